Context: an optimization exercise on an open-source flow, tuned for small area and a short achievable clock period. The choices shown serve that exercise and are no tape-out recipe.
At most, simulation tests tie the RTL to the original design; equivalence was not proved.
Runs are listed by start time; runs that overlapped did not see each other's results, and the first one shown may already differ from the original design.
The series may have gaps, and a smaller design here may also do less where the tests do not look.
For runs 1 to 8, 11, 12, 22, 29, 30, 32, 36, 37, 42 and 43, only the layout was checked, not whether the RTL still works.

`flow/run.sh`:
```
#!/bin/bash
# synth_recipe.tcl (not shown) runs the flow's synth.tcl, then flattens the netlist and writes it again
# the make line also repeats each setting of config.mk as NAME=value (left out here)
make -C /OpenROAD-flow-scripts/flow DESIGN_CONFIG=/design/flow/config.mk WORK_HOME=/design/flow/orfs CLKGATE_MAP_FILE= SYNTH_SCRIPT=/design/flow/synth_recipe.tcl finish
```
`flow/config.mk`:
```
export PLATFORM = sky130hd
export DESIGN_NAME = cordic_sqrt_pipelined
export DESIGN_NICKNAME = cordic_sqrt_pipelined
export VERILOG_FILES = /design/flow/design.v
export SDC_FILE = /design/flow/constraint.sdc
export NUM_CORES = 4
export LEC_CHECK = 0
export CAP_MARGIN = 20
export CORE_MARGIN = 2
export CORE_UTILIZATION = 40
export SLEW_MARGIN = 20
```
`flow/constraint.sdc`:
```
create_clock -name core_clock -period 7.3 [get_ports {clk}]
set_input_delay 1.4600 -clock core_clock [delete_from_list [all_inputs] [get_ports {clk}]]
set_output_delay 1.4600 -clock core_clock [all_outputs]
set_load 0.01 [all_outputs]
```
`flow/design.v`:
```
`timescale 1ns/1ps
module cordic_stage_vectoring #(
    parameter DATA_WIDTH = 18,
    parameter ANGLE_WIDTH = 16,
    parameter STAGE_NUM = 0
)(
    input  wire clk,
    input  wire rst_n,
    input  wire signed [DATA_WIDTH-1:0] x_i,
    input  wire signed [DATA_WIDTH-1:0] y_i,
    input  wire signed [ANGLE_WIDTH-1:0] z_i,
    input  wire signed [ANGLE_WIDTH-1:0] arctan_val,
    output reg  signed [DATA_WIDTH-1:0] x_o,
    output reg  signed [DATA_WIDTH-1:0] y_o,
    output reg  signed [ANGLE_WIDTH-1:0] z_o
);
    reg signed [DATA_WIDTH-1:0] x_next, y_next;
    reg signed [ANGLE_WIDTH-1:0] z_next;
    wire d_direction;
    assign d_direction = (y_i[DATA_WIDTH-1] == 1);  
    always @(*) begin
        if (d_direction == 1) begin  
            x_next = x_i - (y_i >>> STAGE_NUM);
            y_next = y_i + (x_i >>> STAGE_NUM);
            z_next = z_i - arctan_val;
        end else begin  
            x_next = x_i + (y_i >>> STAGE_NUM);
            y_next = y_i - (x_i >>> STAGE_NUM);
            z_next = z_i + arctan_val;
        end
    end
    always @(posedge clk or negedge rst_n) begin
        if (!rst_n) begin
            x_o <= 0;
            y_o <= 0;
            z_o <= 0;
        end else begin
            x_o <= x_next;
            y_o <= y_next;
            z_o <= z_next;
        end
    end
endmodule
module cordic_sqrt_pipelined(
    input  wire clk,
    input  wire rst_n,
    input  wire start,
    input  wire signed [17:0] x_in,
    input  wire signed [17:0] y_in,
    output reg  signed [17:0] sqrt_out,
    output reg  done
);
    parameter DATA_WIDTH  = 18;
    parameter ANGLE_WIDTH = 16;
    parameter NUM_STAGES  = 12;
    wire signed [DATA_WIDTH-1:0] x_pipe [0:NUM_STAGES];
    wire signed [DATA_WIDTH-1:0] y_pipe [0:NUM_STAGES];
    wire signed [ANGLE_WIDTH-1:0] z_pipe [0:NUM_STAGES];
    function signed [ANGLE_WIDTH-1:0] get_arctan_val (input integer stage_num);
        case(stage_num)
            0:  get_arctan_val = 16'h2D00;
            1:  get_arctan_val = 16'h1A92;
            2:  get_arctan_val = 16'h0E09;
            3:  get_arctan_val = 16'h0722;
            4:  get_arctan_val = 16'h0395;
            5:  get_arctan_val = 16'h01CA;
            6:  get_arctan_val = 16'h00E5;
            7:  get_arctan_val = 16'h0073;
            8:  get_arctan_val = 16'h0039;
            9:  get_arctan_val = 16'h001D;
            10: get_arctan_val = 16'h000E;
            11: get_arctan_val = 16'h0007;
            default: get_arctan_val = 16'h0000;
        endcase
    endfunction
    assign x_pipe[0] = (x_in[DATA_WIDTH-1]) ? -x_in : x_in;
    assign y_pipe[0] = (y_in[DATA_WIDTH-1]) ? -y_in : y_in;
    assign z_pipe[0] = 0;
    genvar i;
    generate
        for (i = 0; i < NUM_STAGES; i = i + 1) begin : stage_gen
            cordic_stage_vectoring #(.STAGE_NUM(i)) stage (
                .clk(clk),
                .rst_n(rst_n),
                .x_i(x_pipe[i]),
                .y_i(y_pipe[i]),
                .z_i(z_pipe[i]),
                .x_o(x_pipe[i+1]),
                .y_o(y_pipe[i+1]),
                .z_o(z_pipe[i+1]),
                .arctan_val(get_arctan_val(i))
            );
        end
    endgenerate
    wire signed [DATA_WIDTH-1:0] raw_output = x_pipe[NUM_STAGES];
    wire signed [DATA_WIDTH-1:0] scaled_result_temp;
    wire signed [DATA_WIDTH-1:0] intermediate_result;
    wire signed [DATA_WIDTH-1:0] final_scaled_result;
    assign scaled_result_temp = (raw_output >>> 1) + (raw_output >>> 3) - (raw_output >>> 6) - (raw_output >>> 9);
    assign intermediate_result = scaled_result_temp - (scaled_result_temp >>> 12);
    assign final_scaled_result = intermediate_result - (intermediate_result >>> 9);  
    reg [NUM_STAGES:0] start_delay_pipe;
    always @(posedge clk or negedge rst_n) begin
        if (!rst_n) begin
            sqrt_out <= 0;
            done <= 0;
            start_delay_pipe <= 0;
        end else begin
            sqrt_out <= final_scaled_result;
            start_delay_pipe <= {start_delay_pipe[NUM_STAGES-1:0], start};
            done <= start_delay_pipe[NUM_STAGES-1];  
        end
    end
endmodule
```
==> results.toml, run 1 <==
[synth]
synth-edff-count = 0
synth.top_cells.by_area = "dfrtp_1 (29%), ha_1 (16%), xnor2_1 (9.5%)"
yosysSeqAreaShare = 0.294
avgSynthCellArea_um2 = 8.83
syn-num-nets = 4738
synth-async-reset-ratio = 1.00
ys_ff_latch = 432
syn_area_mm2 = 0.0368
yosys.area.top_type = "dfrtp_1"
synthDominantCellAreaShare = 0.294
ys_types = 92
synth_ff_type = "dfrtp_1"
synthCells = 4166
ys_warn_count = 13

[drt]
drtIter0Drc = 1428
vias = 28600
vias_per_cell = 5.21
drt_wl_total_mm = 83.2
wl_per_cell_um = 15.1
drt.antenna.violating_nets = 0
drcViolationCount = 0
dr.pass1.iters = 5

[worst_hold_path]
min_path_cells = 0
hold_path_class = "reg2reg"

[finish]
diodes = 0
nets = 4839
utilization = 0.449
regArea_mm2 = 0.0108
syn2layout_area_growth_pct = 11.6
drive_gt1_frac = 0.0548
fill_cells = 8937
multi_input_area_mm2 = 0.0245

[grt]
grt_use_total = 0.178
gr-max-usage-layer = "met2"
grt_max_degree = 164
grt_pass1_wl_mm = 140
grt_util_met3 = 0.0190
grt_pass1_vias = 28400
grtUsageMet1 = 0.218
grt-ovfl-total = 0
met2_usage = 0.331
antenna_found_initial = 0

[clock_network]
cts-root-buf = "clkbuf_16"
clockBufferDepth = 3
clkTransAtPathRegs_ns = 0.06
numCtsBuffers = 51
clock_latency_ns = 0.62
ctsHoldBuffers = 0
clkSinkCount = 432
cts_tree = "yes"
h-tree-depth = 2

[sta]
slew_viol_final = 0
post-route-min-period_ns = 7.03
clock.fmax_ghz = 0.142
fin_crit_sh = 0.962
tns_ns = 0
finClkSkew_ns = 0.0299
setup_violations = 0
slew_headroom = 0.256
final-hold-violation-count = 0
tightest_slew_ns = 1.10
holdWs_ns = 0.338

[worst_setup_path]
endpoint_kind = "flip-flop"
crit_path_top_delay_cell = "fa_1"
path_class = "reg2reg"
required_ns = 7.83
startpoint_type = "flip-flop"
cp_common_cell = "a21o_1"
crit_arrival_ns = 7.56
max_stage_delay_ns = 0.49
crit_fanout = 7
r2r.worst_path.cells = 31

[place]
globalplace.congestion = 0.872
port_buffers = 57
place_hpwl_mm = 66.8

[status]
status = "complete, no violations"

[floorplan]
fp.dieW_um = 307
rows = 111
start_util = 0.403
core-area_mm2 = 0.0914
fp.dieArea_mm2 = 0.0944
fp.dieH_um = 307
io_pins = 58

[flow_run]
max_cap_violations = 0
layout by cell type (no fill, tap or decap), types with 149 or more instances in the layout:
master,netlist,layout
a21oi_1,395,389
dfrtp_1,432,431
ha_1,483,476
inv_1,385,385
nand2_1,218,218
nor2_1,381,381
nor3_1,153,149
o21ai_0,222,220
xnor2_1,398,397
xor2_1,177,177
area by class of cell:
| class | count | area share |
|---|---|---|
| Sequential cell | 432 | 0.263 |
| Inverter | 387 | 0.0354 |
| Multi-Input combinational cell | 3276 | 0.596 |
| Timing Repair Buffer | 119 | 0.0262 |
| Clock inverter | 21 | 0.00622 |
| Clock buffer | 72 | 0.0367 |
| Tap cell | 1186 | 0.0361 |
worst max-delay path: cells and delay by family (launching register included):
kind            cells  cell delay (ns)
compound gates     16             3.29
fa+ha+maj           6             2.22
simple gates        5             0.65
flops               1             0.38
buf+inv             3             0.29
xor+xnor            1             0.11
flip-flops by register name (all words and copies together), names as in the netlist:
register and count:
done 1, sqrt_out 18, stage_gen.stage.x_o 215, stage_gen.stage.y_o 186
start_delay_pipe 12
per-stage QoR:
stage	instances	worst slack, ns	area [um2]
global route	5493	-0.0824	41100
CTS	5485	0.00478	40800
floorplan	4166	0.294	36800
detailed placement	5391	0.0353	39000
global placement	5391	0.0618	39000
finish	5493	0.274	41100
path summary, 6_finish.rpt:
check / start / endpoint / slack (ns)
worst min register to register: start_delay_pipe[2] / start_delay_pipe[3] / 0.34
max in group asynchronous: rst_n / stage_gen[2].stage.x_o[11] / 5.18
worst min-delay path: start_delay_pipe[2] / start_delay_pipe[3] / 0.34
worst max register to register: stage_gen[11].stage.x_o[9] / sqrt_out[16] / 0.27
min in group asynchronous: rst_n / done / 0.80
worst max-delay path: stage_gen[11].stage.x_o[9] / sqrt_out[16] / 0.27
Yosys cell counts, types with 4 or more instances:
cell,n
nor2b_1,74
or4_1,9
o41ai_1,25
a21oi_1,395
a311o_1,8
nand2b_1,43
nor2_1,381
or3_1,16
a31oi_1,35
a41oi_1,11
nor4_1,52
o21a_1,26
nand2_1,218
o41a_1,4
a2bb2oi_1,9
a211o_1,5
nand3_1,42
or2_1,4
a221oi_1,12
and2_1,14
xnor2_1,398
dfrtp_1,432
mux2i_1,33
nor3_1,153
a21o_1,77
ha_1,483
o21ai_0,222
o21bai_1,100
o211ai_1,5
xor2_1,177
and3_1,17
o31ai_1,6
nor4b_1,10
inv_1,385
o31a_1,14
or2_2,6
a21boi_0,31
a211oi_1,15
fa_1,50
nor3b_1,10
buf_1,13
o21ai_1,4
mux2_2,16
a211oi_2,5
clkbuf_1,53
kinds of logic after synthesis:
logic type               synth area share
flip-flops                          0.294
AND/OR/NAND/NOR                     0.137
AO/OA/AOI/OAI                       0.178
XOR/XNOR                            0.138
multiplexers                       0.0142
adder cells (fa/ha/maj)             0.192
buffers and inverters              0.0471
metal layers:
metal	share of wire	wire, um
met2	0.51	42100
met1	0.44	36800
met3	0.027	2270
met5	0	0
met4	0.023	1940
what timing repair did:
action,CTS,global route
buffers inserted,1,7
cloned,0,0
pin swaps,0,12
gates resized for setup,0,47
endpoints found under the setup margin,1,11
Power of run 1 is left out: the tool's default activity adds up to more than one toggle a clock period on the data nets, which glitch-free logic cannot reach.
==> run 2: changes to the inputs <==
==> flow/design.v (replaced) <==
`timescale 1ns/1ps
module cordic_sqrt_pipelined(
    input  wire clk,
    input  wire rst_n,
    input  wire start,
    input  wire signed [17:0] x_in,
    input  wire signed [17:0] y_in,
    output reg  signed [17:0] sqrt_out,
    output reg  done
);
    localparam N = 12;
    localparam LAT = N + 4;    
    reg signed [17:0] xr [0:N];
    reg signed [17:0] yr [0:N-1];
    always @(posedge clk) begin
        xr[0] <= x_in[17] ? -x_in : x_in;
        yr[0] <= y_in[17] ? -y_in : y_in;
    end
    genvar i;
    generate
        for (i = 0; i < N; i = i + 1) begin : st
            wire signed [17:0] x = xr[i];
            wire signed [17:0] y = yr[i];
            wire neg = y[17];
            wire signed [17:0] ys = y >>> i;
            wire signed [17:0] xs = x >>> i;
            wire [17:0] xn = x + (ys ^ {18{neg}}) + neg;
            wire [17:0] yn = y + (xs ^ {18{~neg}}) + !neg;
            always @(posedge clk) xr[i+1] <= xn;
            if (i < N - 1) begin : yreg
                always @(posedge clk) yr[i+1] <= yn;
            end
        end
    endgenerate
    wire signed [17:0] raw = xr[N];
    wire signed [17:0] s_w = (raw >>> 1) + (raw >>> 3) - (raw >>> 6) - (raw >>> 9);
    reg  signed [17:0] s_r;
    wire signed [17:0] m_w = s_r - (s_r >>> 12);
    reg  signed [17:0] m_r;
    wire signed [17:0] f_w = m_r - (m_r >>> 9);
    always @(posedge clk) begin
        s_r <= s_w;
        m_r <= m_w;
        sqrt_out <= f_w;
    end
    reg [LAT-2:0] vld;
    always @(posedge clk or negedge rst_n) begin
        if (!rst_n) begin
            vld <= 0;
            done <= 1'b0;
        end else begin
            vld <= {vld[LAT-3:0], start};
            done <= vld[LAT-2];
        end
    end
endmodule
==> run 2 against run 1 <==
  * Cell count decreased by 16%
  * Wire length decreased by 18%
  * Cell area decreased by 13%
  * Synthesized cell count decreased by 17%
==> results.toml, run 2 <==
[status]
status = "complete, no violations"

[finish]
syn2layout_area_growth_pct = 11.7
diodes = 0
utilization = 0.451
largest-register = "xr"
drive_gt1_frac = 0.0412
final_common_cell = "dfxtp_1"
layout_common_cells = "dfxtp_1 (489), xnor2_1 (391), ha_1 (360)"
final_area_mm2 = 0.0355
nets = 3987
top_regs = "xr: 233 flops, yr: 204 flops"
largest_reg_flops = 233
fill_cells = 7757

[synth]
synthCells = 3472
synth.top_cells.by_area = "dfxtp_1 (31%), ha_1 (14%), xnor2_1 (11%)"
synthDominantCellAreaShare = 0.309
ys_types = 72
synth_ff_type = "dfxtp_1"
synth-edff-count = 0
avgSynthCellArea_um2 = 9.16
syn-num-nets = 3920
synth-async-reset-ratio = 0.0316
yosys.area.top_type = "dfxtp_1"
yosysSeqAreaShare = 0.321
syn_area_mm2 = 0.0318
ys_warn_count = 3
ys_ff_latch = 507
yosysMostFrequentCell = "dfxtp_1"
synth_common_cells = "dfxtp_1 (491), xnor2_1 (391), ha_1 (360), xor2_1 (258), nor2_1 (233)"

[grt]
grt_pass1_vias = 23400
antenna_found_initial = 0
grt_max_degree = 35
grt_util_met3 = 0.0250
met2_usage = 0.315
grt_use_total = 0.168
grt_pass1_wl_mm = 114
grtUsageMet1 = 0.195
gr-max-usage-layer = "met2"
grt-ovfl-total = 0

[sta]
post-route-min-period_ns = 3.70
slew_viol_final = 0
final-hold-violation-count = 0
tightest_slew_ns = 1.00
tns_ns = 0
finClkSkew_ns = 0.0149
setup_violations = 0
fin_crit_sh = 0.508
rsz0062_at_grt = "false"
slew_headroom = 0.331
clock.fmax_ghz = 0.270

[drt]
drt_wl_total_mm = 68.3
drcViolationCount = 0
dr.pass1.iters = 7
vias = 23400
drtIter0Drc = 1066
wl_per_cell_um = 14.7
drt.antenna.violating_nets = 0
vias_per_cell = 5.05

[worst_setup_path]
rr_endpoint = "s_r[15]"
cp_common_cell = "inv_1"
rrSetupSlack_ns = 3.60
crit_buf_inv = 3
startpoint_type = "flip-flop"
r2r-start = "xr[12][9]"
max_stage_delay_ns = 0.60
r2r.worst_path.cells = 13
crit_family = "compound AO/OA/AOI/OAI gates"
path_class = "reg2reg"
crit_fanout = 3
required_ns = 7.85
cp.depth = 13
crit_path_top_delay_cell = "a2111oi_0"
crit_arrival_ns = 4.25
path_cells = "inv_1, fa_1, inv_1, fa_1, inv_1, ha_1, a211o_1, a2111oi_0, o32ai_1, o2111ai_1, nand2_1, a31oi_1, xnor2_1"
endpoint_kind = "flip-flop"

[clock_network]
cts-root-buf = "clkbuf_16"
h-tree-depth = 2
clkSinkCount = 507
clkTransAtPathRegs_ns = 0.06
numCtsBuffers = 59
ctsHoldBuffers = 0
clockBufferDepth = 3
cts_resized = 0
clock_latency_ns = 0.62
cts_tree = "yes"
cts_setup_buffers = 0

[floorplan]
core-area_mm2 = 0.0789
fp.dieArea_mm2 = 0.0818
io_pins = 58
fp.dieW_um = 286
fp.dieH_um = 286
rows = 103
start_util = 0.403

[place]
globalplace.congestion = 0.836
place_hpwl_mm = 54.7
port_buffers = 57
place_area_mm2 = 0.0335

[worst_hold_path]
worstHoldStart = "vld[10]"
min_path_cells = 0
hold_path_class = "reg2reg"
worstHoldEndpoint = "vld[11]"

[flow_run]
max_cap_violations = 0
[run 2: changes by cell type after synthesis, sizes merged, moves of 60 or more]
| cell | previous run | this run |
|---|---|---|
| ha | 483 | 360 |
| o21a | 26 | 86 |
| o21bai | 100 | 33 |
| dfxtp | 0 | 491 |
| xor2 | 180 | 258 |
| dfrtp | 432 | 16 |
| a21oi | 395 | 229 |
| nor2 | 381 | 233 |
| inv | 385 | 216 |
| nor3 | 153 | 46 |
[run 2: cells by family after synthesis]
family,synth area share
AO/OA/AOI/OAI,0.180
AND/OR/NAND/NOR,0.111
XOR/XNOR,0.179
flip-flops,0.321
adder cells (fa/ha/maj),0.172
buffers and inverters,0.0328
multiplexers,0.00421
[run 2: through the flow]
step | worst slack [ns] | hold WS, ns | instances
after detailed placement | 3.59 | 0.336 | 4528
after global placement | 3.56 | 0.334 | 4528
after floorplan | 3.92 | 0.331 | 3472
after CTS | 3.59 | 0.347 | 4639
after global routing | 3.27 | 0.356 | 4639
final | 3.60 | 0.345 | 4639
[run 2: worst max path at each step]
stage	slack, ns	end	from
detailed placement	3.59	yr[0][16]	y_in[5]
floorplan	3.92	s_r[16]	xr[12][9]
finish	3.60	s_r[15]	xr[12][9]
global placement	3.56	s_r[15]	xr[12][9]
global route	3.27	s_r[15]	xr[12][9]
CTS	3.59	s_r[15]	xr[12][9]
[run 2: final cells by class]
cell class / count / area (um2) / share of cell area
multi-input cells: 2692 / 20500 / 0.578
clock buffers: 84 / 1740 / 0.0490
repair buffers: 63 / 616 / 0.0173
well taps: 1050 / 1310 / 0.0370
inverters: 216 / 811 / 0.0228
flip-flops and latches: 507 / 10200 / 0.288
clock inverters: 27 / 288 / 0.00810
[run 2: worst reg2reg max path: cells and delay by family (launching register included)]
kind / cells / cell delay, ns
fa+ha+maj: 3 / 1.19
compound gates: 5 / 1.62
simple gates: 1 / 0.12
flops: 1 / 0.35
buf+inv: 3 / 0.23
xor+xnor: 1 / 0.13
[run 2: layer usage]
metal / up-vias / part of all wire
met4: 0 / 0.028
met5: - / 0
met2: 317 / 0.51
met1: 10800 / 0.44
met3: 110 / 0.029
li1: 12200 / -
Power of run 2 is left out for the same reason.
==> run 3: changes to the inputs <==
--- a/flow/config.mk
+++ b/flow/config.mk
@@ -5,7 +5,9 @@
 export SDC_FILE = /design/flow/constraint.sdc
 export NUM_CORES = 4
 export LEC_CHECK = 0
+export ABC_CLOCK_PERIOD_IN_PS = 2500
 export CAP_MARGIN = 20
 export CORE_MARGIN = 2
 export CORE_UTILIZATION = 40
+export SETUP_SLACK_MARGIN = 4.4
 export SLEW_MARGIN = 20
==> run 3 against run 2 <==
  * Cell area rose by 3.4%
  * Via count rose by 1.1%
  * Clock skew is 0.012 ns higher
  * Wire length grew 2.9%
  * Sequential share of layout area decreased by 0.87 points
  * Critical path type unchanged
  * Non-clock buffer count increased by 70
  * Synthesized cell count unchanged
  * Count of clock-buffer cells in the layout down 5
  * Highest routed layer unchanged
  * Synthesized area did not move
  * Register-to-register slack improved by 0.52 ns
  * Critical path depth unchanged
  * Flip-flop and latch count did not move
==> results.toml, run 3 <==
[grt]
grt-ovfl-total = 0
grt_max_degree = 32
grt_use_total = 0.169
grt_pass1_vias = 23400
antenna_found_initial = 0
grt_pass1_wl_mm = 115

[synth]
avgSynthCellArea_um2 = 9.16
ys_types = 72
ys_ff_latch = 507
synth_common_cells = "dfxtp_1 (491), xnor2_1 (391), ha_1 (360), xor2_1 (258), nor2_1 (233)"
synth-async-reset-ratio = 0.0316
synthCells = 3472
syn-num-nets = 3920
synth_ff_type = "dfxtp_1"
syn_area_mm2 = 0.0318
synthDominantCellAreaShare = 0.309
yosysMostFrequentCell = "dfxtp_1"
yosys.area.top_type = "dfxtp_1"
yosysSeqAreaShare = 0.321
synth-edff-count = 0
synth.top_cells.by_area = "dfxtp_1 (31%), ha_1 (14%), xnor2_1 (11%)"
ys_warn_count = 3

[floorplan]
core-area_mm2 = 0.0789
start_util = 0.403
fp.dieW_um = 286
fp.dieH_um = 286
io_pins = 58
fp.dieArea_mm2 = 0.0818
rows = 103

[sta]
clock.fmax_ghz = 0.314
finClkSkew_ns = 0.0273
post-route-min-period_ns = 3.19
setup_violations = 0
slew_viol_final = 0
fin_crit_sh = 0.436
holdWs_ns = 0.347
rsz0062_at_grt = "true"
slew_headroom = 0.529
final-hold-violation-count = 0
tns_ns = 0
tightest_slew_ns = 0.704

[worst_setup_path]
rr_endpoint = "s_r[13]"
rrSetupSlack_ns = 4.11
r2r.worst_path.cells = 13
crit_arrival_ns = 3.68
endpoint_kind = "flip-flop"
max_stage_delay_ns = 0.49
startpoint_type = "flip-flop"
path_class = "reg2reg"
crit_buf_inv = 4
crit_family = "adder cells"
crit_fanout = 3
required_ns = 7.79
crit_path_top_delay_cell = "fa_1"
path_cells = "inv_4, fa_1, inv_1, fa_1, inv_2, ha_4, a211o_1, a2111oi_4, o32ai_2, o2111ai_1, nand2_1, buf_4, xor2_1"
cp_common_cell = "fa_1"
r2r-start = "xr[12][6]"

[place]
dpl.cell_count = 4528
globalplace.congestion = 0.849
place_hpwl_mm = 55.0
port_buffers = 57

[finish]
nets = 4054
syn2layout_area_growth_pct = 15.5
drive_gt1_frac = 0.0849
utilization = 0.466
regArea_mm2 = 0.0103
multi_input_area_mm2 = 0.0211
largest-register = "xr"
largest_reg_flops = 233
top_regs = "xr: 233 flops, yr: 204 flops"
fill_cells = 7640
layout_common_cells = "dfxtp_1 (476), xnor2_1 (382), ha_1 (356)"
fin_cells = 4701
final_common_cell = "dfxtp_1"
diodes = 0

[clock_network]
cts_tree = "yes"
clkSinkCount = 507
clkTransAtPathRegs_ns = 0.06
h-tree-depth = 2
cts-root-buf = "clkbuf_16"
clockBufferDepth = 3
clock_latency_ns = 0.63
numCtsBuffers = 56

[flow_run]
max_cap_violations = 0

[worst_hold_path]
hold_path_class = "reg2reg"
min_path_cells = 0
worstHoldEndpoint = "vld[1]"
worstHoldStart = "vld[0]"

[drt]
wl_per_cell_um = 15.0
drcViolationCount = 0
vias = 23700
drt.antenna.violating_nets = 0
drtIter0Drc = 1037
drt_wl_total_mm = 70.3
vias_per_cell = 5.04
dr.pass1.iters = 5

[status]
status = "complete, no violations"
==> run 3: cell counts after synthesis <==
No cell type changed its count.
==> run 3: how the worst max path moves through the flow <==
| stage | cells past startpoint | start | endpoint |
|---|---|---|---|
| 2_1_floorplan | 15 | xr[12][9] | s_r[16] |
| 3_3_place_gp | 7 | x_in[3] | xr[0][15] |
| 3_5_place_dp | 11 | yr[0][17] | yr[1][16] |
| 4_1_cts | 15 | xr[12][6] | s_r[16] |
| 5_1_grt | 15 | xr[12][6] | s_r[16] |
| 6_report | 13 | xr[12][6] | s_r[13] |
==> run 3: per-stage QoR <==
stage,instance area (um2),worst slack [ns]
final,36700,4.11
after global placement,33600,3.64
after floorplan,31900,4.22
after detailed placement,33600,3.68
after CTS,35800,4.09
after global routing,36700,3.94
==> run 3: final cells by class <==
class                      count  area share
clock buffer                  79      0.0424
clock inverter                24     0.00984
inverter                     216      0.0222
multi-input combinational   2692       0.574
sequential                   507       0.279
tap                         1050      0.0358
timing repair buffer         133      0.0363
==> run 3: metal layers <==
| layer | track usage | vias up | wire length [um] |
|---|---|---|---|
| met4 | 0.0526 | 0 | 2070 |
| li1 | - | 12300 | - |
| met1 | 0.193 | 11000 | 30100 |
| met5 | 0 | - | 0 |
| met2 | 0.323 | 276 | 36300 |
| met3 | 0.0214 | 122 | 1820 |
==> run 3: logic make-up after synthesis <==
kind of cell / after synthesis / synth area share
flip-flops: 507 / 0.321
AND/OR/NAND/NOR: 739 / 0.111
adder cells (fa/ha/maj): 409 / 0.172
XOR/XNOR: 649 / 0.179
multiplexers: 13 / 0.00421
AO/OA/AOI/OAI: 882 / 0.180
buffers and inverters: 273 / 0.0328
==> run 3: timing repair <==
item	4_1_cts	5_1_grt
pin swaps	16	37
setup buffers	11	55
setup endpoints to repair	138	105
hold buffers	0	0
cloned	1	3
hold endpoints to repair	0	0
resized for setup	69	104
Power of run 3 is left out for the same reason.
==> run 4: changes to the inputs <==
--- a/flow/config.mk
+++ b/flow/config.mk
@@ -9,5 +9,4 @@
 export CAP_MARGIN = 20
 export CORE_MARGIN = 2
 export CORE_UTILIZATION = 40
-export SETUP_SLACK_MARGIN = 4.4
 export SLEW_MARGIN = 20
==> run 4 against run 3 <==
  * Count of clock-buffer cells in the layout up 5
  * Non-clock buffer count decreased by 70
  * Via count shrank 1.1%
  * Global-route usage shrank 0.13 points
  * Setup slack got worse by 0.52 ns
  * Register-to-register slack got worse by 0.52 ns
  * Wire length is 2.9% lower
  * Highest routed layer unchanged
  * Critical path type unchanged
  * Synthesized cell count stayed put
  * Core utilization decreased by 1.5 points
==> results.toml, run 4 <==
[drt]
drt.antenna.violating_nets = 0
drt_wl_total_mm = 68.3
vias = 23400
vias_per_cell = 5.05
wl_per_cell_um = 14.7
drcViolationCount = 0
dr.pass1.iters = 7
drtIter0Drc = 1066

[synth]
synth_ff_type = "dfxtp_1"
synth-async-reset-ratio = 0.0316
avgSynthCellArea_um2 = 9.16
synth-edff-count = 0
ys_ff_latch = 507
yosysSeqAreaShare = 0.321
ys_types = 72
yosys.area.top_type = "dfxtp_1"
syn-num-nets = 3920
ys_warn_count = 3
synth_common_cells = "dfxtp_1 (491), xnor2_1 (391), ha_1 (360), xor2_1 (258), nor2_1 (233)"
yosysMostFrequentCell = "dfxtp_1"
syn_area_mm2 = 0.0318
synthDominantCellAreaShare = 0.309
synthCells = 3472
synth.top_cells.by_area = "dfxtp_1 (31%), ha_1 (14%), xnor2_1 (11%)"

[finish]
syn2layout_area_growth_pct = 11.7
nets = 3987
drive_gt1_frac = 0.0412
layout_common_cells = "dfxtp_1 (489), xnor2_1 (391), ha_1 (360)"
largest_reg_flops = 233
diodes = 0
top_regs = "xr: 233 flops, yr: 204 flops"
largest-register = "xr"
final_common_cell = "dfxtp_1"

[worst_setup_path]
crit_path_top_delay_cell = "a2111oi_0"
path_cells = "inv_1, fa_1, inv_1, fa_1, inv_1, ha_1, a211o_1, a2111oi_0, o32ai_1, o2111ai_1, nand2_1, a31oi_1, xnor2_1"
cp_common_cell = "inv_1"
crit_arrival_ns = 4.25
crit_buf_inv = 3
required_ns = 7.85
max_stage_delay_ns = 0.60
startpoint_type = "flip-flop"
path_class = "reg2reg"
crit_family = "compound AO/OA/AOI/OAI gates"
crit_fanout = 3
endpoint_kind = "flip-flop"

[place]
globalplace.congestion = 0.836
place_hpwl_mm = 54.7
port_buffers = 57
dpl_worst_slack_ns = 3.59

[floorplan]
fp.dieH_um = 286
fp.dieArea_mm2 = 0.0818
start_util = 0.403
io_pins = 58
rows = 103
fp.dieW_um = 286
core-area_mm2 = 0.0789

[sta]
fin_crit_sh = 0.508
final-hold-violation-count = 0
post-route-min-period_ns = 3.70
slew_viol_final = 0
finClkSkew_ns = 0.0149
rsz0062_at_grt = "false"
tns_ns = 0
slew_headroom = 0.331
clock.fmax_ghz = 0.270
setup_ws_ns = 3.60
setup_violations = 0
tightest_slew_ns = 1.00

[status]
status = "complete, no violations"

[grt]
grt_pass1_vias = 23400
grt-ovfl-total = 0
grt_pass1_wl_mm = 114
grt_max_degree = 35
grt_use_total = 0.168
antenna_found_initial = 0

[clock_network]
numCtsBuffers = 59
ctsHoldBuffers = 0
clock_latency_ns = 0.62
clockBufferDepth = 3
cts-root-buf = "clkbuf_16"
cts_resized = 0
clkTransAtPathRegs_ns = 0.06
clkSinkCount = 507
h-tree-depth = 2
cts_tree = "yes"
cts_setup_buffers = 0

[worst_hold_path]
hold_path_class = "reg2reg"

[flow_run]
max_cap_violations = 0
## run 4: metrics by stage
| stage | area [um2] | utilization | hold slack (ns) | instances |
|---|---|---|---|---|
| final | 35500 | 0.451 | 0.345 | 4639 |
| after global routing | 35500 | 0.451 | 0.356 | 4639 |
| after CTS | 35500 | 0.451 | 0.347 | 4639 |
| after detailed placement | 33500 | 0.425 | 0.336 | 4528 |
| after global placement | 33500 | 0.425 | 0.334 | 4528 |
| after floorplan | 31800 | - | 0.331 | 3472 |
## run 4: cells by family (layout without fill, tap and decap cells)
group / Yosys count / after routing / share of synthesized area
muxes: 13 / 13 / 0.00421
AOI/OAI and AO/OA: 882 / 882 / 0.180
buffers and inverters: 273 / 390 / 0.0328
adders and majority gates: 409 / 409 / 0.172
and+or+nand+nor: 739 / 739 / 0.111
DFF: 507 / 507 / 0.321
xor gates and xnor gates: 649 / 649 / 0.179
## run 4: final cells by class
cell class	instances	area, um2
Timing Repair Buffer	63	616
Clock buffer	84	1740
Tap cell	1050	1310
Sequential cell	507	10200
Clock inverter	27	288
Inverter	216	811
Multi-Input combinational cell	2692	20500
Fill cell	7757	43300
## run 4: worst paths after layout
| check | from | end | slack [ns] | cells after the start |
|---|---|---|---|---|
| min | vld[10] | vld[11] | 0.34 | 0 |
| min reg2reg | vld[10] | vld[11] | 0.34 | 0 |
| max | xr[12][9] | s_r[15] | 3.60 | 13 |
| max reg2reg | xr[12][9] | s_r[15] | 3.60 | 13 |
| max in group asynchronous | rst_n | vld[6] | 5.59 | 1 |
| min in group asynchronous | rst_n | vld[3] | 1.26 | 1 |
## run 4: metal layers
| layer | up-vias | wire, um | share of wire | global-route usage |
|---|---|---|---|---|
| met3 | 110 | 1980 | 0.029 | 0.0250 |
| met1 | 10800 | 29800 | 0.44 | 0.195 |
| li1 | 12200 | - | - | - |
| met2 | 317 | 34600 | 0.51 | 0.315 |
| met4 | 0 | 1940 | 0.028 | 0.0495 |
| met5 | - | 0 | 0 | 0 |
## run 4: worst reg2reg max path: cells and delay by family, from the launching register on
family / cells / cell delay, ns
AOI/OAI and AO/OA: 5 / 1.62
xor gates and xnor gates: 1 / 0.13
adders and majority gates: 3 / 1.19
buffers and inverters: 3 / 0.23
DFF: 1 / 0.35
and+or+nand+nor: 1 / 0.12
Power of run 4 is left out for the same reason.
==> run 5: changes to the inputs <==
--- a/flow/design.v
+++ b/flow/design.v
@@ -1,4 +1,30 @@
 `timescale 1ns/1ps
+module bk_add #(parameter W = 18) (
+    input  wire [W-1:0] a,
+    input  wire [W-1:0] b,
+    input  wire         ci,
+    output wire [W-1:0] s
+);
+    reg [W-1:0] p, G, P;
+    integer l, j;
+    always @* begin
+        p = a ^ b;
+        G = a & b;
+        P = p;
+        G[0] = G[0] | (p[0] & ci);
+        for (l = 1; (1 << l) <= 2 * W; l = l + 1)
+            for (j = (1 << l) - 1; j < W; j = j + (1 << l)) begin
+                G[j] = G[j] | (P[j] & G[j - (1 << (l - 1))]);
+                P[j] = P[j] & P[j - (1 << (l - 1))];
+            end
+        for (l = 6; l > 0; l = l - 1)
+            for (j = (1 << l) + (1 << (l - 1)) - 1; j < W; j = j + (1 << l)) begin
+                G[j] = G[j] | (P[j] & G[j - (1 << (l - 1))]);
+                P[j] = P[j] & P[j - (1 << (l - 1))];
+            end
+    end
+    assign s = p ^ {G[W-2:0], ci};
+endmodule
 module cordic_sqrt_pipelined(
     input  wire clk,
     input  wire rst_n,
@@ -24,20 +50,33 @@
             wire neg = y[17];
             wire signed [17:0] ys = y >>> i;
             wire signed [17:0] xs = x >>> i;
-            wire [17:0] xn = x + (ys ^ {18{neg}}) + neg;
-            wire [17:0] yn = y + (xs ^ {18{~neg}}) + !neg;
+            wire [17:0] xn, yn;
+            bk_add #(18) ax (.a(x), .b(ys ^ {18{neg}}), .ci(neg), .s(xn));
             always @(posedge clk) xr[i+1] <= xn;
-            if (i < N - 1) begin : yreg
+            if (i < N - 1) begin : yu
+                bk_add #(18) ay (.a(y), .b(xs ^ {18{~neg}}), .ci(~neg), .s(yn));
                 always @(posedge clk) yr[i+1] <= yn;
             end
         end
     endgenerate
     wire signed [17:0] raw = xr[N];
-    wire signed [17:0] s_w = (raw >>> 1) + (raw >>> 3) - (raw >>> 6) - (raw >>> 9);
-    reg  signed [17:0] s_r;
-    wire signed [17:0] m_w = s_r - (s_r >>> 12);
-    reg  signed [17:0] m_r;
-    wire signed [17:0] f_w = m_r - (m_r >>> 9);
+    wire [17:0] o1 = raw >>> 1;
+    wire [17:0] o2 = raw >>> 3;
+    wire [17:0] o3 = ~(raw >>> 6);
+    wire [17:0] o4 = ~(raw >>> 9);
+    wire [17:0] c1s = o1 ^ o2 ^ o3;
+    wire [17:0] c1c = (o1 & o2) | (o1 & o3) | (o2 & o3);
+    wire [17:0] r2b = {c1c[16:0], 1'b0};
+    wire [17:0] c2s = c1s ^ r2b ^ o4;
+    wire [17:0] c2c = (c1s & r2b) | (c1s & o4) | (r2b & o4);
+    wire [17:0] s_w;
+    bk_add #(18) as_ (.a(c2s), .b({c2c[16:0], 1'b1}), .ci(1'b1), .s(s_w));
+    reg  [17:0] s_r;
+    wire [17:0] m_w;
+    bk_add #(18) am (.a(s_r), .b(~{{12{s_r[17]}}, s_r[17:12]}), .ci(1'b1), .s(m_w));
+    reg  [17:0] m_r;
+    wire [17:0] f_w;
+    bk_add #(18) af (.a(m_r), .b(~{{9{m_r[17]}}, m_r[17:9]}), .ci(1'b1), .s(f_w));
     always @(posedge clk) begin
         s_r <= s_w;
         m_r <= m_w;
--- a/flow/config.mk
+++ b/flow/config.mk
@@ -5,8 +5,8 @@
 export SDC_FILE = /design/flow/constraint.sdc
 export NUM_CORES = 4
 export LEC_CHECK = 0
-export ABC_CLOCK_PERIOD_IN_PS = 2500
 export CAP_MARGIN = 20
 export CORE_MARGIN = 2
 export CORE_UTILIZATION = 40
+export SETUP_SLACK_MARGIN = 4.4
 export SLEW_MARGIN = 20
==> run 5 against run 4 <==
  * Highest routed layer unchanged
  * Hold slack worse by 0.0071 ns
  * Non-clock buffer count is 38 higher
  * Synthesized area down 5.0%
  * Synthesized cell count is 14% lower
  * Clock skew increased by 0.028 ns
  * Via count shrank 20%
  * Flip-flop and latch count did not move
  * Wire length down 17%
==> results.toml, run 5 <==
[drt]
vias = 18800
drtIter0Drc = 558
drt_wl_total_mm = 56.8
drcViolationCount = 0
wl_per_cell_um = 13.8
dr.pass1.iters = 4
drt.antenna.violating_nets = 0
vias_per_cell = 4.55

[worst_setup_path]
crit_fanout = 2
required_ns = 7.81
endpoint_kind = "flip-flop"
path_class = "reg2reg"
crit_arrival_ns = 4.17
startpoint_type = "flip-flop"

[finish]
fill_cells = 6967
top_regs = "xr: 233 flops, yr: 204 flops"
final_common_cell = "inv_1"
largest_reg_flops = 233
layout_common_cells = "inv_1 (573), dfxtp_1 (474), ha_1 (354)"
diodes = 0
nets = 3718
drive_gt1_frac = 0.0964
syn2layout_area_growth_pct = 16.3
largest-register = "xr"

[grt]
grt_pass1_wl_mm = 95.5
grt_pass1_vias = 19700
antenna_found_initial = 0
grt_max_degree = 34
grt-ovfl-total = 0
grt_use_total = 0.150

[synth]
synth_top_family_by_area = "adder cells"
synthAdderAreaFrac = 0.290
yosys.area.top_type = "dfxtp_1"
syn_area_mm2 = 0.0302
synth-xor-area-share = 0.150
ys_warn_count = 4
syn-num-nets = 3597
yosysMostFrequentCell = "inv_1"
avgSynthCellArea_um2 = 10.1
synth.top_cells.by_area = "dfxtp_1 (33%), ha_1 (15%), fa_1 (14%)"
synth-simple-area-share = 0.0603
synthCells = 2986
ys_types = 54
ys_ff_latch = 507
synthDominantCellAreaShare = 0.325
synth-edff-count = 0
synth_compound_area_frac = 0.0786
synth-async-reset-ratio = 0.0316
synth_mux_area_frac = 0.00501
yosysSeqAreaShare = 0.338
synth_common_cells = "inv_1 (582), dfxtp_1 (491), ha_1 (357), xnor2_1 (318), fa_1 (215)"
synth_ff_type = "dfxtp_1"

[clock_network]
numCtsBuffers = 57
cts-root-buf = "clkbuf_16"
h-tree-depth = 2
clockBufferDepth = 3
cts_tree = "yes"
clkTransAtPathRegs_ns = 0.06
clock_latency_ns = 0.63
clkSinkCount = 507

[floorplan]
core-area_mm2 = 0.0747
rows = 100
io_pins = 58
fp.dieW_um = 279
fp.dieH_um = 279
start_util = 0.405
fp.dieArea_mm2 = 0.0778

[sta]
tightest_slew_ns = 0.741
slew_headroom = 0.504
setup_violations = 0
tns_ns = 0
final-hold-violation-count = 0
fin_crit_sh = 0.501
clock.fmax_ghz = 0.273
rsz0062_at_grt = "true"
finClkSkew_ns = 0.0433
post-route-min-period_ns = 3.66
slew_viol_final = 0

[worst_hold_path]
hold_path_class = "reg2reg"

[place]
place_hpwl_mm = 44.6
port_buffers = 57
globalplace.congestion = 0.799

[flow_run]
max_cap_violations = 0

[status]
status = "complete, no violations"
[run 5: cell type report]
cell class                      instances  area (um2)  share of cell area
Sequential cell                       507       10300               0.292
Tap cell                              969        1210              0.0345
Clock inverter                         31         490              0.0139
Multi-Input combinational cell       1858       18400               0.523
Clock buffer                           75        1580              0.0450
Inverter                              582        2190              0.0622
Timing Repair Buffer                  101        1060              0.0301
[run 5: kinds of logic after synthesis]
kind of cell,count (synthesis)
buffers and inverters,621
adder cells (fa/ha/maj),572
XOR/XNOR,519
flip-flops,507
AO/OA/AOI/OAI,379
AND/OR/NAND/NOR,373
multiplexers,15
[run 5: path summary, 6_finish.rpt]
path                       depth (start not counted)  slack (ns)      end       from
setup / recovery                                  13        3.64  s_r[17]  xr[12][5]
hold / removal                                     0        0.34  vld[13]    vld[12]
setup reg to reg                                  13        3.64  s_r[17]  xr[12][5]
hold reg to reg                                    0        0.34  vld[13]    vld[12]
max in group asynchronous                          1        5.60   vld[0]      rst_n
min in group asynchronous                          1        1.25  vld[14]      rst_n
[run 5: timing repair]
item                       4_1_cts  5_1_grt
pin swaps                       19       41
setup endpoints to repair      216      112
resized for setup               99      120
setup buffers                   17       17
hold buffers                     0        0
gates cloned                     1        2
[run 5: per-layer routing]
layer	up-vias	part of all wire	global-route usage	routed length (um)
li1	9683	-	-	-
met1	8819	0.44	0.178	24700
met2	173	0.51	0.276	28900
met3	95	0.029	0.0238	1620
met4	0	0.026	0.0437	1490
met5	-	0	0	0
[run 5: critical path, stage by stage (launching register included)]
cell and delay (ns):
dfxtp_2 0.32, inv_2 0.04, fa_1 0.48, fa_1 0.52, inv_1 0.05, ha_1 0.26, nor2b_4 0.12, o31a_1 0.29
o31a_1 0.27, a311oi_1 0.28, o21bai_1 0.15, a31o_2 0.26, fa_2 0.36, xor2_1 0.14
[run 5: per-stage QoR]
step                      utilization  setup WS (ns)  hold WS (ns)  instances  instance area, um2
after floorplan                     -           3.78         0.331       2986               30400
after global placement          0.429           3.57         0.333       3980               32000
after detailed placement        0.429           3.54         0.337       3980               32000
after CTS                       0.462           3.68         0.338       4104               34500
after global routing            0.471           3.51         0.335       4123               35200
final                           0.471           3.64         0.337       4123               35200
Power of run 5 is left out for the same reason.
==> run 6: changes to the inputs <==
--- a/flow/config.mk
+++ b/flow/config.mk
@@ -8,5 +8,5 @@
 export CAP_MARGIN = 20
 export CORE_MARGIN = 2
 export CORE_UTILIZATION = 40
-export SETUP_SLACK_MARGIN = 4.4
+export SETUP_SLACK_MARGIN = 4.8
 export SLEW_MARGIN = 20
==> run 6 against run 5 <==
  * Non-clock buffer count up 249
  * Global-route usage increased by 1.3 points
  * Fmax is 2.7% higher
  * Still clean
  * Clock skew fell by 0.021 ns
  * Sequential share of layout area fell by 3.9 points
  * Largest cell class unchanged
==> results.toml, run 6 <==
[synth]
synth_ff_type = "dfxtp_1"
avgSynthCellArea_um2 = 10.1
ys_warn_count = 4
syn_area_mm2 = 0.0302
synth-async-reset-ratio = 0.0316
synth-xor-area-share = 0.150
synth_top_family_by_area = "adder cells"
synthDominantCellAreaShare = 0.325
ys_types = 54
yosysMostFrequentCell = "inv_1"
synth-simple-area-share = 0.0603
synthCells = 2986
syn-num-nets = 3597
yosysSeqAreaShare = 0.338
synth_mux_area_frac = 0.00501
synth_compound_area_frac = 0.0786
synth.top_cells.by_area = "dfxtp_1 (33%), ha_1 (15%), fa_1 (14%)"
synth-edff-count = 0
synthAdderAreaFrac = 0.290
ys_ff_latch = 507
yosys.area.top_type = "dfxtp_1"
synth_common_cells = "inv_1 (582), dfxtp_1 (491), ha_1 (357), xnor2_1 (318), fa_1 (215)"

[worst_hold_path]
worstHoldEndpoint = "vld[9]"
min_path_cells = 0
worstHoldStart = "vld[8]"
hold_path_class = "reg2reg"

[finish]
fin_cells = 4375
top_regs = "xr: 233 flops, yr: 204 flops"
nets = 3969
syn2layout_area_growth_pct = 34.8
diodes = 0
fill_cells = 6285
drive_gt1_frac = 0.312
multi_input_area_mm2 = 0.0215
largest_reg_flops = 233
largest-register = "xr"
layout_common_cells = "inv_1 (553), dfxtp_1 (455), ha_1 (302)"
final_common_cell = "inv_1"
utilization = 0.546
regArea_mm2 = 0.0103

[place]
port_buffers = 57
dpl.cell_count = 3982
dpl_worst_slack_ns = 3.49
globalplace.congestion = 0.810
place_hpwl_mm = 44.3

[clock_network]
ctsHoldBuffers = 0
cts_tree = "yes"
clockBufferDepth = 3
clock_latency_ns = 0.61
clkTransAtPathRegs_ns = 0.06
numCtsBuffers = 58
cts-root-buf = "clkbuf_16"
clkSinkCount = 507
h-tree-depth = 2

[grt]
grt_max_degree = 19
grt_use_total = 0.163
antenna_found_initial = 1
grt-ovfl-total = 0
grt_pass1_wl_mm = 104
grt_pass1_vias = 21300

[drt]
met3_length_mm = 1.75
vias = 20300
wl_per_cell_um = 14.7
vias_per_cell = 4.64
drtIter0Drc = 565
drt.antenna.violating_nets = 0
dr.pass1.iters = 4
drcViolationCount = 0
wl_met1_mm = 26.0
drt_wl_total_mm = 64.3
top_layer = "met4"
wl_met2_mm = 34.7

[sta]
clock.fmax_ghz = 0.281
setup_ws_ns = 3.74
slew_headroom = 0.333
post-route-min-period_ns = 3.56
fin_crit_sh = 0.488
setup_violations = 0
tns_ns = 0
finClkSkew_ns = 0.0223
rsz0062_at_grt = "true"
slew_viol_final = 0
tightest_slew_ns = 0.999
final-hold-violation-count = 0

[worst_setup_path]
path_class = "reg2reg"
r2r-start = "xr[12][10]"
crit_fanout = 4
r2r.worst_path.cells = 12
required_ns = 7.80
crit_arrival_ns = 4.06
rrSetupSlack_ns = 3.74
endpoint_kind = "flip-flop"
startpoint_type = "flip-flop"
rr_endpoint = "s_r[17]"

[floorplan]
rows = 100
io_pins = 58
start_util = 0.405
fp.dieH_um = 279
fp.dieW_um = 279
core-area_mm2 = 0.0747
fp.dieArea_mm2 = 0.0778

[status]
status = "complete, no violations"

[flow_run]
max_cap_violations = 0
[run 6: cell counts after synthesis]
Identical to the previous run, type by type.
[run 6: routing by layer]
metal,up-vias,GRT usage
met5,-,0
li1,10200,-
met1,9772,0.186
met3,118,0.0235
met4,0,0.0502
met2,190,0.310
[run 6: how the worst max path moves through the flow]
| stage | startpoint | end | depth (start not counted) |
|---|---|---|---|
| after global routing | xr[12][8] | s_r[17] | 12 |
| final | xr[12][10] | s_r[17] | 12 |
| after detailed placement | y_in[8] | yr[0][15] | 6 |
| after CTS | xr[12][8] | s_r[17] | 12 |
| after global placement | y_in[8] | yr[0][15] | 6 |
| after floorplan | xr[12][5] | s_r[17] | 13 |
[run 6: repair_timing]
action                                 CTS  global route
setup endpoints to repair              319           266
gates resized for setup                600           373
pin swaps                              266           272
endpoints found under the hold margin    0             0
setup buffers                          170           100
cloned                                  14             1
[run 6: area by class of cell]
cell class | count | area share
multi-input combinational | 1859 | 0.528
sequential | 507 | 0.253
timing repair buffer | 350 | 0.0863
inverter | 582 | 0.0538
clock buffer | 68 | 0.0385
tap | 969 | 0.0297
clock inverter | 40 | 0.0112
[run 6: cells by family after synthesis]
group / after synthesis
and+or+nand+nor: 373
AOI/OAI and AO/OA: 379
DFF: 507
buffers and inverters: 621
adders and majority gates: 572
xor gates and xnor gates: 519
muxes: 15
[run 6: stage by stage]
step	instance area (um2)	hold WS, ns
2_1_floorplan	31100	0.331
3_3_place_gp	32500	0.332
3_5_place_dp	32500	0.335
4_1_cts	38200	0.350
5_1_grt	40800	0.356
6_report	40800	0.349
[run 6: critical path, stage by stage, from the launching register on]
cell and delay, ns:
dfxtp_1 0.37, inv_2 0.10, fa_1 0.47, fa_1 0.49
inv_1 0.06, ha_4 0.24, a211o_1 0.29, o31a_1 0.32
a311oi_2 0.22, o21bai_1 0.13, a31o_2 0.27, fa_2 0.35
xor2_1 0.14
Power of run 6 is left out for the same reason.
==> run 7: changes to the inputs <==
--- a/flow/config.mk
+++ b/flow/config.mk
@@ -5,8 +5,9 @@
 export SDC_FILE = /design/flow/constraint.sdc
 export NUM_CORES = 4
 export LEC_CHECK = 0
+export ABC_AREA = 1
 export CAP_MARGIN = 20
 export CORE_MARGIN = 2
 export CORE_UTILIZATION = 40
-export SETUP_SLACK_MARGIN = 4.8
+export SETUP_SLACK_MARGIN = 4.6
 export SLEW_MARGIN = 20
==> run 7 against run 6 <==
  * Critical endpoint unchanged
  * Cell area down 12%
  * Register-to-register slack better by 0.51 ns
  * Largest cell class unchanged
  * Hold slack worse by 0.0029 ns
  * Cell count down 1.2%
  * Die area up 0.72%
  * Count of clock-buffer cells in the layout up 11
  * Fmax up 17%
==> results.toml, run 7 <==
[flow_run]
max_cap_violations = 0

[drt]
dr.pass1.iters = 5
drcViolationCount = 0
drt.antenna.violating_nets = 0
vias_per_cell = 4.44
wl_per_cell_um = 12.9
drtIter0Drc = 633
vias = 19200
drt_wl_total_mm = 55.7

[worst_setup_path]
crit_arrival_ns = 3.57
rrSetupSlack_ns = 4.25
path_class = "reg2reg"
path_cells = "inv_2, fa_1, fa_1, inv_2, ha_4, a21oi_4, o21ai_2, nand4_1, nand3_2, a21oi_4, o21ai_2, fa_2, xor2_1"
crit_fanout = 3
r2r.worst_path.cells = 13
rr_endpoint = "s_r[17]"
max_stage_delay_ns = 0.51
startpoint_type = "flip-flop"
r2r-start = "xr[12][4]"
crit_path_top_delay_cell = "fa_1"
endpoint_kind = "flip-flop"
required_ns = 7.82

[synth]
synth-async-reset-ratio = 0.0316
yosysSeqAreaShare = 0.336
ys_ff_latch = 507
yosysMostFrequentCell = "inv_1"
synthDominantCellAreaShare = 0.323
avgSynthCellArea_um2 = 9.73
yosys.area.top_type = "dfxtp_1"
synthCells = 3130
ys_types = 49
syn-num-nets = 3741
synth_ff_type = "dfxtp_1"
synth_common_cells = "inv_1 (672), dfxtp_1 (491), ha_1 (357), xnor2_1 (294), nand2_1 (292)"
ys_warn_count = 4
syn_area_mm2 = 0.0305
synth.top_cells.by_area = "dfxtp_1 (32%), ha_1 (15%), fa_1 (14%)"
synth-edff-count = 0

[finish]
top_regs = "xr: 233 flops, yr: 204 flops"
final_common_cell = "inv_1"
regArea_mm2 = 0.0103
multi_input_area_mm2 = 0.0183
syn2layout_area_growth_pct = 17.9
fill_cells = 7040
diodes = 0
largest-register = "xr"
final_area_mm2 = 0.0359
largest_reg_flops = 233
drive_gt1_frac = 0.131
layout_common_cells = "inv_1 (654), dfxtp_1 (456), ha_1 (350)"
utilization = 0.475
nets = 3913

[floorplan]
fp.dieW_um = 280
rows = 101
fp.dieH_um = 280
fp.dieArea_mm2 = 0.0784
start_util = 0.402
io_pins = 58
core-area_mm2 = 0.0757

[grt]
antenna_found_initial = 0
grt-ovfl-total = 0
grt_use_total = 0.146
grt_pass1_wl_mm = 94.7
grt_pass1_vias = 19800
grt_max_degree = 34

[worst_hold_path]
worstHoldStart = "vld[3]"
worstHoldEndpoint = "vld[4]"
min_path_cells = 0
hold_path_class = "reg2reg"

[sta]
slew_viol_final = 0
post-route-min-period_ns = 3.05
final-hold-violation-count = 0
rsz0062_at_grt = "true"
finClkSkew_ns = 0.0434
setup_violations = 0
clock.fmax_ghz = 0.328
tightest_slew_ns = 0.681
tns_ns = 0
fin_crit_sh = 0.418
slew_headroom = 0.545

[clock_network]
cts_tree = "yes"
cts-root-buf = "clkbuf_16"
clockBufferDepth = 3
numCtsBuffers = 58
clkTransAtPathRegs_ns = 0.06
h-tree-depth = 2
clock_latency_ns = 0.63
clkSinkCount = 507

[place]
port_buffers = 57
place_hpwl_mm = 43.5
globalplace.congestion = 0.811
place_area_mm2 = 0.0322

[status]
status = "complete, no violations"
## run 7: cell families (layout without fill, tap and decap cells)
family / count (synthesis) / after routing / synth area share
flip-flops: 507 / 507 / 0.336
AND/OR/NAND/NOR: 479 / 479 / 0.0665
AO/OA/AOI/OAI: 313 / 313 / 0.0655
adder cells (fa/ha/maj): 572 / 572 / 0.288
buffers and inverters: 728 / 944 / 0.0912
multiplexers: 14 / 14 / 0.00460
XOR/XNOR: 517 / 517 / 0.149
## run 7: worst max-delay path, delay by kind of cell, from the launching register on
kind | cells | cell delay (ns)
AOI/OAI and AO/OA | 4 | 0.54
xor gates and xnor gates | 1 | 0.14
adders and majority gates | 4 | 1.61
buffers and inverters | 2 | 0.09
DFF | 1 | 0.32
and+or+nand+nor | 2 | 0.24
## run 7: worst max path at each step
stage | from | end | slack (ns) | depth (start not counted)
finish | xr[12][4] | s_r[17] | 4.25 | 13
global route | xr[12][4] | s_r[15] | 4.09 | 13
CTS | xr[12][4] | s_r[15] | 4.25 | 13
detailed placement | xr[12][17] | s_r[15] | 3.80 | 12
global placement | xr[12][17] | s_r[17] | 3.85 | 12
floorplan | xr[12][5] | s_r[16] | 4.39 | 12
## run 7: through the flow
| stage | hold WS [ns] | setup WS (ns) | instances |
|---|---|---|---|
| after global placement | 0.333 | 3.85 | 4135 |
| after floorplan | 0.331 | 4.39 | 3130 |
| after global routing | 0.352 | 4.09 | 4324 |
| after CTS | 0.348 | 4.25 | 4256 |
| final | 0.346 | 4.25 | 4324 |
| after detailed placement | 0.335 | 3.80 | 4135 |
## run 7: repair_timing
| item | CTS | global route |
|---|---|---|
| setup endpoints to repair | 203 | 115 |
| buffers inserted | 14 | 63 |
| gates resized for setup | 88 | 179 |
| endpoints found under the hold margin | 0 | 0 |
| pin swaps | 10 | 53 |
| gates cloned | 3 | 5 |
| hold buffers | 0 | 0 |
## run 7: area by class of cell
| class | instances | area share |
|---|---|---|
| multi-input combinational | 1895 | 0.510 |
| clock inverter | 25 | 0.00676 |
| clock buffer | 79 | 0.0460 |
| sequential | 507 | 0.287 |
| tap | 978 | 0.0341 |
| timing repair buffer | 148 | 0.0437 |
| inverter | 692 | 0.0725 |
## run 7: metal layers
metal,GRT usage,part of all wire,up-vias
met5,0,0,-
met1,0.178,0.45,8996
met2,0.267,0.50,139
met4,0.0433,0.030,0
li1,-,-,9958
met3,0.0212,0.024,100
Power of run 7 is left out for the same reason.
==> run 8: changes to the inputs <==
==> flow/design.v (replaced) <==
`timescale 1ns/1ps
module cordic_sqrt_pipelined(
    input  wire clk,
    input  wire rst_n,
    input  wire start,
    input  wire signed [17:0] x_in,
    input  wire signed [17:0] y_in,
    output reg  signed [17:0] sqrt_out,
    output reg  done
);
    localparam N = 12;
    localparam LAT = N + 4;    
    reg signed [17:0] xr [0:N];
    reg signed [17:0] yr [0:N-1];
    always @(posedge clk) begin
        xr[0] <= x_in[17] ? -x_in : x_in;
        yr[0] <= y_in[17] ? -y_in : y_in;
    end
    genvar i;
    generate
        for (i = 0; i < N; i = i + 1) begin : st
            wire signed [17:0] x = xr[i];
            wire signed [17:0] y = yr[i];
            wire neg = y[17];
            wire signed [17:0] ys = y >>> i;
            wire signed [17:0] xs = x >>> i;
            wire [17:0] xn = x + (ys ^ {18{neg}}) + neg;
            wire [17:0] yn = y + (xs ^ {18{~neg}}) + !neg;
            always @(posedge clk) xr[i+1] <= xn;
            if (i < N - 1) begin : yreg
                always @(posedge clk) yr[i+1] <= yn;
            end
        end
    endgenerate
    wire signed [17:0] raw = xr[N];
    wire signed [17:0] s_w = (raw >>> 1) + (raw >>> 3) - (raw >>> 6) - (raw >>> 9);
    reg  signed [17:0] s_r;
    wire signed [17:0] m_w = s_r - (s_r >>> 12);
    reg  signed [17:0] m_r;
    wire signed [17:0] f_w = m_r - (m_r >>> 9);
    always @(posedge clk) begin
        s_r <= s_w;
        m_r <= m_w;
        sqrt_out <= f_w;
    end
    reg [LAT-2:0] vld;
    always @(posedge clk or negedge rst_n) begin
        if (!rst_n) begin
            vld <= 0;
            done <= 1'b0;
        end else begin
            vld <= {vld[LAT-3:0], start};
            done <= vld[LAT-2];
        end
    end
endmodule
==> run 8 against run 7 <==
  * Hold slack worse by 0.0044 ns
  * Critical path depth is 1 higher
  * Cell count is 46% higher
  * Global-route usage is 4.7 points higher
  * Flip-flop and latch count stayed put
  * Sequential share of layout area is 3.4 points lower
  * Critical path type unchanged
  * Critical endpoint is now s_r[10]
==> results.toml, run 8 <==
[sta]
final-hold-violation-count = 0
post-route-min-period_ns = 2.69
tightest_slew_ns = 0.676
finClkSkew_ns = 0.0195
setup_violations = 0
tns_ns = 0
rsz0062_at_grt = "true"
slew_viol_final = 0
fin_crit_sh = 0.369
slew_headroom = 0.548
clock.fmax_ghz = 0.372

[synth]
avgSynthCellArea_um2 = 7.27
synthCells = 4968
ys_types = 46
ys_ff_latch = 507
synth.top_cells.by_area = "dfxtp_1 (27%), nand2_1 (14%), ha_1 (12%)"
syn-num-nets = 5416
synth-edff-count = 0
yosys.area.top_type = "dfxtp_1"
synth-async-reset-ratio = 0.0316
synth_ff_type = "dfxtp_1"
syn_area_mm2 = 0.0361
synth_common_cells = "nand2_1 (1,324), inv_1 (669), dfxtp_1 (491), xor2_1 (369), ha_1 (360)"
yosysMostFrequentCell = "nand2_1"
synthDominantCellAreaShare = 0.272
ys_warn_count = 3
yosysSeqAreaShare = 0.283

[floorplan]
fp.dieArea_mm2 = 0.0927
io_pins = 58
fp.dieW_um = 305
start_util = 0.403
rows = 110
core-area_mm2 = 0.0897
fp.dieH_um = 305

[grt]
grt_pass1_vias = 29500
grt-ovfl-total = 0
antenna_found_initial = 1
grt_use_total = 0.193
grt_pass1_wl_mm = 148
grt_max_degree = 35

[finish]
final_common_cell = "nand2_1"
nets = 5515
top_regs = "xr: 233 flops, yr: 204 flops"
diodes = 0
syn2layout_area_growth_pct = 12.1
largest_reg_flops = 233
fill_cells = 9171
largest-register = "xr"
layout_common_cells = "nand2_1 (1,319), inv_1 (663), dfxtp_1 (477)"
drive_gt1_frac = 0.0543

[worst_hold_path]
min_path_cells = 0
hold_path_class = "reg2reg"

[worst_setup_path]
r2r.worst_path.cells = 14
crit_fanout = 3
endpoint_kind = "flip-flop"
rrSetupSlack_ns = 4.61
required_ns = 7.83
path_cells = "inv_4, fa_1, inv_2, fa_1, inv_2, ha_4, fa_2, nand3_2, nand2_4, a21oi_4, nor2_1, nand2_1, nand2_1, xor2_1"
startpoint_type = "flip-flop"
path_class = "reg2reg"
crit_path_top_delay_cell = "fa_1"
crit_arrival_ns = 3.22
max_stage_delay_ns = 0.52

[clock_network]
clkSinkCount = 507
numCtsBuffers = 60
h-tree-depth = 2
clkTransAtPathRegs_ns = 0.06
clockBufferDepth = 3
clock_latency_ns = 0.64
cts_tree = "yes"
cts-root-buf = "clkbuf_16"

[place]
globalplace.congestion = 0.885
port_buffers = 57
place_hpwl_mm = 75.0

[flow_run]
max_cap_violations = 0

[drt]
drcViolationCount = 0
drt_wl_total_mm = 90.3
drtIter0Drc = 1521
vias = 30300
dr.pass1.iters = 5
drt.antenna.violating_nets = 0
vias_per_cell = 4.81
wl_per_cell_um = 14.4

[status]
status = "complete, no violations"
[run 8: cell count changes in the layout (fill, tap and decap cells not counted), sizes merged, moves of 43 or more]
cell    before   now
a21oi       94   314
a31oi       49     6
buf         82    17
fa         215    49
nand2      294  1337
nand3       33   306
nor2       112   327
nor3         7    76
o21ai       52   143
o21bai       0    55
xnor2      294   196
xor2       223   369
[run 8: per-layer routing]
layer  up-vias  GRT usage  part of all wire
li1      16100          -                 -
met1     13500      0.247              0.47
met2       459      0.344              0.47
met3       144     0.0197             0.032
met4         0     0.0542             0.026
met5         -          0                 0
[run 8: area by class of cell]
cell class	instances	area (um2)	area share
Multi-Input combinational cell	3749	23300	0.576
Sequential cell	507	10300	0.253
Clock inverter	37	572	0.0141
Clock buffer	75	1670	0.0412
Inverter	676	2540	0.0628
Timing Repair Buffer	73	669	0.0165
Tap cell	1176	1470	0.0363
[run 8: cell families after synthesis]
kind of cell,after synthesis,synth area share
simple gates,2138,0.244
buf+inv,712,0.0762
compound gates,637,0.108
xor+xnor,565,0.137
flops,507,0.283
fa+ha+maj,409,0.152
[run 8: critical path, delay by kind of cell, from the launching register on]
kind	cells	cell delay, ns
compound gates	1	0.13
xor+xnor	1	0.13
fa+ha+maj	4	1.51
buf+inv	3	0.14
flops	1	0.34
simple gates	5	0.35
[run 8: path summary, 6_finish.rpt]
kind | start | endpoint
max reg2reg | xr[12][6] | s_r[10]
min | vld[14] | done
max in group asynchronous | rst_n | vld[5]
min reg2reg | vld[14] | done
max | xr[12][6] | s_r[10]
min in group asynchronous | rst_n | done
[run 8: repair_timing]
item                                    in CTS  in global routing
pin swaps                                    3                  8
gates resized for setup                     55                 41
endpoints found under the setup margin      54                 50
hold buffers                                 0                  0
buffers inserted                             3                  7
[run 8: through the flow]
stage / std cells / hold slack (ns) / instance area (um2) / util / setup WS [ns]
floorplan: 4968 / 0.331 / 36100 / - / 4.60
finish: 6293 / 0.342 / 40500 / 0.451 / 4.61
global placement: 6171 / 0.332 / 38000 / 0.424 / 4.02
CTS: 6286 / 0.348 / 40300 / 0.450 / 4.53
global route: 6293 / 0.361 / 40500 / 0.451 / 4.48
detailed placement: 6171 / 0.335 / 38000 / 0.424 / 4.11
Power of run 8 is left out for the same reason.
==> run 9: changes to the inputs <==
--- a/flow/design.v
+++ b/flow/design.v
@@ -1,4 +1,30 @@
 `timescale 1ns/1ps
+module bk_add #(parameter W = 18) (
+    input  wire [W-1:0] a,
+    input  wire [W-1:0] b,
+    input  wire         ci,
+    output wire [W-1:0] s
+);
+    reg [W-1:0] p, G, P;
+    integer l, j;
+    always @* begin
+        p = a ^ b;
+        G = a & b;
+        P = p;
+        G[0] = G[0] | (p[0] & ci);
+        for (l = 1; (1 << l) <= 2 * W; l = l + 1)
+            for (j = (1 << l) - 1; j < W; j = j + (1 << l)) begin
+                G[j] = G[j] | (P[j] & G[j - (1 << (l - 1))]);
+                P[j] = P[j] & P[j - (1 << (l - 1))];
+            end
+        for (l = 6; l > 0; l = l - 1)
+            for (j = (1 << l) + (1 << (l - 1)) - 1; j < W; j = j + (1 << l)) begin
+                G[j] = G[j] | (P[j] & G[j - (1 << (l - 1))]);
+                P[j] = P[j] & P[j - (1 << (l - 1))];
+            end
+    end
+    assign s = p ^ {G[W-2:0], ci};
+endmodule
 module cordic_sqrt_pipelined(
     input  wire clk,
     input  wire rst_n,
@@ -9,7 +35,7 @@
     output reg  done
 );
     localparam N = 12;
-    localparam LAT = N + 4;    
+    localparam LAT = N + 5;    
     reg signed [17:0] xr [0:N];
     reg signed [17:0] yr [0:N-1];
     always @(posedge clk) begin
@@ -24,20 +50,38 @@
             wire neg = y[17];
             wire signed [17:0] ys = y >>> i;
             wire signed [17:0] xs = x >>> i;
-            wire [17:0] xn = x + (ys ^ {18{neg}}) + neg;
-            wire [17:0] yn = y + (xs ^ {18{~neg}}) + !neg;
+            wire [17:0] xn, yn;
+            bk_add #(18) ax (.a(x), .b(ys ^ {18{neg}}), .ci(neg), .s(xn));
             always @(posedge clk) xr[i+1] <= xn;
-            if (i < N - 1) begin : yreg
+            if (i < N - 1) begin : yu
+                bk_add #(18) ay (.a(y), .b(xs ^ {18{~neg}}), .ci(~neg), .s(yn));
                 always @(posedge clk) yr[i+1] <= yn;
             end
         end
     endgenerate
     wire signed [17:0] raw = xr[N];
-    wire signed [17:0] s_w = (raw >>> 1) + (raw >>> 3) - (raw >>> 6) - (raw >>> 9);
-    reg  signed [17:0] s_r;
-    wire signed [17:0] m_w = s_r - (s_r >>> 12);
-    reg  signed [17:0] m_r;
-    wire signed [17:0] f_w = m_r - (m_r >>> 9);
+    wire [17:0] o1 = raw >>> 1;
+    wire [17:0] o2 = raw >>> 3;
+    wire [17:0] o3 = ~(raw >>> 6);
+    wire [17:0] o4 = ~(raw >>> 9);
+    wire [17:0] c1s = o1 ^ o2 ^ o3;
+    wire [17:0] c1c = (o1 & o2) | (o1 & o3) | (o2 & o3);
+    wire [17:0] r2b = {c1c[16:0], 1'b0};
+    wire [17:0] c2s = c1s ^ r2b ^ o4;
+    wire [17:0] c2c = (c1s & r2b) | (c1s & o4) | (r2b & o4);
+    reg  [17:0] ps_r, pc_r;
+    always @(posedge clk) begin
+        ps_r <= c2s;
+        pc_r <= {c2c[16:0], 1'b1};
+    end
+    wire [17:0] s_w;
+    bk_add #(18) as_ (.a(ps_r), .b(pc_r), .ci(1'b1), .s(s_w));
+    reg  [17:0] s_r;
+    wire [17:0] m_w;
+    bk_add #(18) am (.a(s_r), .b(~{{12{s_r[17]}}, s_r[17:12]}), .ci(1'b1), .s(m_w));
+    reg  [17:0] m_r;
+    wire [17:0] f_w;
+    bk_add #(18) af (.a(m_r), .b(~{{9{m_r[17]}}, m_r[17:9]}), .ci(1'b1), .s(f_w));
     always @(posedge clk) begin
         s_r <= s_w;
         m_r <= m_w;
==> run 9 against run 8 <==
  * Still clean
  * First-iteration DRC count is 69% lower
  * Synthesized cell count down 41%
  * Count of clock-buffer cells in the layout up 10
  * Sequential share of layout area rose by 5.5 points
  * Cell count down 35%
  * Register-to-register slack better by 0.04 ns
  * Global-route usage decreased by 5.0 points
  * Critical path depth is 1 lower
  * Synthesized area decreased by 16%
  * Core utilization increased by 2.7 points
  * Wire length fell by 38%
  * Setup slack better by 0.041 ns
==> results.toml, run 9 <==
[clock_network]
clkSinkCount = 543
clkTransAtPathRegs_ns = 0.06
clock_latency_ns = 0.63
ctsHoldBuffers = 0
cts-root-buf = "clkbuf_16"
cts_tree = "yes"
clockBufferDepth = 3
h-tree-depth = 2
numCtsBuffers = 60

[sta]
finClkSkew_ns = 0.0586
tns_ns = 0
rsz0062_at_grt = "true"
tightest_slew_ns = 0.728
final-hold-violation-count = 0
post-route-min-period_ns = 2.65
fin_crit_sh = 0.363
slew_headroom = 0.513
setup_violations = 0
slew_viol_final = 0
clock.fmax_ghz = 0.377
setup_ws_ns = 4.65

[synth]
synthDominantCellAreaShare = 0.348
ys_ff_latch = 543
avgSynthCellArea_um2 = 10.4
synth_common_cells = "dfxtp_1 (526), inv_1 (452), ha_1 (357), xor2_1 (304), nand2_1 (275)"
synthCells = 2912
synth-async-reset-ratio = 0.0313
syn_area_mm2 = 0.0302
ys_types = 46
ys_warn_count = 4
synth-edff-count = 0
yosysMostFrequentCell = "dfxtp_1"
yosys.area.top_type = "dfxtp_1"
synth.top_cells.by_area = "dfxtp_1 (35%), ha_1 (15%), fa_1 (14%)"
syn-num-nets = 3523
yosysSeqAreaShare = 0.362
synth_ff_type = "dfxtp_1"

[drt]
drt_wl_total_mm = 55.9
dr.pass1.iters = 5
vias_per_cell = 4.55
drcViolationCount = 0
wl_per_cell_um = 13.6
vias = 18700
drt.antenna.violating_nets = 0
drtIter0Drc = 470

[floorplan]
fp.dieW_um = 279
core-area_mm2 = 0.0747
io_pins = 58
fp.dieArea_mm2 = 0.0778
fp.dieH_um = 279
start_util = 0.405
rows = 100

[worst_setup_path]
rrSetupSlack_ns = 4.65
crit_fanout = 8
path_class = "reg2reg"
crit_arrival_ns = 3.10
required_ns = 7.75
endpoint_kind = "flip-flop"
r2r.worst_path.cells = 13
r2r-start = "yr[2][17]"
startpoint_type = "flip-flop"
rr_endpoint = "yr[3][17]"

[place]
globalplace.congestion = 0.809
dpl_worst_slack_ns = 3.89
port_buffers = 57
place_hpwl_mm = 42.8

[grt]
grt_pass1_vias = 19300
grt-ovfl-total = 0
antenna_found_initial = 0
grt_use_total = 0.143
grt_max_degree = 28
grt_pass1_wl_mm = 92.3

[finish]
largest-register = "xr"
syn2layout_area_growth_pct = 18.3
drive_gt1_frac = 0.134
final_common_cell = "dfxtp_1"
top_regs = "xr: 232 flops, yr: 205 flops"
nets = 3695
diodes = 0
largest_reg_flops = 232
layout_common_cells = "dfxtp_1 (504), inv_1 (431), ha_1 (352)"

[flow_run]
max_cap_violations = 0

[worst_hold_path]
hold_path_class = "reg2reg"
worstHoldEndpoint = "vld[7]"
min_path_cells = 0
worstHoldStart = "vld[6]"

[status]
status = "complete, no violations"
[run 9: cells by family (layout without fill, tap and decap cells)]
| group | after synthesis | after routing | share of synthesized area |
|---|---|---|---|
| buffers and inverters | 492 | 711 | 0.0623 |
| adder cells (fa/ha/maj) | 572 | 572 | 0.290 |
| XOR/XNOR | 516 | 516 | 0.149 |
| AND/OR/NAND/NOR | 483 | 483 | 0.0698 |
| flip-flops | 543 | 543 | 0.362 |
| AO/OA/AOI/OAI | 289 | 289 | 0.0602 |
| multiplexers | 17 | 17 | 0.00567 |
[run 9: cell type report]
class                   instances  area (um2)
fillers                      6849       38900
multi-input cells            1877       18200
flip-flops and latches        543       11000
clock buffers                  85        1730
inverters                     455        1710
repair buffers                147        1600
well taps                     969        1210
clock inverters                24         329
[run 9: worst max path at each step]
| stage | start | endpoint | slack (ns) |
|---|---|---|---|
| global placement | yr[9][17] | yr[10][15] | 3.92 |
| floorplan | yr[9][17] | yr[10][15] | 4.63 |
| finish | yr[2][17] | yr[3][17] | 4.65 |
| global route | yr[2][17] | yr[3][17] | 4.51 |
| CTS | xr[3][3] | yr[4][15] | 4.60 |
| detailed placement | yr[9][17] | yr[10][15] | 3.89 |
[run 9: metal layers]
layer / part of all wire / GRT usage / vias up
li1: - / - / 9586
met1: 0.42 / 0.165 / 8774
met2: 0.52 / 0.269 / 179
met3: 0.027 / 0.0210 / 120
met4: 0.033 / 0.0477 / 0
met5: 0 / 0 / -
[run 9: worst max-delay path, stage by stage, from the launching register on]
cell      delay, ns
dfxtp_4        0.38
buf_12         0.15
buf_6          0.11
xnor2_2        0.13
ha_1           0.34
nand2_2        0.08
nor2_2         0.11
nand2_1        0.08
nand2_2        0.11
inv_2          0.07
o21ai_4        0.18
a211oi_2       0.11
fa_1           0.44
xor2_1         0.16
[run 9: timing repair]
item | in CTS | in global routing
endpoints found under the setup margin | 191 | 127
resized for setup | 86 | 181
buffers inserted | 14 | 58
cloned | 2 | 9
pin swaps | 5 | 62
[run 9: per-stage QoR]
| stage | util | instance area (um2) | std cells | hold slack [ns] |
|---|---|---|---|---|
| after detailed placement | 0.427 | 31900 | 3908 | 0.321 |
| final | 0.479 | 35800 | 4100 | 0.315 |
| after global routing | 0.479 | 35800 | 4100 | 0.323 |
| after floorplan | - | 30200 | 2912 | 0.310 |
| after global placement | 0.427 | 31900 | 3908 | 0.314 |
| after CTS | 0.460 | 34400 | 4033 | 0.304 |
Power of run 9 is left out for the same reason.
==> run 10: changes to the inputs <==
==> flow/flow/run.sh (new file) <==
#!/bin/bash
# Standard layout, run whole; its output goes to standard.log.
bash standard.sh > standard.log 2>&1
==> flow/standard.sh (new file) <==
#!/bin/bash
# synth_recipe.tcl (not shown) runs the flow's synth.tcl, then flattens the netlist and writes it again
# the make line also repeats each setting of config.mk as NAME=value (left out here)
make -C /OpenROAD-flow-scripts/flow DESIGN_CONFIG=/design/flow/config.mk WORK_HOME=/design/flow/orfs CLKGATE_MAP_FILE= SYNTH_SCRIPT=/design/flow/synth_recipe.tcl "${@:-finish}"
removed: flow/run.sh
==> run 10 against run 9 <==
  * Critical path depth unchanged
  * Highest routed layer unchanged
  * Sequential share of layout area unchanged
  * Synthesized area did not move
  * Non-clock buffer count is the same
  * Still clean
  * Register-to-register slack barely moved
  * Die area unchanged
==> results.toml, run 10 <==
[status]
status = "complete, no violations"

[floorplan]
rows = 100
fp.dieH_um = 279
fp.dieArea_mm2 = 0.0778
fp.dieW_um = 279
io_pins = 58
start_util = 0.405
core-area_mm2 = 0.0747

[synth]
syn-num-nets = 3523
ys_warn_count = 4
synthDominantCellAreaShare = 0.348
yosys.area.top_type = "dfxtp_1"
yosysMostFrequentCell = "dfxtp_1"
synth_common_cells = "dfxtp_1 (526), inv_1 (452), ha_1 (357), xor2_1 (304), nand2_1 (275)"
syn_area_mm2 = 0.0302
synth-async-reset-ratio = 0.0313
ys_ff_latch = 543
synthCells = 2912
avgSynthCellArea_um2 = 10.4
synth-edff-count = 0
ys_types = 46
yosysSeqAreaShare = 0.362
synth_ff_type = "dfxtp_1"
synth.top_cells.by_area = "dfxtp_1 (35%), ha_1 (15%), fa_1 (14%)"

[place]
globalplace.congestion = 0.809
place_hpwl_mm = 42.8
port_buffers = 57
dpl_worst_slack_ns = 3.89

[sta]
final-hold-violation-count = 0
setup_ws_ns = 4.65
rsz0062_at_grt = "true"
setup_violations = 0
tns_ns = 0
tightest_slew_ns = 0.728
slew_viol_final = 0
post-route-min-period_ns = 2.65
clock.fmax_ghz = 0.377
fin_crit_sh = 0.363
slew_headroom = 0.513
finClkSkew_ns = 0.0586

[finish]
top_regs = "xr: 232 flops, yr: 205 flops"
syn2layout_area_growth_pct = 18.3
layout_common_cells = "dfxtp_1 (504), inv_1 (431), ha_1 (352)"
multi_input_area_mm2 = 0.0182
fill_cells = 6849
largest-register = "xr"
drive_gt1_frac = 0.134
largest_reg_flops = 232
diodes = 0
regArea_mm2 = 0.0110
nets = 3695
final_common_cell = "dfxtp_1"

[drt]
wl_per_cell_um = 13.6
drt.antenna.violating_nets = 0
drtIter0Drc = 470
vias = 18700
drcViolationCount = 0
vias_per_cell = 4.55
dr.pass1.iters = 5
drt_wl_total_mm = 55.9

[clock_network]
clkSinkCount = 543
clockBufferDepth = 3
cts_tree = "yes"
clkTransAtPathRegs_ns = 0.06
cts-root-buf = "clkbuf_16"
numCtsBuffers = 60
h-tree-depth = 2
clock_latency_ns = 0.63
ctsHoldBuffers = 0

[worst_setup_path]
crit_arrival_ns = 3.10
endpoint_kind = "flip-flop"
r2r.worst_path.cells = 13
startpoint_type = "flip-flop"
crit_fanout = 8
required_ns = 7.75
path_class = "reg2reg"

[grt]
grt_max_degree = 28
grt_pass1_wl_mm = 92.3
grt_pass1_vias = 19300
antenna_found_initial = 0
grt-ovfl-total = 0
grt_use_total = 0.143

[flow_run]
max_cap_violations = 0

[worst_hold_path]
min_path_cells = 0
hold_path_class = "reg2reg"
run 10: cell counts after synthesis:
Identical to the previous run, type by type.
run 10: cell type report:
cell class / instances / area share
multi-input cells: 1877 / 0.508
flip-flops and latches: 543 / 0.308
clock buffers: 85 / 0.0483
inverters: 455 / 0.0479
repair buffers: 147 / 0.0448
well taps: 969 / 0.0339
clock inverters: 24 / 0.00920
run 10: final timing paths:
kind / from / endpoint / slack, ns
hold / removal: vld[6] / vld[7] / 0.31
min in group asynchronous: rst_n / done / 1.27
hold reg to reg: vld[6] / vld[7] / 0.31
setup reg to reg: yr[2][17] / yr[3][17] / 4.65
setup / recovery: yr[2][17] / yr[3][17] / 4.65
max in group asynchronous: rst_n / vld[0] / 5.52
run 10: what timing repair did:
item / CTS / global route
endpoints found under the setup margin: 191 / 127
gates cloned: 2 / 9
gates resized for setup: 86 / 181
buffers inserted: 14 / 58
pin swaps: 5 / 62
run 10: through the flow:
| stage | util | hold slack, ns | instance area [um2] | std cells |
|---|---|---|---|---|
| CTS | 0.460 | 0.304 | 34400 | 4033 |
| detailed placement | 0.427 | 0.321 | 31900 | 3908 |
| global route | 0.479 | 0.323 | 35800 | 4100 |
| global placement | 0.427 | 0.314 | 31900 | 3908 |
| floorplan | - | 0.310 | 30200 | 2912 |
| finish | 0.479 | 0.315 | 35800 | 4100 |
run 10: worst max-delay path: stages, from the launching register on:
cell and delay (ns):
dfxtp_4 0.38, buf_12 0.15, buf_6 0.11, xnor2_2 0.13, ha_1 0.34, nand2_2 0.08, nor2_2 0.11, nand2_1 0.08
nand2_2 0.11, inv_2 0.07, o21ai_4 0.18, a211oi_2 0.11, fa_1 0.44, xor2_1 0.16
run 10: metal layers:
layer  vias to the layer above  global-route usage  wire [um]
li1                       9586                   -          -
met1                      8774               0.165      23300
met2                       179               0.269      29300
met3                       120              0.0210       1480
met4                         0              0.0477       1840
met5                         -                   0          0
run 10: cell families after synthesis:
kind of cell / count (synthesis) / synth area share
and+or+nand+nor: 483 / 0.0698
buffers and inverters: 492 / 0.0623
adders and majority gates: 572 / 0.290
DFF: 543 / 0.362
AOI/OAI and AO/OA: 289 / 0.0602
muxes: 17 / 0.00567
xor gates and xnor gates: 516 / 0.149
Power of run 10 is left out for the same reason.
==> run 11: changes to the inputs <==
--- a/flow/design.v
+++ b/flow/design.v
@@ -35,7 +35,7 @@
     output reg  done
 );
     localparam N = 12;
-    localparam LAT = N + 5;    
+    localparam LAT = N + 4;    
     reg signed [17:0] xr [0:N];
     reg signed [17:0] yr [0:N-1];
     always @(posedge clk) begin
@@ -77,14 +77,18 @@
     wire [17:0] s_w;
     bk_add #(18) as_ (.a(ps_r), .b(pc_r), .ci(1'b1), .s(s_w));
     reg  [17:0] s_r;
-    wire [17:0] m_w;
-    bk_add #(18) am (.a(s_r), .b(~{{12{s_r[17]}}, s_r[17:12]}), .ci(1'b1), .s(m_w));
-    reg  [17:0] m_r;
+    wire [5:0] t6 = s_r[17:12];
+    wire [6:0] nt7 = -{t6[5], t6};                       
+    wire [17:0] nt = {{11{nt7[6]}}, nt7};
+    wire [17:0] nh = ~{{9{s_r[17]}}, s_r[17:9]};         
+    wire dm = ~s_r[17] & (s_r[8:5] == 4'b0000) & (s_r[4:0] < s_r[16:12]);
+    wire dp =  s_r[17] & (s_r[8:5] == 4'b1111) & (s_r[4:0] >= s_r[16:12]);
+    wire [17:0] f1s = s_r ^ nt ^ nh;
+    wire [17:0] f1c = (s_r & nt) | (s_r & nh) | (nt & nh);
     wire [17:0] f_w;
-    bk_add #(18) af (.a(m_r), .b(~{{9{m_r[17]}}, m_r[17:9]}), .ci(1'b1), .s(f_w));
+    bk_add #(18) af (.a(f1s), .b({f1c[16:0], ~dp}), .ci(dm), .s(f_w));
     always @(posedge clk) begin
         s_r <= s_w;
-        m_r <= m_w;
         sqrt_out <= f_w;
     end
     reg [LAT-2:0] vld;
==> flow/run.sh (new file) <==
#!/bin/bash
# synth_recipe.tcl (not shown) runs the flow's synth.tcl, then flattens the netlist and writes it again
# the make line also repeats each setting of config.mk as NAME=value (left out here)
make -C /OpenROAD-flow-scripts/flow DESIGN_CONFIG=/design/flow/config.mk WORK_HOME=/design/flow/orfs CLKGATE_MAP_FILE= SYNTH_SCRIPT=/design/flow/synth_recipe.tcl finish
removed: flow/flow/run.sh
removed: flow/standard.sh
==> run 11 against run 10 <==
  * Still clean
  * Clock skew down 0.031 ns
  * Non-clock buffer count up 15
  * Wire length rose by 2.1%
  * Core utilization rose by 0.21 points
  * Critical path depth up 3
  * Via count rose by 2.8%
  * Fmax down 15%
  * Hold slack improved by 0.014 ns
  * Setup slack worse by 0.48 ns
  * Count of clock-buffer cells in the layout is 6 lower
  * Global-route usage increased by 0.23 points
  * Die area up 1.0%
  * Critical endpoint is now sqrt_out[13]
==> results.toml, run 11 <==
[status]
status = "complete, no violations"

[sta]
slew_headroom = 0.545
tns_ns = 0
setup_ws_ns = 4.17
setup_violations = 0
slew_viol_final = 0
rsz0062_at_grt = "true"
post-route-min-period_ns = 3.13
finClkSkew_ns = 0.0277
tightest_slew_ns = 0.681
final-hold-violation-count = 0
clock.fmax_ghz = 0.319
fin_crit_sh = 0.429

[finish]
fill_cells = 7045
top_regs = "xr: 233 flops, yr: 204 flops"
drive_gt1_frac = 0.132
final_common_cell = "inv_1"
utilization = 0.481
diodes = 0
largest-register = "xr"
nets = 3891
layout_common_cells = "inv_1 (639), dfxtp_1 (486), ha_1 (340)"
largest_reg_flops = 233
syn2layout_area_growth_pct = 19.3

[synth]
syn_area_mm2 = 0.0305
synth_common_cells = "inv_1 (655), dfxtp_1 (508), ha_1 (349), nand2_1 (282), xnor2_1 (272)"
synthDominantCellAreaShare = 0.333
synth.top_cells.by_area = "dfxtp_1 (33%), ha_1 (14%), fa_1 (14%)"
avgSynthCellArea_um2 = 9.85
synthCells = 3102
synth_ff_type = "dfxtp_1"
synth-async-reset-ratio = 0.0305
yosys.area.top_type = "dfxtp_1"
ys_warn_count = 4
synth-edff-count = 0
syn-num-nets = 3705
yosysSeqAreaShare = 0.346
ys_ff_latch = 524
yosysMostFrequentCell = "inv_1"
ys_types = 51

[grt]
grt_pass1_vias = 19600
grt_pass1_wl_mm = 94.1
grt_use_total = 0.146
antenna_found_initial = 0
grt_max_degree = 34
grt-ovfl-total = 0

[clock_network]
cts-root-buf = "clkbuf_16"
clockBufferDepth = 3
ctsHoldBuffers = 0
clock_latency_ns = 0.63
numCtsBuffers = 59
clkTransAtPathRegs_ns = 0.06
h-tree-depth = 2
clkSinkCount = 524
cts_tree = "yes"

[drt]
drt_wl_total_mm = 57.1
drcViolationCount = 0
vias = 19200
drtIter0Drc = 624
vias_per_cell = 4.45
wl_per_cell_um = 13.2
drt.antenna.violating_nets = 0
dr.pass1.iters = 5

[floorplan]
fp.dieH_um = 280
fp.dieW_um = 280
core-area_mm2 = 0.0758
fp.dieArea_mm2 = 0.0786
start_util = 0.403
io_pins = 58
rows = 101

[place]
port_buffers = 57
dpl_worst_slack_ns = 3.88
place_hpwl_mm = 43.9
globalplace.congestion = 0.795

[worst_setup_path]
cp-startpoint = "s_r[12]"
path_cells = "inv_2, ha_2, nand3_2, nor2_4, nand2_4, nand2_2, inv_1, fa_2, ha_1, a21oi_1, nor2_1, a211oi_2, nand2_4, buf_4, fa_2, xor2_1"
required_ns = 7.82
crit_arrival_ns = 3.65
crit_path_top_delay_cell = "fa_2"
r2r-start = "s_r[12]"
startpoint_type = "flip-flop"
crit_fanout = 8
path_class = "reg2reg"
max_stage_delay_ns = 0.39
endpoint_kind = "flip-flop"

[worst_hold_path]
hold_path_class = "reg2reg"
worstHoldStart = "ps_r[0]"

[flow_run]
max_cap_violations = 0
## run 11: cells by family after synthesis
logic type / Yosys count / synth area share
multiplexers: 15 / 0.00496
flip-flops: 524 / 0.346
adder cells (fa/ha/maj): 564 / 0.284
AND/OR/NAND/NOR: 484 / 0.0676
XOR/XNOR: 522 / 0.150
buffers and inverters: 693 / 0.0864
AO/OA/AOI/OAI: 300 / 0.0614
## run 11: final timing paths
kind,end,slack (ns),depth (start not counted)
setup / recovery,sqrt_out[13],4.17,16
max in group asynchronous,done,5.59,1
hold / removal,s_r[0],0.33,0
setup reg to reg,sqrt_out[13],4.17,16
hold reg to reg,s_r[0],0.33,0
min in group asynchronous,vld[0],1.26,1
## run 11: per-stage QoR
stage	instances	hold slack, ns	instance area [um2]
final	4315	0.329	36400
after global routing	4315	0.329	36400
after floorplan	3102	0.310	30700
after CTS	4234	0.328	34900
after global placement	4107	0.314	32300
after detailed placement	4107	0.320	32300
## run 11: per-layer routing
| metal | GRT usage | wire length, um | vias up |
|---|---|---|---|
| li1 | - | - | 9935 |
| met1 | 0.182 | 26100 | 9031 |
| met2 | 0.261 | 28300 | 141 |
| met3 | 0.0191 | 1410 | 77 |
| met4 | 0.0403 | 1310 | 0 |
| met5 | 0 | 0 | - |
## run 11: worst max-delay path, delay by kind of cell, from the launching register on
family                   cells  cell delay [ns]
adder cells (fa/ha/maj)      4             1.15
AND/OR/NAND/NOR              6             0.61
AO/OA/AOI/OAI                2             0.41
buffers and inverters        3             0.37
flip-flops                   1             0.32
XOR/XNOR                     1             0.16
## run 11: what timing repair did
action / 4_1_cts / 5_1_grt
cloned: 1 / 10
pin swaps: 17 / 52
setup endpoints to repair: 186 / 109
hold endpoints to repair: 0 / 0
buffers inserted: 16 / 71
resized for setup: 109 / 167
## run 11: cell type report
cell class                 instances  area, um2  area share
timing repair buffer             162       1710      0.0469
inverter                         656       2470      0.0678
sequential                       524      10600       0.292
tap                              978       1220      0.0336
multi-input combinational       1885      18300       0.502
clock inverter                    31        389      0.0107
clock buffer                      79       1710      0.0470
Power of run 11 is left out for the same reason.
==> run 12: changes to the inputs <==
==> flow/flow/run.sh (new file) <==
#!/bin/bash
# Standard layout, except that the port buffers are buf_2 cells rather than
# the delay cells buffer_ports picks by default. Output goes to standard.log.
export BUFFER_PORTS_ARGS="-buffer_cell sky130_fd_sc_hd__buf_2"
bash standard.sh "BUFFER_PORTS_ARGS=$BUFFER_PORTS_ARGS" finish > standard.log 2>&1
==> flow/standard.sh (new file) <==
#!/bin/bash
# synth_recipe.tcl (not shown) runs the flow's synth.tcl, then flattens the netlist and writes it again
# the make line also repeats each setting of config.mk as NAME=value (left out here)
make -C /OpenROAD-flow-scripts/flow DESIGN_CONFIG=/design/flow/config.mk WORK_HOME=/design/flow/orfs CLKGATE_MAP_FILE= SYNTH_SCRIPT=/design/flow/synth_recipe.tcl "${@:-finish}"
removed: flow/run.sh
==> run 12 against run 11 <==
  * Still clean
  * Non-clock buffer count up 5
  * Die area stayed put
  * Wire length grew 0.39%
  * Hold slack better by 0.018 ns
  * Synthesized area did not move
  * Fmax down 2.1%
  * Via count rose by 0.32%
==> results.toml, run 12 <==
[floorplan]
fp.dieH_um = 280
fp.dieW_um = 280
core-area_mm2 = 0.0758
rows = 101
fp.dieArea_mm2 = 0.0786
start_util = 0.403
io_pins = 58

[sta]
clock.fmax_ghz = 0.313
slew_headroom = 0.627
fin_crit_sh = 0.438
tns_ns = 0
rsz0062_at_grt = "true"
setup_violations = 0
final-hold-violation-count = 0
post-route-min-period_ns = 3.20
slew_viol_final = 0
tightest_slew_ns = 0.559
finClkSkew_ns = 0.0284

[synth]
yosysSeqAreaShare = 0.346
ys_ff_latch = 524
syn_area_mm2 = 0.0305
synth.top_cells.by_area = "dfxtp_1 (33%), ha_1 (14%), fa_1 (14%)"
synth_common_cells = "inv_1 (655), dfxtp_1 (508), ha_1 (349), nand2_1 (282), xnor2_1 (272)"
syn-num-nets = 3705
yosysMostFrequentCell = "inv_1"
synth-async-reset-ratio = 0.0305
ys_warn_count = 4
ys_types = 51
synth_ff_type = "dfxtp_1"
yosys.area.top_type = "dfxtp_1"
synth-edff-count = 0
synthDominantCellAreaShare = 0.333
synthCells = 3102
avgSynthCellArea_um2 = 9.85

[finish]
final_common_cell = "inv_1"
diodes = 0
nets = 3895
largest_reg_flops = 233
drive_gt1_frac = 0.150
syn2layout_area_growth_pct = 18.6
top_regs = "xr: 233 flops, yr: 204 flops"
fill_cells = 7039
layout_common_cells = "inv_1 (636), dfxtp_1 (487), ha_1 (341)"
largest-register = "xr"

[worst_setup_path]
crit_fanout = 4
max_stage_delay_ns = 0.54
path_cells = "inv_4, ha_4, nand4_1, o221ai_2, o211ai_1, fa_2, fa_2, nand3_2, nand2_2, nand3_2, nand2_2, nand3_2, nand2_4, nand2_4, nand2_4, nand2_1, nand2_2, fa_2"
endpoint_kind = "flip-flop"
crit_arrival_ns = 3.78
crit_family = "adder cells"
crit_path_top_delay_cell = "fa_2"
crit_buf_inv = 1
required_ns = 7.88
path_class = "reg2reg"
startpoint_type = "flip-flop"

[grt]
grt_pass1_wl_mm = 94.5
antenna_found_initial = 0
grt_use_total = 0.146
grt_pass1_vias = 19700
grt_max_degree = 34
grt-ovfl-total = 0

[place]
globalplace.congestion = 0.800
port_buffers = 57
place_hpwl_mm = 43.7

[worst_hold_path]
hold_path_class = "reg2reg"

[clock_network]
h-tree-depth = 2
clkSinkCount = 524
numCtsBuffers = 58
clock_latency_ns = 0.63
cts-root-buf = "clkbuf_16"
clkTransAtPathRegs_ns = 0.06
ctsHoldBuffers = 0
cts_tree = "yes"
clockBufferDepth = 3

[drt]
drcViolationCount = 0
drtIter0Drc = 643
wl_per_cell_um = 13.3
drt_wl_total_mm = 57.3
drt.antenna.violating_nets = 0
vias_per_cell = 4.46
vias = 19200
dr.pass1.iters = 5

[status]
status = "complete, no violations"

[flow_run]
max_cap_violations = 0
-- run 12: path summary, 6_finish.rpt --
check                             start           end  slack [ns]  cells past startpoint
worst max register to register  s_r[13]  sqrt_out[16]        4.10                     18
worst max-delay path            s_r[13]  sqrt_out[16]        4.10                     18
max in group asynchronous         rst_n       vld[11]        6.28                      1
min in group asynchronous         rst_n        vld[0]        0.74                      1
worst min register to register   vld[2]        vld[3]        0.35                      0
worst min-delay path             vld[2]        vld[3]        0.35                      0
-- run 12: cell type report --
cell class	instances	area, um2	area share
well taps	978	1220	0.0338
clock buffers	81	1720	0.0475
clock inverters	28	380	0.0105
inverters	656	2470	0.0683
repair buffers	167	1470	0.0406
multi-input cells	1885	18300	0.506
flip-flops and latches	524	10600	0.293
-- run 12: kinds of logic after synthesis --
logic type,after synthesis,share of synthesized area
buffers and inverters,693,0.0864
adder cells (fa/ha/maj),564,0.284
flip-flops,524,0.346
XOR/XNOR,522,0.150
AND/OR/NAND/NOR,484,0.0676
AO/OA/AOI/OAI,300,0.0614
multiplexers,15,0.00496
-- run 12: per-stage QoR --
step / cell area [um2] / std cells / util / hold slack [ns] / worst slack [ns]
after floorplan: 30700 / 3102 / - / 0.310 / 4.23
after global placement: 32100 / 4107 / 0.423 / 0.333 / 3.86
after detailed placement: 32100 / 4107 / 0.423 / 0.335 / 3.85
after CTS: 34600 / 4234 / 0.457 / 0.349 / 4.14
after global routing: 36200 / 4319 / 0.478 / 0.355 / 3.91
final: 36200 / 4319 / 0.478 / 0.347 / 4.10
-- run 12: worst reg2reg max path, cell delays in order (launching register included) --
cell	delay (ns)
dfxtp_2	0.35
inv_4	0.06
ha_4	0.26
nand4_1	0.13
o221ai_2	0.21
o211ai_1	0.16
fa_2	0.42
fa_2	0.36
nand3_2	0.07
nand2_2	0.06
nand3_2	0.06
nand2_2	0.06
nand3_2	0.08
nand2_4	0.07
nand2_4	0.06
nand2_4	0.06
nand2_1	0.08
nand2_2	0.06
fa_2	0.54
-- run 12: per-layer routing --
layer	GRT usage	vias to the layer above	part of all wire
li1	-	9921	-
met1	0.182	9081	0.46
met2	0.264	153	0.49
met3	0.0205	91	0.026
met4	0.0380	0	0.024
met5	0	-	0
-- run 12: repair_timing --
item | CTS | global route
cloned | 2 | 7
setup buffers | 16 | 78
gates resized for setup | 72 | 176
pin swaps | 20 | 65
setup endpoints to repair | 181 | 116
Power of run 12 is left out for the same reason.
==> run 13: changes to the inputs <==
--- a/flow/design.v
+++ b/flow/design.v
@@ -35,7 +35,7 @@
     output reg  done
 );
     localparam N = 12;
-    localparam LAT = N + 4;    
+    localparam LAT = N + 5;    
     reg signed [17:0] xr [0:N];
     reg signed [17:0] yr [0:N-1];
     always @(posedge clk) begin
@@ -77,18 +77,14 @@
     wire [17:0] s_w;
     bk_add #(18) as_ (.a(ps_r), .b(pc_r), .ci(1'b1), .s(s_w));
     reg  [17:0] s_r;
-    wire [5:0] t6 = s_r[17:12];
-    wire [6:0] nt7 = -{t6[5], t6};                       
-    wire [17:0] nt = {{11{nt7[6]}}, nt7};
-    wire [17:0] nh = ~{{9{s_r[17]}}, s_r[17:9]};         
-    wire dm = ~s_r[17] & (s_r[8:5] == 4'b0000) & (s_r[4:0] < s_r[16:12]);
-    wire dp =  s_r[17] & (s_r[8:5] == 4'b1111) & (s_r[4:0] >= s_r[16:12]);
-    wire [17:0] f1s = s_r ^ nt ^ nh;
-    wire [17:0] f1c = (s_r & nt) | (s_r & nh) | (nt & nh);
+    wire [17:0] m_w;
+    bk_add #(18) am (.a(s_r), .b(~{{12{s_r[17]}}, s_r[17:12]}), .ci(1'b1), .s(m_w));
+    reg  [17:0] m_r;
     wire [17:0] f_w;
-    bk_add #(18) af (.a(f1s), .b({f1c[16:0], ~dp}), .ci(dm), .s(f_w));
+    bk_add #(18) af (.a(m_r), .b(~{{9{m_r[17]}}, m_r[17:9]}), .ci(1'b1), .s(f_w));
     always @(posedge clk) begin
         s_r <= s_w;
+        m_r <= m_w;
         sqrt_out <= f_w;
     end
     reg [LAT-2:0] vld;
==> run 13 against run 12 <==
  * Synthesized cell count decreased by 6.1%
  * Synthesized area decreased by 1.0%
  * Core utilization decreased by 0.77 points
  * Hold slack got worse by 0.020 ns
  * Flip-flop and latch count increased by 19
  * Non-clock buffer count decreased by 36
==> results.toml, run 13 <==
[floorplan]
fp.dieArea_mm2 = 0.0778
start_util = 0.405
io_pins = 58
fp.dieH_um = 279
rows = 100
core-area_mm2 = 0.0747
fp.dieW_um = 279

[finish]
top_regs = "xr: 232 flops, yr: 205 flops"
final_common_cell = "dfxtp_1"
layout_common_cells = "dfxtp_1 (505), inv_1 (435), ha_1 (357)"
nets = 3680
final_area_mm2 = 0.0351
diodes = 0
largest_reg_flops = 232
fin_cells = 4084
drive_gt1_frac = 0.138
largest-register = "xr"
syn2layout_area_growth_pct = 16.2
utilization = 0.470

[synth]
ys_ff_latch = 543
avgSynthCellArea_um2 = 10.4
synth-edff-count = 0
synth-async-reset-ratio = 0.0313
synthCells = 2912
syn-num-nets = 3523
ys_warn_count = 4
yosysMostFrequentCell = "dfxtp_1"
synth.top_cells.by_area = "dfxtp_1 (35%), ha_1 (15%), fa_1 (14%)"
yosys.area.top_type = "dfxtp_1"
synthDominantCellAreaShare = 0.348
syn_area_mm2 = 0.0302
synth_common_cells = "dfxtp_1 (526), inv_1 (452), ha_1 (357), xor2_1 (304), nand2_1 (275)"
ys_types = 46
yosysSeqAreaShare = 0.362
synth_ff_type = "dfxtp_1"

[status]
status = "complete, no violations"

[drt]
vias = 18400
drt_wl_total_mm = 55.0
wl_per_cell_um = 13.5
drtIter0Drc = 550
vias_per_cell = 4.51
drt.antenna.violating_nets = 0
drcViolationCount = 0
dr.pass1.iters = 5

[place]
place_hpwl_mm = 42.3
globalplace.congestion = 0.816
dpl.cell_count = 3909
port_buffers = 57
place_area_mm2 = 0.0316

[sta]
post-route-min-period_ns = 2.68
setup_violations = 0
slew_headroom = 0.614
clock.fmax_ghz = 0.373
slew_viol_final = 0
rsz0062_at_grt = "true"
final-hold-violation-count = 0
tns_ns = 0
tightest_slew_ns = 0.579
finClkSkew_ns = 0.0184
fin_crit_sh = 0.368

[flow_run]
max_cap_violations = 0

[grt]
grt_pass1_wl_mm = 90.6
grt_pass1_vias = 19000
grt-ovfl-total = 0
antenna_found_initial = 0
grt_max_degree = 28
grt_use_total = 0.142

[worst_setup_path]
endpoint_kind = "flip-flop"
startpoint_type = "flip-flop"
crit_fanout = 6
required_ns = 7.79
r2r.worst_path.cells = 14
crit_arrival_ns = 3.17
path_class = "reg2reg"

[clock_network]
numCtsBuffers = 61
cts_tree = "yes"
clkSinkCount = 543
cts-root-buf = "clkbuf_16"
clockBufferDepth = 3
clkTransAtPathRegs_ns = 0.06
clock_latency_ns = 0.61
h-tree-depth = 2

[worst_hold_path]
hold_path_class = "reg2reg"
min_path_cells = 0
-- run 13: routing by layer --
| metal | vias to the layer above | track usage | wire length (um) |
|---|---|---|---|
| li1 | 9550 | - | - |
| met1 | 8627 | 0.161 | 22900 |
| met2 | 160 | 0.269 | 29000 |
| met3 | 96 | 0.0200 | 1260 |
| met4 | 0 | 0.0484 | 1730 |
| met5 | - | 0 | 0 |
-- run 13: cells by family after synthesis --
kind of cell / count (synthesis) / share of synthesized area
adder cells (fa/ha/maj): 572 / 0.290
flip-flops: 543 / 0.362
XOR/XNOR: 516 / 0.149
buffers and inverters: 492 / 0.0623
AND/OR/NAND/NOR: 483 / 0.0698
AO/OA/AOI/OAI: 289 / 0.0602
multiplexers: 17 / 0.00567
-- run 13: through the flow --
stage	setup WS (ns)	hold WS, ns
after floorplan	4.63	0.310
after global placement	3.90	0.314
after detailed placement	3.88	0.317
after CTS	4.51	0.330
after global routing	4.45	0.332
final	4.62	0.327
-- run 13: area by class of cell --
cell class,count,area [um2]
Clock buffer,83,1760
Clock inverter,26,254
Fill cell,6914,39600
Inverter,455,1720
Multi-Input combinational cell,1877,18000
Sequential cell,543,11000
Tap cell,969,1210
Timing Repair Buffer,131,1150
-- run 13: final timing paths --
kind | slack, ns | start | to
max | 4.62 | yr[6][17] | yr[7][13]
min | 0.33 | ps_r[0] | s_r[0]
max reg2reg | 4.62 | yr[6][17] | yr[7][13]
min reg2reg | 0.33 | ps_r[0] | s_r[0]
max in group asynchronous | 6.28 | rst_n | vld[4]
min in group asynchronous | 0.75 | rst_n | done
-- run 13: critical path: stages (launching register included) --
cell and delay [ns]:
dfxtp_4 0.37, buf_12 0.15, buf_4 0.14, xnor2_2 0.20, ha_1 0.26, nand2_1 0.09
inv_1 0.04, a21boi_1 0.19, nand2_2 0.11, nand2_1 0.08, o211ai_1 0.08, buf_4 0.17
buf_4 0.13, fa_1 0.39, xor2_1 0.15
-- run 13: what timing repair did --
item,4_1_cts,5_1_grt
pin swaps,6,27
gates cloned,3,6
buffers inserted,11,46
setup endpoints to repair,164,100
resized for setup,66,137
hold buffers,0,0
Power of run 13 is left out for the same reason.
==> run 14: changes to the inputs <==
--- a/flow/config.mk
+++ b/flow/config.mk
@@ -9,5 +9,5 @@
 export CAP_MARGIN = 20
 export CORE_MARGIN = 2
 export CORE_UTILIZATION = 40
-export SETUP_SLACK_MARGIN = 4.6
+export SETUP_SLACK_MARGIN = 4.75
 export SLEW_MARGIN = 20
==> run 14 against run 13 <==
  * Critical path depth unchanged
  * Non-clock buffer count grew 114
  * Register-to-register slack improved by 0.06 ns
  * Hold slack about the same
  * Via count grew 4.6%
  * Cell count up 2.8%
  * Core utilization is 3.8 points higher
  * Global-route usage rose by 0.57 points
  * Critical endpoint is now yr[1][16]
  * Largest cell class unchanged
==> results.toml, run 14 <==
[synth]
synthDominantCellAreaShare = 0.348
synth-async-reset-ratio = 0.0313
yosysSeqAreaShare = 0.362
syn-num-nets = 3523
ys_types = 46
synth_top_family_by_area = "adder cells"
ys_warn_count = 4
synthCells = 2912
synth_common_cells = "dfxtp_1 (526), inv_1 (452), ha_1 (357), xor2_1 (304), nand2_1 (275)"
yosys.area.top_type = "dfxtp_1"
synth-simple-area-share = 0.0698
synth-xor-area-share = 0.149
synth_mux_area_frac = 0.00567
ys_ff_latch = 543
synth.top_cells.by_area = "dfxtp_1 (35%), ha_1 (15%), fa_1 (14%)"
synthAdderAreaFrac = 0.290
avgSynthCellArea_um2 = 10.4
syn_area_mm2 = 0.0302
synth_ff_type = "dfxtp_1"
synth-edff-count = 0
synth_compound_area_frac = 0.0602
yosysMostFrequentCell = "dfxtp_1"

[sta]
tns_ns = 0
slew_viol_final = 0
tightest_slew_ns = 0.580
clock.fmax_ghz = 0.381
rsz0062_at_grt = "true"
setup_violations = 0
slew_headroom = 0.613
finClkSkew_ns = 0.0254
final-hold-violation-count = 0
fin_crit_sh = 0.360
post-route-min-period_ns = 2.63

[finish]
top_regs = "xr: 232 flops, yr: 205 flops"
drive_gt1_frac = 0.253
regArea_mm2 = 0.0110
multi_input_area_mm2 = 0.0196
final_common_cell = "dfxtp_1"
syn2layout_area_growth_pct = 25.5
nets = 3792
final_area_mm2 = 0.0379
largest_reg_flops = 232
layout_common_cells = "dfxtp_1 (499), inv_1 (404), ha_1 (329)"
diodes = 0
largest-register = "xr"
fill_cells = 6555

[floorplan]
io_pins = 58
fp.dieArea_mm2 = 0.0778
rows = 100
start_util = 0.405
fp.dieW_um = 279
fp.dieH_um = 279
core-area_mm2 = 0.0747

[drt]
drt_wl_total_mm = 59.3
dr.pass1.iters = 5
vias_per_cell = 4.59
drt.antenna.violating_nets = 0
wl_per_cell_um = 14.1
vias = 19300
drtIter0Drc = 581
drcViolationCount = 0

[worst_hold_path]
min_path_cells = 0
hold_path_class = "reg2reg"

[worst_setup_path]
crit_fanout = 7
rrSetupSlack_ns = 4.67
required_ns = 7.84
startpoint_type = "flip-flop"
r2r.worst_path.cells = 14
endpoint_kind = "flip-flop"
path_class = "reg2reg"
crit_arrival_ns = 3.16

[clock_network]
cts-root-buf = "clkbuf_16"
clkSinkCount = 543
h-tree-depth = 2
numCtsBuffers = 59
ctsHoldBuffers = 0
clockBufferDepth = 3
cts_tree = "yes"
clkTransAtPathRegs_ns = 0.06
clock_latency_ns = 0.63

[place]
place_hpwl_mm = 42.7
port_buffers = 57
globalplace.congestion = 0.836
place_area_mm2 = 0.0317

[grt]
grt_max_degree = 28
grtUsageMet1 = 0.171
grt_pass1_wl_mm = 94.3
grt_util_met3 = 0.0223
grt_pass1_vias = 19600
gr-max-usage-layer = "met2"
met2_usage = 0.276
antenna_found_initial = 0
grt-ovfl-total = 0
grt_use_total = 0.147

[flow_run]
max_cap_violations = 0

[status]
status = "complete, no violations"
==> run 14: cell counts after synthesis <==
Identical to the previous run, type by type.
==> run 14: logic make-up (layout without fill, tap and decap cells) <==
logic type	count (synthesis)	count (layout)
mux	17	17
fa+ha+maj	572	572
compound gates	289	289
xor+xnor	516	516
buf+inv	492	810
flops	543	543
simple gates	483	483
==> run 14: timing repair <==
item,CTS,global route
endpoints found under the setup margin,237,166
hold endpoints to repair,0,0
resized for setup,156,416
setup buffers,53,116
pin swaps,45,160
cloned,7,6
==> run 14: per-stage QoR <==
| stage | hold WS (ns) | util | worst slack, ns | std cells |
|---|---|---|---|---|
| 2_1_floorplan | 0.310 | - | 4.75 | 2912 |
| 3_3_place_gp | 0.317 | 0.424 | 4.02 | 3907 |
| 3_5_place_dp | 0.317 | 0.424 | 4.02 | 3907 |
| 4_1_cts | 0.332 | 0.468 | 4.65 | 4077 |
| 5_1_grt | 0.331 | 0.508 | 4.55 | 4199 |
| 6_report | 0.327 | 0.508 | 4.67 | 4199 |
==> run 14: worst paths after layout <==
| path | from | end |
|---|---|---|
| hold reg to reg | ps_r[0] | s_r[0] |
| max in group asynchronous | rst_n | vld[3] |
| setup reg to reg | yr[0][17] | yr[1][16] |
| min in group asynchronous | rst_n | done |
| hold / removal | ps_r[0] | s_r[0] |
| setup / recovery | yr[0][17] | yr[1][16] |
==> run 14: cell type report <==
type	count	share of cell area
clock inverters	33	0.00990
inverters	455	0.0465
flip-flops and latches	543	0.291
well taps	969	0.0320
repair buffers	245	0.0598
multi-input cells	1877	0.517
clock buffers	77	0.0439
==> run 14: metal layers <==
layer / wire [um] / part of all wire
met5: 0 / 0
met4: 1670 / 0.028
met3: 1420 / 0.024
met2: 31600 / 0.53
met1: 24700 / 0.42
==> run 14: critical path, stage by stage (launching register included) <==
cell      delay, ns
dfxtp_4        0.40
buf_6          0.14
buf_12         0.12
buf_12         0.14
xnor2_4        0.14
ha_4           0.29
nand3_2        0.08
nand2_2        0.08
nand2_2        0.05
nand2_2        0.10
inv_4          0.05
o21ai_4        0.25
a211oi_2       0.12
fa_2           0.54
inv_1          0.03
Power of run 14 is left out for the same reason.
==> run 15: changes to the inputs <==
--- a/flow/config.mk
+++ b/flow/config.mk
@@ -9,5 +9,5 @@
 export CAP_MARGIN = 20
 export CORE_MARGIN = 2
 export CORE_UTILIZATION = 40
-export SETUP_SLACK_MARGIN = 4.75
+export SETUP_SLACK_MARGIN = 4.3
 export SLEW_MARGIN = 20
==> run 15 against run 14 <==
  * Core utilization decreased by 5.5 points
  * Cell area is 11% lower
  * Non-clock buffer count is 172 lower
  * Setup slack worse by 0.17 ns
  * Cell count down 4.1%
  * Hold slack about the same
  * Sequential share of layout area increased by 3.4 points
  * Register-to-register slack got worse by 0.17 ns
  * Synthesized cell count unchanged
  * Largest cell class unchanged
==> results.toml, run 15 <==
[worst_setup_path]
required_ns = 7.81
crit_arrival_ns = 3.31
path_cells = "buf_6, xor2_1, fa_1, inv_1, nand3_1, nand2_1, nand2_1, nand2_1, inv_1, o21ai_2, a31oi_1, fa_1, xnor2_1"
max_stage_delay_ns = 0.43
crit_path_top_delay_cell = "fa_1"
crit_buf_inv = 3
cp_common_cell = "nand2_1"
endpoint_kind = "flip-flop"
crit_fanout = 25
path_class = "reg2reg"
crit_family = "adder cells"
startpoint_type = "flip-flop"

[drt]
met3_length_mm = 1.28
wl_per_cell_um = 12.9
vias_per_cell = 4.49
top_layer = "met4"
wl_met2_mm = 26.8
drcViolationCount = 0
dr.pass1.iters = 5
drt_wl_total_mm = 51.9
drtIter0Drc = 510
vias = 18100
drt.antenna.violating_nets = 0
wl_met1_mm = 22.2

[synth]
yosysSeqAreaShare = 0.362
yosys.area.top_type = "dfxtp_1"
ys_ff_latch = 543
syn-num-nets = 3523
synthDominantCellAreaShare = 0.348
ys_types = 46
synth.top_cells.by_area = "dfxtp_1 (35%), ha_1 (15%), fa_1 (14%)"
syn_area_mm2 = 0.0302
synth-async-reset-ratio = 0.0313
synthCells = 2912
avgSynthCellArea_um2 = 10.4
synth_ff_type = "dfxtp_1"
yosysMostFrequentCell = "dfxtp_1"
synth-edff-count = 0
synth_common_cells = "dfxtp_1 (526), inv_1 (452), ha_1 (357), xor2_1 (304), nand2_1 (275)"
ys_warn_count = 4

[clock_network]
clkSinkCount = 543
cts-root-buf = "clkbuf_16"
clockBufferDepth = 3
h-tree-depth = 2
clock_latency_ns = 0.61
ctsHoldBuffers = 0
cts_tree = "yes"
clkTransAtPathRegs_ns = 0.06
numCtsBuffers = 61

[grt]
antenna_found_initial = 0
grt_max_degree = 35
grt-ovfl-total = 0
grt_pass1_wl_mm = 89.6
grt_pass1_vias = 18800
grt_use_total = 0.140

[finish]
layout_common_cells = "dfxtp_1 (519), inv_1 (448), ha_1 (357)"
fill_cells = 7035
final_common_cell = "dfxtp_1"
final_area_mm2 = 0.0339
nets = 3622
diodes = 0
largest_reg_flops = 232
top_regs = "xr: 232 flops, yr: 205 flops"
drive_gt1_frac = 0.0818
regArea_mm2 = 0.0110
syn2layout_area_growth_pct = 12.0
multi_input_area_mm2 = 0.0175
largest-register = "xr"

[sta]
setup_ws_ns = 4.50
slew_headroom = 0.616
rsz0062_at_grt = "false"
holdWs_ns = 0.327
finClkSkew_ns = 0.0205
tns_ns = 0
slew_viol_final = 0
fin_crit_sh = 0.383
final-hold-violation-count = 0
tightest_slew_ns = 0.575
post-route-min-period_ns = 2.80
clock.fmax_ghz = 0.357
setup_violations = 0

[place]
port_buffers = 57
place_hpwl_mm = 42.3
globalplace.congestion = 0.816
dpl_worst_slack_ns = 3.88
place_area_mm2 = 0.0316

[floorplan]
fp.dieArea_mm2 = 0.0778
io_pins = 58
fp.dieH_um = 279
fp.dieW_um = 279
core-area_mm2 = 0.0747
start_util = 0.405
rows = 100

[status]
status = "complete, no violations"

[worst_hold_path]
hold_path_class = "reg2reg"

[flow_run]
max_cap_violations = 0
[run 15: logic make-up (layout without fill, tap and decap cells)]
logic type	Yosys count	in the layout	share of synthesized area
xor+xnor	516	516	0.149
simple gates	483	483	0.0698
fa+ha+maj	572	572	0.290
compound gates	289	289	0.0602
mux	17	17	0.00567
flops	543	543	0.362
buf+inv	492	637	0.0623
[run 15: timing repair]
item	CTS	global route
resized for setup	14	27
pin swaps	1	2
buffers inserted	1	6
gates cloned	0	1
setup endpoints to repair	64	63
[run 15: cell type report]
type                            instances  share of cell area
Sequential cell                       543               0.324
Multi-Input combinational cell       1877               0.516
Clock buffer                           83              0.0520
Timing Repair Buffer                   73              0.0140
Clock inverter                         26             0.00750
Inverter                              455              0.0506
Tap cell                              969              0.0358
[run 15: stage by stage]
stage,instances,util
6_report,4026,0.453
3_5_place_dp,3909,0.423
5_1_grt,4026,0.453
2_1_floorplan,2912,-
3_3_place_gp,3909,0.423
4_1_cts,4019,0.451
[run 15: layer usage]
metal  vias to the layer above  GRT usage
li1                       9430          -
met1                      8395      0.159
met4                         0     0.0474
met3                        93     0.0202
met2                       153      0.264
met5                         -          0
[run 15: path summary, 6_finish.rpt]
kind | start | end | slack, ns | cells after the start
worst max-delay path | yr[5][17] | yr[6][15] | 4.50 | 13
worst min-delay path | ps_r[0] | s_r[0] | 0.33 | 0
worst max register to register | yr[5][17] | yr[6][15] | 4.50 | 13
worst min register to register | ps_r[0] | s_r[0] | 0.33 | 0
max in group asynchronous | rst_n | vld[4] | 6.28 | 1
min in group asynchronous | rst_n | done | 0.75 | 1
Power of run 15 is left out for the same reason.
==> run 16: changes to the inputs <==
--- a/flow/config.mk
+++ b/flow/config.mk
@@ -9,5 +9,6 @@
 export CAP_MARGIN = 20
 export CORE_MARGIN = 2
 export CORE_UTILIZATION = 40
-export SETUP_SLACK_MARGIN = 4.3
+export CTS_BUF_LIST = sky130_fd_sc_hd__clkbuf_8
+export SETUP_SLACK_MARGIN = 4.6
 export SLEW_MARGIN = 20
==> run 16 against run 15 <==
  * Synthesized cell count unchanged
  * Global-route usage increased by 0.51 points
  * Wire length increased by 7.7%
  * Clock skew increased by 0.032 ns
  * Critical endpoint is now xr[1][13]
  * Hold slack got worse by 0.021 ns
  * First-iteration DRC count increased by 2.4%
  * Synthesized area unchanged
==> results.toml, run 16 <==
[synth]
ys_types = 46
synth.top_cells.by_area = "dfxtp_1 (35%), ha_1 (15%), fa_1 (14%)"
synth_ff_type = "dfxtp_1"
ys_warn_count = 4
synthDominantCellAreaShare = 0.348
synth-edff-count = 0
yosysSeqAreaShare = 0.362
syn-num-nets = 3523
avgSynthCellArea_um2 = 10.4
yosys.area.top_type = "dfxtp_1"
synthCells = 2912
synth-async-reset-ratio = 0.0313
synth_common_cells = "dfxtp_1 (526), inv_1 (452), ha_1 (357), xor2_1 (304), nand2_1 (275)"
syn_area_mm2 = 0.0302
ys_ff_latch = 543
yosysMostFrequentCell = "dfxtp_1"

[floorplan]
fp.dieArea_mm2 = 0.0778
rows = 100
fp.dieH_um = 279
core-area_mm2 = 0.0747
fp.dieW_um = 279
io_pins = 58
start_util = 0.405

[sta]
setup_violations = 0
fin_crit_sh = 0.366
tns_ns = 0
slew_viol_final = 0
rsz0062_at_grt = "true"
post-route-min-period_ns = 2.67
clock.fmax_ghz = 0.375
final-hold-violation-count = 0
tightest_slew_ns = 0.582
slew_headroom = 0.612
finClkSkew_ns = 0.0527

[place]
place_hpwl_mm = 42.3
globalplace.congestion = 0.816
port_buffers = 57

[clock_network]
h-tree-depth = 3
cts_tree = "yes"
cts-root-buf = "clkbuf_8"
clkSinkCount = 543
numCtsBuffers = 95
clock_latency_ns = 0.72
clockBufferDepth = 3
clkTransAtPathRegs_ns = 0.07

[grt]
grt-ovfl-total = 0
grt_pass1_vias = 19400
grt_pass1_wl_mm = 92.0
grt_max_degree = 28
grt_use_total = 0.145
antenna_found_initial = 1

[worst_setup_path]
required_ns = 7.90
cp.depth = 13
max_stage_delay_ns = 0.38
path_cells = "buf_12, buf_4, xor2_2, ha_4, a21oi_2, a21boi_2, nand2_2, nand2_2, o211ai_1, buf_4, buf_4, fa_2, xor2_1"
endpoint_kind = "flip-flop"
crit_buf_inv = 4
path_class = "reg2reg"
crit_arrival_ns = 3.27
crit_fanout = 5
r2r.worst_path.cells = 13
crit_path_top_delay_cell = "dfxtp_4"
startpoint_type = "flip-flop"
cp_common_cell = "buf_4"
crit_family = "adder cells"

[status]
status = "complete, no violations"

[drt]
drt_wl_total_mm = 55.9
vias = 18900
dr.pass1.iters = 6
drcViolationCount = 0
drt.antenna.violating_nets = 0
wl_per_cell_um = 13.4
vias_per_cell = 4.51
drtIter0Drc = 522

[finish]
top_regs = "xr: 232 flops, yr: 205 flops"
final_common_cell = "dfxtp_1"
syn2layout_area_growth_pct = 18.0
largest-register = "xr"
nets = 3754
layout_common_cells = "dfxtp_1 (500), inv_1 (458), ha_1 (351)"
utilization = 0.478
drive_gt1_frac = 0.177
fill_cells = 6899
largest_reg_flops = 232

[worst_hold_path]
min_path_cells = 0
hold_path_class = "reg2reg"

[flow_run]
max_cap_violations = 0
-- run 16: cell counts after synthesis --
No cell type changed its count.
-- run 16: metrics by stage --
stage / worst slack [ns] / area [um2] / hold WS [ns] / instances
5_1_grt: 4.51 / 35700 / 0.315 / 4185
3_3_place_gp: 3.90 / 31600 / 0.314 / 3909
2_1_floorplan: 4.63 / 30200 / 0.310 / 2912
6_report: 4.63 / 35700 / 0.306 / 4185
3_5_place_dp: 3.88 / 31600 / 0.317 / 3909
4_1_cts: 4.57 / 34100 / 0.301 / 4093
-- run 16: area by class of cell --
class                   count  area (um2)  area share
multi-input cells        1877       18300       0.513
flip-flops and latches    543       11000       0.309
inverters                 455        1720      0.0481
clock buffers             115        1580      0.0443
repair buffers            171        1440      0.0404
well taps                 969        1210      0.0340
clock inverters            54         398      0.0111
diodes                      1        2.50   0.0000701
-- run 16: path summary, 6_finish.rpt --
check / start / to / slack, ns
worst max-delay path: yr[0][17] / xr[1][13] / 4.63
worst min-delay path: vld[7] / vld[8] / 0.31
worst max register to register: yr[0][17] / xr[1][13] / 4.63
worst min register to register: vld[7] / vld[8] / 0.31
max in group asynchronous: rst_n / vld[3] / 6.34
min in group asynchronous: rst_n / done / 0.65
-- run 16: logic make-up after synthesis --
kind of cell | count (synthesis) | synth area share
flip-flops | 543 | 0.362
buffers and inverters | 492 | 0.0623
XOR/XNOR | 516 | 0.149
adder cells (fa/ha/maj) | 572 | 0.290
multiplexers | 17 | 0.00567
AND/OR/NAND/NOR | 483 | 0.0698
AO/OA/AOI/OAI | 289 | 0.0602
-- run 16: layer usage --
layer	wire length (um)	up-vias	track usage
met5	0	-	0
met3	1570	129	0.0276
li1	-	9715	-
met1	23100	8837	0.160
met2	29200	204	0.269
met4	1980	0	0.0618
-- run 16: timing repair --
| action | CTS | global route |
|---|---|---|
| buffers inserted | 11 | 87 |
| gates cloned | 4 | 4 |
| endpoints found under the hold margin | 0 | 0 |
| setup endpoints to repair | 162 | 104 |
| hold buffers | 0 | 0 |
| pin swaps | 13 | 58 |
| gates resized for setup | 76 | 206 |
Power of run 16 is left out for the same reason.
==> run 17: changes to the inputs <==
--- a/flow/config.mk
+++ b/flow/config.mk
@@ -9,6 +9,7 @@
 export CAP_MARGIN = 20
 export CORE_MARGIN = 2
 export CORE_UTILIZATION = 40
-export CTS_BUF_LIST = sky130_fd_sc_hd__clkbuf_8
+export CTS_CLUSTER_DIAMETER = 100
+export CTS_CLUSTER_SIZE = 24
 export SETUP_SLACK_MARGIN = 4.6
 export SLEW_MARGIN = 20
==> run 17 against run 16 <==
  * Sequential share of layout area up 1.3 points
  * Hold slack better by 0.032 ns
  * Cell area down 4.2%
  * Wire length down 3.9%
  * Critical endpoint is now yr[5][13]
  * Register-to-register slack about the same
  * Fmax about the same
  * Count of clock-buffer cells in the layout down 82
  * Clock skew down 0.030 ns
  * Flip-flop and latch count unchanged
==> results.toml, run 17 <==
[status]
status = "complete, no violations"

[sta]
final-hold-violation-count = 0
slew_viol_final = 0
rsz0062_at_grt = "true"
tightest_slew_ns = 0.575
fin_crit_sh = 0.366
setup_violations = 0
clock.fmax_ghz = 0.375
slew_headroom = 0.616
tns_ns = 0
setup_ws_ns = 4.63
post-route-min-period_ns = 2.67
finClkSkew_ns = 0.0229

[place]
dpl_worst_slack_ns = 3.88
place_hpwl_mm = 42.3
port_buffers = 57
place_area_mm2 = 0.0316
globalplace.congestion = 0.816

[worst_hold_path]
hold_path_class = "reg2reg"
worstHoldStart = "ps_r[0]"
min_path_cells = 0
worstHoldEndpoint = "s_r[0]"

[clock_network]
numCtsBuffers = 30
clockBufferDepth = 3
clkSinkCount = 543
clkTransAtPathRegs_ns = 0.09
clock_latency_ns = 0.61
cts-root-buf = "clkbuf_16"
h-tree-depth = 1
cts_tree = "yes"

[worst_setup_path]
rr_endpoint = "yr[5][13]"
rrSetupSlack_ns = 4.63
path_cells = "buf_12, xnor2_2, ha_1, a21o_1, a21boi_1, nand2_1, nand2_1, o211ai_1, buf_4, buf_6, fa_2, xor2_1"
endpoint_kind = "flip-flop"
required_ns = 7.79
startpoint_type = "flip-flop"
crit_path_top_delay_cell = "dfxtp_4"
crit_arrival_ns = 3.16
crit_fanout = 7
cp-startpoint = "yr[4][17]"
max_stage_delay_ns = 0.39
r2r-start = "yr[4][17]"
r2r.worst_path.cells = 12
cp_common_cell = "nand2_1"
path_class = "reg2reg"

[grt]
antenna_found_initial = 0
grt_use_total = 0.138
grt_pass1_wl_mm = 89.1
grt_max_degree = 28
grt_pass1_vias = 18600
grt-ovfl-total = 0

[finish]
final_common_cell = "dfxtp_1"
top_regs = "xr: 232 flops, yr: 205 flops"
drive_gt1_frac = 0.130
layout_common_cells = "dfxtp_1 (505), inv_1 (434), ha_1 (356)"
nets = 3666
fill_cells = 7007
largest-register = "xr"
syn2layout_area_growth_pct = 13.1
diodes = 0
final_area_mm2 = 0.0342
largest_reg_flops = 232
utilization = 0.458

[drt]
dr.pass1.iters = 4
vias = 18200
drcViolationCount = 0
drt.antenna.violating_nets = 0
drt_wl_total_mm = 53.7
drtIter0Drc = 563
wl_per_cell_um = 13.3
vias_per_cell = 4.52

[synth]
synth_mux_area_frac = 0.00567
yosys.area.top_type = "dfxtp_1"
synth-xor-area-share = 0.149
syn_area_mm2 = 0.0302
avgSynthCellArea_um2 = 10.4
synth.top_cells.by_area = "dfxtp_1 (35%), ha_1 (15%), fa_1 (14%)"
ys_warn_count = 4
synth_top_family_by_area = "adder cells"
syn-num-nets = 3523
synthAdderAreaFrac = 0.290
synth_common_cells = "dfxtp_1 (526), inv_1 (452), ha_1 (357), xor2_1 (304), nand2_1 (275)"
synth_compound_area_frac = 0.0602
synthCells = 2912
synth_ff_type = "dfxtp_1"
yosysMostFrequentCell = "dfxtp_1"
ys_ff_latch = 543
synth-edff-count = 0
synth-async-reset-ratio = 0.0313
synthDominantCellAreaShare = 0.348
synth-simple-area-share = 0.0698
yosysSeqAreaShare = 0.362
ys_types = 46

[floorplan]
fp.dieW_um = 279
fp.dieH_um = 279
fp.dieArea_mm2 = 0.0778
start_util = 0.405
core-area_mm2 = 0.0747
io_pins = 58
rows = 100

[flow_run]
max_cap_violations = 0
## run 17: cell types whose count changed in the layout (fill, tap and decap cells not counted), sizes merged
| cell | previous run | this run |
|---|---|---|
| clkbuf | 119 | 40 |
| inv | 487 | 460 |
| buf | 165 | 139 |
| clkinv | 14 | 4 |
| clkinvlp | 5 | 2 |
| bufinv | 3 | 1 |
| diode | 1 | 0 |
## run 17: worst max-delay path by stage
stage                      end  slack (ns)
finish               yr[5][13]        4.63
global route         yr[5][13]        4.49
CTS                  yr[2][16]        4.51
detailed placement  yr[10][17]        3.88
global placement    yr[10][14]        3.90
floorplan           yr[10][15]        4.63
## run 17: final cells by class
type / count / area (um2) / share of cell area
clock buffers: 33 / 793 / 0.0232
clock inverters: 12 / 149 / 0.00436
inverters: 455 / 1710 / 0.0501
multi-input cells: 1877 / 18000 / 0.528
flip-flops and latches: 543 / 11000 / 0.322
well taps: 969 / 1210 / 0.0355
repair buffers: 148 / 1260 / 0.0368
## run 17: layer usage
| metal | track usage | part of all wire |
|---|---|---|
| met2 | 0.268 | 0.53 |
| met1 | 0.159 | 0.42 |
| met3 | 0.0138 | 0.016 |
| met4 | 0.0416 | 0.033 |
| met5 | 0 | 0 |
## run 17: kinds of logic after synthesis
group                    Yosys count
adder cells (fa/ha/maj)          572
multiplexers                      17
XOR/XNOR                         516
AO/OA/AOI/OAI                    289
buffers and inverters            492
AND/OR/NAND/NOR                  483
flip-flops                       543
## run 17: critical path, delay by kind of cell, from the launching register on
family	cells	cell delay, ns
AOI/OAI and AO/OA	3	0.57
xor gates and xnor gates	2	0.29
adders and majority gates	2	0.68
buffers and inverters	3	0.45
DFF	1	0.39
and+or+nand+nor	2	0.17
## run 17: repair_timing
action                     CTS  global route
gates resized for setup     68           149
hold buffers                 0             0
cloned                       3             6
buffers inserted            19            55
setup endpoints to repair  169           101
pin swaps                    8            58
## run 17: stage by stage
step	std cells	hold WS (ns)
after floorplan	2912	0.310
after global placement	3909	0.314
after detailed placement	3909	0.317
after CTS	3976	0.345
after global routing	4037	0.344
final	4037	0.337
Power of run 17 is left out for the same reason.
==> run 18: changes to the inputs <==
--- a/flow/config.mk
+++ b/flow/config.mk
@@ -8,8 +8,6 @@
 export ABC_AREA = 1
 export CAP_MARGIN = 20
 export CORE_MARGIN = 2
-export CORE_UTILIZATION = 40
-export CTS_CLUSTER_DIAMETER = 100
-export CTS_CLUSTER_SIZE = 24
+export CORE_UTILIZATION = 55
 export SETUP_SLACK_MARGIN = 4.6
 export SLEW_MARGIN = 20
==> run 18 against run 17 <==
  * Core utilization is 19 points higher
  * Critical endpoint is now yr[7][13]
  * Largest cell class unchanged
  * Via count up 5.3%
  * Count of clock-buffer cells in the layout up 46
  * Wire length rose by 12%
  * Non-clock buffer count decreased by 10
  * Flip-flop and latch count did not move
  * Synthesized area did not move
  * Critical path type unchanged
  * Global-route usage grew 7.8 points
  * Die area down 27%
  * Highest routed layer unchanged
==> results.toml, run 18 <==
[synth]
avgSynthCellArea_um2 = 10.4
synth.top_cells.by_area = "dfxtp_1 (35%), ha_1 (15%), fa_1 (14%)"
synth_compound_area_frac = 0.0602
syn-num-nets = 3523
synth-simple-area-share = 0.0698
syn_area_mm2 = 0.0302
ys_types = 46
synth-xor-area-share = 0.149
yosysSeqAreaShare = 0.362
synth_mux_area_frac = 0.00567
synth-edff-count = 0
synth_top_family_by_area = "adder cells"
synth_common_cells = "dfxtp_1 (526), inv_1 (452), ha_1 (357), xor2_1 (304), nand2_1 (275)"
synth_ff_type = "dfxtp_1"
synth-async-reset-ratio = 0.0313
ys_ff_latch = 543
yosysMostFrequentCell = "dfxtp_1"
synthDominantCellAreaShare = 0.348
synthCells = 2912
yosys.area.top_type = "dfxtp_1"
synthAdderAreaFrac = 0.290
ys_warn_count = 4

[finish]
syn2layout_area_growth_pct = 15.1
final_area_mm2 = 0.0348
nets = 3683
top_regs = "xr: 232 flops, yr: 205 flops"
diodes = 0
regArea_mm2 = 0.0110
drive_gt1_frac = 0.142
largest-register = "xr"
fin_cells = 3812
fill_cells = 4428
final_common_cell = "dfxtp_1"
multi_input_area_mm2 = 0.0180
largest_reg_flops = 232
layout_common_cells = "dfxtp_1 (506), inv_1 (431), ha_1 (353)"

[worst_setup_path]
crit_arrival_ns = 3.13
max_stage_delay_ns = 0.39
startpoint_type = "flip-flop"
endpoint_kind = "flip-flop"
crit_fanout = 12
crit_path_top_delay_cell = "fa_1"
crit_family = "adder cells"
path_class = "reg2reg"
required_ns = 7.80
crit_buf_inv = 3
path_cells = "buf_12, buf_4, xnor2_1, ha_1, a21o_1, a21boi_0, nand2_1, nand2_1, o211ai_1, buf_4, fa_1, xor2_1"

[sta]
tns_ns = 0
clock.fmax_ghz = 0.380
final-hold-violation-count = 0
slew_viol_final = 0
finClkSkew_ns = 0.0254
slew_headroom = 0.618
tightest_slew_ns = 0.572
setup_ws_ns = 4.67
post-route-min-period_ns = 2.63
setup_violations = 0
fin_crit_sh = 0.360
rsz0062_at_grt = "true"

[status]
status = "complete, no violations"

[place]
port_buffers = 57
dpl_worst_slack_ns = 3.82
place_area_mm2 = 0.0313
globalplace.congestion = 0.800
place_hpwl_mm = 46.6
dpl.cell_count = 3633

[drt]
dr.pass1.iters = 5
vias = 19200
drt_wl_total_mm = 60.2
wl_per_cell_um = 15.8
drcViolationCount = 0
drtIter0Drc = 528
drt.antenna.violating_nets = 0
vias_per_cell = 5.04

[clock_network]
h-tree-depth = 2
numCtsBuffers = 57
clockBufferDepth = 3
clkSinkCount = 543
clock_latency_ns = 0.63
clkTransAtPathRegs_ns = 0.06
cts_tree = "yes"
cts-root-buf = "clkbuf_16"

[grt]
grt_use_total = 0.217
grt-ovfl-total = 0
grt_pass1_vias = 20300
antenna_found_initial = 0
grt_pass1_wl_mm = 98.7
grt_max_degree = 28

[floorplan]
fp.dieH_um = 238
fp.dieArea_mm2 = 0.0569
core-area_mm2 = 0.0541
fp.dieW_um = 238
io_pins = 58
rows = 85
start_util = 0.558

[worst_hold_path]
hold_path_class = "reg2reg"

[flow_run]
max_cap_violations = 0
==> run 18: cell counts after synthesis <==
No cell type changed its count.
==> run 18: metal layers <==
metal,up-vias,part of all wire,track usage
met5,-,0,0
met4,0,0.032,0.0803
met3,130,0.024,0.0290
met2,205,0.53,0.411
met1,9334,0.41,0.246
li1,9535,-,-
==> run 18: cell families (layout without fill, tap and decap cells) <==
family	Yosys count	in the layout
XOR/XNOR	516	516
AO/OA/AOI/OAI	289	289
AND/OR/NAND/NOR	483	483
multiplexers	17	17
flip-flops	543	543
adder cells (fa/ha/maj)	572	572
buffers and inverters	492	696
==> run 18: cell type report <==
cell class	instances	share of cell area
multi-input cells	1877	0.519
inverters	455	0.0493
repair buffers	138	0.0328
well taps	696	0.0250
flip-flops and latches	543	0.316
clock inverters	24	0.0107
clock buffers	79	0.0474
==> run 18: worst register-to-register path, cell delays in order, from the launching register on <==
cell and delay [ns]:
dfxtp_4 0.36, buf_12 0.15, buf_4 0.14, xnor2_1 0.12
ha_1 0.33, a21o_1 0.18, a21boi_0 0.16, nand2_1 0.11
nand2_1 0.07, o211ai_1 0.15, buf_4 0.19, fa_1 0.39
xor2_1 0.15
==> run 18: repair_timing <==
action                     in CTS  in global routing
gates resized for setup        54                158
cloned                          2                  3
pin swaps                       7                 29
setup endpoints to repair     179                115
setup buffers                  17                 54
hold buffers                    0                  0
==> run 18: final timing paths <==
kind	from	end	slack, ns	cells after the start
setup / recovery	yr[6][17]	yr[7][13]	4.67	12
hold / removal	ps_r[0]	s_r[0]	0.34	0
setup reg to reg	yr[6][17]	yr[7][13]	4.67	12
hold reg to reg	ps_r[0]	s_r[0]	0.34	0
max in group asynchronous	rst_n	vld[8]	6.30	1
min in group asynchronous	rst_n	vld[15]	0.75	1
==> run 18: through the flow <==
step | util | hold WS (ns)
floorplan | - | 0.310
global placement | 0.577 | 0.320
detailed placement | 0.577 | 0.324
CTS | 0.622 | 0.344
global route | 0.643 | 0.355
finish | 0.643 | 0.338
Power of run 18 is left out for the same reason.
==> run 19: changes to the inputs <==
--- a/flow/config.mk
+++ b/flow/config.mk
@@ -9,5 +9,8 @@
 export CAP_MARGIN = 20
 export CORE_MARGIN = 2
 export CORE_UTILIZATION = 55
+export CTS_CLUSTER_DIAMETER = 100
+export CTS_CLUSTER_SIZE = 32
 export SETUP_SLACK_MARGIN = 4.6
 export SLEW_MARGIN = 20
+export TNS_END_PERCENT = 10
==> run 19 against run 18 <==
  * Flip-flop and latch count did not move
  * Synthesized cell count unchanged
  * Register-to-register slack got worse by 0.02 ns
  * Non-clock buffer count decreased by 16
  * Sequential share of layout area is 1.6 points higher
  * Still clean on timing, DRC and antenna
==> results.toml, run 19 <==
[sta]
rsz0062_at_grt = "true"
setup_violations = 0
slew_viol_final = 0
final-hold-violation-count = 0
finClkSkew_ns = 0.0232
slew_headroom = 0.620
post-route-min-period_ns = 2.65
tns_ns = 0
clock.fmax_ghz = 0.377
fin_crit_sh = 0.363
tightest_slew_ns = 0.569
holdWs_ns = 0.343

[drt]
vias_per_cell = 5.05
top_layer = "met4"
vias = 18800
wl_met1_mm = 24.5
wl_per_cell_um = 15.7
dr.pass1.iters = 5
met3_length_um = 958
drt_wl_total_mm = 58.3
drtIter0Drc = 514
drt.antenna.violating_nets = 0
wl_met2_mm = 31.1
drcViolationCount = 0

[worst_setup_path]
cp_common_cell = "nand2_1"
path_cells = "clkbuf_16, nand2_1, o21ai_0, fa_2, inv_2, nand3_1, nand2_2, nand2_1, nand2_2, nand2_1, o211ai_1, a31oi_2, fa_2, inv_1"
path_class = "reg2reg"
required_ns = 7.77
crit_family = "adder cells"
crit_fanout = 13
endpoint_kind = "flip-flop"
crit_arrival_ns = 3.12
crit_path_top_delay_cell = "fa_2"
startpoint_type = "flip-flop"
max_stage_delay_ns = 0.57
crit_buf_inv = 3

[synth]
syn-num-nets = 3523
synth_ff_type = "dfxtp_1"
ys_types = 46
yosysSeqAreaShare = 0.362
synth_common_cells = "dfxtp_1 (526), inv_1 (452), ha_1 (357), xor2_1 (304), nand2_1 (275)"
synth_top_family_by_area = "adder cells"
synth-edff-count = 0
synth-xor-area-share = 0.149
ys_warn_count = 4
syn_area_mm2 = 0.0302
ys_ff_latch = 543
yosys.area.top_type = "dfxtp_1"
synthCells = 2912
synth.top_cells.by_area = "dfxtp_1 (35%), ha_1 (15%), fa_1 (14%)"
avgSynthCellArea_um2 = 10.4
synth-simple-area-share = 0.0698
synth-async-reset-ratio = 0.0313
synth_compound_area_frac = 0.0602
synth_mux_area_frac = 0.00567
yosysMostFrequentCell = "dfxtp_1"
synthDominantCellAreaShare = 0.348
synthAdderAreaFrac = 0.290

[place]
globalplace.congestion = 0.800
place_hpwl_mm = 46.6
port_buffers = 57

[grt]
grt-ovfl-total = 0
antenna_found_initial = 0
grt_pass1_wl_mm = 96.4
grt_pass1_vias = 19900
grt_use_total = 0.209
grt_max_degree = 34

[finish]
final_common_cell = "dfxtp_1"
multi_input_area_mm2 = 0.0179
top_regs = "xr: 232 flops, yr: 205 flops"
syn2layout_area_growth_pct = 9.66
fill_cells = 4585
layout_common_cells = "dfxtp_1 (507), inv_1 (437), ha_1 (357)"
regArea_mm2 = 0.0110
nets = 3633
diodes = 0
largest-register = "xr"
drive_gt1_frac = 0.107
largest_reg_flops = 232

[floorplan]
rows = 85
start_util = 0.558
io_pins = 58
core-area_mm2 = 0.0541
fp.dieArea_mm2 = 0.0569
fp.dieH_um = 238
fp.dieW_um = 238

[worst_hold_path]
hold_path_class = "reg2reg"

[clock_network]
clockBufferDepth = 3
cts_tree = "yes"
clkSinkCount = 543
numCtsBuffers = 23
clock_latency_ns = 0.59
cts-root-buf = "clkbuf_16"
clkTransAtPathRegs_ns = 0.11
h-tree-depth = 1
ctsHoldBuffers = 0

[status]
status = "complete, no violations"

[flow_run]
max_cap_violations = 0
==> run 19: path summary, 6_finish.rpt <==
kind	startpoint	end	slack (ns)	cells after the start
setup / recovery	yr[4][17]	yr[5][14]	4.65	14
hold / removal	ps_r[0]	s_r[0]	0.34	0
setup reg to reg	yr[4][17]	yr[5][14]	4.65	14
hold reg to reg	ps_r[0]	s_r[0]	0.34	0
max in group asynchronous	rst_n	vld[10]	6.29	1
min in group asynchronous	rst_n	vld[6]	0.77	1
==> run 19: repair_timing <==
action,4_1_cts,5_1_grt
hold endpoints to repair,0,0
buffers inserted,16,39
cloned,1,4
pin swaps,5,26
resized for setup,39,134
setup endpoints to repair,180,132
==> run 19: layout make-up <==
type	instances	area share
repair buffers	122	0.0293
multi-input cells	1877	0.539
inverters	455	0.0517
clock buffers	25	0.0179
well taps	696	0.0263
clock inverters	7	0.00396
flip-flops and latches	543	0.332
==> run 19: logic make-up after synthesis <==
| logic type | count (synthesis) |
|---|---|
| and+or+nand+nor | 483 |
| xor gates and xnor gates | 516 |
| AOI/OAI and AO/OA | 289 |
| DFF | 543 |
| buffers and inverters | 492 |
| adders and majority gates | 572 |
| muxes | 17 |
==> run 19: through the flow <==
stage	util	cell area [um2]	instances	setup slack (ns)
3_3_place_gp	0.577	31300	3633	3.99
2_1_floorplan	-	30200	2912	4.63
3_5_place_dp	0.577	31300	3633	3.82
6_report	0.612	33200	3725	4.65
5_1_grt	0.612	33200	3725	4.50
4_1_cts	0.596	32300	3682	4.53
==> run 19: routing by layer <==
metal	global-route usage	vias up
li1	-	9404
met3	0.0194	96
met2	0.406	166
met5	0	-
met4	0.0614	0
met1	0.243	9151
Power of run 19 is left out for the same reason.
==> run 20: changes to the inputs <==
--- a/flow/config.mk
+++ b/flow/config.mk
@@ -10,7 +10,7 @@
 export CORE_MARGIN = 2
 export CORE_UTILIZATION = 55
 export CTS_CLUSTER_DIAMETER = 100
-export CTS_CLUSTER_SIZE = 32
+export CTS_CLUSTER_SIZE = 24
 export SETUP_SLACK_MARGIN = 4.6
 export SLEW_MARGIN = 20
 export TNS_END_PERCENT = 10
==> run 20 against run 19 <==
  * Still clean
  * Synthesized area unchanged
  * First-iteration DRC count down 5.8%
  * Cell count shrank 0.19%
  * Via count shrank 0.44%
  * Clock skew fell by 0.0078 ns
  * Global-route usage grew 0.14 points
  * Cell area is 0.66% lower
  * Wire length decreased by 0.45%
  * Critical path type unchanged
  * Critical endpoint is now yr[5][15]
==> results.toml, run 20 <==
[sta]
tightest_slew_ns = 0.585
slew_headroom = 0.610
post-route-min-period_ns = 2.70
fin_crit_sh = 0.370
clock.fmax_ghz = 0.370
finClkSkew_ns = 0.0154
tns_ns = 0
holdWs_ns = 0.330
slew_viol_final = 0
rsz0062_at_grt = "true"
final-hold-violation-count = 0
setup_violations = 0

[place]
place_area_mm2 = 0.0313
globalplace.congestion = 0.800
place_hpwl_mm = 46.6
port_buffers = 57

[synth]
synth_ff_type = "dfxtp_1"
yosysMostFrequentCell = "dfxtp_1"
ys_warn_count = 4
synthCells = 2912
synthDominantCellAreaShare = 0.348
ys_types = 46
ys_ff_latch = 543
synth-async-reset-ratio = 0.0313
yosysSeqAreaShare = 0.362
yosys.area.top_type = "dfxtp_1"
synth-edff-count = 0
syn_area_mm2 = 0.0302
avgSynthCellArea_um2 = 10.4
synth_common_cells = "dfxtp_1 (526), inv_1 (452), ha_1 (357), xor2_1 (304), nand2_1 (275)"
syn-num-nets = 3523
synth.top_cells.by_area = "dfxtp_1 (35%), ha_1 (15%), fa_1 (14%)"

[drt]
vias = 18700
dr.pass1.iters = 5
drtIter0Drc = 484
drt_wl_total_mm = 58.1
drt.antenna.violating_nets = 0
vias_per_cell = 5.04
drcViolationCount = 0
wl_per_cell_um = 15.6

[finish]
top_regs = "xr: 232 flops, yr: 205 flops"
syn2layout_area_growth_pct = 8.94
largest_reg_flops = 232
drive_gt1_frac = 0.0917
nets = 3627
layout_common_cells = "dfxtp_1 (510), inv_1 (440), ha_1 (356)"
diodes = 0
final_common_cell = "dfxtp_1"
final_area_mm2 = 0.0329
largest-register = "xr"

[worst_setup_path]
startpoint_type = "flip-flop"
path_class = "reg2reg"
crit_fanout = 27
rr_endpoint = "yr[5][15]"
rrSetupSlack_ns = 4.60
crit_arrival_ns = 3.17
r2r.worst_path.cells = 14
r2r-start = "yr[4][17]"
required_ns = 7.77
cp-startpoint = "yr[4][17]"
endpoint_kind = "flip-flop"
cp-endpoint = "yr[5][15]"

[grt]
grt_use_total = 0.211
grt-ovfl-total = 0
grt_pass1_vias = 20000
grt_max_degree = 32
grt_pass1_wl_mm = 96.9
antenna_found_initial = 0

[flow_run]
max_cap_violations = 0

[clock_network]
clock_latency_ns = 0.59
clkSinkCount = 543
cts_tree = "yes"
clkTransAtPathRegs_ns = 0.09
clockBufferDepth = 3
numCtsBuffers = 27
cts-root-buf = "clkbuf_16"
h-tree-depth = 1

[status]
status = "complete, no violations"

[floorplan]
core-area_mm2 = 0.0541
rows = 85
io_pins = 58
fp.dieArea_mm2 = 0.0569
fp.dieH_um = 238
fp.dieW_um = 238
start_util = 0.558

[worst_hold_path]
hold_path_class = "reg2reg"
worstHoldStart = "ps_r[0]"
[run 20: area by class of cell]
type / instances / area [um2]
Inverter: 455 / 1710
Clock inverter: 6 / 93.8
Tap cell: 696 / 871
Clock buffer: 29 / 683
Multi-Input combinational cell: 1877 / 17700
Sequential cell: 543 / 11000
Fill cell: 4606 / 21200
Timing Repair Buffer: 112 / 881
[run 20: cells by family (layout without fill, tap and decap cells)]
family	count (synthesis)	in the layout	synth area share
flip-flops	543	543	0.362
adder cells (fa/ha/maj)	572	572	0.290
XOR/XNOR	516	516	0.149
AO/OA/AOI/OAI	289	289	0.0602
AND/OR/NAND/NOR	483	483	0.0698
multiplexers	17	17	0.00567
buffers and inverters	492	602	0.0623
[run 20: per-layer routing]
metal,GRT usage,wire length (um),share of wire,up-vias
met5,0,0,0,-
met4,0.0652,1780,0.031,0
met3,0.0200,1160,0.020,104
met2,0.407,30800,0.53,178
met1,0.244,24300,0.42,9061
li1,-,-,-,9392
[run 20: timing repair]
item / CTS / global route
cloned: 1 / 3
resized for setup: 40 / 77
setup buffers: 17 / 29
pin swaps: 4 / 17
hold buffers: 0 / 0
setup endpoints to repair: 184 / 127
[run 20: critical path: stages, from the launching register on]
cell and delay [ns]:
dfxtp_1 0.33, buf_8 0.19, nand2_1 0.09, o21ai_0 0.10, fa_1 0.39, inv_1 0.10, nand3_1 0.08, nand2_1 0.14
nand2_1 0.07, nand2_1 0.12, nand2_1 0.06, o211ai_1 0.17, a31oi_1 0.18, fa_1 0.42, xnor2_1 0.15
[run 20: metrics by stage]
step | util | setup WS, ns | std cells
floorplan | - | 4.63 | 2912
global placement | 0.577 | 3.99 | 3633
detailed placement | 0.577 | 3.82 | 3633
CTS | 0.597 | 4.53 | 3686
global route | 0.608 | 4.40 | 3718
finish | 0.608 | 4.60 | 3718
[run 20: worst min path at each step]
stage,cells past startpoint,endpoint,slack (ns)
detailed placement,0,s_r[0],0.32
finish,0,s_r[0],0.33
CTS,0,s_r[0],0.34
global route,0,s_r[0],0.35
global placement,0,s_r[0],0.32
floorplan,0,s_r[0],0.31
Power of run 20 is left out for the same reason.
==> run 21: changes to the inputs <==
==> flow/run.sh (new file) <==
#!/bin/bash
# synth_recipe.tcl (not shown) runs the flow's synth.tcl, then flattens the netlist and writes it again
# the make line also repeats each setting of config.mk as NAME=value (left out here)
make -C /OpenROAD-flow-scripts/flow DESIGN_CONFIG=/design/flow/config.mk WORK_HOME=/design/flow/orfs CLKGATE_MAP_FILE= SYNTH_SCRIPT=/design/flow/synth_recipe.tcl finish
removed: flow/flow/run.sh
removed: flow/standard.sh
==> run 21 against run 20 <==
  * Critical path type is now reg2out
  * Register-to-register slack barely moved
  * Critical endpoint is now sqrt_out[1]
  * Synthesized cell count did not move
  * Wire length barely moved
==> results.toml, run 21 <==
[worst_setup_path]
crit_path_top_delay_cell = "clkdlybuf4s50_1"
required_ns = 5.84
startpoint_type = "flip-flop"
rr_endpoint = "yr[1][16]"
path_class = "reg2out"
crit_family = "buffers and inverters"
crit_buf_inv = 1
rrSetupSlack_ns = 4.60
r2r-start = "yr[0][17]"
endpoint_kind = "output pin"
cp-endpoint = "sqrt_out[1]"
crit_arrival_ns = 1.44
cp.depth = 1
cp-startpoint = "sqrt_out[1]"
max_stage_delay_ns = 0.53
r2r.worst_path.cells = 10
crit_fanout = 1
path_cells = "clkdlybuf4s50_1"

[sta]
finClkSkew_ns = 0.0169
slew_viol_final = 0
tightest_slew_ns = 0.693
post-route-min-period_ns = 2.90
clock.fmax_ghz = 0.344
setup_violations = 0
final-hold-violation-count = 0
tns_ns = 0
holdWs_ns = 0.336
rsz0062_at_grt = "true"
slew_headroom = 0.536
fin_crit_sh = 0.398

[finish]
diodes = 0
fin_cells = 3713
syn2layout_area_growth_pct = 9.75
final_area_mm2 = 0.0332
top_regs = "xr: 232 flops, yr: 205 flops"
drive_gt1_frac = 0.0709
largest-register = "xr"
fill_cells = 4470
final_common_cell = "dfxtp_1"
nets = 3621
largest_reg_flops = 232
layout_common_cells = "dfxtp_1 (513), inv_1 (438), ha_1 (356)"

[flow_run]
max_cap_violations = 0

[floorplan]
io_pins = 58
fp.dieArea_mm2 = 0.0569
fp.dieH_um = 238
start_util = 0.558
rows = 85
fp.dieW_um = 238
core-area_mm2 = 0.0541

[clock_network]
h-tree-depth = 1
clkSinkCount = 543
cts-root-buf = "clkbuf_16"
clockBufferDepth = 3
clock_latency_ns = 0.59
clkTransAtPathRegs_ns = 0.09
cts_tree = "yes"
numCtsBuffers = 27

[place]
dpl.cell_count = 3634
place_area_mm2 = 0.0315
port_buffers = 57
globalplace.congestion = 0.799
place_hpwl_mm = 46.6

[grt]
grt-ovfl-total = 0
antenna_found_initial = 0
grt_max_degree = 32
grt_pass1_wl_mm = 96.4
grt_use_total = 0.210
grt_pass1_vias = 19700

[synth]
synth-async-reset-ratio = 0.0313
yosysSeqAreaShare = 0.362
ys_warn_count = 4
yosysMostFrequentCell = "dfxtp_1"
syn-num-nets = 3523
synth-edff-count = 0
synthDominantCellAreaShare = 0.348
synthCells = 2912
ys_types = 46
syn_area_mm2 = 0.0302
avgSynthCellArea_um2 = 10.4
synth_common_cells = "dfxtp_1 (526), inv_1 (452), ha_1 (357), xor2_1 (304), nand2_1 (275)"
synth.top_cells.by_area = "dfxtp_1 (35%), ha_1 (15%), fa_1 (14%)"
synth_ff_type = "dfxtp_1"
yosys.area.top_type = "dfxtp_1"
ys_ff_latch = 543

[drt]
drt_wl_total_mm = 58.0
wl_per_cell_um = 15.6
vias = 18500
drcViolationCount = 0
drtIter0Drc = 619
dr.pass1.iters = 5
vias_per_cell = 4.97
drt.antenna.violating_nets = 0

[worst_hold_path]
hold_path_class = "reg2reg"

[status]
status = "complete, no violations"
run 21: worst min-delay path by stage:
stage                     startpoint      to  slack [ns]  cells past startpoint
after detailed placement     ps_r[0]  s_r[0]        0.31                      0
after floorplan              ps_r[0]  s_r[0]        0.31                      0
final                        ps_r[0]  s_r[0]        0.34                      0
after CTS                    ps_r[0]  s_r[0]        0.34                      0
after global routing         ps_r[0]  s_r[0]        0.36                      0
after global placement       ps_r[0]  s_r[0]        0.32                      0
run 21: final cells by class:
| class | count | area, um2 | share of cell area |
|---|---|---|---|
| inverters | 455 | 1710 | 0.0516 |
| well taps | 696 | 871 | 0.0262 |
| clock inverters | 4 | 36.3 | 0.00109 |
| repair buffers | 106 | 1150 | 0.0345 |
| clock buffers | 32 | 714 | 0.0215 |
| multi-input cells | 1877 | 17700 | 0.534 |
| flip-flops and latches | 543 | 11000 | 0.331 |
run 21: logic make-up after synthesis:
logic type / synth area share
AO/OA/AOI/OAI: 0.0602
AND/OR/NAND/NOR: 0.0698
multiplexers: 0.00567
XOR/XNOR: 0.149
buffers and inverters: 0.0623
adder cells (fa/ha/maj): 0.290
flip-flops: 0.362
run 21: stage by stage:
step	util	setup slack (ns)
3_5_place_dp	0.583	3.85
2_1_floorplan	-	4.63
6_report	0.613	4.40
3_3_place_gp	0.583	3.95
5_1_grt	0.613	4.34
4_1_cts	0.601	4.35
run 21: routing by layer:
metal  up-vias  global-route usage  share of wire
met1      8873               0.252           0.42
met5         -                   0              0
met3        75              0.0169          0.016
met2       134               0.402           0.53
li1       9381                   -              -
met4         0              0.0563          0.026
run 21: what timing repair did:
item / in CTS / in global routing
setup buffers: 16 / 21
resized for setup: 31 / 88
hold buffers: 0 / 0
gates cloned: 0 / 6
endpoints found under the setup margin: 182 / 172
pin swaps: 1 / 19
Power of run 21 is left out for the same reason.
==> run 22: changes to the inputs <==
--- a/flow/design.v
+++ b/flow/design.v
@@ -6,22 +6,19 @@
     output wire [W-1:0] s
 );
     reg [W-1:0] p, G, P;
-    integer l, j;
+    integer l, j, k;
     always @* begin
         p = a ^ b;
         G = a & b;
         P = p;
         G[0] = G[0] | (p[0] & ci);
-        for (l = 1; (1 << l) <= 2 * W; l = l + 1)
-            for (j = (1 << l) - 1; j < W; j = j + (1 << l)) begin
-                G[j] = G[j] | (P[j] & G[j - (1 << (l - 1))]);
-                P[j] = P[j] & P[j - (1 << (l - 1))];
-            end
-        for (l = 6; l > 0; l = l - 1)
-            for (j = (1 << l) + (1 << (l - 1)) - 1; j < W; j = j + (1 << l)) begin
-                G[j] = G[j] | (P[j] & G[j - (1 << (l - 1))]);
-                P[j] = P[j] & P[j - (1 << (l - 1))];
-            end
+        for (l = 0; (1 << l) < W; l = l + 1)
+            for (j = 0; j < W; j = j + 1)
+                if ((j >> l) & 1) begin
+                    k = ((j >> l) << l) - 1;
+                    G[j] = G[j] | (P[j] & G[k]);
+                    P[j] = P[j] & P[k];
+                end
     end
     assign s = p ^ {G[W-2:0], ci};
 endmodule
==> flow/flow/run.sh (new file) <==
#!/bin/bash
# Standard layout, except that the port buffers are buf_2 cells rather than
# the delay cells buffer_ports picks by default. Output goes to standard.log.
export BUFFER_PORTS_ARGS="-buffer_cell sky130_fd_sc_hd__buf_2"
bash standard.sh "BUFFER_PORTS_ARGS=$BUFFER_PORTS_ARGS" finish > standard.log 2>&1
==> flow/standard.sh (new file) <==
#!/bin/bash
# synth_recipe.tcl (not shown) runs the flow's synth.tcl, then flattens the netlist and writes it again
# the make line also repeats each setting of config.mk as NAME=value (left out here)
make -C /OpenROAD-flow-scripts/flow DESIGN_CONFIG=/design/flow/config.mk WORK_HOME=/design/flow/orfs CLKGATE_MAP_FILE= SYNTH_SCRIPT=/design/flow/synth_recipe.tcl "${@:-finish}"
removed: flow/run.sh
==> run 22 against run 21 <==
  * Count of clock-buffer cells in the layout decreased by 4
  * First-iteration DRC count rose by 39%
  * Critical path depth grew 9
  * Cell area grew 5.1%
  * Via count up 26%
  * Die area is 7.2% higher
  * Sequential share of layout area fell by 1.6 points
  * Cell count is 26% higher
  * Clock skew increased by 0.0078 ns
  * Setup slack improved by 0.22 ns
  * Still clean on timing, DRC and antenna
  * Critical endpoint is now yr[11][17]
  * Non-clock buffer count fell by 3
==> results.toml, run 22 <==
[status]
status = "complete, no violations"

[drt]
drt_wl_total_mm = 66.7
wl_per_cell_um = 14.2
vias = 23400
drcViolationCount = 0
drtIter0Drc = 861
vias_per_cell = 4.97
drt.antenna.violating_nets = 0
dr.pass1.iters = 5

[worst_setup_path]
rrSetupSlack_ns = 4.62
crit_path_top_delay_cell = "dfxtp_1"
crit_arrival_ns = 3.16
cp_common_cell = "xor2_1"
r2r.worst_path.cells = 10
path_cells = "xor2_1, inv_2, ha_1, nand2_1, o21ai_1, inv_1, o21ai_0, a21oi_1, fa_1, xor2_1"
crit_family = "adder cells"
crit_buf_inv = 2
r2r-start = "xr[10][17]"
required_ns = 7.78
path_class = "reg2reg"
crit_fanout = 9
endpoint_kind = "flip-flop"
rr_endpoint = "yr[11][17]"
startpoint_type = "flip-flop"
max_stage_delay_ns = 0.46

[clock_network]
clkSinkCount = 543
clockBufferDepth = 3
clkTransAtPathRegs_ns = 0.09
numCtsBuffers = 27
h-tree-depth = 1
clock_latency_ns = 0.60
cts-root-buf = "clkbuf_16"
cts_tree = "yes"

[finish]
layout_common_cells = "inv_1 (692), nand2_1 (682), dfxtp_1 (516)"
drive_gt1_frac = 0.0660
fill_cells = 5212
largest_reg_flops = 233
final_common_cell = "inv_1"
regArea_mm2 = 0.0110
multi_input_area_mm2 = 0.0187
top_regs = "xr: 233 flops, yr: 204 flops"
largest-register = "xr"
utilization = 0.594
syn2layout_area_growth_pct = 7.47
fin_cells = 4695
diodes = 0
nets = 4429

[grt]
grt_pass1_vias = 23300
grt_max_degree = 35
grt-ovfl-total = 0
antenna_found_initial = 1
grt_use_total = 0.219
grt_pass1_wl_mm = 109

[synth]
yosysMostFrequentCell = "inv_1"
synthDominantCellAreaShare = 0.324
synth-async-reset-ratio = 0.0313
avgSynthCellArea_um2 = 8.48
syn_area_mm2 = 0.0325
syn-num-nets = 4336
yosysSeqAreaShare = 0.338
synthCells = 3827
synth_common_cells = "inv_1 (694), nand2_1 (689), dfxtp_1 (526), ha_1 (335), xor2_1 (276)"
synth-edff-count = 0
ys_warn_count = 4
ys_ff_latch = 543
synth_ff_type = "dfxtp_1"
ys_types = 52
synth.top_cells.by_area = "dfxtp_1 (32%), ha_1 (13%), fa_1 (8.3%)"
yosys.area.top_type = "dfxtp_1"

[floorplan]
fp.dieH_um = 247
start_util = 0.553
core-area_mm2 = 0.0587
fp.dieArea_mm2 = 0.0610
fp.dieW_um = 247
rows = 89
io_pins = 58

[sta]
final-hold-violation-count = 0
tightest_slew_ns = 0.544
fin_crit_sh = 0.368
setup_violations = 0
clock.fmax_ghz = 0.373
slew_headroom = 0.638
finClkSkew_ns = 0.0247
slew_viol_final = 0
post-route-min-period_ns = 2.68
rsz0062_at_grt = "true"
holdWs_ns = 0.334
tns_ns = 0

[worst_hold_path]
worstHoldStart = "ps_r[0]"
hold_path_class = "reg2reg"
min_path_cells = 0
worstHoldEndpoint = "s_r[0]"

[place]
port_buffers = 57
place_hpwl_mm = 54.0
dpl.cell_count = 4623
globalplace.congestion = 0.856

[flow_run]
max_cap_violations = 0
run 22: changes by cell type after synthesis, moves of 28 or more:
| cell | delta |
|---|---|
| xor2_1 | -28 |
| inv_1 | +242 |
| fa_1 | -80 |
| nor2_1 | +72 |
| nand2_1 | +414 |
| xnor2_1 | -31 |
| a21oi_1 | +45 |
| o21bai_1 | +55 |
| nand3_1 | +204 |
run 22: routing by layer:
layer	up-vias	wire length, um	GRT usage
met4	0	1970	0.0656
li1	12100	-	-
met2	247	34500	0.416
met5	-	0	0
met1	10900	28600	0.260
met3	116	1640	0.0195
run 22: metrics by stage:
step	area, um2	worst slack, ns
after CTS	34400	4.48
after detailed placement	33500	4.01
after global routing	34900	4.45
after global placement	33500	4.08
final	34900	4.62
after floorplan	32500	4.68
run 22: how the worst max path moves through the flow:
stage,from,to,slack [ns],cells after the start
after floorplan,yr[3][17],yr[4][17],4.68,14
after global placement,yr[9][17],yr[10][16],4.08,10
after detailed placement,yr[9][17],yr[10][17],4.01,10
after CTS,yr[3][17],yr[4][17],4.48,13
after global routing,yr[0][17],yr[1][17],4.45,14
final,xr[10][17],yr[11][17],4.62,10
run 22: cells by family after synthesis:
| group | after synthesis | synth area share |
|---|---|---|
| AND/OR/NAND/NOR | 1181 | 0.153 |
| AO/OA/AOI/OAI | 396 | 0.0779 |
| adder cells (fa/ha/maj) | 470 | 0.212 |
| flip-flops | 543 | 0.338 |
| buffers and inverters | 762 | 0.0899 |
| multiplexers | 18 | 0.00559 |
| XOR/XNOR | 457 | 0.123 |
run 22: cell type report:
| class | instances | share of cell area |
|---|---|---|
| Clock buffer | 28 | 0.0195 |
| Clock inverter | 3 | 0.00104 |
| Inverter | 723 | 0.0778 |
| Multi-Input combinational cell | 2522 | 0.537 |
| Sequential cell | 543 | 0.315 |
| Tap cell | 773 | 0.0277 |
| Timing Repair Buffer | 103 | 0.0224 |
run 22: timing repair:
action | CTS | global route
pin swaps | 0 | 5
resized for setup | 18 | 47
setup buffers | 13 | 25
hold buffers | 0 | 0
gates cloned | 0 | 3
endpoints found under the hold margin | 0 | 0
endpoints found under the setup margin | 99 | 51
Power of run 22 is left out for the same reason.
==> run 23: changes to the inputs <==
--- a/flow/design.v
+++ b/flow/design.v
@@ -6,19 +6,22 @@
     output wire [W-1:0] s
 );
     reg [W-1:0] p, G, P;
-    integer l, j, k;
+    integer l, j;
     always @* begin
         p = a ^ b;
         G = a & b;
         P = p;
         G[0] = G[0] | (p[0] & ci);
-        for (l = 0; (1 << l) < W; l = l + 1)
-            for (j = 0; j < W; j = j + 1)
-                if ((j >> l) & 1) begin
-                    k = ((j >> l) << l) - 1;
-                    G[j] = G[j] | (P[j] & G[k]);
-                    P[j] = P[j] & P[k];
-                end
+        for (l = 1; (1 << l) <= 2 * W; l = l + 1)
+            for (j = (1 << l) - 1; j < W; j = j + (1 << l)) begin
+                G[j] = G[j] | (P[j] & G[j - (1 << (l - 1))]);
+                P[j] = P[j] & P[j - (1 << (l - 1))];
+            end
+        for (l = 6; l > 0; l = l - 1)
+            for (j = (1 << l) + (1 << (l - 1)) - 1; j < W; j = j + (1 << l)) begin
+                G[j] = G[j] | (P[j] & G[j - (1 << (l - 1))]);
+                P[j] = P[j] & P[j - (1 << (l - 1))];
+            end
     end
     assign s = p ^ {G[W-2:0], ci};
 endmodule
--- a/flow/config.mk
+++ b/flow/config.mk
@@ -10,7 +10,7 @@
 export CORE_MARGIN = 2
 export CORE_UTILIZATION = 55
 export CTS_CLUSTER_DIAMETER = 100
-export CTS_CLUSTER_SIZE = 24
+export CTS_CLUSTER_SIZE = 28
 export SETUP_SLACK_MARGIN = 4.6
 export SLEW_MARGIN = 20
 export TNS_END_PERCENT = 10
==> run 23 against run 22 <==
  * Sequential share of layout area increased by 2.1 points
  * Synthesized area is 6.9% lower
  * Setup slack got worse by 0.053 ns
  * Flip-flop and latch count did not move
  * Clock skew is 0.0023 ns higher
  * Cell count down 21%
  * Global-route usage fell by 1.0 points
  * Hold slack gained 0.0062 ns
  * Largest cell class unchanged
  * First-iteration DRC count shrank 44%
  * Still clean
  * Cell area is 6.3% lower
==> results.toml, run 23 <==
[status]
status = "complete, no violations"

[synth]
synth_ff_type = "dfxtp_1"
synthAdderAreaFrac = 0.290
yosys.area.top_type = "dfxtp_1"
yosysMostFrequentCell = "dfxtp_1"
ys_warn_count = 4
synthDominantCellAreaShare = 0.348
avgSynthCellArea_um2 = 10.4
ys_ff_latch = 543
synth_mux_area_frac = 0.00567
yosysSeqAreaShare = 0.362
syn_area_mm2 = 0.0302
synth_common_cells = "dfxtp_1 (526), inv_1 (452), ha_1 (357), xor2_1 (304), nand2_1 (275)"
synth-async-reset-ratio = 0.0313
synth-xor-area-share = 0.149
synth-edff-count = 0
synth-simple-area-share = 0.0698
synth_top_family_by_area = "adder cells"
synthCells = 2912
ys_types = 46
synth_compound_area_frac = 0.0602
syn-num-nets = 3523
synth.top_cells.by_area = "dfxtp_1 (35%), ha_1 (15%), fa_1 (14%)"

[drt]
drt_wl_total_mm = 57.3
dr.pass1.iters = 5
drt.antenna.violating_nets = 0
vias_per_cell = 5.02
vias = 18600
drtIter0Drc = 480
drcViolationCount = 0
wl_per_cell_um = 15.4

[sta]
rsz0062_at_grt = "true"
clock.fmax_ghz = 0.365
slew_viol_final = 0
setup_ws_ns = 4.56
tns_ns = 0
slew_headroom = 0.617
setup_violations = 0
tightest_slew_ns = 0.573
final-hold-violation-count = 0
post-route-min-period_ns = 2.74
finClkSkew_ns = 0.0270
fin_crit_sh = 0.375

[finish]
largest-register = "xr"
largest_reg_flops = 232
syn2layout_area_growth_pct = 8.10
top_regs = "xr: 232 flops, yr: 205 flops"
nets = 3615
diodes = 0
layout_common_cells = "dfxtp_1 (512), inv_1 (443), ha_1 (357)"
drive_gt1_frac = 0.0817
fill_cells = 4628
final_common_cell = "dfxtp_1"

[clock_network]
numCtsBuffers = 25
h-tree-depth = 1
clock_latency_ns = 0.60
clkTransAtPathRegs_ns = 0.11
clkSinkCount = 543
ctsHoldBuffers = 0
cts-root-buf = "clkbuf_16"
clockBufferDepth = 3
cts_tree = "yes"

[worst_setup_path]
cp-startpoint = "yr[8][17]"
crit_fanout = 9
endpoint_kind = "flip-flop"
crit_arrival_ns = 3.24
startpoint_type = "flip-flop"
r2r-start = "yr[8][17]"
path_class = "reg2reg"
required_ns = 7.80

[grt]
grt_pass1_vias = 19900
grt_max_degree = 32
grt-ovfl-total = 0
grt_pass1_wl_mm = 96.3
antenna_found_initial = 0
grt_use_total = 0.209

[floorplan]
fp.dieH_um = 238
fp.dieW_um = 238
rows = 85
io_pins = 58
core-area_mm2 = 0.0541
start_util = 0.558
fp.dieArea_mm2 = 0.0569

[place]
port_buffers = 57
globalplace.congestion = 0.800
dpl_worst_slack_ns = 3.82
place_hpwl_mm = 46.6

[flow_run]
max_cap_violations = 0

[worst_hold_path]
worstHoldStart = "ps_r[0]"
hold_path_class = "reg2reg"
[run 23: cell count changes after synthesis, sizes merged, moves of 57 or more]
cell and delta:
o21bai -57, inv -262, nor2 -77, nand3 -202, fa +80, nand2 -427
[run 23: timing repair]
action	CTS	global route
buffers inserted	15	22
hold endpoints to repair	0	0
endpoints found under the setup margin	183	128
resized for setup	37	48
gates cloned	1	2
pin swaps	3	8
[run 23: worst max-delay path, cell delays in order (launching register included)]
cell and delay (ns):
dfxtp_4 0.38, buf_4 0.19, nand2_1 0.07, o21ai_0 0.10
fa_1 0.41, inv_2 0.08, nand3_1 0.08, nand2_2 0.11
nand2_1 0.07, nand2_2 0.11, nand2_1 0.07, o211ai_1 0.21
a31oi_2 0.18, fa_2 0.55, inv_1 0.03
[run 23: cell families (layout without fill, tap and decap cells)]
logic type | after synthesis | count (layout)
DFF | 543 | 543
buffers and inverters | 492 | 592
xor gates and xnor gates | 516 | 516
and+or+nand+nor | 483 | 483
AOI/OAI and AO/OA | 289 | 289
adders and majority gates | 572 | 572
muxes | 17 | 17
[run 23: worst paths after layout]
| path | depth (start not counted) | slack, ns | end |
|---|---|---|---|
| max | 14 | 4.56 | yr[9][14] |
| max in group asynchronous | 1 | 6.29 | vld[8] |
| min reg2reg | 0 | 0.34 | s_r[0] |
| max reg2reg | 14 | 4.56 | yr[9][14] |
| min in group asynchronous | 1 | 0.75 | vld[15] |
| min | 0 | 0.34 | s_r[0] |
[run 23: per-layer routing]
metal,vias up,global-route usage,routed length [um]
met5,-,0,0
met4,0,0.0612,1840
met3,104,0.0199,1090
met2,155,0.405,30200
met1,8974,0.243,24100
li1,9366,-,-
[run 23: stage by stage]
step                hold slack (ns)  utilization  std cells  instance area (um2)
floorplan                     0.310            -       2912                30200
finish                        0.340        0.604       3708                32700
global placement              0.320        0.577       3633                31300
CTS                           0.343        0.596       3684                32300
detailed placement            0.324        0.577       3633                31300
global route                  0.357        0.604       3708                32700
[run 23: area by class of cell]
type / instances / area (um2) / share of cell area
multi-input combinational: 1877 / 17600 / 0.539
sequential: 543 / 11000 / 0.336
inverter: 455 / 1710 / 0.0524
tap: 696 / 871 / 0.0266
timing repair buffer: 102 / 759 / 0.0232
clock buffer: 28 / 637 / 0.0195
clock inverter: 7 / 88.8 / 0.00272
Power of run 23 is left out for the same reason.
==> run 24: changes to the inputs <==
--- a/flow/config.mk
+++ b/flow/config.mk
@@ -8,9 +8,9 @@
 export ABC_AREA = 1
 export CAP_MARGIN = 20
 export CORE_MARGIN = 2
-export CORE_UTILIZATION = 55
+export CORE_UTILIZATION = 60
 export CTS_CLUSTER_DIAMETER = 100
-export CTS_CLUSTER_SIZE = 28
-export SETUP_SLACK_MARGIN = 4.6
+export CTS_CLUSTER_SIZE = 24
+export SETUP_SLACK_MARGIN = 4.5
 export SLEW_MARGIN = 20
-export TNS_END_PERCENT = 10
+export TNS_END_PERCENT = 0
==> run 24 against run 23 <==
  * Still clean
  * Wire length fell by 2.2%
  * Synthesized area did not move
  * Fmax rose by 0.58%
  * Global-route usage rose by 1.0 points
  * Synthesized cell count did not move
  * Sequential share of layout area rose by 0.23 points
==> results.toml, run 24 <==
[status]
status = "complete, no violations"

[sta]
finClkSkew_ns = 0.0172
setup_violations = 0
fin_crit_sh = 0.373
slew_viol_final = 0
clock.fmax_ghz = 0.368
tns_ns = 0
tightest_slew_ns = 0.537
post-route-min-period_ns = 2.72
slew_headroom = 0.641
holdWs_ns = 0.340
setup_ws_ns = 4.58
final-hold-violation-count = 0
rsz0062_at_grt = "true"

[synth]
synthDominantCellAreaShare = 0.348
synth_common_cells = "dfxtp_1 (526), inv_1 (452), ha_1 (357), xor2_1 (304), nand2_1 (275)"
yosys.area.top_type = "dfxtp_1"
synth_ff_type = "dfxtp_1"
ys_warn_count = 4
synth-edff-count = 0
yosysMostFrequentCell = "dfxtp_1"
syn-num-nets = 3523
synthCells = 2912
ys_ff_latch = 543
avgSynthCellArea_um2 = 10.4
syn_area_mm2 = 0.0302
synth.top_cells.by_area = "dfxtp_1 (35%), ha_1 (15%), fa_1 (14%)"
yosysSeqAreaShare = 0.362
ys_types = 46
synth-async-reset-ratio = 0.0313

[clock_network]
clockBufferDepth = 3
numCtsBuffers = 27
clkTransAtPathRegs_ns = 0.09
cts_tree = "yes"
cts-root-buf = "clkbuf_16"
clock_latency_ns = 0.59
clkSinkCount = 543
h-tree-depth = 1

[floorplan]
core-area_mm2 = 0.0500
fp.dieArea_mm2 = 0.0522
start_util = 0.605
fp.dieW_um = 228
io_pins = 58
fp.dieH_um = 228
rows = 82

[drt]
dr.pass1.iters = 4
drt_wl_total_mm = 56.0
drtIter0Drc = 612
wl_per_cell_um = 15.3
vias_per_cell = 5.02
drt.antenna.violating_nets = 0
vias = 18400
drcViolationCount = 0

[worst_setup_path]
crit_fanout = 27
cp_common_cell = "nand2_1"
max_stage_delay_ns = 0.45
crit_arrival_ns = 3.18
path_class = "reg2reg"
crit_buf_inv = 2
crit_family = "adder cells"
crit_path_top_delay_cell = "fa_1"
startpoint_type = "flip-flop"
endpoint_kind = "flip-flop"
path_cells = "buf_12, nand2_1, o21ai_0, fa_1, inv_1, nand3_1, nand2_2, nand2_1, nand2_1, nand2_1, o211ai_1, a31oi_1, fa_1, xnor2_2"
required_ns = 7.76

[finish]
top_regs = "xr: 232 flops, yr: 205 flops"
diodes = 0
final_common_cell = "dfxtp_1"
largest-register = "xr"
nets = 3605
utilization = 0.649
layout_common_cells = "dfxtp_1 (517), inv_1 (446), ha_1 (357)"
drive_gt1_frac = 0.0707
fill_cells = 4121
largest_reg_flops = 232
syn2layout_area_growth_pct = 7.27

[flow_run]
max_cap_violations = 0

[place]
globalplace.congestion = 0.840
place_hpwl_mm = 45.6
port_buffers = 57
dpl_worst_slack_ns = 3.93

[grt]
antenna_found_initial = 0
grt_pass1_vias = 19400
grt_pass1_wl_mm = 93.9
grt-ovfl-total = 0
grt_use_total = 0.219
grt_max_degree = 34

[worst_hold_path]
hold_path_class = "reg2reg"
run 24: logic make-up (layout without fill, tap and decap cells):
logic type | after synthesis | in the layout | synth area share
flip-flops | 543 | 543 | 0.362
AND/OR/NAND/NOR | 483 | 483 | 0.0698
buffers and inverters | 492 | 580 | 0.0623
XOR/XNOR | 516 | 516 | 0.149
AO/OA/AOI/OAI | 289 | 289 | 0.0602
multiplexers | 17 | 17 | 0.00567
adder cells (fa/ha/maj) | 572 | 572 | 0.290
run 24: worst register-to-register path: stages (launching register included):
cell and delay (ns):
dfxtp_1 0.34, buf_12 0.18, nand2_1 0.09, o21ai_0 0.12, fa_1 0.40, inv_1 0.10
nand3_1 0.09, nand2_2 0.11, nand2_1 0.06, nand2_1 0.09, nand2_1 0.06, o211ai_1 0.19
a31oi_1 0.17, fa_1 0.45, xnor2_2 0.16
run 24: repair_timing:
item	CTS	global route
hold buffers	0	0
cloned	0	1
pin swaps	0	4
gates resized for setup	12	48
setup buffers	1	26
endpoints found under the setup margin	132	131
run 24: final cells by class:
type | count | area (um2) | share of cell area
timing repair buffer | 90 | 644 | 0.0199
inverter | 455 | 1710 | 0.0528
sequential | 543 | 11000 | 0.339
clock buffer | 31 | 711 | 0.0219
tap | 672 | 841 | 0.0259
clock inverter | 4 | 37.5 | 0.00116
multi-input combinational | 1877 | 17500 | 0.540
run 24: per-stage QoR:
stage | std cells | instance area, um2
floorplan | 2912 | 30200
finish | 3672 | 32400
detailed placement | 3609 | 31200
CTS | 3645 | 32000
global route | 3672 | 32400
global placement | 3609 | 31200
run 24: layer usage:
metal | vias up | global-route usage | share of wire
met1 | 8876 | 0.261 | 0.43
met3 | 80 | 0.0200 | 0.013
met4 | 0 | 0.0527 | 0.027
met5 | - | 0 | 0
li1 | 9364 | - | -
met2 | 106 | 0.424 | 0.53
run 24: final timing paths:
path	start	end	slack, ns	cells past startpoint
max	yr[4][17]	yr[5][15]	4.58	14
min	ps_r[0]	s_r[0]	0.34	0
max reg2reg	yr[4][17]	yr[5][15]	4.58	14
min reg2reg	ps_r[0]	s_r[0]	0.34	0
max in group asynchronous	rst_n	vld[8]	6.27	1
min in group asynchronous	rst_n	vld[12]	0.78	1
Power of run 24 is left out for the same reason.
==> run 25: changes to the inputs <==
==> flow/flow/run.sh (replaced) <==
#!/bin/bash
# Standard layout with two changes:
#  - full and half adders are left to abc as plain gates (sky130 fa and ha cells are added to
#    DONT_USE_CELLS; the platform's own list is repeated, since this replaces it);
#  - port buffers are buf_2 cells rather than the delay cells buffer_ports
#    picks by default.
# Output goes to standard.log.
DU=" sky130_fd_sc_hd__probe_p_8 sky130_fd_sc_hd__probec_p_8 sky130_fd_sc_hd__lpflow_bleeder_1 sky130_fd_sc_hd__lpflow_clkbufkapwr_1 sky130_fd_sc_hd__lpflow_clkbufkapwr_16 sky130_fd_sc_hd__lpflow_clkbufkapwr_2 sky130_fd_sc_hd__lpflow_clkbufkapwr_4 sky130_fd_sc_hd__lpflow_clkbufkapwr_8 sky130_fd_sc_hd__lpflow_clkinvkapwr_1 sky130_fd_sc_hd__lpflow_clkinvkapwr_16 sky130_fd_sc_hd__lpflow_clkinvkapwr_2 sky130_fd_sc_hd__lpflow_clkinvkapwr_4 sky130_fd_sc_hd__lpflow_clkinvkapwr_8 sky130_fd_sc_hd__lpflow_decapkapwr_12 sky130_fd_sc_hd__lpflow_decapkapwr_3 sky130_fd_sc_hd__lpflow_decapkapwr_4 sky130_fd_sc_hd__lpflow_decapkapwr_6 sky130_fd_sc_hd__lpflow_decapkapwr_8 sky130_fd_sc_hd__lpflow_inputiso0n_1 sky130_fd_sc_hd__lpflow_inputiso0p_1 sky130_fd_sc_hd__lpflow_inputiso1n_1 sky130_fd_sc_hd__lpflow_inputiso1p_1 sky130_fd_sc_hd__lpflow_inputisolatch_1 sky130_fd_sc_hd__lpflow_isobufsrc_1 sky130_fd_sc_hd__lpflow_isobufsrc_16 sky130_fd_sc_hd__lpflow_isobufsrc_2 sky130_fd_sc_hd__lpflow_isobufsrc_4 sky130_fd_sc_hd__lpflow_isobufsrc_8 sky130_fd_sc_hd__lpflow_isobufsrckapwr_16 sky130_fd_sc_hd__lpflow_lsbuf_lh_hl_isowell_tap_1 sky130_fd_sc_hd__lpflow_lsbuf_lh_hl_isowell_tap_2 sky130_fd_sc_hd__lpflow_lsbuf_lh_hl_isowell_tap_4 sky130_fd_sc_hd__lpflow_lsbuf_lh_isowell_4 sky130_fd_sc_hd__lpflow_lsbuf_lh_isowell_tap_1 sky130_fd_sc_hd__lpflow_lsbuf_lh_isowell_tap_2 sky130_fd_sc_hd__lpflow_lsbuf_lh_isowell_tap_4 #  sky130_fd_sc_hd__fa_1 sky130_fd_sc_hd__fa_2 sky130_fd_sc_hd__fa_4 sky130_fd_sc_hd__ha_1 sky130_fd_sc_hd__ha_2 sky130_fd_sc_hd__ha_4"
export BUFFER_PORTS_ARGS="-buffer_cell sky130_fd_sc_hd__buf_2"
bash standard.sh "DONT_USE_CELLS=$DU" "BUFFER_PORTS_ARGS=$BUFFER_PORTS_ARGS" finish > standard.log 2>&1
==> run 25 against run 24 <==
  * Fmax about the same
  * First-iteration DRC count grew 92%
  * Register-to-register slack hardly changed
  * Synthesized cell count grew 71%
  * Flip-flop and latch count did not move
  * Wire length grew 18%
  * Cell count up 56%
  * Via count increased by 49%
  * Setup slack worse by 0.00056 ns
  * Critical path type unchanged
  * Highest routed layer unchanged
==> results.toml, run 25 <==
[worst_setup_path]
r2r-start = "yr[10][17]"
crit_path_top_delay_cell = "dfxtp_1"
r2r.worst_path.cells = 17
path_class = "reg2reg"
cp-endpoint = "yr[11][15]"
rr_endpoint = "yr[11][15]"
startpoint_type = "flip-flop"
cp-startpoint = "yr[10][17]"
crit_fanout = 19
max_stage_delay_ns = 0.85
rrSetupSlack_ns = 4.58
cp_common_cell = "nand2_1"
endpoint_kind = "flip-flop"
required_ns = 7.81
path_cells = "inv_2, nand2_2, nand2_2, inv_2, nand2_1, nand2_1, nor2_1, a21oi_1, nand2_1, nand2_1, nand2_1, nand2_1, nand2_1, nand2_1, nand2_1, nand2_1, nand2_1"
crit_arrival_ns = 3.23

[finish]
utilization = 0.634
largest-register = "xr"
syn2layout_area_growth_pct = 3.97
final_area_mm2 = 0.0342
layout_common_cells = "nand2_1 (1,852), inv_1 (685), dfxtp_1 (524)"
top_regs = "xr: 232 flops, yr: 205 flops"
final_common_cell = "nand2_1"
largest_reg_flops = 232
nets = 5051
drive_gt1_frac = 0.0640
diodes = 0

[place]
globalplace.congestion = 0.852
place_hpwl_mm = 53.5
place_area_mm2 = 0.0335
port_buffers = 57

[grt]
grt-ovfl-total = 0
grt_use_total = 0.237
antenna_found_initial = 0
grt_pass1_wl_mm = 113
grt_max_degree = 42
grt_pass1_vias = 25100

[floorplan]
fp.dieArea_mm2 = 0.0568
rows = 85
core-area_mm2 = 0.0540
start_util = 0.610
fp.dieH_um = 238
fp.dieW_um = 238
io_pins = 58

[clock_network]
numCtsBuffers = 27
cts_resized = 0
clockBufferDepth = 3
cts_setup_buffers = 0
ctsHoldBuffers = 0
h-tree-depth = 1
cts_tree = "yes"
clkTransAtPathRegs_ns = 0.09
cts-root-buf = "clkbuf_16"
clkSinkCount = 543
clock_latency_ns = 0.61

[drt]
wl_per_cell_um = 11.6
drt_wl_total_mm = 66.1
vias_per_cell = 4.79
vias = 27400
drt.antenna.violating_nets = 0
dr.pass1.iters = 7
drcViolationCount = 0
drtIter0Drc = 1173

[sta]
tns_ns = 0
clock.fmax_ghz = 0.368
tightest_slew_ns = 0.817
holdWs_ns = 0.342
fin_crit_sh = 0.373
rsz0062_at_grt = "true"
finClkSkew_ns = 0.0236
setup_violations = 0
post-route-min-period_ns = 2.72
slew_headroom = 0.451
final-hold-violation-count = 0
slew_viol_final = 0

[synth]
synth-async-reset-ratio = 0.0313
synth.top_cells.by_area = "dfxtp_1 (32%), nand2_1 (21%), xor2_1 (11%)"
yosysSeqAreaShare = 0.333
synth_ff_type = "dfxtp_1"
yosys.area.top_type = "dfxtp_1"
syn-num-nets = 5032
synthCells = 4993
synthDominantCellAreaShare = 0.320
syn_area_mm2 = 0.0329
synth_common_cells = "nand2_1 (1,852), inv_1 (685), dfxtp_1 (526), xor2_1 (400), nor2_1 (360)"
ys_warn_count = 4
avgSynthCellArea_um2 = 6.60
yosysMostFrequentCell = "nand2_1"
synth-edff-count = 0
ys_ff_latch = 543
ys_types = 57

[status]
status = "complete, no violations"

[flow_run]
max_cap_violations = 0

[worst_hold_path]
hold_path_class = "reg2reg"
## run 25: changes by cell type after synthesis, moves of 29 or more
cell	delta
a21o_1	-30
buf_6	+36
fa_1	-215
ha_1	-357
inv_1	+233
nand2_1	+1577
nand2_2	+86
nand3_1	+178
nand3b_1	+29
nor2_1	+285
o21ai_0	+81
or2_1	+30
or2_2	+50
xor2_1	+96
## run 25: metal layers
| metal | vias to the layer above | wire length (um) | track usage |
|---|---|---|---|
| li1 | 15100 | - | - |
| met4 | 0 | 1710 | 0.0585 |
| met1 | 12000 | 29600 | 0.281 |
| met2 | 225 | 33500 | 0.458 |
| met5 | - | 0 | 0 |
| met3 | 82 | 1310 | 0.0185 |
## run 25: critical path, delay by kind of cell, from the launching register on
kind,cells,cell delay (ns)
and+or+nand+nor,14,1.14
buffers and inverters,2,0.47
AOI/OAI and AO/OA,1,0.15
DFF,1,0.85
## run 25: cell families (layout without fill, tap and decap cells)
| logic type | count (synthesis) | count (layout) | synth area share |
|---|---|---|---|
| AO/OA/AOI/OAI | 295 | 295 | 0.0526 |
| adder cells (fa/ha/maj) | 4 | 4 | 0.00122 |
| buffers and inverters | 789 | 814 | 0.102 |
| multiplexers | 1 | 1 | 0.000342 |
| XOR/XNOR | 596 | 596 | 0.161 |
| AND/OR/NAND/NOR | 2765 | 2765 | 0.350 |
| flip-flops | 543 | 543 | 0.333 |
## run 25: final cells by class
cell class / count / area [um2]
inverter: 713 / 2680
timing repair buffer: 66 / 353
tap: 696 / 871
clock buffer: 30 / 687
sequential: 543 / 11000
fill: 5202 / 19800
clock inverter: 5 / 71.3
multi-input combinational: 3661 / 18600
## run 25: worst min-delay path by stage
stage / from / to / slack [ns] / cells after the start
6_report: ps_r[0] / s_r[0] / 0.34 / 0
4_1_cts: vld[9] / vld[10] / 0.34 / 0
3_5_place_dp: ps_r[0] / s_r[0] / 0.32 / 0
2_1_floorplan: ps_r[0] / s_r[0] / 0.31 / 0
5_1_grt: ps_r[0] / s_r[0] / 0.36 / 0
3_3_place_gp: ps_r[0] / s_r[0] / 0.33 / 0
## run 25: per-stage QoR
stage / setup WS (ns) / std cells
detailed placement: 4.28 / 5679
floorplan: 4.66 / 4993
global placement: 4.28 / 5679
finish: 4.58 / 5714
CTS: 4.51 / 5714
global route: 4.20 / 5714
Power of run 25 is left out for the same reason.
==> run 26: changes to the inputs <==
==> flow/flow/run.sh (replaced) <==
#!/bin/bash
# Standard layout with two changes:
#  - full adders are left to abc as plain gates (sky130 fa cells are added to
#    DONT_USE_CELLS; the platform's own list is repeated, since this replaces it);
#  - port buffers are buf_2 cells rather than the delay cells buffer_ports
#    picks by default.
# Output goes to standard.log.
DU=" sky130_fd_sc_hd__probe_p_8 sky130_fd_sc_hd__probec_p_8 sky130_fd_sc_hd__lpflow_bleeder_1 sky130_fd_sc_hd__lpflow_clkbufkapwr_1 sky130_fd_sc_hd__lpflow_clkbufkapwr_16 sky130_fd_sc_hd__lpflow_clkbufkapwr_2 sky130_fd_sc_hd__lpflow_clkbufkapwr_4 sky130_fd_sc_hd__lpflow_clkbufkapwr_8 sky130_fd_sc_hd__lpflow_clkinvkapwr_1 sky130_fd_sc_hd__lpflow_clkinvkapwr_16 sky130_fd_sc_hd__lpflow_clkinvkapwr_2 sky130_fd_sc_hd__lpflow_clkinvkapwr_4 sky130_fd_sc_hd__lpflow_clkinvkapwr_8 sky130_fd_sc_hd__lpflow_decapkapwr_12 sky130_fd_sc_hd__lpflow_decapkapwr_3 sky130_fd_sc_hd__lpflow_decapkapwr_4 sky130_fd_sc_hd__lpflow_decapkapwr_6 sky130_fd_sc_hd__lpflow_decapkapwr_8 sky130_fd_sc_hd__lpflow_inputiso0n_1 sky130_fd_sc_hd__lpflow_inputiso0p_1 sky130_fd_sc_hd__lpflow_inputiso1n_1 sky130_fd_sc_hd__lpflow_inputiso1p_1 sky130_fd_sc_hd__lpflow_inputisolatch_1 sky130_fd_sc_hd__lpflow_isobufsrc_1 sky130_fd_sc_hd__lpflow_isobufsrc_16 sky130_fd_sc_hd__lpflow_isobufsrc_2 sky130_fd_sc_hd__lpflow_isobufsrc_4 sky130_fd_sc_hd__lpflow_isobufsrc_8 sky130_fd_sc_hd__lpflow_isobufsrckapwr_16 sky130_fd_sc_hd__lpflow_lsbuf_lh_hl_isowell_tap_1 sky130_fd_sc_hd__lpflow_lsbuf_lh_hl_isowell_tap_2 sky130_fd_sc_hd__lpflow_lsbuf_lh_hl_isowell_tap_4 sky130_fd_sc_hd__lpflow_lsbuf_lh_isowell_4 sky130_fd_sc_hd__lpflow_lsbuf_lh_isowell_tap_1 sky130_fd_sc_hd__lpflow_lsbuf_lh_isowell_tap_2 sky130_fd_sc_hd__lpflow_lsbuf_lh_isowell_tap_4 #  sky130_fd_sc_hd__fa_1 sky130_fd_sc_hd__fa_2 sky130_fd_sc_hd__fa_4"
export BUFFER_PORTS_ARGS="-buffer_cell sky130_fd_sc_hd__buf_2"
bash standard.sh "DONT_USE_CELLS=$DU" "BUFFER_PORTS_ARGS=$BUFFER_PORTS_ARGS" finish > standard.log 2>&1
==> run 26 against run 25 <==
  * Still clean
  * Hold slack worse by 0.0025 ns
  * Synthesized area down 11%
  * Flip-flop and latch count did not move
  * Critical path type unchanged
  * Critical endpoint is now xr[3][15]
==> results.toml, run 26 <==
[sta]
rsz0062_at_grt = "true"
tightest_slew_ns = 0.605
finClkSkew_ns = 0.0225
final-hold-violation-count = 0
post-route-min-period_ns = 2.71
setup_violations = 0
clock.fmax_ghz = 0.369
tns_ns = 0
setup_ws_ns = 4.59
slew_headroom = 0.593
slew_viol_final = 0
fin_crit_sh = 0.371

[clock_network]
clockBufferDepth = 3
cts_tree = "yes"
numCtsBuffers = 27
cts-root-buf = "clkbuf_16"
h-tree-depth = 1
clkSinkCount = 543
clkTransAtPathRegs_ns = 0.09
clock_latency_ns = 0.58

[drt]
vias = 19200
drt.antenna.violating_nets = 0
drt_wl_total_mm = 55.6
drcViolationCount = 0
dr.pass1.iters = 4
wl_per_cell_um = 15.1
drtIter0Drc = 559
vias_per_cell = 5.22

[place]
port_buffers = 57
dpl.cell_count = 3606
place_hpwl_mm = 45.3
globalplace.congestion = 0.830
dpl_worst_slack_ns = 4.05

[synth]
synth-async-reset-ratio = 0.0313
synthCells = 2971
ys_warn_count = 4
yosys.area.top_type = "dfxtp_1"
synthDominantCellAreaShare = 0.359
yosysMostFrequentCell = "ha_1"
ys_types = 43
synth-edff-count = 0
ys_ff_latch = 543
syn-num-nets = 3618
syn_area_mm2 = 0.0293
yosysSeqAreaShare = 0.374
avgSynthCellArea_um2 = 9.87
synth.top_cells.by_area = "dfxtp_1 (36%), ha_1 (26%), xnor2_1 (8.7%)"
synth_ff_type = "dfxtp_1"
synth_common_cells = "ha_1 (608), dfxtp_1 (526), nand2_1 (326), xnor2_1 (291), nor2_1 (280)"

[floorplan]
core-area_mm2 = 0.0479
fp.dieW_um = 225
fp.dieH_um = 225
fp.dieArea_mm2 = 0.0506
io_pins = 58
start_util = 0.611
rows = 80

[grt]
grt-ovfl-total = 0
grt_pass1_wl_mm = 92.1
grt_max_degree = 34
grt_use_total = 0.224
grt_pass1_vias = 19700
antenna_found_initial = 0

[finish]
drive_gt1_frac = 0.0723
layout_common_cells = "ha_1 (608), dfxtp_1 (515), nand2_1 (321)"
largest_reg_flops = 232
nets = 3702
fin_cells = 3672
diodes = 0
syn2layout_area_growth_pct = 7.50
largest-register = "xr"
utilization = 0.657
final_common_cell = "ha_1"
top_regs = "xr: 232 flops, yr: 205 flops"

[worst_setup_path]
endpoint_kind = "flip-flop"
cp_common_cell = "nand2_1"
required_ns = 7.82
startpoint_type = "flip-flop"
path_cells = "buf_12, xor2_1, ha_1, ha_1, or2_2, nand3_1, nand2_1, nand3_1, nand3_2, nand2_1, nand2_1, nand3_1, nand2_1, ha_1, nor2_1, xnor2_1"
rrSetupSlack_ns = 4.59
crit_fanout = 16
crit_arrival_ns = 3.22
max_stage_delay_ns = 0.39
crit_path_top_delay_cell = "dfxtp_2"
crit_family = "simple AND/OR/NAND/NOR gates"
crit_buf_inv = 1
path_class = "reg2reg"

[status]
status = "complete, no violations"

[flow_run]
max_cap_violations = 0

[worst_hold_path]
hold_path_class = "reg2reg"
run 26: cell types whose count changed in the layout (fill, tap and decap cells not counted), sizes merged, moves of 103 or more:
cell,change
nand3,-172
xor2,-165
nand2,-1618
ha,+608
inv,-507
xnor2,+103
run 26: timing repair:
action	in CTS	in global routing
hold buffers	0	0
buffers inserted	0	30
gates resized for setup	9	45
setup endpoints to repair	123	132
cloned	0	5
run 26: final cells by class:
class / count / area (um2)
timing repair buffer: 97 / 773
multi-input combinational: 2180 / 17500
tap: 615 / 769
sequential: 543 / 11000
clock inverter: 2 / 36.3
fill: 3913 / 16400
clock buffer: 29 / 683
inverter: 206 / 773
run 26: worst paths after layout:
kind,from,to,depth (start not counted)
max reg2reg,yr[2][17],xr[3][15],16
max in group asynchronous,rst_n,done,1
max,yr[2][17],xr[3][15],16
min,ps_r[0],s_r[0],0
min in group asynchronous,rst_n,vld[14],1
min reg2reg,ps_r[0],s_r[0],0
run 26: kinds of logic after synthesis:
| kind of cell | count (synthesis) | synth area share |
|---|---|---|
| flops | 543 | 0.374 |
| compound gates | 252 | 0.0559 |
| simple gates | 767 | 0.111 |
| buf+inv | 248 | 0.0332 |
| fa+ha+maj | 608 | 0.260 |
| xor+xnor | 534 | 0.160 |
| mux | 19 | 0.00696 |
run 26: stage by stage:
stage                     cell area (um2)  hold WS, ns
final                               31500        0.340
after floorplan                     29300        0.310
after global routing                31500        0.353
after detailed placement            30200        0.323
after CTS                           31000        0.345
after global placement              30200        0.314
run 26: worst register-to-register path, cell delays in order (launching register included):
cell and delay (ns):
dfxtp_2 0.39, buf_12 0.18, xor2_1 0.16, ha_1 0.24, ha_1 0.17, or2_2 0.28, nand3_1 0.07, nand2_1 0.10
nand3_1 0.10, nand3_2 0.14, nand2_1 0.10, nand2_1 0.11, nand3_1 0.10, nand2_1 0.05, ha_1 0.19, nor2_1 0.12
xnor2_1 0.12
run 26: per-layer routing:
metal,GRT usage,share of wire
met5,0,0
met4,0.0767,0.037
met3,0.0220,0.019
met2,0.437,0.53
met1,0.250,0.42
Power of run 26 is left out for the same reason.
==> run 27: changes to the inputs <==
--- a/flow/config.mk
+++ b/flow/config.mk
@@ -11,6 +11,6 @@
 export CORE_UTILIZATION = 60
 export CTS_CLUSTER_DIAMETER = 100
 export CTS_CLUSTER_SIZE = 24
-export SETUP_SLACK_MARGIN = 4.5
+export SETUP_SLACK_MARGIN = 4.78
 export SLEW_MARGIN = 20
 export TNS_END_PERCENT = 0
==> run 27 against run 26 <==
  * Count of clock-buffer cells in the layout is 1 higher
  * Synthesized cell count stayed put
  * Global-route usage is 0.29 points higher
  * Setup slack better by 0.13 ns
  * Die area stayed put
  * Still clean
  * Wire length is 4.3% higher
  * Highest routed layer unchanged
  * Critical path depth stayed put
  * Core utilization is 2.8 points higher
  * First-iteration DRC count is 6.8% lower
  * Clock skew is 0.0072 ns lower
  * Flip-flop and latch count stayed put
==> results.toml, run 27 <==
[clock_network]
numCtsBuffers = 26
clock_latency_ns = 0.59
clkTransAtPathRegs_ns = 0.09
h-tree-depth = 1
cts_tree = "yes"
clockBufferDepth = 3
cts-root-buf = "clkbuf_16"
clkSinkCount = 543
ctsHoldBuffers = 0

[worst_setup_path]
required_ns = 7.80
startpoint_type = "flip-flop"
path_class = "reg2reg"
endpoint_kind = "flip-flop"
crit_fanout = 6
r2r.worst_path.cells = 16
crit_arrival_ns = 3.07

[grt]
grt_pass1_wl_mm = 93.2
grt_max_degree = 26
grt_use_total = 0.226
antenna_found_initial = 0
grt_pass1_vias = 19800
grt-ovfl-total = 0

[finish]
utilization = 0.685
top_regs = "xr: 232 flops, yr: 205 flops"
largest_reg_flops = 232
diodes = 0
layout_common_cells = "ha_1 (585), dfxtp_1 (514), nand2_1 (281)"
fill_cells = 3777
final_common_cell = "ha_1"
nets = 3769
regArea_mm2 = 0.0110
multi_input_area_mm2 = 0.0183
largest-register = "xr"
drive_gt1_frac = 0.141
syn2layout_area_growth_pct = 12.0

[drt]
dr.pass1.iters = 5
drcViolationCount = 0
drt_wl_total_mm = 58.0
wl_per_cell_um = 15.5
drt.antenna.violating_nets = 0
vias = 19600
vias_per_cell = 5.23
drtIter0Drc = 521

[synth]
ys_warn_count = 4
avgSynthCellArea_um2 = 9.87
syn-num-nets = 3618
synthCells = 2971
yosysSeqAreaShare = 0.374
synthDominantCellAreaShare = 0.359
synth.top_cells.by_area = "dfxtp_1 (36%), ha_1 (26%), xnor2_1 (8.7%)"
synth-async-reset-ratio = 0.0313
syn_area_mm2 = 0.0293
yosysMostFrequentCell = "ha_1"
yosys.area.top_type = "dfxtp_1"
synth_ff_type = "dfxtp_1"
synth_common_cells = "ha_1 (608), dfxtp_1 (526), nand2_1 (326), xnor2_1 (291), nor2_1 (280)"
synth-edff-count = 0
ys_ff_latch = 543
ys_types = 43

[worst_hold_path]
min_path_cells = 0
hold_path_class = "reg2reg"

[sta]
tns_ns = 0
rsz0062_at_grt = "true"
setup_violations = 0
post-route-min-period_ns = 2.57
final-hold-violation-count = 0
finClkSkew_ns = 0.0153
clock.fmax_ghz = 0.389
tightest_slew_ns = 0.566
slew_viol_final = 0
slew_headroom = 0.622
fin_crit_sh = 0.352

[floorplan]
start_util = 0.611
rows = 80
io_pins = 58
core-area_mm2 = 0.0479
fp.dieH_um = 225
fp.dieW_um = 225
fp.dieArea_mm2 = 0.0506

[status]
status = "complete, no violations"

[place]
place_hpwl_mm = 44.9
port_buffers = 57
globalplace.congestion = 0.849

[flow_run]
max_cap_violations = 0
run 27: cell counts after synthesis:
Identical to the previous run, type by type.
run 27: area by class of cell:
type	instances	area share
multi-input combinational	2180	0.556
sequential	543	0.335
timing repair buffer	165	0.0409
inverter	206	0.0236
tap	615	0.0234
clock buffer	30	0.0209
clock inverter	2	0.000381
run 27: cells by family (layout without fill, tap and decap cells):
kind of cell    after synthesis  in the layout  share of synthesized area
buf+inv                     248            403                     0.0332
compound gates              252            252                     0.0559
simple gates                767            767                      0.111
xor+xnor                    534            534                      0.160
fa+ha+maj                   608            608                      0.260
mux                          19             19                    0.00696
flops                       543            543                      0.374
run 27: critical path, cell delays in order (launching register included):
cell and delay (ns):
dfxtp_2 0.35, buf_12 0.15, buf_4 0.14, buf_4 0.13, xnor2_1 0.16, ha_1 0.30
a21oi_1 0.18, nand2_2 0.10, nand3_2 0.07, nand3_2 0.10, nand2_2 0.10, nand2_2 0.06
nand4_1 0.10, nand2_1 0.08, ha_2 0.19, nor2_4 0.10, xor2_2 0.18
run 27: layer usage:
metal  routed length, um  share of wire  track usage
met1               24200           0.42        0.254
met2               30700           0.53        0.441
met4                2010          0.035       0.0771
met3                1030          0.018       0.0231
met5                   0              0            0
run 27: path summary, 6_finish.rpt:
kind                              to  startpoint  slack, ns
setup / recovery           yr[7][17]   yr[6][17]       4.73
hold / removal                s_r[0]     ps_r[0]       0.34
setup reg to reg           yr[7][17]   yr[6][17]       4.73
hold reg to reg               s_r[0]     ps_r[0]       0.34
max in group asynchronous       done       rst_n       6.28
min in group asynchronous     vld[0]       rst_n       0.77
run 27: timing repair:
| action | CTS | global route |
|---|---|---|
| gates cloned | 5 | 0 |
| pin swaps | 8 | 71 |
| setup endpoints to repair | 245 | 173 |
| resized for setup | 55 | 188 |
| setup buffers | 31 | 67 |
run 27: stage by stage:
| stage | worst slack [ns] | instances | hold slack, ns | instance area, um2 |
|---|---|---|---|---|
| global route | 4.57 | 3741 | 0.351 | 32800 |
| finish | 4.73 | 3741 | 0.335 | 32800 |
| floorplan | 4.69 | 2971 | 0.310 | 29300 |
| detailed placement | 4.10 | 3606 | 0.318 | 30200 |
| CTS | 4.67 | 3674 | 0.338 | 31500 |
| global placement | 4.16 | 3606 | 0.315 | 30200 |
Power of run 27 is left out for the same reason.
==> run 28: changes to the inputs <==
--- a/flow/config.mk
+++ b/flow/config.mk
@@ -11,6 +11,6 @@
 export CORE_UTILIZATION = 60
 export CTS_CLUSTER_DIAMETER = 100
 export CTS_CLUSTER_SIZE = 24
-export SETUP_SLACK_MARGIN = 4.78
+export SETUP_SLACK_MARGIN = 4.65
 export SLEW_MARGIN = 20
 export TNS_END_PERCENT = 0
==> run 28 against run 27 <==
  * Still clean on timing, DRC and antenna
  * Count of clock-buffer cells in the layout is 1 higher
  * Critical path depth stayed put
  * Non-clock buffer count is 12 lower
==> results.toml, run 28 <==
[finish]
drive_gt1_frac = 0.108
largest-register = "xr"
layout_common_cells = "ha_1 (602), dfxtp_1 (515), nand2_1 (306)"
syn2layout_area_growth_pct = 10.0
top_regs = "xr: 232 flops, yr: 205 flops"
fill_cells = 3906
nets = 3757
final_common_cell = "ha_1"
diodes = 0
largest_reg_flops = 232

[grt]
grt_pass1_wl_mm = 91.8
antenna_found_initial = 1
grt_max_degree = 34
grt_use_total = 0.222
grt_pass1_vias = 19800
grt-ovfl-total = 0

[drt]
drcViolationCount = 0
dr.pass1.iters = 6
met3_length_um = 967
vias = 19500
drt_wl_total_mm = 57.0
vias_per_cell = 5.22
wl_per_cell_um = 15.3
wl_met2_mm = 30.6
drt.antenna.violating_nets = 0
drtIter0Drc = 660
top_layer = "met5"
wl_met1_mm = 23.6

[synth]
yosysMostFrequentCell = "ha_1"
syn_area_mm2 = 0.0293
synth-edff-count = 0
synth-async-reset-ratio = 0.0313
yosys.area.top_type = "dfxtp_1"
synthDominantCellAreaShare = 0.359
yosysSeqAreaShare = 0.374
synth.top_cells.by_area = "dfxtp_1 (36%), ha_1 (26%), xnor2_1 (8.7%)"
avgSynthCellArea_um2 = 9.87
synth_ff_type = "dfxtp_1"
synth_common_cells = "ha_1 (608), dfxtp_1 (526), nand2_1 (326), xnor2_1 (291), nor2_1 (280)"
ys_warn_count = 4
ys_types = 43
synthCells = 2971
syn-num-nets = 3618
ys_ff_latch = 543

[sta]
post-route-min-period_ns = 2.60
rsz0062_at_grt = "true"
tightest_slew_ns = 0.560
slew_headroom = 0.626
fin_crit_sh = 0.357
setup_violations = 0
clock.fmax_ghz = 0.384
final-hold-violation-count = 0
slew_viol_final = 0
tns_ns = 0
finClkSkew_ns = 0.0284

[worst_setup_path]
max_stage_delay_ns = 0.36
r2r-start = "yr[2][17]"
crit_arrival_ns = 3.11
path_cells = "buf_12, xor2_2, ha_1, ha_1, or2_2, nand3_1, nand2_2, nand3_2, nand3_4, nand2_2, nand2_2, nand3_2, nand2_1, ha_1, nor2_2, xnor2_1"
cp.depth = 16
rrSetupSlack_ns = 4.70
crit_path_top_delay_cell = "dfxtp_4"
cp-startpoint = "yr[2][17]"
crit_fanout = 14
startpoint_type = "flip-flop"
path_class = "reg2reg"
crit_buf_inv = 1
required_ns = 7.81
r2r.worst_path.cells = 16
endpoint_kind = "flip-flop"
cp-endpoint = "xr[3][15]"
rr_endpoint = "xr[3][15]"
crit_family = "simple AND/OR/NAND/NOR gates"

[floorplan]
core-area_mm2 = 0.0479
fp.dieW_um = 225
fp.dieH_um = 225
start_util = 0.611
io_pins = 58
rows = 80
fp.dieArea_mm2 = 0.0506

[clock_network]
cts_tree = "yes"
numCtsBuffers = 26
clock_latency_ns = 0.60
clkTransAtPathRegs_ns = 0.09
clockBufferDepth = 3
cts-root-buf = "clkbuf_16"
h-tree-depth = 1
clkSinkCount = 543

[worst_hold_path]
hold_path_class = "reg2reg"

[place]
place_hpwl_mm = 45.3
port_buffers = 57
globalplace.congestion = 0.833

[status]
status = "complete, no violations"

[flow_run]
max_cap_violations = 0
==> run 28: final cells by class <==
| class | count | area [um2] | share of cell area |
|---|---|---|---|
| multi-input combinational | 2180 | 17800 | 0.552 |
| sequential | 543 | 11000 | 0.341 |
| timing repair buffer | 153 | 1200 | 0.0374 |
| inverter | 206 | 773 | 0.0240 |
| tap | 615 | 769 | 0.0239 |
| clock buffer | 31 | 679 | 0.0211 |
| clock inverter | 2 | 23.8 | 0.000737 |
==> run 28: logic make-up (layout without fill, tap and decap cells) <==
logic type,after synthesis,count (layout),share of synthesized area
buffers and inverters,248,392,0.0332
AOI/OAI and AO/OA,252,252,0.0559
and+or+nand+nor,767,767,0.111
xor gates and xnor gates,534,534,0.160
muxes,19,19,0.00696
DFF,543,543,0.374
adders and majority gates,608,608,0.260
==> run 28: worst min path at each step <==
stage	cells past startpoint	end	from	slack, ns
2_1_floorplan	0	s_r[0]	ps_r[0]	0.31
3_3_place_gp	0	s_r[0]	ps_r[0]	0.32
3_5_place_dp	0	s_r[0]	ps_r[0]	0.32
4_1_cts	0	s_r[0]	ps_r[0]	0.35
5_1_grt	0	vld[10]	vld[9]	0.34
6_report	0	s_r[0]	ps_r[0]	0.34
==> run 28: through the flow <==
step / std cells / cell area (um2) / hold slack (ns) / worst slack, ns / util
2_1_floorplan: 2971 / 29300 / 0.310 / 4.66 / -
3_3_place_gp: 3606 / 30200 / 0.317 / 4.18 / 0.630
3_5_place_dp: 3606 / 30200 / 0.324 / 4.09 / 0.630
4_1_cts: 3639 / 30900 / 0.345 / 4.41 / 0.645
5_1_grt: 3730 / 32200 / 0.344 / 4.54 / 0.673
6_report: 3730 / 32200 / 0.344 / 4.70 / 0.673
==> run 28: per-layer routing <==
layer,track usage,up-vias
met4,0.0679,2
met3,0.0232,108
met2,0.442,163
met1,0.244,9083
met5,0,-
li1,-,10100
==> run 28: what timing repair did <==
item,in CTS,in global routing
gates resized for setup,11,121
endpoints found under the setup margin,191,188
setup buffers,0,86
gates cloned,0,5
hold buffers,0,0
endpoints found under the hold margin,0,0
pin swaps,0,23
Power of run 28 is left out for the same reason.
==> run 29: changes to the inputs <==
--- a/flow/design.v
+++ b/flow/design.v
@@ -35,7 +35,7 @@
     output reg  done
 );
     localparam N = 12;
-    localparam LAT = N + 5;    
+    localparam LAT = N + 4;    
     reg signed [17:0] xr [0:N];
     reg signed [17:0] yr [0:N-1];
     always @(posedge clk) begin
@@ -77,14 +77,18 @@
     wire [17:0] s_w;
     bk_add #(18) as_ (.a(ps_r), .b(pc_r), .ci(1'b1), .s(s_w));
     reg  [17:0] s_r;
-    wire [17:0] m_w;
-    bk_add #(18) am (.a(s_r), .b(~{{12{s_r[17]}}, s_r[17:12]}), .ci(1'b1), .s(m_w));
-    reg  [17:0] m_r;
+    wire [5:0] t6 = s_r[17:12];
+    wire [6:0] nt7 = -{t6[5], t6};                       
+    wire [17:0] nt = {{11{nt7[6]}}, nt7};
+    wire [17:0] nh = ~{{9{s_r[17]}}, s_r[17:9]};         
+    wire dm = ~s_r[17] & (s_r[8:5] == 4'b0000) & (s_r[4:0] < s_r[16:12]);
+    wire dp =  s_r[17] & (s_r[8:5] == 4'b1111) & (s_r[4:0] >= s_r[16:12]);
+    wire [17:0] f1s = s_r ^ nt ^ nh;
+    wire [17:0] f1c = (s_r & nt) | (s_r & nh) | (nt & nh);
     wire [17:0] f_w;
-    bk_add #(18) af (.a(m_r), .b(~{{9{m_r[17]}}, m_r[17:9]}), .ci(1'b1), .s(f_w));
+    bk_add #(18) af (.a(f1s), .b({f1c[16:0], ~dp}), .ci(dm), .s(f_w));
     always @(posedge clk) begin
         s_r <= s_w;
-        m_r <= m_w;
         sqrt_out <= f_w;
     end
     reg [LAT-2:0] vld;
==> run 29 against run 28 <==
  * Still clean
  * Clock skew fell by 0.0066 ns
  * Register-to-register slack got worse by 0.65 ns
  * Hold slack improved by 0.010 ns
  * First-iteration DRC count fell by 8.9%
  * Via count fell by 3.2%
  * Count of clock-buffer cells in the layout fell by 2
  * Fmax fell by 20%
  * Synthesized area fell by 1.1%
  * Die area fell by 1.1%
  * Global-route usage rose by 0.12 points
  * Sequential share of layout area rose by 0.16 points
  * Largest cell class unchanged
==> results.toml, run 29 <==
[finish]
nets = 3666
drive_gt1_frac = 0.0709
final_common_cell = "ha_1"
syn2layout_area_growth_pct = 6.61
diodes = 0
fin_cells = 3647
layout_common_cells = "ha_1 (592), dfxtp_1 (499), nand2_1 (317)"
top_regs = "xr: 233 flops, yr: 204 flops"
largest-register = "xr"
largest_reg_flops = 233
fill_cells = 3955

[synth]
synthCells = 2965
syn-num-nets = 3603
synth-async-reset-ratio = 0.0305
synthDominantCellAreaShare = 0.351
synth_common_cells = "ha_1 (599), dfxtp_1 (508), nand2_1 (323), xnor2_1 (289), nor2_1 (264)"
ys_types = 46
synth.top_cells.by_area = "dfxtp_1 (35%), ha_1 (26%), xnor2_1 (8.7%)"
syn_area_mm2 = 0.0290
yosys.area.top_type = "dfxtp_1"
yosysMostFrequentCell = "ha_1"
avgSynthCellArea_um2 = 9.78
yosysSeqAreaShare = 0.364
ys_warn_count = 4
ys_ff_latch = 524
synth-edff-count = 0
synth_ff_type = "dfxtp_1"

[drt]
wl_per_cell_um = 14.9
dr.pass1.iters = 5
drt_wl_total_mm = 54.5
vias_per_cell = 5.17
drt.antenna.violating_nets = 0
drtIter0Drc = 601
drcViolationCount = 0
vias = 18900

[worst_setup_path]
r2r-start = "s_r[16]"
path_class = "reg2reg"
crit_arrival_ns = 3.77
cp-startpoint = "s_r[16]"
endpoint_kind = "flip-flop"
required_ns = 7.81
crit_fanout = 3
startpoint_type = "flip-flop"

[grt]
grt_use_total = 0.223
grt_max_degree = 34
antenna_found_initial = 0
grt_pass1_vias = 19200
grt_pass1_wl_mm = 91.3
grt-ovfl-total = 0

[floorplan]
fp.dieW_um = 224
io_pins = 58
fp.dieH_um = 224
core-area_mm2 = 0.0477
fp.dieArea_mm2 = 0.0501
start_util = 0.607
rows = 80

[sta]
finClkSkew_ns = 0.0218
clock.fmax_ghz = 0.307
setup_violations = 0
rsz0062_at_grt = "true"
final-hold-violation-count = 0
slew_headroom = 0.338
slew_viol_final = 0
tns_ns = 0
tightest_slew_ns = 0.992
fin_crit_sh = 0.446
post-route-min-period_ns = 3.25

[clock_network]
h-tree-depth = 1
clkSinkCount = 524
clock_latency_ns = 0.58
cts-root-buf = "clkbuf_16"
cts_tree = "yes"
numCtsBuffers = 26
clkTransAtPathRegs_ns = 0.10
clockBufferDepth = 3

[place]
port_buffers = 57
globalplace.congestion = 0.844
place_hpwl_mm = 45.0
dpl.cell_count = 3600

[worst_hold_path]
hold_path_class = "reg2reg"
worstHoldStart = "vld[13]"

[status]
status = "complete, no violations"

[flow_run]
max_cap_violations = 0
## run 29: cell count changes after synthesis, sizes merged, moves of 3 or more
cell / delta
dfxtp: -18
xor2: +14
o21ai: +13
nor2: -11
a21oi: +9
ha: -9
inv: +6
nand3: -5
a21o: -4
nand4: +4
a211oi: -3
## run 29: cell families after synthesis
kind of cell / share of synthesized area
mux: 0.00703
simple gates: 0.111
fa+ha+maj: 0.258
buf+inv: 0.0343
compound gates: 0.0595
flops: 0.364
xor+xnor: 0.165
## run 29: critical path, stage by stage (launching register included)
cell and delay [ns]:
dfxtp_4 0.38, inv_4 0.04, ha_4 0.27, nand2_4 0.05, nor3_2 0.14, nor2_1 0.05, o211ai_1 0.11, o2111ai_1 0.14
ha_1 0.30, ha_2 0.16, or2_4 0.23, ha_4 0.16, inv_2 0.04, nand2_2 0.05, a21oi_2 0.13, o21bai_2 0.08
nand4_1 0.10, nand2_2 0.08, nand2_2 0.07, nand2_2 0.06, nand2_1 0.07, nand2_1 0.05, ha_2 0.18, nor2_2 0.09
xor2_1 0.15
## run 29: worst paths after layout
| path | to | slack, ns | cells after the start |
|---|---|---|---|
| setup / recovery | sqrt_out[15] | 4.05 | 24 |
| hold / removal | vld[14] | 0.35 | 0 |
| setup reg to reg | sqrt_out[15] | 4.05 | 24 |
| hold reg to reg | vld[14] | 0.35 | 0 |
| max in group asynchronous | vld[7] | 6.30 | 1 |
| min in group asynchronous | vld[14] | 0.75 | 1 |
## run 29: repair_timing
item                                    CTS  global route
resized for setup                        16             8
hold buffers                              0             0
setup buffers                            14             1
endpoints found under the setup margin  174           246
pin swaps                                19             3
endpoints found under the hold margin     0             0
## run 29: cell type report
cell class	instances	area [um2]	area share
clock buffers	29	683	0.0221
clock inverters	3	65.1	0.00210
inverters	212	803	0.0260
multi-input cells	2186	17600	0.568
flip-flops and latches	524	10600	0.343
well taps	615	769	0.0249
repair buffers	78	447	0.0144
## run 29: stage by stage
stage                     setup WS (ns)  utilization  cell area (um2)  hold slack (ns)
after global routing               3.87        0.648            30900            0.359
after CTS                          4.06        0.647            30900            0.361
final                              4.05        0.648            30900            0.354
after floorplan                    4.12            -            29100            0.310
after global placement             3.83        0.628            30000            0.336
after detailed placement           3.79        0.628            30000            0.336
## run 29: layer usage
layer	wire [um]	up-vias	global-route usage
met2	29100	151	0.440
met4	1690	0	0.0675
li1	-	9955	-
met1	22700	8656	0.250
met5	0	-	0
met3	989	90	0.0219
Power of run 29 is left out for the same reason.
==> run 30: changes to the inputs <==
--- a/flow/design.v
+++ b/flow/design.v
@@ -24,6 +24,35 @@
             end
     end
     assign s = p ^ {G[W-2:0], ci};
+endmodule
+module bk_add_lc #(parameter W = 18) (
+    input  wire [W-1:0] a,
+    input  wire [W-1:1] b,
+    input  wire         b0,
+    input  wire         ci,
+    output wire [W-1:0] s
+);
+    localparam V = W - 1;
+    reg [V-1:0] p, G, P;
+    integer l, j;
+    always @* begin
+        p = a[W-1:1] ^ b;
+        G = a[W-1:1] & b;
+        P = p;
+        for (l = 1; (1 << l) <= 2 * V; l = l + 1)
+            for (j = (1 << l) - 1; j < V; j = j + (1 << l)) begin
+                G[j] = G[j] | (P[j] & G[j - (1 << (l - 1))]);
+                P[j] = P[j] & P[j - (1 << (l - 1))];
+            end
+        for (l = 6; l > 0; l = l - 1)
+            for (j = (1 << l) + (1 << (l - 1)) - 1; j < V; j = j + (1 << l)) begin
+                G[j] = G[j] | (P[j] & G[j - (1 << (l - 1))]);
+                P[j] = P[j] & P[j - (1 << (l - 1))];
+            end
+    end
+    wire c1 = (a[0] & b0) | (a[0] & ci) | (b0 & ci);
+    wire [V-1:0] c = G | (P & {V{c1}});    
+    assign s = {p ^ {c[V-2:0], c1}, a[0] ^ b0 ^ ci};
 endmodule
 module cordic_sqrt_pipelined(
     input  wire clk,
@@ -86,7 +115,7 @@
     wire [17:0] f1s = s_r ^ nt ^ nh;
     wire [17:0] f1c = (s_r & nt) | (s_r & nh) | (nt & nh);
     wire [17:0] f_w;
-    bk_add #(18) af (.a(f1s), .b({f1c[16:0], ~dp}), .ci(dm), .s(f_w));
+    bk_add_lc #(18) af (.a(f1s), .b(f1c[16:0]), .b0(~dp), .ci(dm), .s(f_w));
     always @(posedge clk) begin
         s_r <= s_w;
         sqrt_out <= f_w;
==> run 30 against run 29 <==
  * Setup slack better by 0.47 ns
  * Global-route usage rose by 0.63 points
  * Critical path depth is 10 lower
  * Largest cell class unchanged
==> results.toml, run 30 <==
[sta]
slew_viol_final = 0
tightest_slew_ns = 0.741
rsz0062_at_grt = "true"
tns_ns = 0
finClkSkew_ns = 0.0301
clock.fmax_ghz = 0.359
setup_violations = 0
slew_headroom = 0.502
final-hold-violation-count = 0
post-route-min-period_ns = 2.79
fin_crit_sh = 0.382

[synth]
synth-edff-count = 0
yosysMostFrequentCell = "ha_1"
syn_area_mm2 = 0.0292
yosys.area.top_type = "dfxtp_1"
synth.top_cells.by_area = "dfxtp_1 (35%), ha_1 (25%), xnor2_1 (8.3%)"
synthCells = 3061
synth_common_cells = "ha_1 (590), dfxtp_1 (508), nand2_1 (381), xnor2_1 (277), xor2_1 (273)"
synth_ff_type = "dfxtp_1"
syn-num-nets = 3690
synthDominantCellAreaShare = 0.348
avgSynthCellArea_um2 = 9.54
yosysSeqAreaShare = 0.362
synth-async-reset-ratio = 0.0305
ys_ff_latch = 524
ys_warn_count = 5
ys_types = 47

[grt]
grt_use_total = 0.230
antenna_found_initial = 0
grt_max_degree = 32
grt-ovfl-total = 0
grt_pass1_vias = 20100
grt_pass1_wl_mm = 94.0

[place]
place_hpwl_mm = 46.3
globalplace.congestion = 0.911
port_buffers = 57

[worst_setup_path]
rrSetupSlack_ns = 4.51
crit_arrival_ns = 3.32
path_cells = "inv_1, nand4_1, xor2_1, inv_1, ha_1, xnor2_1, ha_1, nand2_4, nor3_4, nand2_1, inv_2, nand2_4, nand3_1, xor2_1"
crit_path_top_delay_cell = "dfxtp_4"
startpoint_type = "flip-flop"
max_stage_delay_ns = 0.39
endpoint_kind = "flip-flop"
crit_fanout = 5
path_class = "reg2reg"
r2r.worst_path.cells = 14
required_ns = 7.83

[drt]
vias = 19800
drt.antenna.violating_nets = 0
vias_per_cell = 5.22
drtIter0Drc = 647
dr.pass1.iters = 7
drcViolationCount = 0
drt_wl_total_mm = 58.2
wl_per_cell_um = 15.4

[clock_network]
cts_tree = "yes"
clkTransAtPathRegs_ns = 0.10
cts-root-buf = "clkbuf_16"
clock_latency_ns = 0.60
clkSinkCount = 524
numCtsBuffers = 26
clockBufferDepth = 3
h-tree-depth = 1

[finish]
nets = 3799
top_regs = "xr: 233 flops, yr: 204 flops"
layout_common_cells = "ha_1 (583), dfxtp_1 (493), nand2_1 (365)"
diodes = 0
largest_reg_flops = 233
utilization = 0.666
fill_cells = 3835
drive_gt1_frac = 0.0888
largest-register = "xr"
final_common_cell = "ha_1"
syn2layout_area_growth_pct = 9.15

[worst_hold_path]
min_path_cells = 0
hold_path_class = "reg2reg"

[floorplan]
core-area_mm2 = 0.0478
start_util = 0.610
fp.dieArea_mm2 = 0.0505
rows = 80
fp.dieW_um = 225
fp.dieH_um = 225
io_pins = 58

[flow_run]
max_cap_violations = 0

[status]
status = "complete, no violations"
-- run 30: cell count changes after synthesis, sizes merged, moves of 9 or more --
cell and delta:
nand2 +58, inv +45, a21oi +25, a21o -24, nand3 -16, o21bai +16
xor2 +16, nor3 +13, xnor2 -12, or2 -11, a211oi -9, ha -9
-- run 30: cell type report --
cell class	count	area (um2)	share of cell area
clock buffers	30	687	0.0216
flip-flops and latches	524	10600	0.333
inverters	258	986	0.0309
repair buffers	125	976	0.0306
multi-input cells	2235	17800	0.557
clock inverters	4	85.1	0.00267
well taps	615	769	0.0241
-- run 30: final timing paths --
kind	startpoint	end
worst min register to register	ps_r[0]	s_r[0]
min in group asynchronous	rst_n	vld[3]
worst max register to register	s_r[16]	sqrt_out[9]
worst min-delay path	ps_r[0]	s_r[0]
worst max-delay path	s_r[16]	sqrt_out[9]
max in group asynchronous	rst_n	vld[0]
-- run 30: logic make-up (layout without fill, tap and decap cells) --
logic type / Yosys count / count (layout) / synth area share
AND/OR/NAND/NOR: 797 / 797 / 0.114
flip-flops: 524 / 524 / 0.362
XOR/XNOR: 550 / 550 / 0.165
multiplexers: 19 / 19 / 0.00698
AO/OA/AOI/OAI: 279 / 279 / 0.0589
adder cells (fa/ha/maj): 590 / 590 / 0.253
buffers and inverters: 302 / 417 / 0.0408
-- run 30: per-layer routing --
layer,share of wire,track usage
met1,0.41,0.258
met2,0.53,0.448
met3,0.031,0.0251
met4,0.027,0.0718
met5,0,0
-- run 30: repair_timing --
action                     CTS  global route
pin swaps                   15            26
setup endpoints to repair  172           177
cloned                       1             4
resized for setup           31            72
setup buffers               18            38
hold buffers                 0             0
-- run 30: stage by stage --
step	hold slack, ns	cell area, um2	worst slack (ns)	instances
after floorplan	0.310	29200	4.65	3061
after global placement	0.335	30100	4.21	3696
after detailed placement	0.326	30100	4.13	3696
after CTS	0.349	31200	4.51	3749
after global routing	0.359	31900	4.34	3791
final	0.348	31900	4.51	3791
-- run 30: critical path, delay by kind of cell, from the launching register on --
family | cells | cell delay [ns]
xor+xnor | 3 | 0.54
fa+ha+maj | 2 | 0.65
buf+inv | 3 | 0.35
flops | 1 | 0.39
simple gates | 6 | 0.80
Power of run 30 is left out for the same reason.
==> run 31: changes to the inputs <==
--- a/flow/design.v
+++ b/flow/design.v
@@ -25,35 +25,6 @@
     end
     assign s = p ^ {G[W-2:0], ci};
 endmodule
-module bk_add_lc #(parameter W = 18) (
-    input  wire [W-1:0] a,
-    input  wire [W-1:1] b,
-    input  wire         b0,
-    input  wire         ci,
-    output wire [W-1:0] s
-);
-    localparam V = W - 1;
-    reg [V-1:0] p, G, P;
-    integer l, j;
-    always @* begin
-        p = a[W-1:1] ^ b;
-        G = a[W-1:1] & b;
-        P = p;
-        for (l = 1; (1 << l) <= 2 * V; l = l + 1)
-            for (j = (1 << l) - 1; j < V; j = j + (1 << l)) begin
-                G[j] = G[j] | (P[j] & G[j - (1 << (l - 1))]);
-                P[j] = P[j] & P[j - (1 << (l - 1))];
-            end
-        for (l = 6; l > 0; l = l - 1)
-            for (j = (1 << l) + (1 << (l - 1)) - 1; j < V; j = j + (1 << l)) begin
-                G[j] = G[j] | (P[j] & G[j - (1 << (l - 1))]);
-                P[j] = P[j] & P[j - (1 << (l - 1))];
-            end
-    end
-    wire c1 = (a[0] & b0) | (a[0] & ci) | (b0 & ci);
-    wire [V-1:0] c = G | (P & {V{c1}});    
-    assign s = {p ^ {c[V-2:0], c1}, a[0] ^ b0 ^ ci};
-endmodule
 module cordic_sqrt_pipelined(
     input  wire clk,
     input  wire rst_n,
@@ -64,7 +35,7 @@
     output reg  done
 );
     localparam N = 12;
-    localparam LAT = N + 4;    
+    localparam LAT = N + 5;    
     reg signed [17:0] xr [0:N];
     reg signed [17:0] yr [0:N-1];
     always @(posedge clk) begin
@@ -106,18 +77,14 @@
     wire [17:0] s_w;
     bk_add #(18) as_ (.a(ps_r), .b(pc_r), .ci(1'b1), .s(s_w));
     reg  [17:0] s_r;
-    wire [5:0] t6 = s_r[17:12];
-    wire [6:0] nt7 = -{t6[5], t6};                       
-    wire [17:0] nt = {{11{nt7[6]}}, nt7};
-    wire [17:0] nh = ~{{9{s_r[17]}}, s_r[17:9]};         
-    wire dm = ~s_r[17] & (s_r[8:5] == 4'b0000) & (s_r[4:0] < s_r[16:12]);
-    wire dp =  s_r[17] & (s_r[8:5] == 4'b1111) & (s_r[4:0] >= s_r[16:12]);
-    wire [17:0] f1s = s_r ^ nt ^ nh;
-    wire [17:0] f1c = (s_r & nt) | (s_r & nh) | (nt & nh);
+    wire [17:0] m_w;
+    bk_add #(18) am (.a(s_r), .b(~{{12{s_r[17]}}, s_r[17:12]}), .ci(1'b1), .s(m_w));
+    reg  [17:0] m_r;
     wire [17:0] f_w;
-    bk_add_lc #(18) af (.a(f1s), .b(f1c[16:0]), .b0(~dp), .ci(dm), .s(f_w));
+    bk_add #(18) af (.a(m_r), .b(~{{9{m_r[17]}}, m_r[17:9]}), .ci(1'b1), .s(f_w));
     always @(posedge clk) begin
         s_r <= s_w;
+        m_r <= m_w;
         sqrt_out <= f_w;
     end
     reg [LAT-2:0] vld;
--- a/flow/config.mk
+++ b/flow/config.mk
@@ -5,7 +5,7 @@
 export SDC_FILE = /design/flow/constraint.sdc
 export NUM_CORES = 4
 export LEC_CHECK = 0
-export ABC_AREA = 1
+export ABC_AREA = 0
 export CAP_MARGIN = 20
 export CORE_MARGIN = 2
 export CORE_UTILIZATION = 60
==> run 31 against run 30 <==
  * Register-to-register slack worse by 0.02 ns
  * Still clean
  * First-iteration DRC count grew 23%
  * Synthesized cell count fell by 9.8%
  * Wire length down 3.3%
  * Critical path type is now in2reg
  * Sequential share of layout area up 1.7 points
  * Highest routed layer unchanged
  * Hold slack got worse by 0.018 ns
  * Largest cell class unchanged
  * Cell count is 8.8% lower
  * Critical endpoint is now yr[0][14]
==> results.toml, run 31 <==
[finish]
regArea_mm2 = 0.0110
final_common_cell = "ha_1"
syn2layout_area_growth_pct = 8.17
final_area_mm2 = 0.0314
drive_gt1_frac = 0.0830
layout_common_cells = "ha_1 (603), dfxtp_1 (515), xnor2_1 (336)"
diodes = 0
top_regs = "xr: 232 flops, yr: 205 flops"
fill_cells = 3867
nets = 3487
utilization = 0.658
multi_input_area_mm2 = 0.0180
largest-register = "xr"
largest_reg_flops = 232

[clock_network]
numCtsBuffers = 26
clock_latency_ns = 0.59
clkTransAtPathRegs_ns = 0.09
cts-root-buf = "clkbuf_16"
h-tree-depth = 1
ctsHoldBuffers = 0
cts_tree = "yes"
clkSinkCount = 543
clockBufferDepth = 3

[drt]
drtIter0Drc = 797
dr.pass1.iters = 5
drt_wl_total_mm = 56.3
vias = 18900
vias_per_cell = 5.46
drcViolationCount = 0
drt.antenna.violating_nets = 0
wl_per_cell_um = 16.3

[sta]
setup_violations = 0
tns_ns = 0
slew_headroom = 0.613
final-hold-violation-count = 0
post-route-min-period_ns = 2.86
finClkSkew_ns = 0.0213
slew_viol_final = 0
clock.fmax_ghz = 0.349
fin_crit_sh = 0.392
rsz0062_at_grt = "true"
tightest_slew_ns = 0.580

[place]
place_area_mm2 = 0.0300
globalplace.congestion = 0.834
place_hpwl_mm = 44.3
port_buffers = 57

[synth]
ys_ff_latch = 543
synthCells = 2760
synth.top_cells.by_area = "dfxtp_1 (36%), ha_1 (26%), xnor2_1 (10%)"
synth_ff_type = "dfxtp_1"
avgSynthCellArea_um2 = 10.5
synth-async-reset-ratio = 0.0313
ys_types = 53
yosysMostFrequentCell = "ha_1"
synth-edff-count = 0
syn-num-nets = 3407
ys_warn_count = 4
yosysSeqAreaShare = 0.377
yosys.area.top_type = "dfxtp_1"
syn_area_mm2 = 0.0291
synth_common_cells = "ha_1 (608), dfxtp_1 (526), xnor2_1 (342), nor2_1 (227), xor2_1 (196)"
synthDominantCellAreaShare = 0.362

[floorplan]
fp.dieH_um = 224
core-area_mm2 = 0.0477
start_util = 0.609
fp.dieArea_mm2 = 0.0502
fp.dieW_um = 224
rows = 80
io_pins = 58

[grt]
grt-ovfl-total = 0
grt_max_degree = 34
antenna_found_initial = 1
grt_pass1_vias = 19000
grt_pass1_wl_mm = 92.6
grt_use_total = 0.225

[worst_hold_path]
hold_path_class = "reg2reg"

[worst_setup_path]
crit_fanout = 4
path_class = "in2reg"
endpoint_kind = "flip-flop"
startpoint_type = "primary input"
crit_arrival_ns = 3.37
required_ns = 7.81

[status]
status = "complete, no violations"

[flow_run]
max_cap_violations = 0
[run 31: worst max-delay path, stage by stage]
cell and delay [ns]:
buf_2 0.12, or4_4 0.55, or4_4 0.52, or4_4 0.45, o21ai_2 0.15, xnor2_1 0.13
[run 31: worst paths after layout]
kind	to	startpoint	depth (start not counted)	slack [ns]
worst max-delay path	yr[0][14]	y_in[6]	6	4.44
worst min-delay path	s_r[0]	ps_r[0]	0	0.33
worst max register to register	xr[6][15]	yr[5][17]	12	4.49
worst min register to register	s_r[0]	ps_r[0]	0	0.33
max in group asynchronous	vld[9]	rst_n	1	6.29
min in group asynchronous	vld[15]	rst_n	1	0.75
[run 31: layout make-up]
| cell class | instances | share of cell area |
|---|---|---|
| inverters | 50 | 0.00597 |
| well taps | 615 | 0.0245 |
| clock buffers | 28 | 0.0209 |
| clock inverters | 3 | 0.00171 |
| flip-flops and latches | 543 | 0.350 |
| multi-input cells | 2123 | 0.572 |
| repair buffers | 96 | 0.0251 |
[run 31: through the flow]
stage                     hold slack (ns)  setup slack [ns]  cells
after floorplan                     0.310              4.07   2760
after global placement              0.314              3.89   3394
after detailed placement            0.323              3.82   3394
after CTS                           0.334              4.47   3441
after global routing                0.339              4.35   3458
final                               0.331              4.44   3458
[run 31: repair_timing]
action / in CTS / in global routing
gates resized for setup: 47 / 40
endpoints found under the setup margin: 224 / 173
setup buffers: 13 / 15
hold endpoints to repair: 0 / 0
pin swaps: 11 / 20
gates cloned: 3 / 2
[run 31: logic make-up (layout without fill, tap and decap cells)]
family / count (synthesis) / count (layout) / share of synthesized area
adders and majority gates: 608 / 608 / 0.262
and+or+nand+nor: 504 / 504 / 0.0782
AOI/OAI and AO/OA: 460 / 460 / 0.104
muxes: 13 / 13 / 0.00495
xor gates and xnor gates: 538 / 538 / 0.162
buffers and inverters: 94 / 177 / 0.0121
DFF: 543 / 543 / 0.377
[run 31: routing by layer]
metal / wire (um) / vias up / track usage
li1: - / 9768 / -
met1: 28300 / 8901 / 0.315
met2: 25800 / 158 / 0.381
met3: 1400 / 53 / 0.0235
met4: 835 / 0 / 0.0361
met5: 0 / - / 0
Power of run 31 is left out for the same reason.
==> run 32: changes to the inputs <==
--- a/flow/design.v
+++ b/flow/design.v
@@ -35,7 +35,7 @@
     output reg  done
 );
     localparam N = 12;
-    localparam LAT = N + 5;    
+    localparam LAT = N + 4;    
     reg signed [17:0] xr [0:N];
     reg signed [17:0] yr [0:N-1];
     always @(posedge clk) begin
@@ -69,24 +69,38 @@
     wire [17:0] r2b = {c1c[16:0], 1'b0};
     wire [17:0] c2s = c1s ^ r2b ^ o4;
     wire [17:0] c2c = (c1s & r2b) | (c1s & o4) | (r2b & o4);
-    reg  [17:0] ps_r, pc_r;
+    wire [9:0] lo_w = {1'b0, c2s[8:0]} + {1'b0, c2c[7:0], 1'b1} + 10'd1;
+    reg  [8:0] slo_r, psh_r, pch_r;
+    reg        c9_r;
     always @(posedge clk) begin
-        ps_r <= c2s;
-        pc_r <= {c2c[16:0], 1'b1};
+        slo_r <= lo_w[8:0];
+        c9_r  <= lo_w[9];
+        psh_r <= c2s[17:9];
+        pch_r <= c2c[16:8];
     end
-    wire [17:0] s_w;
-    bk_add #(18) as_ (.a(ps_r), .b(pc_r), .ci(1'b1), .s(s_w));
+    wire [8:0] shi_w;
+    bk_add #(9) as_ (.a(psh_r), .b(pch_r), .ci(c9_r), .s(shi_w));
+    wire [17:0] s_w = {shi_w, slo_r};
+    wire [5:0] t6 = s_w[17:12];
+    wire [6:0] nt_w = -{t6[5], t6};                       
+    wire dm_w = ~s_w[17] & (s_w[8:5] == 4'b0000) & (s_w[4:0] < s_w[16:12]);
+    wire dp_w =  s_w[17] & (s_w[8:5] == 4'b1111) & (s_w[4:0] >= s_w[16:12]);
     reg  [17:0] s_r;
-    wire [17:0] m_w;
-    bk_add #(18) am (.a(s_r), .b(~{{12{s_r[17]}}, s_r[17:12]}), .ci(1'b1), .s(m_w));
-    reg  [17:0] m_r;
+    reg  [6:0]  nt_r;
+    reg         dm_r, dp_r;
+    always @(posedge clk) begin
+        s_r  <= s_w;
+        nt_r <= nt_w;
+        dm_r <= dm_w;
+        dp_r <= dp_w;
+    end
+    wire [17:0] nt = {{11{nt_r[6]}}, nt_r};
+    wire [17:0] nh = ~{{9{s_r[17]}}, s_r[17:9]};           
+    wire [17:0] f1s = s_r ^ nt ^ nh;
+    wire [17:0] f1c = (s_r & nt) | (s_r & nh) | (nt & nh);
     wire [17:0] f_w;
-    bk_add #(18) af (.a(m_r), .b(~{{9{m_r[17]}}, m_r[17:9]}), .ci(1'b1), .s(f_w));
-    always @(posedge clk) begin
-        s_r <= s_w;
-        m_r <= m_w;
-        sqrt_out <= f_w;
-    end
+    bk_add #(18) af (.a(f1s), .b({f1c[16:0], ~dp_r}), .ci(dm_r), .s(f_w));
+    always @(posedge clk) sqrt_out <= f_w;
     reg [LAT-2:0] vld;
     always @(posedge clk or negedge rst_n) begin
         if (!rst_n) begin
--- a/flow/config.mk
+++ b/flow/config.mk
@@ -5,7 +5,7 @@
 export SDC_FILE = /design/flow/constraint.sdc
 export NUM_CORES = 4
 export LEC_CHECK = 0
-export ABC_AREA = 0
+export ABC_AREA = 1
 export CAP_MARGIN = 20
 export CORE_MARGIN = 2
 export CORE_UTILIZATION = 60
==> run 32 against run 31 <==
  * Register-to-register slack worse by 0.20 ns
  * Count of clock-buffer cells in the layout fell by 1
  * Critical path depth grew 17
  * Synthesized cell count grew 8.7%
  * Cell area fell by 0.94%
  * Hold slack improved by 0.013 ns
  * Flip-flop and latch count is 18 lower
  * Core utilization decreased by 0.89 points
  * Critical path type is now reg2reg
  * Clock skew is 0.0071 ns lower
  * Setup slack worse by 0.15 ns
  * Synthesized area grew 0.84%
==> results.toml, run 32 <==
[flow_run]
max_cap_violations = 0

[worst_hold_path]
hold_path_class = "reg2reg"

[synth]
synth-edff-count = 0
syn-num-nets = 3647
synth-simple-area-share = 0.116
yosysMostFrequentCell = "ha_1"
synth-xor-area-share = 0.165
ys_types = 47
yosysSeqAreaShare = 0.361
synthAdderAreaFrac = 0.259
ys_ff_latch = 525
syn_area_mm2 = 0.0293
yosys.area.top_type = "dfxtp_1"
ys_warn_count = 5
synth.top_cells.by_area = "dfxtp_1 (35%), ha_1 (26%), xnor2_1 (8.7%)"
synth_common_cells = "ha_1 (607), dfxtp_1 (509), nand2_1 (342), xnor2_1 (292), nor2_1 (272)"
synth_mux_area_frac = 0.00696
synthDominantCellAreaShare = 0.348
synth_compound_area_frac = 0.0585
synth_top_family_by_area = "adder cells"
avgSynthCellArea_um2 = 9.77
synth-async-reset-ratio = 0.0305
synthCells = 3001
synth_ff_type = "dfxtp_1"

[sta]
rsz0062_at_grt = "true"
fin_crit_sh = 0.413
finClkSkew_ns = 0.0142
clock.fmax_ghz = 0.332
slew_headroom = 0.449
post-route-min-period_ns = 3.01
final-hold-violation-count = 0
tns_ns = 0
slew_viol_final = 0
setup_violations = 0
tightest_slew_ns = 0.820

[worst_setup_path]
endpoint_kind = "flip-flop"
crit_arrival_ns = 3.50
path_cells = "ha_4, ha_2, or2_4, ha_4, inv_2, nand2_2, a21oi_2, o21bai_2, nand3_1, nand2_1, ha_2, nor2_4, xor2_2, inv_2, buf_4, buf_4, buf_4, buf_4, buf_4, nand2_2, inv_1, nand2_1, nand2_1"
path_class = "reg2reg"
crit_path_top_delay_cell = "dfxtp_2"
crit_buf_inv = 8
startpoint_type = "flip-flop"
cp_common_cell = "buf_4"
required_ns = 7.78
crit_family = "buffers and inverters"
crit_fanout = 3
max_stage_delay_ns = 0.34

[finish]
layout_common_cells = "ha_1 (598), dfxtp_1 (498), nand2_1 (337)"
final_common_cell = "ha_1"
drive_gt1_frac = 0.0711
syn2layout_area_growth_pct = 6.26
top_regs = "xr: 233 flops, yr: 204 flops, sqrt_out: 18 flops"
largest-register = "xr"
largest_reg_flops = 233
diodes = 0
nets = 3709

[floorplan]
core-area_mm2 = 0.0479
rows = 80
start_util = 0.611
fp.dieW_um = 225
fp.dieArea_mm2 = 0.0506
fp.dieH_um = 225
io_pins = 58

[place]
port_buffers = 57
globalplace.congestion = 0.860
place_hpwl_mm = 45.1

[drt]
wl_per_cell_um = 15.0
drtIter0Drc = 531
vias = 19000
dr.pass1.iters = 5
drt.antenna.violating_nets = 0
vias_per_cell = 5.17
drcViolationCount = 0
drt_wl_total_mm = 55.1

[clock_network]
clkTransAtPathRegs_ns = 0.10
clockBufferDepth = 3
h-tree-depth = 1
ctsHoldBuffers = 0
cts_tree = "yes"
clkSinkCount = 525
numCtsBuffers = 25
clock_latency_ns = 0.59
cts-root-buf = "clkbuf_16"

[status]
status = "complete, no violations"

[grt]
antenna_found_initial = 0
grt_pass1_vias = 19500
grt-ovfl-total = 0
grt_max_degree = 34
grt_use_total = 0.223
grt_pass1_wl_mm = 92.5
## run 32: area by class of cell
cell class / count / area, um2
Sequential cell: 525 / 10600
Clock buffer: 27 / 633
Inverter: 204 / 767
Multi-Input combinational cell: 2229 / 17900
Fill cell: 3936 / 16800
Timing Repair Buffer: 78 / 458
Tap cell: 615 / 769
Clock inverter: 1 / 5.00
## run 32: metrics by stage
step	cell area, um2	worst slack, ns	utilization	std cells	hold slack [ns]
global route	31100	4.12	0.650	3679	0.365
CTS	31100	4.25	0.649	3679	0.346
global placement	30300	3.94	0.631	3637	0.334
floorplan	29400	4.27	-	3001	0.331
detailed placement	30300	3.86	0.631	3637	0.336
finish	31100	4.29	0.650	3679	0.344
## run 32: logic make-up (layout without fill, tap and decap cells)
| group | count (synthesis) | in the layout |
|---|---|---|
| multiplexers | 19 | 19 |
| flip-flops | 525 | 525 |
| buffers and inverters | 247 | 310 |
| AO/OA/AOI/OAI | 263 | 263 |
| XOR/XNOR | 551 | 551 |
| AND/OR/NAND/NOR | 789 | 789 |
| adder cells (fa/ha/maj) | 607 | 607 |
## run 32: path summary, 6_finish.rpt
kind | startpoint | to | slack (ns) | depth (start not counted)
max | psh_r[0] | nt_r[5] | 4.29 | 23
min | vld[14] | done | 0.34 | 0
max reg2reg | psh_r[0] | nt_r[5] | 4.29 | 23
min reg2reg | vld[14] | done | 0.34 | 0
max in group asynchronous | rst_n | vld[12] | 6.28 | 1
min in group asynchronous | rst_n | done | 0.76 | 1
## run 32: timing repair
action                     CTS  global route
gates cloned                 0             0
setup endpoints to repair  183           225
setup buffers               14             0
pin swaps                   20             8
resized for setup           31             9
hold endpoints to repair     0             0
## run 32: layer usage
metal / vias up / routed length (um) / GRT usage
met2: 139 / 28800 / 0.433
li1: 10100 / - / -
met3: 84 / 1220 / 0.0227
met1: 8717 / 23600 / 0.257
met5: - / 0 / 0
met4: 0 / 1440 / 0.0620
## run 32: worst register-to-register path, stage by stage, from the launching register on
cell and delay [ns]:
dfxtp_2 0.34, ha_4 0.22, ha_2 0.15, or2_4 0.23, ha_4 0.15, inv_2 0.04, nand2_2 0.06, a21oi_2 0.13
o21bai_2 0.09, nand3_1 0.07, nand2_1 0.06, ha_2 0.19, nor2_4 0.10, xor2_2 0.17, inv_2 0.07, buf_4 0.13
buf_4 0.12, buf_4 0.12, buf_4 0.12, buf_4 0.12, nand2_2 0.07, inv_1 0.04, nand2_1 0.06, nand2_1 0.05
Power of run 32 is left out for the same reason.
==> run 33: changes to the inputs <==
--- a/flow/design.v
+++ b/flow/design.v
@@ -35,7 +35,7 @@
     output reg  done
 );
     localparam N = 12;
-    localparam LAT = N + 4;    
+    localparam LAT = N + 5;    
     reg signed [17:0] xr [0:N];
     reg signed [17:0] yr [0:N-1];
     always @(posedge clk) begin
@@ -69,38 +69,24 @@
     wire [17:0] r2b = {c1c[16:0], 1'b0};
     wire [17:0] c2s = c1s ^ r2b ^ o4;
     wire [17:0] c2c = (c1s & r2b) | (c1s & o4) | (r2b & o4);
-    wire [9:0] lo_w = {1'b0, c2s[8:0]} + {1'b0, c2c[7:0], 1'b1} + 10'd1;
-    reg  [8:0] slo_r, psh_r, pch_r;
-    reg        c9_r;
+    reg  [17:0] ps_r, pc_r;
     always @(posedge clk) begin
-        slo_r <= lo_w[8:0];
-        c9_r  <= lo_w[9];
-        psh_r <= c2s[17:9];
-        pch_r <= c2c[16:8];
+        ps_r <= c2s;
+        pc_r <= {c2c[16:0], 1'b1};
     end
-    wire [8:0] shi_w;
-    bk_add #(9) as_ (.a(psh_r), .b(pch_r), .ci(c9_r), .s(shi_w));
-    wire [17:0] s_w = {shi_w, slo_r};
-    wire [5:0] t6 = s_w[17:12];
-    wire [6:0] nt_w = -{t6[5], t6};                       
-    wire dm_w = ~s_w[17] & (s_w[8:5] == 4'b0000) & (s_w[4:0] < s_w[16:12]);
-    wire dp_w =  s_w[17] & (s_w[8:5] == 4'b1111) & (s_w[4:0] >= s_w[16:12]);
+    wire [17:0] s_w;
+    bk_add #(18) as_ (.a(ps_r), .b(pc_r), .ci(1'b1), .s(s_w));
     reg  [17:0] s_r;
-    reg  [6:0]  nt_r;
-    reg         dm_r, dp_r;
+    wire [17:0] m_w;
+    bk_add #(18) am (.a(s_r), .b(~{{12{s_r[17]}}, s_r[17:12]}), .ci(1'b1), .s(m_w));
+    reg  [17:0] m_r;
+    wire [17:0] f_w;
+    bk_add #(18) af (.a(m_r), .b(~{{9{m_r[17]}}, m_r[17:9]}), .ci(1'b1), .s(f_w));
     always @(posedge clk) begin
-        s_r  <= s_w;
-        nt_r <= nt_w;
-        dm_r <= dm_w;
-        dp_r <= dp_w;
+        s_r <= s_w;
+        m_r <= m_w;
+        sqrt_out <= f_w;
     end
-    wire [17:0] nt = {{11{nt_r[6]}}, nt_r};
-    wire [17:0] nh = ~{{9{s_r[17]}}, s_r[17:9]};           
-    wire [17:0] f1s = s_r ^ nt ^ nh;
-    wire [17:0] f1c = (s_r & nt) | (s_r & nh) | (nt & nh);
-    wire [17:0] f_w;
-    bk_add #(18) af (.a(f1s), .b({f1c[16:0], ~dp_r}), .ci(dm_r), .s(f_w));
-    always @(posedge clk) sqrt_out <= f_w;
     reg [LAT-2:0] vld;
     always @(posedge clk or negedge rst_n) begin
         if (!rst_n) begin
--- a/flow/config.mk
+++ b/flow/config.mk
@@ -8,7 +8,7 @@
 export ABC_AREA = 1
 export CAP_MARGIN = 20
 export CORE_MARGIN = 2
-export CORE_UTILIZATION = 60
+export CORE_UTILIZATION = 70
 export CTS_CLUSTER_DIAMETER = 100
 export CTS_CLUSTER_SIZE = 24
 export SETUP_SLACK_MARGIN = 4.65
==> run 33 against run 32 <==
  * Global-route usage is 3.4 points higher
  * First-iteration DRC count rose by 19%
  * Critical path depth down 7
  * Critical endpoint is now yr[4][15]
==> results.toml, run 33 <==
[status]
status = "complete, no violations"

[clock_network]
h-tree-depth = 1
clkTransAtPathRegs_ns = 0.09
cts-root-buf = "clkbuf_16"
cts_tree = "yes"
clockBufferDepth = 3
numCtsBuffers = 26
clkSinkCount = 543
clock_latency_ns = 0.58

[sta]
fin_crit_sh = 0.364
post-route-min-period_ns = 2.66
final-hold-violation-count = 0
rsz0062_at_grt = "true"
slew_headroom = 0.624
tightest_slew_ns = 0.560
finClkSkew_ns = 0.0140
clock.fmax_ghz = 0.376
tns_ns = 0
setup_violations = 0
slew_viol_final = 0

[finish]
largest_reg_flops = 232
fin_cells = 3622
syn2layout_area_growth_pct = 8.42
largest-register = "xr"
final_common_cell = "ha_1"
nets = 3735
top_regs = "xr: 232 flops, yr: 205 flops"
drive_gt1_frac = 0.0903
diodes = 0
layout_common_cells = "ha_1 (607), dfxtp_1 (515), nand2_1 (313)"
fill_cells = 2836

[grt]
antenna_found_initial = 0
grt_max_degree = 34
grt_pass1_vias = 19900
grt_use_total = 0.258
met2_usage = 0.511
grtUsageMet1 = 0.289
grt_util_met3 = 0.0212
grt_pass1_wl_mm = 92.5
gr-max-usage-layer = "met2"
grt-ovfl-total = 0

[worst_setup_path]
endpoint_kind = "flip-flop"
startpoint_type = "flip-flop"
max_stage_delay_ns = 0.37
required_ns = 7.81
crit_path_top_delay_cell = "dfxtp_4"
path_cells = "buf_12, xnor2_2, ha_1, ha_1, or2_2, nand3_1, nand2_2, nand3_1, nand3_2, nand2_2, nand2_2, nand3_1, nand2_1, ha_1, nor2_1, xnor2_1"
crit_fanout = 13
path_class = "reg2reg"
crit_arrival_ns = 3.17

[place]
dpl.cell_count = 3523
place_hpwl_mm = 45.1
globalplace.congestion = 0.859
port_buffers = 57

[drt]
drcViolationCount = 0
drt.antenna.violating_nets = 0
wl_per_cell_um = 15.9
drtIter0Drc = 632
dr.pass1.iters = 5
vias = 19600
drt_wl_total_mm = 57.5
vias_per_cell = 5.40

[floorplan]
fp.dieH_um = 209
fp.dieArea_mm2 = 0.0435
start_util = 0.713
io_pins = 58
core-area_mm2 = 0.0411
rows = 74
fp.dieW_um = 209

[synth]
ys_types = 43
syn_area_mm2 = 0.0293
synth_common_cells = "ha_1 (608), dfxtp_1 (526), nand2_1 (326), xnor2_1 (291), nor2_1 (280)"
yosysSeqAreaShare = 0.374
synth-edff-count = 0
synthCells = 2971
yosys.area.top_type = "dfxtp_1"
synth_ff_type = "dfxtp_1"
syn-num-nets = 3618
yosysMostFrequentCell = "ha_1"
ys_ff_latch = 543
synthDominantCellAreaShare = 0.359
ys_warn_count = 4
synth-async-reset-ratio = 0.0313
synth.top_cells.by_area = "dfxtp_1 (36%), ha_1 (26%), xnor2_1 (8.7%)"
avgSynthCellArea_um2 = 9.87

[worst_hold_path]
hold_path_class = "reg2reg"

[flow_run]
max_cap_violations = 0
[run 33: cell types whose count changed after synthesis, sizes merged, moves of 4 or more]
cell	delta
dfxtp	+17
inv	+4
nand3	-8
a21oi	-15
nand2	-20
xor2	-16
nor3	+5
nor4	-5
nor2	+7
[run 33: layout make-up]
class	count	area, um2	share of cell area
sequential	543	11000	0.346
clock buffer	29	683	0.0215
multi-input combinational	2180	17600	0.554
timing repair buffer	131	1040	0.0329
inverter	206	773	0.0243
clock inverter	1	11.3	0.000354
tap	532	666	0.0209
[run 33: metal layers]
| metal | share of wire | wire length [um] |
|---|---|---|
| met1 | 0.42 | 24100 |
| met2 | 0.53 | 30500 |
| met3 | 0.019 | 1080 |
| met4 | 0.033 | 1870 |
| met5 | 0 | 0 |
[run 33: logic make-up (layout without fill, tap and decap cells)]
group	count (synthesis)	in the layout	synth area share
multiplexers	19	19	0.00696
XOR/XNOR	534	534	0.160
adder cells (fa/ha/maj)	608	608	0.260
AND/OR/NAND/NOR	767	767	0.111
AO/OA/AOI/OAI	252	252	0.0559
flip-flops	543	543	0.374
buffers and inverters	248	367	0.0332
[run 33: what timing repair did]
item,4_1_cts,5_1_grt
pin swaps,0,7
setup endpoints to repair,189,152
gates resized for setup,20,65
hold buffers,0,0
setup buffers,1,63
cloned,2,3
[run 33: path summary, 6_finish.rpt]
| check | slack, ns | cells after the start | end | start |
|---|---|---|---|---|
| setup reg to reg | 4.64 | 16 | yr[4][15] | yr[3][17] |
| hold reg to reg | 0.35 | 0 | s_r[0] | ps_r[0] |
| setup / recovery | 4.64 | 16 | yr[4][15] | yr[3][17] |
| min in group asynchronous | 0.77 | 1 | vld[15] | rst_n |
| hold / removal | 0.35 | 0 | s_r[0] | ps_r[0] |
| max in group asynchronous | 6.27 | 1 | vld[7] | rst_n |
[run 33: worst max-delay path, delay by kind of cell (launching register included)]
kind                     cells  cell delay (ns)
flip-flops                   1             0.37
buffers and inverters        1             0.15
adder cells (fa/ha/maj)      3             0.67
XOR/XNOR                     2             0.25
AND/OR/NAND/NOR             10             1.15
[run 33: through the flow]
stage / hold WS, ns / cell area [um2] / setup WS, ns / util
2_1_floorplan: 0.310 / 29300 / 4.66 / -
3_3_place_gp: 0.315 / 30100 / 4.16 / 0.732
3_5_place_dp: 0.331 / 30100 / 4.07 / 0.732
4_1_cts: 0.351 / 30900 / 4.48 / 0.753
5_1_grt: 0.353 / 31800 / 4.49 / 0.773
6_report: 0.351 / 31800 / 4.64 / 0.773
Power of run 33 is left out for the same reason.
==> run 34: changes to the inputs <==
--- a/flow/config.mk
+++ b/flow/config.mk
@@ -8,9 +8,10 @@
 export ABC_AREA = 1
 export CAP_MARGIN = 20
 export CORE_MARGIN = 2
-export CORE_UTILIZATION = 70
+export CORE_UTILIZATION = 60
 export CTS_CLUSTER_DIAMETER = 100
 export CTS_CLUSTER_SIZE = 24
-export SETUP_SLACK_MARGIN = 4.65
+export PLACE_DENSITY = 0.7
+export SETUP_SLACK_MARGIN = 4.7
 export SLEW_MARGIN = 20
 export TNS_END_PERCENT = 0
==> run 34 against run 33 <==
  * Still clean on timing, DRC and antenna
  * Hold slack got worse by 0.011 ns
  * Sequential share of layout area fell by 0.52 points
  * First-iteration DRC count rose by 10%
  * Count of clock-buffer cells in the layout rose by 2
  * Die area rose by 16%
  * Cell count rose by 2.8%
  * Synthesized cell count did not move
  * Critical path type unchanged
  * Largest cell class unchanged
  * Highest routed layer unchanged
==> results.toml, run 34 <==
[worst_hold_path]
min_path_cells = 0
hold_path_class = "reg2reg"
worstHoldStart = "ps_r[0]"

[synth]
synthAdderAreaFrac = 0.260
yosysSeqAreaShare = 0.374
synth-xor-area-share = 0.160
synth_ff_type = "dfxtp_1"
syn_area_mm2 = 0.0293
synth-async-reset-ratio = 0.0313
synth_common_cells = "ha_1 (608), dfxtp_1 (526), nand2_1 (326), xnor2_1 (291), nor2_1 (280)"
synth_top_family_by_area = "adder cells"
ys_ff_latch = 543
synth-edff-count = 0
synth.top_cells.by_area = "dfxtp_1 (36%), ha_1 (26%), xnor2_1 (8.7%)"
ys_warn_count = 4
avgSynthCellArea_um2 = 9.87
synthCells = 2971
synth_mux_area_frac = 0.00696
ys_types = 43
yosysMostFrequentCell = "ha_1"
syn-num-nets = 3618
synth_compound_area_frac = 0.0559
synth-simple-area-share = 0.111
yosys.area.top_type = "dfxtp_1"
synthDominantCellAreaShare = 0.359

[sta]
holdWs_ns = 0.340
slew_viol_final = 0
slew_headroom = 0.629
post-route-min-period_ns = 2.60
clock.fmax_ghz = 0.385
rsz0062_at_grt = "true"
tightest_slew_ns = 0.555
finClkSkew_ns = 0.00985
final-hold-violation-count = 0
fin_crit_sh = 0.356
setup_violations = 0
tns_ns = 0

[grt]
grt_pass1_wl_mm = 91.2
grt-ovfl-total = 0
grt_max_degree = 34
antenna_found_initial = 0
grt_use_total = 0.219
grt_pass1_vias = 19600

[finish]
layout_common_cells = "ha_1 (599), dfxtp_1 (514), nand2_1 (298)"
final_common_cell = "ha_1"
largest-register = "xr"
diodes = 0
largest_reg_flops = 232
fill_cells = 3728
syn2layout_area_growth_pct = 10.1
top_regs = "xr: 232 flops, yr: 205 flops"
drive_gt1_frac = 0.111
nets = 3750

[floorplan]
fp.dieArea_mm2 = 0.0506
core-area_mm2 = 0.0479
fp.dieW_um = 225
rows = 80
io_pins = 58
start_util = 0.611
fp.dieH_um = 225

[clock_network]
cts-root-buf = "clkbuf_16"
numCtsBuffers = 26
cts_tree = "yes"
clockBufferDepth = 3
clkSinkCount = 543
clock_latency_ns = 0.59
clkTransAtPathRegs_ns = 0.09
h-tree-depth = 1
ctsHoldBuffers = 0

[drt]
drtIter0Drc = 697
dr.pass1.iters = 5
wl_per_cell_um = 15.3
drt_wl_total_mm = 56.9
vias_per_cell = 5.24
drcViolationCount = 0
vias = 19500
drt.antenna.violating_nets = 0

[worst_setup_path]
crit_fanout = 12
required_ns = 7.81
crit_path_top_delay_cell = "dfxtp_4"
cp-startpoint = "yr[6][17]"
path_cells = "buf_12, xnor2_2, ha_1, ha_1, or2_1, nand3_1, nand2_1, nand3_1, nand3_2, buf_4, a31o_2, ha_1, nor2_2, xnor2_1"
max_stage_delay_ns = 0.36
crit_arrival_ns = 3.11
r2r.worst_path.cells = 14
cp_common_cell = "ha_1"
rr_endpoint = "yr[7][11]"
cp-endpoint = "yr[7][11]"
path_class = "reg2reg"
startpoint_type = "flip-flop"
endpoint_kind = "flip-flop"
rrSetupSlack_ns = 4.70
r2r-start = "yr[6][17]"

[place]
port_buffers = 57
globalplace.congestion = 0.852
place_hpwl_mm = 44.9

[status]
status = "complete, no violations"

[flow_run]
max_cap_violations = 0
[run 34: what timing repair did]
item / in CTS / in global routing
pin swaps: 0 / 27
buffers inserted: 0 / 77
gates cloned: 0 / 6
endpoints found under the setup margin: 197 / 202
resized for setup: 12 / 139
endpoints found under the hold margin: 0 / 0
[run 34: per-layer routing]
layer  track usage  vias to the layer above  wire length (um)
met2         0.436                      170             30500
met5             0                        -                 0
met4        0.0624                        0              1510
li1              -                    10100                 -
met3        0.0199                       99              1140
met1         0.245                     9116             23800
[run 34: logic make-up (layout without fill, tap and decap cells)]
family | Yosys count | count (layout)
AOI/OAI and AO/OA | 252 | 252
buffers and inverters | 248 | 384
xor gates and xnor gates | 534 | 534
adders and majority gates | 608 | 608
and+or+nand+nor | 767 | 767
DFF | 543 | 543
muxes | 19 | 19
[run 34: worst max-delay path: cells and delay by family (launching register included)]
kind | cells | cell delay (ns)
simple gates | 6 | 0.71
buf+inv | 2 | 0.30
flops | 1 | 0.36
xor+xnor | 2 | 0.30
fa+ha+maj | 3 | 0.64
compound gates | 1 | 0.19
[run 34: area by class of cell]
| class | instances | area, um2 | area share |
|---|---|---|---|
| Inverter | 206 | 773 | 0.0240 |
| Sequential cell | 543 | 11000 | 0.341 |
| Multi-Input combinational cell | 2180 | 17900 | 0.553 |
| Clock inverter | 1 | 7.51 | 0.000233 |
| Tap cell | 615 | 769 | 0.0238 |
| Timing Repair Buffer | 146 | 1170 | 0.0363 |
| Clock buffer | 31 | 711 | 0.0220 |
[run 34: how the worst min path moves through the flow]
| stage | to | slack, ns |
|---|---|---|
| floorplan | s_r[0] | 0.31 |
| global placement | s_r[0] | 0.32 |
| detailed placement | s_r[0] | 0.31 |
| CTS | s_r[0] | 0.35 |
| global route | s_r[0] | 0.36 |
| finish | s_r[0] | 0.34 |
[run 34: metrics by stage]
step | setup slack [ns] | cells | instance area (um2) | utilization
after floorplan | 4.66 | 2971 | 29300 | -
after global placement | 4.21 | 3607 | 30200 | 0.630
after detailed placement | 4.14 | 3607 | 30200 | 0.630
after CTS | 4.43 | 3639 | 31000 | 0.646
after global routing | 4.57 | 3722 | 32300 | 0.673
final | 4.70 | 3722 | 32300 | 0.673
Power of run 34 is left out for the same reason.
==> run 35: changes to the inputs <==
--- a/flow/config.mk
+++ b/flow/config.mk
@@ -9,9 +9,8 @@
 export CAP_MARGIN = 20
 export CORE_MARGIN = 2
 export CORE_UTILIZATION = 60
-export CTS_CLUSTER_DIAMETER = 100
-export CTS_CLUSTER_SIZE = 24
-export PLACE_DENSITY = 0.7
-export SETUP_SLACK_MARGIN = 4.7
+export CTS_CLUSTER_DIAMETER = 80
+export CTS_CLUSTER_SIZE = 20
+export SETUP_SLACK_MARGIN = 4.65
 export SLEW_MARGIN = 20
 export TNS_END_PERCENT = 0
==> run 35 against run 34 <==
  * Die area unchanged
  * Still clean on timing, DRC and antenna
  * Sequential share of layout area down 0.43 points
  * Largest cell class unchanged
  * Critical path type unchanged
  * Core utilization up 0.85 points
  * Cell count up 0.83%
  * Hold slack better by 0.0041 ns
  * Synthesized area unchanged
  * Clock skew up 0.0053 ns
==> results.toml, run 35 <==
[place]
port_buffers = 57
globalplace.congestion = 0.833
place_hpwl_mm = 45.3
dpl.cell_count = 3606

[clock_network]
clkSinkCount = 543
cts-root-buf = "clkbuf_16"
clkTransAtPathRegs_ns = 0.07
numCtsBuffers = 36
cts_tree = "yes"
ctsHoldBuffers = 0
h-tree-depth = 2
clockBufferDepth = 3
clock_latency_ns = 0.57

[worst_setup_path]
rr_endpoint = "yr[3][17]"
endpoint_kind = "flip-flop"
path_class = "reg2reg"
startpoint_type = "flip-flop"
rrSetupSlack_ns = 4.69
required_ns = 7.78
r2r-start = "yr[2][17]"
r2r.worst_path.cells = 16
crit_arrival_ns = 3.08
crit_fanout = 14

[sta]
tns_ns = 0
finClkSkew_ns = 0.0151
fin_crit_sh = 0.357
slew_viol_final = 0
slew_headroom = 0.623
tightest_slew_ns = 0.565
setup_violations = 0
final-hold-violation-count = 0
post-route-min-period_ns = 2.61
rsz0062_at_grt = "true"
clock.fmax_ghz = 0.383

[drt]
drt_wl_total_mm = 57.6
drtIter0Drc = 657
drt.antenna.violating_nets = 0
wl_per_cell_um = 15.3
dr.pass1.iters = 5
drcViolationCount = 0
vias = 19600
vias_per_cell = 5.22

[floorplan]
fp.dieW_um = 225
start_util = 0.611
io_pins = 58
rows = 80
core-area_mm2 = 0.0479
fp.dieH_um = 225
fp.dieArea_mm2 = 0.0506

[grt]
grt_pass1_vias = 20000
antenna_found_initial = 1
grt-ovfl-total = 0
grt_use_total = 0.225
grt_pass1_wl_mm = 92.4
grt_max_degree = 34

[finish]
nets = 3767
syn2layout_area_growth_pct = 11.5
top_regs = "xr: 232 flops, yr: 205 flops"
final_common_cell = "ha_1"
diodes = 0
layout_common_cells = "ha_1 (602), dfxtp_1 (515), nand2_1 (305)"
largest-register = "xr"
largest_reg_flops = 232
drive_gt1_frac = 0.115
fill_cells = 3862
fin_cells = 3753

[worst_hold_path]
worstHoldStart = "ps_r[0]"
hold_path_class = "reg2reg"
min_path_cells = 0
worstHoldEndpoint = "s_r[0]"

[synth]
synth_ff_type = "dfxtp_1"
ys_warn_count = 4
synth-edff-count = 0
syn_area_mm2 = 0.0293
ys_ff_latch = 543
ys_types = 43
synth-async-reset-ratio = 0.0313
synthDominantCellAreaShare = 0.359
yosysSeqAreaShare = 0.374
synthCells = 2971
synth.top_cells.by_area = "dfxtp_1 (36%), ha_1 (26%), xnor2_1 (8.7%)"
synth_common_cells = "ha_1 (608), dfxtp_1 (526), nand2_1 (326), xnor2_1 (291), nor2_1 (280)"
yosysMostFrequentCell = "ha_1"
syn-num-nets = 3618
yosys.area.top_type = "dfxtp_1"
avgSynthCellArea_um2 = 9.87

[status]
status = "complete, no violations"

[flow_run]
max_cap_violations = 0
run 35: cell counts after synthesis:
Identical to the previous run, type by type.
run 35: area by class of cell:
| class | count | area (um2) | area share |
|---|---|---|---|
| clock buffers | 45 | 996 | 0.0305 |
| clock inverters | 11 | 141 | 0.00433 |
| inverters | 206 | 773 | 0.0237 |
| multi-input cells | 2180 | 17800 | 0.545 |
| flip-flops and latches | 543 | 11000 | 0.336 |
| well taps | 615 | 769 | 0.0235 |
| repair buffers | 153 | 1200 | 0.0368 |
run 35: worst max-delay path, cell delays in order (launching register included):
cell	delay, ns
dfxtp_4	0.37
buf_12	0.15
xnor2_2	0.13
ha_1	0.27
ha_1	0.17
or2_4	0.24
nand3_2	0.07
nand2_2	0.10
nand3_2	0.10
nand3_4	0.08
nand2_2	0.10
nand2_2	0.07
nand4_1	0.08
nand2_1	0.07
ha_2	0.18
nor2_1	0.13
xor2_1	0.19
run 35: worst max path at each step:
stage | from | end | slack (ns) | depth (start not counted)
after floorplan | yr[8][17] | yr[9][17] | 4.66 | 17
after global placement | yr[7][17] | yr[8][17] | 4.18 | 15
after detailed placement | yr[8][17] | yr[9][17] | 4.09 | 15
after CTS | yr[9][17] | yr[10][17] | 4.43 | 12
after global routing | yr[1][17] | yr[2][17] | 4.53 | 14
final | yr[2][17] | yr[3][17] | 4.69 | 16
run 35: routing by layer:
layer  global-route usage  vias to the layer above  wire [um]
met5                    0                        -         12
met4               0.0895                        2       2060
met3               0.0249                      131       1070
met2                0.442                      188      30600
met1                0.245                     9099      23800
li1                     -                    10200          -
run 35: repair_timing:
item / 4_1_cts / 5_1_grt
resized for setup: 12 / 121
cloned: 0 / 5
buffers inserted: 0 / 86
pin swaps: 0 / 20
setup endpoints to repair: 194 / 188
run 35: cells by family after synthesis:
group	count (synthesis)	synth area share
simple gates	767	0.111
fa+ha+maj	608	0.260
flops	543	0.374
xor+xnor	534	0.160
compound gates	252	0.0559
buf+inv	248	0.0332
mux	19	0.00696
run 35: through the flow:
step	setup slack (ns)	hold slack, ns	instance area (um2)	utilization
finish	4.69	0.344	32700	0.682
CTS	4.43	0.346	31400	0.655
detailed placement	4.09	0.324	30200	0.630
floorplan	4.66	0.310	29300	-
global placement	4.18	0.317	30200	0.630
global route	4.53	0.354	32700	0.682
Power of run 35 is left out for the same reason.
==> run 36: changes to the inputs <==
--- a/flow/design.v
+++ b/flow/design.v
@@ -35,7 +35,7 @@
     output reg  done
 );
     localparam N = 12;
-    localparam LAT = N + 5;    
+    localparam LAT = N + 4;    
     reg signed [17:0] xr [0:N];
     reg signed [17:0] yr [0:N-1];
     always @(posedge clk) begin
@@ -69,24 +69,25 @@
     wire [17:0] r2b = {c1c[16:0], 1'b0};
     wire [17:0] c2s = c1s ^ r2b ^ o4;
     wire [17:0] c2c = (c1s & r2b) | (c1s & o4) | (r2b & o4);
-    reg  [17:0] ps_r, pc_r;
+    wire [9:0] lo_w = {1'b0, c2s[8:0]} + {1'b0, c2c[7:0], 1'b1} + 10'd1;
+    reg  [8:0] slo_r, psh_r, pch_r;
+    reg        c9_r;
     always @(posedge clk) begin
-        ps_r <= c2s;
-        pc_r <= {c2c[16:0], 1'b1};
+        slo_r <= lo_w[8:0];
+        c9_r  <= lo_w[9];
+        psh_r <= c2s[17:9];
+        pch_r <= c2c[16:8];
     end
-    wire [17:0] s_w;
-    bk_add #(18) as_ (.a(ps_r), .b(pc_r), .ci(1'b1), .s(s_w));
-    reg  [17:0] s_r;
+    wire [8:0] shi_w;
+    bk_add #(9) as_ (.a(psh_r), .b(pch_r), .ci(c9_r), .s(shi_w));
+    wire [17:0] s_w = {shi_w, slo_r};
     wire [17:0] m_w;
-    bk_add #(18) am (.a(s_r), .b(~{{12{s_r[17]}}, s_r[17:12]}), .ci(1'b1), .s(m_w));
+    bk_add #(18) am (.a(s_w), .b(~{{12{s_w[17]}}, s_w[17:12]}), .ci(1'b1), .s(m_w));
     reg  [17:0] m_r;
+    always @(posedge clk) m_r <= m_w;
     wire [17:0] f_w;
     bk_add #(18) af (.a(m_r), .b(~{{9{m_r[17]}}, m_r[17:9]}), .ci(1'b1), .s(f_w));
-    always @(posedge clk) begin
-        s_r <= s_w;
-        m_r <= m_w;
-        sqrt_out <= f_w;
-    end
+    always @(posedge clk) sqrt_out <= f_w;
     reg [LAT-2:0] vld;
     always @(posedge clk or negedge rst_n) begin
         if (!rst_n) begin
--- a/flow/config.mk
+++ b/flow/config.mk
@@ -9,8 +9,8 @@
 export CAP_MARGIN = 20
 export CORE_MARGIN = 2
 export CORE_UTILIZATION = 60
-export CTS_CLUSTER_DIAMETER = 80
-export CTS_CLUSTER_SIZE = 20
-export SETUP_SLACK_MARGIN = 4.65
+export CTS_CLUSTER_DIAMETER = 100
+export CTS_CLUSTER_SIZE = 24
+export SETUP_SLACK_MARGIN = 4.75
 export SLEW_MARGIN = 20
 export TNS_END_PERCENT = 0
==> run 36 against run 35 <==
  * Still clean on timing, DRC and antenna
  * Synthesized area decreased by 1.7%
  * Non-clock buffer count decreased by 74
  * Global-route usage decreased by 0.14 points
  * Hold slack improved by 0.012 ns
  * Cell count decreased by 2.5%
  * Critical path depth increased by 8
  * First-iteration DRC count decreased by 11%
  * Wire length decreased by 5.9%
  * Fmax decreased by 25%
  * Critical endpoint is now m_r[15]
==> results.toml, run 36 <==
[floorplan]
core-area_mm2 = 0.0475
start_util = 0.606
fp.dieW_um = 223
rows = 80
io_pins = 58
fp.dieArea_mm2 = 0.0498
fp.dieH_um = 223

[synth]
synth_common_cells = "ha_1 (606), dfxtp_1 (501), nand2_1 (342), xnor2_1 (281), nor2_1 (273)"
ys_types = 45
ys_ff_latch = 517
syn-num-nets = 3624
synth.top_cells.by_area = "dfxtp_1 (35%), ha_1 (26%), xnor2_1 (8.5%)"
yosys.area.top_type = "dfxtp_1"
synthDominantCellAreaShare = 0.348
synth-xor-area-share = 0.163
synth-edff-count = 0
synth_top_family_by_area = "adder cells"
synthAdderAreaFrac = 0.263
synth-async-reset-ratio = 0.0309
avgSynthCellArea_um2 = 9.67
yosysMostFrequentCell = "ha_1"
synth_compound_area_frac = 0.0545
synth-simple-area-share = 0.114
ys_warn_count = 5
yosysSeqAreaShare = 0.362
synth_ff_type = "dfxtp_1"
synthCells = 2979
synth_mux_area_frac = 0.00708
syn_area_mm2 = 0.0288

[sta]
fin_crit_sh = 0.478
slew_viol_final = 0
clock.fmax_ghz = 0.287
final-hold-violation-count = 0
tightest_slew_ns = 1.10
holdWs_ns = 0.356
setup_violations = 0
rsz0062_at_grt = "true"
finClkSkew_ns = 0.0194
slew_headroom = 0.263
tns_ns = 0
post-route-min-period_ns = 3.49

[flow_run]
max_cap_violations = 0

[worst_setup_path]
crit_arrival_ns = 4.01
crit_path_top_delay_cell = "dfxtp_2"
startpoint_type = "flip-flop"
required_ns = 7.82
max_stage_delay_ns = 0.33
path_cells = "ha_4, ha_2, or2_4, ha_4, or2_4, nand3_2, and2_4, inv_4, ha_4, inv_2, ha_4, ha_4, or2_4, nand3_2, nand2_2, nand3_2, nand3_4, nand2_2, nand2_2, nand3_2, nand2_2, ha_4, nor2_4, xnor2_1"
crit_fanout = 3
crit_buf_inv = 2
path_class = "reg2reg"
crit_family = "simple AND/OR/NAND/NOR gates"
cp_common_cell = "ha_4"
endpoint_kind = "flip-flop"

[clock_network]
cts-root-buf = "clkbuf_16"
clkTransAtPathRegs_ns = 0.10
clkSinkCount = 517
h-tree-depth = 1
ctsHoldBuffers = 0
numCtsBuffers = 25
clock_latency_ns = 0.58
clockBufferDepth = 3
cts_tree = "yes"

[drt]
drt_wl_total_mm = 54.2
met3_length_mm = 1.06
vias = 18900
top_layer = "met4"
wl_per_cell_um = 14.8
drt.antenna.violating_nets = 0
dr.pass1.iters = 4
drcViolationCount = 0
vias_per_cell = 5.17
drtIter0Drc = 585
wl_met2_mm = 28.1
wl_met1_mm = 23.3

[grt]
grt-ovfl-total = 0
grt_pass1_wl_mm = 91.6
antenna_found_initial = 0
grt_pass1_vias = 19500
grt_max_degree = 34
grt_use_total = 0.224

[place]
place_hpwl_mm = 44.4
port_buffers = 57
globalplace.congestion = 0.838

[finish]
top_regs = "xr: 233 flops, yr: 204 flops"
syn2layout_area_growth_pct = 7.15
diodes = 0
drive_gt1_frac = 0.0677
fill_cells = 3935
final_common_cell = "ha_1"
layout_common_cells = "ha_1 (587), dfxtp_1 (497), nand2_1 (335)"
nets = 3687
largest_reg_flops = 233
largest-register = "xr"

[status]
status = "complete, no violations"

[worst_hold_path]
hold_path_class = "reg2reg"
run 36: cell types whose count changed in the layout (fill, tap and decap cells not counted), moves of 16 or more:
cell,change
nand2_1,+30
nand3_1,+17
nand2_2,-16
dfxtp_1,-18
clkbuf_16,-18
buf_4,-60
run 36: timing repair:
item | CTS | global route
buffers inserted | 14 | 2
pin swaps | 24 | 16
resized for setup | 35 | 24
setup endpoints to repair | 246 | 300
gates cloned | 0 | 0
run 36: cell type report:
type                            instances  area (um2)  share of cell area
Tap cell                              615         769              0.0249
Timing Repair Buffer                   79         483              0.0156
Sequential cell                       517       10400               0.338
Clock inverter                          1        11.3            0.000365
Inverter                              228         858              0.0278
Clock buffer                           29         641              0.0207
Multi-Input combinational cell       2191       17700               0.573
run 36: kinds of logic (layout without fill, tap and decap cells):
family / Yosys count / in the layout
adder cells (fa/ha/maj): 606 / 606
multiplexers: 19 / 19
flip-flops: 517 / 517
AND/OR/NAND/NOR: 786 / 786
buffers and inverters: 271 / 337
AO/OA/AOI/OAI: 245 / 245
XOR/XNOR: 535 / 535
run 36: through the flow:
stage	instances	util	setup WS (ns)	area, um2
4_1_cts	3658	0.647	3.76	30800
2_1_floorplan	2979	-	3.70	28900
3_3_place_gp	3614	0.626	3.45	29800
5_1_grt	3660	0.650	3.64	30900
3_5_place_dp	3614	0.626	3.45	29800
6_report	3660	0.650	3.81	30900
run 36: path summary, 6_finish.rpt:
path                                from  slack [ns]  endpoint  cells past startpoint
worst max-delay path            psh_r[0]        3.81   m_r[15]                     24
worst min-delay path              vld[1]        0.36    vld[2]                      0
worst max register to register  psh_r[0]        3.81   m_r[15]                     24
worst min register to register    vld[1]        0.36    vld[2]                      0
max in group asynchronous          rst_n        6.28    vld[9]                      1
min in group asynchronous          rst_n        0.77   vld[11]                      1
run 36: layer usage:
| metal | vias up | global-route usage |
|---|---|---|
| li1 | 9965 | - |
| met1 | 8701 | 0.257 |
| met2 | 152 | 0.434 |
| met3 | 89 | 0.0252 |
| met4 | 0 | 0.0652 |
| met5 | - | 0 |
run 36: worst reg2reg max path, stage by stage (launching register included):
cell and delay [ns]:
dfxtp_2 0.33, ha_4 0.23, ha_2 0.16, or2_4 0.23, ha_4 0.15, or2_4 0.22
nand3_2 0.06, and2_4 0.16, inv_4 0.04, ha_4 0.26, inv_2 0.04, ha_4 0.21
ha_4 0.14, or2_4 0.25, nand3_2 0.07, nand2_2 0.06, nand3_2 0.09, nand3_4 0.09
nand2_2 0.08, nand2_2 0.07, nand3_2 0.08, nand2_2 0.06, ha_4 0.16, nor2_4 0.09
xnor2_1 0.11
Power of run 36 is left out for the same reason.
==> run 37: changes to the inputs <==
--- a/flow/config.mk
+++ b/flow/config.mk
@@ -11,6 +11,6 @@
 export CORE_UTILIZATION = 60
 export CTS_CLUSTER_DIAMETER = 100
 export CTS_CLUSTER_SIZE = 24
-export SETUP_SLACK_MARGIN = 4.75
+export SETUP_SLACK_MARGIN = 4.65
 export SLEW_MARGIN = 20
 export TNS_END_PERCENT = 0
==> run 37 against run 36 <==
  * Wire length did not move
  * Critical path depth did not move
  * Cell area did not move
  * Critical endpoint unchanged
  * Core utilization did not move
==> results.toml, run 37 <==
[status]
status = "complete, no violations"

[place]
port_buffers = 57
globalplace.congestion = 0.838
place_hpwl_mm = 44.4

[worst_setup_path]
crit_fanout = 3
cp_common_cell = "ha_4"
startpoint_type = "flip-flop"
max_stage_delay_ns = 0.33
path_cells = "ha_4, ha_2, or2_4, ha_4, or2_4, nand3_2, and2_4, inv_4, ha_4, inv_2, ha_4, ha_4, or2_4, nand3_2, nand2_2, nand3_2, nand3_4, nand2_2, nand2_2, nand3_2, nand2_2, ha_4, nor2_4, xnor2_1"
crit_arrival_ns = 4.01
path_class = "reg2reg"
crit_path_top_delay_cell = "dfxtp_2"
required_ns = 7.82
endpoint_kind = "flip-flop"

[finish]
layout_common_cells = "ha_1 (587), dfxtp_1 (497), nand2_1 (335)"
final_common_cell = "ha_1"
nets = 3687
syn2layout_area_growth_pct = 7.15
diodes = 0
fill_cells = 3935
drive_gt1_frac = 0.0677
largest_reg_flops = 233
top_regs = "xr: 233 flops, yr: 204 flops"
multi_input_area_mm2 = 0.0177
regArea_mm2 = 0.0104
largest-register = "xr"

[clock_network]
h-tree-depth = 1
clkTransAtPathRegs_ns = 0.10
clock_latency_ns = 0.58
clockBufferDepth = 3
ctsHoldBuffers = 0
cts_tree = "yes"
clkSinkCount = 517
numCtsBuffers = 25
cts-root-buf = "clkbuf_16"

[grt]
antenna_found_initial = 0
grt_max_degree = 34
grt_pass1_vias = 19500
grt_use_total = 0.224
grt-ovfl-total = 0
grt_pass1_wl_mm = 91.6

[floorplan]
core-area_mm2 = 0.0475
fp.dieH_um = 223
fp.dieArea_mm2 = 0.0498
fp.dieW_um = 223
io_pins = 58
start_util = 0.606
rows = 80

[flow_run]
max_cap_violations = 0

[synth]
synth_common_cells = "ha_1 (606), dfxtp_1 (501), nand2_1 (342), xnor2_1 (281), nor2_1 (273)"
avgSynthCellArea_um2 = 9.67
synth-edff-count = 0
ys_ff_latch = 517
synthDominantCellAreaShare = 0.348
synth_ff_type = "dfxtp_1"
syn-num-nets = 3624
synth-async-reset-ratio = 0.0309
yosysMostFrequentCell = "ha_1"
yosys.area.top_type = "dfxtp_1"
ys_warn_count = 5
ys_types = 45
syn_area_mm2 = 0.0288
synth.top_cells.by_area = "dfxtp_1 (35%), ha_1 (26%), xnor2_1 (8.5%)"
synthCells = 2979
yosysSeqAreaShare = 0.362

[drt]
vias_per_cell = 5.17
wl_met1_mm = 23.3
wl_per_cell_um = 14.8
drt_wl_total_mm = 54.2
vias = 18900
met3_length_mm = 1.06
wl_met2_mm = 28.1
dr.pass1.iters = 4
drt.antenna.violating_nets = 0
drcViolationCount = 0
drtIter0Drc = 585
top_layer = "met4"

[worst_hold_path]
hold_path_class = "reg2reg"

[sta]
tns_ns = 0
final-hold-violation-count = 0
fin_crit_sh = 0.478
clock.fmax_ghz = 0.287
slew_headroom = 0.263
slew_viol_final = 0
tightest_slew_ns = 1.10
setup_violations = 0
post-route-min-period_ns = 3.49
finClkSkew_ns = 0.0194
rsz0062_at_grt = "true"
==> run 37: kinds of logic (layout without fill, tap and decap cells) <==
group	after synthesis	count (layout)	share of synthesized area
simple gates	786	786	0.114
fa+ha+maj	606	606	0.263
xor+xnor	535	535	0.163
flops	517	517	0.362
buf+inv	271	337	0.0365
compound gates	245	245	0.0545
mux	19	19	0.00708
==> run 37: critical path: cells and delay by family (launching register included) <==
kind                     cells  cell delay [ns]
AND/OR/NAND/NOR             14             1.61
adder cells (fa/ha/maj)      7             1.31
flip-flops                   1             0.33
buffers and inverters        2             0.08
XOR/XNOR                     1             0.11
==> run 37: routing by layer <==
metal	up-vias	track usage
met5	-	0
met4	0	0.0652
met3	89	0.0252
met2	152	0.434
met1	8701	0.257
li1	9965	-
==> run 37: final timing paths <==
check | start | end | slack (ns) | cells past startpoint
max | psh_r[0] | m_r[15] | 3.81 | 24
min | vld[1] | vld[2] | 0.36 | 0
max reg2reg | psh_r[0] | m_r[15] | 3.81 | 24
min reg2reg | vld[1] | vld[2] | 0.36 | 0
max in group asynchronous | rst_n | vld[9] | 6.28 | 1
min in group asynchronous | rst_n | vld[11] | 0.77 | 1
==> run 37: repair_timing <==
item,CTS,global route
buffers inserted,14,2
pin swaps,24,16
endpoints found under the hold margin,0,0
resized for setup,35,24
endpoints found under the setup margin,204,264
==> run 37: metrics by stage <==
step | instances | util | instance area (um2) | worst slack [ns] | hold slack (ns)
after CTS | 3658 | 0.647 | 30800 | 3.76 | 0.357
after floorplan | 2979 | - | 28900 | 3.70 | 0.331
after global routing | 3660 | 0.650 | 30900 | 3.64 | 0.363
after global placement | 3614 | 0.626 | 29800 | 3.45 | 0.335
final | 3660 | 0.650 | 30900 | 3.81 | 0.356
after detailed placement | 3614 | 0.626 | 29800 | 3.45 | 0.335
==> run 37: layout make-up <==
cell class	count	share of cell area
multi-input combinational	2191	0.573
clock buffer	29	0.0207
inverter	228	0.0278
sequential	517	0.338
clock inverter	1	0.000365
timing repair buffer	79	0.0156
tap	615	0.0249
Power of run 37 is left out for the same reason.
==> run 38: changes to the inputs <==
--- a/flow/design.v
+++ b/flow/design.v
@@ -35,7 +35,7 @@
     output reg  done
 );
     localparam N = 12;
-    localparam LAT = N + 4;    
+    localparam LAT = N + 5;    
     reg signed [17:0] xr [0:N];
     reg signed [17:0] yr [0:N-1];
     always @(posedge clk) begin
@@ -69,25 +69,24 @@
     wire [17:0] r2b = {c1c[16:0], 1'b0};
     wire [17:0] c2s = c1s ^ r2b ^ o4;
     wire [17:0] c2c = (c1s & r2b) | (c1s & o4) | (r2b & o4);
-    wire [9:0] lo_w = {1'b0, c2s[8:0]} + {1'b0, c2c[7:0], 1'b1} + 10'd1;
-    reg  [8:0] slo_r, psh_r, pch_r;
-    reg        c9_r;
+    reg  [17:0] ps_r, pc_r;
     always @(posedge clk) begin
-        slo_r <= lo_w[8:0];
-        c9_r  <= lo_w[9];
-        psh_r <= c2s[17:9];
-        pch_r <= c2c[16:8];
+        ps_r <= c2s;
+        pc_r <= {c2c[16:0], 1'b1};
     end
-    wire [8:0] shi_w;
-    bk_add #(9) as_ (.a(psh_r), .b(pch_r), .ci(c9_r), .s(shi_w));
-    wire [17:0] s_w = {shi_w, slo_r};
+    wire [17:0] s_w;
+    bk_add #(18) as_ (.a(ps_r), .b(pc_r), .ci(1'b1), .s(s_w));
+    reg  [17:0] s_r;
     wire [17:0] m_w;
-    bk_add #(18) am (.a(s_w), .b(~{{12{s_w[17]}}, s_w[17:12]}), .ci(1'b1), .s(m_w));
+    bk_add #(18) am (.a(s_r), .b(~{{12{s_r[17]}}, s_r[17:12]}), .ci(1'b1), .s(m_w));
     reg  [17:0] m_r;
-    always @(posedge clk) m_r <= m_w;
     wire [17:0] f_w;
     bk_add #(18) af (.a(m_r), .b(~{{9{m_r[17]}}, m_r[17:9]}), .ci(1'b1), .s(f_w));
-    always @(posedge clk) sqrt_out <= f_w;
+    always @(posedge clk) begin
+        s_r <= s_w;
+        m_r <= m_w;
+        sqrt_out <= f_w;
+    end
     reg [LAT-2:0] vld;
     always @(posedge clk or negedge rst_n) begin
         if (!rst_n) begin
--- a/flow/config.mk
+++ b/flow/config.mk
@@ -11,6 +11,7 @@
 export CORE_UTILIZATION = 60
 export CTS_CLUSTER_DIAMETER = 100
 export CTS_CLUSTER_SIZE = 24
+export GPL_ROUTABILITY_DRIVEN = 0
 export SETUP_SLACK_MARGIN = 4.65
 export SLEW_MARGIN = 20
 export TNS_END_PERCENT = 0
==> run 38 against run 37 <==
  * Critical path depth down 8
  * Register-to-register slack improved by 0.81 ns
  * Global-route usage decreased by 0.10 points
  * Highest routed layer unchanged
  * Cell area up 2.7%
==> results.toml, run 38 <==
[flow_run]
max_cap_violations = 0

[worst_hold_path]
hold_path_class = "reg2reg"
min_path_cells = 0

[synth]
synth-xor-area-share = 0.160
synth.top_cells.by_area = "dfxtp_1 (36%), ha_1 (26%), xnor2_1 (8.7%)"
synth_ff_type = "dfxtp_1"
synth_compound_area_frac = 0.0559
synth_common_cells = "ha_1 (608), dfxtp_1 (526), nand2_1 (326), xnor2_1 (291), nor2_1 (280)"
synth-edff-count = 0
syn_area_mm2 = 0.0293
synth-async-reset-ratio = 0.0313
ys_types = 43
yosysSeqAreaShare = 0.374
synth_mux_area_frac = 0.00696
synthCells = 2971
avgSynthCellArea_um2 = 9.87
synthDominantCellAreaShare = 0.359
synth-simple-area-share = 0.111
ys_warn_count = 4
synthAdderAreaFrac = 0.260
yosysMostFrequentCell = "ha_1"
yosys.area.top_type = "dfxtp_1"
ys_ff_latch = 543
synth_top_family_by_area = "adder cells"
syn-num-nets = 3618

[worst_setup_path]
max_stage_delay_ns = 0.37
crit_fanout = 12
cp.depth = 16
crit_arrival_ns = 3.17
crit_path_top_delay_cell = "dfxtp_4"
r2r.worst_path.cells = 16
crit_buf_inv = 1
required_ns = 7.79
path_class = "reg2reg"
crit_family = "simple AND/OR/NAND/NOR gates"
endpoint_kind = "flip-flop"
startpoint_type = "flip-flop"
path_cells = "buf_12, xnor2_1, ha_1, ha_1, or2_1, nand3_1, nand2_2, nand3_1, nand3_2, nand2_1, nand2_1, nand4_1, nand2_1, ha_1, nor2_2, xor2_1"

[floorplan]
fp.dieArea_mm2 = 0.0506
fp.dieH_um = 225
core-area_mm2 = 0.0479
fp.dieW_um = 225
start_util = 0.611
rows = 80
io_pins = 58

[grt]
grt_use_total = 0.223
antenna_found_initial = 0
grt-ovfl-total = 0
grt_pass1_wl_mm = 92.3
grt_pass1_vias = 19500
grt_max_degree = 32

[place]
dpl_worst_slack_ns = 4.10
port_buffers = 57
place_hpwl_mm = 45.2

[drt]
dr.pass1.iters = 4
drcViolationCount = 0
wl_per_cell_um = 15.2
drtIter0Drc = 523
vias_per_cell = 5.20
drt.antenna.violating_nets = 0
vias = 19200
drt_wl_total_mm = 56.2

[sta]
finClkSkew_ns = 0.0191
tightest_slew_ns = 0.556
rsz0062_at_grt = "true"
slew_headroom = 0.626
clock.fmax_ghz = 0.373
tns_ns = 0
fin_crit_sh = 0.367
slew_viol_final = 0
final-hold-violation-count = 0
post-route-min-period_ns = 2.68
setup_violations = 0
setup_ws_ns = 4.62

[finish]
nets = 3717
regArea_mm2 = 0.0110
final_common_cell = "ha_1"
largest_reg_flops = 232
fill_cells = 3911
syn2layout_area_growth_pct = 8.20
multi_input_area_mm2 = 0.0176
largest-register = "xr"
layout_common_cells = "ha_1 (607), dfxtp_1 (515), nand2_1 (313)"
diodes = 0
drive_gt1_frac = 0.0849
top_regs = "xr: 232 flops, yr: 205 flops"
utilization = 0.662

[status]
status = "complete, no violations"

[clock_network]
numCtsBuffers = 26
clockBufferDepth = 3
clkTransAtPathRegs_ns = 0.09
h-tree-depth = 1
ctsHoldBuffers = 0
cts_tree = "yes"
cts-root-buf = "clkbuf_16"
clock_latency_ns = 0.59
clkSinkCount = 543
## run 38: cell count changes after synthesis, moves of 4 or more
cell     delta
nand4_1     -5
nor2_1      +7
or2_2       +9
a21o_1      +4
nand3_1    -12
xor2_1     -11
nand3_2     +9
nand2_1    -16
or2_1       -9
inv_1      -20
dfxtp_1    +25
xnor2_1    +10
## run 38: layout make-up
type                    count  share of cell area
inverters                 206              0.0244
repair buffers            113              0.0276
clock inverters             2            0.000434
well taps                 615              0.0243
clock buffers              29              0.0215
multi-input cells        2180               0.555
flip-flops and latches    543               0.347
## run 38: worst reg2reg max path: cells and delay by family (launching register included)
kind | cells | cell delay (ns)
and+or+nand+nor | 10 | 1.05
adders and majority gates | 3 | 0.64
xor gates and xnor gates | 2 | 0.39
DFF | 1 | 0.37
buffers and inverters | 1 | 0.16
## run 38: per-stage QoR
stage | hold WS (ns) | instance area (um2) | instances
global placement | 0.335 | 30200 | 3606
CTS | 0.360 | 31000 | 3639
detailed placement | 0.340 | 30200 | 3606
global route | 0.366 | 31700 | 3688
finish | 0.358 | 31700 | 3688
floorplan | 0.310 | 29300 | 2971
## run 38: layer usage
layer  vias to the layer above  part of all wire  routed length, um  track usage
li1                      10100                 -                  -            -
met1                      8932              0.42              23900        0.254
met2                       134              0.54              30300        0.447
met3                        67             0.017                938       0.0203
met4                         0             0.020               1130       0.0442
met5                         -                 0                  0            0
## run 38: cells by family after synthesis
logic type	count (synthesis)
DFF	543
and+or+nand+nor	767
xor gates and xnor gates	534
muxes	19
adders and majority gates	608
buffers and inverters	248
AOI/OAI and AO/OA	252
## run 38: path summary, 6_finish.rpt
kind	start	to	slack [ns]
hold / removal	vld[15]	done	0.36
setup reg to reg	yr[6][17]	yr[7][17]	4.62
setup / recovery	yr[6][17]	yr[7][17]	4.62
hold reg to reg	vld[15]	done	0.36
max in group asynchronous	rst_n	vld[2]	6.30
min in group asynchronous	rst_n	vld[15]	0.75
## run 38: timing repair
item | CTS | global route
setup endpoints to repair | 191 | 168
gates resized for setup | 20 | 62
setup buffers | 2 | 44
gates cloned | 0 | 5
pin swaps | 0 | 9
hold endpoints to repair | 0 | 0
Power of run 38 is left out for the same reason.
==> run 39: changes to the inputs <==
==> flow/flow/run.sh (replaced) <==
#!/bin/bash
# Standard layout with two changes:
#  - full and half adders are left to abc as plain gates (sky130 fa and ha cells are added to
#    DONT_USE_CELLS; the platform's own list is repeated, since this replaces it);
#  - port buffers are buf_2 cells rather than the delay cells buffer_ports
#    picks by default.
# Output goes to standard.log.
DU=" sky130_fd_sc_hd__probe_p_8 sky130_fd_sc_hd__probec_p_8 sky130_fd_sc_hd__lpflow_bleeder_1 sky130_fd_sc_hd__lpflow_clkbufkapwr_1 sky130_fd_sc_hd__lpflow_clkbufkapwr_16 sky130_fd_sc_hd__lpflow_clkbufkapwr_2 sky130_fd_sc_hd__lpflow_clkbufkapwr_4 sky130_fd_sc_hd__lpflow_clkbufkapwr_8 sky130_fd_sc_hd__lpflow_clkinvkapwr_1 sky130_fd_sc_hd__lpflow_clkinvkapwr_16 sky130_fd_sc_hd__lpflow_clkinvkapwr_2 sky130_fd_sc_hd__lpflow_clkinvkapwr_4 sky130_fd_sc_hd__lpflow_clkinvkapwr_8 sky130_fd_sc_hd__lpflow_decapkapwr_12 sky130_fd_sc_hd__lpflow_decapkapwr_3 sky130_fd_sc_hd__lpflow_decapkapwr_4 sky130_fd_sc_hd__lpflow_decapkapwr_6 sky130_fd_sc_hd__lpflow_decapkapwr_8 sky130_fd_sc_hd__lpflow_inputiso0n_1 sky130_fd_sc_hd__lpflow_inputiso0p_1 sky130_fd_sc_hd__lpflow_inputiso1n_1 sky130_fd_sc_hd__lpflow_inputiso1p_1 sky130_fd_sc_hd__lpflow_inputisolatch_1 sky130_fd_sc_hd__lpflow_isobufsrc_1 sky130_fd_sc_hd__lpflow_isobufsrc_16 sky130_fd_sc_hd__lpflow_isobufsrc_2 sky130_fd_sc_hd__lpflow_isobufsrc_4 sky130_fd_sc_hd__lpflow_isobufsrc_8 sky130_fd_sc_hd__lpflow_isobufsrckapwr_16 sky130_fd_sc_hd__lpflow_lsbuf_lh_hl_isowell_tap_1 sky130_fd_sc_hd__lpflow_lsbuf_lh_hl_isowell_tap_2 sky130_fd_sc_hd__lpflow_lsbuf_lh_hl_isowell_tap_4 sky130_fd_sc_hd__lpflow_lsbuf_lh_isowell_4 sky130_fd_sc_hd__lpflow_lsbuf_lh_isowell_tap_1 sky130_fd_sc_hd__lpflow_lsbuf_lh_isowell_tap_2 sky130_fd_sc_hd__lpflow_lsbuf_lh_isowell_tap_4 #  sky130_fd_sc_hd__fa_1 sky130_fd_sc_hd__fa_2 sky130_fd_sc_hd__fa_4 sky130_fd_sc_hd__ha_1 sky130_fd_sc_hd__ha_2 sky130_fd_sc_hd__ha_4"
export BUFFER_PORTS_ARGS="-buffer_cell sky130_fd_sc_hd__buf_2"
bash standard.sh "DONT_USE_CELLS=$DU" "BUFFER_PORTS_ARGS=$BUFFER_PORTS_ARGS" finish > standard.log 2>&1
--- a/flow/config.mk
+++ b/flow/config.mk
@@ -11,7 +11,6 @@
 export CORE_UTILIZATION = 60
 export CTS_CLUSTER_DIAMETER = 100
 export CTS_CLUSTER_SIZE = 24
-export GPL_ROUTABILITY_DRIVEN = 0
-export SETUP_SLACK_MARGIN = 4.65
+export SETUP_SLACK_MARGIN = 4.75
 export SLEW_MARGIN = 20
 export TNS_END_PERCENT = 0
==> run 39 against run 38 <==
  * Sequential share of layout area down 2.7 points
  * Core utilization down 2.8 points
  * Critical path depth down 15
  * Synthesized area up 12%
  * Synthesized cell count up 68%
  * Setup slack better by 0.13 ns
  * Via count up 43%
  * Critical endpoint is now done
==> results.toml, run 39 <==
[status]
status = "complete, no violations"

[grt]
gr-max-usage-layer = "met2"
antenna_found_initial = 0
grt_util_met3 = 0.0184
grt_use_total = 0.237
grt_max_degree = 42
grtUsageMet1 = 0.283
grt_pass1_wl_mm = 113
met2_usage = 0.455
grt-ovfl-total = 0
grt_pass1_vias = 25200

[finish]
drive_gt1_frac = 0.0644
largest_reg_flops = 232
layout_common_cells = "nand2_1 (1,852), inv_1 (685), dfxtp_1 (522)"
diodes = 0
nets = 5051
syn2layout_area_growth_pct = 3.97
fin_cells = 5715
final_common_cell = "nand2_1"
top_regs = "xr: 232 flops, yr: 205 flops"
largest-register = "xr"

[synth]
synth-async-reset-ratio = 0.0313
synthDominantCellAreaShare = 0.320
synth_ff_type = "dfxtp_1"
syn_area_mm2 = 0.0329
synth-edff-count = 0
synthCells = 4993
yosysSeqAreaShare = 0.333
yosysMostFrequentCell = "nand2_1"
syn-num-nets = 5032
synth.top_cells.by_area = "dfxtp_1 (32%), nand2_1 (21%), xor2_1 (11%)"
avgSynthCellArea_um2 = 6.60
yosys.area.top_type = "dfxtp_1"
ys_types = 57
synth_common_cells = "nand2_1 (1,852), inv_1 (685), dfxtp_1 (526), xor2_1 (400), nor2_1 (360)"
ys_warn_count = 4
ys_ff_latch = 543

[floorplan]
start_util = 0.610
fp.dieArea_mm2 = 0.0568
io_pins = 58
core-area_mm2 = 0.0540
fp.dieH_um = 238
rows = 85
fp.dieW_um = 238

[place]
globalplace.congestion = 0.846
dpl.cell_count = 5679
port_buffers = 57
place_hpwl_mm = 53.6
dpl_worst_slack_ns = 4.29

[clock_network]
clkSinkCount = 543
clockBufferDepth = 3
clkTransAtPathRegs_ns = 0.09
numCtsBuffers = 27
cts-root-buf = "clkbuf_16"
cts_tree = "yes"
ctsHoldBuffers = 0
clock_latency_ns = 0.60
h-tree-depth = 1

[worst_setup_path]
crit_family = "flip-flops"
path_class = "reg2out"
startpoint_type = "flip-flop"
crit_path_top_delay_cell = "dfrtp_1"
max_stage_delay_ns = 0.36
rr_endpoint = "xr[5][17]"
crit_fanout = 1
required_ns = 5.84
crit_buf_inv = 1
crit_arrival_ns = 1.09
path_cells = "buf_2"
endpoint_kind = "output pin"
r2r.worst_path.cells = 16
rrSetupSlack_ns = 4.82
r2r-start = "yr[4][17]"

[sta]
finClkSkew_ns = 0.0155
slew_headroom = 0.458
fin_crit_sh = 0.350
slew_viol_final = 0
setup_ws_ns = 4.75
tns_ns = 0
clock.fmax_ghz = 0.392
post-route-min-period_ns = 2.55
setup_violations = 0
tightest_slew_ns = 0.807
rsz0062_at_grt = "true"
final-hold-violation-count = 0

[drt]
vias = 27400
drt_wl_total_mm = 66.6
vias_per_cell = 4.79
wl_per_cell_um = 11.7
drt.antenna.violating_nets = 0
drcViolationCount = 0
drtIter0Drc = 1080
dr.pass1.iters = 5

[worst_hold_path]
min_path_cells = 0
worstHoldEndpoint = "vld[2]"
hold_path_class = "reg2reg"
worstHoldStart = "vld[1]"

[flow_run]
max_cap_violations = 0
-- run 39: cell count changes in the layout (fill, tap and decap cells not counted), sizes merged, moves of 29 or more --
cell	previous run	this run
nand3	80	252
or2	23	87
ha	608	0
nor2	282	371
inv	206	714
nand3b	4	33
xnor2	291	188
buf	108	66
xor2	243	408
o21ai	21	114
nand2	327	1945
-- run 39: logic make-up after synthesis --
group	count (synthesis)	share of synthesized area
DFF	543	0.333
muxes	1	0.000342
xor gates and xnor gates	596	0.161
buffers and inverters	789	0.102
adders and majority gates	4	0.00122
AOI/OAI and AO/OA	295	0.0526
and+or+nand+nor	2765	0.350
-- run 39: worst reg2reg max path, cell delays in order, from the launching register on --
cell and delay (ns):
dfxtp_1 0.32, buf_4 0.39, inv_2 0.24, nand2_1 0.10, nand2_1 0.09, nand2_1 0.09
inv_1 0.04, nor2_1 0.14, nand4_1 0.12, nand2_1 0.15, nand2_1 0.09, nand2_2 0.15
nand3_1 0.10, nand2_1 0.16, nand2_1 0.07, nand2_1 0.06, nand2_1 0.07
-- run 39: layout make-up --
class | count | area [um2]
tap | 696 | 871
clock buffer | 32 | 704
inverter | 713 | 2680
fill | 5154 | 19800
multi-input combinational | 3661 | 18600
clock inverter | 4 | 37.5
sequential | 543 | 11000
timing repair buffer | 66 | 364
-- run 39: through the flow --
| step | instance area [um2] | util | hold WS (ns) |
|---|---|---|---|
| floorplan | 32900 | - | 0.310 |
| detailed placement | 33500 | 0.620 | 0.323 |
| CTS | 34200 | 0.634 | 0.348 |
| global route | 34200 | 0.634 | 0.351 |
| global placement | 33500 | 0.620 | 0.325 |
| finish | 34200 | 0.634 | 0.341 |
-- run 39: routing by layer --
metal	up-vias	part of all wire	wire length [um]
met4	0	0.026	1700
met1	12000	0.45	30300
met2	198	0.50	33300
li1	15000	-	-
met5	-	0	0
met3	86	0.020	1340
-- run 39: worst max path at each step --
| stage | startpoint | to | slack (ns) | cells past startpoint |
|---|---|---|---|---|
| 6_report | done | done | 4.75 | 1 |
| 5_1_grt | yr[0][17] | xr[1][17] | 4.50 | 19 |
| 4_1_cts | yr[10][17] | xr[11][12] | 4.55 | 15 |
| 3_5_place_dp | x_in[0] | xr[0][12] | 4.29 | 11 |
| 3_3_place_gp | y_in[0] | yr[0][16] | 4.32 | 11 |
| 2_1_floorplan | y_in[0] | yr[0][16] | 4.70 | 10 |
-- run 39: what timing repair did --
item / 4_1_cts / 5_1_grt
setup endpoints to repair: 37 / 140
setup buffers: 0 / 0
gates resized for setup: 1 / 5
cloned: 0 / 0
Power of run 39 is left out for the same reason.
==> run 40: changes to the inputs <==
==> flow/flow/run.sh (replaced) <==
#!/bin/bash
# Standard layout with two changes:
#  - full adders are left to abc as plain gates (sky130 fa cells are added to
#    DONT_USE_CELLS; the platform's own list is repeated, since this replaces it);
#  - port buffers are buf_2 cells rather than the delay cells buffer_ports
#    picks by default.
# Output goes to standard.log.
DU=" sky130_fd_sc_hd__probe_p_8 sky130_fd_sc_hd__probec_p_8 sky130_fd_sc_hd__lpflow_bleeder_1 sky130_fd_sc_hd__lpflow_clkbufkapwr_1 sky130_fd_sc_hd__lpflow_clkbufkapwr_16 sky130_fd_sc_hd__lpflow_clkbufkapwr_2 sky130_fd_sc_hd__lpflow_clkbufkapwr_4 sky130_fd_sc_hd__lpflow_clkbufkapwr_8 sky130_fd_sc_hd__lpflow_clkinvkapwr_1 sky130_fd_sc_hd__lpflow_clkinvkapwr_16 sky130_fd_sc_hd__lpflow_clkinvkapwr_2 sky130_fd_sc_hd__lpflow_clkinvkapwr_4 sky130_fd_sc_hd__lpflow_clkinvkapwr_8 sky130_fd_sc_hd__lpflow_decapkapwr_12 sky130_fd_sc_hd__lpflow_decapkapwr_3 sky130_fd_sc_hd__lpflow_decapkapwr_4 sky130_fd_sc_hd__lpflow_decapkapwr_6 sky130_fd_sc_hd__lpflow_decapkapwr_8 sky130_fd_sc_hd__lpflow_inputiso0n_1 sky130_fd_sc_hd__lpflow_inputiso0p_1 sky130_fd_sc_hd__lpflow_inputiso1n_1 sky130_fd_sc_hd__lpflow_inputiso1p_1 sky130_fd_sc_hd__lpflow_inputisolatch_1 sky130_fd_sc_hd__lpflow_isobufsrc_1 sky130_fd_sc_hd__lpflow_isobufsrc_16 sky130_fd_sc_hd__lpflow_isobufsrc_2 sky130_fd_sc_hd__lpflow_isobufsrc_4 sky130_fd_sc_hd__lpflow_isobufsrc_8 sky130_fd_sc_hd__lpflow_isobufsrckapwr_16 sky130_fd_sc_hd__lpflow_lsbuf_lh_hl_isowell_tap_1 sky130_fd_sc_hd__lpflow_lsbuf_lh_hl_isowell_tap_2 sky130_fd_sc_hd__lpflow_lsbuf_lh_hl_isowell_tap_4 sky130_fd_sc_hd__lpflow_lsbuf_lh_isowell_4 sky130_fd_sc_hd__lpflow_lsbuf_lh_isowell_tap_1 sky130_fd_sc_hd__lpflow_lsbuf_lh_isowell_tap_2 sky130_fd_sc_hd__lpflow_lsbuf_lh_isowell_tap_4 #  sky130_fd_sc_hd__fa_1 sky130_fd_sc_hd__fa_2 sky130_fd_sc_hd__fa_4"
export BUFFER_PORTS_ARGS="-buffer_cell sky130_fd_sc_hd__buf_2"
bash standard.sh "DONT_USE_CELLS=$DU" "BUFFER_PORTS_ARGS=$BUFFER_PORTS_ARGS" finish > standard.log 2>&1
--- a/flow/config.mk
+++ b/flow/config.mk
@@ -8,9 +8,9 @@
 export ABC_AREA = 1
 export CAP_MARGIN = 20
 export CORE_MARGIN = 2
-export CORE_UTILIZATION = 60
+export CORE_UTILIZATION = 50
 export CTS_CLUSTER_DIAMETER = 100
 export CTS_CLUSTER_SIZE = 24
-export SETUP_SLACK_MARGIN = 4.75
+export SETUP_SLACK_MARGIN = 4.65
 export SLEW_MARGIN = 20
 export TNS_END_PERCENT = 0
==> run 40 against run 39 <==
  * Global-route usage shrank 5.2 points
  * Count of clock-buffer cells in the layout fell by 3
  * Critical path depth grew 13
  * Synthesized area down 11%
  * Synthesized cell count shrank 40%
  * Via count shrank 29%
  * Highest routed layer unchanged
  * Still clean on timing, DRC and antenna
  * Fmax is 2.3% lower
  * Cell count down 32%
  * Die area rose by 6.7%
==> results.toml, run 40 <==
[clock_network]
numCtsBuffers = 26
clkTransAtPathRegs_ns = 0.09
h-tree-depth = 1
cts_tree = "yes"
cts-root-buf = "clkbuf_16"
clkSinkCount = 543
clock_latency_ns = 0.59
clockBufferDepth = 3
ctsHoldBuffers = 0

[synth]
synth_mux_area_frac = 0.00696
synth_top_family_by_area = "adder cells"
ys_ff_latch = 543
syn-num-nets = 3618
synth_compound_area_frac = 0.0559
synth-async-reset-ratio = 0.0313
yosys.area.top_type = "dfxtp_1"
synthDominantCellAreaShare = 0.359
synth_common_cells = "ha_1 (608), dfxtp_1 (526), nand2_1 (326), xnor2_1 (291), nor2_1 (280)"
syn_area_mm2 = 0.0293
yosysSeqAreaShare = 0.374
avgSynthCellArea_um2 = 9.87
ys_warn_count = 4
synthAdderAreaFrac = 0.260
synth.top_cells.by_area = "dfxtp_1 (36%), ha_1 (26%), xnor2_1 (8.7%)"
ys_types = 43
synthCells = 2971
yosysMostFrequentCell = "ha_1"
synth-xor-area-share = 0.160
synth_ff_type = "dfxtp_1"
synth-edff-count = 0
synth-simple-area-share = 0.111

[drt]
drt.antenna.violating_nets = 0
vias = 19300
dr.pass1.iters = 6
wl_per_cell_um = 14.6
drcViolationCount = 0
drtIter0Drc = 572
drt_wl_total_mm = 56.6
vias_per_cell = 5.00

[worst_hold_path]
worstHoldStart = "ps_r[0]"
min_path_cells = 0
hold_path_class = "reg2reg"
worstHoldEndpoint = "s_r[0]"

[grt]
grt_pass1_wl_mm = 92.3
grt_pass1_vias = 19800
antenna_found_initial = 0
grt_max_degree = 34
grt_use_total = 0.185
grt-ovfl-total = 0

[finish]
syn2layout_area_growth_pct = 10.4
nets = 3743
diodes = 0
largest_reg_flops = 232
final_common_cell = "ha_1"
layout_common_cells = "ha_1 (604), dfxtp_1 (515), nand2_1 (300)"
utilization = 0.560
fill_cells = 5137
top_regs = "xr: 232 flops, yr: 205 flops"
largest-register = "xr"
drive_gt1_frac = 0.105

[flow_run]
max_cap_violations = 0

[place]
dpl_worst_slack_ns = 4.18
globalplace.congestion = 0.826
port_buffers = 57
place_hpwl_mm = 45.2

[worst_setup_path]
crit_arrival_ns = 3.11
crit_fanout = 13
rrSetupSlack_ns = 4.69
path_class = "reg2reg"
startpoint_type = "flip-flop"
endpoint_kind = "flip-flop"
r2r-start = "yr[5][17]"
rr_endpoint = "xr[6][11]"
required_ns = 7.79
cp-startpoint = "yr[5][17]"
r2r.worst_path.cells = 14

[sta]
slew_headroom = 0.658
rsz0062_at_grt = "true"
setup_ws_ns = 4.69
clock.fmax_ghz = 0.383
fin_crit_sh = 0.358
final-hold-violation-count = 0
finClkSkew_ns = 0.0232
setup_violations = 0
slew_viol_final = 0
post-route-min-period_ns = 2.61
tightest_slew_ns = 0.513
tns_ns = 0

[status]
status = "complete, no violations"

[floorplan]
io_pins = 58
fp.dieW_um = 246
fp.dieH_um = 246
rows = 88
core-area_mm2 = 0.0578
start_util = 0.507
fp.dieArea_mm2 = 0.0606
run 40: worst max-delay path, cell delays in order, from the launching register on:
cell and delay, ns:
dfxtp_4 0.36, buf_12 0.15, xor2_1 0.16, ha_1 0.28, ha_1 0.17, or2_2 0.30, a21oi_1 0.17, o21bai_2 0.11
nand4_1 0.10, nand2_2 0.09, nand3_1 0.08, nand2_1 0.05, ha_1 0.20, nor2_2 0.14, xnor2_2 0.15
run 40: layout make-up:
class                           instances  area [um2]  share of cell area
Clock buffer                           29         683              0.0211
Clock inverter                          2        37.5             0.00116
Inverter                              206         773              0.0239
Multi-Input combinational cell       2180       17800               0.550
Sequential cell                       543       11000               0.340
Tap cell                              765         957              0.0296
Timing Repair Buffer                  139        1120              0.0347
run 40: per-stage QoR:
step           area [um2]  hold slack [ns]  cells
5_1_grt             32400            0.352   3864
4_1_cts             31100            0.344   3788
3_3_place_gp        30400            0.319   3757
2_1_floorplan       29300            0.310   2971
3_5_place_dp        30400            0.321   3757
6_report            32400            0.337   3864
run 40: how the worst max path moves through the flow:
stage                           end
after floorplan           yr[9][17]
after global placement    yr[9][17]
after detailed placement  yr[1][17]
after CTS                 yr[4][17]
after global routing      yr[4][17]
final                     xr[6][11]
run 40: cell families (layout without fill, tap and decap cells):
| kind of cell | after synthesis | after routing |
|---|---|---|
| flip-flops | 543 | 543 |
| AO/OA/AOI/OAI | 252 | 252 |
| buffers and inverters | 248 | 376 |
| adder cells (fa/ha/maj) | 608 | 608 |
| multiplexers | 19 | 19 |
| XOR/XNOR | 534 | 534 |
| AND/OR/NAND/NOR | 767 | 767 |
run 40: timing repair:
item	in CTS	in global routing
setup endpoints to repair	182	196
gates resized for setup	7	128
hold endpoints to repair	0	0
setup buffers	0	70
pin swaps	0	27
gates cloned	0	6
run 40: metal layers:
| layer | GRT usage | part of all wire | vias to the layer above |
|---|---|---|---|
| met2 | 0.369 | 0.54 | 159 |
| li1 | - | - | 10100 |
| met1 | 0.202 | 0.41 | 8943 |
| met3 | 0.0164 | 0.018 | 99 |
| met5 | 0 | 0 | - |
| met4 | 0.0578 | 0.029 | 0 |
Power of run 40 is left out for the same reason.
==> run 41: changes to the inputs <==
--- a/flow/config.mk
+++ b/flow/config.mk
@@ -8,9 +8,9 @@
 export ABC_AREA = 1
 export CAP_MARGIN = 20
 export CORE_MARGIN = 2
-export CORE_UTILIZATION = 50
+export CORE_UTILIZATION = 60
 export CTS_CLUSTER_DIAMETER = 100
-export CTS_CLUSTER_SIZE = 24
+export CTS_CLUSTER_SIZE = 28
 export SETUP_SLACK_MARGIN = 4.65
 export SLEW_MARGIN = 20
 export TNS_END_PERCENT = 0
==> run 41 against run 40 <==
  * Clock skew fell by 0.0030 ns
  * Via count rose by 0.97%
  * Non-clock buffer count rose by 15
  * Count of clock-buffer cells in the layout fell by 1
  * Core utilization rose by 11 points
  * Die area fell by 16%
  * Hold slack improved by 0.019 ns
  * Register-to-register slack barely moved
  * Cell count fell by 3.4%
  * Cell area fell by 0.24%
==> results.toml, run 41 <==
[grt]
grt_use_total = 0.222
antenna_found_initial = 1
grt-ovfl-total = 0
grt_pass1_vias = 19700
grt_pass1_wl_mm = 91.8
grt_max_degree = 34

[finish]
syn2layout_area_growth_pct = 10.1
final_common_cell = "ha_1"
largest_reg_flops = 232
layout_common_cells = "ha_1 (603), dfxtp_1 (515), nand2_1 (306)"
final_area_mm2 = 0.0323
fin_cells = 3731
drive_gt1_frac = 0.108
diodes = 0
top_regs = "xr: 232 flops, yr: 205 flops"
nets = 3756
largest-register = "xr"

[clock_network]
cts-root-buf = "clkbuf_16"
ctsHoldBuffers = 0
numCtsBuffers = 24
cts_tree = "yes"
clkTransAtPathRegs_ns = 0.10
clock_latency_ns = 0.59
clockBufferDepth = 3
clkSinkCount = 543
h-tree-depth = 1

[drt]
dr.pass1.iters = 5
drt.antenna.violating_nets = 0
drcViolationCount = 0
drt_wl_total_mm = 57.1
wl_per_cell_um = 15.3
vias_per_cell = 5.23
drtIter0Drc = 698
vias = 19500

[sta]
tns_ns = 0
post-route-min-period_ns = 2.62
slew_viol_final = 0
setup_violations = 0
finClkSkew_ns = 0.0202
final-hold-violation-count = 0
rsz0062_at_grt = "true"
clock.fmax_ghz = 0.382
tightest_slew_ns = 0.558
setup_ws_ns = 4.68
fin_crit_sh = 0.358
slew_headroom = 0.627

[worst_setup_path]
endpoint_kind = "flip-flop"
crit_arrival_ns = 3.14
startpoint_type = "flip-flop"
path_class = "reg2reg"
required_ns = 7.82
crit_fanout = 14

[synth]
avgSynthCellArea_um2 = 9.87
synth-edff-count = 0
synthDominantCellAreaShare = 0.359
yosys.area.top_type = "dfxtp_1"
synthCells = 2971
ys_ff_latch = 543
synth_ff_type = "dfxtp_1"
synth_common_cells = "ha_1 (608), dfxtp_1 (526), nand2_1 (326), xnor2_1 (291), nor2_1 (280)"
yosysMostFrequentCell = "ha_1"
synth.top_cells.by_area = "dfxtp_1 (36%), ha_1 (26%), xnor2_1 (8.7%)"
syn_area_mm2 = 0.0293
ys_types = 43
syn-num-nets = 3618
yosysSeqAreaShare = 0.374
synth-async-reset-ratio = 0.0313
ys_warn_count = 4

[status]
status = "complete, no violations"

[floorplan]
fp.dieW_um = 225
io_pins = 58
fp.dieArea_mm2 = 0.0506
fp.dieH_um = 225
rows = 80
core-area_mm2 = 0.0479
start_util = 0.611

[flow_run]
max_cap_violations = 0

[place]
port_buffers = 57
place_hpwl_mm = 45.3
dpl.cell_count = 3606
place_area_mm2 = 0.0302
dpl_worst_slack_ns = 4.09
globalplace.congestion = 0.833

[worst_hold_path]
hold_path_class = "reg2reg"
[run 41: cell counts after synthesis]
Identical to the previous run, type by type.
[run 41: worst max-delay path, stage by stage, from the launching register on]
cell,delay (ns)
dfxtp_4,0.37
buf_12,0.15
xor2_2,0.17
ha_1,0.27
ha_1,0.17
or2_2,0.29
nand3_1,0.10
nand2_2,0.09
nand3_2,0.09
nand3_4,0.11
buf_6,0.15
a31o_2,0.19
ha_2,0.18
nor2_2,0.11
xnor2_1,0.12
[run 41: cell type report]
cell class                      count  area, um2
Sequential cell                   543      11000
Clock inverter                      5       82.6
Tap cell                          615        769
Fill cell                        3905      15700
Timing Repair Buffer              154       1210
Clock buffer                       28        657
Inverter                          206        773
Multi-Input combinational cell   2180      17800
[run 41: final timing paths]
kind	cells after the start	from	to	slack (ns)
setup / recovery	14	yr[2][17]	xr[3][11]	4.68
hold / removal	0	ps_r[0]	s_r[0]	0.36
setup reg to reg	14	yr[2][17]	xr[3][11]	4.68
hold reg to reg	0	ps_r[0]	s_r[0]	0.36
max in group asynchronous	1	rst_n	vld[9]	6.29
min in group asynchronous	1	rst_n	vld[15]	0.76
[run 41: logic make-up (layout without fill, tap and decap cells)]
group / Yosys count / count (layout) / share of synthesized area
multiplexers: 19 / 19 / 0.00696
adder cells (fa/ha/maj): 608 / 608 / 0.260
AND/OR/NAND/NOR: 767 / 767 / 0.111
buffers and inverters: 248 / 393 / 0.0332
XOR/XNOR: 534 / 534 / 0.160
AO/OA/AOI/OAI: 252 / 252 / 0.0559
flip-flops: 543 / 543 / 0.374
[run 41: per-layer routing]
layer,track usage,share of wire,up-vias
met2,0.440,0.53,182
li1,-,-,10100
met3,0.0214,0.019,116
met4,0.0716,0.034,2
met5,0,0.00023,-
met1,0.245,0.42,9058
[run 41: stage by stage]
| step | hold WS (ns) | util |
|---|---|---|
| final | 0.355 | 0.673 |
| after detailed placement | 0.324 | 0.630 |
| after floorplan | 0.310 | - |
| after global placement | 0.317 | 0.630 |
| after CTS | 0.360 | 0.646 |
| after global routing | 0.364 | 0.673 |
[run 41: timing repair]
action                     in CTS  in global routing
cloned                          0                  5
hold endpoints to repair        0                  0
setup endpoints to repair     192                191
gates resized for setup        10                120
pin swaps                       0                 23
setup buffers                   0                 87
Power of run 41 is left out for the same reason.
==> run 42: changes to the inputs <==
--- a/flow/design.v
+++ b/flow/design.v
@@ -37,25 +37,30 @@
     localparam N = 12;
     localparam LAT = N + 5;    
     reg signed [17:0] xr [0:N];
-    reg signed [17:0] yr [0:N-1];
+    reg signed [17:0] ya [0:N-1];
+    reg               nr [0:N-1];
+    wire signed [17:0] y0 = y_in[17] ? -y_in : y_in;    
     always @(posedge clk) begin
         xr[0] <= x_in[17] ? -x_in : x_in;
-        yr[0] <= y_in[17] ? -y_in : y_in;
+        ya[0] <= y0 ^ {18{y0[17]}};
+        nr[0] <= y0[17];
     end
     genvar i;
     generate
         for (i = 0; i < N; i = i + 1) begin : st
             wire signed [17:0] x = xr[i];
-            wire signed [17:0] y = yr[i];
-            wire neg = y[17];
-            wire signed [17:0] ys = y >>> i;
-            wire signed [17:0] xs = x >>> i;
-            wire [17:0] xn, yn;
-            bk_add #(18) ax (.a(x), .b(ys ^ {18{neg}}), .ci(neg), .s(xn));
+            wire signed [17:0] a = ya[i];
+            wire n = nr[i];
+            wire [17:0] xn;
+            bk_add #(18) ax (.a(x), .b(a >>> i), .ci(n), .s(xn));
             always @(posedge clk) xr[i+1] <= xn;
             if (i < N - 1) begin : yu
-                bk_add #(18) ay (.a(y), .b(xs ^ {18{~neg}}), .ci(~neg), .s(yn));
-                always @(posedge clk) yr[i+1] <= yn;
+                wire [17:0] z;
+                bk_add #(18) ay (.a(a), .b(~(x >>> i)), .ci(1'b1), .s(z));
+                always @(posedge clk) begin
+                    ya[i+1] <= z ^ {18{z[17]}};
+                    nr[i+1] <= z[17] ^ n;
+                end
             end
         end
     endgenerate
--- a/flow/config.mk
+++ b/flow/config.mk
@@ -10,7 +10,7 @@
 export CORE_MARGIN = 2
 export CORE_UTILIZATION = 60
 export CTS_CLUSTER_DIAMETER = 100
-export CTS_CLUSTER_SIZE = 28
+export CTS_CLUSTER_SIZE = 24
 export SETUP_SLACK_MARGIN = 4.65
 export SLEW_MARGIN = 20
 export TNS_END_PERCENT = 0
==> run 42 against run 41 <==
  * Via count is 0.39% lower
  * Critical path depth is 2 lower
  * Count of clock-buffer cells in the layout is 1 higher
  * First-iteration DRC count is 17% lower
  * Clock skew is 0.0029 ns lower
  * Core utilization is 1.5 points higher
  * Synthesized cell count is 1.2% higher
  * Non-clock buffer count is 3 higher
  * Cell count is 1.6% higher
  * Fmax is 4.3% lower
  * Setup slack worse by 0.12 ns
  * Largest cell class unchanged
==> results.toml, run 42 <==
[drt]
dr.pass1.iters = 5
vias_per_cell = 5.12
drcViolationCount = 0
drt_wl_total_mm = 57.5
wl_per_cell_um = 15.2
drtIter0Drc = 579
drt.antenna.violating_nets = 0
vias = 19400

[floorplan]
fp.dieArea_mm2 = 0.0502
rows = 80
fp.dieH_um = 224
core-area_mm2 = 0.0477
io_pins = 58
start_util = 0.608
fp.dieW_um = 224

[clock_network]
clkSinkCount = 544
numCtsBuffers = 26
clockBufferDepth = 3
ctsHoldBuffers = 0
cts-root-buf = "clkbuf_16"
clock_latency_ns = 0.60
h-tree-depth = 1
clkTransAtPathRegs_ns = 0.09
cts_tree = "yes"

[synth]
synth-edff-count = 0
yosysMostFrequentCell = "ha_1"
synthCells = 3007
synth.top_cells.by_area = "dfxtp_1 (36%), ha_1 (28%), xnor2_1 (9.6%)"
avgSynthCellArea_um2 = 9.65
synth_ff_type = "dfxtp_1"
synth-async-reset-ratio = 0.0313
yosysSeqAreaShare = 0.378
ys_ff_latch = 544
syn_area_mm2 = 0.0290
synth_common_cells = "ha_1 (641), dfxtp_1 (527), nand2_1 (349), inv_1 (340), xnor2_1 (317)"
yosys.area.top_type = "dfxtp_1"
syn-num-nets = 3687
ys_types = 45
synthDominantCellAreaShare = 0.363
ys_warn_count = 5

[sta]
setup_violations = 0
clock.fmax_ghz = 0.366
finClkSkew_ns = 0.0173
rsz0062_at_grt = "true"
tightest_slew_ns = 0.584
tns_ns = 0
slew_headroom = 0.610
final-hold-violation-count = 0
slew_viol_final = 0
fin_crit_sh = 0.374
post-route-min-period_ns = 2.73

[finish]
top_regs = "xr: 233 flops, ya: 193 flops"
layout_common_cells = "ha_1 (604), dfxtp_1 (502), inv_1 (328)"
syn2layout_area_growth_pct = 13.1
final_common_cell = "ha_1"
drive_gt1_frac = 0.141
largest-register = "xr"
nets = 3853
diodes = 0
largest_reg_flops = 233

[grt]
grt_pass1_vias = 19900
grt_use_total = 0.231
grt_pass1_wl_mm = 93.6
antenna_found_initial = 0
grt-ovfl-total = 0
grt_max_degree = 26

[place]
port_buffers = 57
globalplace.congestion = 0.856
place_hpwl_mm = 45.0

[worst_setup_path]
rrSetupSlack_ns = 4.57
crit_arrival_ns = 3.25
crit_family = "adder cells"
crit_path_top_delay_cell = "dfxtp_1"
path_class = "reg2reg"
required_ns = 7.82
path_cells = "clkinvlp_4, buf_4, ha_1, a21oi_1, nor2_1, a211oi_1, nand2_1, ha_2, nor2_4, xor2_4, clkbuf_16, xnor2_1"
max_stage_delay_ns = 0.41
startpoint_type = "flip-flop"
endpoint_kind = "flip-flop"
crit_fanout = 6
crit_buf_inv = 3

[worst_hold_path]
hold_path_class = "reg2reg"

[flow_run]
max_cap_violations = 0

[status]
status = "complete, no violations"
==> run 42: cell count changes in the layout (fill, tap and decap cells not counted), moves of 22 or more <==
cell and change:
nand2_2 +48, dfxtp_2 +22, a21oi_1 +32, xor2_1 -122, nand2_1 -27, xnor2_1 +29, inv_1 +122, a21o_1 -36
nor2_1 -26
==> run 42: stage by stage <==
step / hold WS [ns] / utilization / instance area (um2) / setup slack [ns] / cells
after floorplan: 0.310 / - / 29100 / 4.58 / 3007
final: 0.343 / 0.688 / 32800 / 4.57 / 3790
after global placement: 0.317 / 0.628 / 30000 / 3.93 / 3661
after detailed placement: 0.325 / 0.629 / 30000 / 3.86 / 3661
after global routing: 0.352 / 0.688 / 32800 / 4.41 / 3790
after CTS: 0.347 / 0.672 / 32100 / 4.58 / 3760
==> run 42: logic make-up after synthesis <==
group / Yosys count / synth area share
xor+xnor: 446 / 0.137
fa+ha+maj: 641 / 0.276
flops: 544 / 0.378
simple gates: 774 / 0.111
buf+inv: 365 / 0.0498
compound gates: 237 / 0.0479
==> run 42: final timing paths <==
check / from / end / depth (start not counted)
max: xr[8][17] / ya[9][11] / 12
min: ps_r[0] / s_r[0] / 0
max reg2reg: xr[8][17] / ya[9][11] / 12
min reg2reg: ps_r[0] / s_r[0] / 0
max in group asynchronous: rst_n / vld[10] / 1
min in group asynchronous: rst_n / done / 1
==> run 42: area by class of cell <==
type / instances / area (um2)
inverters: 346 / 1320
multi-input cells: 2098 / 17500
clock buffers: 29 / 683
repair buffers: 157 / 1520
fillers: 3756 / 14900
flip-flops and latches: 544 / 11000
well taps: 615 / 769
clock inverters: 1 / 8.76
==> run 42: what timing repair did <==
| action | in CTS | in global routing |
|---|---|---|
| endpoints found under the hold margin | 0 | 0 |
| pin swaps | 59 | 74 |
| gates resized for setup | 148 | 120 |
| setup buffers | 60 | 23 |
| cloned | 9 | 7 |
| setup endpoints to repair | 246 | 276 |
==> run 42: layer usage <==
metal	GRT usage	vias to the layer above	part of all wire
met5	0	-	0
met4	0.0951	0	0.047
met3	0.0236	123	0.023
met2	0.462	206	0.54
met1	0.242	8968	0.39
li1	-	10100	-
Power of run 42 is left out for the same reason.
==> run 43: changes to the inputs <==
--- a/flow/config.mk
+++ b/flow/config.mk
@@ -11,6 +11,6 @@
 export CORE_UTILIZATION = 60
 export CTS_CLUSTER_DIAMETER = 100
 export CTS_CLUSTER_SIZE = 24
-export SETUP_SLACK_MARGIN = 4.65
+export SETUP_SLACK_MARGIN = 4.75
 export SLEW_MARGIN = 20
 export TNS_END_PERCENT = 0
==> run 43 against run 42 <==
  * Die area did not move
  * Cell area rose by 1.6%
  * Via count rose by 1.0%
  * Global-route usage rose by 0.097 points
==> results.toml, run 43 <==
[floorplan]
fp.dieH_um = 224
start_util = 0.608
rows = 80
fp.dieW_um = 224
core-area_mm2 = 0.0477
io_pins = 58
fp.dieArea_mm2 = 0.0502

[worst_setup_path]
crit_family = "simple AND/OR/NAND/NOR gates"
max_stage_delay_ns = 0.35
startpoint_type = "flip-flop"
cp-endpoint = "ya[2][5]"
rrSetupSlack_ns = 4.63
cp_common_cell = "nand2_2"
crit_arrival_ns = 3.15
cp-startpoint = "xr[1][2]"
r2r.worst_path.cells = 21
crit_path_top_delay_cell = "dfxtp_2"
rr_endpoint = "ya[2][5]"
crit_fanout = 4
path_class = "reg2reg"
required_ns = 7.78
r2r-start = "xr[1][2]"
cp.depth = 21
crit_buf_inv = 4
path_cells = "inv_2, ha_1, ha_2, inv_2, nand2_2, nand2_2, nand2_2, nand3_2, nand2_2, nand3_2, nand2_4, nand2_2, nand2_2, nand2_2, o311ai_2, ha_2, nor2_4, xor2_4, buf_6, clkbuf_16, xnor2_2"
endpoint_kind = "flip-flop"

[sta]
holdWs_ns = 0.339
fin_crit_sh = 0.366
finClkSkew_ns = 0.0219
slew_viol_final = 0
rsz0062_at_grt = "true"
final-hold-violation-count = 0
tightest_slew_ns = 0.556
clock.fmax_ghz = 0.375
tns_ns = 0
slew_headroom = 0.629
setup_violations = 0
post-route-min-period_ns = 2.67

[flow_run]
max_cap_violations = 0

[synth]
ys_warn_count = 5
synthCells = 3007
ys_ff_latch = 544
synth-edff-count = 0
synth-async-reset-ratio = 0.0313
yosysMostFrequentCell = "ha_1"
syn-num-nets = 3687
avgSynthCellArea_um2 = 9.65
synth_common_cells = "ha_1 (641), dfxtp_1 (527), nand2_1 (349), inv_1 (340), xnor2_1 (317)"
synthDominantCellAreaShare = 0.363
syn_area_mm2 = 0.0290
yosys.area.top_type = "dfxtp_1"
synth.top_cells.by_area = "dfxtp_1 (36%), ha_1 (28%), xnor2_1 (9.6%)"
yosysSeqAreaShare = 0.378
synth_ff_type = "dfxtp_1"
ys_types = 45

[drt]
dr.pass1.iters = 7
wl_per_cell_um = 15.3
drt.antenna.violating_nets = 0
drt_wl_total_mm = 58.6
drtIter0Drc = 552
vias_per_cell = 5.13
drcViolationCount = 0
vias = 19600

[clock_network]
clkSinkCount = 544
cts_tree = "yes"
numCtsBuffers = 26
h-tree-depth = 1
clockBufferDepth = 3
cts-root-buf = "clkbuf_16"
clkTransAtPathRegs_ns = 0.10
clock_latency_ns = 0.59

[finish]
largest_reg_flops = 233
drive_gt1_frac = 0.165
nets = 3882
layout_common_cells = "ha_1 (600), dfxtp_1 (498), inv_1 (323)"
final_area_mm2 = 0.0334
syn2layout_area_growth_pct = 14.9
final_common_cell = "ha_1"
largest-register = "xr"
top_regs = "xr: 233 flops, ya: 193 flops"

[grt]
grt_pass1_vias = 19600
grt_pass1_wl_mm = 93.9
grt_max_degree = 26
grt-ovfl-total = 0
antenna_found_initial = 2
grt_use_total = 0.232

[status]
status = "complete, no violations"

[worst_hold_path]
hold_path_class = "reg2reg"

[place]
globalplace.congestion = 0.848
place_hpwl_mm = 45.5
port_buffers = 57
place_area_mm2 = 0.0301
run 43: cell counts after synthesis:
No cell type changed its count.
run 43: cell families after synthesis:
family / Yosys count / share of synthesized area
XOR/XNOR: 446 / 0.137
buffers and inverters: 365 / 0.0498
AND/OR/NAND/NOR: 774 / 0.111
adder cells (fa/ha/maj): 641 / 0.276
AO/OA/AOI/OAI: 237 / 0.0479
flip-flops: 544 / 0.378
run 43: metrics by stage:
step	setup WS (ns)	cells	util
2_1_floorplan	4.67	3007	-
3_5_place_dp	4.14	3660	0.631
6_report	4.63	3820	0.699
4_1_cts	4.60	3769	0.673
3_3_place_gp	4.18	3660	0.631
5_1_grt	4.47	3819	0.699
run 43: layout make-up:
cell class              count  area (um2)
diodes                      1        2.50
clock buffers              29         683
clock inverters             1        8.76
fillers                  3725       14400
inverters                 346        1320
multi-input cells        2098       17800
flip-flops and latches    544       11000
well taps                 615         769
repair buffers            186        1730
run 43: timing repair:
action,4_1_cts,5_1_grt
setup buffers,71,43
pin swaps,61,84
cloned,8,7
hold buffers,0,0
setup endpoints to repair,260,300
gates resized for setup,124,184
run 43: worst min-delay path by stage:
stage	start	endpoint	slack (ns)	cells past startpoint
floorplan	ps_r[0]	s_r[0]	0.31	0
global placement	ps_r[0]	s_r[0]	0.32	0
detailed placement	ps_r[0]	s_r[0]	0.32	0
CTS	ps_r[0]	s_r[0]	0.34	0
global route	ps_r[0]	s_r[0]	0.35	0
finish	ps_r[0]	s_r[0]	0.34	0
run 43: routing by layer:
metal  share of wire  up-vias  wire, um  global-route usage
met3           0.020      103      1170              0.0227
met2            0.52      226     30600               0.445
met5         0.00022        -        13                   0
met4           0.031        2      1840              0.0647
li1                -    10200         -                   -
met1            0.43     9102     25000               0.271
Power of run 43 is left out for the same reason.

## port drivers added, routing unchanged
In the flow no input, the clock included, has a driving cell. The finished layouts below were timed again as built, in two steps.
Step 1 (the two cells are an assumption about what drives the block):
set clk [get_ports {clk}]
set_driving_cell -lib_cell sky130_fd_sc_hd__clkbuf_16 $clk
set_driving_cell -lib_cell sky130_fd_sc_hd__buf_2 [delete_from_list [all_inputs] $clk]
Step 2 moves the port delays by t, midway between the first and last clock arrival at a register: inputs arrive t later, outputs are due t later. That takes back most of the time a late clock gives input paths.
Three values: no drivers, after step 1, after step 2; two values: the first two.
| run | t, ns | setup WS [ns] | worst data-port slew with drivers (ns) | cell pins on the clock port's net |
|---|---|---|---|---|
| run 1 | 0.665 | 0.274 / 0.274 / 0.274 | 0.06 | 1 |
| run 2 | 0.677 | 3.595 / 3.595 / 3.579 | 0.04 | 1 |
| run 3 | 0.672 | 4.114 / 4.114 / 3.852 | 0.04 | 1 |
| run 4 | 0.677 | 3.595 / 3.595 / 3.579 | 0.04 | 1 |
| run 5 | 0.671 | 3.643 / 3.643 / 3.643 | 0.04 | 1 |
| run 6 | 0.656 | 3.739 / 3.739 / 3.739 | 0.04 | 1 |
| run 7 | 0.675 | 4.250 / 4.250 / 4.137 | 0.03 | 1 |
| run 8 | 0.692 | 4.609 / 4.585 / 4.015 | 0.04 | 1 |
| run 9 | 0.662 | 4.650 / 4.595 / 4.079 | 0.04 | 1 |
| run 10 | 0.662 | 4.650 / 4.595 / 4.079 | 0.04 | 1 |
| run 11 | 0.675 | 4.170 / 4.170 / 4.055 | 0.03 | 1 |
| run 12 | 0.682 | 4.101 / 4.101 / 4.101 | 0.03 | 1 |
| run 13 | 0.670 | 4.617 / 4.617 / 4.380 | 0.03 | 1 |
| run 14 | 0.681 | 4.674 / 4.670 / 4.408 | 0.04 | 1 |
| run 15 | 0.667 | 4.503 / 4.503 / 4.381 | 0.03 | 1 |
| run 16 | 0.758 | 4.630 / 4.582 / 4.386 | 0.03 | 1 |
| run 17 | 0.662 | 4.630 / 4.630 / 4.391 | 0.03 | 1 |
| run 18 | 0.675 | 4.669 / 4.669 / 4.343 | 0.05 | 1 |
| run 19 | 0.634 | 4.649 / 4.649 / 4.360 | 0.05 | 1 |
| run 20 | 0.640 | 4.596 / 4.596 / 4.368 | 0.05 | 1 |
| run 21 | 0.635 | 4.396 / 4.339 / 4.035 | 0.04 | 1 |
| run 22 | 0.647 | 4.617 / 4.617 / 4.410 | 0.04 | 1 |
| run 23 | 0.639 | 4.564 / 4.564 / 4.351 | 0.04 | 1 |
| run 24 | 0.637 | 4.579 / 4.579 / 4.359 | 0.03 | 1 |
| run 25 | 0.655 | 4.579 / 4.579 / 4.266 | 0.04 | 1 |
| run 26 | 0.629 | 4.594 / 4.594 / 4.366 | 0.03 | 1 |
| run 27 | 0.635 | 4.728 / 4.703 / 4.360 | 0.04 | 1 |
| run 28 | 0.639 | 4.697 / 4.697 / 4.384 | 0.04 | 1 |
| run 29 | 0.632 | 4.047 / 4.047 / 4.047 | 0.03 | 1 |
| run 30 | 0.643 | 4.514 / 4.514 / 4.236 | 0.03 | 1 |
| run 31 | 0.645 | 4.438 / 4.478 / 3.833 | 0.04 | 1 |
| run 32 | 0.635 | 4.286 / 4.286 / 4.286 | 0.04 | 1 |
| run 33 | 0.635 | 4.644 / 4.644 / 4.314 | 0.03 | 1 |
| run 34 | 0.634 | 4.700 / 4.700 / 4.359 | 0.04 | 1 |
| run 35 | 0.615 | 4.692 / 4.692 / 4.397 | 0.03 | 1 |
| run 36 | 0.630 | 3.813 / 3.813 / 3.813 | 0.04 | 1 |
| run 37 | 0.630 | 3.813 / 3.813 / 3.813 | 0.04 | 1 |
| run 38 | 0.640 | 4.619 / 4.619 / 4.392 | 0.03 | 1 |
| run 39 | 0.655 | 4.747 / 4.683 / 4.327 | 0.04 | 1 |
| run 40 | 0.640 | 4.686 / 4.686 / 4.421 | 0.04 | 1 |
| run 41 | 0.633 | 4.684 / 4.684 / 4.393 | 0.03 | 1 |
| run 42 | 0.645 | 4.566 / 4.566 / 4.292 | 0.03 | 1 |
| run 43 | 0.636 | 4.630 / 4.630 / 4.364 | 0.03 | 1 |
After both steps setup and hold are still met in every run listed. The setup slack of run 31, which loses most, moves by +0.040 ns with the drivers and by -0.605 ns with both steps.
